Source: an optimization exercise on an open RTL-to-GDS flow (aim: small area and a short achievable clock period). Production flows keep margins and buffers that such runs may drop.
At most, simulation tests tie the RTL to the original design; equivalence was not proved.
Runs are listed by start time; runs that overlapped did not see each other's results, and the first one shown may already differ from the original design.
The series may have gaps, and a smaller design here may also do less where the tests do not look.
The RTL of runs 1 to 12, 14, 15, 17, 19, 22 to 27 and 35 was laid out without a check of its function.
In runs 14, 15 and 17 to 41 the design's own scripts or RTL, not TritonCTS, make the clock network.
The flow treats the clock pin as an ideal source. Dropping or thinning the clock tree relies on that and would not hold on a real chip.
Power figures rest on the tool's default switching activity, not on a simulated workload.

<file path="design.v">
module stopwatch_01(clk,rst,key_reset,key_start_pasue,key_display_stop,hex0,hex1,hex2,hex3,hex4,hex5,hex6,hex7,led0,led1,led2,led3);
	input		clk,rst,key_reset,key_start_pasue,key_display_stop;
	output [6:0]	hex0,hex1,hex2,hex3,hex4,hex5,hex6,hex7;
	output	led0,led1,led2,led3;
	reg	led0,led1,led2;
	assign	led3=1'b0;
	reg	display_work;
	reg	counter_work;
	parameter	DELAY_TIME=10000000;
	localparam	TICK_COUNT=2;
	reg	[3:0]	hour_display_high;
	reg	[3:0]	hour_display_low;
	reg	[3:0]	minute_display_high;
	reg	[3:0]	minute_display_low;
	reg	[3:0]	second_display_high;
	reg	[3:0]	second_display_low;
	reg	[3:0]	msecond_display_high;
	reg	[3:0]	msecond_display_low;
	reg	[3:0]	hour_counter_high;
	reg	[3:0]	hour_counter_low;
	reg	[3:0]	minute_counter_high;
	reg	[3:0]	minute_counter_low;
	reg	[3:0]	second_counter_high;
	reg	[3:0]	second_counter_low;
	reg	[3:0]	msecond_counter_high;
	reg	[3:0]	msecond_counter_low;
	reg	start;
	reg	display;
	reg	[31:0]counter;
	reg	cnt;
	reg	reset;
	reg	cnt1;
	reg	cnt2;
	reg	cnt3;
	reg	[31:0]counter1;
	reg	[31:0]counter2;
	reg	[31:0]counter3;
	sevenseg	led_hour_display_high(hour_display_high,hex7);
	sevenseg	led_hour_display_low(hour_display_low,hex6);
	sevenseg	led_minute_display_high(minute_display_high,hex5);
	sevenseg	led_minute_display_low(minute_display_low,hex4);
	sevenseg	led_second_display_high(second_display_high,hex3);
	sevenseg	led_second_display_low(second_display_low,hex2);
	sevenseg	led_msecond_display_high(msecond_display_high,hex1);
	sevenseg	led_msecond_display_low(msecond_display_low,hex0);
	always@(posedge clk)
		if(rst)
			begin
				counter<=0;
				counter1<=0;
				counter2<=0;
				counter3<=0;
				cnt=0;
				start=0;
				display=0;
				reset=0;
				led0=0;
				led1=0;
				led2=0;
				hour_display_high=0;
				hour_display_low=0;
				minute_display_high=0;
				minute_display_low=0;
				second_display_high=0;
				second_display_low=0;
				msecond_display_high=0;
				msecond_display_low=0;
				hour_counter_high=0;
				hour_counter_low=0;
				minute_counter_high=0;
				minute_counter_low=0;
				second_counter_high=0;
				second_counter_low=0;
				msecond_counter_high=0;
				msecond_counter_low=0;
			end
		else
		begin
			if(counter==TICK_COUNT)
				begin
				counter<=0;
				cnt=1;
			if(key_start_pasue==0)
				begin
					if(counter1==50)
						begin
							start=~start;
							counter1<=0;
							led0=start;
						end
					else
						counter1<=counter1+1;
				end
			if(key_display_stop==0)
				begin
					if(counter3==50)
						begin
							display=~display;
							counter3<=0;
							led2=display;
						end
					else
						counter3<=counter3+1;
				end
			if(key_reset==0)
				begin
					if(counter2==50)
						begin
							reset=~reset;
							counter2<=0;
							led1=reset;
						end
					else
						counter2<=counter2+1;
				end
			if(start==1)
				begin
					msecond_counter_low=msecond_counter_low+1;
					cnt=0;
				end
			if(msecond_counter_low==10)
				begin
					msecond_counter_high=msecond_counter_high+1;
					msecond_counter_low=0;
				end
			if(msecond_counter_high==10)
				begin
					second_counter_low=second_counter_low+1;
					msecond_counter_high=0;
				end
			if(second_counter_low==10)
				begin
					second_counter_high=second_counter_high+1;
					second_counter_low=0;
				end
			if(second_counter_high==6)
				begin
					minute_counter_low=minute_counter_low+1;
					second_counter_high=0;
				end
			if(minute_counter_low==10)
				begin
					minute_counter_high=minute_counter_high+1;
					minute_counter_low=0;
				end
			if(minute_counter_high==6)
				begin
					hour_counter_low=hour_counter_low+1;
					minute_counter_high=0;
				end
			if(hour_counter_low==10)
				begin
					hour_counter_high=hour_counter_high+1;
					hour_counter_low=0;
				end
			if(reset==1)
				begin
				msecond_display_low=0;
				msecond_display_high=0;
				second_display_low=0;
				second_display_high=0;
				minute_display_low=0;
				minute_display_high=0;
				hour_display_low=0;
				hour_display_high=0;
				msecond_counter_low=0;
				msecond_counter_high=0;
				second_counter_low=0;
				second_counter_high=0;
				minute_counter_low=0;
				minute_counter_high=0;
				hour_counter_low=0;
				hour_counter_high=0;
				reset=0;
				end
			if(display==0)
				begin
				msecond_display_low=msecond_counter_low;
				msecond_display_high=msecond_counter_high;
				second_display_low=second_counter_low;
				second_display_high=second_counter_high;
				minute_display_low=minute_counter_low;
				minute_display_high=minute_counter_high;
				hour_display_low=hour_counter_low;
				hour_display_high=hour_counter_high;
				end
			end
			else
				counter<=counter+1;
		end
endmodule
module sevenseg(data,ledsegments);
	input [3:0] data;
	output [6:0]ledsegments;
	reg[6:0] ledsegments;
	always@(*)
		case(data)
			0:ledsegments=7'b100_0000;
			1:ledsegments=7'b111_1001;
			2:ledsegments=7'b010_0100;
			3:ledsegments=7'b011_0000;
			4:ledsegments=7'b001_1001;
			5:ledsegments=7'b001_0010;
			6:ledsegments=7'b000_0010;
			7:ledsegments=7'b111_1000;
			8:ledsegments=7'b000_0000;
			9:ledsegments=7'b001_0000;
		default:ledsegments=7'b111_1111;
		endcase
endmodule
</file>
<file path="run.sh">
#!/bin/bash
# synth_recipe.tcl (not shown) runs the flow's synth.tcl, then flattens the netlist and writes it again
# the make line also repeats each setting of config.mk as NAME=value (left out here)
make -C /OpenROAD-flow-scripts/flow DESIGN_CONFIG=/design/flow/config.mk WORK_HOME=/design/flow/orfs CLKGATE_MAP_FILE= SYNTH_SCRIPT=/design/flow/synth_recipe.tcl finish
</file>
<file path="config.mk">
export PLATFORM = sky130hd
export DESIGN_NAME = stopwatch_01
export DESIGN_NICKNAME = stopwatch_01
export VERILOG_FILES = /design/flow/design.v
export SDC_FILE = /design/flow/constraint.sdc
export NUM_CORES = 4
export LEC_CHECK = 0
export CAP_MARGIN = 20
export CORE_MARGIN = 2
export CORE_UTILIZATION = 40
export SLEW_MARGIN = 20
</file>
<file path="constraint.sdc">
create_clock -name core_clock -period 5.0 [get_ports {clk}]
set_input_delay 1.0000 -clock core_clock [delete_from_list [all_inputs] [get_ports {clk}]]
set_output_delay 1.0000 -clock core_clock [all_outputs]
set_load 0.01 [all_outputs]
</file>
==> results_dict.tcl, run 1 <==
set metrics [dict create \
    grt_first_pass_wirelength_um 49100 \
    cts_htree_levels 1 \
    floorplan.initialDensity_pct 40.5 \
    worstSetupPathDepth 17 \
    synth.cell_area_sq_mm 0.0128 \
    firstDrtPassIters 4 \
    crit_slowest_cell "sky130_fd_sc_hd__or4b_1" \
    run_status "finished clean" \
    final_cell_mix "253 x sky130_fd_sc_hd__dfxtp_1, 192 x sky130_fd_sc_hd__nor2_1, 159 x sky130_fd_sc_hd__nand2_1" \
    yosys_warnings 2 \
    worst_slew_pin_slew_ns 1.11 \
    synth_cells 1503 \
    design.final.nets 1648 \
    finalClockSkew_ns 0.0181 \
    route.detailed.drc 0 \
    grt_setup_unrepaired "false" \
    clk_transition_reported_paths_ns 0.06 \
    clockBufferDepth 3 \
    filler_cell_count 3039 \
    beginning_of_the_worst_register_to_register_path "counter1[15]" \
    finalMaxSlewViolations 0 \
    gr-max-usage-layer "met2" \
    grt_overflow_total 0 \
    ff2ff_path_depth 17 \
    detailroute.via_count 10700 \
    syn_area_per_cell_sq_um 8.49 \
    timing.reg2reg.setup_slack_ns 0.41 \
    numCtsBuffers 28 \
    finalHoldViolCount 0 \
    die_area_sq_mm 0.0333 \
    p_per_area_mw_per_mm2 288 \
    post_synth_and_or_nand_nor_area_fraction_pct 24.4 \
    global_route.usage.met1_pct 24.4 \
    wl_final_um 29000 \
    synth_compound_area_share_pct 14.9 \
    grt.total_usage_pct 17.4 \
    count_of_buffers_inserted_at_the_top_level_ports 63 \
    post_synth_mux_area_share_pct 3.01 \
    power_leakage_nw 5.85 \
    hold-path-cell-count 2 \
    die_h_um 183 \
    finalPower_w 0.00431 \
    ys_seq_area_share_pct 39.7 \
    drive_gt1_share_pct 8.45 \
    avgRoutedWirePerCell_um 14.4 \
    gr-usage-met3_pct 2.33 \
    grt_start_max_net_pins 39 \
    netlist.top_cell.by_area "sky130_fd_sc_hd__dfxtp_1" \
    antenna_violating_nets_post_route 0 \
    layout-area-overhead-vs-synth_pct 17.3 \
    synth_edf_count 0 \
    hold_path_class "reg -> reg" \
    num_io_pins 65 \
    total_inserted_antenna_cells 0 \
    maxCapViolCount 0 \
    worstPathCellList "nor4_1, nand4_1, o31a_1, o2111ai_2, buf_4, xnor2_1, nand3_2, and2_1, o211ai_2, a21oi_1, o2111ai_1, o211ai_2, inv_1, ha_1, inv_1, or4b_1, o211a_1" \
    fin_cells 2011 \
    globalRouteMet2Util_pct 27.6 \
    synth_ff_type "sky130_fd_sc_hd__dfxtp_1" \
    clk-insertion-delay-late_ns 0.55 \
    period_needed_ns 4.59 \
    worst_path_dominant_cell_family "simple AND/OR/NAND/NOR gates" \
    postCtsSetupBuffers 0 \
    synth_top_family_by_area "simple AND/OR/NAND/NOR gates" \
    timing.max_slew.rel_slack_pct 25.9 \
    std_cell_rows 65 \
    regToRegEndpoint "hex5[4]" \
    max_freq_mhz 218 \
    tns_ns 0 \
    synth.ff_latch_count 253 \
    final_util_pct 47.5 \
    drt_iter0_drc 579 \
    dieWidth_um 183 \
    timing_worst_setup_path_type "reg -> reg" \
    yosysTopAreaCellShare_pct 39.7 \
    final_common_cell "sky130_fd_sc_hd__dfxtp_1" \
    placedCellCount 1959 \
    cts.hold.buffers_added 0 \
    vdd.ir_drop.worst_mv 0.274 \
    number_of_antenna_violations_at_the_first_check_in_global_routing 0 \
    crit_path_start_kind "flip-flop" \
    post-route-period-util_pct 91.8 \
    worst_path_largest_cell_delay_ns 0.50 \
    yosys.cell_types.count 84 \
    clock_root_buffer "sky130_fd_sc_hd__clkbuf_16" \
    critPathLaunch "counter1[15]" \
    viasPerCell 5.30 \
    critical_path.endpoint "hex5[4]" \
    crit_fanout 8 \
    hpwl_um 20100 \
    number_of_global_route_vias_before_repair 10100 \
    core-area_sq_mm 0.0315 \
    ff_latch_area_sq_mm 0.00506 \
    post_synth_adder_cell_area_pct 5.49 \
    num_clock_sinks 253 \
    worst_ep_arrival_time_ns 5.01 \
    finalWeightedCongestion 0.887 \
    worstSetupEndpointType "flip-flop" \
    multi_input_gate_area_sq_mm 0.00724 \
    crit_required_ns 5.42 \
    critical_path_buf_inv_count 3 \
    finalSetupViolCount 0 \
    clock_tree_from_tritoncts "built" \
    synth-xor-area-share_pct 8.86 \
    ys_top_cells_by_area "sky130_fd_sc_hd__dfxtp_1 40%, sky130_fd_sc_hd__nor2_1 5.7%, sky130_fd_sc_hd__xor2_1 5.6%" \
    async_reset_ff_share_pct 0 \
]
-- report_power, final --
part / total [W] / internal [W] / leakage [nW] / switching, W
Sequential: 0.00204 / 0.00202 / 2.04 / 0.0000110
Combinational: 0.000221 / 0.0000529 / 3.35 / 0.000168
Clock: 0.00206 / 0.00124 / 0.468 / 0.000815
-- metal layers --
layer,part of all wire (%),up-vias
met5,0,-
met4,3.1,0
met3,4.2,46
met2,43,213
met1,50,4942
li1,-,5455
-- kinds of logic (layout without fill, tap and decap cells) --
kind of cell | count (synthesis) | in the layout
muxes | 38 | 38
DFF | 253 | 253
AOI/OAI and AO/OA | 276 | 276
other | 1 | 1
and+or+nand+nor | 632 | 632
xor gates and xnor gates | 129 | 129
adders and majority gates | 56 | 56
buffers and inverters | 118 | 224
-- Yosys cell counts (12+ instances only) --
library cell and count:
sky130_fd_sc_hd__nand3_1 52, sky130_fd_sc_hd__or3_1 28, sky130_fd_sc_hd__o31ai_1 23, sky130_fd_sc_hd__inv_1 61
sky130_fd_sc_hd__dfxtp_1 253, sky130_fd_sc_hd__and3_1 38, sky130_fd_sc_hd__o21ai_0 70, sky130_fd_sc_hd__nor4_1 31
sky130_fd_sc_hd__a21oi_1 64, sky130_fd_sc_hd__xor2_1 82, sky130_fd_sc_hd__nand4_1 36, sky130_fd_sc_hd__and2_1 12
sky130_fd_sc_hd__clkbuf_1 49, sky130_fd_sc_hd__nor2_1 192, sky130_fd_sc_hd__nand2_1 159, sky130_fd_sc_hd__mux2i_1 35
sky130_fd_sc_hd__nor3_1 22, sky130_fd_sc_hd__xnor2_1 47, sky130_fd_sc_hd__ha_1 56
-- registers in the layout (all words and copies together), names as in the netlist, 7 cells and up --
name      flops
hex4          7
hex3          7
hex5          7
counter      32
hex2          7
hex7          7
hex6          7
hex1          7
hex0          7
counter1     32
counter3     32
counter2     32
-- final cells by class --
cell class                 instances  share of cell area [%]
tap                              402                    3.36
multi-input combinational       1132                    48.4
sequential                       253                    33.9
inverter                          62                    1.56
clock inverter                     7                   0.402
clock buffer                      45                    5.86
timing repair buffer             110                    6.54
-- timing repair --
item	in CTS	in global routing
gates resized for setup	0	0
setup endpoints to repair	0	1
hold endpoints to repair	0	0
-- stage by stage --
step | hold slack [ns] | worst slack (ns) | area (sq um)
2_1_floorplan | 0.415 | 0.762 | 12800
3_5_place_dp | 0.436 | 0.0593 | 14000
5_1_grt | 0.480 | 0.0228 | 15000
3_3_place_gp | 0.427 | 0.146 | 14000
6_report | 0.442 | 0.412 | 15000
4_1_cts | 0.451 | 0.444 | 15000
-- tightest hold or removal path: cells and delay by family, from the launching register on --
family,cells,cell delay (ns)
flops,1,0.31
compound gates,1,0.06
simple gates,1,0.05
-- worst min path at each step --
stage / startpoint / end / slack (ns)
3_5_place_dp: hour_display_low[0] / hour_display_low[0] / 0.44
4_1_cts: hour_display_low[0] / hour_display_low[0] / 0.45
2_1_floorplan: hour_display_low[0] / hour_display_low[0] / 0.41
5_1_grt: msecond_display_high[1] / msecond_display_high[1] / 0.48
6_report: hour_display_low[0] / hour_display_low[0] / 0.44
3_3_place_gp: hour_display_low[0] / hour_display_low[0] / 0.43
==> inputs of run 2 (changes only) <==
==> design.v (replaced) <==
module stopwatch_01(clk,rst,key_reset,key_start_pasue,key_display_stop,hex0,hex1,hex2,hex3,hex4,hex5,hex6,hex7,led0,led1,led2,led3);
	input		clk,rst,key_reset,key_start_pasue,key_display_stop;
	output [6:0]	hex0,hex1,hex2,hex3,hex4,hex5,hex6,hex7;
	output	led0,led1,led2,led3;
	assign	led3 = 1'b0;
	reg	[1:0]	pre;
	wire	tick = pre[1];
	reg	[5:0]	hold_s, hold_d, hold_r;
	reg	start, freeze, cleared;
	reg	[3:0]	t0, t1, t2, t4, t6, t7;
	reg	[2:0]	t3, t5;
	reg	[3:0]	s0, s1, s2, s4, s6, s7;
	reg	[2:0]	s3, s5;
	wire	at50_s = hold_s[5] & hold_s[4] & hold_s[1];
	wire	at50_d = hold_d[5] & hold_d[4] & hold_d[1];
	wire	at50_r = hold_r[5] & hold_r[4] & hold_r[1];
	wire	push_s = tick & ~key_start_pasue;
	wire	push_d = tick & ~key_display_stop;
	wire	push_r = tick & ~key_reset;
	wire	fire_s = push_s & at50_s;
	wire	fire_d = push_d & at50_d;
	wire	fire_r = push_r & at50_r;
	wire	start_n  = start ^ fire_s;
	wire	freeze_n = freeze ^ fire_d;
	wire	clr = rst | fire_r;
	wire	n0 = t0[3] & t0[0];
	wire	n1 = t1[3] & t1[0];
	wire	n2 = t2[3] & t2[0];
	wire	n3 = t3[2] & t3[0];
	wire	n4 = t4[3] & t4[0];
	wire	n5 = t5[2] & t5[0];
	wire	n6 = t6[3] & t6[0];
	wire	c0 = tick & start_n;
	wire	c1 = c0 & n0;
	wire	c2 = c1 & n1;
	wire	c3 = c2 & n2;
	wire	c4 = c3 & n3;
	wire	c5 = c4 & n4;
	wire	c6 = c5 & n5;
	wire	c7 = c6 & n6;
	function [3:0] inc10;
		input [3:0] d;
		inc10 = {(d[3] & ~d[0]) | (d[2] & d[1] & d[0]), d[2] ^ (d[1] & d[0]), (d[1] ^ d[0]) & ~d[3], ~d[0]};
	endfunction
	function [2:0] inc6;
		input [2:0] d;
		inc6 = {(d[2] & ~d[0]) | (d[1] & d[0]), (d[1] ^ d[0]) & ~d[2], ~d[0]};
	endfunction
	wire	[3:0]	t0_n = clr ? 4'd0 : c0 ? inc10(t0) : t0;
	wire	[3:0]	t1_n = clr ? 4'd0 : c1 ? inc10(t1) : t1;
	wire	[3:0]	t2_n = clr ? 4'd0 : c2 ? inc10(t2) : t2;
	wire	[2:0]	t3_n = clr ? 3'd0 : c3 ? inc6(t3)  : t3;
	wire	[3:0]	t4_n = clr ? 4'd0 : c4 ? inc10(t4) : t4;
	wire	[2:0]	t5_n = clr ? 3'd0 : c5 ? inc6(t5)  : t5;
	wire	[3:0]	t6_n = clr ? 4'd0 : c6 ? inc10(t6) : t6;
	wire	[3:0]	t7_n = clr ? 4'd0 : c7 ? t7 + 4'd1 : t7;
	wire	load = clr | ~freeze_n;
	always @(posedge clk) begin
		pre[0] <= ~rst & ~pre[0] & ~pre[1];
		pre[1] <= ~rst & pre[0];
		hold_s <= rst ? 6'd0 : push_s ? (at50_s ? 6'd0 : hold_s + 6'd1) : hold_s;
		hold_d <= rst ? 6'd0 : push_d ? (at50_d ? 6'd0 : hold_d + 6'd1) : hold_d;
		hold_r <= rst ? 6'd0 : push_r ? (at50_r ? 6'd0 : hold_r + 6'd1) : hold_r;
		start   <= ~rst & start_n;
		freeze  <= ~rst & freeze_n;
		cleared <= ~rst & (cleared | fire_r);
		t0 <= t0_n; t1 <= t1_n; t2 <= t2_n; t3 <= t3_n;
		t4 <= t4_n; t5 <= t5_n; t6 <= t6_n; t7 <= t7_n;
		if (load) begin
			s0 <= t0_n; s1 <= t1_n; s2 <= t2_n; s3 <= t3_n;
			s4 <= t4_n; s5 <= t5_n; s6 <= t6_n; s7 <= t7_n;
		end
	end
	assign	led0 = start;
	assign	led1 = cleared;
	assign	led2 = freeze;
	seg10	u0(s0, hex0);
	seg10	u1(s1, hex1);
	seg10	u2(s2, hex2);
	seg10	u3({1'b0, s3}, hex3);
	seg10	u4(s4, hex4);
	seg10	u5({1'b0, s5}, hex5);
	seg10	u6(s6, hex6);
	sevenseg	u7(s7, hex7);
endmodule
module seg10(data, ledsegments);
	input	[3:0]	data;
	output	[6:0]	ledsegments;
	wire	b3 = data[3], b2 = data[2], b1 = data[1], b0 = data[0];
	wire	a = b3 | b1 | (b2 & b0) | (~b2 & ~b0);
	wire	b = ~b2 | (b1 & b0) | (~b1 & ~b0);
	wire	c = b2 | ~b1 | b0;
	wire	d = b3 | (~b2 & ~b0) | (b1 & ~b0) | (~b2 & b1) | (b2 & ~b1 & b0);
	wire	e = (~b2 & ~b0) | (b1 & ~b0);
	wire	f = b3 | (~b1 & ~b0) | (b2 & ~b1) | (b2 & ~b0);
	wire	g = b3 | (~b2 & b1) | (b2 & ~b1) | (b1 & ~b0);
	assign	ledsegments = ~{g, f, e, d, c, b, a};
endmodule
module sevenseg(data,ledsegments);
	input [3:0] data;
	output [6:0]ledsegments;
	reg[6:0] ledsegments;
	always@(*)
		case(data)
			0:ledsegments=7'b100_0000;
			1:ledsegments=7'b111_1001;
			2:ledsegments=7'b010_0100;
			3:ledsegments=7'b011_0000;
			4:ledsegments=7'b001_1001;
			5:ledsegments=7'b001_0010;
			6:ledsegments=7'b000_0010;
			7:ledsegments=7'b111_1000;
			8:ledsegments=7'b000_0000;
			9:ledsegments=7'b001_0000;
		default:ledsegments=7'b111_1111;
		endcase
endmodule
==> run 2 against run 1 <==
Compared with the run above:
- first-iteration DRC count shrank 81%
- worst setup slack improved by 1.4 ns
- maximum frequency grew 43%
- count of clock-buffer cells in the layout decreased by 36
- sequential power down 63%
- final area is 65% lower
- cell count is 68% lower
- non-clock buffer count down 45
- critical endpoint is now hex7[1]
- largest cell class is now registers
- highest routed layer unchanged
==> results_dict.tcl, run 2 <==
set metrics [dict create \
    crit_required_ns 5.28 \
    synth.ff_latch_count 90 \
    firstDrtPassIters 4 \
    num_clock_sinks 90 \
    count_of_buffers_inserted_at_the_top_level_ports 63 \
    yosysTopAreaCellShare_pct 28.0 \
    total_inserted_antenna_cells 0 \
    finalHoldViolCount 0 \
    number_of_antenna_violations_at_the_first_check_in_global_routing 0 \
    yosys_warnings 2 \
    design.final.nets 521 \
    postCtsResizedCells 0 \
    grt_first_pass_wirelength_um 12700 \
    timing.max_slew.rel_slack_pct 53.7 \
    number_of_global_route_vias_before_repair 2888 \
    yosys.cell_types.count 46 \
    pre_cts_slack_ns 1.40 \
    detailroute.via_count 3107 \
    worstSetupEndpointType "flip-flop" \
    grt_setup_unrepaired "false" \
    setup_ws_ns 1.78 \
    crit_slowest_cell "sky130_fd_sc_hd__or2_2" \
    die_h_um 108 \
    worst_path_largest_cell_delay_ns 0.56 \
    crit_fanout 36 \
    final_design_area_no_fill_sq_mm 0.00520 \
    wl_final_um 7230 \
    finalClockSkew_ns 0.0117 \
    critical_path_buf_inv_count 3 \
    numCtsBuffers 9 \
    hpwl_um 5360 \
    timing_worst_setup_path_type "in -> reg" \
    finalPower_w 0.00129 \
    core-area_sq_mm 0.0104 \
    power_leakage_nw 2.09 \
    library_cell_appearing_most_often_on_the_critical_path "sky130_fd_sc_hd__inv_1" \
    fin_cells 639 \
    tns_ns 0 \
    drt_iter0_drc 108 \
    worst_ep_arrival_time_ns 3.50 \
    grt.total_usage_pct 13.5 \
    grt_start_max_net_pins 37 \
    period_needed_ns 3.22 \
    finalWeightedCongestion 0.760 \
    clock_root_buffer "sky130_fd_sc_hd__clkbuf_8" \
    cts.hold.buffers_added 0 \
    clock_tree_from_tritoncts "built" \
    maxCapViolCount 0 \
    placedCellCount 623 \
    worst_path_dominant_cell_family "simple AND/OR/NAND/NOR gates" \
    avgRoutedWirePerCell_um 11.3 \
    post-route-period-util_pct 64.3 \
    netlist.top_cell.by_area "sky130_fd_sc_hd__dfxtp_1" \
    clockBufferDepth 2 \
    viasPerCell 4.86 \
    synth_ff_type "sky130_fd_sc_hd__dfxtp_1" \
    grt_overflow_total 0 \
    clk-insertion-delay-late_ns 0.36 \
    drive_gt1_share_pct 6.76 \
    ys_seq_area_share_pct 49.0 \
    cts_htree_levels 3 \
    ys_top_cells_by_area "sky130_fd_sc_hd__dfxtp_1 28%, sky130_fd_sc_hd__edfxtp_1 21%, sky130_fd_sc_hd__ha_1 5.3%" \
    std_cell_rows 37 \
    synth.cell_area_sq_mm 0.00429 \
    placed_area_sq_mm 0.00501 \
    finalSetupViolCount 0 \
    synth_edf_count 30 \
    run_status "finished clean" \
    synth.top_cells.by_count "60 x sky130_fd_sc_hd__dfxtp_1, 60 x sky130_fd_sc_hd__nor2_1, 38 x sky130_fd_sc_hd__a21oi_1" \
    floorplan.initialDensity_pct 41.3 \
    num_io_pins 65 \
    antenna_violating_nets_post_route 0 \
    hold_path_class "reg -> reg" \
    final_cell_mix "63 x sky130_fd_sc_hd__clkdlybuf4s50_1, 60 x sky130_fd_sc_hd__nor2_1, 60 x sky130_fd_sc_hd__dfxtp_1" \
    syn_area_per_cell_sq_um 9.76 \
    async_reset_ff_share_pct 0 \
    worst_slew_pin_slew_ns 0.694 \
    clk_transition_reported_paths_ns 0.08 \
    largest_reg_flops 7 \
    p_per_area_mw_per_mm2 248 \
    finalMaxSlewViolations 0 \
    route.detailed.drc 0 \
    max_freq_mhz 311 \
    die_area_sq_mm 0.0116 \
    vdd.ir_drop.worst_mv 0.145 \
    layout-area-overhead-vs-synth_pct 21.4 \
    synth_cells 439 \
    dieWidth_um 108 \
    final_common_cell "sky130_fd_sc_hd__clkdlybuf4s50_1" \
    worstPathCellList "clkdlybuf4s50_1, nor2b_1, and4_1, or2_2, a211oi_2, inv_1, ha_1, inv_1, o21a_1, a21oi_1" \
    crit_path_start_kind "input port" \
    postCtsSetupBuffers 0 \
]
## run 2: path summary, 6_finish.rpt
check / startpoint / endpoint / slack (ns) / cells after the start
setup / recovery: key_reset / hex7[1] / 1.78 / 10
hold reg to reg: pre[0] / pre[0] / 0.41 / 1
hold / removal: pre[0] / pre[0] / 0.41 / 1
setup reg to reg: pre[1] / hex7[3] / 2.37 / 9
## run 2: cells by family after synthesis
group | synth area share [%]
fa+ha+maj | 5.25
mux | 3.18
simple gates | 21.9
flops | 49.0
buf+inv | 3.50
xor+xnor | 7.76
compound gates | 9.25
other cells | 0.0875
## run 2: per-layer routing
layer / wire length [um] / GRT usage [%] / vias up / part of all wire (%)
met3: 281 / 2.30 / 11 / 3.9
met4: 141 / 6.32 / 0 / 1.9
met5: 0 / 0 / - / 0
met2: 3330 / 22.2 / 49 / 46
met1: 3480 / 17.2 / 1437 / 48
li1: - / - / 1610 / -
## run 2: report_power, final
group	internal [W]	switching (W)
logic	0.0000245	0.0000224
clock network	0.000230	0.000250
registers	0.000756	0.00000591
## run 2: cell type report
type                            count  area, sq um
Tap cell                          136          170
Sequential cell                    90         2100
Clock buffer                        9          124
Timing Repair Buffer               65          646
Multi-Input combinational cell    316         2030
Inverter                           16         60.1
Clock inverter                      7         67.6
Fill cell                         991         5170
## run 2: per-stage QoR
stage / hold slack, ns / utilization, %
detailed placement: 0.396 / 48.3
finish: 0.407 / 50.2
global placement: 0.391 / 48.3
floorplan: 0.383 / -
CTS: 0.409 / 50.2
global route: 0.418 / 50.2
==> inputs of run 3 (changes only) <==
--- a/design.v
+++ b/design.v
@@ -97,21 +97,10 @@
 	assign	ledsegments = ~{g, f, e, d, c, b, a};
 endmodule
 module sevenseg(data,ledsegments);
-	input [3:0] data;
-	output [6:0]ledsegments;
-	reg[6:0] ledsegments;
-	always@(*)
-		case(data)
-			0:ledsegments=7'b100_0000;
-			1:ledsegments=7'b111_1001;
-			2:ledsegments=7'b010_0100;
-			3:ledsegments=7'b011_0000;
-			4:ledsegments=7'b001_1001;
-			5:ledsegments=7'b001_0010;
-			6:ledsegments=7'b000_0010;
-			7:ledsegments=7'b111_1000;
-			8:ledsegments=7'b000_0000;
-			9:ledsegments=7'b001_0000;
-		default:ledsegments=7'b111_1111;
-		endcase
+	input	[3:0]	data;
+	output	[6:0]	ledsegments;
+	localparam	[111:0]	TABLE = {7'b111_1111, 7'b111_1111, 7'b111_1111, 7'b111_1111, 7'b111_1111, 7'b111_1111,
+				7'b001_0000, 7'b000_0000, 7'b111_1000, 7'b000_0010, 7'b001_0010,
+				7'b001_1001, 7'b011_0000, 7'b010_0100, 7'b111_1001, 7'b100_0000};
+	assign	ledsegments = TABLE[data*7 +: 7];
 endmodule
==> flow/run.sh (new file) <==
#!/bin/bash
# Standard ORFS layout, with the port buffers inserted as small buf_1 cells
# instead of the default pick. All tool output goes to flow_make.log.
set -euo pipefail
cat >> config.mk <<'MK'
export BUFFER_PORTS_ARGS = -buffer_cell sky130_fd_sc_hd__buf_1
MK
bash standard.sh > flow_make.log 2>&1
==> standard.sh (new file) <==
#!/bin/bash
# synth_recipe.tcl (not shown) runs the flow's synth.tcl, then flattens the netlist and writes it again
# the make line also repeats each setting of config.mk as NAME=value (left out here)
make -C /OpenROAD-flow-scripts/flow DESIGN_CONFIG=/design/flow/config.mk WORK_HOME=/design/flow/orfs CLKGATE_MAP_FILE= SYNTH_SCRIPT=/design/flow/synth_recipe.tcl "${@:-finish}"
--- a/config.mk
+++ b/config.mk
@@ -9,3 +9,4 @@
 export CORE_MARGIN = 2
 export CORE_UTILIZATION = 40
 export SLEW_MARGIN = 20
+export BUFFER_PORTS_ARGS = -buffer_cell sky130_fd_sc_hd__buf_1
removed: run.sh
==> run 3 against run 2 <==
Compared with the run above:
- clock skew decreased by 0.0011 ns
- total power is 7.0% lower
- combinational power is 17% lower
- maximum frequency up 17%
- sequential cell count decreased by 7
- still clean
==> results_dict.tcl, run 3 <==
set metrics [dict create \
    run_status "finished clean" \
    grt.total_usage_pct 14.1 \
    maxCapViolCount 0 \
    worst_slew_pin_slew_ns 0.921 \
    grt_start_max_net_pins 31 \
    worstSetupEndpointType "output port" \
    setup_ws_ns 2.26 \
    final_cell_mix "63 x sky130_fd_sc_hd__buf_1, 53 x sky130_fd_sc_hd__dfxtp_1, 42 x sky130_fd_sc_hd__a21oi_1" \
    grt_setup_unrepaired "false" \
    synth.top_cells.by_count "53 x sky130_fd_sc_hd__dfxtp_1, 42 x sky130_fd_sc_hd__a21oi_1, 40 x sky130_fd_sc_hd__nand2_1" \
    timing.reg2reg.setup_slack_ns 2.92 \
    die_area_sq_mm 0.0113 \
    synth.cell_area_sq_mm 0.00418 \
    finalHoldViolCount 0 \
    clockBufferDepth 2 \
    num_io_pins 65 \
    timing_worst_setup_path_type "reg -> out" \
    number_of_global_route_vias_before_repair 2957 \
    finalWeightedCongestion 0.794 \
    clk-insertion-delay-late_ns 0.35 \
    cts_htree_levels 3 \
    die_h_um 106 \
    layout-area-overhead-vs-synth_pct 12.8 \
    route.detailed.drc 0 \
    vdd.ir_drop.worst_mv 0.173 \
    hpwl_um 5580 \
    finalPower_w 0.00120 \
    synth_cells 450 \
    worst_ep_arrival_time_ns 1.74 \
    synth_edf_count 30 \
    grt_overflow_total 0 \
    comb_power_share_pct 3.3 \
    core-area_sq_mm 0.0102 \
    finalMaxSlewViolations 0 \
    floorplan.initialDensity_pct 40.9 \
    clk_transition_reported_paths_ns 0.08 \
    regToRegEndpoint "s4[2]" \
    num_clock_sinks 83 \
    power_leakage_nw 1.84 \
    antenna_violating_nets_post_route 0 \
    yosys.cell_types.count 39 \
    viasPerCell 5.14 \
    crit_required_ns 4.00 \
    design.final.nets 532 \
    total_inserted_antenna_cells 0 \
    yosys_warnings 1 \
    crit_fanout 5 \
    cts.hold.buffers_added 0 \
    finalClockSkew_ns 0.0105 \
    netlist.top_cell.by_area "sky130_fd_sc_hd__dfxtp_1" \
    async_reset_ff_share_pct 0 \
    synth_ff_type "sky130_fd_sc_hd__dfxtp_1" \
    crit_path_start_kind "flip-flop" \
    hold_path_class "reg -> reg" \
    firstDrtPassIters 5 \
    power_switching_w 0.000255 \
    max_freq_mhz 365 \
    count_of_buffers_inserted_at_the_top_level_ports 63 \
    drive_gt1_share_pct 4.86 \
    beginning_of_the_worst_register_to_register_path "t0[0]" \
    tns_ns 0 \
    p_seq_share_pct 58.9 \
    number_of_antenna_violations_at_the_first_check_in_global_routing 0 \
    numCtsBuffers 9 \
    yosysTopAreaCellShare_pct 25.4 \
    wl_final_um 8060 \
    min_delay_worst_endpoint "pre[0]" \
    period_needed_ns 2.74 \
    p_per_area_mw_per_mm2 254 \
    post-route-period-util_pct 54.7 \
    ys_top_cells_by_area "sky130_fd_sc_hd__dfxtp_1 25%, sky130_fd_sc_hd__edfxtp_1 22%, sky130_fd_sc_hd__ha_1 5.4%" \
    final_util_pct 46.1 \
    clock_root_buffer "sky130_fd_sc_hd__clkbuf_8" \
    synth.ff_latch_count 83 \
    reg.largest.list "hold_d x6, hold_r x6, hold_s x6" \
    std_cell_rows 37 \
    pre_cts_slack_ns 2.35 \
    finalSetupViolCount 0 \
    detailroute.via_count 3339 \
    hold-path-cell-count 1 \
    power.switching_fraction_pct 21.3 \
    grt_first_pass_wirelength_um 13100 \
    timing.max_slew.rel_slack_pct 38.6 \
    timing.hold.worst.start "pre[0]" \
    avgRoutedWirePerCell_um 12.4 \
    ff2ff_path_depth 4 \
    clock_power_share_pct 37.9 \
    syn_area_per_cell_sq_um 9.30 \
    p_int_w 0.000944 \
    drt_iter0_drc 178 \
    ys_seq_area_share_pct 46.9 \
    clock_tree_from_tritoncts "built" \
    dieWidth_um 106 \
    final_common_cell "sky130_fd_sc_hd__buf_1" \
    most_numerous_cell_in_the_yosys_netlist "sky130_fd_sc_hd__dfxtp_1" \
    postCtsSetupBuffers 0 \
    postCtsResizedCells 0 \
]
-- run 3: cell types whose count changed after synthesis, sizes merged, moves of 4 or more --
cell	delta
xnor2	-7
nor2	-22
nand2	+8
or4	+5
dfxtp	-7
a31oi	+4
xor2	-8
o31ai	+10
nand4	+5
and2	+4
o21ai	+10
-- run 3: routing by layer --
| metal | wire length, um | GRT usage [%] | part of all wire (%) |
|---|---|---|---|
| met2 | 3860 | 23.5 | 48 |
| met1 | 3830 | 17.6 | 47 |
| met5 | 0 | 0 | 0 |
| met3 | 330 | 4.11 | 4.1 |
| met4 | 45 | 4.51 | 0.56 |
-- run 3: worst max-delay path, cell delays in order (launching register included) --
cell                       delay [ns]
sky130_fd_sc_hd__edfxtp_1        0.42
sky130_fd_sc_hd__inv_1           0.12
sky130_fd_sc_hd__ha_1            0.18
sky130_fd_sc_hd__or2_2           0.27
sky130_fd_sc_hd__a21oi_1         0.19
sky130_fd_sc_hd__a31oi_1         0.06
sky130_fd_sc_hd__buf_1           0.14
-- run 3: cell families (layout without fill, tap and decap cells) --
logic type               count (synthesis)  count (layout)  synth area share [%]
AND/OR/NAND/NOR                        187             187                  23.5
AO/OA/AOI/OAI                           89              89                  12.4
flip-flops                              83              83                  46.9
buffers and inverters                   35              99                  3.50
XOR/XNOR                                23              23                  4.81
adder cells (fa/ha/maj)                 18              18                  5.38
multiplexers                            14              14                  3.38
other                                    1               1                0.0896
-- run 3: how the worst max path moves through the flow --
stage | start | end | cells after the start
3_3_place_gp | key_display_stop | s6[1] | 6
5_1_grt | s7[1] | hex7[0] | 6
6_report | s7[1] | hex7[3] | 6
2_1_floorplan | key_display_stop | s0[0] | 5
3_5_place_dp | key_display_stop | s4[2] | 6
4_1_cts | s7[1] | hex7[3] | 6
-- run 3: area by class of cell --
class                   instances  area (sq um)
multi-input cells             332          2080
clock buffers                  11           131
fillers                       978          5510
repair buffers                 66           259
inverters                      17          63.8
well taps                     136           170
flip-flops and latches         83          1960
clock inverters                 5          53.8
-- run 3: power by group through the flow --
stage | clock, W | sequential [W] | combinational (W)
6_report | 0.000454 | 0.000706 | 0.0000391
5_1_grt | 0.000494 | 0.000707 | 0.0000446
4_1_cts | 0.000467 | 0.000706 | 0.0000397
3_5_place_dp | 0 | 0.000722 | 0.0000394
3_3_place_gp | 0 | 0.000721 | 0.0000382
2_1_floorplan | 0 | 0.000720 | 0.0000305
-- run 3: stage by stage --
stage	hold WS, ns	instance area [sq um]	std cells
2_1_floorplan	0.383	4180	450
3_3_place_gp	0.391	4530	634
3_5_place_dp	0.393	4530	634
4_1_cts	0.405	4720	650
5_1_grt	0.422	4720	650
6_report	0.405	4720	650
==> inputs of run 4 (changes only) <==
==> run.sh (new file) <==
#!/bin/bash
# synth_recipe.tcl (not shown) runs the flow's synth.tcl, then flattens the netlist and writes it again
# the make line also repeats each setting of config.mk as NAME=value (left out here)
make -C /OpenROAD-flow-scripts/flow DESIGN_CONFIG=/design/flow/config.mk WORK_HOME=/design/flow/orfs CLKGATE_MAP_FILE= SYNTH_SCRIPT=/design/flow/synth_recipe.tcl finish
--- a/config.mk
+++ b/config.mk
@@ -9,4 +9,3 @@
 export CORE_MARGIN = 2
 export CORE_UTILIZATION = 40
 export SLEW_MARGIN = 20
-export BUFFER_PORTS_ARGS = -buffer_cell sky130_fd_sc_hd__buf_1
removed: flow/run.sh
removed: standard.sh
==> run 4 against run 3 <==
Compared with the run above:
- non-clock buffer count unchanged
- critical path type unchanged
- worst setup slack worse by 0.37 ns
- die area unchanged
- sequential share of layout area down 3.2 points
- sequential cell count unchanged
- highest routed layer unchanged
- via count down 2.1%
- count of clock-buffer cells in the layout up 1
- clock power down 3%
- maximum frequency down 12%
==> results_dict.tcl, run 4 <==
set metrics [dict create \
    route.detailed.drc 0 \
    clock_root_buffer "sky130_fd_sc_hd__clkbuf_8" \
    tns_ns 0 \
    filler_cell_count 984 \
    design.final.nets 532 \
    timing.max_slew.rel_slack_pct 35.7 \
    power_switching_w 0.000244 \
    final_common_cell "sky130_fd_sc_hd__clkdlybuf4s50_1" \
    p_seq_share_pct 59.1 \
    grt_setup_unrepaired "false" \
    crit_fanout 5 \
    post-route-period-util_pct 62.2 \
    netlist.top_cell.by_area "sky130_fd_sc_hd__dfxtp_1" \
    yosys_warnings 1 \
    cts_htree_levels 3 \
    most_numerous_cell_in_the_yosys_netlist "sky130_fd_sc_hd__dfxtp_1" \
    die_area_sq_mm 0.0113 \
    synth_ff_type "sky130_fd_sc_hd__dfxtp_1" \
    reg.largest.list "hold_d x6, hold_r x6, hold_s x6" \
    multi_input_gate_area_sq_mm 0.00209 \
    comb_power_share_pct 4.0 \
    num_io_pins 65 \
    clk_transition_reported_paths_ns 0.07 \
    hpwl_um 5720 \
    timing_worst_setup_path_type "reg -> out" \
    count_of_buffers_inserted_at_the_top_level_ports 63 \
    viasPerCell 5.03 \
    synth.cell_area_sq_mm 0.00418 \
    grt.total_usage_pct 15.2 \
    grt_overflow_total 0 \
    clock_tree_from_tritoncts "built" \
    std_cell_rows 37 \
    critPathLaunch "s7[1]" \
    period_needed_ns 3.11 \
    number_of_antenna_violations_at_the_first_check_in_global_routing 0 \
    antenna_violating_nets_post_route 0 \
    core-area_sq_mm 0.0102 \
    finalWeightedCongestion 0.779 \
    ff_latch_area_sq_mm 0.00196 \
    floorplan.initialDensity_pct 40.9 \
    max_freq_mhz 322 \
    hold_path_class "reg -> reg" \
    crit_path_start_kind "flip-flop" \
    worst_slew_pin_slew_ns 0.964 \
    async_reset_ff_share_pct 0 \
    number_of_global_route_vias_before_repair 3059 \
    synth.ff_latch_count 83 \
    postCtsResizedCells 0 \
    synth_edf_count 30 \
    finalHoldWorstSlack_ns 0.406 \
    avgRoutedWirePerCell_um 12.5 \
    cts.hold.buffers_added 0 \
    p_per_area_mw_per_mm2 234 \
    maxCapViolCount 0 \
    p_int_w 0.000952 \
    ys_seq_area_share_pct 46.9 \
    grt_first_pass_wirelength_um 14000 \
    final_design_area_no_fill_sq_mm 0.00511 \
    total_inserted_antenna_cells 0 \
    syn_area_per_cell_sq_um 9.30 \
    power_leakage_nw 1.99 \
    grt_start_max_net_pins 31 \
    beginning_of_the_worst_register_to_register_path "hold_s[4]" \
    numCtsBuffers 9 \
    worst_ep_arrival_time_ns 2.11 \
    vdd.ir_drop.worst_mv 0.135 \
    worstSetupEndpointType "output port" \
    placed_area_sq_mm 0.00494 \
    finalMaxSlewViolations 0 \
    yosys.cell_types.count 39 \
    drt_iter0_drc 167 \
    detailroute.via_count 3268 \
    crit_required_ns 4.00 \
    ys_top_cells_by_area "sky130_fd_sc_hd__dfxtp_1 25%, sky130_fd_sc_hd__edfxtp_1 22%, sky130_fd_sc_hd__ha_1 5.4%" \
    drive_gt1_share_pct 4.47 \
    clock_power_share_pct 36.9 \
    synth_cells 450 \
    die_h_um 106 \
    finalHoldViolCount 0 \
    clk-insertion-delay-late_ns 0.34 \
    firstDrtPassIters 5 \
    postCtsSetupBuffers 0 \
    final_cell_mix "63 x sky130_fd_sc_hd__clkdlybuf4s50_1, 53 x sky130_fd_sc_hd__dfxtp_1, 42 x sky130_fd_sc_hd__a21oi_1" \
    finalClockSkew_ns 0.00720 \
    num_clock_sinks 83 \
    clockBufferDepth 2 \
    dieWidth_um 106 \
    layout-area-overhead-vs-synth_pct 22.2 \
    power.switching_fraction_pct 20.4 \
    timing.hold.worst.start "pre[0]" \
    yosysTopAreaCellShare_pct 25.4 \
    wl_final_um 8140 \
    finalSetupViolCount 0 \
    synth.top_cells.by_count "53 x sky130_fd_sc_hd__dfxtp_1, 42 x sky130_fd_sc_hd__a21oi_1, 40 x sky130_fd_sc_hd__nand2_1" \
    run_status "finished clean" \
]
==> run 4: logic make-up (layout without fill, tap and decap cells) <==
kind of cell    Yosys count  in the layout  synth area share [%]
buf+inv                  35             99                  3.50
flops                    83             83                  46.9
simple gates            187            187                  23.5
compound gates           89             89                  12.4
fa+ha+maj                18             18                  5.38
mux                      14             14                  3.38
xor+xnor                 23             23                  4.81
other cells               1              1                0.0896
==> run 4: worst paths after layout <==
check	end	slack, ns	cells past startpoint
max	hex7[3]	1.89	6
min reg2reg	pre[0]	0.41	1
max reg2reg	s2[2]	2.92	5
min	pre[0]	0.41	1
==> run 4: final cells by class <==
cell class / instances / share of cell area (%)
clock buffer: 12 / 2.64
clock inverter: 4 / 0.832
sequential: 83 / 38.4
multi-input combinational: 332 / 40.8
timing repair buffer: 66 / 12.8
inverter: 17 / 1.25
tap: 136 / 3.33
==> run 4: layer usage <==
metal  track usage, %  wire [um]  up-vias
li1                 -          -     1705
met1             19.4       3970     1500
met2             25.5       3800       53
met3             3.74        296       10
met4             4.32         65        0
met5                0          0        -
==> run 4: power by group through the flow <==
stage | clock network, W | logic, W | registers, W
2_1_floorplan | 0 | 0.0000305 | 0.000720
6_report | 0.000441 | 0.0000478 | 0.000707
5_1_grt | 0.000484 | 0.0000532 | 0.000707
4_1_cts | 0.000457 | 0.0000485 | 0.000706
3_5_place_dp | 0 | 0.0000485 | 0.000722
3_3_place_gp | 0 | 0.0000475 | 0.000722
==> run 4: worst max-delay path, stage by stage (launching register included) <==
cell and delay [ns]:
sky130_fd_sc_hd__edfxtp_1 0.42, sky130_fd_sc_hd__inv_1 0.12, sky130_fd_sc_hd__ha_1 0.18, sky130_fd_sc_hd__or2_2 0.26, sky130_fd_sc_hd__a21oi_1 0.21, sky130_fd_sc_hd__a31oi_1 0.07, sky130_fd_sc_hd__clkdlybuf4s50_1 0.51
==> run 4: metrics by stage <==
stage / total power, W / util [%] / instances / worst slack [ns]
2_1_floorplan: 0.000751 / - / 450 / 2.18
3_3_place_gp: 0.000769 / 48.2 / 634 / 1.50
3_5_place_dp: 0.000770 / 48.3 / 634 / 1.86
4_1_cts: 0.00121 / 50.0 / 650 / 1.88
5_1_grt: 0.00124 / 50.0 / 650 / 1.74
6_report: 0.00120 / 50.0 / 650 / 1.89
==> inputs of run 5 (changes only) <==
==> flow/run.sh (new file) <==
#!/bin/bash
# Standard ORFS layout, with the port buffers inserted as small buf_1 cells
# instead of the default pick. All tool output goes to flow_make.log.
set -euo pipefail
cat >> config.mk <<'MK'
export BUFFER_PORTS_ARGS = -buffer_cell sky130_fd_sc_hd__buf_1
MK
bash standard.sh > flow_make.log 2>&1
==> standard.sh (new file) <==
#!/bin/bash
# synth_recipe.tcl (not shown) runs the flow's synth.tcl, then flattens the netlist and writes it again
# the make line also repeats each setting of config.mk as NAME=value (left out here)
make -C /OpenROAD-flow-scripts/flow DESIGN_CONFIG=/design/flow/config.mk WORK_HOME=/design/flow/orfs CLKGATE_MAP_FILE= SYNTH_SCRIPT=/design/flow/synth_recipe.tcl "${@:-finish}"
--- a/config.mk
+++ b/config.mk
@@ -5,7 +5,9 @@
 export SDC_FILE = /design/flow/constraint.sdc
 export NUM_CORES = 4
 export LEC_CHECK = 0
+export ABC_AREA = 1
 export CAP_MARGIN = 20
 export CORE_MARGIN = 2
-export CORE_UTILIZATION = 40
+export CORE_UTILIZATION = 70
 export SLEW_MARGIN = 20
+export BUFFER_PORTS_ARGS = -buffer_cell sky130_fd_sc_hd__buf_1
removed: run.sh
==> run 5 against run 4 <==
Compared with the run above:
- sequential power decreased by 1%
- clock skew about the same
- utilization increased by 32 points
- via count increased by 7.9%
- global-route usage increased by 10 points
- synthesized area decreased by 1.6%
- routed wire length decreased by 3.4%
- largest cell class is now registers
- highest routed layer unchanged
==> results_dict.tcl, run 5 <==
set metrics [dict create \
    firstDrtPassIters 4 \
    clock_tree_from_tritoncts "built" \
    synth.top_cells.by_count "90 x sky130_fd_sc_hd__inv_1, 71 x sky130_fd_sc_hd__nand2_1, 61 x sky130_fd_sc_hd__nor2_1" \
    hold_path_class "reg -> reg" \
    antenna_violating_nets_post_route 0 \
    reg.largest.list "hold_d x6, hold_r x6, hold_s x6" \
    dieWidth_um 80.7 \
    clock_root_buffer "sky130_fd_sc_hd__clkbuf_8" \
    die_h_um 80.7 \
    total_inserted_antenna_cells 0 \
    final_cell_mix "90 x sky130_fd_sc_hd__inv_1, 71 x sky130_fd_sc_hd__nand2_1, 63 x sky130_fd_sc_hd__buf_1" \
    number_of_global_route_vias_before_repair 3112 \
    finalMaxSlewViolations 0 \
    viasPerCell 5.39 \
    vdd.ir_drop.worst_mv 0.264 \
    synth_ff_type "sky130_fd_sc_hd__dfxtp_1" \
    run_status "finished clean" \
    tns_ns 0 \
    num_io_pins 65 \
    most_numerous_cell_in_the_yosys_netlist "sky130_fd_sc_hd__inv_1" \
    synth.cell_area_sq_mm 0.00412 \
    avgRoutedWirePerCell_um 12.0 \
    crit_fanout 8 \
    period_needed_ns 2.73 \
    finalHoldViolCount 0 \
    ff_latch_area_sq_mm 0.00196 \
    cts.hold.buffers_added 0 \
    worstSetupEndpointType "output port" \
    finalSetupViolCount 0 \
    filler_cell_count 352 \
    postCtsSetupBuffers 0 \
    critPathLaunch "s7[2]" \
    crit_required_ns 4.00 \
    worst_slew_pin_slew_ns 0.739 \
    ys_seq_area_share_pct 47.6 \
    syn_area_per_cell_sq_um 8.11 \
    grt_overflow_total 0 \
    detailroute.via_count 3525 \
    yosys_warnings 1 \
    grt_first_pass_wirelength_um 13100 \
    final_common_cell "sky130_fd_sc_hd__inv_1" \
    num_clock_sinks 83 \
    clk-insertion-delay-late_ns 0.34 \
    p_per_area_mw_per_mm2 264 \
    yosys.cell_types.count 33 \
    clk_transition_reported_paths_ns 0.08 \
    grt_setup_unrepaired "false" \
    async_reset_ff_share_pct 0 \
    netlist.top_cell.by_area "sky130_fd_sc_hd__dfxtp_1" \
    std_cell_rows 27 \
    count_of_buffers_inserted_at_the_top_level_ports 63 \
    grt.total_usage_pct 25.6 \
    number_of_antenna_violations_at_the_first_check_in_global_routing 0 \
    core-area_sq_mm 0.00561 \
    post-route-period-util_pct 54.7 \
    drive_gt1_share_pct 4.81 \
    maxCapViolCount 0 \
    wl_final_um 7860 \
    postCtsResizedCells 0 \
    layout-area-overhead-vs-synth_pct 12.3 \
    crit_path_start_kind "flip-flop" \
    placed_area_sq_mm 0.00442 \
    worst_ep_arrival_time_ns 1.73 \
    timing.hold.worst.start "pre[0]" \
    die_area_sq_mm 0.00651 \
    synth_cells 508 \
    synth_edf_count 30 \
    max_freq_mhz 366 \
    drt_iter0_drc 255 \
    power_leakage_nw 1.93 \
    grt_start_max_net_pins 31 \
    pre_cts_slack_ns 1.96 \
    setup_ws_ns 2.27 \
    finalWeightedCongestion 0.785 \
    floorplan.initialDensity_pct 73.4 \
    timing_worst_setup_path_type "reg -> out" \
    synth.ff_latch_count 83 \
    finalClockSkew_ns 0.00677 \
    yosysTopAreaCellShare_pct 25.8 \
    final_design_area_no_fill_sq_mm 0.00463 \
    clockBufferDepth 2 \
    ys_top_cells_by_area "sky130_fd_sc_hd__dfxtp_1 26%, sky130_fd_sc_hd__edfxtp_1 22%, sky130_fd_sc_hd__inv_1 8.2%" \
    hpwl_um 5490 \
    multi_input_gate_area_sq_mm 0.00179 \
    timing.max_slew.rel_slack_pct 50.6 \
    design.final.nets 600 \
    cts_htree_levels 3 \
    beginning_of_the_worst_register_to_register_path "pre[1]" \
    numCtsBuffers 9 \
    route.detailed.drc 0 \
]
-- run 5: per-stage QoR --
step	power, W	instances	hold slack [ns]	util, %
6_report	0.00122	654	0.418	82.5
5_1_grt	0.00125	654	0.439	82.5
4_1_cts	0.00123	654	0.421	82.5
3_5_place_dp	0.000738	638	0.405	78.8
3_3_place_gp	0.000737	638	0.399	78.8
2_1_floorplan	0.000732	508	0.390	-
-- run 5: layout make-up --
class	count	share of cell area, %
Sequential cell	83	42.4
Multi-Input combinational cell	329	38.6
Inverter	90	7.30
Timing Repair Buffer	64	5.27
Clock buffer	9	2.68
Tap cell	72	1.95
Clock inverter	7	1.79
-- run 5: worst max-delay path, stage by stage, from the launching register on --
cell and delay (ns):
sky130_fd_sc_hd__edfxtp_1 0.51, sky130_fd_sc_hd__o21ai_0 0.53, sky130_fd_sc_hd__o21ai_0 0.19, sky130_fd_sc_hd__buf_1 0.17
-- run 5: path summary, 6_finish.rpt --
path / endpoint / slack, ns / cells past startpoint
worst max-delay path: hex7[0] / 2.27 / 3
worst min register to register: pre[0] / 0.42 / 1
worst max register to register: s4[0] / 2.45 / 7
worst min-delay path: pre[0] / 0.42 / 1
-- run 5: report_power, final --
group / switching (W) / internal, W / total [W] / leakage (nW)
Clock: 0.000225 / 0.000275 / 0.000500 / 0.108
Sequential: 0.00000338 / 0.000697 / 0.000700 / 0.798
Combinational: 0.0000155 / 0.00000583 / 0.0000213 / 1.03
Total: 0.000244 / 0.000978 / 0.00122 / 1.93
-- run 5: cell families after synthesis --
group                      share of synthesized area, %
and+or+nand+nor                                    22.7
AOI/OAI and AO/OA                                  14.5
buffers and inverters                              9.02
DFF                                                47.6
adders and majority gates                          5.47
xor gates and xnor gates                          0.638
other                                            0.0910
-- run 5: per-layer routing --
layer | wire length, um | vias to the layer above | track usage, % | share of wire (%)
met5 | 0 | - | 0 | 0
met4 | 135 | 0 | 11.7 | 1.7
met3 | 315 | 14 | 3.71 | 4.0
met2 | 3640 | 87 | 43.9 | 46
met1 | 3770 | 1592 | 32.2 | 48
li1 | - | 1832 | - | -
==> inputs of run 6 (changes only) <==
--- a/config.mk
+++ b/config.mk
@@ -9,5 +9,6 @@
 export CAP_MARGIN = 20
 export CORE_MARGIN = 2
 export CORE_UTILIZATION = 70
+export SETUP_SLACK_MARGIN = 3.0
 export SLEW_MARGIN = 20
 export BUFFER_PORTS_ARGS = -buffer_cell sky130_fd_sc_hd__buf_1
==> run 6 against run 5 <==
Compared with the run above:
- the flow now stops in clock tree synthesis
- synthesized cell count unchanged
- synthesized area unchanged
==> results_dict.tcl, run 6 <==
set metrics [dict create \
    synth_edf_count 30 \
    synth_cells 508 \
    ys_seq_area_share_pct 47.6 \
    postCtsSetupBuffers 55 \
    num_io_pins 65 \
    synth.cell_area_sq_mm 0.00412 \
    dieWidth_um 80.7 \
    floorplan.initialDensity_pct 73.4 \
    num_clock_sinks 83 \
    clock_root_buffer "sky130_fd_sc_hd__clkbuf_8" \
    synth.ff_latch_count 83 \
    postCtsResizedCells 199 \
    flow.stopped_at "clock tree synthesis" \
    numCtsBuffers 9 \
    yosys.cell_types.count 33 \
    syn_area_per_cell_sq_um 8.11 \
    finalWeightedCongestion 0.833 \
    yosysTopAreaCellShare_pct 25.8 \
    hpwl_um 5570 \
    flow.first_error "[ERROR DPL-0038] Utilization greater than 100%, impossible to legalize" \
    placed_area_sq_mm 0.00447 \
    synth.top_cells.by_count "90 x sky130_fd_sc_hd__inv_1, 71 x sky130_fd_sc_hd__nand2_1, 61 x sky130_fd_sc_hd__nor2_1" \
    yosys_warnings 1 \
    async_reset_ff_share_pct 0 \
    run_status "aborted with a tool error" \
    die_h_um 80.7 \
    synth_ff_type "sky130_fd_sc_hd__dfxtp_1" \
    clockBufferDepth 2 \
    netlist.top_cell.by_area "sky130_fd_sc_hd__dfxtp_1" \
    ys_top_cells_by_area "sky130_fd_sc_hd__dfxtp_1 26%, sky130_fd_sc_hd__edfxtp_1 22%, sky130_fd_sc_hd__inv_1 8.2%" \
    count_of_buffers_inserted_at_the_top_level_ports 63 \
    cts_htree_levels 3 \
    std_cell_rows 27 \
    cts.hold.buffers_added 0 \
    most_numerous_cell_in_the_yosys_netlist "sky130_fd_sc_hd__inv_1" \
]
-- run 6: power by group through the flow --
stage / Combinational (W) / Sequential, W / Clock [W]
floorplan: 0.0000195 / 0.000716 / 0
global placement: 0.0000232 / 0.000716 / 0
detailed placement: 0.0000243 / 0.000716 / 0
-- run 6: worst max path at each step --
stage	from	endpoint	slack, ns
3_5_place_dp	key_reset	s5[0]	2.13
3_3_place_gp	key_reset	s5[0]	2.19
2_1_floorplan	key_start_pasue	s7[0]	2.65
-- run 6: cells by family after synthesis --
kind of cell / Yosys count / synth area share, %
other cells: 1 / 0.0910
fa+ha+maj: 18 / 5.47
compound gates: 108 / 14.5
xor+xnor: 3 / 0.638
simple gates: 199 / 22.7
flops: 83 / 47.6
buf+inv: 96 / 9.02
-- run 6: stage by stage --
step | util (%) | total power (W) | worst slack [ns] | cells
3_5_place_dp | 79.7 | 0.000741 | 2.13 | 637
2_1_floorplan | - | 0.000735 | 2.65 | 508
3_3_place_gp | 79.7 | 0.000739 | 2.19 | 637
==> inputs of run 7 (changes only) <==
--- a/design.v
+++ b/design.v
@@ -99,8 +99,8 @@
 module sevenseg(data,ledsegments);
 	input	[3:0]	data;
 	output	[6:0]	ledsegments;
-	localparam	[111:0]	TABLE = {7'b111_1111, 7'b111_1111, 7'b111_1111, 7'b111_1111, 7'b111_1111, 7'b111_1111,
-				7'b001_0000, 7'b000_0000, 7'b111_1000, 7'b000_0010, 7'b001_0010,
-				7'b001_1001, 7'b011_0000, 7'b010_0100, 7'b111_1001, 7'b100_0000};
-	assign	ledsegments = TABLE[data*7 +: 7];
+	wire	[6:0]	lit;
+	seg10	u(data, lit);
+	wire	blank = data[3] & (data[2] | data[1]);
+	assign	ledsegments = lit | {7{blank}};
 endmodule
--- a/config.mk
+++ b/config.mk
@@ -8,7 +8,6 @@
 export ABC_AREA = 1
 export CAP_MARGIN = 20
 export CORE_MARGIN = 2
-export CORE_UTILIZATION = 70
-export SETUP_SLACK_MARGIN = 3.0
+export CORE_UTILIZATION = 50
 export SLEW_MARGIN = 20
 export BUFFER_PORTS_ARGS = -buffer_cell sky130_fd_sc_hd__buf_1
==> run 7 against run 6 <==
Compared with the run above:
- the run now finishes clean
- synthesized cell count decreased by 2.4%
- synthesized area decreased by 2.3%
==> results_dict.tcl, run 7 <==
set metrics [dict create \
    power_leakage_nw 1.86 \
    clock_tree_from_tritoncts "built" \
    finalSetupViolCount 0 \
    finalMaxSlewViolations 0 \
    syn_area_per_cell_sq_um 8.11 \
    setup_ws_ns 2.32 \
    async_reset_ff_share_pct 0 \
    finalHoldViolCount 0 \
    clockBufferDepth 2 \
    crit_slowest_cell "sky130_fd_sc_hd__nand2_1" \
    tns_ns 0 \
    firstDrtPassIters 4 \
    hpwl_um 5450 \
    finalClockSkew_ns 0.00886 \
    num_io_pins 65 \
    synth_cells 496 \
    hold_path_class "reg -> reg" \
    core-area_sq_mm 0.00777 \
    synth.ff_latch_count 83 \
    comb_power_share_pct 1.7 \
    worstSetupEndpointType "flip-flop" \
    synth.cell_area_sq_mm 0.00402 \
    worstPathCellList "buf_1, nor2_1, nand4_1, nand2_1, inv_1, o21ai_0, a21oi_1" \
    grt.total_usage_pct 17.9 \
    finalPower_w 0.00123 \
    hold-path-cell-count 1 \
    grt_start_max_net_pins 31 \
    most_numerous_cell_in_the_yosys_netlist "sky130_fd_sc_hd__inv_1" \
    run_status "finished clean" \
    yosys_warnings 1 \
    beginning_of_the_worst_register_to_register_path "pre[1]" \
    finalWeightedCongestion 0.800 \
    worst_ep_arrival_time_ns 2.77 \
    antenna_violating_nets_post_route 0 \
    final_common_cell "sky130_fd_sc_hd__inv_1" \
    worst_slew_pin_slew_ns 0.738 \
    crit_fanout 21 \
    number_of_global_route_vias_before_repair 2990 \
    dieWidth_um 93.7 \
    clk-insertion-delay-late_ns 0.34 \
    std_cell_rows 32 \
    drt_iter0_drc 141 \
    viasPerCell 4.96 \
    detailroute.via_count 3338 \
    synth.top_cells.by_count "83 x sky130_fd_sc_hd__inv_1, 72 x sky130_fd_sc_hd__nand2_1, 63 x sky130_fd_sc_hd__nor2_1" \
    clock_power_share_pct 41.6 \
    design.final.nets 584 \
    grt_first_pass_wirelength_um 12700 \
    crit_required_ns 5.09 \
    post-route-period-util_pct 53.6 \
    cts.hold.buffers_added 0 \
    ff2ff_path_depth 7 \
    yosysTopAreaCellShare_pct 26.4 \
    netlist.top_cell.by_area "sky130_fd_sc_hd__dfxtp_1" \
    avgRoutedWirePerCell_um 11.1 \
    max_freq_mhz 373 \
    min_delay_worst_endpoint "pre[0]" \
    pre_cts_slack_ns 1.94 \
    layout-area-overhead-vs-synth_pct 13.7 \
    placed_area_sq_mm 0.00436 \
    crit_path_start_kind "input port" \
    multi_input_gate_area_sq_mm 0.00172 \
    numCtsBuffers 9 \
    power_switching_w 0.000250 \
    grt_overflow_total 0 \
    worst_path_dominant_cell_family "simple AND/OR/NAND/NOR gates" \
    timing.reg2reg.setup_slack_ns 2.47 \
    timing_worst_setup_path_type "in -> reg" \
    synth_edf_count 30 \
    floorplan.initialDensity_pct 51.8 \
    p_int_w 0.000985 \
    cts_htree_levels 3 \
    final_design_area_no_fill_sq_mm 0.00457 \
    postCtsResizedCells 0 \
    timing.hold.worst.start "pre[0]" \
    reg.largest.list "hold_d x6, hold_r x6, hold_s x6" \
    yosys.cell_types.count 32 \
    ys_seq_area_share_pct 48.8 \
    maxCapViolCount 0 \
    ys_top_cells_by_area "sky130_fd_sc_hd__dfxtp_1 26%, sky130_fd_sc_hd__edfxtp_1 22%, sky130_fd_sc_hd__inv_1 7.7%" \
    count_of_buffers_inserted_at_the_top_level_ports 63 \
    clk_transition_reported_paths_ns 0.08 \
    grt_setup_unrepaired "false" \
    clock_root_buffer "sky130_fd_sc_hd__clkbuf_8" \
    vdd.ir_drop.worst_mv 0.168 \
    route.detailed.drc 0 \
    regToRegEndpoint "s4[0]" \
    final_cell_mix "83 x sky130_fd_sc_hd__inv_1, 72 x sky130_fd_sc_hd__nand2_1, 63 x sky130_fd_sc_hd__nor2_1, 63 x sky130_fd_sc_hd__buf_1, 53 x sky130_fd_sc_hd__dfxtp_1" \
    ff_latch_area_sq_mm 0.00196 \
    filler_cell_count 740 \
    postCtsSetupBuffers 0 \
    p_per_area_mw_per_mm2 270 \
    worst_path_largest_cell_delay_ns 0.59 \
    wl_final_um 7500 \
    critical_path_buf_inv_count 2 \
    total_inserted_antenna_cells 0 \
    die_area_sq_mm 0.00878 \
    timing.max_slew.rel_slack_pct 50.7 \
    synth_ff_type "sky130_fd_sc_hd__dfxtp_1" \
    p_seq_share_pct 56.7 \
    die_h_um 93.7 \
    period_needed_ns 2.68 \
    power.switching_fraction_pct 20.2 \
    drive_gt1_share_pct 3.85 \
    num_clock_sinks 83 \
    number_of_antenna_violations_at_the_first_check_in_global_routing 0 \
]
-- run 7: cell types whose count changed after synthesis, moves of 2 or more --
cell	previous run	this run
sky130_fd_sc_hd__nand3b_1	2	4
sky130_fd_sc_hd__nand3_1	12	9
sky130_fd_sc_hd__a21oi_1	48	51
sky130_fd_sc_hd__nor2_1	61	63
sky130_fd_sc_hd__xor2_1	3	5
sky130_fd_sc_hd__o21ai_0	39	37
sky130_fd_sc_hd__ha_1	18	13
sky130_fd_sc_hd__nand4_1	5	7
sky130_fd_sc_hd__inv_1	90	83
-- run 7: cells by family after synthesis --
kind of cell,after synthesis,synth area share [%]
simple gates,198,22.7
compound gates,107,14.6
buf+inv,88,8.49
flops,83,48.8
fa+ha+maj,13,4.04
xor+xnor,6,1.31
other cells,1,0.0932
-- run 7: how the worst max path moves through the flow --
| stage | slack [ns] | depth (start not counted) | endpoint | startpoint |
|---|---|---|---|---|
| 2_1_floorplan | 2.53 | 5 | s0[0] | key_display_stop |
| 3_3_place_gp | 2.00 | 7 | s5[0] | key_reset |
| 3_5_place_dp | 1.94 | 7 | s5[0] | key_reset |
| 4_1_cts | 2.30 | 7 | s5[0] | key_reset |
| 5_1_grt | 2.09 | 7 | s3[0] | key_reset |
| 6_report | 2.32 | 7 | s4[0] | key_reset |
-- run 7: power groups by stage --
stage	Combinational (W)	Clock, W	Sequential [W]
after floorplan	0.0000162	0	0.000715
after global placement	0.0000206	0	0.000716
after detailed placement	0.0000211	0	0.000716
after CTS	0.0000212	0.000526	0.000700
after global routing	0.0000252	0.000555	0.000701
final	0.0000208	0.000514	0.000700
-- run 7: final cells by class --
type | count | area share [%]
well taps | 102 | 2.79
repair buffers | 64 | 5.33
clock buffers | 12 | 2.95
inverters | 83 | 6.81
multi-input cells | 325 | 37.6
clock inverters | 4 | 1.64
flip-flops and latches | 83 | 42.9
-- run 7: metrics by stage --
step           hold WS (ns)  util [%]  std cells
2_1_floorplan         0.390         -        496
3_3_place_gp          0.403      56.2        657
4_1_cts               0.426      58.9        673
3_5_place_dp          0.421      56.2        657
5_1_grt               0.445      58.9        673
6_report              0.427      58.9        673
-- run 7: per-layer routing --
| layer | track usage [%] | part of all wire [%] | up-vias |
|---|---|---|---|
| met4 | 6.52 | 0.60 | 0 |
| li1 | - | - | 1794 |
| met2 | 31.3 | 50 | 53 |
| met5 | 0 | 0 | - |
| met3 | 2.73 | 3.6 | 4 |
| met1 | 22.4 | 46 | 1487 |
==> inputs of run 8 (changes only) <==
--- a/config.mk
+++ b/config.mk
@@ -9,5 +9,8 @@
 export CAP_MARGIN = 20
 export CORE_MARGIN = 2
 export CORE_UTILIZATION = 50
+export CTS_BUF_LIST = sky130_fd_sc_hd__clkbuf_16
+export CTS_CLUSTER_DIAMETER = 500
+export CTS_CLUSTER_SIZE = 100
 export SLEW_MARGIN = 20
 export BUFFER_PORTS_ARGS = -buffer_cell sky130_fd_sc_hd__buf_1
==> run 8 against run 7 <==
Compared with the run above:
- register-to-register slack improved by 0.02 ns
- critical path depth did not move
- routed wire length fell by 0.43%
- sequential share of layout area fell by 0.93 points
- hold slack got worse by 0.0050 ns
- clock skew fell by 0.0012 ns
- synthesized cell count did not move
- maximum frequency fell by 0.33%
==> results_dict.tcl, run 8 <==
set metrics [dict create \
    worst_path_largest_cell_delay_ns 0.58 \
    pre_cts_slack_ns 1.94 \
    finalSetupViolCount 0 \
    postCtsSetupBuffers 0 \
    min_delay_worst_endpoint "pre[1]" \
    synth_ff_type "sky130_fd_sc_hd__dfxtp_1" \
    route.detailed.drc 0 \
    avgRoutedWirePerCell_um 11.1 \
    final_cell_mix "86 x sky130_fd_sc_hd__inv_1, 72 x sky130_fd_sc_hd__nand2_1, 63 x sky130_fd_sc_hd__nor2_1, 63 x sky130_fd_sc_hd__buf_1, 53 x sky130_fd_sc_hd__dfxtp_1" \
    beginning_of_the_worst_register_to_register_path "pre[1]" \
    timing.hold.worst.start "pre[0]" \
    grt_overflow_total 0 \
    critical_path_buf_inv_count 2 \
    postCtsResizedCells 0 \
    setup_ws_ns 2.31 \
    post-route-period-util_pct 53.8 \
    dieWidth_um 93.7 \
    reg.largest.list "hold_d x6, hold_r x6, hold_s x6" \
    number_of_antenna_violations_at_the_first_check_in_global_routing 0 \
    clockBufferDepth 2 \
    p_int_w 0.00114 \
    most_numerous_cell_in_the_yosys_netlist "sky130_fd_sc_hd__inv_1" \
    finalWeightedCongestion 0.800 \
    synth.top_cells.by_count "83 x sky130_fd_sc_hd__inv_1, 72 x sky130_fd_sc_hd__nand2_1, 63 x sky130_fd_sc_hd__nor2_1" \
    count_of_buffers_inserted_at_the_top_level_ports 63 \
    drive_gt1_share_pct 3.85 \
    finalHoldViolCount 0 \
    ys_top_cells_by_area "sky130_fd_sc_hd__dfxtp_1 26%, sky130_fd_sc_hd__edfxtp_1 22%, sky130_fd_sc_hd__inv_1 7.7%" \
    grt_start_max_net_pins 31 \
    critPathLaunch "key_reset" \
    ff2ff_path_depth 7 \
    synth_cells 496 \
    regToRegEndpoint "s5[0]" \
    p_per_area_mw_per_mm2 300 \
    crit_fanout 21 \
    syn_area_per_cell_sq_um 8.11 \
    tns_ns 0 \
    run_status "finished clean" \
    clock_tree_from_tritoncts "built" \
    floorplan.initialDensity_pct 51.8 \
    cts_htree_levels 3 \
    antenna_violating_nets_post_route 0 \
    num_clock_sinks 83 \
    synth_edf_count 30 \
    max_freq_mhz 372 \
    clk_transition_reported_paths_ns 0.06 \
    total_inserted_antenna_cells 0 \
    grt_first_pass_wirelength_um 12800 \
    finalMaxSlewViolations 0 \
    synth.ff_latch_count 83 \
    hpwl_um 5450 \
    worst_path_dominant_cell_family "simple AND/OR/NAND/NOR gates" \
    period_needed_ns 2.69 \
    p_seq_share_pct 50.0 \
    clk-insertion-delay-late_ns 0.32 \
    routedLengthMet1_um 3430 \
    numCtsBuffers 9 \
    timing.max_slew.rel_slack_pct 51.2 \
    die_area_sq_mm 0.00878 \
    power.switching_fraction_pct 19.1 \
    vdd.ir_drop.worst_mv 0.212 \
    std_cell_rows 32 \
    max_layer_used "met4" \
    hold-path-cell-count 2 \
    design.final.nets 584 \
    yosysTopAreaCellShare_pct 26.4 \
    number_of_global_route_vias_before_repair 2992 \
    firstDrtPassIters 4 \
    yosys.cell_types.count 32 \
    placedCellCount 657 \
    timing_worst_setup_path_type "in -> reg" \
    crit_slowest_cell "sky130_fd_sc_hd__nand2_1" \
    maxCapViolCount 0 \
    detailroute.via_count 3364 \
    viasPerCell 5.00 \
    finalClockSkew_ns 0.00769 \
    ys_seq_area_share_pct 48.8 \
    clock_root_buffer "sky130_fd_sc_hd__clkbuf_16" \
    grt_setup_unrepaired "false" \
    wl_final_um 7470 \
    drt_iter0_drc 159 \
    final_common_cell "sky130_fd_sc_hd__inv_1" \
    worstPathCellList "buf_1, nor2_1, nand4_1, nand2_1, inv_1, o21ai_0, a21oi_1" \
    num_io_pins 65 \
    detailroute.wirelength.met2_um 3770 \
    crit_required_ns 5.06 \
    power_leakage_nw 1.92 \
    async_reset_ff_share_pct 0 \
    worst_ep_arrival_time_ns 2.75 \
    timing.reg2reg.setup_slack_ns 2.49 \
    layout-area-overhead-vs-synth_pct 16.2 \
    synth.cell_area_sq_mm 0.00402 \
    routed-wl-met3_um 247 \
    worst_slew_pin_slew_ns 0.731 \
    hold_path_class "reg -> reg" \
    clock_power_share_pct 48.6 \
    netlist.top_cell.by_area "sky130_fd_sc_hd__dfxtp_1" \
    yosys_warnings 1 \
    core-area_sq_mm 0.00777 \
    power_switching_w 0.000268 \
    die_h_um 93.7 \
    worstSetupEndpointType "flip-flop" \
    grt.total_usage_pct 18.1 \
    crit_path_start_kind "input port" \
    cts.hold.buffers_added 0 \
    comb_power_share_pct 1.5 \
    fin_cells 673 \
]
==> run 8: changes by cell type in the layout (fill, tap and decap cells not counted), sizes merged <==
cell	delta
clkbuf	-3
inv	+3
==> run 8: worst max path at each step <==
stage | to | slack (ns) | cells after the start
detailed placement | s5[0] | 1.94 | 7
global placement | s5[0] | 2.00 | 7
finish | s5[0] | 2.31 | 7
CTS | s5[0] | 2.28 | 7
floorplan | s0[0] | 2.53 | 5
global route | s3[0] | 2.07 | 7
==> run 8: through the flow <==
step / total power [W] / utilization, % / hold slack (ns) / instance area, sq um
after floorplan: 0.000731 / - / 0.390 / 4020
after global placement: 0.000737 / 56.2 / 0.403 / 4360
after detailed placement: 0.000737 / 56.2 / 0.421 / 4360
after CTS: 0.00142 / 60.2 / 0.424 / 4680
after global routing: 0.00146 / 60.2 / 0.442 / 4680
final: 0.00140 / 60.2 / 0.422 / 4680
==> run 8: cell type report <==
cell class / instances / area, sq um
Sequential cell: 83 / 1960
Timing Repair Buffer: 64 / 244
Inverter: 83 / 312
Tap cell: 102 / 128
Clock inverter: 7 / 86.3
Fill cell: 727 / 3090
Multi-Input combinational cell: 325 / 1720
Clock buffer: 9 / 225
==> run 8: logic make-up after synthesis <==
kind of cell               synth area share [%]
AOI/OAI and AO/OA                          14.6
xor gates and xnor gates                   1.31
adders and majority gates                  4.04
buffers and inverters                      8.49
DFF                                        48.8
other                                    0.0932
and+or+nand+nor                            22.7
==> run 8: worst reg2reg max path: stages, from the launching register on <==
cell,delay [ns]
sky130_fd_sc_hd__dfxtp_1,0.45
sky130_fd_sc_hd__inv_1,0.12
sky130_fd_sc_hd__nor2_1,0.22
sky130_fd_sc_hd__nand4_1,0.18
sky130_fd_sc_hd__nand2_1,0.58
sky130_fd_sc_hd__inv_1,0.46
sky130_fd_sc_hd__o21ai_0,0.18
sky130_fd_sc_hd__a21oi_1,0.07
==> run 8: power groups by stage <==
stage                     logic [W]  clock network (W)  registers, W
after floorplan           0.0000162                  0      0.000715
after global placement    0.0000206                  0      0.000716
after detailed placement  0.0000211                  0      0.000716
after CTS                 0.0000212           0.000699      0.000701
after global routing      0.0000252           0.000729      0.000701
final                     0.0000208           0.000682      0.000701
==> run 8: routing by layer <==
layer,up-vias,track usage (%)
li1,1800,-
met1,1505,22.3
met2,57,31.6
met3,2,2.97
met4,0,6.88
met5,-,0
==> inputs of run 9 (changes only) <==
--- a/config.mk
+++ b/config.mk
@@ -8,9 +8,7 @@
 export ABC_AREA = 1
 export CAP_MARGIN = 20
 export CORE_MARGIN = 2
-export CORE_UTILIZATION = 50
-export CTS_BUF_LIST = sky130_fd_sc_hd__clkbuf_16
-export CTS_CLUSTER_DIAMETER = 500
-export CTS_CLUSTER_SIZE = 100
+export CORE_UTILIZATION = 45
+export SETUP_SLACK_MARGIN = 2.7
 export SLEW_MARGIN = 20
 export BUFFER_PORTS_ARGS = -buffer_cell sky130_fd_sc_hd__buf_1
==> run 9 against run 8 <==
Compared with the run above:
- still clean on timing, DRC and antenna
- sequential cell count stayed put
- maximum frequency is 6.4% higher
- critical path depth is 2 lower
- clock power is 32% lower
- routed wire length is 23% higher
- cell count is 9.2% higher
- non-clock buffer count is 55 higher
- total power is 15% lower
- synthesized area stayed put
- critical endpoint is now hex0[0]
==> results_dict.tcl, run 9 <==
set metrics [dict create \
    run_status "finished clean" \
    finalPower_w 0.00119 \
    setup_ws_ns 2.47 \
    finalWeightedCongestion 0.836 \
    p_per_area_mw_per_mm2 214 \
    std_cell_rows 34 \
    worst_ep_arrival_time_ns 1.53 \
    pre_cts_slack_ns 1.84 \
    die_h_um 98.5 \
    core-area_sq_mm 0.00868 \
    final_cell_mix "67 x sky130_fd_sc_hd__nand2_1, 57 x sky130_fd_sc_hd__inv_1, 52 x sky130_fd_sc_hd__dfxtp_1" \
    finalSetupViolCount 0 \
    cts_htree_levels 3 \
    hpwl_um 5320 \
    grt_setup_unrepaired "true" \
    crit_fanout 4 \
    synth_ff_type "sky130_fd_sc_hd__dfxtp_1" \
    ys_seq_area_share_pct 48.8 \
    synth.ff_latch_count 83 \
    die_area_sq_mm 0.00971 \
    firstDrtPassIters 4 \
    drt_iter0_drc 113 \
    clockBufferDepth 2 \
    power_leakage_nw 2.42 \
    most_numerous_cell_in_the_yosys_netlist "sky130_fd_sc_hd__inv_1" \
    avgRoutedWirePerCell_um 12.5 \
    viasPerCell 5.05 \
    vdd.ir_drop.worst_mv 0.145 \
    post-route-period-util_pct 50.5 \
    design.final.nets 640 \
    maxCapViolCount 0 \
    multi_input_gate_area_sq_mm 0.00215 \
    yosysTopAreaCellShare_pct 26.4 \
    grt_overflow_total 0 \
    timing_worst_setup_path_type "reg -> out" \
    yosys_warnings 1 \
    final_util_pct 64.4 \
    finalClockSkew_ns 0.00789 \
    drive_gt1_share_pct 36.7 \
    number_of_antenna_violations_at_the_first_check_in_global_routing 0 \
    total_inserted_antenna_cells 0 \
    netlist.top_cell.by_area "sky130_fd_sc_hd__dfxtp_1" \
    async_reset_ff_share_pct 0 \
    ff_latch_area_sq_mm 0.00196 \
    hold_path_class "reg -> reg" \
    crit_path_start_kind "flip-flop" \
    tns_ns 0 \
    synth_edf_count 30 \
    clock_root_buffer "sky130_fd_sc_hd__clkbuf_8" \
    worstSetupEndpointType "output port" \
    num_clock_sinks 83 \
    route.detailed.drc 0 \
    count_of_buffers_inserted_at_the_top_level_ports 63 \
    dieWidth_um 98.5 \
    clock_tree_from_tritoncts "built" \
    synth.top_cells.by_count "83 x sky130_fd_sc_hd__inv_1, 72 x sky130_fd_sc_hd__nand2_1, 63 x sky130_fd_sc_hd__nor2_1" \
    period_needed_ns 2.53 \
    reg.largest.list "hold_d x6, hold_r x6, hold_s x6" \
    crit_required_ns 4.00 \
    antenna_violating_nets_post_route 0 \
    grt.total_usage_pct 17.6 \
    cts.hold.buffers_added 0 \
    max_freq_mhz 396 \
    synth_cells 496 \
    grt_first_pass_wirelength_um 14200 \
    finalHoldViolCount 0 \
    grt_start_max_net_pins 31 \
    clk_transition_reported_paths_ns 0.08 \
    finalMaxSlewViolations 0 \
    wl_final_um 9220 \
    syn_area_per_cell_sq_um 8.11 \
    number_of_global_route_vias_before_repair 3370 \
    numCtsBuffers 9 \
    finalHoldWorstSlack_ns 0.418 \
    final_common_cell "sky130_fd_sc_hd__nand2_1" \
    timing.reg2reg.setup_slack_ns 2.96 \
    clk-insertion-delay-late_ns 0.34 \
    ys_top_cells_by_area "sky130_fd_sc_hd__dfxtp_1 26%, sky130_fd_sc_hd__edfxtp_1 22%, sky130_fd_sc_hd__inv_1 7.7%" \
    floorplan.initialDensity_pct 46.4 \
    filler_cell_count 729 \
    detailroute.via_count 3715 \
    layout-area-overhead-vs-synth_pct 38.9 \
    yosys.cell_types.count 32 \
    synth.cell_area_sq_mm 0.00402 \
    num_io_pins 65 \
]
## run 9: through the flow
| stage | instance area [sq um] | std cells |
|---|---|---|
| CTS | 5160 | 716 |
| floorplan | 4070 | 496 |
| global route | 5590 | 735 |
| global placement | 4410 | 662 |
| finish | 5590 | 735 |
| detailed placement | 4410 | 662 |
## run 9: worst paths after layout
path | start | end | cells after the start
max | s0[1] | hex0[0] | 5
min | pre[0] | pre[0] | 1
max reg2reg | pre[1] | s4[0] | 8
min reg2reg | pre[0] | pre[0] | 1
## run 9: logic make-up (layout without fill, tap and decap cells)
kind of cell | count (synthesis) | in the layout | share of synthesized area [%]
flip-flops | 83 | 83 | 48.8
adder cells (fa/ha/maj) | 13 | 13 | 4.04
other | 1 | 1 | 0.0932
buffers and inverters | 88 | 218 | 8.49
XOR/XNOR | 6 | 6 | 1.31
AO/OA/AOI/OAI | 107 | 107 | 14.6
AND/OR/NAND/NOR | 198 | 199 | 22.7
## run 9: cell type report
cell class	instances	share of cell area (%)
multi-input cells	326	38.4
well taps	108	2.42
clock inverters	6	1.19
flip-flops and latches	83	35.1
clock buffers	10	2.28
inverters	83	6.02
repair buffers	119	14.6
## run 9: worst max-delay path: stages, from the launching register on
cell and delay (ns):
sky130_fd_sc_hd__edfxtp_1 0.49, sky130_fd_sc_hd__inv_2 0.16, sky130_fd_sc_hd__buf_6 0.12, sky130_fd_sc_hd__o211ai_1 0.10
sky130_fd_sc_hd__a21oi_1 0.17, sky130_fd_sc_hd__buf_2 0.16
## run 9: layer usage
metal | routed length [um] | part of all wire (%) | GRT usage, % | up-vias
met1 | 4120 | 45 | 21.5 | 1739
met5 | 0 | 0 | 0 | -
met2 | 4750 | 51 | 31.3 | 53
met3 | 272 | 2.9 | 2.62 | 6
li1 | - | - | - | 1917
met4 | 80 | 0.87 | 6.43 | 0
## run 9: repair_timing
action | in CTS | in global routing
setup buffers | 38 | 18
gates resized for setup | 130 | 90
setup endpoints to repair | 92 | 127
cloned | 0 | 1
pin swaps | 32 | 32
## run 9: power breakdown
part | total, W | internal [W] | switching [W]
combinational | 0.0000293 | 0.00000998 | 0.0000193
sequential | 0.000701 | 0.000697 | 0.00000380
clock | 0.000463 | 0.000231 | 0.000232
total | 0.00119 | 0.000938 | 0.000255
==> inputs of run 10 (changes only) <==
--- a/config.mk
+++ b/config.mk
@@ -9,6 +9,6 @@
 export CAP_MARGIN = 20
 export CORE_MARGIN = 2
 export CORE_UTILIZATION = 45
-export SETUP_SLACK_MARGIN = 2.7
+export SETUP_SLACK_MARGIN = 2.9
 export SLEW_MARGIN = 20
 export BUFFER_PORTS_ARGS = -buffer_cell sky130_fd_sc_hd__buf_1
==> run 10 against run 9 <==
Compared with the run above:
- die area did not move
- clock power rose by about 20%
- synthesized area did not move
- worst setup slack improved by 0.0045 ns
==> results_dict.tcl, run 10 <==
set metrics [dict create \
    count_of_buffers_inserted_at_the_top_level_ports 63 \
    hold_path_class "reg -> reg" \
    viasPerCell 5.11 \
    filler_cell_count 653 \
    ys_top_cells_by_area "sky130_fd_sc_hd__dfxtp_1 26%, sky130_fd_sc_hd__edfxtp_1 22%, sky130_fd_sc_hd__inv_1 7.7%" \
    dieWidth_um 98.5 \
    netlist.top_cell.by_area "sky130_fd_sc_hd__dfxtp_1" \
    max_freq_mhz 396 \
    detailroute.via_count 3876 \
    maxCapViolCount 0 \
    synth_ff_type "sky130_fd_sc_hd__dfxtp_1" \
    placed_area_sq_mm 0.00442 \
    grt_first_pass_wirelength_um 15800 \
    num_clock_sinks 83 \
    worst_path_dominant_cell_family "flip-flops" \
    library_cell_appearing_most_often_on_the_critical_path "sky130_fd_sc_hd__nor2_4" \
    floorplan.initialDensity_pct 46.4 \
    setup_ws_ns 2.48 \
    antenna_violating_nets_post_route 0 \
    run_status "finished clean" \
    clock_root_buffer "sky130_fd_sc_hd__clkbuf_8" \
    power.switching_fraction_pct 22.1 \
    power_leakage_nw 2.67 \
    yosysTopAreaCellShare_pct 26.4 \
    period_needed_ns 2.52 \
    cts_htree_levels 3 \
    worstPathCellList "inv_2, nor2_4, nor2_4, nor3_1, buf_2" \
    yosys.cell_types.count 32 \
    grt.total_usage_pct 20.0 \
    clockBufferDepth 2 \
    num_io_pins 65 \
    synth_cells 496 \
    async_reset_ff_share_pct 0 \
    hpwl_um 5510 \
    finalHoldWorstSlack_ns 0.416 \
    number_of_global_route_vias_before_repair 3526 \
    pre_cts_slack_ns 1.80 \
    clock_tree_from_tritoncts "built" \
    clk-insertion-delay-late_ns 0.36 \
    synth.ff_latch_count 83 \
    p_seq_share_pct 54.4 \
    core-area_sq_mm 0.00868 \
    ff_latch_area_sq_mm 0.00196 \
    power_switching_w 0.000285 \
    design.final.nets 664 \
    die_area_sq_mm 0.00971 \
    cts.hold.buffers_added 0 \
    grt_overflow_total 0 \
    critical_path_buf_inv_count 2 \
    worst_path_largest_cell_delay_ns 0.45 \
    crit_required_ns 4.00 \
    multi_input_gate_area_sq_mm 0.00236 \
    vdd.ir_drop.worst_mv 0.162 \
    most_numerous_cell_in_the_yosys_netlist "sky130_fd_sc_hd__inv_1" \
    crit_path_start_kind "flip-flop" \
    layout-area-overhead-vs-synth_pct 51.0 \
    worst_ep_arrival_time_ns 1.52 \
    final_common_cell "sky130_fd_sc_hd__nand2_1" \
    crit_slowest_cell "sky130_fd_sc_hd__edfxtp_1" \
    grt_start_max_net_pins 31 \
    synth_edf_count 30 \
    std_cell_rows 34 \
    clock_power_share_pct 43.1 \
    finalWeightedCongestion 0.827 \
    route.detailed.drc 0 \
    die_h_um 98.5 \
    drive_gt1_share_pct 46.2 \
    tns_ns 0 \
    numCtsBuffers 9 \
    grt_setup_unrepaired "true" \
    comb_power_share_pct 2.5 \
    synth.cell_area_sq_mm 0.00402 \
    finalHoldViolCount 0 \
    timing_worst_setup_path_type "reg -> out" \
    finalClockSkew_ns 0.00868 \
    clk_transition_reported_paths_ns 0.09 \
    avgRoutedWirePerCell_um 13.6 \
    final_design_area_no_fill_sq_mm 0.00607 \
    syn_area_per_cell_sq_um 8.11 \
    number_of_antenna_violations_at_the_first_check_in_global_routing 0 \
    finalSetupViolCount 0 \
    p_per_area_mw_per_mm2 212 \
    yosys_warnings 1 \
    drt_iter0_drc 123 \
    worstSetupEndpointType "output port" \
    wl_final_um 10300 \
    firstDrtPassIters 4 \
    p_int_w 0.00100 \
    total_inserted_antenna_cells 0 \
    synth.top_cells.by_count "83 x sky130_fd_sc_hd__inv_1, 72 x sky130_fd_sc_hd__nand2_1, 63 x sky130_fd_sc_hd__nor2_1" \
    reg.largest.list "hold_d x6, hold_r x6, hold_s x6" \
    final_cell_mix "55 x sky130_fd_sc_hd__nand2_1, 54 x sky130_fd_sc_hd__inv_1, 54 x sky130_fd_sc_hd__buf_4" \
    finalMaxSlewViolations 0 \
    post-route-period-util_pct 50.5 \
    crit_fanout 4 \
    ys_seq_area_share_pct 48.8 \
]
==> run 10: cell families (layout without fill, tap and decap cells) <==
family	Yosys count	after routing	synth area share [%]
buffers and inverters	88	242	8.49
adder cells (fa/ha/maj)	13	13	4.04
AND/OR/NAND/NOR	198	199	22.7
other	1	1	0.0932
flip-flops	83	83	48.8
XOR/XNOR	6	6	1.31
AO/OA/AOI/OAI	107	107	14.6
==> run 10: final timing paths <==
check / from / end / slack, ns / cells past startpoint
min reg2reg: pre[0] / pre[0] / 0.42 / 1
min: pre[0] / pre[0] / 0.42 / 1
max reg2reg: hold_s[1] / s6[3] / 2.92 / 9
max: s4[2] / hex4[3] / 2.48 / 5
==> run 10: final cells by class <==
class / instances / area share [%]
Clock buffer: 11 / 2.86
Clock inverter: 5 / 0.989
Inverter: 83 / 5.62
Multi-Input combinational cell: 326 / 38.9
Sequential cell: 83 / 32.3
Tap cell: 108 / 2.22
Timing Repair Buffer: 143 / 17.1
==> run 10: power by group through the flow <==
stage | Clock (W) | Sequential, W | Combinational [W]
floorplan | 0 | 0.000716 | 0.0000182
CTS | 0.000563 | 0.000701 | 0.0000289
global route | 0.000596 | 0.000702 | 0.0000371
detailed placement | 0 | 0.000717 | 0.0000242
global placement | 0 | 0.000717 | 0.0000238
finish | 0.000556 | 0.000701 | 0.0000324
==> run 10: what timing repair did <==
| item | CTS | global route |
|---|---|---|
| buffers inserted | 52 | 27 |
| gates cloned | 1 | 1 |
| gates resized for setup | 163 | 119 |
| setup endpoints to repair | 118 | 120 |
| pin swaps | 44 | 37 |
==> run 10: through the flow <==
stage | cells | power, W | util, %
after floorplan | 496 | 0.000734 | -
after global placement | 662 | 0.000740 | 50.9
after detailed placement | 662 | 0.000741 | 50.9
after CTS | 731 | 0.00129 | 62.0
after global routing | 759 | 0.00133 | 70.0
final | 759 | 0.00129 | 70.0
==> run 10: per-layer routing <==
metal / up-vias / track usage [%] / routed length (um)
met5: - / 0 / 0
met4: 0 / 6.32 / 147
met3: 13 / 4.33 / 414
met2: 83 / 35.8 / 5460
met1: 1818 / 23.9 / 4330
li1: 1962 / - / -
==> inputs of run 11 (changes only) <==
--- a/design.v
+++ b/design.v
@@ -55,6 +55,9 @@
 	wire	[3:0]	t6_n = clr ? 4'd0 : c6 ? inc10(t6) : t6;
 	wire	[3:0]	t7_n = clr ? 4'd0 : c7 ? t7 + 4'd1 : t7;
 	wire	load = clr | ~freeze_n;
+	wire	[29:0]	s_n;
+	hold_mux	#(30)	u_hold({t7_n, t6_n, t5_n, t4_n, t3_n, t2_n, t1_n, t0_n},
+				{s7, s6, s5, s4, s3, s2, s1, s0}, load, s_n);
 	always @(posedge clk) begin
 		pre[0] <= ~rst & ~pre[0] & ~pre[1];
 		pre[1] <= ~rst & pre[0];
@@ -66,10 +69,7 @@
 		cleared <= ~rst & (cleared | fire_r);
 		t0 <= t0_n; t1 <= t1_n; t2 <= t2_n; t3 <= t3_n;
 		t4 <= t4_n; t5 <= t5_n; t6 <= t6_n; t7 <= t7_n;
-		if (load) begin
-			s0 <= t0_n; s1 <= t1_n; s2 <= t2_n; s3 <= t3_n;
-			s4 <= t4_n; s5 <= t5_n; s6 <= t6_n; s7 <= t7_n;
-		end
+		{s7, s6, s5, s4, s3, s2, s1, s0} <= s_n;
 	end
 	assign	led0 = start;
 	assign	led1 = cleared;
@@ -77,11 +77,18 @@
 	seg10	u0(s0, hex0);
 	seg10	u1(s1, hex1);
 	seg10	u2(s2, hex2);
-	seg10	u3({1'b0, s3}, hex3);
+	seg6	u3(s3, hex3);
 	seg10	u4(s4, hex4);
-	seg10	u5({1'b0, s5}, hex5);
+	seg6	u5(s5, hex5);
 	seg10	u6(s6, hex6);
 	sevenseg	u7(s7, hex7);
+endmodule
+module hold_mux(a, b, sel, y);
+	parameter	W = 1;
+	input	[W-1:0]	a, b;
+	input		sel;
+	output	[W-1:0]	y;
+	assign	y = sel ? a : b;
 endmodule
 module seg10(data, ledsegments);
 	input	[3:0]	data;
@@ -99,8 +106,26 @@
 module sevenseg(data,ledsegments);
 	input	[3:0]	data;
 	output	[6:0]	ledsegments;
-	wire	[6:0]	lit;
-	seg10	u(data, lit);
-	wire	blank = data[3] & (data[2] | data[1]);
-	assign	ledsegments = lit | {7{blank}};
+	wire	b3 = data[3], b2 = data[2], b1 = data[1], b0 = data[0];
+	wire	on = ~(b3 & (b2 | b1));
+	wire	a = b3 | b1 | (b2 & b0) | (~b2 & ~b0);
+	wire	b = ~b2 | (b1 & b0) | (~b1 & ~b0);
+	wire	c = b2 | ~b1 | b0;
+	wire	d = b3 | (~b2 & ~b0) | (b1 & ~b0) | (~b2 & b1) | (b2 & ~b1 & b0);
+	wire	e = (~b2 & ~b0) | (b1 & ~b0);
+	wire	f = b3 | (~b1 & ~b0) | (b2 & ~b1) | (b2 & ~b0);
+	wire	g = b3 | (~b2 & b1) | (b2 & ~b1) | (b1 & ~b0);
+	assign	ledsegments = ~({g, f, e, d, c, b, a} & {7{on}});
 endmodule
+module seg6(data, ledsegments);
+	input	[2:0]	data;
+	output	[6:0]	ledsegments;
+	wire	b2 = data[2], b1 = data[1], b0 = data[0];
+	wire	a = b1 | ~(b2 ^ b0);
+	wire	b = ~(b2 & b0);
+	wire	c = ~(b1 & ~b0);
+	wire	e = ~b2 & ~b0;
+	wire	f = b2 | (~b1 & ~b0);
+	wire	g = b2 | b1;
+	assign	ledsegments = ~{g, f, e, a, c, b, a};
+endmodule
--- a/config.mk
+++ b/config.mk
@@ -8,7 +8,8 @@
 export ABC_AREA = 1
 export CAP_MARGIN = 20
 export CORE_MARGIN = 2
-export CORE_UTILIZATION = 45
-export SETUP_SLACK_MARGIN = 2.9
+export CORE_UTILIZATION = 50
+export SETUP_SLACK_MARGIN = 2.8
 export SLEW_MARGIN = 20
+export SYNTH_HIERARCHICAL = 1
 export BUFFER_PORTS_ARGS = -buffer_cell sky130_fd_sc_hd__buf_1
==> run 11 against run 10 <==
Compared with the run above:
- still clean on timing, DRC and antenna
- maximum frequency is 12% higher
- critical path depth is the same
- count of clock-buffer cells in the layout decreased by 1
- largest power group unchanged
==> results_dict.tcl, run 11 <==
set metrics [dict create \
    run_status "finished clean" \
    regToRegEndpoint "s5[0]" \
    cts_htree_levels 3 \
    beginning_of_the_worst_register_to_register_path "pre[1]" \
    avgRoutedWirePerCell_um 11.5 \
    timing.reg2reg.setup_slack_ns 3.01 \
    hpwl_um 5890 \
    synth.ff_latch_count 83 \
    clock_tree_from_tritoncts "built" \
    clock_root_buffer "sky130_fd_sc_hd__clkbuf_8" \
    detailroute.via_count 4017 \
    finalClockSkew_ns 0.0124 \
    hold_path_class "reg -> reg" \
    finalPower_w 0.00116 \
    ys_top_cells_by_area "sky130_fd_sc_hd__dfxtp_1 40%, sky130_fd_sc_hd__nand2_1 18%, sky130_fd_sc_hd__inv_1 6.9%" \
    post-route-period-util_pct 44.9 \
    crit_fanout 2 \
    layout-area-overhead-vs-synth_pct 28.4 \
    ys_seq_area_share_pct 40.1 \
    wl_final_um 9260 \
    power.switching_fraction_pct 23.1 \
    final_cell_mix "175 x sky130_fd_sc_hd__nand2_1, 65 x sky130_fd_sc_hd__nor2_1, 59 x sky130_fd_sc_hd__dfxtp_1" \
    antenna_violating_nets_post_route 0 \
    power_switching_w 0.000269 \
    async_reset_ff_share_pct 0 \
    netlist.top_cell.by_area "sky130_fd_sc_hd__dfxtp_1" \
    grt_setup_unrepaired "true" \
    critical_path.endpoint "hex3[3]" \
    grt.total_usage_pct 20.7 \
    finalHoldViolCount 0 \
    p_int_w 0.000896 \
    yosys_warnings 7 \
    finalWeightedCongestion 0.825 \
    core-area_sq_mm 0.00813 \
    drive_gt1_share_pct 27.9 \
    grt_first_pass_wirelength_um 15000 \
    comb_power_share_pct 2.6 \
    final_design_area_no_fill_sq_mm 0.00532 \
    synth_edf_count 0 \
    p_seq_share_pct 56.5 \
    clockBufferDepth 2 \
    die_area_sq_mm 0.00903 \
    total_inserted_antenna_cells 0 \
    max_freq_mhz 445 \
    synth.cell_area_sq_mm 0.00414 \
    floorplan.initialDensity_pct 50.9 \
    reg.largest.list "hold_d x6, hold_r x6, hold_s x6" \
    finalMaxSlewViolations 0 \
    p_per_area_mw_per_mm2 219 \
    grt_overflow_total 0 \
    most_numerous_cell_in_the_yosys_netlist "sky130_fd_sc_hd__nand2_1" \
    die_h_um 95.0 \
    firstDrtPassIters 6 \
    dieWidth_um 95.0 \
    final_common_cell "sky130_fd_sc_hd__nand2_1" \
    drt_iter0_drc 194 \
    numCtsBuffers 9 \
    clk_transition_reported_paths_ns 0.08 \
    crit_required_ns 4.00 \
    yosys.cell_types.count 36 \
    cts.hold.buffers_added 0 \
    std_cell_rows 33 \
    design.final.nets 716 \
    finalSetupViolCount 0 \
    power_leakage_nw 2.45 \
    tns_ns 0 \
    yosysTopAreaCellShare_pct 40.1 \
    count_of_buffers_inserted_at_the_top_level_ports 63 \
    route.detailed.drc 0 \
    placed_area_sq_mm 0.00446 \
    synth_cells 610 \
    synth_ff_type "sky130_fd_sc_hd__dfxtp_1" \
    timing_worst_setup_path_type "reg -> out" \
    timing.hold.worst.start "pre[0]" \
    worst_ep_arrival_time_ns 1.25 \
    critPathLaunch "s3[0]" \
    num_clock_sinks 83 \
    number_of_antenna_violations_at_the_first_check_in_global_routing 0 \
    vdd.ir_drop.worst_mv 0.158 \
    maxCapViolCount 0 \
    period_needed_ns 2.25 \
    worstSetupEndpointType "output port" \
    clock_power_share_pct 40.8 \
    clk-insertion-delay-late_ns 0.36 \
    syn_area_per_cell_sq_um 6.79 \
    grt_start_max_net_pins 32 \
    viasPerCell 4.97 \
    number_of_global_route_vias_before_repair 3484 \
    num_io_pins 65 \
    synth.top_cells.by_count "195 x sky130_fd_sc_hd__nand2_1, 83 x sky130_fd_sc_hd__dfxtp_1, 76 x sky130_fd_sc_hd__inv_1" \
    ff2ff_path_depth 10 \
    crit_path_start_kind "flip-flop" \
]
run 11: cell count changes after synthesis, sizes merged, moves of 8 or more:
cell / before / now
nand2: 73 / 197
nand3: 10 / 25
a21oi: 51 / 41
dfxtp: 53 / 83
nor2: 66 / 76
o21ai: 37 / 27
nor3: 28 / 11
edfxtp: 30 / 0
buf: 2 / 10
run 11: how the worst min path moves through the flow:
stage | cells after the start | slack (ns) | end
CTS | 2 | 0.42 | pre[1]
global route | 1 | 0.45 | pre[0]
detailed placement | 1 | 0.41 | pre[0]
floorplan | 1 | 0.39 | pre[0]
global placement | 1 | 0.40 | pre[0]
finish | 1 | 0.42 | pre[0]
run 11: power by group through the flow:
| stage | combinational [W] | sequential (W) | clock, W |
|---|---|---|---|
| floorplan | 0.0000172 | 0.000682 | 0 |
| global placement | 0.0000228 | 0.000683 | 0 |
| detailed placement | 0.0000229 | 0.000683 | 0 |
| CTS | 0.0000253 | 0.000663 | 0.000484 |
| global route | 0.0000344 | 0.000659 | 0.000516 |
| finish | 0.0000307 | 0.000659 | 0.000476 |
run 11: Yosys stat by module (local to each module, per instance), a selection:
module	flops+latches	cells	copies in the design
seg10	0	22	5
stopwatch_01	83	353	1
sevenseg	0	24	1
seg6	0	13	2
run 11: layout make-up:
type	instances	area (sq um)
clock buffer	10	128
sequential	83	1730
tap	105	131
fill	732	2820
multi-input combinational	433	2380
inverter	84	364
timing repair buffer	87	514
clock inverter	6	66.3
run 11: cell families (layout without fill, tap and decap cells):
family,after synthesis,after routing,share of synthesized area [%]
xor+xnor,4,4,0.846
compound gates,74,74,10.0
other cells,1,1,0.0905
simple gates,338,341,35.6
flops,83,83,40.1
buf+inv,97,187,9.43
fa+ha+maj,13,13,3.93
run 11: timing repair:
item,in CTS,in global routing
pin swaps,11,31
setup buffers,8,16
setup endpoints to repair,90,76
gates resized for setup,77,121
cloned,2,1
run 11: per-stage QoR:
stage / util, % / instances / hold slack, ns / worst slack [ns]
after floorplan: - / 610 / 0.390 / 2.70
after global placement: 54.9 / 765 / 0.399 / 1.77
after global routing: 65.4 / 808 / 0.453 / 2.70
after detailed placement: 54.9 / 765 / 0.405 / 1.63
after CTS: 60.1 / 791 / 0.418 / 2.75
final: 65.4 / 808 / 0.417 / 2.75
run 11: metal layers:
| layer | global-route usage [%] | part of all wire, % |
|---|---|---|
| met5 | 0 | 0 |
| met2 | 35.2 | 49 |
| met4 | 7.37 | 0.97 |
| met3 | 3.79 | 3.2 |
| met1 | 26.3 | 46 |
run 11: worst max-delay path, stage by stage, from the launching register on:
cell and delay (ns):
sky130_fd_sc_hd__dfxtp_2 0.34, sky130_fd_sc_hd__inv_2 0.05, sky130_fd_sc_hd__ha_4 0.25, sky130_fd_sc_hd__inv_2 0.03, sky130_fd_sc_hd__nor2_4 0.10, sky130_fd_sc_hd__buf_6 0.12
==> inputs of run 12 (changes only) <==
--- a/config.mk
+++ b/config.mk
@@ -9,7 +9,6 @@
 export CAP_MARGIN = 20
 export CORE_MARGIN = 2
 export CORE_UTILIZATION = 50
-export SETUP_SLACK_MARGIN = 2.8
 export SLEW_MARGIN = 20
 export SYNTH_HIERARCHICAL = 1
 export BUFFER_PORTS_ARGS = -buffer_cell sky130_fd_sc_hd__buf_1
==> run 12 against run 11 <==
Compared with the run above:
- still clean on timing, DRC and antenna
- count of clock-buffer cells in the layout is 2 higher
- maximum frequency shrank 17%
- routed wire length is 15% lower
- sequential cell count is the same
- sequential share of layout area is 3.0 points higher
- final area down 12%
- critical path type is now in -> reg
==> results_dict.tcl, run 12 <==
set metrics [dict create \
    run_status "finished clean" \
    netlist.top_cell.by_area "sky130_fd_sc_hd__dfxtp_1" \
    die_h_um 95.0 \
    finalMaxSlewViolations 0 \
    synth.top_cells.by_count "195 x sky130_fd_sc_hd__nand2_1, 83 x sky130_fd_sc_hd__dfxtp_1, 76 x sky130_fd_sc_hd__inv_1" \
    avgRoutedWirePerCell_um 10.0 \
    firstDrtPassIters 5 \
    clk-insertion-delay-late_ns 0.35 \
    floorplan.initialDensity_pct 50.9 \
    std_cell_rows 33 \
    count_of_buffers_inserted_at_the_top_level_ports 63 \
    synth.ff_latch_count 83 \
    timing_worst_setup_path_type "in -> reg" \
    post-route-period-util_pct 54.3 \
    num_io_pins 65 \
    ys_top_cells_by_area "sky130_fd_sc_hd__dfxtp_1 40%, sky130_fd_sc_hd__nand2_1 18%, sky130_fd_sc_hd__inv_1 6.9%" \
    power_leakage_nw 2.13 \
    synth_ff_type "sky130_fd_sc_hd__dfxtp_1" \
    grt_first_pass_wirelength_um 13400 \
    vdd.ir_drop.worst_mv 0.155 \
    synth_cells 610 \
    yosysTopAreaCellShare_pct 40.1 \
    num_clock_sinks 83 \
    design.final.nets 689 \
    crit_fanout 21 \
    drt_iter0_drc 109 \
    worstSetupEndpointType "flip-flop" \
    clk_transition_reported_paths_ns 0.08 \
    synth.cell_area_sq_mm 0.00414 \
    finalClockSkew_ns 0.0113 \
    yosys.cell_types.count 36 \
    clock_tree_from_tritoncts "built" \
    tns_ns 0 \
    final_design_area_no_fill_sq_mm 0.00466 \
    most_numerous_cell_in_the_yosys_netlist "sky130_fd_sc_hd__nand2_1" \
    period_needed_ns 2.72 \
    grt_start_max_net_pins 32 \
    dieWidth_um 95.0 \
    worst_ep_arrival_time_ns 2.96 \
    grt.total_usage_pct 18.5 \
    finalWeightedCongestion 0.787 \
    detailroute.via_count 3678 \
    placedCellCount 765 \
    async_reset_ff_share_pct 0 \
    core-area_sq_mm 0.00813 \
    syn_area_per_cell_sq_um 6.79 \
    synth_edf_count 0 \
    number_of_antenna_violations_at_the_first_check_in_global_routing 0 \
    drive_gt1_share_pct 6.51 \
    postCtsResizedCells 0 \
    layout-area-overhead-vs-synth_pct 12.6 \
    total_inserted_antenna_cells 0 \
    p_per_area_mw_per_mm2 263 \
    clock_root_buffer "sky130_fd_sc_hd__clkbuf_8" \
    final_common_cell "sky130_fd_sc_hd__nand2_1" \
    crit_path_start_kind "input port" \
    worst_slew_pin_slew_ns 0.755 \
    placed_area_sq_mm 0.00443 \
    crit_required_ns 5.24 \
    hpwl_um 5680 \
    final_cell_mix "194 x sky130_fd_sc_hd__nand2_1, 83 x sky130_fd_sc_hd__dfxtp_1, 76 x sky130_fd_sc_hd__inv_1" \
    grt_setup_unrepaired "false" \
    cts.hold.buffers_added 0 \
    timing.max_slew.rel_slack_pct 49.6 \
    die_area_sq_mm 0.00903 \
    number_of_global_route_vias_before_repair 3187 \
    finalHoldViolCount 0 \
    antenna_violating_nets_post_route 0 \
    hold_path_class "reg -> reg" \
    ys_seq_area_share_pct 40.1 \
    max_freq_mhz 368 \
    clockBufferDepth 2 \
    route.detailed.drc 0 \
    finalPower_w 0.00123 \
    numCtsBuffers 9 \
    viasPerCell 4.71 \
    yosys_warnings 7 \
    finalSetupViolCount 0 \
    reg.largest.list "hold_d x6, hold_r x6, hold_s x6" \
    wl_final_um 7840 \
    grt_overflow_total 0 \
    fin_cells 781 \
    postCtsSetupBuffers 0 \
    final_util_pct 57.3 \
    cts_htree_levels 3 \
    maxCapViolCount 0 \
]
run 12: logic make-up after synthesis:
kind of cell	count (synthesis)	synth area share, %
xor gates and xnor gates	4	0.846
buffers and inverters	97	9.43
other	1	0.0905
DFF	83	40.1
adders and majority gates	13	3.93
AOI/OAI and AO/OA	74	10.0
and+or+nand+nor	338	35.6
run 12: report_power, final:
group	total (W)	leakage [nW]	switching, W	internal (W)
Sequential	0.000667	0.669	0.00000329	0.000664
Clock	0.000539	0.113	0.000231	0.000308
Combinational	0.0000215	1.35	0.0000156	0.00000583
run 12: critical path, stage by stage:
cell,delay [ns]
sky130_fd_sc_hd__buf_1,0.07
sky130_fd_sc_hd__nor2_1,0.20
sky130_fd_sc_hd__nand4_1,0.19
sky130_fd_sc_hd__nand2_1,0.61
sky130_fd_sc_hd__inv_1,0.47
sky130_fd_sc_hd__o21ai_0,0.19
sky130_fd_sc_hd__a21oi_1,0.08
sky130_fd_sc_hd__nand2_1,0.08
sky130_fd_sc_hd__nand2_1,0.06
run 12: Yosys stat by module (local to each module, per instance), excerpt:
module	flops+latches	times used	cell area, sq um	cells inside
stopwatch_01	83	1	3040	353
sevenseg	0	1	118	24
seg6	0	2	70.1	13
seg10	0	5	95.1	22
run 12: cell type report:
type                    instances  area [sq um]
clock inverters                 4          72.6
multi-input cells             430          2090
repair buffers                 63           236
well taps                     105           131
clock buffers                  12           155
flip-flops and latches         83          1660
fillers                       825          3470
inverters                      84           315
run 12: path summary, 6_finish.rpt:
path                   from      to  slack [ns]  cells after the start
setup / recovery  key_reset   s2[0]        2.28                      9
hold / removal       pre[0]  pre[0]        0.42                      1
setup reg to reg     pre[1]   s2[0]        2.38                      9
hold reg to reg      pre[0]  pre[0]        0.42                      1
run 12: metrics by stage:
| stage | setup slack [ns] | hold slack [ns] |
|---|---|---|
| floorplan | 2.66 | 0.390 |
| global placement | 1.80 | 0.399 |
| detailed placement | 1.62 | 0.412 |
| CTS | 2.00 | 0.425 |
| global route | 2.01 | 0.440 |
| finish | 2.28 | 0.421 |
run 12: metal layers:
metal | wire [um] | vias to the layer above | part of all wire, % | global-route usage, %
li1 | - | 2031 | - | -
met1 | 4070 | 1583 | 52 | 24.3
met2 | 3420 | 57 | 44 | 30.2
met3 | 256 | 7 | 3.3 | 3.32
met4 | 102 | 0 | 1.3 | 7.25
met5 | 0 | - | 0 | 0
==> inputs of run 13 (changes only) <==
==> design.v (replaced) <==
module stopwatch_01(clk,rst,key_reset,key_start_pasue,key_display_stop,hex0,hex1,hex2,hex3,hex4,hex5,hex6,hex7,led0,led1,led2,led3);
	input		clk,rst,key_reset,key_start_pasue,key_display_stop;
	output [6:0]	hex0,hex1,hex2,hex3,hex4,hex5,hex6,hex7;
	output	led0,led1,led2,led3;
	assign	led3 = 1'b0;
	reg	[1:0]	pre;
	wire	tick = pre[1];
	reg	[5:0]	hold_s, hold_d, hold_r;
	reg	start, freeze, cleared;
	reg	[3:0]	t0, t1, t2, t4, t6, t7;
	reg	[2:0]	t3, t5;
	reg	[3:0]	s0, s1, s2, s4, s6, s7;
	reg	[2:0]	s3, s5;
	wire	at50_s = hold_s[5] & hold_s[4] & hold_s[1];
	wire	at50_d = hold_d[5] & hold_d[4] & hold_d[1];
	wire	at50_r = hold_r[5] & hold_r[4] & hold_r[1];
	wire	push_s = tick & ~key_start_pasue;
	wire	push_d = tick & ~key_display_stop;
	wire	push_r = tick & ~key_reset;
	wire	fire_s = push_s & at50_s;
	wire	fire_d = push_d & at50_d;
	wire	fire_r = push_r & at50_r;
	wire	start_n  = start ^ fire_s;
	wire	freeze_n = freeze ^ fire_d;
	wire	clr = rst | fire_r;
	function [3:0] step10;
		input [3:0] d;
		step10 = {(~d[0]), (~d[1] & ~d[0]) | (d[3] & d[2] & d[0]), (~d[2] & d[0]) | (d[3] & ~d[1]) | (d[3] & d[2]), ~((d[2] & ~d[0]) | (~d[3]))};
	endfunction
	function [2:0] step6;
		input [2:0] d;
		step6 = {(d[0]), (~d[2] & ~d[1]) | (d[2] & d[0]), (~d[1])};
	endfunction
	function [3:0] step16;
		input [3:0] d;
		step16 = {(d[3] & ~d[2] & ~d[0]) | (~d[3] & d[0]) | (~d[2] & d[1]), (~d[3] & d[2] & d[1]) | (d[3] & ~d[2]) | (d[3] & ~d[1]), (d[1] & d[0]) | (~d[3] & d[2] & d[1]) | (d[2] & d[0]) | (~d[3] & ~d[2] & ~d[1] & ~d[0]), (~d[3] & d[1]) | (d[2] & d[1] & d[0]) | (~d[3] & d[2] & ~d[0]) | (d[3] & ~d[2] & ~d[1])};
	endfunction
	wire	n0 = (~t0[3] & t0[2]);
	wire	n1 = (~t1[3] & t1[2]);
	wire	n2 = (~t2[3] & t2[2]);
	wire	n3 = (t3[1] & ~t3[0]);
	wire	n4 = (~t4[3] & t4[2]);
	wire	n5 = (t5[1] & ~t5[0]);
	wire	n6 = (~t6[3] & t6[2]);
	wire	c0 = tick & start_n;
	wire	c1 = c0 & n0;
	wire	c2 = c1 & n1;
	wire	c3 = c2 & n2;
	wire	c4 = c3 & n3;
	wire	c5 = c4 & n4;
	wire	c6 = c5 & n5;
	wire	c7 = c6 & n6;
	wire	[3:0]	t0_n = clr ? 4'd0 : c0 ? step10(t0) : t0;
	wire	[3:0]	t1_n = clr ? 4'd0 : c1 ? step10(t1) : t1;
	wire	[3:0]	t2_n = clr ? 4'd0 : c2 ? step10(t2) : t2;
	wire	[2:0]	t3_n = clr ? 3'd0 : c3 ? step6(t3) : t3;
	wire	[3:0]	t4_n = clr ? 4'd0 : c4 ? step10(t4) : t4;
	wire	[2:0]	t5_n = clr ? 3'd0 : c5 ? step6(t5) : t5;
	wire	[3:0]	t6_n = clr ? 4'd0 : c6 ? step10(t6) : t6;
	wire	[3:0]	t7_n = clr ? 4'd0 : c7 ? step16(t7) : t7;
	wire	load = clr | ~freeze_n;
	wire	[29:0]	s_n;
	hold_mux	#(30)	u_hold({t7_n, t6_n, t5_n, t4_n, t3_n, t2_n, t1_n, t0_n},
				{s7, s6, s5, s4, s3, s2, s1, s0}, load, s_n);
	always @(posedge clk) begin
		pre[0] <= ~rst & ~pre[0] & ~pre[1];
		pre[1] <= ~rst & pre[0];
		hold_s <= rst ? 6'd0 : push_s ? (at50_s ? 6'd0 : hold_s + 6'd1) : hold_s;
		hold_d <= rst ? 6'd0 : push_d ? (at50_d ? 6'd0 : hold_d + 6'd1) : hold_d;
		hold_r <= rst ? 6'd0 : push_r ? (at50_r ? 6'd0 : hold_r + 6'd1) : hold_r;
		start   <= ~rst & start_n;
		freeze  <= ~rst & freeze_n;
		cleared <= ~rst & (cleared | fire_r);
		t0 <= t0_n; t1 <= t1_n; t2 <= t2_n; t3 <= t3_n;
		t4 <= t4_n; t5 <= t5_n; t6 <= t6_n; t7 <= t7_n;
		{s7, s6, s5, s4, s3, s2, s1, s0} <= s_n;
	end
	assign	led0 = start;
	assign	led1 = cleared;
	assign	led2 = freeze;
	dec10	u0(s0, hex0);
	dec10	u1(s1, hex1);
	dec10	u2(s2, hex2);
	dec6	u3(s3, hex3);
	dec10	u4(s4, hex4);
	dec6	u5(s5, hex5);
	dec10	u6(s6, hex6);
	dec16	u7(s7, hex7);
endmodule
module hold_mux(a, b, sel, y);
	parameter	W = 1;
	input	[W-1:0]	a, b;
	input		sel;
	output	[W-1:0]	y;
	assign	y = sel ? a : b;
endmodule
module dec10(d, seg);
	input	[3:0]	d;
	output	[6:0]	seg;
	assign	seg[0] = ~((~d[2] & ~d[0]) | (d[1]));
	assign	seg[1] = (~d[3] & ~d[2] & d[1]);
	assign	seg[2] = (d[2] & d[1] & ~d[0]);
	assign	seg[3] = (d[3] & ~d[1]);
	assign	seg[4] = ~((d[3] & d[2] & d[1]) | (~d[3] & ~d[0]));
	assign	seg[5] = (d[3] & ~d[0]);
	assign	seg[6] = (~d[1] & ~d[0]);
endmodule
module dec6(d, seg);
	input	[2:0]	d;
	output	[6:0]	seg;
	assign	seg[0] = (d[1] & d[0]);
	assign	seg[1] = (d[1] & ~d[0]);
	assign	seg[2] = (d[2] & ~d[1]);
	assign	seg[3] = (d[1] & d[0]);
	assign	seg[4] = ~((~d[1] & ~d[0]));
	assign	seg[5] = (~d[2] & d[0]) | (d[2] & ~d[1]);
	assign	seg[6] = ~((~d[1] & d[0]) | (d[2]));
endmodule
module dec16(d, seg);
	input	[3:0]	d;
	output	[6:0]	seg;
	assign	seg[0] = (d[1]);
	assign	seg[1] = (d[1] & d[0]) | (d[2] & ~d[0]);
	assign	seg[2] = ~((d[2] & ~d[1]) | (~d[2] & ~d[0]) | (~d[3] & ~d[1]));
	assign	seg[3] = (~d[3] & ~d[2] & d[0]) | (d[1]);
	assign	seg[4] = (~d[3] & d[0]) | (d[1]) | (d[3] & d[2]);
	assign	seg[5] = ~((~d[1] & ~d[0]) | (d[3] & ~d[2] & ~d[0]) | (d[3] & d[2] & ~d[1]));
	assign	seg[6] = (d[1] & d[0]) | (~d[3] & ~d[2]) | (d[2] & d[1]);
endmodule
==> run 13 against run 12 <==
Compared with the run above:
- still clean on timing, DRC and antenna
- maximum frequency decreased by 4.0%
- via count decreased by 3.8%
- utilization increased by 0.73 points
- die area decreased by 6.0%
- clock skew increased by 0.0022 ns
- register-to-register slack got worse by 0.10 ns
- critical path depth unchanged
- synthesized area decreased by 6.2%
- sequential cell count unchanged
- critical endpoint unchanged
- largest power group unchanged
==> results_dict.tcl, run 13 <==
set metrics [dict create \
    synth.cell_area_sq_mm 0.00388 \
    syn_area_per_cell_sq_um 6.75 \
    setup_ws_ns 2.17 \
    yosysTopAreaCellShare_pct 42.8 \
    count_of_buffers_inserted_at_the_top_level_ports 63 \
    synth_cells 575 \
    clock_tree_from_tritoncts "built" \
    finalMaxSlewViolations 0 \
    synth.top_cells.by_count "188 x sky130_fd_sc_hd__nand2_1, 83 x sky130_fd_sc_hd__dfxtp_1, 83 x sky130_fd_sc_hd__nor2_1" \
    drt_iter0_drc 141 \
    hold_path_class "reg -> reg" \
    hpwl_um 5540 \
    finalHoldViolCount 0 \
    floorplan.initialDensity_pct 51.1 \
    dieWidth_um 92.1 \
    timing.hold.worst.start "pre[0]" \
    grt_first_pass_wirelength_um 13500 \
    cts_htree_levels 3 \
    synth_ff_type "sky130_fd_sc_hd__dfxtp_1" \
    reg.largest.list "hold_d x6, hold_r x6, hold_s x6" \
    layout-area-overhead-vs-synth_pct 13.8 \
    die_h_um 92.1 \
    finalClockSkew_ns 0.0135 \
    antenna_violating_nets_post_route 0 \
    max_freq_mhz 353 \
    drive_gt1_share_pct 4.84 \
    most_numerous_cell_in_the_yosys_netlist "sky130_fd_sc_hd__nand2_1" \
    route.detailed.drc 0 \
    cts.hold.buffers_added 0 \
    synth_edf_count 0 \
    ys_top_cells_by_area "sky130_fd_sc_hd__dfxtp_1 43%, sky130_fd_sc_hd__nand2_1 18%, sky130_fd_sc_hd__nor2_1 8.0%" \
    numCtsBuffers 9 \
    globalRouteMet2Util_pct 32.2 \
    period_needed_ns 2.83 \
    power_leakage_nw 1.94 \
    clk_transition_reported_paths_ns 0.08 \
    grt.total_usage_pct 19.1 \
    p_per_area_mw_per_mm2 284 \
    worstSetupEndpointType "flip-flop" \
    min_delay_worst_endpoint "pre[0]" \
    detailroute.via_count 3537 \
    num_io_pins 65 \
    crit_fanout 31 \
    vdd.ir_drop.worst_mv 0.138 \
    final_common_cell "sky130_fd_sc_hd__nand2_1" \
    finalSetupViolCount 0 \
    firstDrtPassIters 4 \
    total_inserted_antenna_cells 0 \
    postCtsResizedCells 0 \
    timing.max_slew.rel_slack_pct 34.0 \
    gr-usage-met3_pct 3.20 \
    clockBufferDepth 2 \
    beginning_of_the_worst_register_to_register_path "pre[1]" \
    regToRegEndpoint "s2[0]" \
    maxCapViolCount 0 \
    yosys.cell_types.count 37 \
    num_clock_sinks 83 \
    hold-path-cell-count 1 \
    crit_path_start_kind "input port" \
    grt_setup_unrepaired "false" \
    async_reset_ff_share_pct 0 \
    tns_ns 0 \
    finalWeightedCongestion 0.765 \
    std_cell_rows 32 \
    global_route.usage.met1_pct 25.0 \
    run_status "finished clean" \
    grt_overflow_total 0 \
    final_cell_mix "188 x sky130_fd_sc_hd__nand2_1, 83 x sky130_fd_sc_hd__nor2_1, 83 x sky130_fd_sc_hd__dfxtp_1" \
    clk-insertion-delay-late_ns 0.35 \
    design.final.nets 645 \
    worst_slew_pin_slew_ns 0.988 \
    core-area_sq_mm 0.00761 \
    timing.reg2reg.setup_slack_ns 2.28 \
    grt_start_max_net_pins 32 \
    post-route-period-util_pct 56.6 \
    synth.ff_latch_count 83 \
    number_of_antenna_violations_at_the_first_check_in_global_routing 0 \
    wl_final_um 7620 \
    finalPower_w 0.00126 \
    clock_root_buffer "sky130_fd_sc_hd__clkbuf_8" \
    gr-max-usage-layer "met2" \
    number_of_global_route_vias_before_repair 3137 \
    die_area_sq_mm 0.00849 \
    netlist.top_cell.by_area "sky130_fd_sc_hd__dfxtp_1" \
    yosys_warnings 7 \
    ys_seq_area_share_pct 42.8 \
    postCtsSetupBuffers 0 \
    worst_ep_arrival_time_ns 3.12 \
    ff2ff_path_depth 9 \
    timing_worst_setup_path_type "in -> reg" \
    pre_cts_slack_ns 1.82 \
    crit_required_ns 5.29 \
    avgRoutedWirePerCell_um 10.3 \
    viasPerCell 4.76 \
]
run 13: changes by cell type after synthesis, sizes merged, moves of 4 or more:
cell    previous run  this run
nand2            197       190
and2               7         1
ha                13         3
nor2              76        88
inv               84        79
a211oi             3         7
a21oi             41        31
nand3             25        11
a31oi              1         5
run 13: worst max-delay path by stage:
stage,cells past startpoint,from,slack [ns],end
CTS,9,key_display_stop,2.16,s2[0]
floorplan,12,key_start_pasue,2.61,s5[0]
global placement,9,key_display_stop,1.87,s7[2]
detailed placement,9,key_display_stop,1.82,s5[0]
finish,9,key_display_stop,2.17,s2[0]
global route,9,key_display_stop,1.89,s0[0]
run 13: critical path, stage by stage:
cell and delay (ns):
sky130_fd_sc_hd__buf_1 0.07, sky130_fd_sc_hd__nor2_1 0.16, sky130_fd_sc_hd__nand2_1 0.12, sky130_fd_sc_hd__xor2_1 0.15
sky130_fd_sc_hd__nor2_1 0.11, sky130_fd_sc_hd__nand2_1 0.59, sky130_fd_sc_hd__inv_2 0.70, sky130_fd_sc_hd__nand2_1 0.11
sky130_fd_sc_hd__nand2_1 0.09
run 13: area by class of cell:
type / instances / area [sq um]
sequential: 83 / 1660
clock inverter: 6 / 115
fill: 752 / 3190
timing repair buffer: 63 / 236
clock buffer: 9 / 124
multi-input combinational: 401 / 1860
tap: 102 / 128
inverter: 79 / 297
run 13: stage by stage:
stage                     hold WS (ns)  std cells  util, %  area [sq um]
after floorplan                  0.390        575        -          3880
after global placement           0.402        728     54.9          4180
after detailed placement         0.415        728     54.9          4180
after CTS                        0.428        743     58.1          4420
after global routing             0.459        743     58.1          4420
final                            0.426        743     58.1          4420
run 13: routing by layer:
layer | part of all wire [%] | vias up
li1 | - | 1917
met1 | 49 | 1552
met2 | 46 | 59
met3 | 3.8 | 9
met4 | 1.3 | 0
met5 | 0 | -
run 13: Yosys stat by module, one instance, submodules excluded, a selection:
module        times used  flip-flops and latches  area, sq um
stopwatch_01           1                      83         3060
dec16                  1                       0         85.1
dec10                  5                       0         52.6
dec6                   2                       0         52.6
run 13: cell families after synthesis:
group / synth area share [%]
other: 0.0966
XOR/XNOR: 0.451
adder cells (fa/ha/maj): 0.967
flip-flops: 42.8
AND/OR/NAND/NOR: 35.1
multiplexers: 0.290
buffers and inverters: 9.41
AO/OA/AOI/OAI: 10.9
run 13: report_power, final:
part	internal, W	total [W]	switching, W
registers	0.000664	0.000667	0.00000323
clock network	0.000331	0.000567	0.000236
logic	0.00000592	0.0000214	0.0000155
total	0.00100	0.00126	0.000255
==> inputs of run 14 (changes only) <==
--- a/design.v
+++ b/design.v
@@ -42,26 +42,35 @@
 	wire	n4 = (~t4[3] & t4[2]);
 	wire	n5 = (t5[1] & ~t5[0]);
 	wire	n6 = (~t6[3] & t6[2]);
-	wire	c0 = tick & start_n;
-	wire	c1 = c0 & n0;
-	wire	c2 = c1 & n1;
-	wire	c3 = c2 & n2;
-	wire	c4 = c3 & n3;
-	wire	c5 = c4 & n4;
-	wire	c6 = c5 & n5;
-	wire	c7 = c6 & n6;
-	wire	[3:0]	t0_n = clr ? 4'd0 : c0 ? step10(t0) : t0;
-	wire	[3:0]	t1_n = clr ? 4'd0 : c1 ? step10(t1) : t1;
-	wire	[3:0]	t2_n = clr ? 4'd0 : c2 ? step10(t2) : t2;
-	wire	[2:0]	t3_n = clr ? 3'd0 : c3 ? step6(t3) : t3;
-	wire	[3:0]	t4_n = clr ? 4'd0 : c4 ? step10(t4) : t4;
-	wire	[2:0]	t5_n = clr ? 3'd0 : c5 ? step6(t5) : t5;
-	wire	[3:0]	t6_n = clr ? 4'd0 : c6 ? step10(t6) : t6;
-	wire	[3:0]	t7_n = clr ? 4'd0 : c7 ? step16(t7) : t7;
-	wire	load = clr | ~freeze_n;
-	wire	[29:0]	s_n;
-	hold_mux	#(30)	u_hold({t7_n, t6_n, t5_n, t4_n, t3_n, t2_n, t1_n, t0_n},
-				{s7, s6, s5, s4, s3, s2, s1, s0}, load, s_n);
+	wire	p1 = n0;
+	wire	p2 = p1 & n1;
+	wire	p3 = p2 & n2;
+	wire	p4 = p3 & n3;
+	wire	p5 = p4 & n4;
+	wire	p6 = p5 & n5;
+	wire	p7 = p6 & n6;
+	wire	run = tick & start_n;
+	wire	c0 = run;
+	wire	c1 = run & p1;
+	wire	c2 = run & p2;
+	wire	c3 = run & p3;
+	wire	c4 = run & p4;
+	wire	c5 = run & p5;
+	wire	c6 = run & p6;
+	wire	c7 = run & p7;
+	wire	[3:0]	t0_r = c0 ? step10(t0) : t0;
+	wire	[3:0]	t1_r = c1 ? step10(t1) : t1;
+	wire	[3:0]	t2_r = c2 ? step10(t2) : t2;
+	wire	[2:0]	t3_r = c3 ? step6(t3) : t3;
+	wire	[3:0]	t4_r = c4 ? step10(t4) : t4;
+	wire	[2:0]	t5_r = c5 ? step6(t5) : t5;
+	wire	[3:0]	t6_r = c6 ? step10(t6) : t6;
+	wire	[3:0]	t7_r = c7 ? step16(t7) : t7;
+	wire	[29:0]	t_r = {t7_r, t6_r, t5_r, t4_r, t3_r, t2_r, t1_r, t0_r};
+	wire	[29:0]	s_k;
+	hold_mux	#(30)	u_hold({s7, s6, s5, s4, s3, s2, s1, s0}, t_r, freeze_n, s_k);
+	wire	[29:0]	s_n = s_k & {30{~clr}};
+	wire	[29:0]	t_n = t_r & {30{~clr}};
 	always @(posedge clk) begin
 		pre[0] <= ~rst & ~pre[0] & ~pre[1];
 		pre[1] <= ~rst & pre[0];
@@ -71,8 +80,7 @@
 		start   <= ~rst & start_n;
 		freeze  <= ~rst & freeze_n;
 		cleared <= ~rst & (cleared | fire_r);
-		t0 <= t0_n; t1 <= t1_n; t2 <= t2_n; t3 <= t3_n;
-		t4 <= t4_n; t5 <= t5_n; t6 <= t6_n; t7 <= t7_n;
+		{t7, t6, t5, t4, t3, t2, t1, t0} <= t_n;
 		{s7, s6, s5, s4, s3, s2, s1, s0} <= s_n;
 	end
 	assign	led0 = start;
==> flow/run.sh (replaced) <==
#!/bin/bash
# The standard ORFS layout with two changes:
#  - port buffers are buf_1 cells (BUFFER_PORTS_ARGS),
#  - the clock is buffered by flow/cts_pre.tcl (four clkbuf_16 from the clock
#    port) in place of TritonCTS.
# The make output of the whole flow goes to flow_make.log here; ORFS keeps each
# step's own log under orfs/logs.
set -euo pipefail
here=$(pwd)
cat >> config.mk <<MK
export BUFFER_PORTS_ARGS = -buffer_cell sky130_fd_sc_hd__buf_1
export PRE_CTS_TCL = $here/flow/cts_pre.tcl
MK
bash standard.sh > flow_make.log 2>&1
==> flow/clkbuf.tcl (new file) <==
# Clock buffering used in place of TritonCTS: the clock port drives a few
# clock buffers, each driving the flip-flops of one region of the die; the
# regions split the sinks into equal groups, first by x and then by y.
proc clk_split {keyed parts axis} {
  if {$parts <= 1} { return [list $keyed] }
  set keyed [lsort -integer -index $axis $keyed]
  set half [expr {[llength $keyed] / 2}]
  set sub [expr {$parts / 2}]
  set other [expr {1 - $axis}]
  return [concat [clk_split [lrange $keyed 0 [expr {$half - 1}]] $sub $other] \
                 [clk_split [lrange $keyed $half end] $sub $other]]
}

proc insert_clock_buffers {nbuf master_name} {
  set block [ord::get_db_block]
  set db [ord::get_db]
  set clknet [$block findNet clk]
  set master [$db findMaster $master_name]
  set keyed {}
  foreach it [$clknet getITerms] {
    set loc [[$it getInst] getLocation]
    lappend keyed [list [lindex $loc 0] [lindex $loc 1] $it]
  }
  set b 0
  foreach slice [clk_split $keyed $nbuf 0] {
    if {[llength $slice] == 0} continue
    set sx 0; set sy 0
    foreach k $slice { set sx [expr {$sx + [lindex $k 0]}]; set sy [expr {$sy + [lindex $k 1]}] }
    set cx [expr {int($sx / [llength $slice])}]
    set cy [expr {int($sy / [llength $slice])}]
    set inst [odb::dbInst_create $block $master "clkroot_buf_$b"]
    set net [odb::dbNet_create $block "clkroot_net_$b"]
    $net setSigType CLOCK
    foreach k $slice {
      set it [lindex $k 2]
      $it disconnect
      $it connect $net
    }
    [$inst findITerm A] connect $clknet
    [$inst findITerm X] connect $net
    $inst setLocation $cx $cy
    $inst setPlacementStatus PLACED
    incr b
  }
}
==> flow/cts_pre.tcl (new file) <==
# Runs at the start of ORFS's CTS step (PRE_CTS_TCL). Instead of TritonCTS's
# two-level tree, the clock port drives four clkbuf_16 cells, each driving the
# flip-flops of one quarter of the die (sinks split by x), so every register's
# clock arrives through one buffer with no deliberate skew.
source [file join [file dirname [info script]] clkbuf.tcl]
insert_clock_buffers 4 sky130_fd_sc_hd__clkbuf_16
rename clock_tree_synthesis tritoncts_unused
proc clock_tree_synthesis {args} {
  set_propagated_clock [all_clocks]
}
--- a/config.mk
+++ b/config.mk
@@ -9,6 +9,8 @@
 export CAP_MARGIN = 20
 export CORE_MARGIN = 2
 export CORE_UTILIZATION = 50
+export SETUP_SLACK_MARGIN = 3.0
 export SLEW_MARGIN = 20
 export SYNTH_HIERARCHICAL = 1
 export BUFFER_PORTS_ARGS = -buffer_cell sky130_fd_sc_hd__buf_1
+export PRE_CTS_TCL = /design/flow/flow/cts_pre.tcl
==> run 14 against run 13 <==
Compared with the run above:
- still clean on timing, DRC and antenna
- die area rose by 10%
- cell count increased by 20%
- total power shrank 19%
- sequential cell count stayed put
- sequential share of layout area down 6.9 points
- worst setup slack improved by 0.57 ns
- hold slack got worse by 0.013 ns
- synthesized area rose by 11%
- first-iteration DRC count down 5.0%
- critical path type unchanged
==> results_dict.tcl, run 14 <==
set metrics [dict create \
    design.final.nets 793 \
    finalClockSkew_ns 0.00928 \
    clk-insertion-delay-late_ns 0.15 \
    grt_overflow_total 0 \
    number_of_global_route_vias_before_repair 4009 \
    most_numerous_cell_in_the_yosys_netlist "sky130_fd_sc_hd__nand2_1" \
    yosysTopAreaCellShare_pct 38.6 \
    library_cell_appearing_most_often_on_the_critical_path "sky130_fd_sc_hd__nand2_1" \
    reg.largest.list "hold_d x6, hold_r x6, hold_s x6" \
    grt.total_usage_pct 20.4 \
    antenna_violating_nets_post_route 0 \
    worstPathCellList "buf_12, inv_16, nand2_8, o21ai_4, nand3_4, buf_4, nor2_4, inv_2, nand2_2, nand2_1, nand2_1, nand2_1, inv_1, nor2_1" \
    ys_top_cells_by_area "sky130_fd_sc_hd__dfxtp_1 39%, sky130_fd_sc_hd__nand2_1 21%, sky130_fd_sc_hd__nor2_1 9.8%" \
    setup_ws_ns 2.74 \
    total_inserted_antenna_cells 0 \
    crit_fanout 5 \
    floorplan.initialDensity_pct 51.9 \
    p_int_w 0.000823 \
    final_design_area_no_fill_sq_mm 0.00544 \
    core-area_sq_mm 0.00830 \
    critical_path_buf_inv_count 5 \
    hpwl_um 6060 \
    num_io_pins 65 \
    final_cell_mix "211 x sky130_fd_sc_hd__nand2_1, 106 x sky130_fd_sc_hd__nor2_1, 101 x sky130_fd_sc_hd__inv_1" \
    drive_gt1_share_pct 16.7 \
    finalSetupViolCount 0 \
    power_switching_w 0.000197 \
    firstDrtPassIters 6 \
    wl_final_um 9700 \
    die_area_sq_mm 0.00938 \
    placed_area_sq_mm 0.00468 \
    synth.top_cells.by_count "244 x sky130_fd_sc_hd__nand2_1, 112 x sky130_fd_sc_hd__nor2_1, 108 x sky130_fd_sc_hd__inv_1" \
    crit_required_ns 5.05 \
    synth.cell_area_sq_mm 0.00431 \
    crit_path_start_kind "input port" \
    layout-area-overhead-vs-synth_pct 26.1 \
    synth_cells 699 \
    grt_start_max_net_pins 31 \
    max_freq_mhz 443 \
    p_per_area_mw_per_mm2 188 \
    avgRoutedWirePerCell_um 10.9 \
    syn_area_per_cell_sq_um 6.16 \
    post-route-period-util_pct 45.1 \
    route.detailed.drc 0 \
    timing.reg2reg.setup_slack_ns 3.00 \
    drt_iter0_drc 134 \
    worstSetupEndpointType "flip-flop" \
    hold_path_class "reg -> reg" \
    period_needed_ns 2.26 \
    synth.ff_latch_count 83 \
    crit_slowest_cell "sky130_fd_sc_hd__buf_4" \
    ys_seq_area_share_pct 38.6 \
    viasPerCell 4.86 \
    power_leakage_nw 2.44 \
    yosys.cell_types.count 35 \
    power.switching_fraction_pct 19.3 \
    pre_cts_slack_ns 2.24 \
    finalHoldViolCount 0 \
    worst_path_dominant_cell_family "simple AND/OR/NAND/NOR gates" \
    async_reset_ff_share_pct 0 \
    worst_ep_arrival_time_ns 2.30 \
    clock_power_share_pct 30.8 \
    multi_input_gate_area_sq_mm 0.00245 \
    comb_power_share_pct 3.6 \
    count_of_buffers_inserted_at_the_top_level_ports 63 \
    timing_worst_setup_path_type "in -> reg" \
    detailroute.via_count 4315 \
    dieWidth_um 96.8 \
    finalHoldWorstSlack_ns 0.413 \
    grt_first_pass_wirelength_um 17000 \
    yosys_warnings 7 \
    die_h_um 96.8 \
    netlist.top_cell.by_area "sky130_fd_sc_hd__dfxtp_1" \
    vdd.ir_drop.worst_mv 0.202 \
    p_seq_share_pct 65.6 \
    worst_path_largest_cell_delay_ns 0.19 \
    cts.hold.buffers_added 0 \
    final_common_cell "sky130_fd_sc_hd__nand2_1" \
    finalMaxSlewViolations 0 \
    filler_cell_count 777 \
    tns_ns 0 \
    synth_edf_count 0 \
    std_cell_rows 33 \
    ff_latch_area_sq_mm 0.00167 \
    maxCapViolCount 0 \
    run_status "finished clean" \
    finalWeightedCongestion 0.778 \
    clk_transition_reported_paths_ns 0.08 \
    synth_ff_type "sky130_fd_sc_hd__dfxtp_1" \
    grt_setup_unrepaired "true" \
    number_of_antenna_violations_at_the_first_check_in_global_routing 0 \
]
-- run 14: per-stage QoR --
step	instances	utilization [%]	power (W)
2_1_floorplan	699	-	0.000705
3_3_place_gp	850	56.4	0.000711
3_5_place_dp	850	56.4	0.000711
4_1_cts	880	63.4	0.00103
5_1_grt	888	65.5	0.00105
6_report	888	65.5	0.00102
-- run 14: final cells by class --
type | instances | area share (%)
buffer | 4 | 1.84
inverter | 110 | 8.22
multi-input combinational | 489 | 45.2
sequential | 83 | 30.7
tap | 105 | 2.42
timing repair buffer | 96 | 11.5
timing repair inverter | 1 | 0.115
-- run 14: power groups by stage --
stage,clock [W],sequential [W],combinational [W]
global route,0.000342,0.000670,0.0000402
CTS,0.000324,0.000669,0.0000340
global placement,0,0.000685,0.0000260
finish,0.000314,0.000669,0.0000363
floorplan,0,0.000682,0.0000232
detailed placement,0,0.000685,0.0000265
-- run 14: final timing paths --
| path | startpoint | cells after the start | to |
|---|---|---|---|
| setup / recovery | key_start_pasue | 14 | s2[0] |
| hold / removal | pre[0] | 1 | pre[0] |
| setup reg to reg | t0[2] | 11 | s5[0] |
| hold reg to reg | pre[0] | 1 | pre[0] |
-- run 14: layer usage --
layer  part of all wire, %  wire, um  vias to the layer above  track usage, %
met2                    50      4820                       66            39.5
met4                   1.4       140                        0            2.60
met1                    46      4480                     1946            25.5
met3                   2.6       255                        8           0.867
li1                      -         -                     2295               -
met5                     0         0                        -               0
-- run 14: cells by family (layout without fill, tap and decap cells) --
| family | after synthesis | after routing | share of synthesized area (%) |
|---|---|---|---|
| buffers and inverters | 129 | 211 | 12.3 |
| XOR/XNOR | 3 | 3 | 0.610 |
| flip-flops | 83 | 83 | 38.6 |
| other | 1 | 1 | 0.0870 |
| adder cells (fa/ha/maj) | 3 | 3 | 0.871 |
| AND/OR/NAND/NOR | 409 | 411 | 38.6 |
| AO/OA/AOI/OAI | 71 | 71 | 8.97 |
-- run 14: repair_timing --
item	in CTS	in global routing
cloned	4	0
setup endpoints to repair	71	80
gates resized for setup	71	34
pin swaps	50	25
buffers inserted	22	8
-- run 14: worst reg2reg max path, stage by stage, from the launching register on --
cell and delay, ns:
sky130_fd_sc_hd__dfxtp_1 0.42, sky130_fd_sc_hd__nand2_1 0.16, sky130_fd_sc_hd__nor2_2 0.25, sky130_fd_sc_hd__nand2_2 0.15, sky130_fd_sc_hd__nor2_1 0.38, sky130_fd_sc_hd__nand2_2 0.15
sky130_fd_sc_hd__nand2_1 0.12, sky130_fd_sc_hd__nand2_1 0.07, sky130_fd_sc_hd__nand2_1 0.07, sky130_fd_sc_hd__nand2_1 0.05, sky130_fd_sc_hd__inv_1 0.04, sky130_fd_sc_hd__nor2_1 0.03
-- run 14: per-module statistics from Yosys (local to each module, per instance), excerpt --
module,cells inside,flip-flops and latches
dec10,14,0
dec16,20,0
dec6,12,0
stopwatch_01,488,83
==> inputs of run 15 (changes only) <==
--- a/design.v
+++ b/design.v
@@ -14,15 +14,19 @@
 	wire	at50_s = hold_s[5] & hold_s[4] & hold_s[1];
 	wire	at50_d = hold_d[5] & hold_d[4] & hold_d[1];
 	wire	at50_r = hold_r[5] & hold_r[4] & hold_r[1];
-	wire	push_s = tick & ~key_start_pasue;
-	wire	push_d = tick & ~key_display_stop;
-	wire	push_r = tick & ~key_reset;
-	wire	fire_s = push_s & at50_s;
-	wire	fire_d = push_d & at50_d;
-	wire	fire_r = push_r & at50_r;
-	wire	start_n  = start ^ fire_s;
-	wire	freeze_n = freeze ^ fire_d;
-	wire	clr = rst | fire_r;
+	wire	[5:0]	hold_s_p = at50_s ? 6'd0 : hold_s + 6'd1;
+	wire	[5:0]	hold_d_p = at50_d ? 6'd0 : hold_d + 6'd1;
+	wire	[5:0]	hold_r_p = at50_r ? 6'd0 : hold_r + 6'd1;
+	wire	run, frz, clr, push_s, push_d, push_r, start_d, freeze_d, cleared_d;
+	key_ctl	u_ctl(.rst(rst), .tick(tick), .k_s(key_start_pasue), .k_d(key_display_stop),
+		.k_r(key_reset), .at50_s(at50_s), .at50_d(at50_d), .at50_r(at50_r),
+		.start(start), .freeze(freeze), .cleared(cleared),
+		.run(run), .frz(frz), .clr(clr), .push_s(push_s), .push_d(push_d), .push_r(push_r),
+		.start_d(start_d), .freeze_d(freeze_d), .cleared_d(cleared_d));
+	wire	[5:0]	hold_s_d, hold_d_d, hold_r_d;
+	hold_sel	u_hs(rst, push_s, hold_s_p, hold_s, hold_s_d);
+	hold_sel	u_hd(rst, push_d, hold_d_p, hold_d, hold_d_d);
+	hold_sel	u_hr(rst, push_r, hold_r_p, hold_r, hold_r_d);
 	function [3:0] step10;
 		input [3:0] d;
 		step10 = {(~d[0]), (~d[1] & ~d[0]) | (d[3] & d[2] & d[0]), (~d[2] & d[0]) | (d[3] & ~d[1]) | (d[3] & d[2]), ~((d[2] & ~d[0]) | (~d[3]))};
@@ -42,6 +46,7 @@
 	wire	n4 = (~t4[3] & t4[2]);
 	wire	n5 = (t5[1] & ~t5[0]);
 	wire	n6 = (~t6[3] & t6[2]);
+	wire	p0 = 1'b1;
 	wire	p1 = n0;
 	wire	p2 = p1 & n1;
 	wire	p3 = p2 & n2;
@@ -49,39 +54,35 @@
 	wire	p5 = p4 & n4;
 	wire	p6 = p5 & n5;
 	wire	p7 = p6 & n6;
-	wire	run = tick & start_n;
-	wire	c0 = run;
-	wire	c1 = run & p1;
-	wire	c2 = run & p2;
-	wire	c3 = run & p3;
-	wire	c4 = run & p4;
-	wire	c5 = run & p5;
-	wire	c6 = run & p6;
-	wire	c7 = run & p7;
-	wire	[3:0]	t0_r = c0 ? step10(t0) : t0;
-	wire	[3:0]	t1_r = c1 ? step10(t1) : t1;
-	wire	[3:0]	t2_r = c2 ? step10(t2) : t2;
-	wire	[2:0]	t3_r = c3 ? step6(t3) : t3;
-	wire	[3:0]	t4_r = c4 ? step10(t4) : t4;
-	wire	[2:0]	t5_r = c5 ? step6(t5) : t5;
-	wire	[3:0]	t6_r = c6 ? step10(t6) : t6;
-	wire	[3:0]	t7_r = c7 ? step16(t7) : t7;
-	wire	[29:0]	t_r = {t7_r, t6_r, t5_r, t4_r, t3_r, t2_r, t1_r, t0_r};
-	wire	[29:0]	s_k;
-	hold_mux	#(30)	u_hold({s7, s6, s5, s4, s3, s2, s1, s0}, t_r, freeze_n, s_k);
-	wire	[29:0]	s_n = s_k & {30{~clr}};
-	wire	[29:0]	t_n = t_r & {30{~clr}};
+	wire	[3:0]	t0_d, s0_d;
+	digit_sel	#(4)	u_t0(.run(run), .carry(p0), .frz(frz), .clr(clr), .t(t0), .t_step(step10(t0)), .s(s0), .t_d(t0_d), .s_d(s0_d));
+	wire	[3:0]	t1_d, s1_d;
+	digit_sel	#(4)	u_t1(.run(run), .carry(p1), .frz(frz), .clr(clr), .t(t1), .t_step(step10(t1)), .s(s1), .t_d(t1_d), .s_d(s1_d));
+	wire	[3:0]	t2_d, s2_d;
+	digit_sel	#(4)	u_t2(.run(run), .carry(p2), .frz(frz), .clr(clr), .t(t2), .t_step(step10(t2)), .s(s2), .t_d(t2_d), .s_d(s2_d));
+	wire	[2:0]	t3_d, s3_d;
+	digit_sel	#(3)	u_t3(.run(run), .carry(p3), .frz(frz), .clr(clr), .t(t3), .t_step(step6(t3)), .s(s3), .t_d(t3_d), .s_d(s3_d));
+	wire	[3:0]	t4_d, s4_d;
+	digit_sel	#(4)	u_t4(.run(run), .carry(p4), .frz(frz), .clr(clr), .t(t4), .t_step(step10(t4)), .s(s4), .t_d(t4_d), .s_d(s4_d));
+	wire	[2:0]	t5_d, s5_d;
+	digit_sel	#(3)	u_t5(.run(run), .carry(p5), .frz(frz), .clr(clr), .t(t5), .t_step(step6(t5)), .s(s5), .t_d(t5_d), .s_d(s5_d));
+	wire	[3:0]	t6_d, s6_d;
+	digit_sel	#(4)	u_t6(.run(run), .carry(p6), .frz(frz), .clr(clr), .t(t6), .t_step(step10(t6)), .s(s6), .t_d(t6_d), .s_d(s6_d));
+	wire	[3:0]	t7_d, s7_d;
+	digit_sel	#(4)	u_t7(.run(run), .carry(p7), .frz(frz), .clr(clr), .t(t7), .t_step(step16(t7)), .s(s7), .t_d(t7_d), .s_d(s7_d));
 	always @(posedge clk) begin
 		pre[0] <= ~rst & ~pre[0] & ~pre[1];
 		pre[1] <= ~rst & pre[0];
-		hold_s <= rst ? 6'd0 : push_s ? (at50_s ? 6'd0 : hold_s + 6'd1) : hold_s;
-		hold_d <= rst ? 6'd0 : push_d ? (at50_d ? 6'd0 : hold_d + 6'd1) : hold_d;
-		hold_r <= rst ? 6'd0 : push_r ? (at50_r ? 6'd0 : hold_r + 6'd1) : hold_r;
-		start   <= ~rst & start_n;
-		freeze  <= ~rst & freeze_n;
-		cleared <= ~rst & (cleared | fire_r);
-		{t7, t6, t5, t4, t3, t2, t1, t0} <= t_n;
-		{s7, s6, s5, s4, s3, s2, s1, s0} <= s_n;
+		hold_s <= hold_s_d;
+		hold_d <= hold_d_d;
+		hold_r <= hold_r_d;
+		start   <= start_d;
+		freeze  <= freeze_d;
+		cleared <= cleared_d;
+		t0 <= t0_d; t1 <= t1_d; t2 <= t2_d; t3 <= t3_d;
+		t4 <= t4_d; t5 <= t5_d; t6 <= t6_d; t7 <= t7_d;
+		s0 <= s0_d; s1 <= s1_d; s2 <= s2_d; s3 <= s3_d;
+		s4 <= s4_d; s5 <= s5_d; s6 <= s6_d; s7 <= s7_d;
 	end
 	assign	led0 = start;
 	assign	led1 = cleared;
@@ -95,12 +96,37 @@
 	dec10	u6(s6, hex6);
 	dec16	u7(s7, hex7);
 endmodule
-module hold_mux(a, b, sel, y);
-	parameter	W = 1;
-	input	[W-1:0]	a, b;
-	input		sel;
-	output	[W-1:0]	y;
-	assign	y = sel ? a : b;
+module key_ctl(rst, tick, k_s, k_d, k_r, at50_s, at50_d, at50_r, start, freeze, cleared,
+		run, frz, clr, push_s, push_d, push_r, start_d, freeze_d, cleared_d);
+	input	rst, tick, k_s, k_d, k_r, at50_s, at50_d, at50_r, start, freeze, cleared;
+	output	run, frz, clr, push_s, push_d, push_r, start_d, freeze_d, cleared_d;
+	assign	push_s = tick & ~k_s;
+	assign	push_d = tick & ~k_d;
+	assign	push_r = tick & ~k_r;
+	wire	start_n  = start ^ (push_s & at50_s);
+	wire	freeze_n = freeze ^ (push_d & at50_d);
+	wire	fire_r = push_r & at50_r;
+	assign	run = tick & start_n;
+	assign	frz = freeze_n;
+	assign	clr = rst | fire_r;
+	assign	start_d   = ~rst & start_n;
+	assign	freeze_d  = ~rst & freeze_n;
+	assign	cleared_d = ~rst & (cleared | fire_r);
+endmodule
+module hold_sel(rst, push, stepped, cur, d);
+	input		rst, push;
+	input	[5:0]	stepped, cur;
+	output	[5:0]	d;
+	assign	d = rst ? 6'd0 : push ? stepped : cur;
+endmodule
+module digit_sel(run, carry, frz, clr, t, t_step, s, t_d, s_d);
+	parameter	W = 4;
+	input		run, carry, frz, clr;
+	input	[W-1:0]	t, t_step, s;
+	output	[W-1:0]	t_d, s_d;
+	wire	[W-1:0]	t_r = (run & carry) ? t_step : t;
+	assign	t_d = clr ? {W{1'b0}} : t_r;
+	assign	s_d = clr ? {W{1'b0}} : frz ? s : t_r;
 endmodule
 module dec10(d, seg);
 	input	[3:0]	d;
==> run 15 against run 14 <==
Compared with the run above:
- total power increased by 3.7%
- first-iteration DRC count increased by 25%
- critical path depth decreased by 2
- hold slack improved by 0.010 ns
- maximum frequency increased by 8.7%
- utilization increased by 4.1 points
- clock power about the same
- routed wire length increased by 16%
- via count increased by 6.3%
- clock skew decreased by 0.0046 ns
- sequential share of layout area decreased by 3.5 points
- worst setup slack improved by 0.18 ns
- critical path type unchanged
- critical endpoint unchanged
==> results_dict.tcl, run 15 <==
set metrics [dict create \
    min_delay_worst_endpoint "pre[0]" \
    synth_ff_type "sky130_fd_sc_hd__dfxtp_1" \
    gr-usage-met3_pct 1.62 \
    wl_final_um 11300 \
    setup_ws_ns 2.92 \
    tns_ns 0 \
    hold_path_class "reg -> reg" \
    yosys.cell_types.count 31 \
    globalRouteMet2Util_pct 39.8 \
    p_per_area_mw_per_mm2 172 \
    global_route.usage.met1_pct 27.0 \
    drt_iter0_drc 168 \
    final_common_cell "sky130_fd_sc_hd__nor2_1" \
    most_numerous_cell_in_the_yosys_netlist "sky130_fd_sc_hd__nand2_1" \
    finalHoldViolCount 0 \
    power.switching_fraction_pct 20.9 \
    dieWidth_um 99.7 \
    ys_seq_area_share_pct 36.3 \
    design.final.nets 831 \
    yosysTopAreaCellShare_pct 36.3 \
    floorplan.initialDensity_pct 52.0 \
    hpwl_um 6500 \
    ff2ff_path_depth 10 \
    period_needed_ns 2.08 \
    grt_start_max_net_pins 31 \
    clk-insertion-delay-late_ns 0.15 \
    cts.hold.buffers_added 0 \
    worst_ep_arrival_time_ns 2.13 \
    grt.total_usage_pct 21.1 \
    crit_fanout 5 \
    timing.reg2reg.setup_slack_ns 3.03 \
    synth.top_cells.by_count "170 x sky130_fd_sc_hd__nand2_1, 150 x sky130_fd_sc_hd__nor2_1, 113 x sky130_fd_sc_hd__inv_1" \
    hold-path-cell-count 1 \
    async_reset_ff_share_pct 0 \
    power_leakage_nw 2.94 \
    clk_transition_reported_paths_ns 0.09 \
    synth_cells 739 \
    timing_worst_setup_path_type "in -> reg" \
    num_io_pins 65 \
    die_h_um 99.7 \
    crit_slowest_cell "sky130_fd_sc_hd__buf_12" \
    p_int_w 0.000836 \
    syn_area_per_cell_sq_um 6.20 \
    detailroute.via_count 4586 \
    std_cell_rows 34 \
    route.detailed.drc 0 \
    synth.cell_area_sq_mm 0.00458 \
    vdd.ir_drop.worst_mv 0.179 \
    synth.ff_latch_count 83 \
    number_of_global_route_vias_before_repair 4122 \
    ys_top_cells_by_area "sky130_fd_sc_hd__dfxtp_1 36%, sky130_fd_sc_hd__nand2_1 14%, sky130_fd_sc_hd__nor2_1 12%" \
    maxCapViolCount 0 \
    finalHoldWorstSlack_ns 0.423 \
    grt_first_pass_wirelength_um 18100 \
    yosys_warnings 7 \
    comb_power_share_pct 6.2 \
    run_status "finished clean" \
    count_of_buffers_inserted_at_the_top_level_ports 63 \
    regToRegEndpoint "s7[3]" \
    finalMaxSlewViolations 0 \
    antenna_violating_nets_post_route 0 \
    grt_overflow_total 0 \
    final_util_pct 69.6 \
    beginning_of_the_worst_register_to_register_path "t1[2]" \
    worst_path_largest_cell_delay_ns 0.22 \
    library_cell_appearing_most_often_on_the_critical_path "sky130_fd_sc_hd__nand2_4" \
    finalWeightedCongestion 0.818 \
    drive_gt1_share_pct 23.3 \
    total_inserted_antenna_cells 0 \
    gr-max-usage-layer "met2" \
    fin_cells 929 \
    firstDrtPassIters 4 \
    finalSetupViolCount 0 \
    netlist.top_cell.by_area "sky130_fd_sc_hd__dfxtp_1" \
    core-area_sq_mm 0.00881 \
    clock_power_share_pct 29.8 \
    synth_edf_count 0 \
    placedCellCount 901 \
    number_of_antenna_violations_at_the_first_check_in_global_routing 0 \
    die_area_sq_mm 0.00994 \
    power_switching_w 0.000221 \
    crit_required_ns 5.06 \
    layout-area-overhead-vs-synth_pct 33.8 \
    grt_setup_unrepaired "true" \
    worstSetupEndpointType "flip-flop" \
    worst_slew_pin_slew_ns 0.740 \
    post-route-period-util_pct 41.5 \
    avgRoutedWirePerCell_um 12.1 \
    worstPathCellList "buf_12, clkinv_8, nand3_4, nand2_4, nand2_4, nor2_4, buf_12, nand2_8, nand2_4, nand3_2, nand2_1, inv_1" \
    finalClockSkew_ns 0.00463 \
    timing.max_slew.rel_slack_pct 50.5 \
    crit_path_start_kind "input port" \
    p_seq_share_pct 63.9 \
    timing.hold.worst.start "pre[0]" \
    final_cell_mix "147 x sky130_fd_sc_hd__nor2_1, 129 x sky130_fd_sc_hd__nand2_1, 105 x sky130_fd_sc_hd__inv_1" \
    viasPerCell 4.94 \
    pre_cts_slack_ns 2.10 \
    reg.largest.list "hold_d x6, hold_r x6, hold_s x6" \
    max_freq_mhz 482 \
]
-- run 15: power groups by stage --
stage / Clock [W] / Combinational (W) / Sequential (W)
final: 0.000315 / 0.0000659 / 0.000676
after global routing: 0.000349 / 0.0000765 / 0.000678
after CTS: 0.000324 / 0.0000614 / 0.000676
after detailed placement: 0 / 0.0000556 / 0.000692
after global placement: 0 / 0.0000543 / 0.000692
after floorplan: 0 / 0.0000482 / 0.000690
-- run 15: per-module statistics from Yosys, one instance, submodules excluded, excerpt --
module / area (sq um) / cells inside
key_ctl: 113 / 24
dec6: 52.6 / 12
hold_sel: 128 / 32
stopwatch_01: 2460 / 243
dec16: 85.1 / 20
dec10: 52.6 / 14
-- run 15: worst max-delay path by stage --
stage / endpoint / startpoint / cells past startpoint
after CTS: s4[1] / key_start_pasue / 12
after global placement: s4[1] / key_start_pasue / 10
after detailed placement: s0[2] / key_start_pasue / 10
final: s2[0] / key_start_pasue / 12
after floorplan: s0[1] / key_start_pasue / 10
after global routing: s2[0] / key_start_pasue / 12
-- run 15: critical path: cells and delay by family --
family	cells	cell delay, ns
buffers and inverters	4	0.41
and+or+nand+nor	8	0.72
-- run 15: final cells by class --
cell class / instances / area [sq um]
Inverter: 134 / 561
Tap cell: 108 / 135
Multi-Input combinational cell: 515 / 3100
Sequential cell: 83 / 1670
Fill cell: 734 / 2680
Buffer: 4 / 100
Timing Repair Buffer: 85 / 571
-- run 15: repair_timing --
action	CTS	global route
hold endpoints to repair	0	0
pin swaps	33	56
endpoints found under the setup margin	60	65
gates resized for setup	97	93
gates cloned	4	1
setup buffers	8	11
-- run 15: cells by family (layout without fill, tap and decap cells) --
group | count (synthesis) | after routing | synth area share [%]
adder cells (fa/ha/maj) | 3 | 3 | 0.820
AO/OA/AOI/OAI | 73 | 73 | 8.30
XOR/XNOR | 1 | 1 | 0.191
buffers and inverters | 147 | 223 | 14.0
flip-flops | 83 | 83 | 36.3
AND/OR/NAND/NOR | 430 | 432 | 40.2
other | 2 | 6 | 0.164
-- run 15: stage by stage --
stage / total power (W) / cell area (sq um)
global route: 0.00110 / 6130
global placement: 0.000746 / 4900
detailed placement: 0.000747 / 4900
floorplan: 0.000738 / 4620
CTS: 0.00106 / 5580
finish: 0.00106 / 6130
-- run 15: metal layers --
metal	part of all wire, %	vias up
met2	51	72
met4	0.90	0
met3	2.8	8
li1	-	2434
met5	0	-
met1	46	2072
==> inputs of run 16 (changes only) <==
==> design.v: back to that of run 13 <==
==> flow/run.sh (replaced) <==
#!/bin/bash
# Standard ORFS layout, with the port buffers inserted as small buf_1 cells
# instead of the default pick. All tool output goes to flow_make.log.
set -euo pipefail
cat >> config.mk <<'MK'
export BUFFER_PORTS_ARGS = -buffer_cell sky130_fd_sc_hd__buf_1
MK
bash standard.sh > flow_make.log 2>&1
--- a/config.mk
+++ b/config.mk
@@ -9,8 +9,7 @@
 export CAP_MARGIN = 20
 export CORE_MARGIN = 2
 export CORE_UTILIZATION = 50
-export SETUP_SLACK_MARGIN = 3.0
+export SETUP_SLACK_MARGIN = 2.9
 export SLEW_MARGIN = 20
 export SYNTH_HIERARCHICAL = 1
 export BUFFER_PORTS_ARGS = -buffer_cell sky130_fd_sc_hd__buf_1
-export PRE_CTS_TCL = /design/flow/flow/cts_pre.tcl
removed: flow/clkbuf.tcl
removed: flow/cts_pre.tcl
==> run 16 against run 15 <==
Compared with the run above:
- still clean on timing, DRC and antenna
- cell count shrank 17%
- register-to-register slack gained 0.04 ns
- sequential cell count is the same
- worst setup slack lost 0.012 ns
- combinational power shrank 54%
- critical path depth is the same
- synthesized area shrank 15%
- largest power group unchanged
==> results_dict.tcl, run 16 <==
set metrics [dict create \
    worst_ep_arrival_time_ns 2.37 \
    total_inserted_antenna_cells 0 \
    synth.ff_latch_count 83 \
    grt_first_pass_wirelength_um 14400 \
    grt_overflow_total 0 \
    clockBufferDepth 2 \
    numCtsBuffers 9 \
    yosysTopAreaCellShare_pct 42.8 \
    viasPerCell 4.84 \
    crit_path_start_kind "input port" \
    grt_start_max_net_pins 32 \
    antenna_violating_nets_post_route 0 \
    floorplan.initialDensity_pct 51.1 \
    timing.max_slew.rel_slack_pct 60.7 \
    run_status "finished clean" \
    detailroute.via_count 3714 \
    clk-insertion-delay-late_ns 0.35 \
    dieWidth_um 92.1 \
    power_switching_w 0.000258 \
    worst_slew_pin_slew_ns 0.587 \
    reg.largest.list "hold_d x6, hold_r x6, hold_s x6" \
    number_of_global_route_vias_before_repair 3338 \
    yosys.cell_types.count 37 \
    timing_worst_setup_path_type "in -> reg" \
    drt_iter0_drc 115 \
    most_numerous_cell_in_the_yosys_netlist "sky130_fd_sc_hd__nand2_1" \
    die_area_sq_mm 0.00849 \
    yosys_warnings 7 \
    finalWeightedCongestion 0.794 \
    die_h_um 92.1 \
    netlist.top_cell.by_area "sky130_fd_sc_hd__dfxtp_1" \
    clock_tree_from_tritoncts "built" \
    synth.top_cells.by_count "188 x sky130_fd_sc_hd__nand2_1, 83 x sky130_fd_sc_hd__dfxtp_1, 83 x sky130_fd_sc_hd__nor2_1" \
    timing.reg2reg.setup_slack_ns 3.07 \
    finalSetupViolCount 0 \
    tns_ns 0 \
    vdd.ir_drop.worst_mv 0.153 \
    synth.cell_area_sq_mm 0.00388 \
    ys_top_cells_by_area "sky130_fd_sc_hd__dfxtp_1 43%, sky130_fd_sc_hd__nand2_1 18%, sky130_fd_sc_hd__nor2_1 8.0%" \
    p_per_area_mw_per_mm2 241 \
    worstSetupEndpointType "flip-flop" \
    wl_final_um 8760 \
    number_of_antenna_violations_at_the_first_check_in_global_routing 0 \
    crit_fanout 5 \
    p_seq_share_pct 56.6 \
    layout-area-overhead-vs-synth_pct 25.4 \
    avgRoutedWirePerCell_um 11.4 \
    async_reset_ff_share_pct 0 \
    hold_path_class "reg -> reg" \
    final_common_cell "sky130_fd_sc_hd__nand2_1" \
    power.switching_fraction_pct 22.0 \
    design.final.nets 668 \
    final_cell_mix "181 x sky130_fd_sc_hd__nand2_1, 74 x sky130_fd_sc_hd__nor2_1, 71 x sky130_fd_sc_hd__inv_1" \
    clock_power_share_pct 40.8 \
    clock_root_buffer "sky130_fd_sc_hd__clkbuf_8" \
    num_io_pins 65 \
    hpwl_um 5590 \
    comb_power_share_pct 2.6 \
    post-route-period-util_pct 41.7 \
    power_leakage_nw 2.16 \
    filler_cell_count 699 \
    period_needed_ns 2.09 \
    finalHoldViolCount 0 \
    synth_cells 575 \
    cts_htree_levels 3 \
    grt.total_usage_pct 20.6 \
    syn_area_per_cell_sq_um 6.75 \
    final_design_area_no_fill_sq_mm 0.00487 \
    core-area_sq_mm 0.00761 \
    max_freq_mhz 479 \
    clk_transition_reported_paths_ns 0.08 \
    crit_required_ns 5.29 \
    grt_setup_unrepaired "true" \
    count_of_buffers_inserted_at_the_top_level_ports 63 \
    placed_area_sq_mm 0.00422 \
    maxCapViolCount 0 \
    num_clock_sinks 83 \
    cts.hold.buffers_added 0 \
    route.detailed.drc 0 \
    synth_edf_count 0 \
    firstDrtPassIters 6 \
    synth_ff_type "sky130_fd_sc_hd__dfxtp_1" \
    std_cell_rows 32 \
    p_int_w 0.000914 \
    ys_seq_area_share_pct 42.8 \
    finalClockSkew_ns 0.00984 \
    drive_gt1_share_pct 21.1 \
    finalMaxSlewViolations 0 \
]
[run 16: cell count changes in the layout (fill, tap and decap cells not counted), moves of 13 or more]
cell | previous run | this run
sky130_fd_sc_hd__a21oi_2 | 15 | 2
sky130_fd_sc_hd__nand2_4 | 30 | 3
sky130_fd_sc_hd__dfxtp_1 | 79 | 56
sky130_fd_sc_hd__inv_1 | 105 | 71
sky130_fd_sc_hd__nand2_1 | 129 | 181
sky130_fd_sc_hd__dfxtp_2 | 4 | 18
sky130_fd_sc_hd__clkbuf_2 | 1 | 21
sky130_fd_sc_hd__inv_2 | 22 | 4
sky130_fd_sc_hd__buf_1 | 61 | 38
sky130_fd_sc_hd__nand3_2 | 41 | 2
sky130_fd_sc_hd__nand3_1 | 29 | 8
sky130_fd_sc_hd__nor2_1 | 147 | 74
[run 16: area by class of cell]
class	count	area (sq um)	share of cell area, %
clock buffer	12	145	2.98
tap	102	128	2.62
timing repair buffer	83	444	9.12
clock inverter	4	50.0	1.03
sequential	83	1720	35.3
multi-input combinational	404	2060	42.4
inverter	79	322	6.60
[run 16: critical path: stages]
cell and delay, ns:
sky130_fd_sc_hd__buf_12 0.11, sky130_fd_sc_hd__clkinv_8 0.04, sky130_fd_sc_hd__nand2_8 0.04, sky130_fd_sc_hd__o21bai_4 0.13
sky130_fd_sc_hd__nand3_4 0.09, sky130_fd_sc_hd__nor2_4 0.13, sky130_fd_sc_hd__nand4_4 0.21, sky130_fd_sc_hd__nor2_8 0.20
sky130_fd_sc_hd__nand3_2 0.08, sky130_fd_sc_hd__a21oi_2 0.19, sky130_fd_sc_hd__nand2_1 0.08, sky130_fd_sc_hd__nand2_1 0.07
[run 16: timing repair]
action / in CTS / in global routing
cloned: 2 / 1
resized for setup: 27 / 88
endpoints found under the setup margin: 65 / 78
setup buffers: 10 / 10
pin swaps: 13 / 21
[run 16: final timing paths]
path | from | to | depth (start not counted)
worst max-delay path | key_start_pasue | s6[1] | 12
worst min-delay path | pre[0] | pre[0] | 1
worst max register to register | pre[1] | s7[3] | 12
worst min register to register | pre[0] | pre[0] | 1
[run 16: logic make-up after synthesis]
family | count (synthesis) | share of synthesized area, %
AOI/OAI and AO/OA | 76 | 10.9
xor gates and xnor gates | 2 | 0.451
adders and majority gates | 3 | 0.967
buffers and inverters | 91 | 9.41
DFF | 83 | 42.8
muxes | 1 | 0.290
other | 1 | 0.0966
and+or+nand+nor | 318 | 35.1
[run 16: per-module statistics from Yosys (local to each module, per instance), excerpt]
module	area, sq um	cells	times used
dec16	85.1	20	1
dec6	52.6	12	2
dec10	52.6	14	5
stopwatch_01	3060	364	1
[run 16: per-stage QoR]
step	hold WS (ns)	std cells	utilization, %	setup slack (ns)	total power [W]
after floorplan	0.390	575	-	2.67	0.000699
after global placement	0.399	728	55.4	1.85	0.000705
after detailed placement	0.415	728	55.4	1.80	0.000706
after CTS	0.426	756	60.1	2.90	0.00118
after global routing	0.438	767	64.0	2.79	0.00121
final	0.432	767	64.0	2.91	0.00117
[run 16: power by group through the flow]
stage	clock, W	sequential (W)	combinational (W)
finish	0.000478	0.000663	0.0000301
detailed placement	0	0.000683	0.0000229
CTS	0.000488	0.000668	0.0000261
floorplan	0	0.000682	0.0000172
global placement	0	0.000683	0.0000227
global route	0.000514	0.000664	0.0000337
[run 16: per-layer routing]
| layer | vias to the layer above | global-route usage, % | wire [um] |
|---|---|---|---|
| met1 | 1651 | 26.2 | 4150 |
| met3 | 10 | 4.19 | 346 |
| met2 | 75 | 34.6 | 4160 |
| met5 | - | 0 | 0 |
| li1 | 1978 | - | - |
| met4 | 0 | 7.34 | 106 |
==> inputs of run 17 (changes only) <==
--- a/design.v
+++ b/design.v
@@ -42,26 +42,36 @@
 	wire	n4 = (~t4[3] & t4[2]);
 	wire	n5 = (t5[1] & ~t5[0]);
 	wire	n6 = (~t6[3] & t6[2]);
-	wire	c0 = tick & start_n;
-	wire	c1 = c0 & n0;
-	wire	c2 = c1 & n1;
-	wire	c3 = c2 & n2;
-	wire	c4 = c3 & n3;
-	wire	c5 = c4 & n4;
-	wire	c6 = c5 & n5;
-	wire	c7 = c6 & n6;
-	wire	[3:0]	t0_n = clr ? 4'd0 : c0 ? step10(t0) : t0;
-	wire	[3:0]	t1_n = clr ? 4'd0 : c1 ? step10(t1) : t1;
-	wire	[3:0]	t2_n = clr ? 4'd0 : c2 ? step10(t2) : t2;
-	wire	[2:0]	t3_n = clr ? 3'd0 : c3 ? step6(t3) : t3;
-	wire	[3:0]	t4_n = clr ? 4'd0 : c4 ? step10(t4) : t4;
-	wire	[2:0]	t5_n = clr ? 3'd0 : c5 ? step6(t5) : t5;
-	wire	[3:0]	t6_n = clr ? 4'd0 : c6 ? step10(t6) : t6;
-	wire	[3:0]	t7_n = clr ? 4'd0 : c7 ? step16(t7) : t7;
+	wire	p1 = n0;
+	wire	p2 = p1 & n1;
+	wire	p3 = p2 & n2;
+	wire	p4 = p3 & n3;
+	wire	p5 = p4 & n4;
+	wire	p6 = p5 & n5;
+	wire	p7 = p6 & n6;
+	wire	run = tick & start_n;
+	wire	[7:0]	c;
+	carry_gate	u_carry(run, {p7, p6, p5, p4, p3, p2, p1, 1'b1}, c);
+	wire	c0 = c[0];
+	wire	c1 = c[1];
+	wire	c2 = c[2];
+	wire	c3 = c[3];
+	wire	c4 = c[4];
+	wire	c5 = c[5];
+	wire	c6 = c[6];
+	wire	c7 = c[7];
+	wire	[3:0]	t0_r = c0 ? step10(t0) : t0;
+	wire	[3:0]	t1_r = c1 ? step10(t1) : t1;
+	wire	[3:0]	t2_r = c2 ? step10(t2) : t2;
+	wire	[2:0]	t3_r = c3 ? step6(t3) : t3;
+	wire	[3:0]	t4_r = c4 ? step10(t4) : t4;
+	wire	[2:0]	t5_r = c5 ? step6(t5) : t5;
+	wire	[3:0]	t6_r = c6 ? step10(t6) : t6;
+	wire	[3:0]	t7_r = c7 ? step16(t7) : t7;
+	wire	[29:0]	t_n = {t7_r, t6_r, t5_r, t4_r, t3_r, t2_r, t1_r, t0_r} & {30{~clr}};
 	wire	load = clr | ~freeze_n;
 	wire	[29:0]	s_n;
-	hold_mux	#(30)	u_hold({t7_n, t6_n, t5_n, t4_n, t3_n, t2_n, t1_n, t0_n},
-				{s7, s6, s5, s4, s3, s2, s1, s0}, load, s_n);
+	hold_mux	#(30)	u_hold(t_n, {s7, s6, s5, s4, s3, s2, s1, s0}, load, s_n);
 	always @(posedge clk) begin
 		pre[0] <= ~rst & ~pre[0] & ~pre[1];
 		pre[1] <= ~rst & pre[0];
@@ -71,8 +81,7 @@
 		start   <= ~rst & start_n;
 		freeze  <= ~rst & freeze_n;
 		cleared <= ~rst & (cleared | fire_r);
-		t0 <= t0_n; t1 <= t1_n; t2 <= t2_n; t3 <= t3_n;
-		t4 <= t4_n; t5 <= t5_n; t6 <= t6_n; t7 <= t7_n;
+		{t7, t6, t5, t4, t3, t2, t1, t0} <= t_n;
 		{s7, s6, s5, s4, s3, s2, s1, s0} <= s_n;
 	end
 	assign	led0 = start;
@@ -86,6 +95,12 @@
 	dec6	u5(s5, hex5);
 	dec10	u6(s6, hex6);
 	dec16	u7(s7, hex7);
+endmodule
+module carry_gate(run, p, c);
+	input		run;
+	input	[7:0]	p;
+	output	[7:0]	c;
+	assign	c = p & {8{run}};
 endmodule
 module hold_mux(a, b, sel, y);
 	parameter	W = 1;
==> flow/run.sh (replaced) <==
#!/bin/bash
# The standard ORFS layout with two changes:
#  - port buffers are buf_1 cells (BUFFER_PORTS_ARGS),
#  - the clock is buffered by flow/cts_pre.tcl (four clkbuf_16 from the clock
#    port) in place of TritonCTS.
# The make output of the whole flow goes to flow_make.log here; ORFS keeps each
# step's own log under orfs/logs.
set -euo pipefail
here=$(pwd)
cat >> config.mk <<MK
export BUFFER_PORTS_ARGS = -buffer_cell sky130_fd_sc_hd__buf_1
export PRE_CTS_TCL = $here/flow/cts_pre.tcl
MK
bash standard.sh > flow_make.log 2>&1
==> flow/clkbuf.tcl (new file) <==
# Clock buffering used in place of TritonCTS: the clock port drives a few
# clock buffers, each driving the flip-flops of one region of the die; the
# regions split the sinks into equal groups, first by x and then by y.
proc clk_split {keyed parts axis} {
  if {$parts <= 1} { return [list $keyed] }
  set keyed [lsort -integer -index $axis $keyed]
  set half [expr {[llength $keyed] / 2}]
  set sub [expr {$parts / 2}]
  set other [expr {1 - $axis}]
  return [concat [clk_split [lrange $keyed 0 [expr {$half - 1}]] $sub $other] \
                 [clk_split [lrange $keyed $half end] $sub $other]]
}

proc insert_clock_buffers {nbuf master_name} {
  set block [ord::get_db_block]
  set db [ord::get_db]
  set clknet [$block findNet clk]
  set master [$db findMaster $master_name]
  set keyed {}
  foreach it [$clknet getITerms] {
    set loc [[$it getInst] getLocation]
    lappend keyed [list [lindex $loc 0] [lindex $loc 1] $it]
  }
  set b 0
  foreach slice [clk_split $keyed $nbuf 0] {
    if {[llength $slice] == 0} continue
    set sx 0; set sy 0
    foreach k $slice { set sx [expr {$sx + [lindex $k 0]}]; set sy [expr {$sy + [lindex $k 1]}] }
    set cx [expr {int($sx / [llength $slice])}]
    set cy [expr {int($sy / [llength $slice])}]
    set inst [odb::dbInst_create $block $master "clkroot_buf_$b"]
    set net [odb::dbNet_create $block "clkroot_net_$b"]
    $net setSigType CLOCK
    foreach k $slice {
      set it [lindex $k 2]
      $it disconnect
      $it connect $net
    }
    [$inst findITerm A] connect $clknet
    [$inst findITerm X] connect $net
    $inst setLocation $cx $cy
    $inst setPlacementStatus PLACED
    incr b
  }
}
==> flow/cts_pre.tcl (new file) <==
# Runs at the start of ORFS's CTS step (PRE_CTS_TCL). Instead of TritonCTS's
# two-level tree, the clock port drives four clkbuf_16 cells, each driving the
# flip-flops of one quarter of the die (sinks split by x), so every register's
# clock arrives through one buffer with no deliberate skew.
source [file join [file dirname [info script]] clkbuf.tcl]
insert_clock_buffers 4 sky130_fd_sc_hd__clkbuf_16
rename clock_tree_synthesis tritoncts_unused
proc clock_tree_synthesis {args} {
  set_propagated_clock [all_clocks]
}
--- a/config.mk
+++ b/config.mk
@@ -9,7 +9,8 @@
 export CAP_MARGIN = 20
 export CORE_MARGIN = 2
 export CORE_UTILIZATION = 50
-export SETUP_SLACK_MARGIN = 2.9
+export SETUP_SLACK_MARGIN = 3.0
 export SLEW_MARGIN = 20
 export SYNTH_HIERARCHICAL = 1
 export BUFFER_PORTS_ARGS = -buffer_cell sky130_fd_sc_hd__buf_1
+export PRE_CTS_TCL = /design/flow/flow/cts_pre.tcl
==> run 17 against run 16 <==
Compared with the run above:
- routed wire length fell by 7.4%
- register-to-register slack worse by 0.07 ns
- sequential cell count did not move
- total power fell by 14%
- die area up 0.79%
- final area fell by 1.8%
- sequential share of layout area fell by 0.37 points
- clock skew decreased by 0.0039 ns
- synthesized area is 0.84% higher
- sequential power up 0.9%
- first-iteration DRC count is 22% higher
==> results_dict.tcl, run 17 <==
set metrics [dict create \
    run_status "finished clean" \
    synth.cell_area_sq_mm 0.00392 \
    power_leakage_nw 2.16 \
    total_inserted_antenna_cells 0 \
    yosys.cell_types.count 35 \
    netlist.top_cell.by_area "sky130_fd_sc_hd__dfxtp_1" \
    ff2ff_path_depth 14 \
    most_numerous_cell_in_the_yosys_netlist "sky130_fd_sc_hd__nand2_1" \
    count_of_buffers_inserted_at_the_top_level_ports 63 \
    finalWeightedCongestion 0.816 \
    die_h_um 92.5 \
    hpwl_um 5310 \
    min_delay_worst_endpoint "pre[1]" \
    crit_required_ns 5.05 \
    cts.hold.buffers_added 0 \
    maxCapViolCount 0 \
    worst_ep_arrival_time_ns 2.38 \
    max_freq_mhz 428 \
    ys_seq_area_share_pct 42.4 \
    yosysTopAreaCellShare_pct 42.4 \
    num_io_pins 65 \
    p_per_area_mw_per_mm2 210 \
    finalMaxSlewViolations 0 \
    hold_path_class "reg -> reg" \
    synth_edf_count 0 \
    timing.max_slew.rel_slack_pct 65.1 \
    viasPerCell 4.77 \
    regToRegEndpoint "s7[1]" \
    firstDrtPassIters 4 \
    avgRoutedWirePerCell_um 10.5 \
    grt_start_max_net_pins 31 \
    drt_iter0_drc 140 \
    finalHoldViolCount 0 \
    grt_overflow_total 0 \
    synth_ff_type "sky130_fd_sc_hd__dfxtp_1" \
    timing_worst_setup_path_type "in -> reg" \
    placedCellCount 744 \
    design.final.nets 679 \
    clk_transition_reported_paths_ns 0.08 \
    std_cell_rows 32 \
    grt.total_usage_pct 17.8 \
    worstSetupEndpointType "flip-flop" \
    timing.reg2reg.setup_slack_ns 3.00 \
    pre_cts_slack_ns 1.90 \
    final_common_cell "sky130_fd_sc_hd__nand2_1" \
    crit_path_start_kind "input port" \
    grt_first_pass_wirelength_um 13200 \
    number_of_antenna_violations_at_the_first_check_in_global_routing 0 \
    filler_cell_count 759 \
    setup_ws_ns 2.67 \
    hold-path-cell-count 2 \
    period_needed_ns 2.33 \
    number_of_global_route_vias_before_repair 3145 \
    post-route-period-util_pct 46.7 \
    tns_ns 0 \
    fin_cells 771 \
    synth.ff_latch_count 83 \
    beginning_of_the_worst_register_to_register_path "pre[1]" \
    die_area_sq_mm 0.00856 \
    detailroute.via_count 3677 \
    antenna_violating_nets_post_route 0 \
    finalClockSkew_ns 0.00589 \
    async_reset_ff_share_pct 0 \
    vdd.ir_drop.worst_mv 0.208 \
    wl_final_um 8110 \
    finalHoldWorstSlack_ns 0.436 \
    synth.top_cells.by_count "197 x sky130_fd_sc_hd__nand2_1, 98 x sky130_fd_sc_hd__nor2_1, 83 x sky130_fd_sc_hd__dfxtp_1" \
    layout-area-overhead-vs-synth_pct 22.1 \
    reg.largest.list "hold_d x6, hold_r x6, hold_s x6" \
    floorplan.initialDensity_pct 51.2 \
    dieWidth_um 92.5 \
    yosys_warnings 7 \
    crit_fanout 6 \
    clk-insertion-delay-late_ns 0.15 \
    timing.hold.worst.start "pre[0]" \
    worst_slew_pin_slew_ns 0.523 \
    core-area_sq_mm 0.00765 \
    final_cell_mix "183 x sky130_fd_sc_hd__nand2_1, 94 x sky130_fd_sc_hd__nor2_1, 77 x sky130_fd_sc_hd__dfxtp_1" \
    drive_gt1_share_pct 15.2 \
    grt_setup_unrepaired "true" \
    syn_area_per_cell_sq_um 6.58 \
    synth_cells 595 \
    route.detailed.drc 0 \
    finalSetupViolCount 0 \
    ys_top_cells_by_area "sky130_fd_sc_hd__dfxtp_1 42%, sky130_fd_sc_hd__nand2_1 19%, sky130_fd_sc_hd__nor2_1 9.4%" \
]
-- run 17: through the flow --
step	area, sq um	power [W]	util, %
finish	4780	0.00100	62.5
global route	4780	0.00104	62.5
floorplan	4000	0.000706	-
detailed placement	4240	0.000710	55.5
global placement	4240	0.000709	55.5
CTS	4590	0.00102	60.0
-- run 17: modules after synthesis, one instance, submodules excluded, excerpt --
module        cells  cell area [sq um]  flops+latches
dec16            20               85.1              0
dec6             12               52.6              0
dec10            14               52.6              0
stopwatch_01    367               3030             83
carry_gate       17               65.1              0
-- run 17: cell families (layout without fill, tap and decap cells) --
kind of cell	after synthesis	count (layout)	share of synthesized area, %
other	2	2	0.192
AO/OA/AOI/OAI	63	63	8.72
AND/OR/NAND/NOR	345	345	36.1
multiplexers	1	1	0.256
XOR/XNOR	5	5	1.12
adder cells (fa/ha/maj)	3	3	0.959
flip-flops	83	83	42.4
buffers and inverters	93	167	10.2
-- run 17: worst max-delay path, stage by stage --
cell	delay (ns)
sky130_fd_sc_hd__buf_12	0.11
sky130_fd_sc_hd__inv_16	0.05
sky130_fd_sc_hd__nand2_8	0.04
sky130_fd_sc_hd__nor2_4	0.13
sky130_fd_sc_hd__xnor2_2	0.10
sky130_fd_sc_hd__nor2_4	0.19
sky130_fd_sc_hd__buf_6	0.14
sky130_fd_sc_hd__buf_6	0.09
sky130_fd_sc_hd__nand2_4	0.05
sky130_fd_sc_hd__inv_6	0.09
sky130_fd_sc_hd__buf_6	0.10
sky130_fd_sc_hd__nand2_2	0.03
sky130_fd_sc_hd__nor2_1	0.08
sky130_fd_sc_hd__nor2_1	0.06
sky130_fd_sc_hd__nand2_1	0.06
sky130_fd_sc_hd__nand2_1	0.04
-- run 17: power breakdown --
group | internal, W | leakage [nW] | switching [W]
Combinational | 0.0000103 | 1.44 | 0.0000184
Sequential | 0.000664 | 0.672 | 0.00000484
Clock | 0.000145 | 0.0493 | 0.000161
Total | 0.000820 | 2.16 | 0.000184
-- run 17: what timing repair did --
action | 4_1_cts | 5_1_grt
endpoints found under the setup margin | 60 | 68
gates cloned | 2 | 0
buffers inserted | 11 | 10
pin swaps | 37 | 29
resized for setup | 44 | 38
-- run 17: layer usage --
metal,global-route usage (%),wire (um),share of wire (%)
met4,1.87,89,1.1
met1,23.0,3810,47
met3,0.814,221,2.7
met5,0,0,0
met2,33.8,3990,49
-- run 17: cell type report --
type                       count  area (sq um)  share of cell area, %
inverter                      76           343                   7.17
multi-input combinational    419          2040                   42.8
sequential                    83          1670                   34.9
tap                          102           128                   2.67
timing repair buffer          86           489                   10.2
timing repair inverter         1          7.51                  0.157
buffer                         4           100                   2.09
-- run 17: worst max path at each step --
stage	from	to	slack (ns)	cells after the start
floorplan	key_start_pasue	s4[2]	2.67	15
global placement	key_start_pasue	s0[2]	1.93	15
detailed placement	key_start_pasue	s0[2]	1.90	15
CTS	key_start_pasue	s4[2]	2.69	15
global route	key_start_pasue	s4[2]	2.50	15
finish	key_start_pasue	s7[1]	2.67	16
==> inputs of run 18 (changes only) <==
--- a/design.v
+++ b/design.v
@@ -20,8 +20,9 @@
 	wire	fire_s = push_s & at50_s;
 	wire	fire_d = push_d & at50_d;
 	wire	fire_r = push_r & at50_r;
-	wire	start_n  = start ^ fire_s;
-	wire	freeze_n = freeze ^ fire_d;
+	wire	start_n, freeze_n;
+	key_mux	u_ks(key_start_pasue, start, start ^ (tick & at50_s), start_n);
+	key_mux	u_kd(key_display_stop, freeze, freeze ^ (tick & at50_d), freeze_n);
 	wire	clr = rst | fire_r;
 	function [3:0] step10;
 		input [3:0] d;
@@ -49,7 +50,8 @@
 	wire	p5 = p4 & n4;
 	wire	p6 = p5 & n5;
 	wire	p7 = p6 & n6;
-	wire	run = tick & start_n;
+	wire	run;
+	key_mux	u_run(key_start_pasue, tick & start, tick & (start ^ at50_s), run);
 	wire	[7:0]	c;
 	carry_gate	u_carry(run, {p7, p6, p5, p4, p3, p2, p1, 1'b1}, c);
 	wire	c0 = c[0];
@@ -95,6 +97,11 @@
 	dec6	u5(s5, hex5);
 	dec10	u6(s6, hex6);
 	dec16	u7(s7, hex7);
+endmodule
+module key_mux(k, released, pressed, y);
+	input	k, released, pressed;
+	output	y;
+	assign	y = k ? released : pressed;
 endmodule
 module carry_gate(run, p, c);
 	input		run;
==> run 18 against run 17 <==
Compared with the run above:
- still clean on timing, DRC and antenna
- maximum frequency rose by 17%
- routed wire length decreased by 5.7%
- clock power rose by 1%
- via count decreased by 2.0%
- die area is 1.3% higher
- sequential cell count stayed put
- total power is 0.33% higher
==> results_dict.tcl, run 18 <==
set metrics [dict create \
    post_synth_and_or_nand_nor_area_fraction_pct 36.0 \
    die_h_um 93.1 \
    max_freq_mhz 501 \
    detailroute.via_count 3605 \
    synth-xor-area-share_pct 1.10 \
    post_synth_adder_cell_area_pct 0.946 \
    run_status "finished clean" \
    worstSetupEndpointType "flip-flop" \
    grt_first_pass_wirelength_um 12900 \
    num_io_pins 65 \
    floorplan.initialDensity_pct 51.4 \
    power_leakage_nw 2.14 \
    route.detailed.drc 0 \
    grt_start_max_net_pins 31 \
    synth.top_cells.by_count "208 x sky130_fd_sc_hd__nand2_1, 101 x sky130_fd_sc_hd__nor2_1, 83 x sky130_fd_sc_hd__dfxtp_1" \
    synth_cells 613 \
    period_needed_ns 1.99 \
    post-route-period-util_pct 39.9 \
    synth.ff_latch_count 83 \
    synth_edf_count 0 \
    finalWeightedCongestion 0.807 \
    p_per_area_mw_per_mm2 219 \
    synth.cell_area_sq_mm 0.00397 \
    wl_final_um 7650 \
    synth_top_family_by_area "simple AND/OR/NAND/NOR gates" \
    die_area_sq_mm 0.00867 \
    dieWidth_um 93.1 \
    clk-insertion-delay-late_ns 0.15 \
    crit_fanout 8 \
    async_reset_ff_share_pct 0 \
    std_cell_rows 32 \
    avgRoutedWirePerCell_um 9.90 \
    yosysTopAreaCellShare_pct 41.9 \
    grt_setup_unrepaired "true" \
    hold_path_class "reg -> reg" \
    finalSetupViolCount 0 \
    syn_area_per_cell_sq_um 6.47 \
    count_of_buffers_inserted_at_the_top_level_ports 63 \
    crit_path_start_kind "input port" \
    synth_ff_type "sky130_fd_sc_hd__dfxtp_1" \
    total_inserted_antenna_cells 0 \
    finalMaxSlewViolations 0 \
    hpwl_um 5210 \
    ys_top_cells_by_area "sky130_fd_sc_hd__dfxtp_1 42%, sky130_fd_sc_hd__nand2_1 20%, sky130_fd_sc_hd__nor2_1 9.6%" \
    grt.total_usage_pct 17.1 \
    viasPerCell 4.66 \
    finalHoldViolCount 0 \
    antenna_violating_nets_post_route 0 \
    final_design_area_no_fill_sq_mm 0.00459 \
    placed_area_sq_mm 0.00425 \
    vdd.ir_drop.worst_mv 0.252 \
    number_of_antenna_violations_at_the_first_check_in_global_routing 0 \
    drt_iter0_drc 94 \
    worst_ep_arrival_time_ns 2.09 \
    synth_compound_area_share_pct 8.80 \
    cts.hold.buffers_added 0 \
    reg.largest.list "hold_d x6, hold_r x6, hold_s x6" \
    crit_required_ns 5.10 \
    design.final.nets 681 \
    ys_seq_area_share_pct 41.9 \
    post_synth_mux_area_share_pct 0.252 \
    most_numerous_cell_in_the_yosys_netlist "sky130_fd_sc_hd__nand2_1" \
    finalClockSkew_ns 0.00336 \
    number_of_global_route_vias_before_repair 3157 \
    netlist.top_cell.by_area "sky130_fd_sc_hd__dfxtp_1" \
    layout-area-overhead-vs-synth_pct 15.7 \
    timing_worst_setup_path_type "in -> reg" \
    yosys.cell_types.count 36 \
    drive_gt1_share_pct 9.39 \
    grt_overflow_total 0 \
    firstDrtPassIters 4 \
    yosys_warnings 7 \
    clk_transition_reported_paths_ns 0.08 \
    final_common_cell "sky130_fd_sc_hd__nand2_1" \
    tns_ns 0 \
    maxCapViolCount 0 \
    final_cell_mix "200 x sky130_fd_sc_hd__nand2_1, 99 x sky130_fd_sc_hd__nor2_1, 76 x sky130_fd_sc_hd__dfxtp_1" \
    core-area_sq_mm 0.00773 \
]
## run 18: cell type report
class,instances,area (sq um)
Fill cell,771,3140
Multi-Input combinational cell,429,2010
Sequential cell,83,1670
Inverter,84,350
Timing Repair Buffer,71,333
Tap cell,102,128
Buffer,4,100
## run 18: modules after synthesis, one instance, submodules excluded, a selection
module | area (sq um) | flip-flops and latches | copies in the design | cells inside
dec6 | 52.6 | 0 | 2 | 12
stopwatch_01 | 3030 | 83 | 1 | 373
dec10 | 52.6 | 0 | 5 | 14
dec16 | 85.1 | 0 | 1 | 20
key_mux | 15.0 | 0 | 3 | 4
carry_gate | 65.1 | 0 | 1 | 17
## run 18: final timing paths
kind	cells after the start	startpoint	slack (ns)	endpoint
max	12	key_start_pasue	3.01	s2[0]
min	2	pre[0]	0.42	pre[1]
max reg2reg	13	hold_s[4]	3.09	s2[0]
min reg2reg	2	pre[0]	0.42	pre[1]
## run 18: kinds of logic after synthesis
kind of cell    count (synthesis)
xor+xnor                        5
compound gates                 64
flops                          83
other cells                     2
mux                             1
simple gates                  354
buf+inv                       101
fa+ha+maj                       3
## run 18: power by group
group          switching (W)  internal (W)   total, W
Combinational      0.0000190    0.00000922  0.0000282
Clock               0.000165      0.000146   0.000311
Sequential        0.00000410      0.000664   0.000668
## run 18: metal layers
layer  wire (um)  GRT usage (%)  share of wire [%]
met4          56           1.59               0.73
met3         342           1.29                4.5
met5           0              0                  0
met2        3520           31.8                 46
met1        3730           22.5                 49
## run 18: metrics by stage
| stage | util, % | hold slack [ns] | cells | worst slack, ns | power (W) |
|---|---|---|---|---|---|
| 2_1_floorplan | - | 0.391 | 613 | 2.96 | 0.000705 |
| 3_3_place_gp | 55.1 | 0.400 | 762 | 2.43 | 0.000708 |
| 3_5_place_dp | 55.1 | 0.406 | 762 | 2.38 | 0.000709 |
| 4_1_cts | 57.4 | 0.421 | 769 | 3.00 | 0.00102 |
| 5_1_grt | 59.4 | 0.429 | 773 | 2.93 | 0.00104 |
| 6_report | 59.4 | 0.418 | 773 | 3.01 | 0.00101 |
## run 18: worst max-delay path, stage by stage
cell                       delay [ns]
sky130_fd_sc_hd__buf_12          0.12
sky130_fd_sc_hd__clkinv_8        0.04
sky130_fd_sc_hd__nand2_8         0.04
sky130_fd_sc_hd__nand2_8         0.11
sky130_fd_sc_hd__nand2_4         0.06
sky130_fd_sc_hd__inv_4           0.06
sky130_fd_sc_hd__buf_4           0.11
sky130_fd_sc_hd__buf_4           0.10
sky130_fd_sc_hd__a21oi_1         0.06
sky130_fd_sc_hd__nor3_1          0.23
sky130_fd_sc_hd__nand2_1         0.09
sky130_fd_sc_hd__nand2_1         0.06
## run 18: repair_timing
action                     in CTS  in global routing
buffers inserted                3                  4
resized for setup              19                 41
cloned                          0                  0
setup endpoints to repair      60                 43
pin swaps                       4                 25
==> inputs of run 19 (changes only) <==
--- a/design.v
+++ b/design.v
@@ -62,18 +62,60 @@
 	wire	c5 = c[5];
 	wire	c6 = c[6];
 	wire	c7 = c[7];
-	wire	[3:0]	t0_r = c0 ? step10(t0) : t0;
-	wire	[3:0]	t1_r = c1 ? step10(t1) : t1;
-	wire	[3:0]	t2_r = c2 ? step10(t2) : t2;
-	wire	[2:0]	t3_r = c3 ? step6(t3) : t3;
-	wire	[3:0]	t4_r = c4 ? step10(t4) : t4;
-	wire	[2:0]	t5_r = c5 ? step6(t5) : t5;
-	wire	[3:0]	t6_r = c6 ? step10(t6) : t6;
-	wire	[3:0]	t7_r = c7 ? step16(t7) : t7;
-	wire	[29:0]	t_n = {t7_r, t6_r, t5_r, t4_r, t3_r, t2_r, t1_r, t0_r} & {30{~clr}};
+	wire	[3:0]	t0_p = step10(t0);
+	wire	[3:0]	t0_n;
+	time_bit	u_t0_0(clr, c0, t0_p[0], t0[0], t0_n[0]);
+	time_bit	u_t0_1(clr, c0, t0_p[1], t0[1], t0_n[1]);
+	time_bit	u_t0_2(clr, c0, t0_p[2], t0[2], t0_n[2]);
+	time_bit	u_t0_3(clr, c0, t0_p[3], t0[3], t0_n[3]);
+	wire	[3:0]	t1_p = step10(t1);
+	wire	[3:0]	t1_n;
+	time_bit	u_t1_0(clr, c1, t1_p[0], t1[0], t1_n[0]);
+	time_bit	u_t1_1(clr, c1, t1_p[1], t1[1], t1_n[1]);
+	time_bit	u_t1_2(clr, c1, t1_p[2], t1[2], t1_n[2]);
+	time_bit	u_t1_3(clr, c1, t1_p[3], t1[3], t1_n[3]);
+	wire	[3:0]	t2_p = step10(t2);
+	wire	[3:0]	t2_n;
+	time_bit	u_t2_0(clr, c2, t2_p[0], t2[0], t2_n[0]);
+	time_bit	u_t2_1(clr, c2, t2_p[1], t2[1], t2_n[1]);
+	time_bit	u_t2_2(clr, c2, t2_p[2], t2[2], t2_n[2]);
+	time_bit	u_t2_3(clr, c2, t2_p[3], t2[3], t2_n[3]);
+	wire	[2:0]	t3_p = step6(t3);
+	wire	[2:0]	t3_n;
+	time_bit	u_t3_0(clr, c3, t3_p[0], t3[0], t3_n[0]);
+	time_bit	u_t3_1(clr, c3, t3_p[1], t3[1], t3_n[1]);
+	time_bit	u_t3_2(clr, c3, t3_p[2], t3[2], t3_n[2]);
+	wire	[3:0]	t4_p = step10(t4);
+	wire	[3:0]	t4_n;
+	time_bit	u_t4_0(clr, c4, t4_p[0], t4[0], t4_n[0]);
+	time_bit	u_t4_1(clr, c4, t4_p[1], t4[1], t4_n[1]);
+	time_bit	u_t4_2(clr, c4, t4_p[2], t4[2], t4_n[2]);
+	time_bit	u_t4_3(clr, c4, t4_p[3], t4[3], t4_n[3]);
+	wire	[2:0]	t5_p = step6(t5);
+	wire	[2:0]	t5_n;
+	time_bit	u_t5_0(clr, c5, t5_p[0], t5[0], t5_n[0]);
+	time_bit	u_t5_1(clr, c5, t5_p[1], t5[1], t5_n[1]);
+	time_bit	u_t5_2(clr, c5, t5_p[2], t5[2], t5_n[2]);
+	wire	[3:0]	t6_p = step10(t6);
+	wire	[3:0]	t6_n;
+	time_bit	u_t6_0(clr, c6, t6_p[0], t6[0], t6_n[0]);
+	time_bit	u_t6_1(clr, c6, t6_p[1], t6[1], t6_n[1]);
+	time_bit	u_t6_2(clr, c6, t6_p[2], t6[2], t6_n[2]);
+	time_bit	u_t6_3(clr, c6, t6_p[3], t6[3], t6_n[3]);
+	wire	[3:0]	t7_p = step16(t7);
+	wire	[3:0]	t7_n;
+	time_bit	u_t7_0(clr, c7, t7_p[0], t7[0], t7_n[0]);
+	time_bit	u_t7_1(clr, c7, t7_p[1], t7[1], t7_n[1]);
+	time_bit	u_t7_2(clr, c7, t7_p[2], t7[2], t7_n[2]);
+	time_bit	u_t7_3(clr, c7, t7_p[3], t7[3], t7_n[3]);
+	wire	[29:0]	t_n = {t7_n, t6_n, t5_n, t4_n, t3_n, t2_n, t1_n, t0_n};
+	wire	[29:0]	s_q = {s7, s6, s5, s4, s3, s2, s1, s0};
 	wire	load = clr | ~freeze_n;
 	wire	[29:0]	s_n;
-	hold_mux	#(30)	u_hold(t_n, {s7, s6, s5, s4, s3, s2, s1, s0}, load, s_n);
+	genvar	gi;
+	generate for (gi = 0; gi < 30; gi = gi + 1) begin : g_hold
+		hold_bit	u(load, t_n[gi], s_q[gi], s_n[gi]);
+	end endgenerate
 	always @(posedge clk) begin
 		pre[0] <= ~rst & ~pre[0] & ~pre[1];
 		pre[1] <= ~rst & pre[0];
@@ -109,12 +151,15 @@
 	output	[7:0]	c;
 	assign	c = p & {8{run}};
 endmodule
-module hold_mux(a, b, sel, y);
-	parameter	W = 1;
-	input	[W-1:0]	a, b;
-	input		sel;
-	output	[W-1:0]	y;
-	assign	y = sel ? a : b;
+module time_bit(clr, carry, stepped, cur, d);
+	input	clr, carry, stepped, cur;
+	output	d;
+	assign	d = ~clr & (carry ? stepped : cur);
+endmodule
+module hold_bit(load, t, s, d);
+	input	load, t, s;
+	output	d;
+	assign	d = load ? t : s;
 endmodule
 module dec10(d, seg);
 	input	[3:0]	d;
--- a/config.mk
+++ b/config.mk
@@ -5,7 +5,6 @@
 export SDC_FILE = /design/flow/constraint.sdc
 export NUM_CORES = 4
 export LEC_CHECK = 0
-export ABC_AREA = 1
 export CAP_MARGIN = 20
 export CORE_MARGIN = 2
 export CORE_UTILIZATION = 50
==> run 19 against run 18 <==
Compared with the run above:
- still clean on timing, DRC and antenna
- sequential cell count is the same
- die area grew 2.6%
- sequential share of layout area shrank 1.6 points
- routed wire length grew 6.1%
- maximum frequency shrank 6.5%
==> results_dict.tcl, run 19 <==
set metrics [dict create \
    yosysTopAreaCellShare_pct 40.7 \
    comb_power_share_pct 2.9 \
    period_needed_ns 2.13 \
    synth.top_cells.by_count "83 x sky130_fd_sc_hd__dfxtp_1, 74 x sky130_fd_sc_hd__nor2_1, 33 x sky130_fd_sc_hd__mux2_4, 33 x sky130_fd_sc_hd__mux2i_1, 26 x sky130_fd_sc_hd__o21ai_0" \
    ys_seq_area_share_pct 40.7 \
    pre_cts_slack_ns 2.47 \
    avgRoutedWirePerCell_um 13.3 \
    synth.cell_area_sq_mm 0.00408 \
    post-route-period-util_pct 42.7 \
    finalHoldViolCount 0 \
    grt.total_usage_pct 17.1 \
    worstSetupEndpointType "flip-flop" \
    yosys.cell_types.count 45 \
    die_area_sq_mm 0.00890 \
    clk_transition_reported_paths_ns 0.08 \
    crit_path_start_kind "input port" \
    finalSetupViolCount 0 \
    power_leakage_nw 1.92 \
    final_util_pct 62.6 \
    layout-area-overhead-vs-synth_pct 19.9 \
    finalWeightedCongestion 0.724 \
    synth.ff_latch_count 83 \
    most_numerous_cell_in_the_yosys_netlist "sky130_fd_sc_hd__dfxtp_1" \
    dieWidth_um 94.3 \
    viasPerCell 5.18 \
    number_of_antenna_violations_at_the_first_check_in_global_routing 0 \
    p_per_area_mw_per_mm2 206 \
    finalMaxSlewViolations 0 \
    grt_setup_unrepaired "true" \
    power.switching_fraction_pct 18.4 \
    synth_cells 430 \
    final_cell_mix "72 x sky130_fd_sc_hd__nor2_1, 58 x sky130_fd_sc_hd__dfxtp_1, 53 x sky130_fd_sc_hd__buf_1" \
    num_io_pins 65 \
    tns_ns 0 \
    synth_edf_count 0 \
    timing_worst_setup_path_type "in -> reg" \
    finalClockSkew_ns 0.00934 \
    async_reset_ff_share_pct 0 \
    die_h_um 94.3 \
    fin_cells 610 \
    finalHoldWorstSlack_ns 0.418 \
    clk-insertion-delay-late_ns 0.15 \
    grt_overflow_total 0 \
    p_int_w 0.000822 \
    antenna_violating_nets_post_route 0 \
    synth_ff_type "sky130_fd_sc_hd__dfxtp_1" \
    timing.reg2reg.setup_slack_ns 2.95 \
    run_status "finished clean" \
    grt_start_max_net_pins 22 \
    ys_top_cells_by_area "sky130_fd_sc_hd__dfxtp_1 41%, sky130_fd_sc_hd__mux2_4 12%, sky130_fd_sc_hd__mux2i_1 8.1%" \
    drive_gt1_share_pct 24.4 \
    count_of_buffers_inserted_at_the_top_level_ports 63 \
    crit_fanout 5 \
    syn_area_per_cell_sq_um 9.49 \
    hold_path_class "reg -> reg" \
    vdd.ir_drop.worst_mv 0.152 \
    firstDrtPassIters 4 \
    std_cell_rows 32 \
    detailroute.via_count 3162 \
    route.detailed.drc 0 \
    final_common_cell "sky130_fd_sc_hd__nor2_1" \
    drt_iter0_drc 44 \
    maxCapViolCount 0 \
    floorplan.initialDensity_pct 52.2 \
    yosys_warnings 7 \
    setup_ws_ns 2.87 \
    placedCellCount 588 \
    crit_required_ns 5.04 \
    core-area_sq_mm 0.00781 \
    clock_power_share_pct 30.9 \
    total_inserted_antenna_cells 0 \
    power_switching_w 0.000185 \
    hpwl_um 4910 \
    grt_first_pass_wirelength_um 12700 \
    p_seq_share_pct 66.2 \
    max_freq_mhz 469 \
    reg.largest.list "hold_d x6, hold_r x6, hold_s x6" \
    worst_ep_arrival_time_ns 2.17 \
    wl_final_um 8120 \
    design.final.nets 518 \
    netlist.top_cell.by_area "sky130_fd_sc_hd__dfxtp_1" \
    number_of_global_route_vias_before_repair 2765 \
]
run 19: cell count changes after synthesis, sizes merged, moves of 8 or more:
cell   previous run  this run
a21oi            21        12
and2              1        10
buf              15         6
inv              84        21
mux2              0        34
mux2i             1        33
nand2           210        24
nand3            19        11
nor2            103        74
nor2b             0        20
nor3             13         2
o21ai            34        26
run 19: layout make-up:
| type | instances | area, sq um |
|---|---|---|
| repair buffers | 78 | 459 |
| flip-flops and latches | 83 | 1700 |
| multi-input cells | 322 | 2420 |
| well taps | 102 | 128 |
| fillers | 687 | 2920 |
| inverters | 21 | 78.8 |
| plain buffers | 4 | 100 |
run 19: worst paths after layout:
kind                                        from  endpoint  cells past startpoint
worst max-delay path            key_display_stop     s7[2]                      7
worst min-delay path                      pre[0]    pre[0]                      1
worst max register to register         hold_s[4]     s4[3]                      8
worst min register to register            pre[0]    pre[0]                      1
run 19: per-stage QoR:
stage / power (W) / area, sq um
floorplan: 0.000698 / 4120
global placement: 0.000703 / 4430
detailed placement: 0.000704 / 4430
CTS: 0.00102 / 4740
global route: 0.00105 / 4890
finish: 0.00101 / 4890
run 19: cells by family after synthesis:
logic type | after synthesis | synth area share (%)
adders and majority gates | 3 | 0.920
other | 2 | 0.184
and+or+nand+nor | 178 | 23.6
xor gates and xnor gates | 10 | 2.15
buffers and inverters | 28 | 3.13
muxes | 67 | 20.5
AOI/OAI and AO/OA | 59 | 8.77
DFF | 83 | 40.7
run 19: power by group through the flow:
stage | clock network, W | logic [W] | registers (W)
5_1_grt | 0.000346 | 0.0000321 | 0.000667
6_report | 0.000311 | 0.0000295 | 0.000666
4_1_cts | 0.000324 | 0.0000276 | 0.000666
3_3_place_gp | 0 | 0.0000204 | 0.000683
2_1_floorplan | 0 | 0.0000179 | 0.000680
3_5_place_dp | 0 | 0.0000207 | 0.000683
run 19: layer usage:
layer	part of all wire, %	track usage (%)	vias to the layer above
met2	45	30.2	62
met4	1.6	1.81	0
met5	0	0	-
met3	4.0	0.883	8
met1	50	23.9	1455
li1	-	-	1637
run 19: timing repair:
item | CTS | global route
cloned | 2 | 1
endpoints found under the hold margin | 0 | 0
setup endpoints to repair | 63 | 55
resized for setup | 42 | 39
setup buffers | 11 | 4
hold buffers | 0 | 0
pin swaps | 9 | 14
run 19: worst max-delay path, stage by stage:
cell and delay, ns:
sky130_fd_sc_hd__buf_8 0.10, sky130_fd_sc_hd__mux2_4 0.29, sky130_fd_sc_hd__nor2b_4 0.13, sky130_fd_sc_hd__buf_12 0.15, sky130_fd_sc_hd__nand2_8 0.07, sky130_fd_sc_hd__buf_8 0.13, sky130_fd_sc_hd__mux2_4 0.30
run 19: modules after synthesis, one instance, submodules excluded:
module,cells,flops+latches
time_bit,2,0
hold_bit,1,0
stopwatch_01,246,83
dec6,9,0
dec16,15,0
carry_gate,8,0
key_mux,1,0
dec10,10,0
==> inputs of run 20 (changes only) <==
==> design.v: back to that of run 18 <==
--- a/config.mk
+++ b/config.mk
@@ -5,10 +5,11 @@
 export SDC_FILE = /design/flow/constraint.sdc
 export NUM_CORES = 4
 export LEC_CHECK = 0
+export ABC_AREA = 1
 export CAP_MARGIN = 20
 export CORE_MARGIN = 2
 export CORE_UTILIZATION = 50
-export SETUP_SLACK_MARGIN = 3.0
+export SETUP_SLACK_MARGIN = 3.2
 export SLEW_MARGIN = 20
 export SYNTH_HIERARCHICAL = 1
 export BUFFER_PORTS_ARGS = -buffer_cell sky130_fd_sc_hd__buf_1
==> run 20 against run 19 <==
Compared with the run above:
- still clean
- maximum frequency grew 5.3%
- utilization rose by 9.1 points
- final area up 13%
- synthesized cell count increased by 43%
- via count up 25%
- sequential power fell by 0.9%
- total power is 1.5% higher
- clock skew down 0.0023 ns
- sequential share of layout area is 3.5 points lower
- cell count rose by 32%
- critical endpoint is now s0[2]
==> results_dict.tcl, run 20 <==
set metrics [dict create \
    num_io_pins 65 \
    critical_path_buf_inv_count 4 \
    power_leakage_nw 2.75 \
    avgRoutedWirePerCell_um 12.0 \
    yosys.cell_types.count 36 \
    reg.largest.list "hold_d x6, hold_r x6, hold_s x6" \
    hold-path-cell-count 1 \
    grt_first_pass_wirelength_um 15700 \
    number_of_antenna_violations_at_the_first_check_in_global_routing 0 \
    synth.ff_latch_count 83 \
    clk-insertion-delay-late_ns 0.15 \
    synth.cell_area_sq_mm 0.00397 \
    finalWeightedCongestion 0.779 \
    grt_setup_unrepaired "true" \
    maxCapViolCount 0 \
    post-route-period-util_pct 40.5 \
    max_freq_mhz 493 \
    finalHoldViolCount 0 \
    wl_final_um 9670 \
    grt.total_usage_pct 21.5 \
    worstSetupEndpointType "flip-flop" \
    dieWidth_um 93.1 \
    number_of_global_route_vias_before_repair 3620 \
    yosysTopAreaCellShare_pct 41.9 \
    timing.reg2reg.setup_slack_ns 3.06 \
    final_cell_mix "152 x sky130_fd_sc_hd__nand2_1, 78 x sky130_fd_sc_hd__nor2_1, 55 x sky130_fd_sc_hd__dfxtp_1" \
    route.detailed.drc 0 \
    placed_area_sq_mm 0.00433 \
    placedCellCount 761 \
    run_status "finished clean" \
    timing_worst_setup_path_type "in -> reg" \
    total_inserted_antenna_cells 0 \
    finalClockSkew_ns 0.00709 \
    worst_ep_arrival_time_ns 2.13 \
    core-area_sq_mm 0.00773 \
    antenna_violating_nets_post_route 0 \
    min_delay_worst_endpoint "pre[0]" \
    firstDrtPassIters 4 \
    timing.hold.worst.start "pre[0]" \
    finalPower_w 0.00102 \
    most_numerous_cell_in_the_yosys_netlist "sky130_fd_sc_hd__nand2_1" \
    drive_gt1_share_pct 39.4 \
    count_of_buffers_inserted_at_the_top_level_ports 63 \
    tns_ns 0 \
    worstPathCellList "buf_12, clkinv_8, nand2_8, nand2_8, nand2_4, inv_4, inv_2, or2_4, o21ai_1, o21ai_1, nor2_1, nand2_1, nand2_1" \
    synth.top_cells.by_count "208 x sky130_fd_sc_hd__nand2_1, 101 x sky130_fd_sc_hd__nor2_1, 83 x sky130_fd_sc_hd__dfxtp_1" \
    finalMaxSlewViolations 0 \
    crit_path_start_kind "input port" \
    ys_seq_area_share_pct 41.9 \
    clk_transition_reported_paths_ns 0.08 \
    drt_iter0_drc 175 \
    worst_path_largest_cell_delay_ns 0.22 \
    viasPerCell 4.90 \
    die_h_um 93.1 \
    async_reset_ff_share_pct 0 \
    final_common_cell "sky130_fd_sc_hd__nand2_1" \
    crit_slowest_cell "sky130_fd_sc_hd__or2_4" \
    grt_start_max_net_pins 29 \
    hpwl_um 5520 \
    final_design_area_no_fill_sq_mm 0.00555 \
    vdd.ir_drop.worst_mv 0.233 \
    ys_top_cells_by_area "sky130_fd_sc_hd__dfxtp_1 42%, sky130_fd_sc_hd__nand2_1 20%, sky130_fd_sc_hd__nor2_1 9.6%" \
    std_cell_rows 32 \
    synth_ff_type "sky130_fd_sc_hd__dfxtp_1" \
    floorplan.initialDensity_pct 51.4 \
    detailroute.via_count 3958 \
    regToRegEndpoint "s0[2]" \
    synth_cells 613 \
    design.final.nets 715 \
    finalSetupViolCount 0 \
    hold_path_class "reg -> reg" \
    worstSetupPathDepth 13 \
    period_needed_ns 2.03 \
    syn_area_per_cell_sq_um 6.47 \
    yosys_warnings 7 \
    synth_edf_count 0 \
    netlist.top_cell.by_area "sky130_fd_sc_hd__dfxtp_1" \
    worst_path_dominant_cell_family "simple AND/OR/NAND/NOR gates" \
    crit_fanout 5 \
    die_area_sq_mm 0.00867 \
    ff2ff_path_depth 13 \
    fin_cells 807 \
    p_per_area_mw_per_mm2 184 \
    crit_required_ns 5.10 \
    layout-area-overhead-vs-synth_pct 39.8 \
    beginning_of_the_worst_register_to_register_path "pre[1]" \
    grt_overflow_total 0 \
]
[run 20: power breakdown]
group	total (W)	switching, W	leakage (nW)	internal [W]
Combinational	0.0000465	0.0000266	2.01	0.0000198
Clock	0.000315	0.000169	0.0493	0.000146
Sequential	0.000660	0.00000471	0.688	0.000655
Total	0.00102	0.000200	2.75	0.000821
[run 20: cell type report]
| class | count | area [sq um] |
|---|---|---|
| repair inverters | 4 | 46.3 |
| flip-flops and latches | 83 | 1740 |
| fillers | 627 | 2180 |
| well taps | 102 | 128 |
| plain buffers | 4 | 100 |
| inverters | 84 | 403 |
| multi-input cells | 433 | 2460 |
| repair buffers | 97 | 676 |
[run 20: timing repair]
item | CTS | global route
buffers inserted | 20 | 14
resized for setup | 149 | 145
pin swaps | 46 | 51
setup endpoints to repair | 119 | 117
gates cloned | 8 | 0
endpoints found under the hold margin | 0 | 0
hold buffers | 0 | 0
[run 20: worst max-delay path by stage]
stage,from,end,slack (ns)
6_report,key_start_pasue,s0[2],2.97
5_1_grt,key_start_pasue,s1[2],2.90
4_1_cts,key_start_pasue,s0[2],3.02
3_5_place_dp,key_reset,s6[1],2.21
3_3_place_gp,key_start_pasue,s0[2],2.23
2_1_floorplan,key_start_pasue,s2[2],2.96
[run 20: per-stage QoR]
step	util, %	hold WS (ns)	worst slack, ns
2_1_floorplan	-	0.391	2.96
3_3_place_gp	56.1	0.403	2.23
3_5_place_dp	56.1	0.405	2.21
4_1_cts	65.1	0.421	3.02
5_1_grt	71.8	0.438	2.90
6_report	71.8	0.416	2.97
[run 20: modules after synthesis, one instance, submodules excluded, a selection]
module | area (sq um) | flops+latches | cells inside
key_mux | 15.0 | 0 | 4
dec10 | 52.6 | 0 | 14
dec16 | 85.1 | 0 | 20
dec6 | 52.6 | 0 | 12
carry_gate | 65.1 | 0 | 17
stopwatch_01 | 3030 | 83 | 373
[run 20: cells by family after synthesis]
logic type | synth area share (%)
other | 0.189
buffers and inverters | 10.8
AOI/OAI and AO/OA | 8.80
and+or+nand+nor | 36.0
DFF | 41.9
xor gates and xnor gates | 1.10
muxes | 0.252
adders and majority gates | 0.946
[run 20: routing by layer]
metal,vias to the layer above,part of all wire [%],track usage [%]
met1,1806,45,27.2
met4,0,1.5,3.19
met2,74,50,41.2
met5,-,0,0
li1,2067,-,-
met3,11,3.3,0.967
==> inputs of run 21 (changes only) <==
==> flow/cts_pre.tcl (replaced) <==
# Runs at the start of ORFS's CTS step (PRE_CTS_TCL). Instead of TritonCTS's
# two-level tree, the clock port drives four clkbuf_16 cells, each driving the
# flip-flops of one quarter of the die (sinks split by x, then y), so every register's
# clock arrives through one buffer with no deliberate skew.
source [file join [file dirname [info script]] clkbuf.tcl]
insert_clock_buffers 4 sky130_fd_sc_hd__clkbuf_16
rename clock_tree_synthesis tritoncts_unused
proc clock_tree_synthesis {args} {
  set_propagated_clock [all_clocks]
}
--- a/config.mk
+++ b/config.mk
@@ -9,7 +9,7 @@
 export CAP_MARGIN = 20
 export CORE_MARGIN = 2
 export CORE_UTILIZATION = 50
-export SETUP_SLACK_MARGIN = 3.2
+export SETUP_SLACK_MARGIN = 3.0
 export SLEW_MARGIN = 20
 export SYNTH_HIERARCHICAL = 1
 export BUFFER_PORTS_ARGS = -buffer_cell sky130_fd_sc_hd__buf_1
==> run 21 against run 20 <==
Compared with the run above:
- still clean on timing, DRC and antenna
- total power down 1.4%
- hold slack better by 0.0018 ns
- worst setup slack better by 0.032 ns
- first-iteration DRC count down 46%
- final area down 17%
- routed wire length down 21%
- register-to-register slack better by 0.03 ns
- sequential cell count unchanged
- synthesized area unchanged
- cell count down 4.2%
- clock power down 1%
- critical endpoint is now s2[0]
- largest power group unchanged
==> results_dict.tcl, run 21 <==
set metrics [dict create \
    async_reset_ff_share_pct 0 \
    final_common_cell "sky130_fd_sc_hd__nand2_1" \
    firstDrtPassIters 4 \
    post-route-period-util_pct 39.9 \
    synth_edf_count 0 \
    count_of_buffers_inserted_at_the_top_level_ports 63 \
    final_design_area_no_fill_sq_mm 0.00459 \
    max_freq_mhz 501 \
    vdd.ir_drop.worst_mv 0.252 \
    timing.hold.worst.start "pre[0]" \
    std_cell_rows 32 \
    die_h_um 93.1 \
    clk_transition_reported_paths_ns 0.08 \
    hold_path_class "reg -> reg" \
    grt.total_usage_pct 17.1 \
    finalHoldWorstSlack_ns 0.418 \
    hpwl_um 5210 \
    drive_gt1_share_pct 9.39 \
    synth.ff_latch_count 83 \
    dieWidth_um 93.1 \
    syn_area_per_cell_sq_um 6.47 \
    synth.cell_area_sq_mm 0.00397 \
    num_io_pins 65 \
    number_of_global_route_vias_before_repair 3157 \
    crit_path_start_kind "input port" \
    die_area_sq_mm 0.00867 \
    cts.hold.buffers_added 0 \
    avgRoutedWirePerCell_um 9.90 \
    run_status "finished clean" \
    drt_iter0_drc 94 \
    layout-area-overhead-vs-synth_pct 15.7 \
    finalMaxSlewViolations 0 \
    ff2ff_path_depth 13 \
    crit_required_ns 5.10 \
    synth.top_cells.by_count "208 x sky130_fd_sc_hd__nand2_1, 101 x sky130_fd_sc_hd__nor2_1, 83 x sky130_fd_sc_hd__dfxtp_1" \
    synth_ff_type "sky130_fd_sc_hd__dfxtp_1" \
    p_per_area_mw_per_mm2 219 \
    number_of_antenna_violations_at_the_first_check_in_global_routing 0 \
    yosys_warnings 7 \
    timing.reg2reg.setup_slack_ns 3.09 \
    design.final.nets 681 \
    crit_fanout 8 \
    timing_worst_setup_path_type "in -> reg" \
    grt_setup_unrepaired "true" \
    finalClockSkew_ns 0.00336 \
    viasPerCell 4.66 \
    clk-insertion-delay-late_ns 0.15 \
    reg.largest.list "hold_d x6, hold_r x6, hold_s x6" \
    ys_seq_area_share_pct 41.9 \
    detailroute.via_count 3605 \
    tns_ns 0 \
    yosysTopAreaCellShare_pct 41.9 \
    grt_start_max_net_pins 31 \
    wl_final_um 7650 \
    finalHoldViolCount 0 \
    grt_first_pass_wirelength_um 12900 \
    netlist.top_cell.by_area "sky130_fd_sc_hd__dfxtp_1" \
    finalSetupViolCount 0 \
    power_leakage_nw 2.14 \
    maxCapViolCount 0 \
    regToRegEndpoint "s2[0]" \
    synth_cells 613 \
    total_inserted_antenna_cells 0 \
    hold-path-cell-count 2 \
    min_delay_worst_endpoint "pre[1]" \
    finalWeightedCongestion 0.807 \
    yosys.cell_types.count 36 \
    core-area_sq_mm 0.00773 \
    worstSetupEndpointType "flip-flop" \
    route.detailed.drc 0 \
    grt_overflow_total 0 \
    floorplan.initialDensity_pct 51.4 \
    beginning_of_the_worst_register_to_register_path "hold_s[4]" \
    ys_top_cells_by_area "sky130_fd_sc_hd__dfxtp_1 42%, sky130_fd_sc_hd__nand2_1 20%, sky130_fd_sc_hd__nor2_1 9.6%" \
    period_needed_ns 1.99 \
    worst_ep_arrival_time_ns 2.09 \
    antenna_violating_nets_post_route 0 \
    final_cell_mix "200 x sky130_fd_sc_hd__nand2_1, 99 x sky130_fd_sc_hd__nor2_1, 76 x sky130_fd_sc_hd__dfxtp_1" \
    finalPower_w 0.00101 \
    placed_area_sq_mm 0.00425 \
    most_numerous_cell_in_the_yosys_netlist "sky130_fd_sc_hd__nand2_1" \
]
run 21: cell counts after synthesis:
Identical to the previous run, type by type.
run 21: repair_timing:
item / in CTS / in global routing
buffers inserted: 3 / 4
pin swaps: 4 / 25
setup endpoints to repair: 60 / 43
gates resized for setup: 19 / 41
run 21: worst max path at each step:
stage	start	endpoint	slack, ns	cells past startpoint
2_1_floorplan	key_start_pasue	s1[2]	2.96	13
3_3_place_gp	key_start_pasue	s1[2]	2.43	12
3_5_place_dp	key_start_pasue	s1[2]	2.38	12
4_1_cts	key_start_pasue	s1[2]	3.00	13
5_1_grt	key_start_pasue	s2[2]	2.93	13
6_report	key_start_pasue	s2[0]	3.01	12
run 21: through the flow:
step | utilization (%) | std cells | setup WS (ns)
final | 59.4 | 773 | 3.01
after floorplan | - | 613 | 2.96
after global placement | 55.1 | 762 | 2.43
after detailed placement | 55.1 | 762 | 2.38
after CTS | 57.4 | 769 | 3.00
after global routing | 59.4 | 773 | 2.93
run 21: layout make-up:
type	instances	area, sq um
Buffer	4	100
Inverter	84	350
Fill cell	771	3140
Tap cell	102	128
Timing Repair Buffer	71	333
Multi-Input combinational cell	429	2010
Sequential cell	83	1670
run 21: modules after synthesis, one instance, submodules excluded, a selection:
| module | flops+latches | copies in the design |
|---|---|---|
| carry_gate | 0 | 1 |
| key_mux | 0 | 3 |
| dec10 | 0 | 5 |
| dec16 | 0 | 1 |
| stopwatch_01 | 83 | 1 |
| dec6 | 0 | 2 |
run 21: report_power, final:
part | internal, W | switching [W]
sequential | 0.000664 | 0.00000410
clock | 0.000146 | 0.000165
combinational | 0.00000922 | 0.0000190
total | 0.000819 | 0.000188
run 21: worst max-delay path, cell delays in order:
cell	delay, ns
sky130_fd_sc_hd__buf_12	0.12
sky130_fd_sc_hd__clkinv_8	0.04
sky130_fd_sc_hd__nand2_8	0.04
sky130_fd_sc_hd__nand2_8	0.11
sky130_fd_sc_hd__nand2_4	0.06
sky130_fd_sc_hd__inv_4	0.06
sky130_fd_sc_hd__buf_4	0.11
sky130_fd_sc_hd__buf_4	0.10
sky130_fd_sc_hd__a21oi_1	0.06
sky130_fd_sc_hd__nor3_1	0.23
sky130_fd_sc_hd__nand2_1	0.09
sky130_fd_sc_hd__nand2_1	0.06
run 21: cell families (layout without fill, tap and decap cells):
| group | Yosys count | in the layout | synth area share, % |
|---|---|---|---|
| multiplexers | 1 | 1 | 0.252 |
| AO/OA/AOI/OAI | 64 | 64 | 8.80 |
| AND/OR/NAND/NOR | 354 | 354 | 36.0 |
| adder cells (fa/ha/maj) | 3 | 3 | 0.946 |
| XOR/XNOR | 5 | 5 | 1.10 |
| flip-flops | 83 | 83 | 41.9 |
| other | 2 | 2 | 0.189 |
| buffers and inverters | 101 | 159 | 10.8 |
run 21: layer usage:
metal / global-route usage (%) / share of wire, % / vias to the layer above
met4: 1.59 / 0.73 / 0
met2: 31.8 / 46 / 76
met5: 0 / 0 / -
met1: 22.5 / 49 / 1542
li1: - / - / 1984
met3: 1.29 / 4.5 / 3
==> inputs of run 22 (changes only) <==
--- a/design.v
+++ b/design.v
@@ -50,18 +50,25 @@
 	wire	p5 = p4 & n4;
 	wire	p6 = p5 & n5;
 	wire	p7 = p6 & n6;
-	wire	run;
-	key_mux	u_run(key_start_pasue, tick & start, tick & (start ^ at50_s), run);
-	wire	[7:0]	c;
-	carry_gate	u_carry(run, {p7, p6, p5, p4, p3, p2, p1, 1'b1}, c);
-	wire	c0 = c[0];
-	wire	c1 = c[1];
-	wire	c2 = c[2];
-	wire	c3 = c[3];
-	wire	c4 = c[4];
-	wire	c5 = c[5];
-	wire	c6 = c[6];
-	wire	c7 = c[7];
+	wire	run_released = tick & start;
+	wire	run_pressed = tick & (start ^ at50_s);
+	wire	p0 = 1'b1;
+	wire	c0;
+	key_mux	u_c0(key_start_pasue, run_released & p0, run_pressed & p0, c0);
+	wire	c1;
+	key_mux	u_c1(key_start_pasue, run_released & p1, run_pressed & p1, c1);
+	wire	c2;
+	key_mux	u_c2(key_start_pasue, run_released & p2, run_pressed & p2, c2);
+	wire	c3;
+	key_mux	u_c3(key_start_pasue, run_released & p3, run_pressed & p3, c3);
+	wire	c4;
+	key_mux	u_c4(key_start_pasue, run_released & p4, run_pressed & p4, c4);
+	wire	c5;
+	key_mux	u_c5(key_start_pasue, run_released & p5, run_pressed & p5, c5);
+	wire	c6;
+	key_mux	u_c6(key_start_pasue, run_released & p6, run_pressed & p6, c6);
+	wire	c7;
+	key_mux	u_c7(key_start_pasue, run_released & p7, run_pressed & p7, c7);
 	wire	[3:0]	t0_r = c0 ? step10(t0) : t0;
 	wire	[3:0]	t1_r = c1 ? step10(t1) : t1;
 	wire	[3:0]	t2_r = c2 ? step10(t2) : t2;
@@ -103,12 +110,6 @@
 	output	y;
 	assign	y = k ? released : pressed;
 endmodule
-module carry_gate(run, p, c);
-	input		run;
-	input	[7:0]	p;
-	output	[7:0]	c;
-	assign	c = p & {8{run}};
-endmodule
 module hold_mux(a, b, sel, y);
 	parameter	W = 1;
 	input	[W-1:0]	a, b;
==> flow/cts_pre.tcl (replaced) <==
# Runs at the start of ORFS's CTS step (PRE_CTS_TCL). Instead of TritonCTS's
# two-level tree, the clock port drives four clkbuf_16 cells, each driving the
# flip-flops of one quarter of the die (sinks split by x), so every register's
# clock arrives through one buffer with no deliberate skew.
source [file join [file dirname [info script]] clkbuf.tcl]
insert_clock_buffers 4 sky130_fd_sc_hd__clkbuf_16
rename clock_tree_synthesis tritoncts_unused
proc clock_tree_synthesis {args} {
  set_propagated_clock [all_clocks]
}
==> run 22 against run 21 <==
Compared with the run above:
- maximum frequency is 3.2% higher
- routed wire length rose by 6.7%
- total power down 0.16%
- critical endpoint is now s2[2]
- sequential share of layout area shrank 0.34 points
- largest power group unchanged
- still clean
- die area rose by 3.4%
- register-to-register slack better by 0.07 ns
- via count increased by 6.4%
- largest cell class unchanged
- cell count increased by 5.4%
- clock skew is 0.00087 ns higher
==> results_dict.tcl, run 22 <==
set metrics [dict create \
    run_status "finished clean" \
    number_of_antenna_violations_at_the_first_check_in_global_routing 0 \
    reg.largest.list "hold_d x6, hold_r x6, hold_s x6" \
    hold_path_class "reg -> reg" \
    layout-area-overhead-vs-synth_pct 13.6 \
    post-route-period-util_pct 38.6 \
    timing.reg2reg.setup_slack_ns 3.16 \
    drt_iter0_drc 129 \
    ff_latch_area_sq_mm 0.00168 \
    final_common_cell "sky130_fd_sc_hd__nand2_1" \
    number_of_global_route_vias_before_repair 3135 \
    grt.total_usage_pct 17.2 \
    maxCapViolCount 0 \
    floorplan.initialDensity_pct 50.8 \
    ff2ff_path_depth 15 \
    hpwl_um 5650 \
    min_delay_worst_endpoint "pre[1]" \
    filler_cell_count 828 \
    syn_area_per_cell_sq_um 6.34 \
    worstSetupEndpointType "flip-flop" \
    synth.top_cells.by_count "234 x sky130_fd_sc_hd__nand2_1, 119 x sky130_fd_sc_hd__nor2_1, 84 x sky130_fd_sc_hd__inv_1" \
    finalPower_w 0.00101 \
    comb_power_share_pct 3.0 \
    async_reset_ff_share_pct 0 \
    synth_edf_count 0 \
    clk-insertion-delay-late_ns 0.15 \
    finalMaxSlewViolations 0 \
    total_inserted_antenna_cells 0 \
    cts.hold.buffers_added 0 \
    wl_final_um 8160 \
    most_numerous_cell_in_the_yosys_netlist "sky130_fd_sc_hd__nand2_1" \
    netlist.top_cell.by_area "sky130_fd_sc_hd__dfxtp_1" \
    timing_worst_setup_path_type "in -> reg" \
    die_h_um 94.7 \
    core-area_sq_mm 0.00809 \
    beginning_of_the_worst_register_to_register_path "t3[1]" \
    synth_ff_type "sky130_fd_sc_hd__dfxtp_1" \
    avgRoutedWirePerCell_um 10.0 \
    worstPathCellList "buf_12, inv_1, nand2_1, nand2_2, inv_1, nor2_1, nor2_1, o21ai_0, nor2_1, nand2_1, nand2_1" \
    p_per_area_mw_per_mm2 215 \
    final_cell_mix "224 x sky130_fd_sc_hd__nand2_1, 114 x sky130_fd_sc_hd__nor2_1, 81 x sky130_fd_sc_hd__inv_1" \
    period_needed_ns 1.93 \
    vdd.ir_drop.worst_mv 0.233 \
    regToRegEndpoint "s6[2]" \
    crit_fanout 20 \
    power_switching_w 0.000188 \
    count_of_buffers_inserted_at_the_top_level_ports 63 \
    ys_top_cells_by_area "sky130_fd_sc_hd__dfxtp_1 40%, sky130_fd_sc_hd__nand2_1 21%, sky130_fd_sc_hd__nor2_1 11%" \
    num_io_pins 65 \
    clock_power_share_pct 30.7 \
    finalWeightedCongestion 0.789 \
    finalHoldViolCount 0 \
    crit_path_start_kind "input port" \
    grt_setup_unrepaired "true" \
    crit_required_ns 5.05 \
    worst_path_largest_cell_delay_ns 0.16 \
    synth_cells 648 \
    crit_slowest_cell "sky130_fd_sc_hd__nor2_1" \
    power.switching_fraction_pct 18.7 \
    design.final.nets 720 \
    yosysTopAreaCellShare_pct 40.4 \
    std_cell_rows 33 \
    viasPerCell 4.71 \
    hold-path-cell-count 2 \
    multi_input_gate_area_sq_mm 0.00208 \
    firstDrtPassIters 4 \
    finalClockSkew_ns 0.00423 \
    worst_path_dominant_cell_family "simple AND/OR/NAND/NOR gates" \
    p_seq_share_pct 66.3 \
    dieWidth_um 94.7 \
    worst_ep_arrival_time_ns 1.98 \
    finalSetupViolCount 0 \
    critical_path_buf_inv_count 3 \
    antenna_violating_nets_post_route 0 \
    tns_ns 0 \
    grt_first_pass_wirelength_um 13200 \
    timing.hold.worst.start "pre[0]" \
    synth.ff_latch_count 83 \
    max_freq_mhz 518 \
    die_area_sq_mm 0.00896 \
    p_int_w 0.000818 \
    synth.cell_area_sq_mm 0.00411 \
    yosys_warnings 7 \
    grt_start_max_net_pins 31 \
    ys_seq_area_share_pct 40.4 \
    power_leakage_nw 2.05 \
    drive_gt1_share_pct 9.86 \
    grt_overflow_total 0 \
    detailroute.via_count 3837 \
    route.detailed.drc 0 \
    clk_transition_reported_paths_ns 0.08 \
    yosys.cell_types.count 30 \
]
## run 22: changes by cell type after synthesis, sizes merged, moves of 3 or more
| cell | delta |
|---|---|
| nor3b | +3 |
| o21ai | -7 |
| a21oi | -3 |
| o211ai | -3 |
| nor2 | +21 |
| nand3 | +5 |
| nand2 | +26 |
## run 22: final cells by class
class | count | area share, %
tap | 105 | 2.81
sequential | 83 | 36.0
timing repair buffer | 71 | 7.05
timing repair inverter | 1 | 0.134
buffer | 4 | 2.14
multi-input combinational | 465 | 44.6
inverter | 86 | 7.18
## run 22: worst max path at each step
stage	startpoint	end	depth (start not counted)
2_1_floorplan	key_start_pasue	s0[2]	10
3_3_place_gp	key_start_pasue	s0[2]	10
3_5_place_dp	key_start_pasue	s0[2]	10
4_1_cts	key_start_pasue	s0[2]	11
5_1_grt	key_start_pasue	s2[2]	11
6_report	key_start_pasue	s2[2]	11
## run 22: metrics by stage
step | setup slack, ns | hold WS (ns) | util [%] | std cells | cell area, sq um
floorplan | 3.12 | 0.391 | - | 648 | 4110
global placement | 2.37 | 0.400 | 54.1 | 803 | 4380
detailed placement | 2.31 | 0.407 | 54.1 | 803 | 4380
CTS | 3.02 | 0.426 | 55.8 | 807 | 4510
global route | 2.93 | 0.437 | 57.7 | 815 | 4670
finish | 3.07 | 0.425 | 57.7 | 815 | 4670
## run 22: timing repair
action	CTS	global route
gates cloned	0	1
gates resized for setup	10	49
setup buffers	0	7
setup endpoints to repair	66	46
pin swaps	0	17
## run 22: routing by layer
layer | up-vias | wire (um) | track usage, %
li1 | 2096 | - | -
met1 | 1645 | 3990 | 23.4
met2 | 89 | 3600 | 30.5
met3 | 7 | 435 | 1.20
met4 | 0 | 136 | 2.54
met5 | - | 0 | 0
## run 22: logic make-up (layout without fill, tap and decap cells)
logic type / count (synthesis) / after routing / share of synthesized area [%]
buf+inv: 100 / 162 / 10.5
fa+ha+maj: 3 / 3 / 0.913
other cells: 1 / 1 / 0.0912
xor+xnor: 3 / 3 / 0.639
compound gates: 52 / 52 / 6.88
simple gates: 406 / 406 / 40.5
flops: 83 / 83 / 40.4
## run 22: per-module statistics from Yosys, one instance, submodules excluded, excerpt
module / cells inside / cell area (sq um)
dec10: 14 / 52.6
dec16: 20 / 85.1
dec6: 12 / 52.6
key_mux: 4 / 15.0
stopwatch_01: 397 / 3140
## run 22: power groups by stage
stage	combinational, W	clock (W)	sequential [W]
2_1_floorplan	0.0000239	0	0.000681
3_3_place_gp	0.0000267	0	0.000683
3_5_place_dp	0.0000274	0	0.000684
4_1_cts	0.0000287	0.000319	0.000668
5_1_grt	0.0000337	0.000338	0.000668
6_report	0.0000297	0.000309	0.000667
## run 22: worst register-to-register path: stages (launching register included)
cell and delay (ns):
sky130_fd_sc_hd__dfxtp_1 0.38, sky130_fd_sc_hd__nand2_1 0.09, sky130_fd_sc_hd__nor2_1 0.12, sky130_fd_sc_hd__nand2_1 0.11
sky130_fd_sc_hd__nor2_2 0.15, sky130_fd_sc_hd__nand2_1 0.10, sky130_fd_sc_hd__nor2_1 0.09, sky130_fd_sc_hd__nand2_1 0.07
sky130_fd_sc_hd__nand2_2 0.10, sky130_fd_sc_hd__inv_1 0.07, sky130_fd_sc_hd__nor2_2 0.13, sky130_fd_sc_hd__nor2_1 0.05
sky130_fd_sc_hd__o21ai_1 0.11, sky130_fd_sc_hd__nor2_1 0.06, sky130_fd_sc_hd__nand2_1 0.07, sky130_fd_sc_hd__nand2_1 0.04
==> inputs of run 23 (changes only) <==
--- a/design.v
+++ b/design.v
@@ -11,9 +11,9 @@
 	reg	[2:0]	t3, t5;
 	reg	[3:0]	s0, s1, s2, s4, s6, s7;
 	reg	[2:0]	s3, s5;
-	wire	at50_s = hold_s[5] & hold_s[4] & hold_s[1];
-	wire	at50_d = hold_d[5] & hold_d[4] & hold_d[1];
-	wire	at50_r = hold_r[5] & hold_r[4] & hold_r[1];
+	wire	at50_s = hold_s[5] & hold_s[2] & hold_s[1] & hold_s[0];
+	wire	at50_d = hold_d[5] & hold_d[2] & hold_d[1] & hold_d[0];
+	wire	at50_r = hold_r[5] & hold_r[2] & hold_r[1] & hold_r[0];
 	wire	push_s = tick & ~key_start_pasue;
 	wire	push_d = tick & ~key_display_stop;
 	wire	push_r = tick & ~key_reset;
@@ -84,9 +84,9 @@
 	always @(posedge clk) begin
 		pre[0] <= ~rst & ~pre[0] & ~pre[1];
 		pre[1] <= ~rst & pre[0];
-		hold_s <= rst ? 6'd0 : push_s ? (at50_s ? 6'd0 : hold_s + 6'd1) : hold_s;
-		hold_d <= rst ? 6'd0 : push_d ? (at50_d ? 6'd0 : hold_d + 6'd1) : hold_d;
-		hold_r <= rst ? 6'd0 : push_r ? (at50_r ? 6'd0 : hold_r + 6'd1) : hold_r;
+		hold_s <= rst ? 6'd0 : push_s ? (at50_s ? 6'd0 : {hold_s[4:0], ~(hold_s[5] ^ hold_s[0])}) : hold_s;
+		hold_d <= rst ? 6'd0 : push_d ? (at50_d ? 6'd0 : {hold_d[4:0], ~(hold_d[5] ^ hold_d[0])}) : hold_d;
+		hold_r <= rst ? 6'd0 : push_r ? (at50_r ? 6'd0 : {hold_r[4:0], ~(hold_r[5] ^ hold_r[0])}) : hold_r;
 		start   <= ~rst & start_n;
 		freeze  <= ~rst & freeze_n;
 		cleared <= ~rst & (cleared | fire_r);
==> run 23 against run 22 <==
Compared with the run above:
- still clean on timing, DRC and antenna
- utilization is 2.2 points higher
- cell count is 2.3% lower
- synthesized cell count is 2.6% lower
- hold slack worse by 0.012 ns
- maximum frequency is 1.8% lower
- via count is 1.3% lower
- clock skew is 0.00092 ns higher
- sequential power is 1% higher
- critical path type unchanged
- critical endpoint is now s6[1]
==> results_dict.tcl, run 23 <==
set metrics [dict create \
    total_inserted_antenna_cells 0 \
    worstPathCellList "buf_2, clkinvlp_4, nand2_8, inv_1, nand2_1, inv_1, nand2_1, nand2_1" \
    clk-insertion-delay-late_ns 0.15 \
    die_h_um 93.5 \
    route.detailed.drc 0 \
    finalMaxSlewViolations 0 \
    reg.largest.list "hold_d x6, hold_r x6, hold_s x6" \
    synth_cells 631 \
    dieWidth_um 93.5 \
    grt_first_pass_wirelength_um 13900 \
    worst_ep_arrival_time_ns 2.02 \
    finalPower_w 0.00102 \
    clk_transition_reported_paths_ns 0.08 \
    crit_path_start_kind "input port" \
    synth.cell_area_sq_mm 0.00401 \
    most_numerous_cell_in_the_yosys_netlist "sky130_fd_sc_hd__nand2_1" \
    grt_start_max_net_pins 31 \
    std_cell_rows 32 \
    yosys_warnings 7 \
    synth_ff_type "sky130_fd_sc_hd__dfxtp_1" \
    crit_required_ns 5.05 \
    finalClockSkew_ns 0.00515 \
    cts.hold.buffers_added 0 \
    grt_overflow_total 0 \
    post-route-period-util_pct 39.4 \
    crit_fanout 15 \
    netlist.top_cell.by_area "sky130_fd_sc_hd__dfxtp_1" \
    viasPerCell 4.76 \
    placedCellCount 782 \
    syn_area_per_cell_sq_um 6.35 \
    worstSetupEndpointType "flip-flop" \
    wl_final_um 8350 \
    crit_slowest_cell "sky130_fd_sc_hd__clkinvlp_4" \
    count_of_buffers_inserted_at_the_top_level_ports 63 \
    die_area_sq_mm 0.00875 \
    final_cell_mix "205 x sky130_fd_sc_hd__nand2_1, 99 x sky130_fd_sc_hd__nor2_1, 77 x sky130_fd_sc_hd__inv_1" \
    fin_cells 796 \
    number_of_global_route_vias_before_repair 3191 \
    num_io_pins 65 \
    filler_cell_count 771 \
    drt_iter0_drc 128 \
    ys_seq_area_share_pct 41.5 \
    core-area_sq_mm 0.00773 \
    design.final.nets 701 \
    timing_worst_setup_path_type "in -> reg" \
    firstDrtPassIters 4 \
    yosys.cell_types.count 31 \
    ff2ff_path_depth 14 \
    finalWeightedCongestion 0.833 \
    detailroute.via_count 3787 \
    yosysTopAreaCellShare_pct 41.5 \
    synth.ff_latch_count 83 \
    ff_latch_area_sq_mm 0.00167 \
    synth_edf_count 0 \
    vdd.ir_drop.worst_mv 0.226 \
    hold-path-cell-count 1 \
    max_freq_mhz 508 \
    ys_top_cells_by_area "sky130_fd_sc_hd__dfxtp_1 41%, sky130_fd_sc_hd__nand2_1 20%, sky130_fd_sc_hd__nor2_1 9.9%" \
    tns_ns 0 \
    final_common_cell "sky130_fd_sc_hd__nand2_1" \
    synth.top_cells.by_count "213 x sky130_fd_sc_hd__nand2_1, 106 x sky130_fd_sc_hd__nor2_1, 84 x sky130_fd_sc_hd__inv_1" \
    finalHoldViolCount 0 \
    run_status "finished clean" \
    maxCapViolCount 0 \
    async_reset_ff_share_pct 0 \
    multi_input_gate_area_sq_mm 0.00206 \
    drive_gt1_share_pct 9.94 \
    hold_path_class "reg -> reg" \
    worst_path_largest_cell_delay_ns 0.24 \
    hpwl_um 5570 \
    grt_setup_unrepaired "true" \
    grt.total_usage_pct 18.4 \
    number_of_antenna_violations_at_the_first_check_in_global_routing 0 \
    floorplan.initialDensity_pct 51.8 \
    finalSetupViolCount 0 \
    power_leakage_nw 2.07 \
    antenna_violating_nets_post_route 0 \
    avgRoutedWirePerCell_um 10.5 \
    final_util_pct 59.9 \
    p_per_area_mw_per_mm2 221 \
    library_cell_appearing_most_often_on_the_critical_path "sky130_fd_sc_hd__nand2_1" \
    layout-area-overhead-vs-synth_pct 15.6 \
    period_needed_ns 1.97 \
]
==> run 23: critical path, delay by kind of cell <==
| kind | cells | cell delay (ns) |
|---|---|---|
| buf+inv | 4 | 0.62 |
| simple gates | 4 | 0.39 |
==> run 23: timing repair <==
action                                  CTS  global route
endpoints found under the hold margin     0             0
buffers inserted                          3             5
gates cloned                              2             0
resized for setup                        25            38
endpoints found under the setup margin   66            47
pin swaps                                 2             9
==> run 23: metal layers <==
layer  GRT usage (%)  wire length, um  vias up
met4            2.70               95        0
met2            32.1             3770       64
met1            26.0             4210     1654
met3           0.806              268        5
li1                -                -     2064
met5               0                0        -
==> run 23: worst paths after layout <==
path,startpoint,to,slack [ns]
hold reg to reg,pre[0],pre[0],0.41
setup reg to reg,t3[1],s6[2],3.14
setup / recovery,rst,s6[1],3.03
hold / removal,pre[0],pre[0],0.41
==> run 23: where the power goes <==
group          total (W)  internal, W  switching, W  leakage (nW)
Combinational  0.0000371    0.0000121     0.0000250          1.34
Sequential      0.000674     0.000668    0.00000632         0.675
Clock           0.000311     0.000146      0.000165        0.0493
==> run 23: modules after synthesis (local to each module, per instance), a selection <==
module | area, sq um | cells
dec10 | 52.6 | 14
dec16 | 85.1 | 20
dec6 | 52.6 | 12
key_mux | 15.0 | 4
stopwatch_01 | 3030 | 380
==> run 23: area by class of cell <==
cell class	count	share of cell area, %
multi-input cells	447	44.4
flip-flops and latches	83	36.1
inverters	89	7.51
repair buffers	71	7.00
well taps	102	2.76
plain buffers	4	2.16
==> run 23: cells by family (layout without fill, tap and decap cells) <==
kind of cell / after synthesis / count (layout) / synth area share, %
other: 1 / 1 / 0.0936
DFF: 83 / 83 / 41.5
and+or+nand+nor: 375 / 377 / 38.0
AOI/OAI and AO/OA: 66 / 66 / 8.87
muxes: 1 / 1 / 0.250
buffers and inverters: 103 / 164 / 10.9
xor gates and xnor gates: 2 / 2 / 0.437
==> run 23: stage by stage <==
step	setup WS, ns	hold slack, ns	cell area (sq um)
floorplan	3.20	0.391	4010
global placement	1.95	0.401	4270
detailed placement	1.92	0.401	4270
CTS	3.00	0.413	4490
global route	2.92	0.443	4630
finish	3.03	0.412	4630
==> inputs of run 24 (changes only) <==
--- a/config.mk
+++ b/config.mk
@@ -9,7 +9,7 @@
 export CAP_MARGIN = 20
 export CORE_MARGIN = 2
 export CORE_UTILIZATION = 50
-export SETUP_SLACK_MARGIN = 3.0
+export SETUP_SLACK_MARGIN = 3.1
 export SLEW_MARGIN = 20
 export SYNTH_HIERARCHICAL = 1
 export BUFFER_PORTS_ARGS = -buffer_cell sky130_fd_sc_hd__buf_1
==> run 24 against run 23 <==
Compared with the run above:
- first-iteration DRC count up 4.7%
- via count up 3.4%
- sequential share of layout area down 2.4 points
- worst setup slack better by 0.10 ns
- hold slack better by 0.00068 ns
- largest cell class unchanged
- critical path depth down 1
- utilization up 5.8 points
- maximum frequency up 5.4%
- die area unchanged
- total power up 0.57%
==> results_dict.tcl, run 24 <==
set metrics [dict create \
    crit_fanout 13 \
    placedCellCount 782 \
    route.detailed.drc 0 \
    number_of_antenna_violations_at_the_first_check_in_global_routing 0 \
    worst_ep_arrival_time_ns 1.92 \
    critPathLaunch "rst" \
    finalClockSkew_ns 0.00764 \
    min_delay_worst_endpoint "pre[1]" \
    grt_overflow_total 0 \
    beginning_of_the_worst_register_to_register_path "t0[2]" \
    cts.hold.buffers_added 0 \
    die_area_sq_mm 0.00875 \
    maxCapViolCount 0 \
    grt_first_pass_wirelength_um 14200 \
    timing_worst_setup_path_type "in -> reg" \
    period_needed_ns 1.87 \
    syn_area_per_cell_sq_um 6.35 \
    total_inserted_antenna_cells 0 \
    synth_cells 631 \
    count_of_buffers_inserted_at_the_top_level_ports 63 \
    avgRoutedWirePerCell_um 10.9 \
    p_per_area_mw_per_mm2 202 \
    detailroute.wirelength.met2_um 4100 \
    worstSetupEndpointType "flip-flop" \
    routed-wl-met3_um 324 \
    finalHoldViolCount 0 \
    number_of_global_route_vias_before_repair 3230 \
    clk-insertion-delay-late_ns 0.15 \
    hpwl_um 5570 \
    clk_transition_reported_paths_ns 0.08 \
    hold-path-cell-count 2 \
    synth_compound_area_share_pct 8.87 \
    layout-area-overhead-vs-synth_pct 26.8 \
    regToRegEndpoint "s7[0]" \
    drt_iter0_drc 134 \
    synth-xor-area-share_pct 0.437 \
    synth.cell_area_sq_mm 0.00401 \
    yosys.cell_types.count 31 \
    num_io_pins 65 \
    hold_path_class "reg -> reg" \
    finalPower_w 0.00103 \
    core-area_sq_mm 0.00773 \
    grt_setup_unrepaired "true" \
    post_synth_adder_cell_area_pct 0 \
    drive_gt1_share_pct 23.2 \
    viasPerCell 4.81 \
    filler_cell_count 720 \
    dieWidth_um 93.5 \
    post_synth_mux_area_share_pct 0.250 \
    crit_path_start_kind "input port" \
    design.final.nets 719 \
    ys_top_cells_by_area "sky130_fd_sc_hd__dfxtp_1 41%, sky130_fd_sc_hd__nand2_1 20%, sky130_fd_sc_hd__nor2_1 9.9%" \
    ys_seq_area_share_pct 41.5 \
    synth.top_cells.by_count "213 x sky130_fd_sc_hd__nand2_1, 106 x sky130_fd_sc_hd__nor2_1, 84 x sky130_fd_sc_hd__inv_1" \
    yosys_warnings 7 \
    floorplan.initialDensity_pct 51.8 \
    firstDrtPassIters 4 \
    synth_edf_count 0 \
    synth.ff_latch_count 83 \
    most_numerous_cell_in_the_yosys_netlist "sky130_fd_sc_hd__nand2_1" \
    netlist.top_cell.by_area "sky130_fd_sc_hd__dfxtp_1" \
    detailroute.via_count 3917 \
    reg.largest.list "hold_d x6, hold_r x6, hold_s x6" \
    finalWeightedCongestion 0.833 \
    post_synth_and_or_nand_nor_area_fraction_pct 38.0 \
    timing.hold.worst.start "pre[0]" \
    crit_required_ns 5.05 \
    max_freq_mhz 535 \
    power_leakage_nw 2.24 \
    grt.total_usage_pct 18.9 \
    async_reset_ff_share_pct 0 \
    synth_ff_type "sky130_fd_sc_hd__dfxtp_1" \
    final_cell_mix "198 x sky130_fd_sc_hd__nand2_1, 84 x sky130_fd_sc_hd__nor2_1, 69 x sky130_fd_sc_hd__inv_1" \
    ff_latch_area_sq_mm 0.00171 \
    ff2ff_path_depth 13 \
    die_h_um 93.5 \
    finalMaxSlewViolations 0 \
    max_layer_used "met4" \
    post-route-period-util_pct 37.4 \
    wl_final_um 8850 \
    multi_input_gate_area_sq_mm 0.00226 \
    run_status "finished clean" \
    timing.reg2reg.setup_slack_ns 3.19 \
    std_cell_rows 32 \
    finalSetupViolCount 0 \
    tns_ns 0 \
    yosysTopAreaCellShare_pct 41.5 \
    antenna_violating_nets_post_route 0 \
    synth_top_family_by_area "simple AND/OR/NAND/NOR gates" \
    grt_start_max_net_pins 31 \
    fin_cells 814 \
    vdd.ir_drop.worst_mv 0.209 \
    routedLengthMet1_um 4260 \
    final_common_cell "sky130_fd_sc_hd__nand2_1" \
]
==> run 24: repair_timing <==
action	4_1_cts	5_1_grt
resized for setup	57	118
gates cloned	3	0
setup endpoints to repair	86	85
endpoints found under the hold margin	0	0
setup buffers	7	18
pin swaps	8	32
==> run 24: kinds of logic after synthesis <==
| group | count (synthesis) |
|---|---|
| AOI/OAI and AO/OA | 66 |
| muxes | 1 |
| and+or+nand+nor | 375 |
| buffers and inverters | 103 |
| other | 1 |
| xor gates and xnor gates | 2 |
| DFF | 83 |
==> run 24: Yosys stat by module (local to each module, per instance), excerpt <==
module	times used	flops+latches	area, sq um
dec6	2	0	52.6
stopwatch_01	1	83	3030
key_mux	10	0	15.0
dec10	5	0	52.6
dec16	1	0	85.1
==> run 24: how the worst max path moves through the flow <==
stage	slack, ns	end
final	3.13	s7[0]
after global routing	3.03	s7[3]
after CTS	3.09	s4[2]
after detailed placement	1.92	s2[3]
after global placement	1.95	s1[1]
after floorplan	3.20	s7[0]
==> run 24: final cells by class <==
cell class                      instances  share of cell area, %
Buffer                                  4                   1.97
Inverter                               89                   7.14
Multi-Input combinational cell        448                   44.5
Sequential cell                        83                   33.7
Tap cell                              102                   2.51
Timing Repair Buffer                   88                   10.2
==> run 24: routing by layer <==
metal / vias to the layer above / GRT usage (%)
li1: 2109 / -
met2: 81 / 33.5
met1: 1718 / 26.5
met5: - / 0
met3: 9 / 0.806
met4: 0 / 2.21
==> run 24: where the power goes <==
group	internal [W]	leakage (nW)	total [W]	switching [W]
clock	0.000146	0.0493	0.000308	0.000163
sequential	0.000665	0.688	0.000672	0.00000641
combinational	0.0000184	1.50	0.0000477	0.0000292
total	0.000829	2.24	0.00103	0.000198
==> run 24: per-stage QoR <==
step	hold slack (ns)	util (%)	setup slack (ns)	area [sq um]
floorplan	0.391	-	3.20	4010
global route	0.443	65.7	3.03	5080
global placement	0.401	55.3	1.95	4270
CTS	0.413	59.9	3.09	4630
detailed placement	0.401	55.3	1.92	4270
finish	0.413	65.7	3.13	5080
==> run 24: worst max-delay path, cell delays in order <==
cell and delay, ns:
sky130_fd_sc_hd__buf_6 0.11, sky130_fd_sc_hd__clkinvlp_4 0.25, sky130_fd_sc_hd__buf_6 0.24, sky130_fd_sc_hd__o211ai_1 0.10
sky130_fd_sc_hd__nor2_1 0.08, sky130_fd_sc_hd__nand2_1 0.08, sky130_fd_sc_hd__nand2_1 0.05
==> inputs of run 25 (changes only) <==
--- a/config.mk
+++ b/config.mk
@@ -9,7 +9,7 @@
 export CAP_MARGIN = 20
 export CORE_MARGIN = 2
 export CORE_UTILIZATION = 50
-export SETUP_SLACK_MARGIN = 3.1
+export SETUP_SLACK_MARGIN = 2.9
 export SLEW_MARGIN = 20
 export SYNTH_HIERARCHICAL = 1
 export BUFFER_PORTS_ARGS = -buffer_cell sky130_fd_sc_hd__buf_1
==> run 25 against run 24 <==
Compared with the run above:
- still clean on timing, DRC and antenna
- sequential cell count is the same
- clock skew is essentially flat
- synthesized area is the same
- combinational power shrank 29%
- cell count shrank 3.1%
- sequential power is essentially flat
- synthesized cell count is the same
- register-to-register slack lost 0.09 ns
- worst setup slack lost 0.16 ns
- critical path type unchanged
==> results_dict.tcl, run 25 <==
set metrics [dict create \
    die_area_sq_mm 0.00875 \
    finalClockSkew_ns 0.00723 \
    crit_slowest_cell "sky130_fd_sc_hd__nand2_8" \
    core-area_sq_mm 0.00773 \
    yosys.cell_types.count 31 \
    firstDrtPassIters 6 \
    grt.total_usage_pct 17.4 \
    ys_top_cells_by_area "sky130_fd_sc_hd__dfxtp_1 41%, sky130_fd_sc_hd__nand2_1 20%, sky130_fd_sc_hd__nor2_1 9.9%" \
    grt_setup_unrepaired "true" \
    synth_ff_type "sky130_fd_sc_hd__dfxtp_1" \
    drt_iter0_drc 103 \
    timing_worst_setup_path_type "in -> reg" \
    p_per_area_mw_per_mm2 225 \
    vdd.ir_drop.worst_mv 0.225 \
    total_inserted_antenna_cells 0 \
    worst_ep_arrival_time_ns 2.08 \
    yosysTopAreaCellShare_pct 41.5 \
    clk-insertion-delay-late_ns 0.15 \
    finalWeightedCongestion 0.833 \
    crit_path_start_kind "input port" \
    hold-path-cell-count 1 \
    power_leakage_nw 2.02 \
    tns_ns 0 \
    synth.cell_area_sq_mm 0.00401 \
    finalHoldViolCount 0 \
    design.final.nets 694 \
    count_of_buffers_inserted_at_the_top_level_ports 63 \
    antenna_violating_nets_post_route 0 \
    worstSetupEndpointType "flip-flop" \
    avgRoutedWirePerCell_um 10.2 \
    synth_cells 631 \
    drive_gt1_share_pct 6.70 \
    pre_cts_slack_ns 1.92 \
    final_util_pct 58.7 \
    detailroute.via_count 3751 \
    grt_first_pass_wirelength_um 13200 \
    critical_path_buf_inv_count 5 \
    final_common_cell "sky130_fd_sc_hd__nand2_1" \
    synth.top_cells.by_count "213 x sky130_fd_sc_hd__nand2_1, 106 x sky130_fd_sc_hd__nor2_1, 84 x sky130_fd_sc_hd__inv_1" \
    final_design_area_no_fill_sq_mm 0.00453 \
    viasPerCell 4.75 \
    yosys_warnings 7 \
    finalHoldWorstSlack_ns 0.412 \
    post-route-period-util_pct 40.6 \
    std_cell_rows 32 \
    worst_path_dominant_cell_family "simple AND/OR/NAND/NOR gates" \
    floorplan.initialDensity_pct 51.8 \
    netlist.top_cell.by_area "sky130_fd_sc_hd__dfxtp_1" \
    finalSetupViolCount 0 \
    maxCapViolCount 0 \
    worstPathCellList "buf_1, inv_1, nand2_4, inv_4, nand2_4, nand2_8, inv_1, nand2_1, inv_1, nand2_1, nand2_1" \
    number_of_antenna_violations_at_the_first_check_in_global_routing 0 \
    reg.largest.list "hold_d x6, hold_r x6, hold_s x6" \
    most_numerous_cell_in_the_yosys_netlist "sky130_fd_sc_hd__nand2_1" \
    wl_final_um 8040 \
    grt_start_max_net_pins 33 \
    period_needed_ns 2.03 \
    ys_seq_area_share_pct 41.5 \
    hpwl_um 5570 \
    layout-area-overhead-vs-synth_pct 13.2 \
    die_h_um 93.5 \
    finalMaxSlewViolations 0 \
    synth.ff_latch_count 83 \
    max_freq_mhz 492 \
    number_of_global_route_vias_before_repair 3111 \
    run_status "finished clean" \
    num_io_pins 65 \
    synth_edf_count 0 \
    cts.hold.buffers_added 0 \
    syn_area_per_cell_sq_um 6.35 \
    hold_path_class "reg -> reg" \
    clk_transition_reported_paths_ns 0.08 \
    setup_ws_ns 2.97 \
    crit_required_ns 5.05 \
    final_cell_mix "206 x sky130_fd_sc_hd__nand2_1, 99 x sky130_fd_sc_hd__nor2_1, 83 x sky130_fd_sc_hd__inv_1" \
    route.detailed.drc 0 \
    crit_fanout 32 \
    async_reset_ff_share_pct 0 \
    worstSetupPathDepth 11 \
    ff2ff_path_depth 15 \
    placed_area_sq_mm 0.00427 \
    dieWidth_um 93.5 \
    filler_cell_count 796 \
    grt_overflow_total 0 \
    worst_path_largest_cell_delay_ns 0.23 \
]
[run 25: cells by family after synthesis]
| group | share of synthesized area, % |
|---|---|
| AND/OR/NAND/NOR | 38.0 |
| buffers and inverters | 10.9 |
| flip-flops | 41.5 |
| AO/OA/AOI/OAI | 8.87 |
| XOR/XNOR | 0.437 |
| multiplexers | 0.250 |
| other | 0.0936 |
[run 25: metal layers]
metal / routed length, um / part of all wire [%] / track usage [%] / up-vias
met5: 0 / 0 / 0 / -
met4: 99 / 1.2 / 2.21 / 0
met3: 308 / 3.8 / 0.886 / 7
met2: 3520 / 44 / 30.3 / 70
met1: 4110 / 51 / 24.4 / 1622
li1: - / - / - / 2052
[run 25: Yosys stat by module (local to each module, per instance), excerpt]
module / times used / cells inside / flops+latches
dec16: 1 / 20 / 0
key_mux: 10 / 4 / 0
dec10: 5 / 14 / 0
stopwatch_01: 1 / 380 / 83
dec6: 2 / 12 / 0
[run 25: worst paths after layout]
kind              from     end  slack (ns)
min reg2reg     pre[0]  pre[0]        0.41
max          key_reset   s6[1]        2.97
max reg2reg  hold_s[5]   s1[2]        3.10
min             pre[0]  pre[0]        0.41
[run 25: area by class of cell]
class | count | area (sq um) | share of cell area (%)
multi-input cells | 446 | 2010 | 44.4
flip-flops and latches | 83 | 1670 | 36.8
inverters | 89 | 353 | 7.78
repair buffers | 65 | 273 | 6.02
well taps | 102 | 128 | 2.81
plain buffers | 4 | 100 | 2.21
[run 25: what timing repair did]
| action | 4_1_cts | 5_1_grt |
|---|---|---|
| cloned | 0 | 1 |
| pin swaps | 0 | 2 |
| buffers inserted | 1 | 1 |
| endpoints found under the setup margin | 60 | 38 |
| resized for setup | 17 | 25 |
[run 25: where the power goes]
| part | total (W) | internal (W) | leakage (nW) | switching (W) |
|---|---|---|---|---|
| clock | 0.000310 | 0.000146 | 0.0493 | 0.000164 |
| sequential | 0.000674 | 0.000668 | 0.672 | 0.00000615 |
| combinational | 0.0000338 | 0.0000106 | 1.30 | 0.0000232 |
[run 25: worst reg2reg max path, delay by kind of cell (launching register included)]
family / cells / cell delay [ns]
buffers and inverters: 2 / 0.15
flip-flops: 1 / 0.38
AND/OR/NAND/NOR: 13 / 1.28
[run 25: stage by stage]
step	instances	total power, W
after floorplan	631	0.000713
after global placement	782	0.000719
after detailed placement	782	0.000721
after CTS	787	0.00103
after global routing	789	0.00106
final	789	0.00102
==> inputs of run 26 (changes only) <==
--- a/config.mk
+++ b/config.mk
@@ -5,11 +5,10 @@
 export SDC_FILE = /design/flow/constraint.sdc
 export NUM_CORES = 4
 export LEC_CHECK = 0
-export ABC_AREA = 1
 export CAP_MARGIN = 20
 export CORE_MARGIN = 2
 export CORE_UTILIZATION = 50
-export SETUP_SLACK_MARGIN = 2.9
+export SETUP_SLACK_MARGIN = 3.0
 export SLEW_MARGIN = 20
 export SYNTH_HIERARCHICAL = 1
 export BUFFER_PORTS_ARGS = -buffer_cell sky130_fd_sc_hd__buf_1
==> run 26 against run 25 <==
Compared with the run above:
- sequential cell count unchanged
- utilization rose by 11 points
- combinational power increased by 41%
- hold slack improved by 0.0070 ns
- largest power group unchanged
- highest routed layer unchanged
==> results_dict.tcl, run 26 <==
set metrics [dict create \
    run_status "finished clean" \
    route.detailed.drc 0 \
    grt.total_usage_pct 19.2 \
    crit_fanout 5 \
    library_cell_appearing_most_often_on_the_critical_path "sky130_fd_sc_hd__buf_6" \
    crit_slowest_cell "sky130_fd_sc_hd__o21bai_4" \
    drive_gt1_share_pct 38.8 \
    layout-area-overhead-vs-synth_pct 32.9 \
    yosys_warnings 7 \
    tns_ns 0 \
    synth_ff_type "sky130_fd_sc_hd__dfxtp_1" \
    drt_iter0_drc 132 \
    grt_start_max_net_pins 22 \
    viasPerCell 5.36 \
    hpwl_um 5010 \
    yosysTopAreaCellShare_pct 40.8 \
    most_numerous_cell_in_the_yosys_netlist "sky130_fd_sc_hd__dfxtp_1" \
    floorplan.initialDensity_pct 52.1 \
    finalWeightedCongestion 0.776 \
    finalHoldViolCount 0 \
    period_needed_ns 2.20 \
    worstSetupEndpointType "flip-flop" \
    regToRegEndpoint "s7[1]" \
    crit_required_ns 5.04 \
    timing.hold.worst.start "pre[0]" \
    setup_ws_ns 2.80 \
    ys_top_cells_by_area "sky130_fd_sc_hd__dfxtp_1 41%, sky130_fd_sc_hd__mux2_4 15%, sky130_fd_sc_hd__nor2_1 6.0%" \
    avgRoutedWirePerCell_um 14.6 \
    clk-insertion-delay-late_ns 0.15 \
    grt_setup_unrepaired "true" \
    ys_seq_area_share_pct 40.8 \
    number_of_global_route_vias_before_repair 2978 \
    timing.reg2reg.setup_slack_ns 2.83 \
    synth_edf_count 0 \
    worstPathCellList "buf_6, nand3b_1, buf_6, o21bai_4, clkbuf_16, nor3_4, mux2_4" \
    wl_final_um 9270 \
    beginning_of_the_worst_register_to_register_path "t6[2]" \
    reg.largest.list "hold_d x6, hold_r x6, hold_s x6" \
    total_inserted_antenna_cells 0 \
    detailroute.via_count 3412 \
    critPathLaunch "key_reset" \
    worst_ep_arrival_time_ns 2.24 \
    final_common_cell "sky130_fd_sc_hd__buf_1" \
    yosys.cell_types.count 50 \
    design.final.nets 541 \
    netlist.top_cell.by_area "sky130_fd_sc_hd__dfxtp_1" \
    ff2ff_path_depth 8 \
    pre_cts_slack_ns 2.10 \
    die_h_um 94.2 \
    filler_cell_count 617 \
    finalSetupViolCount 0 \
    p_per_area_mw_per_mm2 189 \
    post-route-period-util_pct 44.1 \
    final_cell_mix "57 x sky130_fd_sc_hd__buf_1, 53 x sky130_fd_sc_hd__nor2_1, 46 x sky130_fd_sc_hd__dfxtp_1" \
    synth.ff_latch_count 83 \
    maxCapViolCount 0 \
    synth_cells 438 \
    cts.hold.buffers_added 0 \
    worst_path_largest_cell_delay_ns 0.27 \
    number_of_antenna_violations_at_the_first_check_in_global_routing 0 \
    num_io_pins 65 \
    power_leakage_nw 2.09 \
    hold-path-cell-count 1 \
    async_reset_ff_share_pct 0 \
    critical_path_buf_inv_count 3 \
    dieWidth_um 94.2 \
    grt_first_pass_wirelength_um 14200 \
    vdd.ir_drop.worst_mv 0.211 \
    grt_overflow_total 0 \
    antenna_violating_nets_post_route 0 \
    core-area_sq_mm 0.00781 \
    clk_transition_reported_paths_ns 0.08 \
    firstDrtPassIters 4 \
    crit_path_start_kind "input port" \
    hold_path_class "reg -> reg" \
    die_area_sq_mm 0.00888 \
    min_delay_worst_endpoint "pre[0]" \
    max_freq_mhz 454 \
    timing_worst_setup_path_type "in -> reg" \
    finalClockSkew_ns 0.00713 \
    synth.cell_area_sq_mm 0.00407 \
    finalMaxSlewViolations 0 \
    count_of_buffers_inserted_at_the_top_level_ports 63 \
    syn_area_per_cell_sq_um 9.30 \
    synth.top_cells.by_count "83 x sky130_fd_sc_hd__dfxtp_1, 65 x sky130_fd_sc_hd__nor2_1, 40 x sky130_fd_sc_hd__mux2_4" \
    std_cell_rows 32 \
    worst_path_dominant_cell_family "buffers and inverters" \
]
-- run 26: cell families (layout without fill, tap and decap cells) --
kind of cell	count (synthesis)	in the layout	synth area share, %
buffers and inverters	36	128	4.36
multiplexers	48	48	17.1
other	1	1	0.0921
flip-flops	83	83	40.8
AO/OA/AOI/OAI	77	78	12.5
XOR/XNOR	2	2	0.430
AND/OR/NAND/NOR	191	194	24.8
-- run 26: per-stage QoR --
step                      cell area, sq um  instances  hold slack, ns  utilization (%)  total power [W]
after floorplan                       4090        438           0.383                -         0.000696
after global placement                4350        588           0.392             55.7         0.000702
after detailed placement              4350        588           0.396             55.7         0.000702
after CTS                             4950        621           0.413             63.4          0.00102
after global routing                  5410        636           0.419             69.3          0.00106
final                                 5410        636           0.419             69.3          0.00102
-- run 26: area by class of cell --
type | count | area, sq um | area share (%)
multi-input combinational | 323 | 2680 | 49.6
sequential | 83 | 1730 | 31.9
timing repair buffer | 103 | 687 | 12.7
tap | 102 | 128 | 2.36
buffer | 4 | 100 | 1.85
inverter | 21 | 83.8 | 1.55
-- run 26: metal layers --
metal / part of all wire [%] / GRT usage [%]
met1: 47 / 26.7
met2: 49 / 34.0
met3: 3.5 / 1.28
met4: 0.80 / 1.57
met5: 0 / 0
-- run 26: how the worst max path moves through the flow --
stage	cells past startpoint	end	slack, ns
after global routing	8	s3[1]	2.72
after floorplan	5	s7[1]	2.87
after CTS	6	s7[1]	2.83
final	7	s2[1]	2.80
after global placement	6	s7[1]	2.14
after detailed placement	6	s7[1]	2.10
-- run 26: timing repair --
action / 4_1_cts / 5_1_grt
gates cloned: 4 / 3
resized for setup: 73 / 82
buffers inserted: 25 / 12
pin swaps: 20 / 25
setup endpoints to repair: 76 / 61
-- run 26: where the power goes --
part           internal, W  switching [W]  total (W)
registers         0.000659     0.00000212   0.000661
logic            0.0000233      0.0000245  0.0000477
clock network     0.000146       0.000167   0.000313
total             0.000828       0.000194    0.00102
-- run 26: per-module statistics from Yosys (local to each module, per instance), excerpt --
module,times used,flip-flops and latches,cell area [sq um],cells
dec6,2,0,52.6,9
key_mux,10,0,15.0,1
dec10,5,0,53.8,10
dec16,1,0,88.8,15
stopwatch_01,1,83,2970,312
==> inputs of run 27 (changes only) <==
--- a/config.mk
+++ b/config.mk
@@ -5,9 +5,10 @@
 export SDC_FILE = /design/flow/constraint.sdc
 export NUM_CORES = 4
 export LEC_CHECK = 0
+export ABC_AREA = 1
 export CAP_MARGIN = 20
 export CORE_MARGIN = 2
-export CORE_UTILIZATION = 50
+export CORE_UTILIZATION = 65
 export SETUP_SLACK_MARGIN = 3.0
 export SLEW_MARGIN = 20
 export SYNTH_HIERARCHICAL = 1
==> run 27 against run 26 <==
Compared with the run above:
- synthesized area is 1.6% lower
- sequential power is 2% higher
- largest power group unchanged
- largest cell class unchanged
- combinational power is 11% lower
- routed wire length is 2.2% lower
- die area is 23% lower
- critical path type unchanged
==> results_dict.tcl, run 27 <==
set metrics [dict create \
    run_status "finished clean" \
    crit_required_ns 5.05 \
    regToRegEndpoint "s6[1]" \
    count_of_buffers_inserted_at_the_top_level_ports 63 \
    dieWidth_um 82.5 \
    clock_power_share_pct 29.7 \
    die_h_um 82.5 \
    grt_first_pass_wirelength_um 14400 \
    filler_cell_count 461 \
    max_freq_mhz 516 \
    num_io_pins 65 \
    crit_path_start_kind "input port" \
    ys_top_cells_by_area "sky130_fd_sc_hd__dfxtp_1 41%, sky130_fd_sc_hd__nand2_1 20%, sky130_fd_sc_hd__nor2_1 9.9%" \
    most_numerous_cell_in_the_yosys_netlist "sky130_fd_sc_hd__nand2_1" \
    crit_fanout 13 \
    floorplan.initialDensity_pct 67.3 \
    synth_cells 631 \
    die_area_sq_mm 0.00681 \
    design.final.nets 704 \
    yosys.cell_types.count 31 \
    setup_ws_ns 3.06 \
    finalSetupViolCount 0 \
    layout-area-overhead-vs-synth_pct 17.6 \
    worst_ep_arrival_time_ns 1.98 \
    comb_power_share_pct 4.2 \
    wl_final_um 9070 \
    final_common_cell "sky130_fd_sc_hd__nand2_1" \
    timing_worst_setup_path_type "in -> reg" \
    avgRoutedWirePerCell_um 11.7 \
    async_reset_ff_share_pct 0 \
    finalMaxSlewViolations 0 \
    post-route-period-util_pct 38.7 \
    critical_path.endpoint "s7[0]" \
    grt_overflow_total 0 \
    drt_iter0_drc 277 \
    power_switching_w 0.000192 \
    gr-usage-met3_pct 1.20 \
    synth_ff_type "sky130_fd_sc_hd__dfxtp_1" \
    finalClockSkew_ns 0.00369 \
    clk_transition_reported_paths_ns 0.08 \
    cts.hold.buffers_added 0 \
    synth_edf_count 0 \
    detailroute.via_count 4014 \
    beginning_of_the_worst_register_to_register_path "t1[2]" \
    syn_area_per_cell_sq_um 6.35 \
    global_route.usage.met1_pct 32.7 \
    yosys_warnings 7 \
    final_cell_mix "204 x sky130_fd_sc_hd__nand2_1, 95 x sky130_fd_sc_hd__nor2_1, 79 x sky130_fd_sc_hd__inv_1" \
    ff2ff_path_depth 15 \
    vdd.ir_drop.worst_mv 0.290 \
    maxCapViolCount 0 \
    period_needed_ns 1.94 \
    p_int_w 0.000828 \
    p_seq_share_pct 66.1 \
    grt.total_usage_pct 25.9 \
    total_inserted_antenna_cells 0 \
    tns_ns 0 \
    number_of_antenna_violations_at_the_first_check_in_global_routing 0 \
    grt_setup_unrepaired "true" \
    critPathLaunch "rst" \
    route.detailed.drc 0 \
    synth.top_cells.by_count "213 x sky130_fd_sc_hd__nand2_1, 106 x sky130_fd_sc_hd__nor2_1, 84 x sky130_fd_sc_hd__inv_1" \
    timing.reg2reg.setup_slack_ns 3.07 \
    yosysTopAreaCellShare_pct 41.5 \
    netlist.top_cell.by_area "sky130_fd_sc_hd__dfxtp_1" \
    power_leakage_nw 2.09 \
    pre_cts_slack_ns 1.93 \
    hpwl_um 5570 \
    hold_path_class "reg -> reg" \
    finalWeightedCongestion 0.833 \
    reg.largest.list "hold_d x6, hold_r x6, hold_s x6" \
    number_of_global_route_vias_before_repair 3438 \
    core-area_sq_mm 0.00596 \
    viasPerCell 5.20 \
    globalRouteMet2Util_pct 48.9 \
    firstDrtPassIters 8 \
    synth.cell_area_sq_mm 0.00401 \
    clk-insertion-delay-late_ns 0.15 \
    p_per_area_mw_per_mm2 216 \
    gr-max-usage-layer "met2" \
    ys_seq_area_share_pct 41.5 \
    synth.ff_latch_count 83 \
    drive_gt1_share_pct 11.3 \
    std_cell_rows 28 \
    finalHoldViolCount 0 \
    antenna_violating_nets_post_route 0 \
    worstSetupEndpointType "flip-flop" \
    grt_start_max_net_pins 31 \
    power.switching_fraction_pct 18.8 \
]
## run 27: changes by cell type after synthesis, sizes merged, moves of 15 or more
cell | before | now
nand2 | 28 | 217
inv | 21 | 88
nor2 | 65 | 107
mux2 | 41 | 0
nor2b | 25 | 0
o21ai | 10 | 32
nand2b | 15 | 0
## run 27: critical path, stage by stage
cell and delay, ns:
sky130_fd_sc_hd__clkbuf_4 0.18, sky130_fd_sc_hd__clkinvlp_4 0.23, sky130_fd_sc_hd__buf_4 0.25, sky130_fd_sc_hd__o211ai_1 0.12, sky130_fd_sc_hd__nor2_1 0.08, sky130_fd_sc_hd__nand2_1 0.07, sky130_fd_sc_hd__nand2_1 0.05
## run 27: routing by layer
metal	vias up	wire length [um]	part of all wire, %
li1	2070	-	-
met1	1771	3960	44
met2	151	4310	48
met3	22	499	5.5
met4	0	292	3.2
met5	-	0	0
## run 27: kinds of logic (layout without fill, tap and decap cells)
group                  Yosys count  in the layout  share of synthesized area [%]
AO/OA/AOI/OAI                   66             66                           8.87
flip-flops                      83             83                           41.5
XOR/XNOR                         2              2                          0.437
other                            1              1                         0.0936
buffers and inverters          103            166                           10.9
multiplexers                     1              1                          0.250
AND/OR/NAND/NOR                375            378                           38.0
## run 27: layout make-up
class,instances,area [sq um],share of cell area (%)
Multi-Input combinational cell,448,2120,44.9
Sequential cell,83,1680,35.6
Timing Repair Buffer,73,372,7.88
Inverter,89,353,7.49
Buffer,4,100,2.12
Tap cell,75,93.8,1.99
## run 27: timing repair
item	4_1_cts	5_1_grt
resized for setup	25	52
endpoints found under the setup margin	61	46
pin swaps	2	13
setup buffers	3	7
gates cloned	2	1
## run 27: how the worst min path moves through the flow
stage | end | cells after the start | slack, ns | start
after global routing | pre[0] | 1 | 0.45 | pre[0]
after global placement | pre[0] | 1 | 0.40 | pre[0]
after CTS | pre[0] | 1 | 0.42 | pre[0]
after floorplan | pre[0] | 1 | 0.39 | pre[0]
after detailed placement | pre[0] | 1 | 0.41 | pre[0]
final | pre[1] | 2 | 0.42 | pre[0]
## run 27: power groups by stage
| stage | clock network (W) | logic, W | registers (W) |
|---|---|---|---|
| after CTS | 0.000309 | 0.0000347 | 0.000674 |
| after global placement | 0 | 0.0000296 | 0.000689 |
| after floorplan | 0 | 0.0000251 | 0.000688 |
| final | 0.000303 | 0.0000424 | 0.000674 |
| after global routing | 0.000332 | 0.0000475 | 0.000675 |
| after detailed placement | 0 | 0.0000309 | 0.000690 |
## run 27: per-stage QoR
step | std cells | util [%] | power, W | area, sq um | hold slack [ns]
final | 772 | 79.1 | 0.00102 | 4710 | 0.423
after detailed placement | 755 | 71.2 | 0.000721 | 4240 | 0.407
after floorplan | 631 | - | 0.000713 | 4010 | 0.391
after global routing | 772 | 79.1 | 0.00106 | 4710 | 0.451
after global placement | 755 | 71.2 | 0.000719 | 4240 | 0.400
after CTS | 764 | 75.1 | 0.00102 | 4470 | 0.421
## run 27: modules after synthesis (local to each module, per instance), excerpt
module        cells  area (sq um)  times used  flops+latches
stopwatch_01    380          3030           1             83
dec6             12          52.6           2              0
dec10            14          52.6           5              0
dec16            20          85.1           1              0
key_mux           4          15.0          10              0
==> inputs of run 28 (changes only) <==
--- a/design.v
+++ b/design.v
@@ -26,7 +26,7 @@
 	wire	clr = rst | fire_r;
 	function [3:0] step10;
 		input [3:0] d;
-		step10 = {(~d[0]), (~d[1] & ~d[0]) | (d[3] & d[2] & d[0]), (~d[2] & d[0]) | (d[3] & ~d[1]) | (d[3] & d[2]), ~((d[2] & ~d[0]) | (~d[3]))};
+		step10 = {~((~d[3] & d[0]) | (d[1])), (~d[3] & d[2]) | (~d[0]), ~((d[2] & ~d[0]) | (d[1])), (d[3]) | (~d[1] & d[0])};
 	endfunction
 	function [2:0] step6;
 		input [2:0] d;
@@ -34,15 +34,15 @@
 	endfunction
 	function [3:0] step16;
 		input [3:0] d;
-		step16 = {(d[3] & ~d[2] & ~d[0]) | (~d[3] & d[0]) | (~d[2] & d[1]), (~d[3] & d[2] & d[1]) | (d[3] & ~d[2]) | (d[3] & ~d[1]), (d[1] & d[0]) | (~d[3] & d[2] & d[1]) | (d[2] & d[0]) | (~d[3] & ~d[2] & ~d[1] & ~d[0]), (~d[3] & d[1]) | (d[2] & d[1] & d[0]) | (~d[3] & d[2] & ~d[0]) | (d[3] & ~d[2] & ~d[1])};
+		step16 = {(d[3] & ~d[2]) | (~d[3] & d[2] & d[1] & d[0]) | (d[3] & ~d[1]) | (d[3] & ~d[0]), (~d[3] & ~d[2] & ~d[1]) | (~d[2] & d[1] & d[0]) | (d[3] & d[2] & ~d[1]) | (d[2] & d[1] & ~d[0]), (~d[1] & d[0]) | (d[1] & ~d[0]), (~d[0])};
 	endfunction
-	wire	n0 = (~t0[3] & t0[2]);
-	wire	n1 = (~t1[3] & t1[2]);
-	wire	n2 = (~t2[3] & t2[2]);
+	wire	n0 = (~t0[3] & ~t0[2] & t0[1]);
+	wire	n1 = (~t1[3] & ~t1[2] & t1[1]);
+	wire	n2 = (~t2[3] & ~t2[2] & t2[1]);
 	wire	n3 = (t3[1] & ~t3[0]);
-	wire	n4 = (~t4[3] & t4[2]);
+	wire	n4 = (~t4[3] & ~t4[2] & t4[1]);
 	wire	n5 = (t5[1] & ~t5[0]);
-	wire	n6 = (~t6[3] & t6[2]);
+	wire	n6 = (~t6[3] & ~t6[2] & t6[1]);
 	wire	p1 = n0;
 	wire	p2 = p1 & n1;
 	wire	p3 = p2 & n2;
@@ -120,13 +120,13 @@
 module dec10(d, seg);
 	input	[3:0]	d;
 	output	[6:0]	seg;
-	assign	seg[0] = ~((~d[2] & ~d[0]) | (d[1]));
-	assign	seg[1] = (~d[3] & ~d[2] & d[1]);
-	assign	seg[2] = (d[2] & d[1] & ~d[0]);
-	assign	seg[3] = (d[3] & ~d[1]);
-	assign	seg[4] = ~((d[3] & d[2] & d[1]) | (~d[3] & ~d[0]));
-	assign	seg[5] = (d[3] & ~d[0]);
-	assign	seg[6] = (~d[1] & ~d[0]);
+	assign	seg[0] = (d[1] & ~d[0]) | (~d[3] & d[2] & ~d[0]);
+	assign	seg[1] = (d[3] & ~d[1]);
+	assign	seg[2] = (~d[3] & d[2] & ~d[1] & d[0]);
+	assign	seg[3] = (~d[3] & d[2] & ~d[0]) | (d[3] & d[1]);
+	assign	seg[4] = (d[2] & ~d[0]) | (d[1]);
+	assign	seg[5] = (d[3] & d[1]) | (~d[3] & d[2] & d[0]);
+	assign	seg[6] = (~d[2] & ~d[0]) | (d[3] & d[1]);
 endmodule
 module dec6(d, seg);
 	input	[2:0]	d;
@@ -142,11 +142,11 @@
 module dec16(d, seg);
 	input	[3:0]	d;
 	output	[6:0]	seg;
-	assign	seg[0] = (d[1]);
-	assign	seg[1] = (d[1] & d[0]) | (d[2] & ~d[0]);
-	assign	seg[2] = ~((d[2] & ~d[1]) | (~d[2] & ~d[0]) | (~d[3] & ~d[1]));
-	assign	seg[3] = (~d[3] & ~d[2] & d[0]) | (d[1]);
-	assign	seg[4] = (~d[3] & d[0]) | (d[1]) | (d[3] & d[2]);
-	assign	seg[5] = ~((~d[1] & ~d[0]) | (d[3] & ~d[2] & ~d[0]) | (d[3] & d[2] & ~d[1]));
-	assign	seg[6] = (d[1] & d[0]) | (~d[3] & ~d[2]) | (d[2] & d[1]);
+	assign	seg[0] = (d[2] & ~d[1]) | (d[3] & d[1]);
+	assign	seg[1] = (~d[3] & ~d[2] & ~d[1] & d[0]) | (d[2] & d[1] & ~d[0]) | (d[3] & d[1]) | (d[3] & d[2]);
+	assign	seg[2] = ~((~d[3] & d[0]) | (~d[2] & ~d[1]) | (~d[3] & d[2]));
+	assign	seg[3] = (d[2] & ~d[1]) | (d[2] & d[0]) | (d[3] & d[1]);
+	assign	seg[4] = (d[2] & ~d[1]) | (d[3] & d[1]) | (d[0]);
+	assign	seg[5] = ~((~d[2] & ~d[1]) | (~d[3] & d[2] & ~d[0]));
+	assign	seg[6] = (d[2] & d[0]) | (d[3] & d[1]) | (d[3] & d[2]) | (~d[3] & ~d[2] & ~d[1] & ~d[0]);
 endmodule
--- a/config.mk
+++ b/config.mk
@@ -8,7 +8,7 @@
 export ABC_AREA = 1
 export CAP_MARGIN = 20
 export CORE_MARGIN = 2
-export CORE_UTILIZATION = 65
+export CORE_UTILIZATION = 50
 export SETUP_SLACK_MARGIN = 3.0
 export SLEW_MARGIN = 20
 export SYNTH_HIERARCHICAL = 1
==> run 28 against run 27 <==
Compared with the run above:
- largest cell class unchanged
- hold slack lost 0.0052 ns
- final area fell by 0.82%
- die area up 26%
- critical path type is now reg -> out
- sequential cell count unchanged
- still clean
==> results_dict.tcl, run 28 <==
set metrics [dict create \
    final_common_cell "sky130_fd_sc_hd__nand2_1" \
    hold_path_class "reg -> reg" \
    finalSetupViolCount 0 \
    timing.max_slew.rel_slack_pct 63.7 \
    detailroute.via_count 3607 \
    num_io_pins 65 \
    drt_iter0_drc 130 \
    finalClockSkew_ns 0.00659 \
    synth.cell_area_sq_mm 0.00394 \
    hpwl_um 5510 \
    number_of_global_route_vias_before_repair 3093 \
    avgRoutedWirePerCell_um 11.0 \
    beginning_of_the_worst_register_to_register_path "t2[1]" \
    post-route-period-util_pct 39.4 \
    async_reset_ff_share_pct 0 \
    floorplan.initialDensity_pct 51.3 \
    finalPower_w 0.00102 \
    grt.total_usage_pct 18.1 \
    worst_ep_arrival_time_ns 0.97 \
    multi_input_gate_area_sq_mm 0.00212 \
    finalHoldViolCount 0 \
    grt_setup_unrepaired "true" \
    std_cell_rows 32 \
    most_numerous_cell_in_the_yosys_netlist "sky130_fd_sc_hd__nand2_1" \
    fin_cells 753 \
    power_leakage_nw 2.09 \
    design.final.nets 658 \
    synth_ff_type "sky130_fd_sc_hd__dfxtp_1" \
    yosys.cell_types.count 36 \
    reg.largest.list "hold_d x6, hold_r x6, hold_s x6" \
    placed_area_sq_mm 0.00420 \
    period_needed_ns 1.97 \
    netlist.top_cell.by_area "sky130_fd_sc_hd__dfxtp_1" \
    dieWidth_um 92.8 \
    synth_edf_count 0 \
    finalWeightedCongestion 0.783 \
    antenna_violating_nets_post_route 0 \
    synth_cells 588 \
    worstSetupEndpointType "output port" \
    crit_path_start_kind "flip-flop" \
    timing.hold.worst.start "pre[0]" \
    final_cell_mix "208 x sky130_fd_sc_hd__nand2_1, 64 x sky130_fd_sc_hd__dfxtp_1, 60 x sky130_fd_sc_hd__nor2_1" \
    syn_area_per_cell_sq_um 6.70 \
    layout-area-overhead-vs-synth_pct 18.6 \
    placedCellCount 737 \
    die_h_um 92.8 \
    ys_top_cells_by_area "sky130_fd_sc_hd__dfxtp_1 42%, sky130_fd_sc_hd__nand2_1 22%, sky130_fd_sc_hd__nor2_1 6.5%" \
    total_inserted_antenna_cells 0 \
    crit_required_ns 4.00 \
    viasPerCell 4.79 \
    clk_transition_reported_paths_ns 0.08 \
    number_of_antenna_violations_at_the_first_check_in_global_routing 0 \
    clk-insertion-delay-late_ns 0.15 \
    grt_overflow_total 0 \
    yosys_warnings 7 \
    timing_worst_setup_path_type "reg -> out" \
    vdd.ir_drop.worst_mv 0.210 \
    synth.ff_latch_count 83 \
    route.detailed.drc 0 \
    ff_latch_area_sq_mm 0.00169 \
    synth.top_cells.by_count "226 x sky130_fd_sc_hd__nand2_1, 83 x sky130_fd_sc_hd__dfxtp_1, 68 x sky130_fd_sc_hd__nor2_1" \
    yosysTopAreaCellShare_pct 42.2 \
    maxCapViolCount 0 \
    finalMaxSlewViolations 0 \
    count_of_buffers_inserted_at_the_top_level_ports 63 \
    worst_slew_pin_slew_ns 0.542 \
    firstDrtPassIters 4 \
    cts.hold.buffers_added 0 \
    final_design_area_no_fill_sq_mm 0.00467 \
    die_area_sq_mm 0.00861 \
    run_status "finished clean" \
    filler_cell_count 747 \
    critPathLaunch "s7[3]" \
    tns_ns 0 \
    finalHoldWorstSlack_ns 0.417 \
    ys_seq_area_share_pct 42.2 \
    core-area_sq_mm 0.00769 \
    grt_start_max_net_pins 31 \
    wl_final_um 8270 \
    grt_first_pass_wirelength_um 13500 \
    max_freq_mhz 508 \
    crit_fanout 5 \
    drive_gt1_share_pct 17.5 \
    p_per_area_mw_per_mm2 218 \
]
==> run 28: changes by cell type in the layout (fill, tap and decap cells not counted), sizes merged, moves of 2 or more <==
cell	previous run	this run
nor3	23	7
nor2	107	71
o21ai	32	23
o211ai	6	0
xor2	1	3
buf	70	68
nor3b	0	3
nand3	24	28
a21oi	25	32
inv	86	64
clkbuf	7	9
nand2	220	233
a211oi	0	12
a21o	0	5
==> run 28: cell families (layout without fill, tap and decap cells) <==
| group | after synthesis | in the layout | synth area share, % |
|---|---|---|---|
| AO/OA/AOI/OAI | 74 | 74 | 10.8 |
| XOR/XNOR | 4 | 4 | 0.889 |
| buffers and inverters | 82 | 143 | 8.89 |
| flip-flops | 83 | 83 | 42.2 |
| other | 1 | 1 | 0.0952 |
| AND/OR/NAND/NOR | 344 | 346 | 37.2 |
==> run 28: what timing repair did <==
action,in CTS,in global routing
pin swaps,5,17
gates resized for setup,28,71
setup endpoints to repair,71,54
gates cloned,1,1
buffers inserted,3,7
==> run 28: Yosys stat by module, one instance, submodules excluded, a selection <==
module        area [sq um]  flops+latches
dec10                 56.3              0
dec16                  118              0
dec6                  52.6              0
key_mux               15.0              0
stopwatch_01          2910             83
==> run 28: through the flow <==
step / utilization [%] / setup WS, ns
after floorplan: - / 3.15
after global placement: 54.7 / 1.99
after detailed placement: 54.7 / 1.93
after CTS: 57.2 / 3.00
after global routing: 60.8 / 2.86
final: 60.8 / 3.03
==> run 28: report_power, final <==
part           leakage [nW]  switching (W)  internal [W]
sequential            0.681     0.00000626      0.000667
combinational          1.36      0.0000265     0.0000141
clock                0.0493       0.000162      0.000145
==> run 28: final timing paths <==
check / endpoint / slack [ns] / cells after the start
worst min register to register: pre[0] / 0.42 / 1
worst max-delay path: hex7[1] / 3.03 / 6
worst max register to register: s6[1] / 3.07 / 13
worst min-delay path: pre[0] / 0.42 / 1
==> run 28: final cells by class <==
class | count | share of cell area, %
plain buffers | 4 | 2.14
flip-flops and latches | 83 | 36.2
repair buffers | 73 | 7.66
multi-input cells | 425 | 45.3
inverters | 66 | 5.97
well taps | 102 | 2.73
==> run 28: worst max-delay path, cell delays in order (launching register included) <==
cell and delay (ns):
sky130_fd_sc_hd__dfxtp_2 0.39, sky130_fd_sc_hd__inv_1 0.09, sky130_fd_sc_hd__nand2_1 0.06, sky130_fd_sc_hd__nand2_1 0.05, sky130_fd_sc_hd__nand2_1 0.06, sky130_fd_sc_hd__nand2_1 0.04, sky130_fd_sc_hd__clkbuf_2 0.12
==> run 28: routing by layer <==
metal  vias to the layer above  share of wire [%]  global-route usage, %
li1                       1959                  -                      -
met1                      1595                 50                   25.5
met2                        53                 47                   31.6
met3                         0                3.2                   1.38
met4                         0                  0                   1.10
met5                         -                  0                      0
==> inputs of run 29 (changes only) <==
--- a/config.mk
+++ b/config.mk
@@ -9,7 +9,7 @@
 export CAP_MARGIN = 20
 export CORE_MARGIN = 2
 export CORE_UTILIZATION = 50
-export SETUP_SLACK_MARGIN = 3.0
+export SETUP_SLACK_MARGIN = 2.7
 export SLEW_MARGIN = 20
 export SYNTH_HIERARCHICAL = 1
 export BUFFER_PORTS_ARGS = -buffer_cell sky130_fd_sc_hd__buf_1
==> run 29 against run 28 <==
Compared with the run above:
- sequential share of layout area grew 2.0 points
- critical path type is now in -> reg
- clock skew shrank 0.0027 ns
- register-to-register slack lost 0.10 ns
- hold slack gained 0.0022 ns
- largest cell class unchanged
- largest power group unchanged
- die area is the same
==> results_dict.tcl, run 29 <==
set metrics [dict create \
    design.final.nets 647 \
    ys_seq_area_share_pct 42.2 \
    finalMaxSlewViolations 0 \
    multi_input_gate_area_sq_mm 0.00196 \
    crit_fanout 24 \
    detailroute.via_count 3502 \
    async_reset_ff_share_pct 0 \
    finalWeightedCongestion 0.783 \
    run_status "finished clean" \
    p_seq_share_pct 66.6 \
    synth_cells 588 \
    route.detailed.drc 0 \
    netlist.top_cell.by_area "sky130_fd_sc_hd__dfxtp_1" \
    die_h_um 92.8 \
    syn_area_per_cell_sq_um 6.70 \
    number_of_global_route_vias_before_repair 3023 \
    placed_area_sq_mm 0.00420 \
    antenna_violating_nets_post_route 0 \
    grt_start_max_net_pins 32 \
    synth_ff_type "sky130_fd_sc_hd__dfxtp_1" \
    firstDrtPassIters 4 \
    count_of_buffers_inserted_at_the_top_level_ports 63 \
    crit_required_ns 5.05 \
    std_cell_rows 32 \
    vdd.ir_drop.worst_mv 0.212 \
    filler_cell_count 781 \
    hpwl_um 5510 \
    timing.hold.worst.start "pre[0]" \
    worstSetupEndpointType "flip-flop" \
    final_cell_mix "224 x sky130_fd_sc_hd__nand2_1, 81 x sky130_fd_sc_hd__dfxtp_1, 66 x sky130_fd_sc_hd__nor2_1" \
    timing.max_slew.rel_slack_pct 60.9 \
    p_per_area_mw_per_mm2 233 \
    synth.ff_latch_count 83 \
    most_numerous_cell_in_the_yosys_netlist "sky130_fd_sc_hd__nand2_1" \
    p_int_w 0.000824 \
    hold_path_class "reg -> reg" \
    synth.top_cells.by_count "226 x sky130_fd_sc_hd__nand2_1, 83 x sky130_fd_sc_hd__dfxtp_1, 68 x sky130_fd_sc_hd__nor2_1" \
    worst_ep_arrival_time_ns 2.20 \
    layout-area-overhead-vs-synth_pct 10.4 \
    yosysTopAreaCellShare_pct 42.2 \
    worst_slew_pin_slew_ns 0.584 \
    dieWidth_um 92.8 \
    timing_worst_setup_path_type "in -> reg" \
    viasPerCell 4.72 \
    setup_ws_ns 2.85 \
    avgRoutedWirePerCell_um 10.0 \
    final_design_area_no_fill_sq_mm 0.00435 \
    max_freq_mhz 465 \
    maxCapViolCount 0 \
    core-area_sq_mm 0.00769 \
    clk_transition_reported_paths_ns 0.08 \
    number_of_antenna_violations_at_the_first_check_in_global_routing 0 \
    cts.hold.buffers_added 0 \
    crit_path_start_kind "input port" \
    num_io_pins 65 \
    finalPower_w 0.00101 \
    timing.reg2reg.setup_slack_ns 2.97 \
    ys_top_cells_by_area "sky130_fd_sc_hd__dfxtp_1 42%, sky130_fd_sc_hd__nand2_1 22%, sky130_fd_sc_hd__nor2_1 6.5%" \
    hold-path-cell-count 1 \
    final_common_cell "sky130_fd_sc_hd__nand2_1" \
    reg.largest.list "hold_d x6, hold_r x6, hold_s x6" \
    finalSetupViolCount 0 \
    min_delay_worst_endpoint "pre[0]" \
    post-route-period-util_pct 43.0 \
    beginning_of_the_worst_register_to_register_path "t1[3]" \
    grt_overflow_total 0 \
    grt_first_pass_wirelength_um 13000 \
    clock_power_share_pct 30.1 \
    die_area_sq_mm 0.00861 \
    yosys.cell_types.count 36 \
    synth_edf_count 0 \
    pre_cts_slack_ns 1.93 \
    finalHoldViolCount 0 \
    period_needed_ns 2.15 \
    wl_final_um 7440 \
    clk-insertion-delay-late_ns 0.15 \
    ff2ff_path_depth 13 \
    total_inserted_antenna_cells 0 \
    final_util_pct 56.6 \
    finalClockSkew_ns 0.00389 \
    tns_ns 0 \
    comb_power_share_pct 3.3 \
    drt_iter0_drc 119 \
    power_switching_w 0.000190 \
    ff_latch_area_sq_mm 0.00166 \
    yosys_warnings 7 \
    floorplan.initialDensity_pct 51.3 \
    regToRegEndpoint "s2[1]" \
    grt.total_usage_pct 17.3 \
    power.switching_fraction_pct 18.7 \
    synth.cell_area_sq_mm 0.00394 \
    grt_setup_unrepaired "false" \
    drive_gt1_share_pct 6.41 \
    power_leakage_nw 1.93 \
]
[run 29: how the worst max path moves through the flow]
| stage | startpoint | endpoint | slack [ns] | cells after the start |
|---|---|---|---|---|
| floorplan | key_start_pasue | s2[1] | 3.15 | 8 |
| global placement | key_reset | s1[3] | 1.99 | 7 |
| detailed placement | key_reset | s3[2] | 1.93 | 7 |
| CTS | key_display_stop | s3[2] | 2.71 | 9 |
| global route | hold_s[2] | s7[2] | 2.69 | 16 |
| finish | rst | s1[3] | 2.85 | 8 |
[run 29: kinds of logic (layout without fill, tap and decap cells)]
| family | after synthesis | after routing | share of synthesized area, % |
|---|---|---|---|
| compound gates | 74 | 74 | 10.8 |
| xor+xnor | 4 | 4 | 0.889 |
| buf+inv | 82 | 134 | 8.89 |
| flops | 83 | 83 | 42.2 |
| other cells | 1 | 1 | 0.0952 |
| simple gates | 344 | 344 | 37.2 |
[run 29: per-stage QoR]
stage / hold slack (ns) / std cells
global placement: 0.401 / 737
floorplan: 0.391 / 588
detailed placement: 0.403 / 737
CTS: 0.416 / 742
finish: 0.420 / 742
global route: 0.465 / 742
[run 29: timing repair]
action / in CTS / in global routing
setup endpoints to repair: 34 / 30
gates resized for setup: 4 / 10
pin swaps: 0 / 1
cloned: 0 / 0
buffers inserted: 1 / 0
[run 29: power groups by stage]
| stage | Combinational (W) | Clock (W) | Sequential (W) |
|---|---|---|---|
| 2_1_floorplan | 0.0000270 | 0 | 0.000688 |
| 3_3_place_gp | 0.0000325 | 0 | 0.000690 |
| 3_5_place_dp | 0.0000333 | 0 | 0.000690 |
| 4_1_cts | 0.0000344 | 0.000316 | 0.000674 |
| 5_1_grt | 0.0000390 | 0.000342 | 0.000676 |
| 6_report | 0.0000336 | 0.000305 | 0.000674 |
[run 29: per-module statistics from Yosys (local to each module, per instance), a selection]
module | flops+latches | cells | copies in the design | cell area [sq um]
dec6 | 0 | 12 | 2 | 52.6
dec16 | 0 | 29 | 1 | 118
key_mux | 0 | 4 | 10 | 15.0
stopwatch_01 | 83 | 333 | 1 | 2910
dec10 | 0 | 13 | 5 | 56.3
[run 29: layout make-up]
cell class                 count  share of cell area, %
multi-input combinational    423                   44.9
sequential                    83                   38.2
inverter                      66                   5.95
timing repair buffer          64                   5.64
tap                          102                   2.93
buffer                         4                   2.30
[run 29: worst max-delay path, stage by stage]
cell and delay [ns]:
sky130_fd_sc_hd__buf_1 0.29, sky130_fd_sc_hd__clkinvlp_4 0.24, sky130_fd_sc_hd__nand2_8 0.21, sky130_fd_sc_hd__inv_4 0.13
sky130_fd_sc_hd__nand2_1 0.11, sky130_fd_sc_hd__a21oi_1 0.06, sky130_fd_sc_hd__nand2_1 0.08, sky130_fd_sc_hd__nand2_1 0.05
[run 29: routing by layer]
metal  global-route usage, %  part of all wire [%]
met1                    24.5                    51
met2                    30.1                    44
met3                    1.38                   3.8
met4                    1.10                  0.77
met5                       0                     0
==> inputs of run 30 (changes only) <==
--- a/config.mk
+++ b/config.mk
@@ -9,7 +9,7 @@
 export CAP_MARGIN = 20
 export CORE_MARGIN = 2
 export CORE_UTILIZATION = 50
-export SETUP_SLACK_MARGIN = 2.7
+export SETUP_SLACK_MARGIN = 2.8
 export SLEW_MARGIN = 20
 export SYNTH_HIERARCHICAL = 1
 export BUFFER_PORTS_ARGS = -buffer_cell sky130_fd_sc_hd__buf_1
==> run 30 against run 29 <==
Compared with the run above:
- still clean on timing, DRC and antenna
- cell count grew 0.27%
- first-iteration DRC count grew 34%
- utilization increased by 0.46 points
- sequential power barely moved
- sequential share of layout area shrank 0.25 points
- critical path type unchanged
- largest power group unchanged
==> results_dict.tcl, run 30 <==
set metrics [dict create \
    avgRoutedWirePerCell_um 10.4 \
    worst_path_largest_cell_delay_ns 0.19 \
    tns_ns 0 \
    synth.ff_latch_count 83 \
    clk_transition_reported_paths_ns 0.08 \
    reg.largest.list "hold_d x6, hold_r x6, hold_s x6" \
    ff_latch_area_sq_mm 0.00167 \
    crit_required_ns 5.10 \
    finalHoldViolCount 0 \
    power_switching_w 0.000189 \
    power.switching_fraction_pct 18.6 \
    fin_cells 744 \
    setup_ws_ns 2.91 \
    grt.total_usage_pct 17.3 \
    yosys.cell_types.count 36 \
    die_area_sq_mm 0.00861 \
    finalPower_w 0.00101 \
    worst_ep_arrival_time_ns 2.19 \
    synth_ff_type "sky130_fd_sc_hd__dfxtp_1" \
    die_h_um 92.8 \
    timing.max_slew.rel_slack_pct 62.5 \
    dieWidth_um 92.8 \
    netlist.top_cell.by_area "sky130_fd_sc_hd__dfxtp_1" \
    route.detailed.drc 0 \
    synth.cell_area_sq_mm 0.00394 \
    finalSetupViolCount 0 \
    p_seq_share_pct 66.6 \
    critical_path_buf_inv_count 2 \
    layout-area-overhead-vs-synth_pct 11.3 \
    comb_power_share_pct 3.4 \
    drive_gt1_share_pct 7.94 \
    num_io_pins 65 \
    drt_iter0_drc 159 \
    run_status "finished clean" \
    finalWeightedCongestion 0.783 \
    ys_top_cells_by_area "sky130_fd_sc_hd__dfxtp_1 42%, sky130_fd_sc_hd__nand2_1 22%, sky130_fd_sc_hd__nor2_1 6.5%" \
    std_cell_rows 32 \
    firstDrtPassIters 4 \
    timing_worst_setup_path_type "in -> reg" \
    placedCellCount 737 \
    antenna_violating_nets_post_route 0 \
    p_per_area_mw_per_mm2 231 \
    worst_path_dominant_cell_family "simple AND/OR/NAND/NOR gates" \
    finalClockSkew_ns 0.00385 \
    filler_cell_count 776 \
    finalMaxSlewViolations 0 \
    async_reset_ff_share_pct 0 \
    worst_slew_pin_slew_ns 0.561 \
    synth_edf_count 0 \
    crit_fanout 24 \
    crit_path_start_kind "input port" \
    hpwl_um 5510 \
    grt_overflow_total 0 \
    core-area_sq_mm 0.00769 \
    wl_final_um 7750 \
    worstPathCellList "buf_1, nor2_8, nand2_4, nand2_8, inv_6, nand2_1, a21oi_1, nand2_1, nand2_1" \
    pre_cts_slack_ns 1.93 \
    post-route-period-util_pct 41.8 \
    clock_power_share_pct 30.0 \
    final_common_cell "sky130_fd_sc_hd__nand2_1" \
    multi_input_gate_area_sq_mm 0.00197 \
    hold_path_class "reg -> reg" \
    floorplan.initialDensity_pct 51.3 \
    worstSetupEndpointType "flip-flop" \
    crit_slowest_cell "sky130_fd_sc_hd__buf_1" \
    grt_start_max_net_pins 32 \
    final_cell_mix "223 x sky130_fd_sc_hd__nand2_1, 79 x sky130_fd_sc_hd__dfxtp_1, 63 x sky130_fd_sc_hd__nor2_1" \
    synth.top_cells.by_count "226 x sky130_fd_sc_hd__nand2_1, 83 x sky130_fd_sc_hd__dfxtp_1, 68 x sky130_fd_sc_hd__nor2_1" \
    most_numerous_cell_in_the_yosys_netlist "sky130_fd_sc_hd__nand2_1" \
    max_freq_mhz 478 \
    viasPerCell 4.76 \
    grt_first_pass_wirelength_um 13100 \
    syn_area_per_cell_sq_um 6.70 \
    yosysTopAreaCellShare_pct 42.2 \
    maxCapViolCount 0 \
    synth_cells 588 \
    count_of_buffers_inserted_at_the_top_level_ports 63 \
    grt_setup_unrepaired "true" \
    library_cell_appearing_most_often_on_the_critical_path "sky130_fd_sc_hd__nand2_1" \
    number_of_global_route_vias_before_repair 3024 \
    vdd.ir_drop.worst_mv 0.211 \
    yosys_warnings 7 \
    number_of_antenna_violations_at_the_first_check_in_global_routing 0 \
    ys_seq_area_share_pct 42.2 \
    clk-insertion-delay-late_ns 0.14 \
    total_inserted_antenna_cells 0 \
    period_needed_ns 2.09 \
    p_int_w 0.000824 \
    power_leakage_nw 1.94 \
    design.final.nets 649 \
    detailroute.via_count 3545 \
]
## run 30: cell counts after synthesis
No cell type changed its count.
## run 30: power by group through the flow
stage	Sequential [W]	Clock [W]	Combinational (W)
2_1_floorplan	0.000688	0	0.0000270
3_3_place_gp	0.000690	0	0.0000325
3_5_place_dp	0.000690	0	0.0000333
4_1_cts	0.000674	0.000316	0.0000344
5_1_grt	0.000676	0.000342	0.0000396
6_report	0.000674	0.000304	0.0000343
## run 30: modules after synthesis (local to each module, per instance), a selection
module	flip-flops and latches	cells	cell area, sq um
key_mux	0	4	15.0
stopwatch_01	83	333	2910
dec16	0	29	118
dec6	0	12	52.6
dec10	0	13	56.3
## run 30: timing repair
action | CTS | global route
setup endpoints to repair | 46 | 33
buffers inserted | 1 | 1
cloned | 0 | 1
pin swaps | 0 | 3
resized for setup | 5 | 19
hold buffers | 0 | 0
## run 30: cell families (layout without fill, tap and decap cells)
kind of cell	after synthesis	in the layout	share of synthesized area [%]
and+or+nand+nor	344	345	37.2
DFF	83	83	42.2
buffers and inverters	82	135	8.89
AOI/OAI and AO/OA	74	74	10.8
xor gates and xnor gates	4	4	0.889
other	1	1	0.0952
## run 30: cell type report
class | instances | share of cell area, %
Multi-Input combinational cell | 424 | 45.0
Sequential cell | 83 | 38.0
Inverter | 66 | 6.02
Timing Repair Buffer | 65 | 5.85
Tap cell | 102 | 2.91
Buffer | 4 | 2.28
## run 30: layer usage
| metal | up-vias | GRT usage, % | wire length, um |
|---|---|---|---|
| li1 | 1947 | - | - |
| met1 | 1533 | 24.8 | 3890 |
| met2 | 59 | 30.0 | 3440 |
| met3 | 6 | 1.38 | 337 |
| met4 | 0 | 1.10 | 78 |
| met5 | - | 0 | 0 |
## run 30: worst reg2reg max path, cell delays in order (launching register included)
cell                      delay, ns
sky130_fd_sc_hd__dfxtp_2       0.34
sky130_fd_sc_hd__nor2_1        0.12
sky130_fd_sc_hd__nand2_2       0.09
sky130_fd_sc_hd__nor2_2        0.12
sky130_fd_sc_hd__nand4_1       0.19
sky130_fd_sc_hd__nor3_2        0.20
sky130_fd_sc_hd__nand2_1       0.06
sky130_fd_sc_hd__nand2_1       0.10
sky130_fd_sc_hd__nand2_1       0.08
sky130_fd_sc_hd__inv_2         0.08
sky130_fd_sc_hd__nand2_1       0.08
sky130_fd_sc_hd__nand2_1       0.08
sky130_fd_sc_hd__xor2_1        0.15
sky130_fd_sc_hd__nor2_1        0.06
sky130_fd_sc_hd__nand2_1       0.06
sky130_fd_sc_hd__nand2_1       0.05
## run 30: stage by stage
stage	hold slack (ns)	area (sq um)	utilization, %
3_3_place_gp	0.401	4200	54.7
2_1_floorplan	0.391	3940	-
3_5_place_dp	0.403	4200	54.7
6_report	0.417	4390	57.1
5_1_grt	0.465	4390	57.1
4_1_cts	0.416	4330	56.3
## run 30: worst paths after layout
path / startpoint / cells after the start / slack (ns) / end
max: key_reset / 9 / 2.91 / s1[3]
min: pre[0] / 1 / 0.42 / pre[0]
max reg2reg: t0[3] / 15 / 3.03 / s7[2]
min reg2reg: pre[0] / 1 / 0.42 / pre[0]
==> inputs of run 31 (changes only) <==
--- a/config.mk
+++ b/config.mk
@@ -9,7 +9,7 @@
 export CAP_MARGIN = 20
 export CORE_MARGIN = 2
 export CORE_UTILIZATION = 50
-export SETUP_SLACK_MARGIN = 2.8
+export SETUP_SLACK_MARGIN = 2.9
 export SLEW_MARGIN = 20
 export SYNTH_HIERARCHICAL = 1
 export BUFFER_PORTS_ARGS = -buffer_cell sky130_fd_sc_hd__buf_1
==> run 31 against run 30 <==
Compared with the run above:
- register-to-register slack better by 0.03 ns
- synthesized cell count unchanged
- routed wire length up 0.76%
- utilization grew 1.2 points
- first-iteration DRC count decreased by 18%
- cell count is 0.54% higher
- sequential power barely moved
- global-route usage about the same
- critical endpoint is now hex7[2]
==> results_dict.tcl, run 31 <==
set metrics [dict create \
    worst_slew_pin_slew_ns 0.584 \
    netlist.top_cell.by_area "sky130_fd_sc_hd__dfxtp_1" \
    timing.max_slew.rel_slack_pct 60.9 \
    crit_fanout 7 \
    syn_area_per_cell_sq_um 6.70 \
    avgRoutedWirePerCell_um 10.4 \
    post-route-period-util_pct 40.0 \
    detailroute.via_count 3593 \
    core-area_sq_mm 0.00769 \
    hold_path_class "reg -> reg" \
    route.detailed.drc 0 \
    regToRegEndpoint "s7[3]" \
    crit_required_ns 4.00 \
    grt_setup_unrepaired "true" \
    num_io_pins 65 \
    worst_ep_arrival_time_ns 1.00 \
    placed_area_sq_mm 0.00420 \
    timing.hold.worst.start "pre[0]" \
    maxCapViolCount 0 \
    yosysTopAreaCellShare_pct 42.2 \
    ys_top_cells_by_area "sky130_fd_sc_hd__dfxtp_1 42%, sky130_fd_sc_hd__nand2_1 22%, sky130_fd_sc_hd__nor2_1 6.5%" \
    timing.reg2reg.setup_slack_ns 3.06 \
    hold-path-cell-count 1 \
    die_area_sq_mm 0.00861 \
    ff2ff_path_depth 14 \
    reg.largest.list "hold_d x6, hold_r x6, hold_s x6" \
    finalHoldViolCount 0 \
    final_common_cell "sky130_fd_sc_hd__nand2_1" \
    finalMaxSlewViolations 0 \
    finalWeightedCongestion 0.783 \
    beginning_of_the_worst_register_to_register_path "t2[3]" \
    placedCellCount 737 \
    finalSetupViolCount 0 \
    yosys.cell_types.count 36 \
    period_needed_ns 2.00 \
    synth_cells 588 \
    drive_gt1_share_pct 10.5 \
    filler_cell_count 767 \
    ys_seq_area_share_pct 42.2 \
    dieWidth_um 92.8 \
    grt.total_usage_pct 17.3 \
    finalHoldWorstSlack_ns 0.420 \
    grt_overflow_total 0 \
    run_status "finished clean" \
    total_inserted_antenna_cells 0 \
    number_of_global_route_vias_before_repair 3022 \
    clk-insertion-delay-late_ns 0.15 \
    yosys_warnings 7 \
    wl_final_um 7800 \
    detailroute.wirelength.met2_um 3460 \
    min_delay_worst_endpoint "pre[0]" \
    timing_worst_setup_path_type "reg -> out" \
    firstDrtPassIters 4 \
    grt_start_max_net_pins 32 \
    count_of_buffers_inserted_at_the_top_level_ports 63 \
    finalClockSkew_ns 0.00363 \
    final_design_area_no_fill_sq_mm 0.00448 \
    antenna_violating_nets_post_route 0 \
    worstSetupEndpointType "output port" \
    viasPerCell 4.80 \
    std_cell_rows 32 \
    synth.top_cells.by_count "226 x sky130_fd_sc_hd__nand2_1, 83 x sky130_fd_sc_hd__dfxtp_1, 68 x sky130_fd_sc_hd__nor2_1" \
    design.final.nets 653 \
    hpwl_um 5510 \
    async_reset_ff_share_pct 0 \
    setup_ws_ns 3.00 \
    routedLengthMet1_um 3970 \
    max_layer_used "met4" \
    synth_ff_type "sky130_fd_sc_hd__dfxtp_1" \
    max_freq_mhz 500 \
    synth.ff_latch_count 83 \
    ff_latch_area_sq_mm 0.00167 \
    most_numerous_cell_in_the_yosys_netlist "sky130_fd_sc_hd__nand2_1" \
    drt_iter0_drc 130 \
    synth_edf_count 0 \
    cts.hold.buffers_added 0 \
    power_leakage_nw 1.98 \
    tns_ns 0 \
    layout-area-overhead-vs-synth_pct 13.7 \
    final_cell_mix "217 x sky130_fd_sc_hd__nand2_1, 77 x sky130_fd_sc_hd__dfxtp_1, 63 x sky130_fd_sc_hd__nor2_1" \
    multi_input_gate_area_sq_mm 0.00201 \
    synth.cell_area_sq_mm 0.00394 \
    vdd.ir_drop.worst_mv 0.212 \
    crit_path_start_kind "flip-flop" \
    clk_transition_reported_paths_ns 0.08 \
    pre_cts_slack_ns 1.93 \
    fin_cells 748 \
    p_per_area_mw_per_mm2 226 \
    routed-wl-met3_um 320 \
    floorplan.initialDensity_pct 51.3 \
    grt_first_pass_wirelength_um 13000 \
    die_h_um 92.8 \
    number_of_antenna_violations_at_the_first_check_in_global_routing 0 \
]
-- run 31: routing by layer --
layer | GRT usage [%] | vias up
li1 | - | 1957
met1 | 24.7 | 1572
met2 | 30.0 | 60
met3 | 1.38 | 4
met4 | 1.10 | 0
met5 | 0 | -
-- run 31: cells by family after synthesis --
family,count (synthesis),share of synthesized area (%)
simple gates,344,37.2
flops,83,42.2
buf+inv,82,8.89
compound gates,74,10.8
xor+xnor,4,0.889
other cells,1,0.0952
-- run 31: area by class of cell --
type | instances | area share (%)
multi-input combinational | 424 | 44.9
timing repair buffer | 69 | 6.73
buffer | 4 | 2.24
sequential | 83 | 37.3
tap | 102 | 2.85
inverter | 66 | 5.95
-- run 31: how the worst max path moves through the flow --
| stage | start | end | depth (start not counted) |
|---|---|---|---|
| floorplan | key_start_pasue | s2[1] | 8 |
| global placement | key_reset | s1[3] | 7 |
| detailed placement | key_reset | s3[2] | 7 |
| CTS | key_reset | s1[3] | 9 |
| global route | t2[3] | s7[2] | 15 |
| finish | s7[2] | hex7[2] | 5 |
-- run 31: what timing repair did --
action,in CTS,in global routing
buffers inserted,1,5
setup endpoints to repair,67,40
gates cloned,0,1
gates resized for setup,11,30
pin swaps,0,6
-- run 31: worst max-delay path, stage by stage, from the launching register on --
cell and delay [ns]:
sky130_fd_sc_hd__dfxtp_2 0.40, sky130_fd_sc_hd__inv_2 0.06, sky130_fd_sc_hd__nand2_1 0.10, sky130_fd_sc_hd__nand2_1 0.07, sky130_fd_sc_hd__o21ai_0 0.08, sky130_fd_sc_hd__clkbuf_2 0.15
-- run 31: power breakdown --
| group | total, W | leakage [nW] | switching, W | internal (W) |
|---|---|---|---|---|
| sequential | 0.000674 | 0.673 | 0.00000621 | 0.000668 |
| combinational | 0.0000350 | 1.25 | 0.0000242 | 0.0000109 |
| clock | 0.000305 | 0.0493 | 0.000160 | 0.000145 |
-- run 31: modules after synthesis, one instance, submodules excluded, a selection --
module	cells inside	flops+latches	cell area, sq um
stopwatch_01	333	83	2910
key_mux	4	0	15.0
dec10	13	0	56.3
dec16	29	0	118
dec6	12	0	52.6
-- run 31: through the flow --
stage / total power (W) / util, %
after floorplan: 0.000715 / -
after global placement: 0.000722 / 54.7
after detailed placement: 0.000723 / 54.7
after CTS: 0.00103 / 56.5
after global routing: 0.00106 / 58.3
final: 0.00101 / 58.3
==> inputs of run 32 (changes only) <==
--- a/design.v
+++ b/design.v
@@ -34,7 +34,7 @@
 	endfunction
 	function [3:0] step16;
 		input [3:0] d;
-		step16 = {(d[3] & ~d[2]) | (~d[3] & d[2] & d[1] & d[0]) | (d[3] & ~d[1]) | (d[3] & ~d[0]), (~d[3] & ~d[2] & ~d[1]) | (~d[2] & d[1] & d[0]) | (d[3] & d[2] & ~d[1]) | (d[2] & d[1] & ~d[0]), (~d[1] & d[0]) | (d[1] & ~d[0]), (~d[0])};
+		step16 = {(d[3] & ~d[2] & ~d[0]) | (~d[3] & d[0]) | (~d[2] & d[1]), (~d[3] & d[2] & d[1]) | (d[3] & ~d[2]) | (d[3] & ~d[1]), (d[1] & d[0]) | (~d[3] & d[2] & d[1]) | (d[2] & d[0]) | (~d[3] & ~d[2] & ~d[1] & ~d[0]), (~d[3] & d[1]) | (d[2] & d[1] & d[0]) | (~d[3] & d[2] & ~d[0]) | (d[3] & ~d[2] & ~d[1])};
 	endfunction
 	wire	n0 = (~t0[3] & ~t0[2] & t0[1]);
 	wire	n1 = (~t1[3] & ~t1[2] & t1[1]);
@@ -142,11 +142,11 @@
 module dec16(d, seg);
 	input	[3:0]	d;
 	output	[6:0]	seg;
-	assign	seg[0] = (d[2] & ~d[1]) | (d[3] & d[1]);
-	assign	seg[1] = (~d[3] & ~d[2] & ~d[1] & d[0]) | (d[2] & d[1] & ~d[0]) | (d[3] & d[1]) | (d[3] & d[2]);
-	assign	seg[2] = ~((~d[3] & d[0]) | (~d[2] & ~d[1]) | (~d[3] & d[2]));
-	assign	seg[3] = (d[2] & ~d[1]) | (d[2] & d[0]) | (d[3] & d[1]);
-	assign	seg[4] = (d[2] & ~d[1]) | (d[3] & d[1]) | (d[0]);
-	assign	seg[5] = ~((~d[2] & ~d[1]) | (~d[3] & d[2] & ~d[0]));
-	assign	seg[6] = (d[2] & d[0]) | (d[3] & d[1]) | (d[3] & d[2]) | (~d[3] & ~d[2] & ~d[1] & ~d[0]);
+	assign	seg[0] = (d[1]);
+	assign	seg[1] = (d[1] & d[0]) | (d[2] & ~d[0]);
+	assign	seg[2] = ~((d[2] & ~d[1]) | (~d[2] & ~d[0]) | (~d[3] & ~d[1]));
+	assign	seg[3] = (~d[3] & ~d[2] & d[0]) | (d[1]);
+	assign	seg[4] = (~d[3] & d[0]) | (d[1]) | (d[3] & d[2]);
+	assign	seg[5] = ~((~d[1] & ~d[0]) | (d[3] & ~d[2] & ~d[0]) | (d[3] & d[2] & ~d[1]));
+	assign	seg[6] = (d[1] & d[0]) | (~d[3] & ~d[2]) | (d[2] & d[1]);
 endmodule
==> run 32 against run 31 <==
Compared with the run above:
- sequential share of layout area up 0.20 points
- global-route usage up 0.90 points
- combinational power up 5%
- still clean
- clock power about the same
- hold slack about the same
- first-iteration DRC count up 11%
- via count up 0.95%
- critical path type is now in -> reg
- utilization down 0.57 points
- critical endpoint is now s5[1]
- maximum frequency up 1.2%
- sequential cell count unchanged
- routed wire length up 5.4%
- synthesized cell count up 0.17%
==> results_dict.tcl, run 32 <==
set metrics [dict create \
    worst_ep_arrival_time_ns 2.07 \
    critPathLaunch "key_start_pasue" \
    routed-wl-met3_um 354 \
    period_needed_ns 1.97 \
    hold_path_class "reg -> reg" \
    timing.max_slew.rel_slack_pct 64.3 \
    clock_power_share_pct 30.1 \
    worst_slew_pin_slew_ns 0.534 \
    total_inserted_antenna_cells 0 \
    avgRoutedWirePerCell_um 11.0 \
    routedLengthMet1_um 4000 \
    ys_top_cells_by_area "sky130_fd_sc_hd__dfxtp_1 42%, sky130_fd_sc_hd__nand2_1 22%, sky130_fd_sc_hd__inv_1 6.1%" \
    std_cell_rows 32 \
    crit_required_ns 5.09 \
    detailroute.wirelength.met2_um 3810 \
    wl_final_um 8220 \
    synth_top_family_by_area "simple AND/OR/NAND/NOR gates" \
    worstSetupEndpointType "flip-flop" \
    most_numerous_cell_in_the_yosys_netlist "sky130_fd_sc_hd__nand2_1" \
    detailroute.via_count 3627 \
    p_per_area_mw_per_mm2 229 \
    number_of_antenna_violations_at_the_first_check_in_global_routing 0 \
    timing.reg2reg.setup_slack_ns 3.12 \
    viasPerCell 4.86 \
    clk_transition_reported_paths_ns 0.08 \
    core-area_sq_mm 0.00769 \
    netlist.top_cell.by_area "sky130_fd_sc_hd__dfxtp_1" \
    p_int_w 0.000825 \
    grt_start_max_net_pins 32 \
    tns_ns 0 \
    grt.total_usage_pct 18.2 \
    synth_edf_count 0 \
    final_cell_mix "224 x sky130_fd_sc_hd__nand2_1, 81 x sky130_fd_sc_hd__dfxtp_1, 63 x sky130_fd_sc_hd__inv_1" \
    ys_seq_area_share_pct 42.3 \
    synth_cells 589 \
    synth.top_cells.by_count "228 x sky130_fd_sc_hd__nand2_1, 83 x sky130_fd_sc_hd__dfxtp_1, 64 x sky130_fd_sc_hd__inv_1" \
    yosys.cell_types.count 33 \
    dieWidth_um 92.7 \
    reg.largest.list "hold_d x6, hold_r x6, hold_s x6" \
    count_of_buffers_inserted_at_the_top_level_ports 63 \
    post-route-period-util_pct 39.5 \
    yosys_warnings 7 \
    drive_gt1_share_pct 7.61 \
    finalClockSkew_ns 0.00520 \
    design.final.nets 651 \
    number_of_global_route_vias_before_repair 3197 \
    num_io_pins 65 \
    grt_first_pass_wirelength_um 13600 \
    max_freq_mhz 506 \
    grt_setup_unrepaired "true" \
    post_synth_and_or_nand_nor_area_fraction_pct 36.5 \
    synth.ff_latch_count 83 \
    beginning_of_the_worst_register_to_register_path "t2[3]" \
    synth_ff_type "sky130_fd_sc_hd__dfxtp_1" \
    syn_area_per_cell_sq_um 6.67 \
    crit_slowest_cell "sky130_fd_sc_hd__a211oi_1" \
    synth.cell_area_sq_mm 0.00393 \
    grt_overflow_total 0 \
    power.switching_fraction_pct 18.9 \
    library_cell_appearing_most_often_on_the_critical_path "sky130_fd_sc_hd__nand2_1" \
    max_layer_used "met4" \
    yosysTopAreaCellShare_pct 42.3 \
    power_switching_w 0.000192 \
    floorplan.initialDensity_pct 51.1 \
    clk-insertion-delay-late_ns 0.15 \
    maxCapViolCount 0 \
    finalHoldViolCount 0 \
    regToRegEndpoint "s7[0]" \
    power_leakage_nw 1.97 \
    die_area_sq_mm 0.00858 \
    layout-area-overhead-vs-synth_pct 12.8 \
    crit_path_start_kind "input port" \
    timing.hold.worst.start "pre[0]" \
    post_synth_adder_cell_area_pct 0 \
    finalSetupViolCount 0 \
    p_seq_share_pct 66.3 \
    post_synth_mux_area_share_pct 0 \
    vdd.ir_drop.worst_mv 0.233 \
    synth-xor-area-share_pct 0.669 \
    route.detailed.drc 0 \
    firstDrtPassIters 4 \
    final_common_cell "sky130_fd_sc_hd__nand2_1" \
    run_status "finished clean" \
    ff2ff_path_depth 12 \
    critical_path.endpoint "s5[1]" \
    synth_compound_area_share_pct 11.5 \
    async_reset_ff_share_pct 0 \
    timing_worst_setup_path_type "in -> reg" \
    final_util_pct 57.7 \
    worst_path_largest_cell_delay_ns 0.32 \
    hpwl_um 5470 \
    finalMaxSlewViolations 0 \
    filler_cell_count 777 \
    crit_fanout 20 \
    finalWeightedCongestion 0.797 \
    drt_iter0_drc 144 \
    die_h_um 92.7 \
    comb_power_share_pct 3.6 \
    finalPower_w 0.00102 \
    worstPathCellList "buf_4, inv_1, nand2_1, nand2_1, inv_1, nor2_1, a211oi_1, nand2_1, nand2_1" \
    antenna_violating_nets_post_route 0 \
]
[run 32: cell count changes in the layout (fill, tap and decap cells not counted), sizes merged, moves of 3 or more]
cell   change
nor2       -8
buf        -5
nor3b      -3
o21ai      +4
[run 32: timing repair]
action,in CTS,in global routing
gates cloned,1,3
pin swaps,0,3
hold buffers,0,0
buffers inserted,1,0
resized for setup,10,20
endpoints found under the setup margin,66,34
[run 32: area by class of cell]
cell class,instances,area [sq um],share of cell area [%]
Timing Repair inverter,1,6.26,0.141
Buffer,4,100,2.26
Multi-Input combinational cell,425,2010,45.4
Sequential cell,83,1660,37.5
Timing Repair Buffer,64,250,5.64
Inverter,67,272,6.12
Tap cell,102,128,2.88
[run 32: how the worst min path moves through the flow]
stage                  end  slack [ns]  cells past startpoint
floorplan           pre[0]        0.39                      1
global placement    pre[0]        0.40                      1
detailed placement  pre[0]        0.41                      1
CTS                 pre[0]        0.42                      1
global route        pre[0]        0.45                      1
finish              pre[0]        0.42                      1
[run 32: per-module statistics from Yosys (local to each module, per instance), a selection]
module,cell area [sq um],cells,flops+latches,times used
stopwatch_01,2940,343,83,1
dec16,85.1,20,0,1
key_mux,15.0,4,0,10
dec6,52.6,12,0,2
dec10,56.3,13,0,5
[run 32: cell families after synthesis]
family,after synthesis
xor+xnor,3
buf+inv,84
flops,83
simple gates,338
other cells,1
compound gates,80
[run 32: power by group through the flow]
stage	Combinational [W]	Sequential (W)	Clock [W]
after floorplan	0.0000253	0.000688	0
after global routing	0.0000418	0.000676	0.000337
after CTS	0.0000350	0.000674	0.000316
after detailed placement	0.0000327	0.000690	0
final	0.0000368	0.000675	0.000306
after global placement	0.0000315	0.000690	0
[run 32: per-layer routing]
| metal | track usage [%] | up-vias |
|---|---|---|
| met5 | 0 | - |
| met4 | 1.35 | 0 |
| met3 | 1.22 | 3 |
| met2 | 33.9 | 69 |
| met1 | 24.3 | 1591 |
| li1 | - | 1964 |
[run 32: through the flow]
stage	cell area, sq um	hold slack (ns)	setup WS (ns)	instances
after floorplan	3930	0.391	3.13	589
after global placement	4200	0.401	1.94	737
after detailed placement	4200	0.409	1.91	737
after CTS	4330	0.422	2.93	743
after global routing	4430	0.450	2.89	746
final	4430	0.419	3.03	746
[run 32: worst max-delay path: cells and delay by family]
| kind | cells | cell delay (ns) |
|---|---|---|
| AND/OR/NAND/NOR | 5 | 0.36 |
| buffers and inverters | 3 | 0.36 |
| AO/OA/AOI/OAI | 1 | 0.32 |
==> inputs of run 33 (changes only) <==
--- a/config.mk
+++ b/config.mk
@@ -9,7 +9,7 @@
 export CAP_MARGIN = 20
 export CORE_MARGIN = 2
 export CORE_UTILIZATION = 50
-export SETUP_SLACK_MARGIN = 2.9
+export SETUP_SLACK_MARGIN = 2.85
 export SLEW_MARGIN = 20
 export SYNTH_HIERARCHICAL = 1
 export BUFFER_PORTS_ARGS = -buffer_cell sky130_fd_sc_hd__buf_1
==> run 33 against run 32 <==
Compared with the run above:
- still clean on timing, DRC and antenna
- sequential share of layout area grew 0.29 points
- highest routed layer unchanged
- synthesized area is the same
- routed wire length shrank 2.7%
- synthesized cell count is the same
==> results_dict.tcl, run 33 <==
set metrics [dict create \
    core-area_sq_mm 0.00769 \
    ff2ff_path_depth 11 \
    crit_path_start_kind "input port" \
    detailroute.via_count 3595 \
    yosysTopAreaCellShare_pct 42.3 \
    grt_overflow_total 0 \
    timing.reg2reg.setup_slack_ns 3.05 \
    max_freq_mhz 490 \
    worst_ep_arrival_time_ns 2.09 \
    drive_gt1_share_pct 6.70 \
    power.switching_fraction_pct 18.9 \
    viasPerCell 4.83 \
    avgRoutedWirePerCell_um 10.8 \
    vdd.ir_drop.worst_mv 0.234 \
    timing_worst_setup_path_type "in -> reg" \
    synth.cell_area_sq_mm 0.00393 \
    post-route-period-util_pct 40.8 \
    yosys_warnings 7 \
    tns_ns 0 \
    design.final.nets 649 \
    dieWidth_um 92.7 \
    async_reset_ff_share_pct 0 \
    firstDrtPassIters 4 \
    finalWeightedCongestion 0.797 \
    std_cell_rows 32 \
    clk-insertion-delay-late_ns 0.15 \
    synth_ff_type "sky130_fd_sc_hd__dfxtp_1" \
    floorplan.initialDensity_pct 51.1 \
    p_int_w 0.000825 \
    most_numerous_cell_in_the_yosys_netlist "sky130_fd_sc_hd__nand2_1" \
    reg.largest.list "hold_d x6, hold_r x6, hold_s x6" \
    p_seq_share_pct 66.3 \
    netlist.top_cell.by_area "sky130_fd_sc_hd__dfxtp_1" \
    hold_path_class "reg -> reg" \
    count_of_buffers_inserted_at_the_top_level_ports 63 \
    die_h_um 92.7 \
    worst_path_largest_cell_delay_ns 0.25 \
    syn_area_per_cell_sq_um 6.67 \
    crit_slowest_cell "sky130_fd_sc_hd__nand2_4" \
    cts.hold.buffers_added 0 \
    yosys.cell_types.count 33 \
    ys_seq_area_share_pct 42.3 \
    synth_cells 589 \
    hold-path-cell-count 1 \
    number_of_global_route_vias_before_repair 3171 \
    final_common_cell "sky130_fd_sc_hd__nand2_1" \
    total_inserted_antenna_cells 0 \
    ys_top_cells_by_area "sky130_fd_sc_hd__dfxtp_1 42%, sky130_fd_sc_hd__nand2_1 22%, sky130_fd_sc_hd__inv_1 6.1%" \
    grt_start_max_net_pins 32 \
    num_io_pins 65 \
    synth.ff_latch_count 83 \
    worst_slew_pin_slew_ns 0.545 \
    worstPathCellList "buf_1, nor2_8, nand2_4, nand2_4, clkinv_8, nand2_1, nand2_1" \
    finalSetupViolCount 0 \
    run_status "finished clean" \
    maxCapViolCount 0 \
    finalHoldViolCount 0 \
    finalPower_w 0.00102 \
    timing.max_slew.rel_slack_pct 63.5 \
    comb_power_share_pct 3.5 \
    synth_edf_count 0 \
    power_leakage_nw 1.95 \
    worstSetupEndpointType "flip-flop" \
    power_switching_w 0.000192 \
    layout-area-overhead-vs-synth_pct 12.0 \
    finalMaxSlewViolations 0 \
    grt_setup_unrepaired "true" \
    die_area_sq_mm 0.00858 \
    grt.total_usage_pct 18.0 \
    drt_iter0_drc 97 \
    wl_final_um 8000 \
    p_per_area_mw_per_mm2 231 \
    crit_required_ns 5.05 \
    crit_fanout 30 \
    finalClockSkew_ns 0.00426 \
    number_of_antenna_violations_at_the_first_check_in_global_routing 0 \
    grt_first_pass_wirelength_um 13400 \
    clock_power_share_pct 30.1 \
    route.detailed.drc 0 \
    hpwl_um 5470 \
    clk_transition_reported_paths_ns 0.08 \
    final_cell_mix "225 x sky130_fd_sc_hd__nand2_1, 81 x sky130_fd_sc_hd__dfxtp_1, 63 x sky130_fd_sc_hd__inv_1" \
    antenna_violating_nets_post_route 0 \
    synth.top_cells.by_count "228 x sky130_fd_sc_hd__nand2_1, 83 x sky130_fd_sc_hd__dfxtp_1, 64 x sky130_fd_sc_hd__inv_1" \
    period_needed_ns 2.04 \
]
## run 33: modules after synthesis, one instance, submodules excluded, excerpt
module        flip-flops and latches  copies in the design  cells inside  cell area, sq um
stopwatch_01                      83                     1           343              2940
dec16                              0                     1            20              85.1
dec10                              0                     5            13              56.3
key_mux                            0                    10             4              15.0
dec6                               0                     2            12              52.6
## run 33: per-stage QoR
step | std cells | hold slack [ns] | cell area [sq um] | util [%] | setup WS [ns]
2_1_floorplan | 589 | 0.391 | 3930 | - | 3.13
3_3_place_gp | 737 | 0.401 | 4200 | 54.6 | 1.94
3_5_place_dp | 737 | 0.409 | 4200 | 54.6 | 1.91
4_1_cts | 742 | 0.422 | 4320 | 56.2 | 2.85
5_1_grt | 744 | 0.450 | 4400 | 57.2 | 2.84
6_report | 744 | 0.419 | 4400 | 57.2 | 2.96
## run 33: worst max-delay path: cells and delay by family
family                 cells  cell delay [ns]
AND/OR/NAND/NOR            5             0.72
buffers and inverters      2             0.33
## run 33: layer usage
layer  up-vias  part of all wire, %  global-route usage, %
li1       1956                    -                      -
met1      1580                   50                   23.9
met2        56                   45                   33.6
met3         3                  3.7                   1.22
met4         0                 0.71                   1.10
met5         -                    0                      0
## run 33: path summary, 6_finish.rpt
kind | startpoint | endpoint
setup / recovery | key_reset | s4[1]
hold reg to reg | pre[0] | pre[0]
hold / removal | pre[0] | pre[0]
setup reg to reg | hold_d[5] | s4[1]
## run 33: logic make-up (layout without fill, tap and decap cells)
group,count (synthesis),after routing,synth area share (%)
xor gates and xnor gates,3,3,0.669
and+or+nand+nor,338,340,36.5
buffers and inverters,84,135,8.98
DFF,83,83,42.3
AOI/OAI and AO/OA,80,80,11.5
other,1,1,0.0954
## run 33: layout make-up
class | count | area, sq um
fillers | 778 | 3290
inverters | 67 | 277
multi-input cells | 424 | 1980
flip-flops and latches | 83 | 1660
plain buffers | 4 | 100
well taps | 102 | 128
repair buffers | 64 | 248
## run 33: repair_timing
item	4_1_cts	5_1_grt
gates cloned	0	2
endpoints found under the setup margin	61	34
pin swaps	0	2
setup buffers	1	0
gates resized for setup	7	17
## run 33: power by group through the flow
stage | Combinational [W] | Clock, W | Sequential [W]
3_5_place_dp | 0.0000327 | 0 | 0.000690
5_1_grt | 0.0000410 | 0.000337 | 0.000676
6_report | 0.0000360 | 0.000306 | 0.000675
3_3_place_gp | 0.0000315 | 0 | 0.000690
4_1_cts | 0.0000336 | 0.000316 | 0.000674
2_1_floorplan | 0.0000253 | 0 | 0.000688
==> inputs of run 34 (changes only) <==
--- a/config.mk
+++ b/config.mk
@@ -9,7 +9,7 @@
 export CAP_MARGIN = 20
 export CORE_MARGIN = 2
 export CORE_UTILIZATION = 50
-export SETUP_SLACK_MARGIN = 2.85
+export SETUP_SLACK_MARGIN = 2.95
 export SLEW_MARGIN = 20
 export SYNTH_HIERARCHICAL = 1
 export BUFFER_PORTS_ARGS = -buffer_cell sky130_fd_sc_hd__buf_1
==> run 34 against run 33 <==
Compared with the run above:
- total power up 0.17%
- die area unchanged
- synthesized area did not move
- critical path depth up 2
- still clean on timing, DRC and antenna
- cell count grew 0.40%
- routed wire length grew 1.4%
- first-iteration DRC count up 14%
- register-to-register slack improved by 0.09 ns
- sequential power about the same
- hold slack hardly changed
- largest cell class unchanged
==> results_dict.tcl, run 34 <==
set metrics [dict create \
    run_status "finished clean" \
    placed_area_sq_mm 0.00420 \
    grt_overflow_total 0 \
    number_of_antenna_violations_at_the_first_check_in_global_routing 0 \
    design.final.nets 652 \
    async_reset_ff_share_pct 0 \
    dieWidth_um 92.7 \
    number_of_global_route_vias_before_repair 3236 \
    period_needed_ns 1.95 \
    avgRoutedWirePerCell_um 10.9 \
    final_cell_mix "223 x sky130_fd_sc_hd__nand2_1, 79 x sky130_fd_sc_hd__dfxtp_1, 63 x sky130_fd_sc_hd__inv_1" \
    max_freq_mhz 512 \
    antenna_violating_nets_post_route 0 \
    std_cell_rows 32 \
    wl_final_um 8110 \
    count_of_buffers_inserted_at_the_top_level_ports 63 \
    crit_slowest_cell "sky130_fd_sc_hd__a211oi_2" \
    timing.max_slew.rel_slack_pct 63.8 \
    synth.ff_latch_count 83 \
    worstSetupEndpointType "flip-flop" \
    synth_edf_count 0 \
    worst_path_largest_cell_delay_ns 0.27 \
    clk-insertion-delay-late_ns 0.15 \
    worst_slew_pin_slew_ns 0.540 \
    clk_transition_reported_paths_ns 0.08 \
    final_common_cell "sky130_fd_sc_hd__nand2_1" \
    vdd.ir_drop.worst_mv 0.236 \
    route.detailed.drc 0 \
    cts.hold.buffers_added 0 \
    worstPathCellList "buf_4, inv_1, nand2_1, nand2_1, inv_1, nor2_1, a211oi_2, nand2_1, nand2_1" \
    drive_gt1_share_pct 8.37 \
    drt_iter0_drc 111 \
    finalHoldViolCount 0 \
    crit_fanout 20 \
    tns_ns 0 \
    p_per_area_mw_per_mm2 228 \
    final_design_area_no_fill_sq_mm 0.00447 \
    crit_required_ns 5.10 \
    grt_setup_unrepaired "true" \
    timing_worst_setup_path_type "in -> reg" \
    hold_path_class "reg -> reg" \
    finalSetupViolCount 0 \
    yosysTopAreaCellShare_pct 42.3 \
    syn_area_per_cell_sq_um 6.67 \
    layout-area-overhead-vs-synth_pct 13.6 \
    core-area_sq_mm 0.00769 \
    finalWeightedCongestion 0.797 \
    total_inserted_antenna_cells 0 \
    ys_top_cells_by_area "sky130_fd_sc_hd__dfxtp_1 42%, sky130_fd_sc_hd__nand2_1 22%, sky130_fd_sc_hd__inv_1 6.1%" \
    post-route-period-util_pct 39.1 \
    finalMaxSlewViolations 0 \
    die_h_um 92.7 \
    synth.top_cells.by_count "228 x sky130_fd_sc_hd__nand2_1, 83 x sky130_fd_sc_hd__dfxtp_1, 64 x sky130_fd_sc_hd__inv_1" \
    finalClockSkew_ns 0.00462 \
    critical_path_buf_inv_count 3 \
    synth_ff_type "sky130_fd_sc_hd__dfxtp_1" \
    viasPerCell 4.88 \
    library_cell_appearing_most_often_on_the_critical_path "sky130_fd_sc_hd__nand2_1" \
    reg.largest.list "hold_d x6, hold_r x6, hold_s x6" \
    hpwl_um 5470 \
    grt_start_max_net_pins 31 \
    num_io_pins 65 \
    synth.cell_area_sq_mm 0.00393 \
    yosys_warnings 7 \
    ys_seq_area_share_pct 42.3 \
    crit_path_start_kind "input port" \
    die_area_sq_mm 0.00858 \
    netlist.top_cell.by_area "sky130_fd_sc_hd__dfxtp_1" \
    firstDrtPassIters 4 \
    most_numerous_cell_in_the_yosys_netlist "sky130_fd_sc_hd__nand2_1" \
    grt_first_pass_wirelength_um 13800 \
    synth_cells 589 \
    worst_ep_arrival_time_ns 2.05 \
    maxCapViolCount 0 \
    floorplan.initialDensity_pct 51.1 \
    grt.total_usage_pct 18.7 \
    worst_path_dominant_cell_family "buffers and inverters" \
    power_leakage_nw 1.99 \
    detailroute.via_count 3649 \
    yosys.cell_types.count 33 \
]
## run 34: cell type report
cell class / instances / area, sq um
Timing Repair Buffer: 66 / 278
Inverter: 67 / 272
Sequential cell: 83 / 1670
Multi-Input combinational cell: 424 / 2020
Buffer: 4 / 100
Fill cell: 769 / 3220
Timing Repair inverter: 1 / 6.26
Tap cell: 102 / 128
## run 34: modules after synthesis, one instance, submodules excluded, excerpt
module,flip-flops and latches,area (sq um)
dec10,0,56.3
dec16,0,85.1
dec6,0,52.6
key_mux,0,15.0
stopwatch_01,83,2940
## run 34: kinds of logic (layout without fill, tap and decap cells)
group | after synthesis | count (layout) | synth area share (%)
simple gates | 338 | 340 | 36.5
compound gates | 80 | 80 | 11.5
flops | 83 | 83 | 42.3
xor+xnor | 3 | 3 | 0.669
buf+inv | 84 | 138 | 8.98
other cells | 1 | 1 | 0.0954
## run 34: power breakdown
part | total, W | internal, W | switching, W | leakage, nW
clock network | 0.000307 | 0.000145 | 0.000162 | 0.0493
registers | 0.000675 | 0.000668 | 0.00000629 | 0.672
logic | 0.0000371 | 0.0000109 | 0.0000262 | 1.27
total | 0.00102 | 0.000825 | 0.000194 | 1.99
## run 34: worst reg2reg max path: stages (launching register included)
cell	delay (ns)
sky130_fd_sc_hd__dfxtp_1	0.36
sky130_fd_sc_hd__nor2_1	0.11
sky130_fd_sc_hd__nand2_1	0.11
sky130_fd_sc_hd__nor2_2	0.19
sky130_fd_sc_hd__nand4_4	0.15
sky130_fd_sc_hd__nor3_2	0.12
sky130_fd_sc_hd__nand2_1	0.08
sky130_fd_sc_hd__nand2_2	0.13
sky130_fd_sc_hd__o21ai_0	0.10
sky130_fd_sc_hd__a211oi_1	0.20
sky130_fd_sc_hd__nor2_1	0.09
sky130_fd_sc_hd__nand2_1	0.08
sky130_fd_sc_hd__nand2_1	0.05
## run 34: routing by layer
metal  part of all wire, %  GRT usage (%)  vias up
li1                      -              -     1966
met1                    50           24.7     1606
met2                    46           35.0       70
met3                   4.0           1.22        7
met4                  0.96           1.35        0
met5                     0              0        -
## run 34: what timing repair did
action                     CTS  global route
gates resized for setup     12            23
pin swaps                    1             3
buffers inserted             1             2
setup endpoints to repair   66            39
gates cloned                 2             1
## run 34: through the flow
step / power (W) / std cells / setup slack, ns / hold WS, ns / util [%]
after floorplan: 0.000714 / 589 / 3.13 / 0.391 / -
after global placement: 0.000721 / 737 / 1.94 / 0.401 / 54.6
after detailed placement: 0.000722 / 737 / 1.91 / 0.409 / 54.6
after CTS: 0.00103 / 744 / 2.97 / 0.422 / 56.6
after global routing: 0.00106 / 747 / 2.89 / 0.450 / 58.1
final: 0.00102 / 747 / 3.05 / 0.419 / 58.1
## run 34: path summary, 6_finish.rpt
| kind | from | to | slack [ns] | cells after the start |
|---|---|---|---|---|
| max reg2reg | t2[3] | s7[3] | 3.14 | 12 |
| min reg2reg | pre[0] | pre[0] | 0.42 | 1 |
| max | key_start_pasue | s5[1] | 3.05 | 9 |
| min | pre[0] | pre[0] | 0.42 | 1 |
==> inputs of run 35 (changes only) <==
--- a/design.v
+++ b/design.v
@@ -26,7 +26,7 @@
 	wire	clr = rst | fire_r;
 	function [3:0] step10;
 		input [3:0] d;
-		step10 = {~((~d[3] & d[0]) | (d[1])), (~d[3] & d[2]) | (~d[0]), ~((d[2] & ~d[0]) | (d[1])), (d[3]) | (~d[1] & d[0])};
+		step10 = {(~d[3] & d[2]) | (d[3] & ~d[2]), ~((d[2] & ~d[1] & ~d[0]) | (~d[2] & d[0])), (d[3] & ~d[2]) | (d[2] & ~d[1]) | (d[3] & d[0]), (~d[2] & d[1] & d[0]) | (d[2] & ~d[1] & d[0]) | (d[3] & d[2])};
 	endfunction
 	function [2:0] step6;
 		input [2:0] d;
@@ -36,13 +36,13 @@
 		input [3:0] d;
 		step16 = {(d[3] & ~d[2] & ~d[0]) | (~d[3] & d[0]) | (~d[2] & d[1]), (~d[3] & d[2] & d[1]) | (d[3] & ~d[2]) | (d[3] & ~d[1]), (d[1] & d[0]) | (~d[3] & d[2] & d[1]) | (d[2] & d[0]) | (~d[3] & ~d[2] & ~d[1] & ~d[0]), (~d[3] & d[1]) | (d[2] & d[1] & d[0]) | (~d[3] & d[2] & ~d[0]) | (d[3] & ~d[2] & ~d[1])};
 	endfunction
-	wire	n0 = (~t0[3] & ~t0[2] & t0[1]);
-	wire	n1 = (~t1[3] & ~t1[2] & t1[1]);
-	wire	n2 = (~t2[3] & ~t2[2] & t2[1]);
+	wire	n0 = (~t0[2] & ~t0[1] & t0[0]);
+	wire	n1 = (~t1[2] & ~t1[1] & t1[0]);
+	wire	n2 = (~t2[2] & ~t2[1] & t2[0]);
 	wire	n3 = (t3[1] & ~t3[0]);
-	wire	n4 = (~t4[3] & ~t4[2] & t4[1]);
+	wire	n4 = (~t4[2] & ~t4[1] & t4[0]);
 	wire	n5 = (t5[1] & ~t5[0]);
-	wire	n6 = (~t6[3] & ~t6[2] & t6[1]);
+	wire	n6 = (~t6[2] & ~t6[1] & t6[0]);
 	wire	p1 = n0;
 	wire	p2 = p1 & n1;
 	wire	p3 = p2 & n2;
@@ -120,13 +120,13 @@
 module dec10(d, seg);
 	input	[3:0]	d;
 	output	[6:0]	seg;
-	assign	seg[0] = (d[1] & ~d[0]) | (~d[3] & d[2] & ~d[0]);
-	assign	seg[1] = (d[3] & ~d[1]);
-	assign	seg[2] = (~d[3] & d[2] & ~d[1] & d[0]);
-	assign	seg[3] = (~d[3] & d[2] & ~d[0]) | (d[3] & d[1]);
-	assign	seg[4] = (d[2] & ~d[0]) | (d[1]);
-	assign	seg[5] = (d[3] & d[1]) | (~d[3] & d[2] & d[0]);
-	assign	seg[6] = (~d[2] & ~d[0]) | (d[3] & d[1]);
+	assign	seg[0] = (~d[3] & d[2] & ~d[1]);
+	assign	seg[1] = (d[2] & d[1] & d[0]);
+	assign	seg[2] = (d[3] & ~d[2]);
+	assign	seg[3] = (d[2] & ~d[1]);
+	assign	seg[4] = ~((~d[2] & ~d[0]) | (~d[3] & d[1]));
+	assign	seg[5] = ~((d[0]) | (~d[3] & ~d[2]));
+	assign	seg[6] = (~d[1] & ~d[0]);
 endmodule
 module dec6(d, seg);
 	input	[2:0]	d;
==> run 35 against run 34 <==
Compared with the run above:
- sequential share of layout area is 1.0 points lower
- combinational power is 9.2% lower
- via count is 3.5% higher
- synthesized area is 3.4% higher
- register-to-register slack hardly changed
- largest power group unchanged
==> results_dict.tcl, run 35 <==
set metrics [dict create \
    comb_power_share_pct 3.3 \
    std_cell_rows 32 \
    hpwl_um 5770 \
    synth_edf_count 0 \
    regToRegEndpoint "s4[2]" \
    ys_seq_area_share_pct 40.9 \
    worst_slew_pin_slew_ns 0.546 \
    maxCapViolCount 0 \
    number_of_antenna_violations_at_the_first_check_in_global_routing 0 \
    most_numerous_cell_in_the_yosys_netlist "sky130_fd_sc_hd__nand2_1" \
    firstDrtPassIters 4 \
    timing_worst_setup_path_type "in -> reg" \
    p_int_w 0.000825 \
    finalMaxSlewViolations 0 \
    netlist.top_cell.by_area "sky130_fd_sc_hd__dfxtp_1" \
    avgRoutedWirePerCell_um 10.8 \
    floorplan.initialDensity_pct 52.0 \
    finalSetupViolCount 0 \
    synth_cells 620 \
    power_switching_w 0.000193 \
    power_leakage_nw 2.02 \
    synth.cell_area_sq_mm 0.00406 \
    vdd.ir_drop.worst_mv 0.219 \
    syn_area_per_cell_sq_um 6.55 \
    route.detailed.drc 0 \
    drt_iter0_drc 163 \
    crit_path_start_kind "input port" \
    worstPathCellList "buf_2, clkinvlp_4, buf_4, nand2_4, nor2_1, nand2_1, nand2_1" \
    wl_final_um 8410 \
    finalWeightedCongestion 0.777 \
    crit_slowest_cell "sky130_fd_sc_hd__buf_2" \
    grt_setup_unrepaired "true" \
    power.switching_fraction_pct 18.9 \
    number_of_global_route_vias_before_repair 3499 \
    final_common_cell "sky130_fd_sc_hd__nand2_1" \
    async_reset_ff_share_pct 0 \
    run_status "finished clean" \
    clk_transition_reported_paths_ns 0.08 \
    tns_ns 0 \
    critical_path.endpoint "s2[1]" \
    synth.ff_latch_count 83 \
    final_cell_mix "179 x sky130_fd_sc_hd__nand2_1, 118 x sky130_fd_sc_hd__nor2_1, 80 x sky130_fd_sc_hd__inv_1" \
    period_needed_ns 1.95 \
    antenna_violating_nets_post_route 0 \
    beginning_of_the_worst_register_to_register_path "hold_s[2]" \
    yosys_warnings 7 \
    clock_power_share_pct 30.4 \
    num_io_pins 65 \
    crit_required_ns 5.05 \
    dieWidth_um 94.1 \
    crit_fanout 17 \
    p_per_area_mw_per_mm2 221 \
    max_freq_mhz 513 \
    ff2ff_path_depth 15 \
    layout-area-overhead-vs-synth_pct 13.2 \
    yosys.cell_types.count 33 \
    reg.largest.list "hold_d x6, hold_r x6, hold_s x6" \
    drive_gt1_share_pct 7.67 \
    ff_latch_area_sq_mm 0.00167 \
    multi_input_gate_area_sq_mm 0.00206 \
    filler_cell_count 756 \
    synth.top_cells.by_count "185 x sky130_fd_sc_hd__nand2_1, 122 x sky130_fd_sc_hd__nor2_1, 83 x sky130_fd_sc_hd__dfxtp_1" \
    die_area_sq_mm 0.00886 \
    detailroute.via_count 3778 \
    count_of_buffers_inserted_at_the_top_level_ports 63 \
    core-area_sq_mm 0.00781 \
    worstSetupEndpointType "flip-flop" \
    grt_overflow_total 0 \
    grt.total_usage_pct 19.3 \
    grt_start_max_net_pins 35 \
    critPathLaunch "rst" \
    worst_ep_arrival_time_ns 2.00 \
    post-route-period-util_pct 38.9 \
    hold_path_class "reg -> reg" \
    design.final.nets 690 \
    cts.hold.buffers_added 0 \
    finalHoldViolCount 0 \
    ys_top_cells_by_area "sky130_fd_sc_hd__dfxtp_1 41%, sky130_fd_sc_hd__nand2_1 17%, sky130_fd_sc_hd__nor2_1 11%" \
    p_seq_share_pct 66.2 \
    timing.reg2reg.setup_slack_ns 3.13 \
    library_cell_appearing_most_often_on_the_critical_path "sky130_fd_sc_hd__nand2_1" \
    die_h_um 94.1 \
    synth_ff_type "sky130_fd_sc_hd__dfxtp_1" \
    finalPower_w 0.00102 \
    finalHoldWorstSlack_ns 0.419 \
    timing.max_slew.rel_slack_pct 63.5 \
    yosysTopAreaCellShare_pct 40.9 \
    finalClockSkew_ns 0.00538 \
    viasPerCell 4.84 \
    total_inserted_antenna_cells 0 \
    worst_path_largest_cell_delay_ns 0.20 \
    grt_first_pass_wirelength_um 14600 \
    clk-insertion-delay-late_ns 0.15 \
]
## run 35: per-stage QoR
step                worst slack [ns]  utilization (%)  cell area, sq um  std cells
detailed placement              1.86             55.3              4320        769
global placement                1.95             55.3              4320        769
floorplan                       3.23                -              4060        620
global route                    2.92             58.9              4600        780
finish                          3.05             58.9              4600        780
CTS                             2.99             57.7              4510        777
## run 35: area by class of cell
cell class	instances	area share, %
plain buffers	4	2.18
repair buffers	68	6.70
multi-input cells	438	44.9
well taps	102	2.78
inverters	85	7.19
flip-flops and latches	83	36.3
## run 35: timing repair
item | 4_1_cts | 5_1_grt
gates resized for setup | 11 | 22
gates cloned | 1 | 1
buffers inserted | 3 | 2
endpoints found under the setup margin | 66 | 32
pin swaps | 1 | 5
## run 35: worst min-delay path by stage
stage                start      to  cells after the start
finish              pre[0]  pre[0]                      1
global route        pre[0]  pre[0]                      1
CTS                 pre[0]  pre[0]                      1
detailed placement  pre[0]  pre[0]                      1
global placement    pre[0]  pre[0]                      1
floorplan           pre[0]  pre[0]                      1
## run 35: logic make-up after synthesis
| family | after synthesis | share of synthesized area [%] |
|---|---|---|
| DFF | 83 | 40.9 |
| AOI/OAI and AO/OA | 78 | 10.9 |
| xor gates and xnor gates | 3 | 0.647 |
| and+or+nand+nor | 349 | 35.4 |
| adders and majority gates | 5 | 1.54 |
| buffers and inverters | 101 | 10.5 |
| other | 1 | 0.0923 |
## run 35: routing by layer
| metal | track usage, % | wire [um] | vias up |
|---|---|---|---|
| li1 | - | - | 2045 |
| met1 | 23.8 | 3930 | 1683 |
| met2 | 37.7 | 4200 | 43 |
| met3 | 0.883 | 182 | 7 |
| met4 | 2.05 | 102 | 0 |
| met5 | 0 | 0 | - |
## run 35: per-module statistics from Yosys (local to each module, per instance), a selection
module        cells  flip-flops and latches  copies in the design
stopwatch_01    369                      83                     1
key_mux           4                       0                    10
dec10            14                       0                     5
dec16            20                       0                     1
dec6             12                       0                     2
## run 35: power by group through the flow
stage | Combinational (W) | Sequential, W | Clock, W
after detailed placement | 0.0000291 | 0.000690 | 0
after CTS | 0.0000313 | 0.000674 | 0.000319
after floorplan | 0.0000241 | 0.000689 | 0
after global routing | 0.0000388 | 0.000676 | 0.000343
after global placement | 0.0000284 | 0.000690 | 0
final | 0.0000337 | 0.000674 | 0.000310
## run 35: critical path: cells and delay by family
kind	cells	cell delay, ns
and+or+nand+nor	4	0.42
buffers and inverters	3	0.58
==> inputs of run 36 (changes only) <==
--- a/design.v
+++ b/design.v
@@ -26,7 +26,7 @@
 	wire	clr = rst | fire_r;
 	function [3:0] step10;
 		input [3:0] d;
-		step10 = {(~d[3] & d[2]) | (d[3] & ~d[2]), ~((d[2] & ~d[1] & ~d[0]) | (~d[2] & d[0])), (d[3] & ~d[2]) | (d[2] & ~d[1]) | (d[3] & d[0]), (~d[2] & d[1] & d[0]) | (d[2] & ~d[1] & d[0]) | (d[3] & d[2])};
+		step10 = {~((~d[3] & d[0]) | (d[1])), (~d[3] & d[2]) | (~d[0]), ~((d[2] & ~d[0]) | (d[1])), (d[3]) | (~d[1] & d[0])};
 	endfunction
 	function [2:0] step6;
 		input [2:0] d;
@@ -36,13 +36,13 @@
 		input [3:0] d;
 		step16 = {(d[3] & ~d[2] & ~d[0]) | (~d[3] & d[0]) | (~d[2] & d[1]), (~d[3] & d[2] & d[1]) | (d[3] & ~d[2]) | (d[3] & ~d[1]), (d[1] & d[0]) | (~d[3] & d[2] & d[1]) | (d[2] & d[0]) | (~d[3] & ~d[2] & ~d[1] & ~d[0]), (~d[3] & d[1]) | (d[2] & d[1] & d[0]) | (~d[3] & d[2] & ~d[0]) | (d[3] & ~d[2] & ~d[1])};
 	endfunction
-	wire	n0 = (~t0[2] & ~t0[1] & t0[0]);
-	wire	n1 = (~t1[2] & ~t1[1] & t1[0]);
-	wire	n2 = (~t2[2] & ~t2[1] & t2[0]);
+	wire	n0 = (~t0[3] & ~t0[2] & t0[1]);
+	wire	n1 = (~t1[3] & ~t1[2] & t1[1]);
+	wire	n2 = (~t2[3] & ~t2[2] & t2[1]);
 	wire	n3 = (t3[1] & ~t3[0]);
-	wire	n4 = (~t4[2] & ~t4[1] & t4[0]);
+	wire	n4 = (~t4[3] & ~t4[2] & t4[1]);
 	wire	n5 = (t5[1] & ~t5[0]);
-	wire	n6 = (~t6[2] & ~t6[1] & t6[0]);
+	wire	n6 = (~t6[3] & ~t6[2] & t6[1]);
 	wire	p1 = n0;
 	wire	p2 = p1 & n1;
 	wire	p3 = p2 & n2;
@@ -50,25 +50,18 @@
 	wire	p5 = p4 & n4;
 	wire	p6 = p5 & n5;
 	wire	p7 = p6 & n6;
-	wire	run_released = tick & start;
-	wire	run_pressed = tick & (start ^ at50_s);
-	wire	p0 = 1'b1;
-	wire	c0;
-	key_mux	u_c0(key_start_pasue, run_released & p0, run_pressed & p0, c0);
-	wire	c1;
-	key_mux	u_c1(key_start_pasue, run_released & p1, run_pressed & p1, c1);
-	wire	c2;
-	key_mux	u_c2(key_start_pasue, run_released & p2, run_pressed & p2, c2);
-	wire	c3;
-	key_mux	u_c3(key_start_pasue, run_released & p3, run_pressed & p3, c3);
-	wire	c4;
-	key_mux	u_c4(key_start_pasue, run_released & p4, run_pressed & p4, c4);
-	wire	c5;
-	key_mux	u_c5(key_start_pasue, run_released & p5, run_pressed & p5, c5);
-	wire	c6;
-	key_mux	u_c6(key_start_pasue, run_released & p6, run_pressed & p6, c6);
-	wire	c7;
-	key_mux	u_c7(key_start_pasue, run_released & p7, run_pressed & p7, c7);
+	wire	run;
+	key_mux	u_run(key_start_pasue, tick & start, tick & (start ^ at50_s), run);
+	wire	[7:0]	c;
+	carry_gate	u_carry(run, {p7, p6, p5, p4, p3, p2, p1, 1'b1}, c);
+	wire	c0 = c[0];
+	wire	c1 = c[1];
+	wire	c2 = c[2];
+	wire	c3 = c[3];
+	wire	c4 = c[4];
+	wire	c5 = c[5];
+	wire	c6 = c[6];
+	wire	c7 = c[7];
 	wire	[3:0]	t0_r = c0 ? step10(t0) : t0;
 	wire	[3:0]	t1_r = c1 ? step10(t1) : t1;
 	wire	[3:0]	t2_r = c2 ? step10(t2) : t2;
@@ -110,6 +103,12 @@
 	output	y;
 	assign	y = k ? released : pressed;
 endmodule
+module carry_gate(run, p, c);
+	input		run;
+	input	[7:0]	p;
+	output	[7:0]	c;
+	assign	c = p & {8{run}};
+endmodule
 module hold_mux(a, b, sel, y);
 	parameter	W = 1;
 	input	[W-1:0]	a, b;
@@ -120,13 +119,13 @@
 module dec10(d, seg);
 	input	[3:0]	d;
 	output	[6:0]	seg;
-	assign	seg[0] = (~d[3] & d[2] & ~d[1]);
-	assign	seg[1] = (d[2] & d[1] & d[0]);
-	assign	seg[2] = (d[3] & ~d[2]);
-	assign	seg[3] = (d[2] & ~d[1]);
-	assign	seg[4] = ~((~d[2] & ~d[0]) | (~d[3] & d[1]));
-	assign	seg[5] = ~((d[0]) | (~d[3] & ~d[2]));
-	assign	seg[6] = (~d[1] & ~d[0]);
+	assign	seg[0] = (d[1] & ~d[0]) | (~d[3] & d[2] & ~d[0]);
+	assign	seg[1] = (d[3] & ~d[1]);
+	assign	seg[2] = (~d[3] & d[2] & ~d[1] & d[0]);
+	assign	seg[3] = (~d[3] & d[2] & ~d[0]) | (d[3] & d[1]);
+	assign	seg[4] = (d[2] & ~d[0]) | (d[1]);
+	assign	seg[5] = (d[3] & d[1]) | (~d[3] & d[2] & d[0]);
+	assign	seg[6] = (~d[2] & ~d[0]) | (d[3] & d[1]);
 endmodule
 module dec6(d, seg);
 	input	[2:0]	d;
==> run 36 against run 35 <==
Compared with the run above:
- still clean
- synthesized cell count down 8.2%
- hold slack worse by 0.0049 ns
- routed wire length down 12%
- cell count down 7.2%
- sequential cell count unchanged
- clock power about the same
- sequential share of layout area up 2.9 points
- total power down 0.76%
- global-route usage down 2.6 points
==> results_dict.tcl, run 36 <==
set metrics [dict create \
    worstSetupEndpointType "flip-flop" \
    worst_slew_pin_slew_ns 0.556 \
    number_of_antenna_violations_at_the_first_check_in_global_routing 0 \
    crit_fanout 8 \
    synth_cells 569 \
    final_cell_mix "215 x sky130_fd_sc_hd__nand2_1, 78 x sky130_fd_sc_hd__dfxtp_1, 61 x sky130_fd_sc_hd__buf_1" \
    total_inserted_antenna_cells 0 \
    count_of_buffers_inserted_at_the_top_level_ports 63 \
    synth.top_cells.by_count "218 x sky130_fd_sc_hd__nand2_1, 83 x sky130_fd_sc_hd__dfxtp_1, 61 x sky130_fd_sc_hd__nor2_1" \
    async_reset_ff_share_pct 0 \
    grt_first_pass_wirelength_um 12300 \
    p_int_w 0.000822 \
    routedLengthMet1_um 3700 \
    ff_latch_area_sq_mm 0.00167 \
    synth_ff_type "sky130_fd_sc_hd__dfxtp_1" \
    viasPerCell 4.76 \
    ys_seq_area_share_pct 44.3 \
    route.detailed.drc 0 \
    layout-area-overhead-vs-synth_pct 13.7 \
    post-route-period-util_pct 39.4 \
    yosys_warnings 7 \
    synth_edf_count 0 \
    firstDrtPassIters 4 \
    filler_cell_count 734 \
    crit_path_start_kind "input port" \
    die_area_sq_mm 0.00821 \
    timing_worst_setup_path_type "in -> reg" \
    hold_path_class "reg -> reg" \
    multi_input_gate_area_sq_mm 0.00180 \
    routed-wl-met3_um 310 \
    power.switching_fraction_pct 18.6 \
    std_cell_rows 31 \
    p_per_area_mw_per_mm2 237 \
    num_io_pins 65 \
    hpwl_um 5050 \
    maxCapViolCount 0 \
    finalMaxSlewViolations 0 \
    antenna_violating_nets_post_route 0 \
    clock_power_share_pct 30.4 \
    clk-insertion-delay-late_ns 0.15 \
    ys_top_cells_by_area "sky130_fd_sc_hd__dfxtp_1 44%, sky130_fd_sc_hd__nand2_1 22%, sky130_fd_sc_hd__nor2_1 6.1%" \
    crit_required_ns 5.05 \
    avgRoutedWirePerCell_um 10.2 \
    yosysTopAreaCellShare_pct 44.3 \
    worst_ep_arrival_time_ns 2.01 \
    synth.cell_area_sq_mm 0.00375 \
    dieWidth_um 90.6 \
    grt_overflow_total 0 \
    grt_start_max_net_pins 32 \
    clk_transition_reported_paths_ns 0.08 \
    floorplan.initialDensity_pct 51.7 \
    cts.hold.buffers_added 0 \
    wl_final_um 7380 \
    synth.ff_latch_count 83 \
    grt_setup_unrepaired "true" \
    finalClockSkew_ns 0.00543 \
    power_leakage_nw 1.97 \
    detailroute.wirelength.met2_um 3310 \
    finalPower_w 0.00101 \
    syn_area_per_cell_sq_um 6.59 \
    yosys.cell_types.count 27 \
    p_seq_share_pct 66.8 \
    core-area_sq_mm 0.00725 \
    detailroute.via_count 3444 \
    grt.total_usage_pct 16.7 \
    reg.largest.list "hold_d x6, hold_r x6, hold_s x6" \
    tns_ns 0 \
    period_needed_ns 1.97 \
    design.final.nets 632 \
    drt_iter0_drc 87 \
    final_common_cell "sky130_fd_sc_hd__nand2_1" \
    netlist.top_cell.by_area "sky130_fd_sc_hd__dfxtp_1" \
    run_status "finished clean" \
    number_of_global_route_vias_before_repair 2907 \
    drive_gt1_share_pct 5.76 \
    timing.max_slew.rel_slack_pct 62.8 \
    max_layer_used "met4" \
    die_h_um 90.6 \
    most_numerous_cell_in_the_yosys_netlist "sky130_fd_sc_hd__nand2_1" \
    max_freq_mhz 508 \
    finalHoldViolCount 0 \
    comb_power_share_pct 2.9 \
    power_switching_w 0.000188 \
    vdd.ir_drop.worst_mv 0.181 \
    finalWeightedCongestion 0.800 \
    finalSetupViolCount 0 \
]
## run 36: cell types whose count changed after synthesis, moves of 5 or more
cell                       change
sky130_fd_sc_hd__a211oi_1     -13
sky130_fd_sc_hd__a21o_1        +5
sky130_fd_sc_hd__a21oi_1       +7
sky130_fd_sc_hd__ha_1          -5
sky130_fd_sc_hd__inv_1        -22
sky130_fd_sc_hd__nand2_1      +33
sky130_fd_sc_hd__nand3_1      +15
sky130_fd_sc_hd__nor2_1       -61
sky130_fd_sc_hd__nor3_2        -6
sky130_fd_sc_hd__o21ai_0       +5
sky130_fd_sc_hd__o22ai_1       -6
## run 36: power groups by stage
stage	Clock [W]	Combinational, W	Sequential (W)
2_1_floorplan	0	0.0000232	0.000688
3_3_place_gp	0	0.0000254	0.000690
3_5_place_dp	0	0.0000263	0.000690
4_1_cts	0.000318	0.0000271	0.000675
5_1_grt	0.000341	0.0000330	0.000676
6_report	0.000307	0.0000289	0.000675
## run 36: repair_timing
| action | CTS | global route |
|---|---|---|
| cloned | 0 | 1 |
| setup buffers | 0 | 4 |
| pin swaps | 0 | 9 |
| endpoints found under the hold margin | 0 | 0 |
| setup endpoints to repair | 50 | 34 |
| gates resized for setup | 15 | 23 |
## run 36: path summary, 6_finish.rpt
| check | start | to | slack, ns | depth (start not counted) |
|---|---|---|---|---|
| worst max-delay path | key_start_pasue | s7[0] | 3.03 | 11 |
| worst min-delay path | pre[0] | pre[0] | 0.41 | 1 |
| worst max register to register | t2[3] | s7[0] | 3.10 | 10 |
| worst min register to register | pre[0] | pre[0] | 0.41 | 1 |
## run 36: layout make-up
type | count | area share (%)
Buffer | 4 | 2.35
Inverter | 62 | 5.93
Multi-Input combinational cell | 407 | 42.2
Sequential cell | 83 | 39.2
Tap cell | 99 | 2.91
Timing Repair Buffer | 69 | 7.37
## run 36: cells by family after synthesis
logic type	after synthesis	share of synthesized area (%)
flops	83	44.3
simple gates	327	35.1
buf+inv	79	9.21
other cells	2	0.200
xor+xnor	2	0.467
compound gates	76	10.7
## run 36: critical path, stage by stage
cell	delay [ns]
sky130_fd_sc_hd__buf_2	0.13
sky130_fd_sc_hd__inv_1	0.05
sky130_fd_sc_hd__nand2_1	0.08
sky130_fd_sc_hd__nand2_4	0.14
sky130_fd_sc_hd__nand2_2	0.07
sky130_fd_sc_hd__inv_2	0.11
sky130_fd_sc_hd__o21ai_2	0.08
sky130_fd_sc_hd__nor3_1	0.15
sky130_fd_sc_hd__nor3_1	0.09
sky130_fd_sc_hd__nand2_1	0.07
sky130_fd_sc_hd__nand2_1	0.05
## run 36: per-layer routing
| layer | global-route usage (%) | vias up |
|---|---|---|
| met4 | 1.79 | 0 |
| met5 | 0 | - |
| li1 | - | 1878 |
| met2 | 30.3 | 80 |
| met3 | 0.918 | 5 |
| met1 | 22.6 | 1481 |
## run 36: per-stage QoR
step	instances	area [sq um]	setup slack [ns]	util [%]	hold WS, ns
global placement	715	4010	2.47	55.2	0.408
global route	724	4260	2.92	58.8	0.448
CTS	719	4150	2.95	57.2	0.419
finish	724	4260	3.03	58.8	0.414
detailed placement	715	4010	2.40	55.2	0.404
floorplan	569	3750	3.00	-	0.391
## run 36: per-module statistics from Yosys, one instance, submodules excluded, a selection
| module | flip-flops and latches | cells | area [sq um] |
|---|---|---|---|
| stopwatch_01 | 83 | 334 | 2800 |
| dec10 | 0 | 13 | 56.3 |
| dec16 | 0 | 20 | 85.1 |
| key_mux | 0 | 4 | 15.0 |
| dec6 | 0 | 12 | 52.6 |
| carry_gate | 0 | 17 | 65.1 |
==> inputs of run 37 (changes only) <==
--- a/config.mk
+++ b/config.mk
@@ -9,7 +9,7 @@
 export CAP_MARGIN = 20
 export CORE_MARGIN = 2
 export CORE_UTILIZATION = 50
-export SETUP_SLACK_MARGIN = 2.95
+export SETUP_SLACK_MARGIN = 3.0
 export SLEW_MARGIN = 20
 export SYNTH_HIERARCHICAL = 1
 export BUFFER_PORTS_ARGS = -buffer_cell sky130_fd_sc_hd__buf_1
==> run 37 against run 36 <==
Compared with the run above:
- largest cell class unchanged
- final area increased by 3.3%
- largest power group unchanged
- clock power barely moved
- sequential share of layout area fell by 1.0 points
- clock skew is essentially flat
- cell count up 0.83%
- combinational power up 7.6%
- via count is 0.29% higher
==> results_dict.tcl, run 37 <==
set metrics [dict create \
    syn_area_per_cell_sq_um 6.59 \
    worst_slew_pin_slew_ns 0.536 \
    yosys.cell_types.count 27 \
    worst_ep_arrival_time_ns 2.03 \
    number_of_global_route_vias_before_repair 2929 \
    worst_path_dominant_cell_family "buffers and inverters" \
    crit_fanout 16 \
    ff_latch_area_sq_mm 0.00168 \
    synth_ff_type "sky130_fd_sc_hd__dfxtp_1" \
    finalHoldWorstSlack_ns 0.414 \
    tns_ns 0 \
    grt_first_pass_wirelength_um 12300 \
    detailroute.via_count 3454 \
    p_per_area_mw_per_mm2 230 \
    crit_path_start_kind "input port" \
    synth_edf_count 0 \
    worstPathCellList "clkbuf_2, inv_4, nand2_8, inv_4, nand2_1, nor2_2, nand2_1, nand2_1" \
    pre_cts_slack_ns 2.40 \
    post-route-period-util_pct 38.7 \
    synth.top_cells.by_count "218 x sky130_fd_sc_hd__nand2_1, 83 x sky130_fd_sc_hd__dfxtp_1, 61 x sky130_fd_sc_hd__nor2_1" \
    number_of_antenna_violations_at_the_first_check_in_global_routing 0 \
    finalHoldViolCount 0 \
    grt_setup_unrepaired "true" \
    firstDrtPassIters 4 \
    layout-area-overhead-vs-synth_pct 17.4 \
    reg.largest.list "hold_d x6, hold_r x6, hold_s x6" \
    period_needed_ns 1.93 \
    yosysTopAreaCellShare_pct 44.3 \
    drt_iter0_drc 95 \
    cts.hold.buffers_added 0 \
    dieWidth_um 90.6 \
    grt_overflow_total 0 \
    core-area_sq_mm 0.00725 \
    std_cell_rows 31 \
    run_status "finished clean" \
    vdd.ir_drop.worst_mv 0.195 \
    viasPerCell 4.73 \
    finalMaxSlewViolations 0 \
    num_io_pins 65 \
    maxCapViolCount 0 \
    count_of_buffers_inserted_at_the_top_level_ports 63 \
    yosys_warnings 7 \
    final_cell_mix "210 x sky130_fd_sc_hd__nand2_1, 70 x sky130_fd_sc_hd__dfxtp_1, 59 x sky130_fd_sc_hd__buf_1" \
    finalSetupViolCount 0 \
    grt_start_max_net_pins 32 \
    filler_cell_count 725 \
    timing_worst_setup_path_type "in -> reg" \
    library_cell_appearing_most_often_on_the_critical_path "sky130_fd_sc_hd__nand2_1" \
    final_design_area_no_fill_sq_mm 0.00440 \
    crit_required_ns 5.09 \
    multi_input_gate_area_sq_mm 0.00186 \
    ys_seq_area_share_pct 44.3 \
    synth_cells 569 \
    synth.ff_latch_count 83 \
    setup_ws_ns 3.07 \
    max_freq_mhz 517 \
    timing.max_slew.rel_slack_pct 64.1 \
    netlist.top_cell.by_area "sky130_fd_sc_hd__dfxtp_1" \
    total_inserted_antenna_cells 0 \
    hpwl_um 5050 \
    grt.total_usage_pct 16.7 \
    finalClockSkew_ns 0.00573 \
    timing.reg2reg.setup_slack_ns 3.09 \
    wl_final_um 7740 \
    finalWeightedCongestion 0.800 \
    placed_area_sq_mm 0.00401 \
    worstSetupEndpointType "flip-flop" \
    floorplan.initialDensity_pct 51.7 \
    critical_path_buf_inv_count 3 \
    route.detailed.drc 0 \
    drive_gt1_share_pct 11.3 \
    antenna_violating_nets_post_route 0 \
    worst_path_largest_cell_delay_ns 0.20 \
    synth.cell_area_sq_mm 0.00375 \
    die_area_sq_mm 0.00821 \
    async_reset_ff_share_pct 0 \
    avgRoutedWirePerCell_um 10.6 \
    die_h_um 90.6 \
    clk_transition_reported_paths_ns 0.08 \
    final_common_cell "sky130_fd_sc_hd__nand2_1" \
    most_numerous_cell_in_the_yosys_netlist "sky130_fd_sc_hd__nand2_1" \
    clk-insertion-delay-late_ns 0.15 \
    finalPower_w 0.00101 \
    hold_path_class "reg -> reg" \
    power_leakage_nw 2.04 \
    ys_top_cells_by_area "sky130_fd_sc_hd__dfxtp_1 44%, sky130_fd_sc_hd__nand2_1 22%, sky130_fd_sc_hd__nor2_1 6.1%" \
    crit_slowest_cell "sky130_fd_sc_hd__inv_4" \
    design.final.nets 638 \
]
==> run 37: worst reg2reg max path, stage by stage, from the launching register on <==
cell,delay [ns]
sky130_fd_sc_hd__dfxtp_1,0.37
sky130_fd_sc_hd__nor3b_1,0.36
sky130_fd_sc_hd__nand4_1,0.23
sky130_fd_sc_hd__nor3_1,0.22
sky130_fd_sc_hd__nand2_2,0.10
sky130_fd_sc_hd__inv_4,0.09
sky130_fd_sc_hd__o21ai_2,0.07
sky130_fd_sc_hd__a32oi_1,0.17
sky130_fd_sc_hd__nor2_1,0.08
sky130_fd_sc_hd__nand2_1,0.07
sky130_fd_sc_hd__nand2_1,0.05
==> run 37: cell type report <==
cell class	count	area share, %
Buffer	4	2.27
Inverter	62	5.83
Multi-Input combinational cell	408	42.3
Sequential cell	83	38.2
Tap cell	99	2.81
Timing Repair Buffer	74	8.58
==> run 37: logic make-up (layout without fill, tap and decap cells) <==
logic type      count (synthesis)  in the layout  share of synthesized area, %
flops                          83             83                          44.3
xor+xnor                        2              2                         0.467
compound gates                 76             76                          10.7
buf+inv                        79            140                          9.21
simple gates                  327            328                          35.1
other cells                     2              2                         0.200
==> run 37: through the flow <==
stage,util [%],instances
detailed placement,55.2,715
finish,60.7,730
global placement,55.2,715
global route,60.7,730
CTS,57.6,721
floorplan,-,569
==> run 37: what timing repair did <==
action	in CTS	in global routing
endpoints found under the setup margin	57	51
buffers inserted	2	6
pin swaps	3	16
cloned	0	3
resized for setup	20	54
==> run 37: where the power goes <==
part / internal, W / total (W) / switching, W
Clock: 0.000145 / 0.000307 / 0.000161
Sequential: 0.000668 / 0.000674 / 0.00000670
Combinational: 0.00000949 / 0.0000311 / 0.0000216
==> run 37: path summary, 6_finish.rpt <==
path	from	to	cells past startpoint
min	pre[0]	pre[0]	1
min reg2reg	pre[0]	pre[0]	1
max reg2reg	t2[1]	s7[2]	10
max	rst	s0[1]	8
==> run 37: routing by layer <==
metal / track usage (%) / wire [um] / vias to the layer above
li1: - / - / 1893
met1: 22.4 / 3880 / 1485
met2: 30.0 / 3520 / 69
met3: 1.25 / 260 / 7
met4: 2.18 / 82 / 0
met5: 0 / 0 / -
==> run 37: per-module statistics from Yosys, one instance, submodules excluded, a selection <==
| module | cells inside | times used | flip-flops and latches | area, sq um |
|---|---|---|---|---|
| key_mux | 4 | 3 | 0 | 15.0 |
| stopwatch_01 | 334 | 1 | 83 | 2800 |
| carry_gate | 17 | 1 | 0 | 65.1 |
| dec6 | 12 | 2 | 0 | 52.6 |
| dec16 | 20 | 1 | 0 | 85.1 |
| dec10 | 13 | 5 | 0 | 56.3 |
==> inputs of run 38 (changes only) <==
==> flow/cts_pre.tcl (replaced) <==
# Runs at the start of ORFS's CTS step (PRE_CTS_TCL). Instead of TritonCTS's
# two-level tree, the clock port drives four clkbuf_16 cells, each driving the
# flip-flops of one quarter of the die (sinks split by x, then y), so every register's
# clock arrives through one buffer with no deliberate skew.
source [file join [file dirname [info script]] clkbuf.tcl]
insert_clock_buffers 4 sky130_fd_sc_hd__clkbuf_16
rename clock_tree_synthesis tritoncts_unused
proc clock_tree_synthesis {args} {
  set_propagated_clock [all_clocks]
}
--- a/config.mk
+++ b/config.mk
@@ -9,7 +9,7 @@
 export CAP_MARGIN = 20
 export CORE_MARGIN = 2
 export CORE_UTILIZATION = 50
-export SETUP_SLACK_MARGIN = 3.0
+export SETUP_SLACK_MARGIN = 2.95
 export SLEW_MARGIN = 20
 export SYNTH_HIERARCHICAL = 1
 export BUFFER_PORTS_ARGS = -buffer_cell sky130_fd_sc_hd__buf_1
==> run 38 against run 37 <==
Compared with the run above:
- maximum frequency decreased by 1.7%
- utilization decreased by 1.9 points
- via count decreased by 0.29%
- synthesized area unchanged
- total power decreased by 0.19%
- worst setup slack got worse by 0.034 ns
- critical endpoint is now s7[0]
- register-to-register slack about the same
- still clean on timing, DRC and antenna
- largest power group unchanged
- synthesized cell count unchanged
- final area decreased by 3.2%
==> results_dict.tcl, run 38 <==
set metrics [dict create \
    netlist.top_cell.by_area "sky130_fd_sc_hd__dfxtp_1" \
    grt.total_usage_pct 16.7 \
    run_status "finished clean" \
    die_h_um 90.6 \
    route.detailed.drc 0 \
    synth.top_cells.by_count "218 x sky130_fd_sc_hd__nand2_1, 83 x sky130_fd_sc_hd__dfxtp_1, 61 x sky130_fd_sc_hd__nor2_1" \
    viasPerCell 4.76 \
    final_cell_mix "215 x sky130_fd_sc_hd__nand2_1, 78 x sky130_fd_sc_hd__dfxtp_1, 61 x sky130_fd_sc_hd__buf_1" \
    max_freq_mhz 508 \
    period_needed_ns 1.97 \
    clk-insertion-delay-late_ns 0.15 \
    most_numerous_cell_in_the_yosys_netlist "sky130_fd_sc_hd__nand2_1" \
    number_of_antenna_violations_at_the_first_check_in_global_routing 0 \
    final_common_cell "sky130_fd_sc_hd__nand2_1" \
    timing.max_slew.rel_slack_pct 62.8 \
    placed_area_sq_mm 0.00401 \
    dieWidth_um 90.6 \
    synth.cell_area_sq_mm 0.00375 \
    synth_edf_count 0 \
    vdd.ir_drop.worst_mv 0.181 \
    finalMaxSlewViolations 0 \
    syn_area_per_cell_sq_um 6.59 \
    p_per_area_mw_per_mm2 237 \
    die_area_sq_mm 0.00821 \
    grt_setup_unrepaired "true" \
    yosys.cell_types.count 27 \
    grt_overflow_total 0 \
    floorplan.initialDensity_pct 51.7 \
    synth_cells 569 \
    worst_slew_pin_slew_ns 0.556 \
    synth.ff_latch_count 83 \
    reg.largest.list "hold_d x6, hold_r x6, hold_s x6" \
    worst_ep_arrival_time_ns 2.01 \
    final_util_pct 58.8 \
    crit_fanout 8 \
    finalHoldViolCount 0 \
    avgRoutedWirePerCell_um 10.2 \
    hold_path_class "reg -> reg" \
    firstDrtPassIters 4 \
    synth_ff_type "sky130_fd_sc_hd__dfxtp_1" \
    drt_iter0_drc 87 \
    drive_gt1_share_pct 5.76 \
    number_of_global_route_vias_before_repair 2907 \
    count_of_buffers_inserted_at_the_top_level_ports 63 \
    layout-area-overhead-vs-synth_pct 13.7 \
    power_leakage_nw 1.97 \
    wl_final_um 7380 \
    ys_seq_area_share_pct 44.3 \
    yosys_warnings 7 \
    hpwl_um 5050 \
    finalWeightedCongestion 0.800 \
    design.final.nets 632 \
    total_inserted_antenna_cells 0 \
    maxCapViolCount 0 \
    ys_top_cells_by_area "sky130_fd_sc_hd__dfxtp_1 44%, sky130_fd_sc_hd__nand2_1 22%, sky130_fd_sc_hd__nor2_1 6.1%" \
    finalClockSkew_ns 0.00543 \
    final_design_area_no_fill_sq_mm 0.00426 \
    finalSetupViolCount 0 \
    detailroute.via_count 3444 \
    clk_transition_reported_paths_ns 0.08 \
    core-area_sq_mm 0.00725 \
    worstSetupEndpointType "flip-flop" \
    grt_start_max_net_pins 32 \
    pre_cts_slack_ns 2.40 \
    crit_required_ns 5.05 \
    tns_ns 0 \
    crit_path_start_kind "input port" \
    timing_worst_setup_path_type "in -> reg" \
    grt_first_pass_wirelength_um 12300 \
    post-route-period-util_pct 39.4 \
    async_reset_ff_share_pct 0 \
    num_io_pins 65 \
    yosysTopAreaCellShare_pct 44.3 \
    antenna_violating_nets_post_route 0 \
    std_cell_rows 31 \
    setup_ws_ns 3.03 \
    filler_cell_count 734 \
]
==> run 38: changes by cell type in the layout (fill, tap and decap cells not counted), sizes merged <==
cell    change
nand2       -1
clkbuf      -3
clkinv      +1
buf         -2
inv         -1
==> run 38: what timing repair did <==
item,CTS,global route
hold buffers,0,0
gates cloned,0,1
buffers inserted,0,4
endpoints found under the setup margin,50,34
pin swaps,0,9
gates resized for setup,15,23
==> run 38: metal layers <==
| metal | GRT usage (%) | up-vias | part of all wire (%) |
|---|---|---|---|
| met2 | 30.3 | 80 | 45 |
| met4 | 1.79 | 0 | 0.92 |
| li1 | - | 1878 | - |
| met3 | 0.918 | 5 | 4.2 |
| met1 | 22.6 | 1481 | 50 |
| met5 | 0 | - | 0 |
==> run 38: through the flow <==
stage          power [W]  hold WS, ns  cells
6_report         0.00101        0.414    724
5_1_grt          0.00105        0.448    724
4_1_cts          0.00102        0.419    719
3_5_place_dp    0.000716        0.404    715
3_3_place_gp    0.000715        0.408    715
2_1_floorplan   0.000712        0.391    569
==> run 38: final cells by class <==
cell class | count | area, sq um | share of cell area, %
flip-flops and latches | 83 | 1670 | 39.2
multi-input cells | 407 | 1800 | 42.2
well taps | 99 | 124 | 2.91
repair buffers | 69 | 314 | 7.37
inverters | 62 | 253 | 5.93
plain buffers | 4 | 100 | 2.35
==> run 38: worst paths after layout <==
path              startpoint      to  slack [ns]  depth (start not counted)
max          key_start_pasue   s7[0]        3.03                         11
min                   pre[0]  pre[0]        0.41                          1
max reg2reg            t2[3]   s7[0]        3.10                         10
min reg2reg           pre[0]  pre[0]        0.41                          1
==> run 38: where the power goes <==
group | switching, W | internal [W]
sequential | 0.00000677 | 0.000668
clock | 0.000161 | 0.000145
combinational | 0.0000197 | 0.00000915
==> run 38: worst max-delay path, stage by stage <==
cell and delay [ns]:
sky130_fd_sc_hd__buf_2 0.13, sky130_fd_sc_hd__inv_1 0.05, sky130_fd_sc_hd__nand2_1 0.08, sky130_fd_sc_hd__nand2_4 0.14, sky130_fd_sc_hd__nand2_2 0.07, sky130_fd_sc_hd__inv_2 0.11, sky130_fd_sc_hd__o21ai_2 0.08, sky130_fd_sc_hd__nor3_1 0.15
sky130_fd_sc_hd__nor3_1 0.09, sky130_fd_sc_hd__nand2_1 0.07, sky130_fd_sc_hd__nand2_1 0.05
==> run 38: kinds of logic after synthesis <==
family	after synthesis	synth area share (%)
flip-flops	83	44.3
other	2	0.200
AO/OA/AOI/OAI	76	10.7
XOR/XNOR	2	0.467
buffers and inverters	79	9.21
AND/OR/NAND/NOR	327	35.1
==> run 38: modules after synthesis (local to each module, per instance), excerpt <==
module,flops+latches,area [sq um]
stopwatch_01,83,2800
dec6,0,52.6
dec16,0,85.1
key_mux,0,15.0
carry_gate,0,65.1
dec10,0,56.3
==> inputs of run 39 (changes only) <==
--- a/config.mk
+++ b/config.mk
@@ -9,7 +9,7 @@
 export CAP_MARGIN = 20
 export CORE_MARGIN = 2
 export CORE_UTILIZATION = 50
-export SETUP_SLACK_MARGIN = 2.95
+export SETUP_SLACK_MARGIN = 2.9
 export SLEW_MARGIN = 20
 export SYNTH_HIERARCHICAL = 1
 export BUFFER_PORTS_ARGS = -buffer_cell sky130_fd_sc_hd__buf_1
==> run 39 against run 38 <==
Compared with the run above:
- still clean on timing, DRC and antenna
- hold slack is essentially flat
- via count shrank 0.67%
- combinational power is essentially flat
- die area is the same
- critical path type unchanged
- largest cell class unchanged
- highest routed layer unchanged
==> results_dict.tcl, run 39 <==
set metrics [dict create \
    finalMaxSlewViolations 0 \
    grt_overflow_total 0 \
    dieWidth_um 90.6 \
    pre_cts_slack_ns 2.40 \
    synth.ff_latch_count 83 \
    reg.largest.list "hold_d x6, hold_r x6, hold_s x6" \
    yosysTopAreaCellShare_pct 44.3 \
    library_cell_appearing_most_often_on_the_critical_path "sky130_fd_sc_hd__nand2_1" \
    vdd.ir_drop.worst_mv 0.184 \
    placed_area_sq_mm 0.00401 \
    antenna_violating_nets_post_route 0 \
    die_area_sq_mm 0.00821 \
    comb_power_share_pct 2.8 \
    number_of_antenna_violations_at_the_first_check_in_global_routing 0 \
    hpwl_um 5050 \
    maxCapViolCount 0 \
    ys_top_cells_by_area "sky130_fd_sc_hd__dfxtp_1 44%, sky130_fd_sc_hd__nand2_1 22%, sky130_fd_sc_hd__nor2_1 6.1%" \
    final_common_cell "sky130_fd_sc_hd__nand2_1" \
    drt_iter0_drc 115 \
    crit_fanout 8 \
    filler_cell_count 737 \
    final_design_area_no_fill_sq_mm 0.00424 \
    finalSetupViolCount 0 \
    clk-insertion-delay-late_ns 0.15 \
    power_leakage_nw 1.97 \
    finalHoldViolCount 0 \
    setup_ws_ns 3.01 \
    yosys.cell_types.count 27 \
    netlist.top_cell.by_area "sky130_fd_sc_hd__dfxtp_1" \
    wl_final_um 7410 \
    crit_slowest_cell "sky130_fd_sc_hd__nor2_1" \
    worst_ep_arrival_time_ns 2.09 \
    timing_worst_setup_path_type "in -> reg" \
    finalWeightedCongestion 0.800 \
    detailroute.wirelength.met2_um 3240 \
    crit_required_ns 5.10 \
    worst_slew_pin_slew_ns 0.556 \
    run_status "finished clean" \
    fin_cells 724 \
    die_h_um 90.6 \
    ys_seq_area_share_pct 44.3 \
    routed-wl-met3_um 254 \
    yosys_warnings 7 \
    number_of_global_route_vias_before_repair 2907 \
    grt_setup_unrepaired "false" \
    synth_edf_count 0 \
    p_seq_share_pct 66.6 \
    async_reset_ff_share_pct 0 \
    detailroute.via_count 3421 \
    power.switching_fraction_pct 18.8 \
    grt.total_usage_pct 16.7 \
    p_per_area_mw_per_mm2 239 \
    layout-area-overhead-vs-synth_pct 13.1 \
    worstPathCellList "buf_2, inv_1, nand2_1, nand2_4, nand2_1, inv_1, inv_1, nand2_1, o21ai_0, nor2_1, nand2_1, nand2_1" \
    timing.max_slew.rel_slack_pct 62.8 \
    design.final.nets 632 \
    tns_ns 0 \
    post-route-period-util_pct 39.8 \
    routedLengthMet1_um 3840 \
    core-area_sq_mm 0.00725 \
    worstSetupEndpointType "flip-flop" \
    most_numerous_cell_in_the_yosys_netlist "sky130_fd_sc_hd__nand2_1" \
    grt_first_pass_wirelength_um 12300 \
    worst_path_largest_cell_delay_ns 0.18 \
    max_layer_used "met4" \
    syn_area_per_cell_sq_um 6.59 \
    finalClockSkew_ns 0.00731 \
    total_inserted_antenna_cells 0 \
    synth.top_cells.by_count "218 x sky130_fd_sc_hd__nand2_1, 83 x sky130_fd_sc_hd__dfxtp_1, 61 x sky130_fd_sc_hd__nor2_1" \
    viasPerCell 4.73 \
    synth_cells 569 \
    worst_path_dominant_cell_family "simple AND/OR/NAND/NOR gates" \
    ff_latch_area_sq_mm 0.00167 \
    period_needed_ns 1.99 \
    crit_path_start_kind "input port" \
    avgRoutedWirePerCell_um 10.2 \
    placedCellCount 715 \
    grt_start_max_net_pins 32 \
    power_switching_w 0.000190 \
    max_freq_mhz 502 \
    final_util_pct 58.5 \
    final_cell_mix "216 x sky130_fd_sc_hd__nand2_1, 79 x sky130_fd_sc_hd__dfxtp_1, 62 x sky130_fd_sc_hd__buf_1" \
    floorplan.initialDensity_pct 51.7 \
    hold_path_class "reg -> reg" \
    multi_input_gate_area_sq_mm 0.00178 \
    critical_path_buf_inv_count 4 \
    std_cell_rows 31 \
    firstDrtPassIters 4 \
    clk_transition_reported_paths_ns 0.08 \
    synth_ff_type "sky130_fd_sc_hd__dfxtp_1" \
    route.detailed.drc 0 \
    clock_power_share_pct 30.5 \
    drive_gt1_share_pct 4.64 \
    p_int_w 0.000822 \
    synth.cell_area_sq_mm 0.00375 \
    num_io_pins 65 \
    count_of_buffers_inserted_at_the_top_level_ports 63 \
]
==> run 39: changes by cell type in the layout (fill, tap and decap cells not counted), sizes merged <==
cell    before  now
clkbuf       6    5
buf         67   68
==> run 39: cells by family after synthesis <==
| kind of cell | synth area share [%] |
|---|---|
| AO/OA/AOI/OAI | 10.7 |
| flip-flops | 44.3 |
| buffers and inverters | 9.21 |
| AND/OR/NAND/NOR | 35.1 |
| XOR/XNOR | 0.467 |
| other | 0.200 |
==> run 39: timing repair <==
item,CTS,global route
buffers inserted,0,4
cloned,0,1
hold buffers,0,0
setup endpoints to repair,48,32
resized for setup,13,15
pin swaps,0,6
==> run 39: per-stage QoR <==
stage / total power, W / hold WS, ns
after floorplan: 0.000712 / 0.391
after global placement: 0.000715 / 0.408
after detailed placement: 0.000716 / 0.404
after CTS: 0.00102 / 0.419
after global routing: 0.00105 / 0.448
final: 0.00101 / 0.414
==> run 39: worst paths after layout <==
check / start / end / slack [ns] / cells after the start
setup / recovery: key_start_pasue / s3[1] / 3.01 / 12
hold / removal: pre[0] / pre[0] / 0.41 / 1
setup reg to reg: t0[3] / s7[2] / 3.11 / 12
hold reg to reg: pre[0] / pre[0] / 0.41 / 1
==> run 39: area by class of cell <==
class | count | share of cell area [%]
multi-input cells | 407 | 42.1
flip-flops and latches | 83 | 39.4
repair buffers | 69 | 7.37
inverters | 62 | 5.90
well taps | 99 | 2.92
plain buffers | 4 | 2.36
==> run 39: modules after synthesis (local to each module, per instance), excerpt <==
module / cells / flip-flops and latches / copies in the design / cell area [sq um]
dec6: 12 / 0 / 2 / 52.6
key_mux: 4 / 0 / 3 / 15.0
dec10: 13 / 0 / 5 / 56.3
stopwatch_01: 334 / 83 / 1 / 2800
dec16: 20 / 0 / 1 / 85.1
carry_gate: 17 / 0 / 1 / 65.1
==> run 39: layer usage <==
metal | track usage (%) | up-vias
met2 | 30.3 | 69
met5 | 0 | -
met3 | 0.918 | 5
met4 | 1.79 | 0
li1 | - | 1878
met1 | 22.6 | 1469
==> run 39: power by group through the flow <==
stage	clock network [W]	logic (W)	registers (W)
6_report	0.000309	0.0000286	0.000675
5_1_grt	0.000341	0.0000326	0.000676
4_1_cts	0.000318	0.0000271	0.000675
3_5_place_dp	0	0.0000263	0.000690
3_3_place_gp	0	0.0000254	0.000690
2_1_floorplan	0	0.0000232	0.000688
==> inputs of run 40 (changes only) <==
--- a/flow/run.sh
+++ b/flow/run.sh
@@ -1,7 +1,7 @@
 #!/bin/bash
 # The standard ORFS layout with two changes:
 #  - port buffers are buf_1 cells (BUFFER_PORTS_ARGS),
-#  - the clock is buffered by flow/cts_pre.tcl (four clkbuf_16 from the clock
+#  - the clock is buffered by flow/cts_pre.tcl (three clkbuf_16 from the clock
 #    port) in place of TritonCTS.
 # The make output of the whole flow goes to flow_make.log here; ORFS keeps each
 # step's own log under orfs/logs.
--- a/flow/clkbuf.tcl
+++ b/flow/clkbuf.tcl
@@ -4,11 +4,12 @@
 proc clk_split {keyed parts axis} {
   if {$parts <= 1} { return [list $keyed] }
   set keyed [lsort -integer -index $axis $keyed]
-  set half [expr {[llength $keyed] / 2}]
-  set sub [expr {$parts / 2}]
+  set lo [expr {$parts / 2}]
+  set hi [expr {$parts - $lo}]
+  set cut [expr {([llength $keyed] * $lo) / $parts}]
   set other [expr {1 - $axis}]
-  return [concat [clk_split [lrange $keyed 0 [expr {$half - 1}]] $sub $other] \
-                 [clk_split [lrange $keyed $half end] $sub $other]]
+  return [concat [clk_split [lrange $keyed 0 [expr {$cut - 1}]] $lo $other] \
+                 [clk_split [lrange $keyed $cut end] $hi $other]]
 }
 
 proc insert_clock_buffers {nbuf master_name} {
==> flow/cts_pre.tcl (replaced) <==
# Runs at the start of ORFS's CTS step (PRE_CTS_TCL). Instead of TritonCTS's
# two-level tree, the clock port drives three clkbuf_16 cells, each driving the
# flip-flops of one third of the die (sinks split by x, then y), so every register's
# clock arrives through one buffer with no deliberate skew.
source [file join [file dirname [info script]] clkbuf.tcl]
insert_clock_buffers 3 sky130_fd_sc_hd__clkbuf_16
rename clock_tree_synthesis tritoncts_unused
proc clock_tree_synthesis {args} {
  set_propagated_clock [all_clocks]
}
--- a/config.mk
+++ b/config.mk
@@ -9,7 +9,7 @@
 export CAP_MARGIN = 20
 export CORE_MARGIN = 2
 export CORE_UTILIZATION = 50
-export SETUP_SLACK_MARGIN = 2.9
+export SETUP_SLACK_MARGIN = 2.95
 export SLEW_MARGIN = 20
 export SYNTH_HIERARCHICAL = 1
 export BUFFER_PORTS_ARGS = -buffer_cell sky130_fd_sc_hd__buf_1
==> run 40 against run 39 <==
Compared with the run above:
- hold slack better by 0.0046 ns
- critical path depth down 7
- final area up 0.88%
==> results_dict.tcl, run 40 <==
set metrics [dict create \
    wl_final_um 7400 \
    synth.top_cells.by_count "218 x sky130_fd_sc_hd__nand2_1, 83 x sky130_fd_sc_hd__dfxtp_1, 61 x sky130_fd_sc_hd__nor2_1" \
    library_cell_appearing_most_often_on_the_critical_path "sky130_fd_sc_hd__nand2_1" \
    worstSetupEndpointType "output port" \
    die_h_um 90.6 \
    synth_edf_count 0 \
    maxCapViolCount 0 \
    number_of_global_route_vias_before_repair 2916 \
    route.detailed.drc 0 \
    worst_path_largest_cell_delay_ns 0.39 \
    firstDrtPassIters 4 \
    timing_worst_setup_path_type "reg -> out" \
    finalWeightedCongestion 0.800 \
    run_status "finished clean" \
    count_of_buffers_inserted_at_the_top_level_ports 63 \
    worst_ep_arrival_time_ns 0.96 \
    finalHoldViolCount 0 \
    hpwl_um 5050 \
    core-area_sq_mm 0.00725 \
    finalMaxSlewViolations 0 \
    std_cell_rows 31 \
    design.final.nets 635 \
    detailroute.via_count 3447 \
    finalClockSkew_ns 0.00888 \
    max_freq_mhz 509 \
    p_per_area_mw_per_mm2 229 \
    power_leakage_nw 1.99 \
    grt_first_pass_wirelength_um 12300 \
    crit_path_start_kind "flip-flop" \
    crit_slowest_cell "sky130_fd_sc_hd__dfxtp_1" \
    timing.max_slew.rel_slack_pct 63.2 \
    tns_ns 0 \
    number_of_antenna_violations_at_the_first_check_in_global_routing 0 \
    period_needed_ns 1.96 \
    antenna_violating_nets_post_route 0 \
    num_io_pins 65 \
    grt_start_max_net_pins 32 \
    final_common_cell "sky130_fd_sc_hd__nand2_1" \
    worstPathCellList "inv_1, nand2_1, nand2_1, nand2_1, buf_1" \
    clk-insertion-delay-late_ns 0.17 \
    synth_cells 569 \
    final_cell_mix "214 x sky130_fd_sc_hd__nand2_1, 74 x sky130_fd_sc_hd__dfxtp_1, 62 x sky130_fd_sc_hd__buf_1" \
    grt.total_usage_pct 16.6 \
    most_numerous_cell_in_the_yosys_netlist "sky130_fd_sc_hd__nand2_1" \
    total_inserted_antenna_cells 0 \
    layout-area-overhead-vs-synth_pct 14.1 \
    grt_setup_unrepaired "false" \
    drive_gt1_share_pct 6.85 \
    crit_fanout 5 \
    async_reset_ff_share_pct 0 \
    worst_slew_pin_slew_ns 0.550 \
    syn_area_per_cell_sq_um 6.59 \
    dieWidth_um 90.6 \
    clk_transition_reported_paths_ns 0.10 \
    crit_required_ns 4.00 \
    grt_overflow_total 0 \
    ys_seq_area_share_pct 44.3 \
    synth_ff_type "sky130_fd_sc_hd__dfxtp_1" \
    avgRoutedWirePerCell_um 10.2 \
    post-route-period-util_pct 39.3 \
    synth.ff_latch_count 83 \
    placed_area_sq_mm 0.00401 \
    viasPerCell 4.74 \
    die_area_sq_mm 0.00821 \
    yosys.cell_types.count 27 \
    yosysTopAreaCellShare_pct 44.3 \
    netlist.top_cell.by_area "sky130_fd_sc_hd__dfxtp_1" \
    drt_iter0_drc 103 \
    reg.largest.list "hold_d x6, hold_r x6, hold_s x6" \
    finalSetupViolCount 0 \
    yosys_warnings 7 \
    synth.cell_area_sq_mm 0.00375 \
    ys_top_cells_by_area "sky130_fd_sc_hd__dfxtp_1 44%, sky130_fd_sc_hd__nand2_1 22%, sky130_fd_sc_hd__nor2_1 6.1%" \
    final_design_area_no_fill_sq_mm 0.00428 \
    floorplan.initialDensity_pct 51.7 \
    vdd.ir_drop.worst_mv 0.272 \
    hold_path_class "reg -> reg" \
]
-- run 40: changes by cell type in the layout (fill, tap and decap cells not counted), sizes merged --
| cell | delta |
|---|---|
| clkinv | -1 |
| clkbuf | -1 |
| buf | +4 |
| inv | +1 |
-- run 40: through the flow --
step	setup WS, ns	total power [W]	util (%)	std cells	hold slack [ns]
3_5_place_dp	2.40	0.000716	55.2	715	0.404
5_1_grt	2.94	0.00102	59.0	727	0.452
4_1_cts	2.95	0.000986	56.8	718	0.422
3_3_place_gp	2.47	0.000715	55.2	715	0.408
6_report	3.04	0.000979	59.0	727	0.418
2_1_floorplan	3.00	0.000712	-	569	0.391
-- run 40: timing repair --
action / 4_1_cts / 5_1_grt
hold buffers: 0 / 0
endpoints found under the setup margin: 50 / 38
gates resized for setup: 15 / 28
pin swaps: 0 / 8
setup buffers: 0 / 8
gates cloned: 0 / 1
-- run 40: metal layers --
metal  up-vias  global-route usage (%)  wire, um
met5         -                       0         0
met4         0                    1.41        55
met3        11                   0.835       304
met2        72                    30.3      3260
met1      1481                    22.4      3790
li1       1883                       -         -
-- run 40: area by class of cell --
type | instances | area [sq um]
buffer | 3 | 75.1
fill | 724 | 2970
inverter | 62 | 253
multi-input combinational | 407 | 1810
sequential | 83 | 1680
tap | 99 | 124
timing repair buffer | 73 | 343
-- run 40: path summary, 6_finish.rpt --
kind	slack [ns]	endpoint	cells after the start	from
worst max register to register	3.07	s7[1]	11	t2[3]
worst min-delay path	0.42	pre[0]	1	pre[0]
worst max-delay path	3.04	hex7[5]	5	s7[2]
worst min register to register	0.42	pre[0]	1	pre[0]
-- run 40: where the power goes --
part | total (W) | switching [W] | internal [W] | leakage, nW
Combinational | 0.0000291 | 0.0000197 | 0.00000941 | 1.28
Sequential | 0.000674 | 0.00000664 | 0.000668 | 0.676
Clock | 0.000275 | 0.000164 | 0.000111 | 0.0370
Total | 0.000979 | 0.000191 | 0.000788 | 1.99
-- run 40: worst max-delay path, delay by kind of cell, from the launching register on --
kind / cells / cell delay, ns
flip-flops: 1 / 0.39
AND/OR/NAND/NOR: 3 / 0.16
buffers and inverters: 2 / 0.25
-- run 40: modules after synthesis, one instance, submodules excluded, a selection --
module / cell area [sq um] / flip-flops and latches / copies in the design / cells
carry_gate: 65.1 / 0 / 1 / 17
dec10: 56.3 / 0 / 5 / 13
dec16: 85.1 / 0 / 1 / 20
dec6: 52.6 / 0 / 2 / 12
key_mux: 15.0 / 0 / 3 / 4
stopwatch_01: 2800 / 83 / 1 / 334
-- run 40: logic make-up after synthesis --
group,Yosys count,synth area share (%)
compound gates,76,10.7
simple gates,327,35.1
other cells,2,0.200
xor+xnor,2,0.467
buf+inv,79,9.21
flops,83,44.3
==> inputs of run 41 (changes only) <==
--- a/design.v
+++ b/design.v
@@ -30,7 +30,7 @@
 	endfunction
 	function [2:0] step6;
 		input [2:0] d;
-		step6 = {(d[0]), (~d[2] & ~d[1]) | (d[2] & d[0]), (~d[1])};
+		step6 = {(d[0]) | (d[2] & ~d[1]), (~d[2] & ~d[1]) | (d[2] & d[0]), (~d[1])};
 	endfunction
 	function [3:0] step16;
 		input [3:0] d;
@@ -132,11 +132,11 @@
 	output	[6:0]	seg;
 	assign	seg[0] = (d[1] & d[0]);
 	assign	seg[1] = (d[1] & ~d[0]);
-	assign	seg[2] = (d[2] & ~d[1]);
+	assign	seg[2] = (d[2] & ~d[1] & ~d[0]);
 	assign	seg[3] = (d[1] & d[0]);
 	assign	seg[4] = ~((~d[1] & ~d[0]));
 	assign	seg[5] = (~d[2] & d[0]) | (d[2] & ~d[1]);
-	assign	seg[6] = ~((~d[1] & d[0]) | (d[2]));
+	assign	seg[6] = (~d[2]);
 endmodule
 module dec16(d, seg);
 	input	[3:0]	d;
==> run 41 against run 40 <==
Compared with the run above:
- global-route usage rose by 1.3 points
- total power is 0.54% lower
- synthesized cell count is 0.70% lower
- largest power group unchanged
- register-to-register slack barely moved
- still clean
- worst setup slack lost 0.014 ns
- first-iteration DRC count up 12%
- sequential share of layout area rose by 0.43 points
- combinational power is 2% higher
- die area shrank 0.39%
==> results_dict.tcl, run 41 <==
set metrics [dict create \
    run_status "finished clean" \
    worst_ep_arrival_time_ns 2.09 \
    power_leakage_nw 1.96 \
    grt_start_max_net_pins 32 \
    placedCellCount 710 \
    total_inserted_antenna_cells 0 \
    core-area_sq_mm 0.00725 \
    filler_cell_count 732 \
    crit_path_start_kind "input port" \
    layout-area-overhead-vs-synth_pct 13.5 \
    crit_fanout 8 \
    async_reset_ff_share_pct 0 \
    grt_overflow_total 0 \
    fin_cells 721 \
    tns_ns 0 \
    wl_final_um 7460 \
    number_of_antenna_violations_at_the_first_check_in_global_routing 0 \
    finalClockSkew_ns 0.00956 \
    hpwl_um 5160 \
    synth.top_cells.by_count "220 x sky130_fd_sc_hd__nand2_1, 83 x sky130_fd_sc_hd__dfxtp_1, 60 x sky130_fd_sc_hd__nor2_1" \
    ys_top_cells_by_area "sky130_fd_sc_hd__dfxtp_1 44%, sky130_fd_sc_hd__nand2_1 22%, sky130_fd_sc_hd__nor2_1 6.0%" \
    synth_compound_area_share_pct 10.7 \
    hold_path_class "reg -> reg" \
    post-route-period-util_pct 39.6 \
    avgRoutedWirePerCell_um 10.3 \
    netlist.top_cell.by_area "sky130_fd_sc_hd__dfxtp_1" \
    antenna_violating_nets_post_route 0 \
    p_per_area_mw_per_mm2 230 \
    clk_transition_reported_paths_ns 0.10 \
    finalWeightedCongestion 0.776 \
    grt_first_pass_wirelength_um 13000 \
    reg.largest.list "hold_d x6, hold_r x6, hold_s x6" \
    synth.cell_area_sq_mm 0.00373 \
    ys_seq_area_share_pct 44.5 \
    std_cell_rows 31 \
    drive_gt1_share_pct 6.59 \
    number_of_global_route_vias_before_repair 3146 \
    synth.ff_latch_count 83 \
    timing.reg2reg.setup_slack_ns 3.06 \
    worstSetupEndpointType "flip-flop" \
    synth_ff_type "sky130_fd_sc_hd__dfxtp_1" \
    detailroute.via_count 3483 \
    crit_required_ns 5.12 \
    yosys.cell_types.count 27 \
    synth_edf_count 0 \
    most_numerous_cell_in_the_yosys_netlist "sky130_fd_sc_hd__nand2_1" \
    post_synth_adder_cell_area_pct 0 \
    synth_cells 565 \
    yosysTopAreaCellShare_pct 44.5 \
    max_freq_mhz 506 \
    finalHoldViolCount 0 \
    count_of_buffers_inserted_at_the_top_level_ports 63 \
    viasPerCell 4.83 \
    design.final.nets 629 \
    grt_setup_unrepaired "false" \
    die_area_sq_mm 0.00818 \
    timing.max_slew.rel_slack_pct 63.8 \
    route.detailed.drc 0 \
    post_synth_mux_area_share_pct 0 \
    drt_iter0_drc 115 \
    period_needed_ns 1.98 \
    finalMaxSlewViolations 0 \
    synth_top_family_by_area "simple AND/OR/NAND/NOR gates" \
    cts.hold.buffers_added 0 \
    dieWidth_um 90.4 \
    post_synth_and_or_nand_nor_area_fraction_pct 35.2 \
    syn_area_per_cell_sq_um 6.61 \
    maxCapViolCount 0 \
    yosys_warnings 7 \
    floorplan.initialDensity_pct 51.5 \
    final_cell_mix "218 x sky130_fd_sc_hd__nand2_1, 72 x sky130_fd_sc_hd__dfxtp_1, 61 x sky130_fd_sc_hd__buf_1" \
    grt.total_usage_pct 17.8 \
    clk-insertion-delay-late_ns 0.16 \
    final_common_cell "sky130_fd_sc_hd__nand2_1" \
    firstDrtPassIters 4 \
    timing_worst_setup_path_type "in -> reg" \
    finalSetupViolCount 0 \
    num_io_pins 65 \
    synth-xor-area-share_pct 0.469 \
    vdd.ir_drop.worst_mv 0.373 \
    worst_slew_pin_slew_ns 0.541 \
    die_h_um 90.4 \
]
run 41: cell types whose count changed in the layout (fill, tap and decap cells not counted), sizes merged:
cell	previous run	this run
o21ai	32	30
o211ai	2	3
nor2	62	61
nor3	8	7
clkinv	0	1
buf	72	70
inv	62	58
clkbuf	4	3
nand2	220	223
run 41: cells by family after synthesis:
logic type	count (synthesis)
flops	83
compound gates	75
other cells	2
simple gates	327
buf+inv	76
xor+xnor	2
run 41: Yosys stat by module, one instance, submodules excluded, excerpt:
| module | area [sq um] | copies in the design | flops+latches | cells |
|---|---|---|---|---|
| carry_gate | 65.1 | 1 | 0 | 17 |
| dec10 | 56.3 | 5 | 0 | 13 |
| dec16 | 85.1 | 1 | 0 | 20 |
| dec6 | 47.5 | 2 | 0 | 11 |
| key_mux | 15.0 | 3 | 0 | 4 |
| stopwatch_01 | 2790 | 1 | 83 | 332 |
run 41: final timing paths:
check,from,to,cells after the start
max,key_start_pasue,s7[3],11
min reg2reg,pre[0],pre[1],2
min,pre[0],pre[1],2
max reg2reg,hold_s[5],s7[3],12
run 41: layout make-up:
| cell class | instances | area, sq um | area share [%] |
|---|---|---|---|
| buffer | 3 | 75.1 | 1.77 |
| tap | 99 | 124 | 2.92 |
| multi-input combinational | 407 | 1820 | 42.8 |
| inverter | 59 | 239 | 5.64 |
| sequential | 83 | 1680 | 39.7 |
| timing repair buffer | 70 | 304 | 7.17 |
run 41: metrics by stage:
stage	utilization [%]	setup slack, ns	hold WS, ns	area [sq um]	total power [W]
floorplan	-	3.00	0.391	3730	0.000711
global placement	54.9	2.02	0.403	3980	0.000715
detailed placement	54.9	1.96	0.405	3980	0.000716
CTS	56.7	2.95	0.428	4110	0.000987
global route	58.5	2.92	0.452	4240	0.00101
finish	58.5	3.02	0.435	4240	0.000974
run 41: timing repair:
action | CTS | global route
endpoints found under the setup margin | 51 | 41
buffers inserted | 0 | 7
pin swaps | 0 | 6
cloned | 0 | 1
gates resized for setup | 19 | 21
run 41: report_power, final:
group | internal, W | switching, W
Combinational | 0.00000958 | 0.0000201
Clock | 0.000111 | 0.000159
Sequential | 0.000668 | 0.00000664
run 41: critical path: stages:
cell	delay [ns]
sky130_fd_sc_hd__buf_2	0.13
sky130_fd_sc_hd__inv_1	0.05
sky130_fd_sc_hd__nand2_1	0.07
sky130_fd_sc_hd__nand2_4	0.13
sky130_fd_sc_hd__nand2_1	0.08
sky130_fd_sc_hd__inv_2	0.10
sky130_fd_sc_hd__buf_4	0.12
sky130_fd_sc_hd__o211ai_1	0.07
sky130_fd_sc_hd__a21oi_1	0.19
sky130_fd_sc_hd__nand2_1	0.08
sky130_fd_sc_hd__nand2_1	0.06
run 41: per-layer routing:
layer,routed length [um],GRT usage (%)
met5,0,0
met4,78,2.44
met3,170,0.751
met2,3650,34.7
met1,3560,22.2

separate check: timing with driven ports:
In the flow no input, the clock included, has a driving cell. The finished layouts below were timed again as built, in two steps. Step 1 assumes that a clkbuf_16 drives the clock port and a buf_2 every other input. Step 2 adds t to the input delays and takes it off the output delays; t is the mean of the earliest and latest rising clock arrival at the registers after step 1. Input paths then give back, and output paths get back, about the clock's delay inside the block. Slacks: no drivers / after step 1 / after step 2; pairs: no drivers / after step 1.
run	t (ns)	setup WS [ns]	hold WS [ns]	clock arrival spread, ns	pins driven straight from the clock port
run 1	0.585	0.412 / 0.412 / -0.004	0.442 / 0.442 / 0.442	0.019 / 0.018	1
run 2	0.380	1.783 / 1.783 / 1.404	0.407 / 0.407 / 0.407	0.012 / 0.011	1
run 3	0.372	2.263 / 2.232 / 2.352	0.405 / 0.405 / 0.405	0.011 / 0.011	1
run 4	0.367	1.890 / 1.860 / 1.840	0.406 / 0.406 / 0.406	0.008 / 0.007	1
run 5	0.369	2.265 / 2.236 / 1.979	0.418 / 0.418 / 0.418	0.007 / 0.007	1
run 7	0.367	2.321 / 2.328 / 1.961	0.427 / 0.427 / 0.427	0.009 / 0.009	1
run 8	0.352	2.312 / 2.323 / 1.971	0.422 / 0.422 / 0.422	0.008 / 0.008	1
run 9	0.370	2.473 / 2.440 / 2.417	0.418 / 0.418 / 0.418	0.008 / 0.008	1
run 10	0.394	2.477 / 2.443 / 2.394	0.416 / 0.416 / 0.416	0.009 / 0.009	1
run 11	0.382	2.753 / 2.723 / 2.461	0.417 / 0.417 / 0.417	0.013 / 0.013	1
run 12	0.380	2.283 / 2.295 / 1.915	0.421 / 0.421 / 0.421	0.012 / 0.012	1
run 13	0.373	2.171 / 2.184 / 1.811	0.426 / 0.426 / 0.426	0.014 / 0.014	1
run 14	0.228	2.744 / 2.777 / 2.550	0.413 / 0.413 / 0.413	0.009 / 0.009	4
run 15	0.229	2.925 / 2.962 / 2.733	0.423 / 0.423 / 0.423	0.004 / 0.005	4
run 16	0.377	2.913 / 2.896 / 2.519	0.432 / 0.432 / 0.432	0.010 / 0.010	1
run 17	0.224	2.666 / 2.698 / 2.475	0.436 / 0.436 / 0.436	0.007 / 0.007	4
run 18	0.221	3.006 / 3.016 / 2.808	0.418 / 0.418 / 0.418	0.004 / 0.004	4
run 19	0.229	2.866 / 2.908 / 2.681	0.418 / 0.418 / 0.418	0.010 / 0.010	4
run 20	0.226	2.973 / 3.005 / 2.779	0.416 / 0.416 / 0.416	0.007 / 0.007	4
run 21	0.221	3.006 / 3.016 / 2.808	0.418 / 0.418 / 0.418	0.004 / 0.004	4
run 22	0.225	3.068 / 3.001 / 2.865	0.425 / 0.425 / 0.425	0.004 / 0.004	4
run 23	0.222	3.032 / 3.003 / 2.866	0.412 / 0.412 / 0.412	0.005 / 0.005	4
run 24	0.222	3.132 / 3.067 / 2.939	0.413 / 0.413 / 0.413	0.007 / 0.008	4
run 25	0.222	2.969 / 2.958 / 2.804	0.412 / 0.412 / 0.412	0.007 / 0.007	4
run 26	0.231	2.796 / 2.832 / 2.606	0.419 / 0.419 / 0.419	0.007 / 0.007	4
run 27	0.225	3.063 / 2.984 / 2.897	0.423 / 0.423 / 0.423	0.004 / 0.004	4
run 28	0.222	3.031 / 2.957 / 2.901	0.417 / 0.417 / 0.417	0.007 / 0.006	4
run 29	0.222	2.851 / 2.834 / 2.682	0.420 / 0.420 / 0.420	0.005 / 0.005	4
run 30	0.221	2.909 / 2.833 / 2.742	0.417 / 0.417 / 0.417	0.005 / 0.005	4
run 31	0.221	3.002 / 2.925 / 2.880	0.420 / 0.420 / 0.420	0.004 / 0.004	4
run 32	0.223	3.025 / 2.963 / 2.856	0.419 / 0.419 / 0.419	0.005 / 0.005	4
run 33	0.222	2.961 / 2.972 / 2.797	0.419 / 0.419 / 0.419	0.005 / 0.004	4
run 34	0.223	3.046 / 2.976 / 2.877	0.419 / 0.419 / 0.419	0.005 / 0.005	4
run 35	0.228	3.053 / 2.991 / 2.882	0.419 / 0.419 / 0.419	0.005 / 0.006	4
run 36	0.218	3.032 / 2.981 / 2.871	0.414 / 0.414 / 0.414	0.006 / 0.005	4
run 37	0.220	3.066 / 3.009 / 2.902	0.414 / 0.414 / 0.414	0.006 / 0.005	4
run 38	0.218	3.032 / 2.981 / 2.871	0.414 / 0.414 / 0.414	0.006 / 0.005	4
run 39	0.220	3.009 / 2.955 / 2.847	0.414 / 0.414 / 0.414	0.007 / 0.007	4
run 40	0.220	3.036 / 2.977 / 2.867	0.418 / 0.418 / 0.418	0.009 / 0.009	3
run 41	0.223	3.022 / 2.993 / 2.843	0.435 / 0.435 / 0.435	0.009 / 0.009	3
Met with ideal ports but missed after step 2: setup timing in run 1. The setup slack of run 1, which loses most, moves by 0.000 ns with the drivers and by -0.416 ns with both steps.
